This design comes from an exercise in tuning for small area on the open sky130 flow, not from production work. RTL that was checked went through simulation tests only; none was proved equivalent to the original. Order is by start time. A run may have started before the one above it ended, and the first run may already hold edits. Not every run is shown, and edits may drop behaviour that the tests do not exercise. No functional check of the RTL was part of runs 5 and 6.

<file path="config.mk">
export PLATFORM = sky130hd
export DESIGN_NAME = axi_dfm_v1_0
export DESIGN_NICKNAME = axi_dfm_v1_0
export VERILOG_FILES = /design/flow/design.v
export SDC_FILE = /design/flow/constraint.sdc
export NUM_CORES = 4
export LEC_CHECK = 0
export CAP_MARGIN = 20
export CORE_MARGIN = 2
export CORE_UTILIZATION = 40
export PLACE_DENSITY = 0.6
export SLEW_MARGIN = 20
</file>
<file path="constraint.sdc">
create_clock -name core_clock -period 5.0 [get_ports {s_axi_aclk}]
set_input_delay 1.0000 -clock core_clock [delete_from_list [all_inputs] [get_ports {s_axi_aclk}]]
set_output_delay 1.0000 -clock core_clock [all_outputs]
set_load 0.01 [all_outputs]
</file>
<file path="design.v">
module data_syn(
    input logic clk_i,
    input logic rst_n_i,
    input logic data_i,
    output logic data_o
);
logic data_a, data_b;
assign data_o = data_b;
always_ff @(posedge clk_i or negedge rst_n_i)
begin
    if (!rst_n_i) begin
        data_a <= 1'b0;
        data_b <= 1'b0;
    end else begin
        data_a <= data_i;
        data_b <= data_a;
    end
end
endmodule
module edge2en(
    input logic clk_i,
    input logic rst_n_i,
    input logic data_i,
    output logic pos_edge_o,
    output logic neg_edge_o,
    output logic any_edge_o
);
logic data_a, data_b;
assign pos_edge_o = ~data_b & data_a;
assign neg_edge_o = ~data_a & data_b;
assign any_edge_o =  data_a ^ data_b;
always_ff @(posedge clk_i or negedge rst_n_i)
begin
    if (!rst_n_i) begin
        data_a <= 1'b0;
        data_b <= 1'b0;
    end else begin
        data_a <= data_i;
        data_b <= data_a;
    end
end
endmodule
module startup #(
    parameter int W = 32
) (
    input logic clk_i,
    input logic rst_n_i,
    input logic  [4:0] gate_sync_i,
    input logic [W-1:0] gate_shift_i,
    output logic [4:0] gate_en_o
);
logic  [4:0] gate_en;
logic [W-1:0] gate_cnt;
logic        gate_next;
logic        gate_done;
assign gate_en_o = gate_en;
edge2en gate_next_en(
    .clk_i(clk_i),
    .rst_n_i(rst_n_i),
    .data_i(gate_done & (gate_en == gate_sync_i)),
    .pos_edge_o(gate_next)
);
always_ff @(posedge clk_i or negedge rst_n_i)
begin
    if (!rst_n_i) begin
        gate_en   <= 5'b00000;
        gate_cnt  <= {W{1'b0}};
        gate_done <= 1'b0;
    end else begin
        gate_en   <= gate_next ? {gate_en[3:0], (gate_sync_i != 5'b01111)} : gate_en;
        gate_cnt  <= gate_next ? {W{1'b0}} : gate_cnt + 1'b1;
        gate_done <= gate_next ? 1'b0 : (gate_cnt == gate_shift_i) ? 1'b1 : gate_done;
    end
end
endmodule
module measure #(
    parameter int W = 32
) (
    input logic clk_i,
    input logic rst_n_i,
    input logic sig_clk_i,
    input logic        gate_en_i,
    input logic [W-1:0] gate_total_i,
    output logic        reg_wr_en_o,
    output logic [2*W-1:0] reg_wr_data_o,
    output logic gate_sync_o
);
logic sig_clk_s;
logic sig_clk_p;
logic gate_sync;
logic gate_sync_n;
logic        gate_en;
logic [W-1:0] gate_cnt;
logic [W-1:0] sig_clk_cnt;
logic [W-1:0] ref_clk_cnt;
logic        reg_wr_en;
logic [2*W-1:0] reg_wr_data;
assign reg_wr_en_o   = reg_wr_en;
assign reg_wr_data_o = reg_wr_data;
assign gate_sync_o = gate_sync;
data_syn sig_clk_syn(
    .clk_i(clk_i),
    .rst_n_i(rst_n_i),
    .data_i(sig_clk_i),
    .data_o(sig_clk_s)
);
edge2en sig_clk_en(
    .clk_i(clk_i),
    .rst_n_i(rst_n_i),
    .data_i(sig_clk_s),
    .pos_edge_o(sig_clk_p)
);
edge2en gate_sync_en(
    .clk_i(clk_i),
    .rst_n_i(rst_n_i),
    .data_i(gate_sync),
    .neg_edge_o(gate_sync_n)
);
always_ff @(posedge clk_i or negedge rst_n_i)
begin
    if (!rst_n_i) begin
        gate_en  <= 1'b0;
        gate_cnt <= {W{1'b0}};
        gate_sync <= 1'b0;
        sig_clk_cnt <= {W{1'b0}};
        ref_clk_cnt <= {W{1'b0}};
        reg_wr_en   <= 1'b0;
        reg_wr_data <= {(2*W){1'b0}};
    end else begin
        if (gate_sync) begin
            gate_en  <= (gate_cnt == gate_total_i) ? 1'b0 : gate_en;
            gate_cnt <= (gate_cnt == gate_total_i) ? {W{1'b0}} : gate_cnt + 1'b1;
            gate_sync <= (sig_clk_p & ~gate_en) ? 1'b0 : gate_sync;
            sig_clk_cnt <= sig_clk_p ? sig_clk_cnt + 1'b1 : sig_clk_cnt;
            ref_clk_cnt <= ref_clk_cnt + 1'b1;
        end else begin
            gate_en  <= gate_en_i;
            gate_cnt <= {W{1'b0}};
            gate_sync <= (sig_clk_p & gate_en) ? 1'b1 : gate_sync;
            sig_clk_cnt <= reg_wr_en ? {W{1'b0}} : sig_clk_cnt;
            ref_clk_cnt <= reg_wr_en ? {W{1'b0}} : ref_clk_cnt;
        end
        reg_wr_en   <= gate_sync_n;
        reg_wr_data <= gate_sync_n ? {ref_clk_cnt, sig_clk_cnt} : reg_wr_data;
    end
end
endmodule
`timescale 1ns / 1ps
module axi_dfm_v1_0(
    input logic s_axi_aclk,
    input logic s_axi_aresetn,
    input  logic [31:0] s_axi_awaddr,
    input  logic        s_axi_awvalid,
    output logic        s_axi_awready,
    input  logic [31:0] s_axi_wdata,
    input  logic        s_axi_wvalid,
    output logic        s_axi_wready,
    output logic s_axi_bvalid,
    input  logic s_axi_bready,
    input  logic [31:0] s_axi_araddr,
    input  logic        s_axi_arvalid,
    output logic        s_axi_arready,
    output logic [31:0] s_axi_rdata,
    output logic        s_axi_rvalid,
    input  logic        s_axi_rready,
    input  logic signal_in,
    output logic signal_done
);
localparam int W = 16;
logic [4:0] gate_en;
logic [4:0] gate_sync;
logic [W-1:0] gate_shift;
logic [W-1:0] gate_total;
logic     [4:0] raw_wr_en;
logic [2*W-1:0] raw_wr_data[5];
logic           reg_wr_en;
logic [2*W-1:0] reg_wr_data;
logic [2*W-1:0] reg_rd_data;
assign s_axi_awready = s_axi_aresetn && s_axi_awvalid && (!s_axi_bvalid || s_axi_bready);
assign s_axi_wready  = s_axi_aresetn && s_axi_wvalid  && (!s_axi_bvalid || s_axi_bready);
assign s_axi_arready = s_axi_aresetn && s_axi_arvalid && (!s_axi_rvalid || s_axi_rready);
assign signal_done = reg_wr_en;
always_ff @(posedge s_axi_aclk or negedge s_axi_aresetn)
begin
    if (!s_axi_aresetn) begin
        gate_shift <= {W{1'b0}};
        gate_total <= {W{1'b0}};
        reg_rd_data <= {(2*W){1'b0}};
        s_axi_bvalid <= 1'b0;
        s_axi_rvalid <= 1'b0;
        s_axi_rdata <= 32'h0000_0000;
    end else begin
        if (s_axi_awready) begin
            case (s_axi_awaddr[7:0])
                8'h00:
                    gate_shift <= s_axi_wdata[W-1:0];
                8'h04:
                    gate_total <= s_axi_wdata[W-1:0];
                default:
                    reg_rd_data <= reg_wr_data;
            endcase
        end
        if (s_axi_arready) begin
            case (s_axi_araddr[7:0])
                8'h00:
                    s_axi_rdata <= {{(32-W){1'b0}}, gate_shift};
                8'h04:
                    s_axi_rdata <= {{(32-W){1'b0}}, gate_total};
                8'h08:
                    s_axi_rdata <= {{(32-W){1'b0}}, reg_rd_data[W-1:0]};
                8'h0C:
                    s_axi_rdata <= {{(32-W){1'b0}}, reg_rd_data[2*W-1:W]};
                default:
                    s_axi_rdata <= 32'h0000_0000;
            endcase
        end
        s_axi_bvalid <= (s_axi_bvalid & ~s_axi_bready) | s_axi_awready;
        s_axi_rvalid <= (s_axi_rvalid & ~s_axi_rready) | s_axi_arready;
    end
end
startup #(.W(W)) startup(
    .clk_i(s_axi_aclk),
    .rst_n_i(s_axi_aresetn),
    .gate_sync_i(gate_sync),
    .gate_shift_i(gate_shift),
    .gate_en_o(gate_en)
);
genvar i;
generate
    for (i = 0; i < 5; i = i + 1) begin: measure_block
        measure #(.W(W)) measure(
            .clk_i(s_axi_aclk),
            .rst_n_i(s_axi_aresetn),
            .sig_clk_i(signal_in),
            .gate_en_i(gate_en[i]),
            .gate_total_i(gate_total),
            .reg_wr_en_o(raw_wr_en[i]),
            .reg_wr_data_o(raw_wr_data[i]),
            .gate_sync_o(gate_sync[i])
        );
    end
endgenerate
always_ff @(posedge s_axi_aclk or negedge s_axi_aresetn)
begin
    if (!s_axi_aresetn) begin
        reg_wr_en   <= 1'b0;
        reg_wr_data <= {(2*W){1'b0}};
    end else begin
        reg_wr_en <= raw_wr_en[0] | raw_wr_en[1] | raw_wr_en[2] | raw_wr_en[3] | raw_wr_en[4];
        case (raw_wr_en)
            5'b00001:
                reg_wr_data <= raw_wr_data[0];
            5'b00010:
                reg_wr_data <= raw_wr_data[1];
            5'b00100:
                reg_wr_data <= raw_wr_data[2];
            5'b01000:
                reg_wr_data <= raw_wr_data[3];
            5'b10000:
                reg_wr_data <= raw_wr_data[4];
            default:
                reg_wr_data <= reg_wr_data;
        endcase
    end
end
endmodule
</file>
<file path="run.sh">
#!/bin/bash
# synth_recipe.tcl (not shown) runs the flow's synth.tcl, then flattens the netlist and writes it again
# the make line also repeats each setting of config.mk as NAME=value (left out here)
make -C /OpenROAD-flow-scripts/flow DESIGN_CONFIG=/design/flow/config.mk WORK_HOME=/design/flow/orfs CLKGATE_MAP_FILE= SYNTH_SCRIPT=/design/flow/synth_recipe.tcl finish
</file>
==> results by group, run 1 <==
Clocking
  • Clk sinks: 568
  • Number of CTS-inserted buffers: 60
  • Library cell used as clock root buffer: sky130_fd_sc_hd__clkbuf_16
  • Resized Gates After CTS: 0
  • Clock insertion delay at the later pin of the skew report: 0.65 ns
  • TritonCTS clock tree: done
  • Count of H-tree levels built during CTS: 2
  • Setup fix buffers added after clock tree synthesis: 0
  • Count of hold buffers inserted by post-cts repair: 0
  • Clock Tree Buf Depth: 3
  • Clock transition at the register clock pins on the worst setup and hold paths after CTS: 0.05 ns

Global routing
  • Global-route track usage on met1: 27.9%
  • Congestion Overflow GR: 0
  • Global-route wire length before repair: 109 mm
  • Highest-utilization routing layer at the global route stage: met2
  • Overall fraction of global-route tracks in use: 19.6%
  • Maximum number of pins on one net before global-route repair: 184
  • Via count of the first global-routing pass: 19100
  • Routing usage on met2: 31.1%
  • Met3 demand-to-capacity share in global routing: 2.57%
  • Initial antenna violation count: 1

Drt
  • Vias per cell: 5.59
  • Remaining antenna violation count: 0
  • Iteration-0 DRC count of the detailed router: 1689
  • Vias post-DR: 19200
  • Post-route DRC violation count: 0
  • Pre-Repair DR Iteration Count: 5
  • Wire length reported by the detailed router: 67.4 mm
  • DR WL/cell: 19.6 um

Logic synthesis
  • Mapped Area: 27000 um2
  • EDFF count, synth: 0
  • Most frequent cells after synthesis: 568 x sky130_fd_sc_hd__dfrtp_1, 201 x sky130_fd_sc_hd__nand2_1, 187 x sky130_fd_sc_hd__mux2_2
  • Ranking of synthesized cells by area: sky130_fd_sc_hd__dfrtp_1 53%, sky130_fd_sc_hd__mux2_2 7.8%, sky130_fd_sc_hd__xnor2_1 3.9%
  • Synthesized netlist cell count: 2497
  • Synth cell types: 70
  • Top cell type's share of synthesized area: 52.7%
  • Most frequent cell after synthesis: sky130_fd_sc_hd__dfrtp_1
  • Largest area contributor in the netlist: sky130_fd_sc_hd__dfrtp_1
  • Top FF cell, synth: sky130_fd_sc_hd__dfrtp_1
  • Number of synthesis warnings: 6
  • Share of synthesized area occupied by flip-flops and latches: 52.7%
  • Syn avg cell area: 10.8 um2
  • Seq cells post-synth: 568
  • Post-synth ARST share: 100%

Worst setup path
  • Setup crit start kind: input port
  • Crit path cell chain: clkdlybuf4s50_1 -> nand2b_1 -> nand3_1 -> inv_1 -> clkdlybuf4s50_1
  • Crit Path Max Fanout: 3
  • Crit path capture type: output port
  • Most prevalent standard cell on the critical path: sky130_fd_sc_hd__clkdlybuf4s50_1
  • CP delay by family, top: buffers and inverters
  • Logic depth of the worst path, buffers included: 5
  • WP data required: 4.00 ns
  • Setup slack of the most critical reg-to-reg path: 2.13 ns
  • Delay of the slowest critical-path stage: 0.55 ns
  • Reg2reg path depth: 6
  • Slowest stage cell, crit path: sky130_fd_sc_hd__clkdlybuf4s50_1
  • Data arrival time of the worst path: 2.53 ns
  • Worst setup path class: in2out
  • Number of buffer and inverter stages on the critical path: 3

Finish
  • Fraction of layout cells with a size suffix above 1: 14.3%
  • Post-Route Utilization: 45.4%
  • Area added between synthesis and finish: 12.7%
  • Final net count: 2643
  • Final cell count without fillers: 3434

STA
  • RSZ-0062 raised after global routing: no
  • Slew Limit Headroom: 23.2%
  • Minimum period implied by the final worst setup slack: 3.53 ns
  • Final max-slew violation count: 0
  • Final hold violations: 0
  • Count of final setup violators: 0
  • Layout Skew: 0.0431 ns
  • Transition time of the tightest slew-check pin: 1.15 ns
  • Setup TNS Final: 0 ns
  • Period utilisation layout: 70.6%
  • FMAX: 283 MHz

Place
  • RePlAce Congestion: 0.847
  • Post-detailed-placement half-perimeter wirelength: 46.9 mm
  • Port Buffers: 61
  • Inst Count DP: 3328

Floorplanning
  • Top Ports: 142
  • Placement Rows: 95
  • Floorplan die area: 69500 um2
  • Die width: 264 um
  • Core area: 66900 um2
  • Starting density of the core: 40.3%
  • Height of the die: 264 um

Hold path
  • Worst hold stages: 0
  • Worst Hold Class: reg2reg

Run status
  • Status: complete, no violations

Job
  • Max-cap check violation count: 0
-- worst register-to-register path: stages (launching register included) --
cell and delay [ns]:
sky130_fd_sc_hd__dfrtp_1 0.57, sky130_fd_sc_hd__or3_1 0.57, sky130_fd_sc_hd__buf_4 0.40, sky130_fd_sc_hd__buf_4 0.21, sky130_fd_sc_hd__nor3_1 0.06, sky130_fd_sc_hd__nor4_1 0.74
sky130_fd_sc_hd__mux2i_1 0.15
-- state kept, by name, summed over array words and instances, names as in the netlist, 32 cells and up, named ones only --
register                           cells
measure_block.measure.sig_clk_cnt     80
measure_block.measure.ref_clk_cnt     80
reg_wr_data                           32
reg_rd_data                           32
measure_block.measure.gate_cnt        80
measure_block.measure.reg_wr_data    160
-- per-stage QoR --
stage,worst slack (ns),area [um2],hold WS [ns]
finish,1.47,30400,0.353
floorplan,2.22,27000,0.331
global route,1.32,30400,0.367
global placement,1.45,28400,0.334
detailed placement,1.38,28400,0.340
CTS,1.43,30300,0.342
-- placed cells by master, fill, tap and decap left out, types with 12 or more instances in the layout --
cell and instances:
sky130_fd_sc_hd__and4_1 20, sky130_fd_sc_hd__nor4_1 43, sky130_fd_sc_hd__or4_1 13, sky130_fd_sc_hd__nand2_1 201
sky130_fd_sc_hd__o211ai_1 16, sky130_fd_sc_hd__nand3_1 87, sky130_fd_sc_hd__a21oi_1 70, sky130_fd_sc_hd__or3_1 53
sky130_fd_sc_hd__conb_1 16, sky130_fd_sc_hd__nand4_1 82, sky130_fd_sc_hd__clkbuf_1 15, sky130_fd_sc_hd__ha_1 21
sky130_fd_sc_hd__clkbuf_16 61, sky130_fd_sc_hd__and3_1 75, sky130_fd_sc_hd__and2_1 12, sky130_fd_sc_hd__nor3_1 60
sky130_fd_sc_hd__o21ai_0 169, sky130_fd_sc_hd__inv_1 96, sky130_fd_sc_hd__dfrtp_1 568, sky130_fd_sc_hd__xnor2_1 121
sky130_fd_sc_hd__mux2_2 187, sky130_fd_sc_hd__mux4_2 16, sky130_fd_sc_hd__mux2i_1 71, sky130_fd_sc_hd__a22o_1 21
sky130_fd_sc_hd__buf_4 36, sky130_fd_sc_hd__xor2_1 71, sky130_fd_sc_hd__nor2_1 132, sky130_fd_sc_hd__clkdlybuf4s50_1 60
-- cell families after synthesis --
family | Yosys count | synth area share (%)
other | 1 | 0.0139
flip-flops | 568 | 52.7
XOR/XNOR | 192 | 6.24
adder cells (fa/ha/maj) | 21 | 0.975
buffers and inverters | 253 | 3.88
AO/OA/AOI/OAI | 365 | 8.49
AND/OR/NAND/NOR | 823 | 15.9
multiplexers | 274 | 11.8
-- path summary, 6_finish.rpt --
check	start	endpoint
worst min register to register	measure_block[2].measure.sig_clk_syn.data_a$_DFF_PN0_	measure_block[2].measure.sig_clk_syn.data_b$_DFF_PN0_
min in group asynchronous	s_axi_aresetn	measure_block[0].measure.reg_wr_data[23]$_DFFE_PN0P_
max in group asynchronous	s_axi_aresetn	measure_block[2].measure.gate_cnt[12]$_DFF_PN0_
worst max register to register	measure_block[1].measure.reg_wr_en$_DFF_PN0_	reg_wr_data[1]$_DFFE_PN0P_
worst min-delay path	measure_block[2].measure.sig_clk_syn.data_a$_DFF_PN0_	measure_block[2].measure.sig_clk_syn.data_b$_DFF_PN0_
worst max-delay path	s_axi_bready	s_axi_awready
-- layout make-up --
class,instances,area [um2]
Multi-Input combinational cell,1691,11800
Clock buffer,85,1710
Clock inverter,19,254
Timing Repair Buffer,101,951
Inverter,96,360
Tap cell,873,1090
Antenna cell,1,2.50
Fill cell,6134,36500
Sequential cell,568,14200
-- per-layer routing --
layer	routed length, um	vias to the layer above
met5	0	-
met2	31400	472
met4	1800	0
met3	3390	97
met1	30800	9698
li1	-	8932
Power of run 1 is not shown: the default activity estimate is doubtful for this run.
==> inputs of run 2 (changes only) <==
==> design.v (replaced) <==
module data_syn(
    input logic clk_i,
    input logic rst_n_i,
    input logic data_i,
    output logic pos_edge_o
);
logic [3:0] data;
assign pos_edge_o = data[2] & ~data[3];
always_ff @(posedge clk_i or negedge rst_n_i)
begin
    if (!rst_n_i) begin
        data <= 4'b0000;
    end else begin
        data <= {data[2:0], data_i};
    end
end
endmodule
module edge2en(
    input logic clk_i,
    input logic rst_n_i,
    input logic data_i,
    output logic pos_edge_o
);
logic data_a, data_b;
assign pos_edge_o = ~data_b & data_a;
always_ff @(posedge clk_i or negedge rst_n_i)
begin
    if (!rst_n_i) begin
        data_a <= 1'b0;
        data_b <= 1'b0;
    end else begin
        data_a <= data_i;
        data_b <= data_a;
    end
end
endmodule
module startup #(
    parameter int W = 32
) (
    input logic clk_i,
    input logic rst_n_i,
    input logic  [4:0] gate_sync_i,
    input logic [W-1:0] gate_shift_i,
    output logic [4:0] gate_en_o
);
logic  [4:0] gate_en;
logic [W-1:0] gate_cnt;
logic        gate_next;
logic        gate_done;
assign gate_en_o = gate_en;
edge2en gate_next_en(
    .clk_i(clk_i),
    .rst_n_i(rst_n_i),
    .data_i(gate_done & (gate_en == gate_sync_i)),
    .pos_edge_o(gate_next)
);
always_ff @(posedge clk_i or negedge rst_n_i)
begin
    if (!rst_n_i) begin
        gate_en   <= 5'b00000;
        gate_cnt  <= {W{1'b0}};
        gate_done <= 1'b0;
    end else begin
        gate_en   <= gate_next ? {gate_en[3:0], (gate_sync_i != 5'b01111)} : gate_en;
        gate_cnt  <= gate_next ? {W{1'b0}} : gate_cnt + 1'b1;
        gate_done <= gate_next ? 1'b0 : (gate_cnt == gate_shift_i) ? 1'b1 : gate_done;
    end
end
endmodule
module measure #(
    parameter int W = 32
) (
    input logic clk_i,
    input logic rst_n_i,
    input logic sig_clk_p_i,
    input logic         gate_en_i,
    input logic [W-1:0] gate_total_i,
    output logic           reg_wr_en_o,
    output logic [2*W-1:0] reg_wr_data_o,
    output logic gate_sync_o
);
logic gate_sync;
logic gate_sync_a;
logic gate_sync_b;
logic         gate_en;
logic [W-1:0] gate_cnt;
logic [W-1:0] sig_clk_cnt;
logic [W-1:0] ref_clk_cnt;
logic reg_wr_en;
assign reg_wr_en_o = reg_wr_en;
assign reg_wr_data_o = {ref_clk_cnt, sig_clk_cnt};
assign gate_sync_o = gate_sync;
always_ff @(posedge clk_i or negedge rst_n_i)
begin
    if (!rst_n_i) begin
        gate_en   <= 1'b0;
        gate_sync <= 1'b0;
        gate_sync_a <= 1'b0;
        gate_sync_b <= 1'b0;
        reg_wr_en <= 1'b0;
    end else begin
        if (gate_sync) begin
            gate_en   <= (gate_cnt == gate_total_i) ? 1'b0 : gate_en;
            gate_sync <= ~(sig_clk_p_i & ~gate_en);
        end else begin
            gate_en   <= gate_en_i;
            gate_sync <= sig_clk_p_i & gate_en;
        end
        gate_sync_a <= gate_sync;
        gate_sync_b <= gate_sync_a;
        reg_wr_en <= ~gate_sync_a & gate_sync_b;
    end
end
always_ff @(posedge clk_i)
begin
    if (gate_sync) begin
        gate_cnt    <= gate_cnt + 1'b1;
        sig_clk_cnt <= sig_clk_cnt + sig_clk_p_i;
        ref_clk_cnt <= ref_clk_cnt + 1'b1;
    end else begin
        gate_cnt    <= {W{1'b0}};
        if (!(gate_sync_a || gate_sync_b)) begin
            sig_clk_cnt <= {W{1'b0}};
            ref_clk_cnt <= {W{1'b0}};
        end
    end
end
endmodule
`timescale 1ns / 1ps
module axi_dfm_v1_0(
    input logic s_axi_aclk,
    input logic s_axi_aresetn,
    input  logic [31:0] s_axi_awaddr,
    input  logic        s_axi_awvalid,
    output logic        s_axi_awready,
    input  logic [31:0] s_axi_wdata,
    input  logic        s_axi_wvalid,
    output logic        s_axi_wready,
    output logic s_axi_bvalid,
    input  logic s_axi_bready,
    input  logic [31:0] s_axi_araddr,
    input  logic        s_axi_arvalid,
    output logic        s_axi_arready,
    output logic [31:0] s_axi_rdata,
    output logic        s_axi_rvalid,
    input  logic        s_axi_rready,
    input  logic signal_in,
    output logic signal_done
);
localparam int W = 16;
logic [4:0] gate_en;
logic [4:0] gate_sync;
logic [W-1:0] gate_shift;
logic [W-1:0] gate_total;
logic         sig_clk_p;
logic     [4:0] raw_wr_en;
logic [2*W-1:0] raw_wr_data[5];
logic           reg_wr_en;
logic [2*W-1:0] reg_wr_data;
logic [2*W-1:0] reg_rd_data;
logic  [W-1:0] rdata;
assign s_axi_awready = s_axi_aresetn && s_axi_awvalid && (!s_axi_bvalid || s_axi_bready);
assign s_axi_wready  = s_axi_aresetn && s_axi_wvalid  && (!s_axi_bvalid || s_axi_bready);
assign s_axi_arready = s_axi_aresetn && s_axi_arvalid && (!s_axi_rvalid || s_axi_rready);
assign s_axi_rdata = {{(32-W){1'b0}}, rdata};
assign signal_done = reg_wr_en;
always_ff @(posedge s_axi_aclk or negedge s_axi_aresetn)
begin
    if (!s_axi_aresetn) begin
        gate_shift <= {W{1'b0}};
        gate_total <= {W{1'b0}};
        reg_rd_data <= {(2*W){1'b0}};
        s_axi_bvalid <= 1'b0;
        s_axi_rvalid <= 1'b0;
    end else begin
        if (s_axi_awready) begin
            case (s_axi_awaddr[7:0])
                8'h00:
                    gate_shift <= s_axi_wdata[W-1:0];
                8'h04:
                    gate_total <= s_axi_wdata[W-1:0];
                default:
                    reg_rd_data <= reg_wr_data;
            endcase
        end
        s_axi_bvalid <= (s_axi_bvalid & ~s_axi_bready) | s_axi_awready;
        s_axi_rvalid <= (s_axi_rvalid & ~s_axi_rready) | s_axi_arready;
    end
end
always_ff @(posedge s_axi_aclk)
begin
    if (!s_axi_rvalid || s_axi_rready) begin
        case (s_axi_araddr[7:0])
            8'h00:
                rdata <= gate_shift;
            8'h04:
                rdata <= gate_total;
            8'h08:
                rdata <= reg_rd_data[W-1:0];
            8'h0C:
                rdata <= reg_rd_data[2*W-1:W];
            default:
                rdata <= {W{1'b0}};
        endcase
    end
end
data_syn sig_clk_syn(
    .clk_i(s_axi_aclk),
    .rst_n_i(s_axi_aresetn),
    .data_i(signal_in),
    .pos_edge_o(sig_clk_p)
);
startup #(.W(W)) startup(
    .clk_i(s_axi_aclk),
    .rst_n_i(s_axi_aresetn),
    .gate_sync_i(gate_sync),
    .gate_shift_i(gate_shift),
    .gate_en_o(gate_en)
);
genvar i;
generate
    for (i = 0; i < 5; i = i + 1) begin: measure_block
        measure #(.W(W)) measure(
            .clk_i(s_axi_aclk),
            .rst_n_i(s_axi_aresetn),
            .sig_clk_p_i(sig_clk_p),
            .gate_en_i(gate_en[i]),
            .gate_total_i(gate_total),
            .reg_wr_en_o(raw_wr_en[i]),
            .reg_wr_data_o(raw_wr_data[i]),
            .gate_sync_o(gate_sync[i])
        );
    end
endgenerate
logic [2*W-1:0] wr_data;
always_comb
begin
    wr_data = {(2*W){1'b0}};
    for (int k = 0; k < 5; k = k + 1)
        wr_data = wr_data | (raw_wr_data[k] & {(2*W){raw_wr_en[k]}});
end
logic wr_multi;
assign wr_multi = (raw_wr_en[0] & (|raw_wr_en[4:1])) | (raw_wr_en[1] & (|raw_wr_en[4:2]))
                | (raw_wr_en[2] & (|raw_wr_en[4:3])) | (raw_wr_en[3] & raw_wr_en[4]);
always_ff @(posedge s_axi_aclk or negedge s_axi_aresetn)
begin
    if (!s_axi_aresetn) begin
        reg_wr_en   <= 1'b0;
        reg_wr_data <= {(2*W){1'b0}};
    end else begin
        reg_wr_en <= |raw_wr_en;
        if ((|raw_wr_en) && !wr_multi)
            reg_wr_data <= wr_data;
    end
end
endmodule
==> run 2 against run 1 <==
Against the previous run:
- still clean
- clock skew fell by 0.032 ns
- flip-flop and latch count down 160
- sequential share of layout area is essentially flat
- die area is 24% lower
- fmax fell by 0.46%
- non-clock buffer count shrank 18
- worst hold slack got worse by 0.0036 ns
- largest cell class unchanged
==> results by group, run 2 <==
Run status
  • Status: complete, no violations (unchanged)

STA
  • Transition time of the tightest slew-check pin: 0.895 ns (was 1.15 ns)
  • Setup TNS Final: 0 ns (unchanged)
  • Slew Limit Headroom: 40.3% (was 23.2%)
  • Count of final setup violators: 0 (unchanged)
  • Period utilisation layout: 71.0% (was 70.6%)
  • FMAX: 282 MHz (was 283 MHz)
  • Layout Skew: 0.0114 ns (was 0.0431 ns)
  • Minimum period implied by the final worst setup slack: 3.55 ns (was 3.53 ns)
  • Worst hold margin: 0.350 ns (was 0.353 ns)
  • Final hold violations: 0 (unchanged)
  • RSZ-0062 raised after global routing: no (unchanged)
  • Final max-slew violation count: 0 (unchanged)

Logic synthesis
  • Ranking of synthesized cells by area: sky130_fd_sc_hd__edfxtp_1 26%, sky130_fd_sc_hd__dfrtp_1 19%, sky130_fd_sc_hd__dfxtp_1 7.9% (was sky130_fd_sc_hd__dfrtp_1 53%, sky130_fd_sc_hd__mux2_2 7.8%, sky130_fd_sc_hd__xnor2_1 3.9%)
  • Multiplexer share of the synthesized area: 7.76% (was 11.8%)
  • Post-synth ARST share: 37.3% (was 100%)
  • Syn avg cell area: 11.1 um2 (was 10.8 um2)
  • Most frequent cell after synthesis: sky130_fd_sc_hd__nor2_1 (was sky130_fd_sc_hd__dfrtp_1)
  • Post-Synth Adder-Cell Area: 1.61% (was 0.975%)
  • Synthesized netlist cell count: 1832 (was 2497)
  • EDFF count, synth: 176 (was 0)
  • Main combinational cell family by area after synthesis: simple AND/OR/NAND/NOR gates (unchanged)
  • Share of synthesized area occupied by flip-flops and latches: 52.8% (was 52.7%)
  • Top cell type's share of synthesized area: 26.1% (was 52.7%)
  • Post-synthesis compound-gate area fraction: 6.53% (was 8.49%)
  • Seq cells post-synth: 408 (was 568)
  • Most frequent cells after synthesis: 178 x sky130_fd_sc_hd__nor2_1, 176 x sky130_fd_sc_hd__edfxtp_1, 152 x sky130_fd_sc_hd__dfrtp_1 (was 568 x sky130_fd_sc_hd__dfrtp_1, 201 x sky130_fd_sc_hd__nand2_1, 187 x sky130_fd_sc_hd__mux2_2)
  • Mapped Area: 20300 um2 (was 27000 um2)
  • Number of synthesis warnings: 6 (unchanged)
  • Synth Area in Simple Gates: 17.2% (was 15.9%)
  • Largest area contributor in the netlist: sky130_fd_sc_hd__edfxtp_1 (was sky130_fd_sc_hd__dfrtp_1)
  • Top FF cell, synth: sky130_fd_sc_hd__edfxtp_1 (was sky130_fd_sc_hd__dfrtp_1)
  • Synth cell types: 48 (was 70)
  • Parity-gate share of the synthesized area counting xor and xnor cells: 11.1% (was 6.24%)

Hold path
  • Beginning of the worst hold path: sig_clk_syn.data[1]$_DFF_PN0_ (was measure_block[2].measure.sig_clk_syn.data_a$_DFF_PN0_)
  • Worst Hold Class: reg2reg (unchanged)
  • Worst-case hold path end point: sig_clk_syn.data[2]$_DFF_PN0_ (was measure_block[2].measure.sig_clk_syn.data_b$_DFF_PN0_)
  • Worst hold stages: 0 (unchanged)

Place
  • Port Buffers: 61 (unchanged)
  • RePlAce Congestion: 0.827 (was 0.847)
  • Post-detailed-placement half-perimeter wirelength: 35.2 mm (was 46.9 mm)

Finish
  • Commonest cells after routing, fill and taps aside: 177 x sky130_fd_sc_hd__nor2_1, 176 x sky130_fd_sc_hd__edfxtp_1, 152 x sky130_fd_sc_hd__dfrtp_1 (was 568 x sky130_fd_sc_hd__dfrtp_1, 201 x sky130_fd_sc_hd__nand2_1, 187 x sky130_fd_sc_hd__mux2_2)
  • Commonest non-fill, non-tap cell in the layout: sky130_fd_sc_hd__nor2_1 (was sky130_fd_sc_hd__dfrtp_1)
  • Diodes inserted: 0 (was 1)
  • Final net count: 1989 (was 2643)
  • Fraction of layout cells with a size suffix above 1: 11.9% (was 14.3%)
  • Biggest registers after layout: measure_block.measure.gate_cnt: 80 flops, measure_block.measure.ref_clk_cnt: 80 flops, measure_block.measure.sig_clk_cnt: 80 flops
  • Area added between synthesis and finish: 12.7% (about the same)
  • Post-Route Utilization: 45.6% (was 45.4%)

Global routing
  • Overall fraction of global-route tracks in use: 19.0% (was 19.6%)
  • Congestion Overflow GR: 0 (unchanged)
  • Global-route wire length before repair: 78.5 mm (was 109 mm)
  • Initial antenna violation count: 2 (was 1)
  • Maximum number of pins on one net before global-route repair: 61 (was 184)
  • Via count of the first global-routing pass: 13700 (was 19100)

Worst setup path
  • Slowest stage cell, crit path: sky130_fd_sc_hd__clkdlybuf4s50_1 (unchanged)
  • Setup crit start kind: input port (unchanged)
  • WP data required: 4.00 ns (about the same)
  • Reg2reg path depth: 8 (was 6)
  • R2r startpoint: sig_clk_syn.data[2]$_DFF_PN0_ (was measure_block[1].measure.reg_wr_en$_DFF_PN0_)
  • Crit path capture type: output port (unchanged)
  • Number of buffer and inverter stages on the critical path: 3 (unchanged)
  • Worst setup path class: in2out (unchanged)
  • Data arrival time of the worst path: 2.55 ns (was 2.53 ns)
  • CP delay by family, top: buffers and inverters (unchanged)
  • Reg-to-reg endpoint: measure_block[1].measure.sig_clk_cnt[14]$_SDFFCE_PN0P_ (was reg_wr_data[1]$_DFFE_PN0P_)
  • Crit path cell chain: clkdlybuf4s50_1 -> nand2b_1 -> buf_4 -> nor2b_1 -> clkdlybuf4s50_1 (was clkdlybuf4s50_1 -> nand2b_1 -> nand3_1 -> inv_1 -> clkdlybuf4s50_1)
  • Most prevalent standard cell on the critical path: sky130_fd_sc_hd__clkdlybuf4s50_1 (unchanged)
  • Delay of the slowest critical-path stage: 0.55 ns (about the same)
  • Setup slack of the most critical reg-to-reg path: 2.38 ns (was 2.13 ns)
  • Crit Path Max Fanout: 18 (was 3)

Drt
  • Max Used Layer: met4 (unchanged)
  • Remaining antenna violation count: 0 (unchanged)
  • Pre-Repair DR Iteration Count: 5 (unchanged)
  • Vias per cell: 5.53 (was 5.59)
  • Detailed-routing wirelength on met1: 22.8 mm (was 30.8 mm)
  • Wire length on met3: 2.17 mm (was 3.39 mm)
  • Vias post-DR: 14200 (was 19200)
  • DR WL/cell: 19.6 um (about the same)
  • Total length of routed met2 wires: 23.7 mm (was 31.4 mm)
  • Post-route DRC violation count: 0 (unchanged)
  • Wire length reported by the detailed router: 50.3 mm (was 67.4 mm)
  • Iteration-0 DRC count of the detailed router: 1170 (was 1689)

Floorplanning
  • Die width: 229 um (was 264 um)
  • Top Ports: 142 (unchanged)
  • Starting density of the core: 40.5% (was 40.3%)
  • Core area: 50100 um2 (was 66900 um2)
  • Placement Rows: 82 (was 95)
  • Floorplan die area: 52500 um2 (was 69500 um2)
  • Height of the die: 229 um (was 264 um)

Clocking
  • TritonCTS clock tree: done (unchanged)
  • Clock insertion delay at the later pin of the skew report: 0.57 ns (was 0.65 ns)
  • Clock transition at the register clock pins on the worst setup and hold paths after CTS: 0.05 ns (about the same)
  • Clock Tree Buf Depth: 3 (unchanged)
  • Resized Gates After CTS: 0 (unchanged)
  • Count of H-tree levels built during CTS: 2 (unchanged)
  • Clk sinks: 408 (was 568)
  • Count of hold buffers inserted by post-cts repair: 0 (unchanged)
  • Number of CTS-inserted buffers: 45 (was 60)
  • Library cell used as clock root buffer: sky130_fd_sc_hd__clkbuf_16 (unchanged)
  • Setup fix buffers added after clock tree synthesis: 0 (unchanged)

Job
  • Max-cap check violation count: 0 (unchanged)
-- run 2: cell types whose count changed after synthesis, sizes merged, moves of 54 or more --
| cell | previous run | this run |
|---|---|---|
| dfrtp | 568 | 152 |
| nand2 | 201 | 106 |
| o21ai | 169 | 64 |
| inv | 96 | 20 |
| dfxtp | 0 | 80 |
| xor2 | 71 | 125 |
| mux2 | 187 | 105 |
| mux2i | 71 | 3 |
| edfxtp | 0 | 176 |
-- run 2: stage by stage --
step / cells / cell area [um2] / setup WS [ns]
floorplan: 1847 / 20300 / 1.86
finish: 2565 / 22800 / 1.45
global route: 2565 / 22800 / 1.36
CTS: 2565 / 22800 / 1.45
detailed placement: 2484 / 21500 / 1.46
global placement: 2484 / 21500 / 1.49
-- run 2: worst max path at each step --
stage	start	endpoint	cells past startpoint
final	s_axi_rready	s_axi_arready	5
after global routing	s_axi_rready	s_axi_arready	5
after CTS	s_axi_rready	s_axi_arready	5
after detailed placement	s_axi_rready	s_axi_arready	5
after global placement	s_axi_rready	s_axi_arready	5
after floorplan	measure_block[0].measure.gate_sync_a$_DFF_PN0_	measure_block[0].measure.ref_clk_cnt[0]$_SDFFCE_PN0P_	1
-- run 2: area by class of cell --
type                    count  area (um2)
flip-flops and latches    408       10700
multi-input cells        1300        9070
inverters                  21        78.8
repair buffers             83         772
well taps                 672         841
fillers                  4707       27200
clock buffers              63        1260
clock inverters            18         118
-- run 2: cell families (layout without fill, tap and decap cells) --
logic type,after synthesis,in the layout
and+or+nand+nor,672,672
DFF,408,408
xor gates and xnor gates,257,257
AOI/OAI and AO/OA,205,205
buffers and inverters,139,185
muxes,124,124
adders and majority gates,26,26
other,1,16
-- run 2: per-layer routing --
metal / up-vias / track usage [%]
met3: 96 / 2.51
met1: 7064 / 26.1
met5: - / 0
met4: 0 / 7.33
li1: 6709 / -
met2: 323 / 30.7
-- run 2: worst register-to-register path, stage by stage (launching register included) --
cell	delay, ns
sky130_fd_sc_hd__dfrtp_1	0.33
sky130_fd_sc_hd__nor2b_1	0.12
sky130_fd_sc_hd__buf_4	0.25
sky130_fd_sc_hd__ha_1	0.28
sky130_fd_sc_hd__ha_1	0.25
sky130_fd_sc_hd__nand2_1	0.14
sky130_fd_sc_hd__or4_1	0.61
sky130_fd_sc_hd__or3_1	0.34
sky130_fd_sc_hd__a21oi_1	0.14
Power of run 2 is not shown: the default activity estimate is doubtful for this run.
==> inputs of run 3 (changes only) <==
--- a/design.v
+++ b/design.v
@@ -111,19 +111,13 @@
         reg_wr_en <= ~gate_sync_a & gate_sync_b;
     end
 end
+logic cnt_clr;
+assign cnt_clr = ~(gate_sync | gate_sync_a | gate_sync_b);
 always_ff @(posedge clk_i)
 begin
-    if (gate_sync) begin
-        gate_cnt    <= gate_cnt + 1'b1;
-        sig_clk_cnt <= sig_clk_cnt + sig_clk_p_i;
-        ref_clk_cnt <= ref_clk_cnt + 1'b1;
-    end else begin
-        gate_cnt    <= {W{1'b0}};
-        if (!(gate_sync_a || gate_sync_b)) begin
-            sig_clk_cnt <= {W{1'b0}};
-            ref_clk_cnt <= {W{1'b0}};
-        end
-    end
+    gate_cnt    <= gate_sync ? gate_cnt + 1'b1 : {W{1'b0}};
+    sig_clk_cnt <= cnt_clr ? {W{1'b0}} : sig_clk_cnt + (sig_clk_p_i & gate_sync);
+    ref_clk_cnt <= cnt_clr ? {W{1'b0}} : ref_clk_cnt + gate_sync;
 end
 endmodule
 `timescale 1ns / 1ps
@@ -158,6 +152,8 @@
 logic           reg_wr_en;
 logic [2*W-1:0] reg_wr_data;
 logic [2*W-1:0] reg_rd_data;
+logic           wr_valid;
+logic           rd_valid;
 logic  [W-1:0] rdata;
 assign s_axi_awready = s_axi_aresetn && s_axi_awvalid && (!s_axi_bvalid || s_axi_bready);
 assign s_axi_wready  = s_axi_aresetn && s_axi_wvalid  && (!s_axi_bvalid || s_axi_bready);
@@ -169,7 +165,7 @@
     if (!s_axi_aresetn) begin
         gate_shift <= {W{1'b0}};
         gate_total <= {W{1'b0}};
-        reg_rd_data <= {(2*W){1'b0}};
+        rd_valid <= 1'b0;
         s_axi_bvalid <= 1'b0;
         s_axi_rvalid <= 1'b0;
     end else begin
@@ -180,12 +176,17 @@
                 8'h04:
                     gate_total <= s_axi_wdata[W-1:0];
                 default:
-                    reg_rd_data <= reg_wr_data;
+                    rd_valid <= wr_valid;
             endcase
         end
         s_axi_bvalid <= (s_axi_bvalid & ~s_axi_bready) | s_axi_awready;
         s_axi_rvalid <= (s_axi_rvalid & ~s_axi_rready) | s_axi_arready;
     end
+end
+always_ff @(posedge s_axi_aclk)
+begin
+    if (s_axi_awready && s_axi_awaddr[7:0] != 8'h00 && s_axi_awaddr[7:0] != 8'h04)
+        reg_rd_data <= reg_wr_data;
 end
 always_ff @(posedge s_axi_aclk)
 begin
@@ -196,9 +197,9 @@
             8'h04:
                 rdata <= gate_total;
             8'h08:
-                rdata <= reg_rd_data[W-1:0];
+                rdata <= rd_valid ? reg_rd_data[W-1:0] : {W{1'b0}};
             8'h0C:
-                rdata <= reg_rd_data[2*W-1:W];
+                rdata <= rd_valid ? reg_rd_data[2*W-1:W] : {W{1'b0}};
             default:
                 rdata <= {W{1'b0}};
         endcase
@@ -245,12 +246,17 @@
 always_ff @(posedge s_axi_aclk or negedge s_axi_aresetn)
 begin
     if (!s_axi_aresetn) begin
-        reg_wr_en   <= 1'b0;
-        reg_wr_data <= {(2*W){1'b0}};
+        reg_wr_en <= 1'b0;
+        wr_valid  <= 1'b0;
     end else begin
         reg_wr_en <= |raw_wr_en;
         if ((|raw_wr_en) && !wr_multi)
-            reg_wr_data <= wr_data;
-    end
-end
-endmodule
+            wr_valid <= 1'b1;
+    end
+end
+always_ff @(posedge s_axi_aclk)
+begin
+    if ((|raw_wr_en) && !wr_multi)
+        reg_wr_data <= wr_data;
+end
+endmodule
==> run 3 against run 2 <==
Against the previous run:
- still clean on timing, DRC and antenna
- worst hold slack got worse by 0.0010 ns
- sequential share of layout area decreased by 2.2 points
- synthesized area down 8.9%
- synthesized cell count is 0.98% lower
- clock-buffer cell count is 7 lower
- cell count down 3.3%
- non-clock buffer count is 4 lower
- flip-flop and latch count increased by 2
- critical path type unchanged
- highest routed layer unchanged
==> results by group, run 3 <==
Floorplanning
  • Die width: 219 um (was 229 um)
  • Core area: 45500 um2 (was 50100 um2)
  • Placement Rows: 78 (was 82)
  • Floorplan die area: 47900 um2 (was 52500 um2)
  • Top Ports: 142 (unchanged)
  • Starting density of the core: 40.6% (was 40.5%)
  • Height of the die: 219 um (was 229 um)

Worst setup path
  • Setup slack of the most critical reg-to-reg path: 2.53 ns (was 2.38 ns)
  • Crit path capture type: output port (unchanged)
  • Data arrival time of the worst path: 2.52 ns (was 2.55 ns)
  • Delay of the slowest critical-path stage: 0.55 ns (about the same)
  • Worst setup startpoint: s_axi_rready (unchanged)
  • Worst setup path class: in2out (unchanged)
  • Most prevalent standard cell on the critical path: sky130_fd_sc_hd__clkdlybuf4s50_1 (unchanged)
  • Crit path to: s_axi_arready (unchanged)
  • WP data required: 4.00 ns (about the same)
  • Reg-to-reg endpoint: measure_block[4].measure.sig_clk_cnt[8]$_SDFF_PN0_ (was measure_block[1].measure.sig_clk_cnt[14]$_SDFFCE_PN0P_)
  • Slowest stage cell, crit path: sky130_fd_sc_hd__clkdlybuf4s50_1 (unchanged)
  • Crit path cell chain: clkdlybuf4s50_1 -> nand2b_1 -> buf_4 -> nor2b_1 -> clkdlybuf4s50_1 (unchanged)
  • Setup crit start kind: input port (unchanged)
  • Crit Path Max Fanout: 18 (unchanged)
  • R2r startpoint: sig_clk_syn.data[3]$_DFF_PN0_ (was sig_clk_syn.data[2]$_DFF_PN0_)
  • Reg2reg path depth: 8 (unchanged)

STA
  • FMAX: 284 MHz (was 282 MHz)
  • Period utilisation layout: 70.3% (was 71.0%)
  • Layout Skew: 0.0241 ns (was 0.0114 ns)
  • Setup TNS Final: 0 ns (unchanged)
  • Minimum period implied by the final worst setup slack: 3.52 ns (was 3.55 ns)
  • RSZ-0062 raised after global routing: no (unchanged)
  • Count of final setup violators: 0 (unchanged)
  • Slew Limit Headroom: 38.8% (was 40.3%)
  • Final max-slew violation count: 0 (unchanged)
  • Transition time of the tightest slew-check pin: 0.917 ns (was 0.895 ns)
  • Final hold violations: 0 (unchanged)

Finish
  • Final net count: 1984 (was 1989)
  • Fraction of layout cells with a size suffix above 1: 8.29% (was 11.9%)
  • Number of filler instances in the final layout: 4306 (was 4707)
  • Area added between synthesis and finish: 14.9% (was 12.7%)
  • Commonest non-fill, non-tap cell in the layout: sky130_fd_sc_hd__dfxtp_1 (was sky130_fd_sc_hd__nor2_1)
  • Commonest cells after routing, fill and taps aside: 240 x sky130_fd_sc_hd__dfxtp_1, 176 x sky130_fd_sc_hd__nor2_1, 140 x sky130_fd_sc_hd__xnor2_1 (was 177 x sky130_fd_sc_hd__nor2_1, 176 x sky130_fd_sc_hd__edfxtp_1, 152 x sky130_fd_sc_hd__dfrtp_1)
  • Area of combinational cells with multiple inputs: 8500 um2 (was 9070 um2)
  • Diodes inserted: 0 (unchanged)
  • Biggest registers after layout: measure_block.measure.gate_cnt: 80 flops, measure_block.measure.ref_clk_cnt: 80 flops, measure_block.measure.sig_clk_cnt: 80 flops (unchanged)
  • Register cell area after layout: 9460 um2 (was 10700 um2)

Logic synthesis
  • Number of synthesis warnings: 6 (unchanged)
  • Most frequent cells after synthesis: 240 x sky130_fd_sc_hd__dfxtp_1, 177 x sky130_fd_sc_hd__nor2_1, 140 x sky130_fd_sc_hd__xnor2_1 (was 178 x sky130_fd_sc_hd__nor2_1, 176 x sky130_fd_sc_hd__edfxtp_1, 152 x sky130_fd_sc_hd__dfrtp_1)
  • Syn avg cell area: 10.2 um2 (was 11.1 um2)
  • EDFF count, synth: 80 (was 176)
  • Top FF cell, synth: sky130_fd_sc_hd__dfxtp_1 (was sky130_fd_sc_hd__edfxtp_1)
  • Post-synth ARST share: 22.0% (was 37.3%)
  • Largest area contributor in the netlist: sky130_fd_sc_hd__dfxtp_1 (was sky130_fd_sc_hd__edfxtp_1)
  • Seq cells post-synth: 410 (was 408)
  • Synth cell types: 50 (was 48)
  • Synthesized netlist cell count: 1814 (was 1832)
  • Mapped Area: 18500 um2 (was 20300 um2)
  • Ranking of synthesized cells by area: sky130_fd_sc_hd__dfxtp_1 26%, sky130_fd_sc_hd__edfxtp_1 13%, sky130_fd_sc_hd__dfrtp_1 12% (was sky130_fd_sc_hd__edfxtp_1 26%, sky130_fd_sc_hd__dfrtp_1 19%, sky130_fd_sc_hd__dfxtp_1 7.9%)
  • Share of synthesized area occupied by flip-flops and latches: 51.2% (was 52.8%)
  • Top cell type's share of synthesized area: 26.0% (was 26.1%)
  • Most frequent cell after synthesis: sky130_fd_sc_hd__dfxtp_1 (was sky130_fd_sc_hd__nor2_1)

Clocking
  • Clock transition at the register clock pins on the worst setup and hold paths after CTS: 0.06 ns (was 0.05 ns)
  • Clock insertion delay at the later pin of the skew report: 0.56 ns (was 0.57 ns)
  • Clk sinks: 410 (was 408)
  • Count of H-tree levels built during CTS: 2 (unchanged)
  • Number of CTS-inserted buffers: 43 (was 45)
  • Library cell used as clock root buffer: sky130_fd_sc_hd__clkbuf_16 (unchanged)
  • Count of hold buffers inserted by post-cts repair: 0 (unchanged)
  • Clock Tree Buf Depth: 3 (unchanged)
  • TritonCTS clock tree: done (unchanged)
  • Resized Gates After CTS: 0 (unchanged)
  • Setup fix buffers added after clock tree synthesis: 0 (unchanged)

Global routing
  • Overall fraction of global-route tracks in use: 18.5% (was 19.0%)
  • Initial antenna violation count: 1 (was 2)
  • Via count of the first global-routing pass: 13100 (was 13700)
  • Maximum number of pins on one net before global-route repair: 61 (unchanged)
  • Global-route wire length before repair: 70.7 mm (was 78.5 mm)
  • Congestion Overflow GR: 0 (unchanged)

Place
  • Port Buffers: 61 (unchanged)
  • Post-detailed-placement half-perimeter wirelength: 31.3 mm (was 35.2 mm)
  • RePlAce Congestion: 0.830 (was 0.827)

Drt
  • Remaining antenna violation count: 0 (unchanged)
  • DR WL/cell: 17.8 um (was 19.6 um)
  • Post-route DRC violation count: 0 (unchanged)
  • Vias post-DR: 13500 (was 14200)
  • Pre-Repair DR Iteration Count: 8 (was 5)
  • Vias per cell: 5.44 (was 5.53)
  • Wire length reported by the detailed router: 44.2 mm (was 50.3 mm)
  • Iteration-0 DRC count of the detailed router: 1046 (was 1170)

Job
  • Max-cap check violation count: 0 (unchanged)

Run status
  • Status: complete, no violations (unchanged)

Hold path
  • Worst hold stages: 0 (unchanged)
  • Worst Hold Class: reg2reg (unchanged)
[run 3: logic make-up (layout without fill, tap and decap cells)]
group | after synthesis | count (layout) | share of synthesized area [%]
other cells | 1 | 16 | 0.0203
fa+ha+maj | 34 | 34 | 2.30
compound gates | 232 | 232 | 8.15
flops | 410 | 410 | 51.2
xor+xnor | 262 | 262 | 12.4
buf+inv | 136 | 188 | 3.18
simple gates | 681 | 681 | 19.2
mux | 58 | 58 | 3.43
[run 3: worst max-delay path: cells and delay by family]
family / cells / cell delay (ns)
buffers and inverters: 3 / 1.25
and+or+nand+nor: 2 / 0.26
[run 3: worst min path at each step]
stage	from	endpoint	slack (ns)
2_1_floorplan	sig_clk_syn.data[0]$_DFF_PN0_	sig_clk_syn.data[1]$_DFF_PN0_	0.33
3_3_place_gp	sig_clk_syn.data[1]$_DFF_PN0_	sig_clk_syn.data[2]$_DFF_PN0_	0.34
3_5_place_dp	sig_clk_syn.data[1]$_DFF_PN0_	sig_clk_syn.data[2]$_DFF_PN0_	0.34
4_1_cts	sig_clk_syn.data[1]$_DFF_PN0_	sig_clk_syn.data[2]$_DFF_PN0_	0.35
5_1_grt	sig_clk_syn.data[1]$_DFF_PN0_	sig_clk_syn.data[2]$_DFF_PN0_	0.36
6_report	sig_clk_syn.data[1]$_DFF_PN0_	sig_clk_syn.data[2]$_DFF_PN0_	0.35
[run 3: final cells by class]
class	instances	share of cell area [%]
Sequential cell	410	44.6
Multi-Input combinational cell	1283	40.1
Tap cell	600	3.54
Clock inverter	24	1.75
Timing Repair Buffer	79	3.73
Inverter	29	0.513
Clock buffer	56	5.79
[run 3: stage by stage]
step | area, um2 | util [%] | setup WS (ns) | cells | hold WS, ns
6_report | 21200 | 46.6 | 1.48 | 2481 | 0.349
5_1_grt | 21200 | 46.6 | 1.37 | 2481 | 0.358
4_1_cts | 21200 | 46.6 | 1.46 | 2481 | 0.351
3_5_place_dp | 19600 | 43.1 | 1.45 | 2401 | 0.337
3_3_place_gp | 19500 | 43.0 | 1.45 | 2398 | 0.337
2_1_floorplan | 18500 | - | 1.29 | 1829 | 0.331
[run 3: per-layer routing]
layer / vias to the layer above / GRT usage [%] / share of wire, %
li1: 6519 / - / -
met1: 6596 / 25.8 / 46
met2: 298 / 29.8 / 46
met3: 72 / 2.99 / 5.2
met4: 0 / 5.05 / 2.1
met5: - / 0 / 0
Power of run 3 is not shown: the default activity estimate is doubtful for this run.
==> inputs of run 4 (changes only) <==
--- a/config.mk
+++ b/config.mk
@@ -8,5 +8,6 @@
 export CAP_MARGIN = 20
 export CORE_MARGIN = 2
 export CORE_UTILIZATION = 40
+export CTS_BUF_LIST = sky130_fd_sc_hd__clkbuf_4
 export PLACE_DENSITY = 0.6
 export SLEW_MARGIN = 20
==> run 4 against run 3 <==
Against the previous run:
- critical endpoint unchanged
- still clean on timing, DRC and antenna
- critical path depth did not move
- via count increased by 3.2%
- non-clock buffer count did not move
- core utilization fell by 0.37 points
==> results by group, run 4 <==
Clocking
  • Number of CTS-inserted buffers: 104 (was 43)
  • Clock Tree Buf Depth: 3 (unchanged)
  • Library cell used as clock root buffer: sky130_fd_sc_hd__clkbuf_4 (was sky130_fd_sc_hd__clkbuf_16)
  • Count of H-tree levels built during CTS: 3 (was 2)
  • Clock insertion delay at the later pin of the skew report: 0.80 ns (was 0.56 ns)
  • Clk sinks: 410 (unchanged)
  • TritonCTS clock tree: done (unchanged)
  • Resized Gates After CTS: 0 (unchanged)
  • Setup fix buffers added after clock tree synthesis: 0 (unchanged)
  • Count of hold buffers inserted by post-cts repair: 0 (unchanged)
  • Clock transition at the register clock pins on the worst setup and hold paths after CTS: 0.06 ns (about the same)

Finish
  • Commonest cells after routing, fill and taps aside: 240 x sky130_fd_sc_hd__dfxtp_1, 176 x sky130_fd_sc_hd__nor2_1, 170 x sky130_fd_sc_hd__clkbuf_4 (was 240 x sky130_fd_sc_hd__dfxtp_1, 176 x sky130_fd_sc_hd__nor2_1, 140 x sky130_fd_sc_hd__xnor2_1)
  • Final std cell area, no fill: 21000 um2 (was 21200 um2)
  • Final net count: 2045 (was 1984)
  • Fraction of layout cells with a size suffix above 1: 13.0% (was 8.29%)
  • Area added between synthesis and finish: 14.0% (was 14.9%)
  • Biggest registers after layout: measure_block.measure.gate_cnt: 80 flops, measure_block.measure.ref_clk_cnt: 80 flops, measure_block.measure.sig_clk_cnt: 80 flops (unchanged)
  • Commonest non-fill, non-tap cell in the layout: sky130_fd_sc_hd__dfxtp_1 (unchanged)

Logic synthesis
  • Synthesized netlist cell count: 1814 (unchanged)
  • Synth cell types: 50 (unchanged)
  • Seq cells post-synth: 410 (unchanged)
  • Most frequent cell after synthesis: sky130_fd_sc_hd__dfxtp_1 (unchanged)
  • Ranking of synthesized cells by area: sky130_fd_sc_hd__dfxtp_1 26%, sky130_fd_sc_hd__edfxtp_1 13%, sky130_fd_sc_hd__dfrtp_1 12% (unchanged)
  • Post-Synth Adder-Cell Area: 2.30% (unchanged)
  • Share of synthesized area occupied by flip-flops and latches: 51.2% (unchanged)
  • Largest area contributor in the netlist: sky130_fd_sc_hd__dfxtp_1 (unchanged)
  • Parity-gate share of the synthesized area counting xor and xnor cells: 12.4% (unchanged)
  • Top FF cell, synth: sky130_fd_sc_hd__dfxtp_1 (unchanged)
  • EDFF count, synth: 80 (unchanged)
  • Post-synth ARST share: 22.0% (unchanged)
  • Number of synthesis warnings: 6 (unchanged)
  • Mapped Area: 18500 um2 (unchanged)
  • Main combinational cell family by area after synthesis: simple AND/OR/NAND/NOR gates (unchanged)
  • Syn avg cell area: 10.2 um2 (unchanged)
  • Post-synthesis compound-gate area fraction: 8.15% (unchanged)
  • Most frequent cells after synthesis: 240 x sky130_fd_sc_hd__dfxtp_1, 177 x sky130_fd_sc_hd__nor2_1, 140 x sky130_fd_sc_hd__xnor2_1 (unchanged)
  • Synth Area in Simple Gates: 19.2% (unchanged)
  • Multiplexer share of the synthesized area: 3.43% (unchanged)
  • Top cell type's share of synthesized area: 26.0% (unchanged)

STA
  • Final max-slew violation count: 0 (unchanged)
  • Count of final setup violators: 0 (unchanged)
  • Transition time of the tightest slew-check pin: 0.931 ns (was 0.917 ns)
  • RSZ-0062 raised after global routing: no (unchanged)
  • FMAX: 284 MHz (about the same)
  • Minimum period implied by the final worst setup slack: 3.53 ns (was 3.52 ns)
  • Setup TNS Final: 0 ns (unchanged)
  • Layout Skew: 0.0490 ns (was 0.0241 ns)
  • Slew Limit Headroom: 37.8% (was 38.8%)
  • Period utilisation layout: 70.5% (was 70.3%)
  • Final hold violations: 0 (unchanged)

Global routing
  • Global-route wire length before repair: 71.9 mm (was 70.7 mm)
  • Maximum number of pins on one net before global-route repair: 61 (unchanged)
  • Initial antenna violation count: 2 (was 1)
  • Via count of the first global-routing pass: 13600 (was 13100)
  • Overall fraction of global-route tracks in use: 18.9% (was 18.5%)
  • Congestion Overflow GR: 0 (unchanged)

Drt
  • Wire length reported by the detailed router: 44.7 mm (was 44.2 mm)
  • Pre-Repair DR Iteration Count: 6 (was 8)
  • Iteration-0 DRC count of the detailed router: 998 (was 1046)
  • Vias per cell: 5.36 (was 5.44)
  • Post-route DRC violation count: 0 (unchanged)
  • Vias post-DR: 13900 (was 13500)
  • Remaining antenna violation count: 0 (unchanged)
  • DR WL/cell: 17.2 um (was 17.8 um)

Worst setup path
  • Setup crit start kind: input port (unchanged)
  • R2r startpoint: sig_clk_syn.data[3]$_DFF_PN0_ (unchanged)
  • WP data required: 4.00 ns (about the same)
  • Worst setup path class: in2out (unchanged)
  • Crit path capture type: output port (unchanged)
  • Setup slack of the most critical reg-to-reg path: 2.54 ns (was 2.53 ns)
  • Data arrival time of the worst path: 2.53 ns (was 2.52 ns)
  • Crit Path Max Fanout: 18 (unchanged)
  • Worst setup startpoint: s_axi_rready (unchanged)

Floorplanning
  • Top Ports: 142 (unchanged)
  • Placement Rows: 78 (unchanged)
  • Core area: 45500 um2 (unchanged)
  • Height of the die: 219 um (unchanged)
  • Floorplan die area: 47900 um2 (unchanged)
  • Die width: 219 um (unchanged)
  • Starting density of the core: 40.6% (unchanged)

Hold path
  • Worst Hold Class: in2async (was reg2reg)

Job
  • Max-cap check violation count: 0 (unchanged)

Place
  • Total placed instance area: 19600 um2 (unchanged)
  • Port Buffers: 61 (unchanged)
  • RePlAce Congestion: 0.830 (unchanged)
  • Post-detailed-placement half-perimeter wirelength: 31.3 mm (unchanged)

Run status
  • Status: complete, no violations (unchanged)
-- run 4: through the flow --
stage                     util (%)  std cells  hold slack, ns  worst slack [ns]
final                         46.3       2596           0.154              1.47
after global routing          46.3       2595          0.0731              1.37
after CTS                     46.3       2594          0.0608              1.46
after detailed placement      43.1       2401           0.337              1.45
after global placement        43.0       2398           0.337              1.45
after floorplan                  -       1829           0.331              1.29
-- run 4: final cells by class --
| type | count | area (um2) |
|---|---|---|
| inverters | 29 | 109 |
| fillers | 4357 | 24400 |
| clock inverters | 23 | 150 |
| diodes | 2 | 5.00 |
| well taps | 600 | 751 |
| repair buffers | 79 | 791 |
| multi-input cells | 1283 | 8500 |
| flip-flops and latches | 410 | 9460 |
| clock buffers | 170 | 1280 |
-- run 4: kinds of logic after synthesis --
kind of cell	after synthesis
and+or+nand+nor	681
DFF	410
xor gates and xnor gates	262
AOI/OAI and AO/OA	232
buffers and inverters	136
muxes	58
adders and majority gates	34
other	1
-- run 4: path summary, 6_finish.rpt --
| path | endpoint | cells after the start |
|---|---|---|
| worst max-delay path | s_axi_arready | 5 |
| worst min-delay path | s_axi_rvalid$_DFF_PN0_ | 1 |
| worst max register to register | measure_block[4].measure.sig_clk_cnt[8]$_SDFF_PN0_ | 8 |
| worst min register to register | sig_clk_syn.data[1]$_DFF_PN0_ | 0 |
| max in group asynchronous | measure_block[2].measure.reg_wr_en$_DFF_PN0_ | 2 |
| min in group core_clock | sig_clk_syn.data[1]$_DFF_PN0_ | 0 |
-- run 4: worst max-delay path, stage by stage --
cell and delay [ns]:
sky130_fd_sc_hd__clkdlybuf4s50_1 0.45, sky130_fd_sc_hd__nand2b_1 0.09, sky130_fd_sc_hd__buf_4 0.26, sky130_fd_sc_hd__nor2b_1 0.18, sky130_fd_sc_hd__clkdlybuf4s50_1 0.55
-- run 4: layer usage --
layer / up-vias / track usage, % / part of all wire (%)
met5: - / 0 / 0
met4: 0 / 6.55 / 2.3
met3: 86 / 4.32 / 5.9
met2: 367 / 29.8 / 46
met1: 6755 / 25.6 / 46
li1: 6715 / - / -
Power of run 4 is not shown: the default activity estimate is doubtful for this run.
==> inputs of run 5 (changes only) <==
--- a/design.v
+++ b/design.v
@@ -80,13 +80,13 @@
     output logic gate_sync_o
 );
 logic gate_sync;
-logic gate_sync_a;
-logic gate_sync_b;
+logic [1:0] close_st;
 logic         gate_en;
 logic [W-1:0] gate_cnt;
 logic [W-1:0] sig_clk_cnt;
 logic [W-1:0] ref_clk_cnt;
 logic reg_wr_en;
+assign reg_wr_en = close_st[1] & ~close_st[0];
 assign reg_wr_en_o = reg_wr_en;
 assign reg_wr_data_o = {ref_clk_cnt, sig_clk_cnt};
 assign gate_sync_o = gate_sync;
@@ -95,9 +95,7 @@
     if (!rst_n_i) begin
         gate_en   <= 1'b0;
         gate_sync <= 1'b0;
-        gate_sync_a <= 1'b0;
-        gate_sync_b <= 1'b0;
-        reg_wr_en <= 1'b0;
+        close_st <= 2'b00;
     end else begin
         if (gate_sync) begin
             gate_en   <= (gate_cnt == gate_total_i) ? 1'b0 : gate_en;
@@ -106,13 +104,12 @@
             gate_en   <= gate_en_i;
             gate_sync <= sig_clk_p_i & gate_en;
         end
-        gate_sync_a <= gate_sync;
-        gate_sync_b <= gate_sync_a;
-        reg_wr_en <= ~gate_sync_a & gate_sync_b;
+        close_st[0] <= gate_sync | (close_st[0] & ~close_st[1]);
+        close_st[1] <= ~gate_sync & close_st[0];
     end
 end
 logic cnt_clr;
-assign cnt_clr = ~(gate_sync | gate_sync_a | gate_sync_b);
+assign cnt_clr = ~(gate_sync | close_st[0]);
 always_ff @(posedge clk_i)
 begin
     gate_cnt    <= gate_sync ? gate_cnt + 1'b1 : {W{1'b0}};
--- a/config.mk
+++ b/config.mk
@@ -8,6 +8,7 @@
 export CAP_MARGIN = 20
 export CORE_MARGIN = 2
 export CORE_UTILIZATION = 40
-export CTS_BUF_LIST = sky130_fd_sc_hd__clkbuf_4
+export CTS_CLUSTER_DIAMETER = 100
+export CTS_CLUSTER_SIZE = 30
 export PLACE_DENSITY = 0.6
 export SLEW_MARGIN = 20
==> run 5 against run 4 <==
Against the previous run:
- global-route usage fell by 1.2 points
- fmax rose by 0.58%
- synthesized area fell by 0.56%
- synthesized cell count rose by 0.94%
- worst setup slack improved by 0.020 ns
- non-clock buffer count did not move
- critical endpoint unchanged
==> results by group, run 5 <==
Run status
  • Status: complete, no violations (unchanged)

Logic synthesis
  • Syn avg cell area: 10.0 um2 (was 10.2 um2)
  • Most frequent cells after synthesis: 240 x sky130_fd_sc_hd__dfxtp_1, 190 x sky130_fd_sc_hd__nor2_1, 141 x sky130_fd_sc_hd__xnor2_1 (was 240 x sky130_fd_sc_hd__dfxtp_1, 177 x sky130_fd_sc_hd__nor2_1, 140 x sky130_fd_sc_hd__xnor2_1)
  • Post-synth ARST share: 21.0% (was 22.0%)
  • Largest area contributor in the netlist: sky130_fd_sc_hd__dfxtp_1 (unchanged)
  • Mapped Area: 18400 um2 (was 18500 um2)
  • Top FF cell, synth: sky130_fd_sc_hd__dfxtp_1 (unchanged)
  • EDFF count, synth: 80 (unchanged)
  • Top cell type's share of synthesized area: 26.2% (was 26.0%)
  • Share of synthesized area occupied by flip-flops and latches: 50.8% (was 51.2%)
  • Synth cell types: 50 (unchanged)
  • Most frequent cell after synthesis: sky130_fd_sc_hd__dfxtp_1 (unchanged)
  • Synthesized netlist cell count: 1831 (was 1814)
  • Ranking of synthesized cells by area: sky130_fd_sc_hd__dfxtp_1 26%, sky130_fd_sc_hd__edfxtp_1 13%, sky130_fd_sc_hd__dfrtp_1 12% (unchanged)
  • Seq cells post-synth: 405 (was 410)
  • Number of synthesis warnings: 6 (unchanged)

Global routing
  • Overall fraction of global-route tracks in use: 17.7% (was 18.9%)
  • Global-route wire length before repair: 68.1 mm (was 71.9 mm)
  • Congestion Overflow GR: 0 (unchanged)
  • Via count of the first global-routing pass: 12500 (was 13600)
  • Maximum number of pins on one net before global-route repair: 64 (was 61)
  • Initial antenna violation count: 0 (was 2)

STA
  • Transition time of the tightest slew-check pin: 1.00 ns (was 0.931 ns)
  • Setup TNS Final: 0 ns (unchanged)
  • Count of final setup violators: 0 (unchanged)
  • Minimum period implied by the final worst setup slack: 3.50 ns (was 3.53 ns)
  • FMAX: 285 MHz (was 284 MHz)
  • RSZ-0062 raised after global routing: no (unchanged)
  • Slew Limit Headroom: 33.0% (was 37.8%)
  • Layout Skew: 0.0255 ns (was 0.0490 ns)
  • Worst hold margin: 0.344 ns (was 0.154 ns)
  • Final hold violations: 0 (unchanged)
  • Final max-slew violation count: 0 (unchanged)
  • Period utilisation layout: 70.1% (was 70.5%)

Drt
  • Post-route DRC violation count: 0 (unchanged)
  • Wire length reported by the detailed router: 42.6 mm (was 44.7 mm)
  • Vias post-DR: 13200 (was 13900)
  • Vias per cell: 5.38 (was 5.36)
  • Remaining antenna violation count: 0 (unchanged)
  • Iteration-0 DRC count of the detailed router: 883 (was 998)
  • DR WL/cell: 17.4 um (was 17.2 um)
  • Pre-Repair DR Iteration Count: 6 (unchanged)

Worst setup path
  • Crit Path Max Fanout: 18 (unchanged)
  • Data arrival time of the worst path: 2.50 ns (was 2.53 ns)
  • Reg-to-reg endpoint: measure_block[4].measure.sig_clk_cnt[15]$_SDFF_PN0_ (was measure_block[4].measure.sig_clk_cnt[8]$_SDFF_PN0_)
  • WP data required: 4.00 ns (about the same)
  • Setup slack of the most critical reg-to-reg path: 2.19 ns (was 2.54 ns)
  • Worst setup path class: in2out (unchanged)
  • Delay of the slowest critical-path stage: 0.54 ns (was 0.55 ns)
  • Crit path cell chain: clkdlybuf4s50_1 -> nand2b_1 -> buf_4 -> nor2b_1 -> clkdlybuf4s50_1 (unchanged)
  • Most prevalent standard cell on the critical path: sky130_fd_sc_hd__clkdlybuf4s50_1 (unchanged)
  • Slowest stage cell, crit path: sky130_fd_sc_hd__clkdlybuf4s50_1 (unchanged)
  • Setup crit start kind: input port (unchanged)
  • Reg2reg path depth: 7 (was 8)
  • R2r startpoint: sig_clk_syn.data[2]$_DFF_PN0_ (was sig_clk_syn.data[3]$_DFF_PN0_)
  • Worst setup startpoint: s_axi_rready (unchanged)
  • Crit path to: s_axi_arready (unchanged)
  • Crit path capture type: output port (unchanged)

Place
  • Inst Count DP: 2427 (was 2401)
  • Total placed instance area: 19500 um2 (was 19600 um2)
  • RePlAce Congestion: 0.841 (was 0.830)
  • Port Buffers: 61 (unchanged)
  • Post-detailed-placement half-perimeter wirelength: 30.7 mm (was 31.3 mm)

Floorplanning
  • Height of the die: 218 um (was 219 um)
  • Core area: 45400 um2 (was 45500 um2)
  • Die width: 218 um (was 219 um)
  • Starting density of the core: 40.4% (was 40.6%)
  • Top Ports: 142 (unchanged)
  • Placement Rows: 78 (unchanged)
  • Floorplan die area: 47600 um2 (was 47900 um2)

Finish
  • Area added between synthesis and finish: 9.04% (was 14.0%)
  • Fraction of layout cells with a size suffix above 1: 5.76% (was 13.0%)
  • Commonest non-fill, non-tap cell in the layout: sky130_fd_sc_hd__dfxtp_1 (unchanged)
  • Biggest registers after layout: measure_block.measure.gate_cnt: 80 flops, measure_block.measure.ref_clk_cnt: 80 flops, measure_block.measure.sig_clk_cnt: 80 flops (unchanged)
  • Number of filler instances in the final layout: 4328 (was 4357)
  • Final net count: 1981 (was 2045)
  • Diodes inserted: 0 (was 2)
  • Commonest cells after routing, fill and taps aside: 240 x sky130_fd_sc_hd__dfxtp_1, 184 x sky130_fd_sc_hd__nor2_1, 141 x sky130_fd_sc_hd__xnor2_1 (was 240 x sky130_fd_sc_hd__dfxtp_1, 176 x sky130_fd_sc_hd__nor2_1, 170 x sky130_fd_sc_hd__clkbuf_4)
  • Final cell count without fillers: 2457 (was 2596)
  • Final std cell area, no fill: 20000 um2 (was 21000 um2)

Clocking
  • Clk sinks: 405 (was 410)
  • TritonCTS clock tree: done (unchanged)
  • Count of hold buffers inserted by post-cts repair: 0 (unchanged)
  • Clock insertion delay at the later pin of the skew report: 0.55 ns (was 0.80 ns)
  • Number of CTS-inserted buffers: 17 (was 104)
  • Library cell used as clock root buffer: sky130_fd_sc_hd__clkbuf_16 (was sky130_fd_sc_hd__clkbuf_4)
  • Clock Tree Buf Depth: 3 (unchanged)
  • Setup fix buffers added after clock tree synthesis: 0 (unchanged)
  • Count of H-tree levels built during CTS: 1 (was 3)
  • Clock transition at the register clock pins on the worst setup and hold paths after CTS: 0.12 ns (was 0.06 ns)
  • Resized Gates After CTS: 0 (unchanged)

Job
  • Max-cap check violation count: 0 (unchanged)

Hold path
  • Worst Hold Class: in2async (unchanged)
## run 5: metal layers
metal	routed length, um	vias to the layer above	global-route usage (%)
met1	20000	6489	24.4
met3	1660	34	2.45
met2	20400	224	30.1
met4	594	0	2.81
li1	-	6460	-
met5	0	-	0
## run 5: final cells by class
| class | count | area, um2 | area share [%] |
|---|---|---|---|
| Sequential cell | 405 | 9330 | 46.6 |
| Multi-Input combinational cell | 1315 | 8570 | 42.8 |
| Tap cell | 600 | 751 | 3.75 |
| Timing Repair Buffer | 79 | 743 | 3.71 |
| Clock buffer | 25 | 455 | 2.28 |
| Inverter | 28 | 105 | 0.525 |
| Clock inverter | 5 | 56.3 | 0.281 |
## run 5: worst min path at each step
stage | cells after the start | end | start
finish | 1 | measure_block[1].measure.close_st[0]$_DFF_PN0_ | s_axi_aresetn
global route | 1 | async pin | s_axi_aresetn
CTS | 1 | async pin | s_axi_aresetn
detailed placement | 0 | sig_clk_syn.data[1]$_DFF_PN0_ | sig_clk_syn.data[0]$_DFF_PN0_
global placement | 0 | sig_clk_syn.data[2]$_DFF_PN0_ | sig_clk_syn.data[1]$_DFF_PN0_
floorplan | 0 | sig_clk_syn.data[1]$_DFF_PN0_ | sig_clk_syn.data[0]$_DFF_PN0_
## run 5: per-stage QoR
stage / utilization [%] / worst slack (ns)
finish: 44.1 / 1.50
CTS: 44.1 / 1.48
floorplan: - / 1.12
detailed placement: 43.0 / 1.44
global route: 44.1 / 1.41
global placement: 43.0 / 1.46
## run 5: cell families (layout without fill, tap and decap cells)
kind of cell	count (synthesis)	count (layout)	synth area share, %
other	1	16	0.0204
muxes	59	59	3.50
DFF	405	405	50.8
and+or+nand+nor	714	714	20.3
AOI/OAI and AO/OA	231	231	7.65
buffers and inverters	126	137	2.99
xor gates and xnor gates	264	264	12.6
adders and majority gates	31	31	2.11
## run 5: worst max-delay path, delay by kind of cell
family	cells	cell delay (ns)
buffers and inverters	3	1.24
AND/OR/NAND/NOR	2	0.25
Power of run 5 is not shown: the default activity estimate is doubtful for this run.
==> inputs of run 6 (changes only) <==
==> flow/run.sh (new file) <==
#!/bin/bash
# Standard ORFS layout with smaller port buffers and a clock tree without dummy loads.
set -euo pipefail
export BUFFER_PORTS_ARGS="-buffer_cell sky130_fd_sc_hd__buf_1"
export CTS_ARGS="-sink_clustering_enable -repair_clock_nets -dont_use_dummy_load -sink_clustering_size 30 -sink_clustering_max_diameter 100"
bash standard.sh finish > flow_make.log 2>&1
==> standard.sh (new file) <==
#!/bin/bash
# synth_recipe.tcl (not shown) runs the flow's synth.tcl, then flattens the netlist and writes it again
# the make line also repeats each setting of config.mk as NAME=value (left out here)
make -C /OpenROAD-flow-scripts/flow DESIGN_CONFIG=/design/flow/config.mk WORK_HOME=/design/flow/orfs CLKGATE_MAP_FILE= SYNTH_SCRIPT=/design/flow/synth_recipe.tcl "${@:-finish}"
--- a/config.mk
+++ b/config.mk
@@ -8,7 +8,5 @@
 export CAP_MARGIN = 20
 export CORE_MARGIN = 2
 export CORE_UTILIZATION = 40
-export CTS_CLUSTER_DIAMETER = 100
-export CTS_CLUSTER_SIZE = 30
 export PLACE_DENSITY = 0.6
 export SLEW_MARGIN = 20
removed: run.sh
==> run 6 against run 5 <==
Against the previous run:
- still clean
- clock-buffer cell count fell by 8
- largest cell class unchanged
- worst hold slack improved by 0.028 ns
- core utilization fell by 1.0 points
- synthesized area did not move
- sequential share of layout area rose by 1.1 points
- final area fell by 2.3%
- critical endpoint is now s_axi_awready
- clock skew rose by 0.020 ns
==> results by group, run 6 <==
Finish
  • Final net count: 1981 (unchanged)
  • Fraction of layout cells with a size suffix above 1: 5.59% (was 5.76%)
  • Area of combinational cells with multiple inputs: 8570 um2 (about the same)
  • Biggest registers after layout: measure_block.measure.gate_cnt: 80 flops, measure_block.measure.ref_clk_cnt: 80 flops, measure_block.measure.sig_clk_cnt: 80 flops (unchanged)
  • Area added between synthesis and finish: 6.55% (was 9.04%)
  • Commonest cells after routing, fill and taps aside: 240 x sky130_fd_sc_hd__dfxtp_1, 184 x sky130_fd_sc_hd__nor2_1, 141 x sky130_fd_sc_hd__xnor2_1 (unchanged)
  • Register cell area after layout: 9330 um2 (unchanged)
  • Final cell count without fillers: 2445 (was 2457)
  • Number of filler instances in the final layout: 4374 (was 4328)
  • Commonest non-fill, non-tap cell in the layout: sky130_fd_sc_hd__dfxtp_1 (unchanged)

Global routing
  • Maximum number of pins on one net before global-route repair: 53 (was 64)
  • Routing usage on met2: 29.3% (was 30.1%)
  • Global-route track usage on met1: 25.3% (was 24.4%)
  • Met3 demand-to-capacity share in global routing: 2.09% (was 2.45%)
  • Highest-utilization routing layer at the global route stage: met2 (unchanged)
  • Global-route wire length before repair: 68.6 mm (was 68.1 mm)
  • Initial antenna violation count: 0 (unchanged)
  • Congestion Overflow GR: 0 (unchanged)
  • Overall fraction of global-route tracks in use: 18.0% (was 17.7%)
  • Via count of the first global-routing pass: 12400 (was 12500)

Logic synthesis
  • Most frequent cells after synthesis: 240 x sky130_fd_sc_hd__dfxtp_1, 190 x sky130_fd_sc_hd__nor2_1, 141 x sky130_fd_sc_hd__xnor2_1 (unchanged)
  • Share of synthesized area occupied by flip-flops and latches: 50.8% (unchanged)
  • Most frequent cell after synthesis: sky130_fd_sc_hd__dfxtp_1 (unchanged)
  • EDFF count, synth: 80 (unchanged)
  • Top FF cell, synth: sky130_fd_sc_hd__dfxtp_1 (unchanged)
  • Seq cells post-synth: 405 (unchanged)
  • Synthesized netlist cell count: 1831 (unchanged)
  • Mapped Area: 18400 um2 (unchanged)
  • Largest area contributor in the netlist: sky130_fd_sc_hd__dfxtp_1 (unchanged)
  • Ranking of synthesized cells by area: sky130_fd_sc_hd__dfxtp_1 26%, sky130_fd_sc_hd__edfxtp_1 13%, sky130_fd_sc_hd__dfrtp_1 12% (unchanged)
  • Syn avg cell area: 10.0 um2 (unchanged)
  • Top cell type's share of synthesized area: 26.2% (unchanged)
  • Synth cell types: 50 (unchanged)
  • Number of synthesis warnings: 6 (unchanged)
  • Post-synth ARST share: 21.0% (unchanged)

Clocking
  • Clock transition at the register clock pins on the worst setup and hold paths after CTS: 0.11 ns (was 0.12 ns)
  • Clk sinks: 405 (unchanged)
  • Count of hold buffers inserted by post-cts repair: 0 (unchanged)
  • Resized Gates After CTS: 0 (unchanged)
  • Library cell used as clock root buffer: sky130_fd_sc_hd__clkbuf_16 (unchanged)
  • TritonCTS clock tree: done (unchanged)
  • Setup fix buffers added after clock tree synthesis: 0 (unchanged)
  • Clock insertion delay at the later pin of the skew report: 0.55 ns (about the same)
  • Count of H-tree levels built during CTS: 1 (unchanged)
  • Clock Tree Buf Depth: 3 (unchanged)
  • Number of CTS-inserted buffers: 17 (unchanged)

Worst setup path
  • Crit path capture type: output port (unchanged)
  • Setup slack of the most critical reg-to-reg path: 2.29 ns (was 2.19 ns)
  • Crit path cell chain: clkbuf_4 -> nand3_1 -> inv_1 -> buf_1 (was clkdlybuf4s50_1 -> nand2b_1 -> buf_4 -> nor2b_1 -> clkdlybuf4s50_1)
  • Data arrival time of the worst path: 2.18 ns (was 2.50 ns)
  • Reg-to-reg endpoint: reg_wr_data[16]$_DFFE_PP_ (was measure_block[4].measure.sig_clk_cnt[15]$_SDFF_PN0_)
  • Delay of the slowest critical-path stage: 0.48 ns (was 0.54 ns)
  • Setup crit start kind: input port (unchanged)
  • Slowest stage cell, crit path: sky130_fd_sc_hd__clkbuf_4 (was sky130_fd_sc_hd__clkdlybuf4s50_1)
  • Crit Path Max Fanout: 38 (was 18)
  • WP data required: 4.00 ns (about the same)
  • Reg2reg path depth: 6 (was 7)
  • R2r startpoint: measure_block[3].measure.close_st[0]$_DFF_PN0_ (was sig_clk_syn.data[2]$_DFF_PN0_)
  • Worst setup path class: in2out (unchanged)

Floorplanning
  • Height of the die: 218 um (unchanged)
  • Floorplan die area: 47600 um2 (unchanged)
  • Die width: 218 um (unchanged)
  • Top Ports: 142 (unchanged)
  • Placement Rows: 78 (unchanged)
  • Starting density of the core: 40.4% (unchanged)
  • Core area: 45400 um2 (unchanged)

Drt
  • DR WL/cell: 17.5 um (was 17.4 um)
  • Remaining antenna violation count: 0 (unchanged)
  • Post-route DRC violation count: 0 (unchanged)
  • Iteration-0 DRC count of the detailed router: 1170 (was 883)
  • Vias per cell: 5.37 (was 5.38)
  • Vias post-DR: 13100 (was 13200)
  • Pre-Repair DR Iteration Count: 5 (was 6)
  • Wire length reported by the detailed router: 42.8 mm (was 42.6 mm)

Place
  • Port Buffers: 61 (unchanged)
  • Post-detailed-placement half-perimeter wirelength: 30.4 mm (was 30.7 mm)
  • Setup slack at placement: 1.77 ns (was 1.44 ns)
  • RePlAce Congestion: 0.825 (was 0.841)
  • Inst Count DP: 2427 (unchanged)

STA
  • Setup TNS Final: 0 ns (unchanged)
  • Count of final setup violators: 0 (unchanged)
  • Period utilisation layout: 63.5% (was 70.1%)
  • Minimum period implied by the final worst setup slack: 3.18 ns (was 3.50 ns)
  • Transition time of the tightest slew-check pin: 0.888 ns (was 1.00 ns)
  • Layout Skew: 0.0452 ns (was 0.0255 ns)
  • Slew Limit Headroom: 40.7% (was 33.0%)
  • RSZ-0062 raised after global routing: no (unchanged)
  • FMAX: 315 MHz (was 285 MHz)
  • Final Worst Setup Slack: 1.82 ns (was 1.50 ns)
  • Final max-slew violation count: 0 (unchanged)
  • Final hold violations: 0 (unchanged)

Hold path
  • Worst hold stages: 0
  • Worst-case hold path end point: sig_clk_syn.data[1]$_DFF_PN0_
  • Beginning of the worst hold path: sig_clk_syn.data[0]$_DFF_PN0_
  • Worst Hold Class: reg2reg (was in2async)

Run status
  • Status: complete, no violations (unchanged)

Job
  • Max-cap check violation count: 0 (unchanged)
## run 6: cell count changes in the layout (fill, tap and decap cells not counted), sizes merged
cell           delta
diode             +1
clkbuf            -7
clkinvlp          -1
inv               -1
clkdlybuf4s50    -60
buf              +59
bufinv            -1
clkinv            -2
## run 6: layout make-up
type | count | share of cell area (%)
Sequential cell | 405 | 47.7
Multi-Input combinational cell | 1315 | 43.8
Tap cell | 600 | 3.84
Clock buffer | 17 | 2.18
Timing Repair Buffer | 79 | 1.88
Inverter | 28 | 0.537
Antenna cell | 1 | 0.0128
## run 6: how the worst max path moves through the flow
stage                                                         from  cells after the start  slack [ns]                         to
finish                                               s_axi_aresetn                      4        1.82              s_axi_awready
global route                                         s_axi_aresetn                      4        1.68              s_axi_awready
CTS                                                  s_axi_aresetn                      4        1.78              s_axi_awready
detailed placement                                 s_axi_awaddr[5]                      5        1.77  gate_shift[0]$_DFFE_PN0P_
global placement                                   s_axi_awaddr[5]                      5        1.79  gate_shift[2]$_DFFE_PN0P_
floorplan           measure_block[2].measure.close_st[0]$_DFF_PN0_                      5        1.12   reg_wr_data[0]$_DFFE_PP_
## run 6: through the flow
| step | hold slack (ns) | util [%] | cell area (um2) |
|---|---|---|---|
| finish | 0.373 | 43.1 | 19600 |
| global route | 0.386 | 43.1 | 19600 |
| CTS | 0.381 | 43.1 | 19600 |
| detailed placement | 0.354 | 42.2 | 19100 |
| global placement | 0.336 | 42.2 | 19100 |
| floorplan | 0.331 | - | 18400 |
## run 6: metal layers
| metal | up-vias | wire, um | share of wire (%) |
|---|---|---|---|
| li1 | 6448 | - | - |
| met5 | - | 0 | 0 |
| met4 | 0 | 1010 | 2.4 |
| met1 | 6411 | 20300 | 47 |
| met3 | 49 | 1440 | 3.4 |
| met2 | 233 | 20100 | 47 |
## run 6: cell families after synthesis
logic type               count (synthesis)  share of synthesized area [%]
AND/OR/NAND/NOR                        714                           20.3
flip-flops                             405                           50.8
XOR/XNOR                               264                           12.6
AO/OA/AOI/OAI                          231                           7.65
buffers and inverters                  126                           2.99
multiplexers                            59                           3.50
adder cells (fa/ha/maj)                 31                           2.11
other                                    1                         0.0204
## run 6: critical path: cells and delay by family
kind / cells / cell delay [ns]
buffers and inverters: 3 / 0.82
AND/OR/NAND/NOR: 1 / 0.32
Power of run 6 is not shown: the default activity estimate is doubtful for this run.
==> inputs of run 7 (changes only) <==
--- a/design.v
+++ b/design.v
@@ -54,6 +54,14 @@
     .data_i(gate_done & (gate_en == gate_sync_i)),
     .pos_edge_o(gate_next)
 );
+logic [W-1:0] gate_cnt_c;
+assign gate_cnt_c[0] = 1'b1;
+genvar k;
+generate
+    for (k = 1; k < W; k = k + 1) begin: carry
+        assign gate_cnt_c[k] = gate_cnt_c[k-1] & gate_cnt[k-1];
+    end
+endgenerate
 always_ff @(posedge clk_i or negedge rst_n_i)
 begin
     if (!rst_n_i) begin
@@ -62,7 +70,7 @@
         gate_done <= 1'b0;
     end else begin
         gate_en   <= gate_next ? {gate_en[3:0], (gate_sync_i != 5'b01111)} : gate_en;
-        gate_cnt  <= gate_next ? {W{1'b0}} : gate_cnt + 1'b1;
+        gate_cnt  <= gate_next ? {W{1'b0}} : gate_cnt ^ gate_cnt_c;
         gate_done <= gate_next ? 1'b0 : (gate_cnt == gate_shift_i) ? 1'b1 : gate_done;
     end
 end
@@ -110,11 +118,27 @@
 end
 logic cnt_clr;
 assign cnt_clr = ~(gate_sync | close_st[0]);
+logic [W-1:0] gate_cnt_c, sig_clk_cnt_c, ref_clk_cnt_c;
+logic [W-1:0] gate_cnt_n, sig_clk_cnt_n, ref_clk_cnt_n;
+assign gate_cnt_c[0]    = 1'b1;
+assign sig_clk_cnt_c[0] = sig_clk_p_i & gate_sync;
+assign ref_clk_cnt_c[0] = gate_sync;
+genvar k;
+generate
+    for (k = 1; k < W; k = k + 1) begin: carry
+        assign gate_cnt_c[k]    = gate_cnt_c[k-1]    & gate_cnt[k-1];
+        assign sig_clk_cnt_c[k] = sig_clk_cnt_c[k-1] & sig_clk_cnt[k-1];
+        assign ref_clk_cnt_c[k] = ref_clk_cnt_c[k-1] & ref_clk_cnt[k-1];
+    end
+endgenerate
+assign gate_cnt_n    = gate_cnt    ^ gate_cnt_c;
+assign sig_clk_cnt_n = sig_clk_cnt ^ sig_clk_cnt_c;
+assign ref_clk_cnt_n = ref_clk_cnt ^ ref_clk_cnt_c;
 always_ff @(posedge clk_i)
 begin
-    gate_cnt    <= gate_sync ? gate_cnt + 1'b1 : {W{1'b0}};
-    sig_clk_cnt <= cnt_clr ? {W{1'b0}} : sig_clk_cnt + (sig_clk_p_i & gate_sync);
-    ref_clk_cnt <= cnt_clr ? {W{1'b0}} : ref_clk_cnt + gate_sync;
+    gate_cnt    <= gate_sync ? gate_cnt_n : {W{1'b0}};
+    sig_clk_cnt <= cnt_clr ? {W{1'b0}} : sig_clk_cnt_n;
+    ref_clk_cnt <= cnt_clr ? {W{1'b0}} : ref_clk_cnt_n;
 end
 endmodule
 `timescale 1ns / 1ps
==> run 7 against run 6 <==
Against the previous run:
- core utilization rose by 0.45 points
- largest cell class unchanged
- die area fell by 4.3%
- via count fell by 23%
- still clean on timing, DRC and antenna
- clock-buffer cell count did not move
==> results by group, run 7 <==
Drt
  • Pre-Repair DR Iteration Count: 5 (unchanged)
  • Vias per cell: 4.92 (was 5.37)
  • Remaining antenna violation count: 0 (unchanged)
  • Wire length reported by the detailed router: 36.3 mm (was 42.8 mm)
  • Post-route DRC violation count: 0 (unchanged)
  • Iteration-0 DRC count of the detailed router: 469 (was 1170)
  • DR WL/cell: 17.7 um (was 17.5 um)
  • Vias post-DR: 10100 (was 13100)

Worst setup path
  • Setup slack of the most critical reg-to-reg path: 0.95 ns (was 2.29 ns)
  • Setup crit start kind: flop (was input port)
  • Crit Path Max Fanout: 20 (was 38)
  • Most prevalent standard cell on the critical path: sky130_fd_sc_hd__ha_1
  • Data arrival time of the worst path: 4.48 ns (was 2.18 ns)
  • WP data required: 5.43 ns (was 4.00 ns)
  • Crit path cell chain: and2_1 -> ha_1 -> ha_1 -> ha_1 -> ha_1 -> ha_1 -> ha_1 -> ha_1 -> ha_1 -> ha_1 -> ha_1 -> ha_1 -> ha_1 -> ha_1 -> ha_1 -> ha_1 -> xnor2_1 -> nor2_1 (was clkbuf_4 -> nand3_1 -> inv_1 -> buf_1)
  • Crit path capture type: flop (was output port)
  • Delay of the slowest critical-path stage: 0.66 ns (was 0.48 ns)
  • Slowest stage cell, crit path: sky130_fd_sc_hd__dfrtp_1 (was sky130_fd_sc_hd__clkbuf_4)
  • Worst setup path class: reg2reg (was in2out)

Clocking
  • Clock transition at the register clock pins on the worst setup and hold paths after CTS: 0.12 ns (was 0.11 ns)
  • Count of hold buffers inserted by post-cts repair: 0 (unchanged)
  • Number of CTS-inserted buffers: 17 (unchanged)
  • Clock Tree Buf Depth: 3 (unchanged)
  • TritonCTS clock tree: done (unchanged)
  • Count of H-tree levels built during CTS: 1 (unchanged)
  • Library cell used as clock root buffer: sky130_fd_sc_hd__clkbuf_16 (unchanged)
  • Clk sinks: 405 (unchanged)
  • Clock insertion delay at the later pin of the skew report: 0.55 ns (about the same)
  • Resized Gates After CTS: 0 (unchanged)
  • Setup fix buffers added after clock tree synthesis: 0 (unchanged)

Run status
  • Status: complete, no violations (unchanged)

Finish
  • Commonest cells after routing, fill and taps aside: 240 x sky130_fd_sc_hd__dfxtp_1, 239 x sky130_fd_sc_hd__ha_1, 152 x sky130_fd_sc_hd__nor2b_1 (was 240 x sky130_fd_sc_hd__dfxtp_1, 184 x sky130_fd_sc_hd__nor2_1, 141 x sky130_fd_sc_hd__xnor2_1)
  • Area added between synthesis and finish: 7.14% (was 6.55%)
  • Biggest registers after layout: measure_block.measure.gate_cnt: 80 flops, measure_block.measure.ref_clk_cnt: 80 flops, measure_block.measure.sig_clk_cnt: 80 flops (unchanged)
  • Commonest non-fill, non-tap cell in the layout: sky130_fd_sc_hd__dfxtp_1 (unchanged)
  • Post-Route Utilization: 43.6% (was 43.1%)
  • Diodes inserted: 0 (was 1)
  • Fraction of layout cells with a size suffix above 1: 6.53% (was 5.59%)
  • Final net count: 1815 (was 1981)

Floorplanning
  • Top Ports: 142 (unchanged)
  • Die width: 213 um (was 218 um)
  • Core area: 43200 um2 (was 45400 um2)
  • Placement Rows: 76 (was 78)
  • Starting density of the core: 40.7% (was 40.4%)
  • Height of the die: 213 um (was 218 um)
  • Floorplan die area: 45600 um2 (was 47600 um2)

STA
  • Worst hold margin: 0.277 ns (was 0.373 ns)
  • Minimum period implied by the final worst setup slack: 4.05 ns (was 3.18 ns)
  • Layout Skew: 0.0352 ns (was 0.0452 ns)
  • Setup TNS Final: 0 ns (unchanged)
  • Transition time of the tightest slew-check pin: 1.04 ns (was 0.888 ns)
  • Final max-slew violation count: 0 (unchanged)
  • Final hold violations: 0 (unchanged)
  • RSZ-0062 raised after global routing: no (unchanged)
  • Count of final setup violators: 0 (unchanged)
  • Period utilisation layout: 81.0% (was 63.5%)
  • Slew Limit Headroom: 30.2% (was 40.7%)
  • FMAX: 247 MHz (was 315 MHz)

Logic synthesis
  • Ranking of synthesized cells by area: sky130_fd_sc_hd__dfxtp_1 27%, sky130_fd_sc_hd__ha_1 17%, sky130_fd_sc_hd__edfxtp_1 14% (was sky130_fd_sc_hd__dfxtp_1 26%, sky130_fd_sc_hd__edfxtp_1 13%, sky130_fd_sc_hd__dfrtp_1 12%)
  • Multiplexer share of the synthesized area: 3.41% (was 3.50%)
  • Main combinational cell family by area after synthesis: adder cells (was simple AND/OR/NAND/NOR gates)
  • Syn avg cell area: 12.2 um2 (was 10.0 um2)
  • Most frequent cell after synthesis: sky130_fd_sc_hd__dfxtp_1 (unchanged)
  • Synth cell types: 40 (was 50)
  • Post-Synth Adder-Cell Area: 17.0% (was 2.11%)
  • Share of synthesized area occupied by flip-flops and latches: 53.2% (was 50.8%)
  • Top FF cell, synth: sky130_fd_sc_hd__dfxtp_1 (unchanged)
  • Post-synthesis compound-gate area fraction: 4.65% (was 7.65%)
  • Parity-gate share of the synthesized area counting xor and xnor cells: 5.64% (was 12.6%)
  • Synth Area in Simple Gates: 13.5% (was 20.3%)
  • Mapped Area: 17500 um2 (was 18400 um2)
  • Number of synthesis warnings: 6 (unchanged)
  • Largest area contributor in the netlist: sky130_fd_sc_hd__dfxtp_1 (unchanged)
  • Synthesized netlist cell count: 1444 (was 1831)
  • Most frequent cells after synthesis: 240 x sky130_fd_sc_hd__dfxtp_1, 239 x sky130_fd_sc_hd__ha_1, 158 x sky130_fd_sc_hd__nor2b_1 (was 240 x sky130_fd_sc_hd__dfxtp_1, 190 x sky130_fd_sc_hd__nor2_1, 141 x sky130_fd_sc_hd__xnor2_1)
  • Seq cells post-synth: 405 (unchanged)
  • Post-synth ARST share: 21.0% (unchanged)
  • Top cell type's share of synthesized area: 27.4% (was 26.2%)
  • EDFF count, synth: 80 (unchanged)

Hold path
  • Worst Hold Class: in2async (was reg2reg)

Job
  • Max-cap check violation count: 0 (unchanged)

Global routing
  • Maximum number of pins on one net before global-route repair: 82 (was 53)
  • Via count of the first global-routing pass: 10200 (was 12400)
  • Congestion Overflow GR: 0 (unchanged)
  • Initial antenna violation count: 0 (unchanged)
  • Overall fraction of global-route tracks in use: 16.4% (was 18.0%)
  • Global-route wire length before repair: 57.4 mm (was 68.6 mm)

Place
  • RePlAce Congestion: 0.777 (was 0.825)
  • Port Buffers: 61 (unchanged)
  • Post-detailed-placement half-perimeter wirelength: 25.1 mm (was 30.4 mm)
## run 7: changes by cell type in the layout (fill, tap and decap cells not counted), moves of 45 or more
cell / previous run / this run
sky130_fd_sc_hd__nor2_1: 184 / 31
sky130_fd_sc_hd__xnor2_1: 141 / 96
sky130_fd_sc_hd__nand4_1: 84 / 21
sky130_fd_sc_hd__nor2b_1: 23 / 152
sky130_fd_sc_hd__or3_1: 54 / 0
sky130_fd_sc_hd__and2_1: 21 / 89
sky130_fd_sc_hd__xor2_1: 123 / 17
sky130_fd_sc_hd__o21ai_0: 78 / 26
sky130_fd_sc_hd__a21oi_1: 58 / 0
sky130_fd_sc_hd__nand3_1: 118 / 34
sky130_fd_sc_hd__ha_1: 31 / 239
sky130_fd_sc_hd__nand2_1: 108 / 56
## run 7: cell type report
cell class	count	area, um2
Multi-Input combinational cell	954	7880
Clock buffer	17	425
Tap cell	585	732
Fill cell	4146	24400
Inverter	13	48.8
Sequential cell	405	9330
Timing Repair Buffer	81	387
## run 7: metal layers
layer	track usage [%]	vias to the layer above	share of wire, %
met3	2.14	43	2.8
met4	2.87	0	1.9
met5	0	-	0
met2	27.7	104	47
li1	-	4996	-
met1	22.7	4960	48
## run 7: through the flow
| step | area [um2] | cells | setup WS, ns |
|---|---|---|---|
| 6_report | 18800 | 2055 | 0.952 |
| 4_1_cts | 18800 | 2055 | 0.804 |
| 3_5_place_dp | 18400 | 2038 | 0.808 |
| 2_1_floorplan | 17600 | 1459 | 1.12 |
| 3_3_place_gp | 18400 | 2038 | 0.823 |
| 5_1_grt | 18800 | 2055 | 0.752 |
## run 7: cell families after synthesis
family | Yosys count
and+or+nand+nor | 414
AOI/OAI and AO/OA | 117
buffers and inverters | 100
muxes | 55
xor gates and xnor gates | 113
other | 1
adders and majority gates | 239
DFF | 405
## run 7: path summary, 6_finish.rpt
kind	startpoint	end	cells past startpoint
min in group core_clock	sig_clk_syn.data[1]$_DFF_PN0_	sig_clk_syn.data[2]$_DFF_PN0_	0
min	s_axi_aresetn	sig_clk_syn.data[2]$_DFF_PN0_	1
max in group asynchronous	s_axi_aresetn	gate_total[13]$_DFFE_PN0P_	2
max	flop	measure_block[0].measure.sig_clk_cnt[15]$_SDFF_PN0_	18
min reg2reg	sig_clk_syn.data[1]$_DFF_PN0_	sig_clk_syn.data[2]$_DFF_PN0_	0
max reg2reg	flop	measure_block[0].measure.sig_clk_cnt[15]$_SDFF_PN0_	18
## run 7: critical path, delay by kind of cell, from the launching register on
family	cells	cell delay (ns)
simple gates	2	0.32
fa+ha+maj	15	2.84
xor+xnor	1	0.14
flops	1	0.66
Power of run 7 is not shown: the default activity estimate is doubtful for this run.
==> inputs of run 8 (changes only) <==
==> run.sh (new file) <==
#!/bin/bash
# synth_recipe.tcl (not shown) runs the flow's synth.tcl, then flattens the netlist and writes it again
# the make line also repeats each setting of config.mk as NAME=value (left out here)
make -C /OpenROAD-flow-scripts/flow DESIGN_CONFIG=/design/flow/config.mk WORK_HOME=/design/flow/orfs CLKGATE_MAP_FILE= SYNTH_SCRIPT=/design/flow/synth_recipe.tcl finish
--- a/config.mk
+++ b/config.mk
@@ -8,5 +8,7 @@
 export CAP_MARGIN = 20
 export CORE_MARGIN = 2
 export CORE_UTILIZATION = 40
+export CTS_CLUSTER_DIAMETER = 100
+export CTS_CLUSTER_SIZE = 30
 export PLACE_DENSITY = 0.6
 export SLEW_MARGIN = 20
removed: flow/run.sh
removed: standard.sh
==> run 8 against run 7 <==
Against the previous run:
- worst setup slack worse by 0.052 ns
- synthesized cell count unchanged
- sequential share of layout area down 1.2 points
- fmax down 1.3%
- flip-flop and latch count unchanged
- non-clock buffer count up 2
- first-iteration DRC count up 4.5%
- critical path type unchanged
==> results by group, run 8 <==
STA
  • Minimum period implied by the final worst setup slack: 4.10 ns (was 4.05 ns)
  • Setup TNS Final: 0 ns (unchanged)
  • RSZ-0062 raised after global routing: no (unchanged)
  • Slew Limit Headroom: 36.8% (was 30.2%)
  • Final max-slew violation count: 0 (unchanged)
  • Layout Skew: 0.0196 ns (was 0.0352 ns)
  • Transition time of the tightest slew-check pin: 0.945 ns (was 1.04 ns)
  • Period utilisation layout: 82.0% (was 81.0%)
  • FMAX: 244 MHz (was 247 MHz)
  • Count of final setup violators: 0 (unchanged)
  • Final hold violations: 0 (unchanged)
  • Final Worst Setup Slack: 0.900 ns (was 0.952 ns)

Worst setup path
  • Setup crit start kind: flop (unchanged)
  • Most prevalent standard cell on the critical path: sky130_fd_sc_hd__ha_1 (unchanged)
  • Data arrival time of the worst path: 4.53 ns (was 4.48 ns)
  • WP data required: 5.43 ns (about the same)
  • Delay of the slowest critical-path stage: 0.65 ns (was 0.66 ns)
  • Setup slack of the most critical reg-to-reg path: 0.90 ns (was 0.95 ns)
  • Number of buffer and inverter stages on the critical path: 0 (unchanged)
  • Worst setup path class: reg2reg (unchanged)
  • Crit Path Max Fanout: 20 (unchanged)
  • Reg2reg path depth: 17 (was 18)
  • Slowest stage cell, crit path: sky130_fd_sc_hd__dfrtp_1 (unchanged)
  • Logic depth of the worst path, buffers included: 17 (was 18)
  • Crit path cell chain: and2_1 -> ha_1 -> ha_1 -> ha_1 -> ha_1 -> ha_1 -> ha_1 -> ha_1 -> ha_1 -> ha_1 -> ha_1 -> ha_1 -> ha_1 -> ha_1 -> ha_1 -> ha_1 -> nor2b_1 (was and2_1 -> ha_1 -> ha_1 -> ha_1 -> ha_1 -> ha_1 -> ha_1 -> ha_1 -> ha_1 -> ha_1 -> ha_1 -> ha_1 -> ha_1 -> ha_1 -> ha_1 -> ha_1 -> xnor2_1 -> nor2_1)
  • CP delay by family, top: adder cells (unchanged)
  • Crit path capture type: flop (unchanged)

Finish
  • Commonest cells after routing, fill and taps aside: 240 x sky130_fd_sc_hd__dfxtp_1, 239 x sky130_fd_sc_hd__ha_1, 153 x sky130_fd_sc_hd__nor2b_1 (was 240 x sky130_fd_sc_hd__dfxtp_1, 239 x sky130_fd_sc_hd__ha_1, 152 x sky130_fd_sc_hd__nor2b_1)
  • Fraction of layout cells with a size suffix above 1: 6.67% (was 6.53%)
  • Final std cell area, no fill: 19300 um2 (was 18800 um2)
  • Diodes inserted: 0 (unchanged)
  • Area added between synthesis and finish: 9.70% (was 7.14%)
  • Biggest registers after layout: measure_block.measure.gate_cnt: 80 flops, measure_block.measure.ref_clk_cnt: 80 flops, measure_block.measure.sig_clk_cnt: 80 flops (unchanged)
  • Final cell count without fillers: 2070 (was 2055)
  • Final net count: 1817 (was 1815)
  • Commonest non-fill, non-tap cell in the layout: sky130_fd_sc_hd__dfxtp_1 (unchanged)

Logic synthesis
  • Share of synthesized area occupied by flip-flops and latches: 53.2% (unchanged)
  • Syn avg cell area: 12.2 um2 (unchanged)
  • Largest area contributor in the netlist: sky130_fd_sc_hd__dfxtp_1 (unchanged)
  • Most frequent cell after synthesis: sky130_fd_sc_hd__dfxtp_1 (unchanged)
  • Seq cells post-synth: 405 (unchanged)
  • Synth cell types: 40 (unchanged)
  • Synthesized netlist cell count: 1444 (unchanged)
  • Number of synthesis warnings: 6 (unchanged)
  • Top cell type's share of synthesized area: 27.4% (unchanged)
  • Ranking of synthesized cells by area: sky130_fd_sc_hd__dfxtp_1 27%, sky130_fd_sc_hd__ha_1 17%, sky130_fd_sc_hd__edfxtp_1 14% (unchanged)
  • Mapped Area: 17500 um2 (unchanged)
  • Top FF cell, synth: sky130_fd_sc_hd__dfxtp_1 (unchanged)
  • EDFF count, synth: 80 (unchanged)
  • Most frequent cells after synthesis: 240 x sky130_fd_sc_hd__dfxtp_1, 239 x sky130_fd_sc_hd__ha_1, 158 x sky130_fd_sc_hd__nor2b_1 (unchanged)
  • Post-synth ARST share: 21.0% (unchanged)

Place
  • Total placed instance area: 18800 um2 (was 18400 um2)
  • Port Buffers: 61 (unchanged)
  • Post-detailed-placement half-perimeter wirelength: 25.8 mm (was 25.1 mm)
  • Setup slack at placement: 0.884 ns (was 0.808 ns)
  • Inst Count DP: 2040 (was 2038)
  • RePlAce Congestion: 0.815 (was 0.777)

Clocking
  • Clock insertion delay at the later pin of the skew report: 0.54 ns (was 0.55 ns)
  • Count of hold buffers inserted by post-cts repair: 0 (unchanged)
  • Count of H-tree levels built during CTS: 1 (unchanged)
  • Clock Tree Buf Depth: 3 (unchanged)
  • Library cell used as clock root buffer: sky130_fd_sc_hd__clkbuf_16 (unchanged)
  • Clock transition at the register clock pins on the worst setup and hold paths after CTS: 0.12 ns (about the same)
  • Resized Gates After CTS: 0 (unchanged)
  • TritonCTS clock tree: done (unchanged)
  • Clk sinks: 405 (unchanged)
  • Number of CTS-inserted buffers: 17 (unchanged)
  • Setup fix buffers added after clock tree synthesis: 0 (unchanged)

Drt
  • Iteration-0 DRC count of the detailed router: 490 (was 469)
  • Vias per cell: 4.85 (was 4.92)
  • Post-route DRC violation count: 0 (unchanged)
  • DR WL/cell: 17.5 um (was 17.7 um)
  • Remaining antenna violation count: 0 (unchanged)
  • Vias post-DR: 10000 (was 10100)
  • Wire length reported by the detailed router: 36.3 mm (about the same)
  • Pre-Repair DR Iteration Count: 5 (unchanged)

Global routing
  • Congestion Overflow GR: 0 (unchanged)
  • Initial antenna violation count: 0 (unchanged)
  • Maximum number of pins on one net before global-route repair: 52 (was 82)
  • Global-route wire length before repair: 56.8 mm (was 57.4 mm)
  • Via count of the first global-routing pass: 10100 (was 10200)
  • Overall fraction of global-route tracks in use: 16.2% (was 16.4%)

Floorplanning
  • Die width: 213 um (unchanged)
  • Floorplan die area: 45600 um2 (unchanged)
  • Core area: 43200 um2 (unchanged)
  • Top Ports: 142 (unchanged)
  • Starting density of the core: 40.7% (unchanged)
  • Placement Rows: 76 (unchanged)
  • Height of the die: 213 um (unchanged)

Hold path
  • Worst Hold Class: reg2reg (was in2async)
  • Worst hold stages: 0

Run status
  • Status: complete, no violations (unchanged)

Job
  • Max-cap check violation count: 0 (unchanged)
==> run 8: kinds of logic (layout without fill, tap and decap cells) <==
logic type | Yosys count | after routing | synth area share, %
AOI/OAI and AO/OA | 117 | 117 | 4.65
xor gates and xnor gates | 113 | 113 | 5.64
adders and majority gates | 239 | 239 | 17.0
buffers and inverters | 100 | 126 | 2.57
DFF | 405 | 405 | 53.2
muxes | 55 | 55 | 3.41
other | 1 | 16 | 0.0214
and+or+nand+nor | 414 | 414 | 13.5
==> run 8: stage by stage <==
step	util [%]	hold slack, ns
CTS	44.6	0.376
global route	44.6	0.390
finish	44.6	0.370
detailed placement	43.5	0.350
global placement	43.5	0.339
floorplan	-	0.331
==> run 8: worst reg2reg max path, stage by stage, from the launching register on <==
cell and delay, ns:
sky130_fd_sc_hd__dfrtp_1 0.65, sky130_fd_sc_hd__and2_1 0.27, sky130_fd_sc_hd__ha_1 0.18, sky130_fd_sc_hd__ha_1 0.20, sky130_fd_sc_hd__ha_1 0.20, sky130_fd_sc_hd__ha_1 0.23
sky130_fd_sc_hd__ha_1 0.21, sky130_fd_sc_hd__ha_1 0.19, sky130_fd_sc_hd__ha_1 0.18, sky130_fd_sc_hd__ha_1 0.18, sky130_fd_sc_hd__ha_1 0.18, sky130_fd_sc_hd__ha_1 0.19
sky130_fd_sc_hd__ha_1 0.19, sky130_fd_sc_hd__ha_1 0.18, sky130_fd_sc_hd__ha_1 0.18, sky130_fd_sc_hd__ha_1 0.18, sky130_fd_sc_hd__ha_1 0.27, sky130_fd_sc_hd__nor2b_1 0.13
==> run 8: path summary, 6_finish.rpt <==
path,start,end
min reg2reg,sig_clk_syn.data[0]$_DFF_PN0_,sig_clk_syn.data[1]$_DFF_PN0_
max reg2reg,flop,measure_block[0].measure.sig_clk_cnt[14]$_SDFF_PN0_
max,flop,measure_block[0].measure.sig_clk_cnt[14]$_SDFF_PN0_
min,sig_clk_syn.data[0]$_DFF_PN0_,sig_clk_syn.data[1]$_DFF_PN0_
max in group asynchronous,s_axi_aresetn,measure_block[4].measure.close_st[0]$_DFF_PN0_
min in group asynchronous,s_axi_aresetn,s_axi_bvalid$_DFF_PN0_
==> run 8: cell type report <==
| type | instances | area, um2 |
|---|---|---|
| multi-input cells | 954 | 7870 |
| clock inverters | 2 | 25.0 |
| repair buffers | 83 | 773 |
| inverters | 13 | 48.8 |
| clock buffers | 28 | 467 |
| well taps | 585 | 732 |
| fillers | 4035 | 23900 |
| flip-flops and latches | 405 | 9330 |
==> run 8: metal layers <==
metal  global-route usage (%)  vias to the layer above  part of all wire, %
li1                         -                     5022                    -
met3                     1.98                       35                  3.3
met4                     3.14                        0                  1.8
met2                     27.9                      108                   48
met5                        0                        -                    0
met1                     22.1                     4883                   47
Power of run 8 is not shown: the default activity estimate is doubtful for this run.
==> inputs of run 9 (changes only) <==
==> flow/run.sh (new file) <==
#!/bin/bash
# Standard ORFS layout, except: an area-oriented ABC mapping script in synthesis
# (registers are mapped before ABC runs, so they are the standard synthesis's),
# smaller port buffers, and a clock tree without dummy loads.
set -euo pipefail
F=$(pwd)/flow
export MY_ABC_SCRIPT=$F/area.script
export BUFFER_PORTS_ARGS="-buffer_cell sky130_fd_sc_hd__buf_1"
export CTS_ARGS="-sink_clustering_enable -repair_clock_nets -dont_use_dummy_load $(cat $F/cts_args.txt)"
bash standard.sh SYNTH_SCRIPT=$F/my_synth.tcl finish > flow_make.log 2>&1
==> flow/area.script (new file) <==
&get -n
&st
&dch -f
&nf -a
&put
==> flow/cts_args.txt (new file) <==
-buf_list sky130_fd_sc_hd__clkbuf_8 -sink_clustering_size 18 -sink_clustering_max_diameter 60
==> flow/my_synth.tcl (new file) <==
proc synth {args} { yosys synth -nofsm -noshare {*}$args }
set fh [open $::env(SCRIPTS_DIR)/synth.tcl]
set body [read $fh]
close $fh
set old {log_cmd abc {*}$abc_args}
set new {set abc_args [lreplace $abc_args 1 1 $::env(MY_ABC_SCRIPT)]; log_cmd abc {*}$abc_args}
if {[string first $old $body] < 0} { error "abc call not found" }
set body [string map [list $old $new] $body]
eval $body
# left out here: clear keep_hierarchy, flatten, clean up, hide names made inside functions, write 1_2_yosys.v
==> standard.sh (new file) <==
#!/bin/bash
# synth_recipe.tcl (not shown) runs the flow's synth.tcl, then flattens the netlist and writes it again
# the make line also repeats each setting of config.mk as NAME=value (left out here)
make -C /OpenROAD-flow-scripts/flow DESIGN_CONFIG=/design/flow/config.mk WORK_HOME=/design/flow/orfs CLKGATE_MAP_FILE= SYNTH_SCRIPT=/design/flow/synth_recipe.tcl "${@:-finish}"
--- a/config.mk
+++ b/config.mk
@@ -8,7 +8,5 @@
 export CAP_MARGIN = 20
 export CORE_MARGIN = 2
 export CORE_UTILIZATION = 40
-export CTS_CLUSTER_DIAMETER = 100
-export CTS_CLUSTER_SIZE = 30
 export PLACE_DENSITY = 0.6
 export SLEW_MARGIN = 20
removed: run.sh
==> run 9 against run 8 <==
Against the previous run:
- global-route usage shrank 0.78 points
- synthesized cell count shrank 7.2%
- worst setup slack gained 0.14 ns
- non-clock buffer count shrank 3
- synthesized area shrank 2.3%
- critical path depth grew 1
- clock skew grew 0.055 ns
- first-iteration DRC count grew 14%
- die area shrank 2.2%
- register-to-register slack gained 0.14 ns
- still clean
- sequential share of layout area grew 1.7 points
- clock-buffer cell count grew 3
==> results by group, run 9 <==
Drt
  • Detailed-routing wirelength on met1: 15.5 mm (was 17.1 mm)
  • Post-route DRC violation count: 0 (unchanged)
  • Pre-Repair DR Iteration Count: 5 (unchanged)
  • Iteration-0 DRC count of the detailed router: 557 (was 490)
  • Vias per cell: 5.00 (was 4.85)
  • Remaining antenna violation count: 0 (unchanged)
  • Max Used Layer: met4 (unchanged)
  • DR WL/cell: 16.7 um (was 17.5 um)
  • Total length of routed met2 wires: 16.3 mm (was 17.3 mm)
  • Vias post-DR: 9949 (was 10000)
  • Wire length on met3: 1.04 mm (was 1.22 mm)
  • Wire length reported by the detailed router: 33.3 mm (was 36.3 mm)

Logic synthesis
  • Syn avg cell area: 12.8 um2 (was 12.2 um2)
  • Most frequent cell after synthesis: sky130_fd_sc_hd__dfxtp_1 (unchanged)
  • Synthesized netlist cell count: 1340 (was 1444)
  • Number of synthesis warnings: 6 (unchanged)
  • Top cell type's share of synthesized area: 28.0% (was 27.4%)
  • Synth cell types: 36 (was 40)
  • EDFF count, synth: 80 (unchanged)
  • Mapped Area: 17100 um2 (was 17500 um2)
  • Post-synth ARST share: 21.0% (unchanged)
  • Largest area contributor in the netlist: sky130_fd_sc_hd__dfxtp_1 (unchanged)
  • Most frequent cells after synthesis: 240 x sky130_fd_sc_hd__dfxtp_1, 239 x sky130_fd_sc_hd__ha_1, 164 x sky130_fd_sc_hd__nor2b_1 (was 240 x sky130_fd_sc_hd__dfxtp_1, 239 x sky130_fd_sc_hd__ha_1, 158 x sky130_fd_sc_hd__nor2b_1)
  • Top FF cell, synth: sky130_fd_sc_hd__dfxtp_1 (unchanged)
  • Ranking of synthesized cells by area: sky130_fd_sc_hd__dfxtp_1 28%, sky130_fd_sc_hd__ha_1 17%, sky130_fd_sc_hd__edfxtp_1 14% (was sky130_fd_sc_hd__dfxtp_1 27%, sky130_fd_sc_hd__ha_1 17%, sky130_fd_sc_hd__edfxtp_1 14%)
  • Seq cells post-synth: 405 (unchanged)
  • Share of synthesized area occupied by flip-flops and latches: 54.4% (was 53.2%)

Finish
  • Final std cell area, no fill: 18600 um2 (was 19300 um2)
  • Number of filler instances in the final layout: 3948 (was 4035)
  • Final net count: 1795 (was 1817)
  • Area added between synthesis and finish: 8.48% (was 9.70%)
  • Commonest cells after routing, fill and taps aside: 240 x sky130_fd_sc_hd__dfxtp_1, 239 x sky130_fd_sc_hd__ha_1, 159 x sky130_fd_sc_hd__nor2b_1 (was 240 x sky130_fd_sc_hd__dfxtp_1, 239 x sky130_fd_sc_hd__ha_1, 153 x sky130_fd_sc_hd__nor2b_1)
  • Diodes inserted: 0 (unchanged)
  • Commonest non-fill, non-tap cell in the layout: sky130_fd_sc_hd__dfxtp_1 (unchanged)
  • Fraction of layout cells with a size suffix above 1: 4.34% (was 6.67%)
  • Biggest registers after layout: measure_block.measure.gate_cnt: 80 flops, measure_block.measure.ref_clk_cnt: 80 flops, measure_block.measure.sig_clk_cnt: 80 flops (unchanged)

Floorplanning
  • Top Ports: 142 (unchanged)
  • Placement Rows: 75 (was 76)
  • Starting density of the core: 40.7% (about the same)
  • Core area: 42100 um2 (was 43200 um2)
  • Height of the die: 211 um (was 213 um)
  • Floorplan die area: 44500 um2 (was 45600 um2)
  • Die width: 211 um (was 213 um)

Clocking
  • Clock Tree Buf Depth: 3 (unchanged)
  • Count of hold buffers inserted by post-cts repair: 0 (unchanged)
  • Clk sinks: 405 (unchanged)
  • Clock transition at the register clock pins on the worst setup and hold paths after CTS: 0.10 ns (was 0.12 ns)
  • TritonCTS clock tree: done (unchanged)
  • Number of CTS-inserted buffers: 31 (was 17)
  • Library cell used as clock root buffer: sky130_fd_sc_hd__clkbuf_8 (was sky130_fd_sc_hd__clkbuf_16)
  • Count of H-tree levels built during CTS: 1 (unchanged)
  • Setup fix buffers added after clock tree synthesis: 0 (unchanged)
  • Clock insertion delay at the later pin of the skew report: 0.64 ns (was 0.54 ns)
  • Resized Gates After CTS: 0 (unchanged)

STA
  • Setup TNS Final: 0 ns (unchanged)
  • FMAX: 253 MHz (was 244 MHz)
  • Final hold violations: 0 (unchanged)
  • Transition time of the tightest slew-check pin: 1.05 ns (was 0.945 ns)
  • Count of final setup violators: 0 (unchanged)
  • RSZ-0062 raised after global routing: no (unchanged)
  • Minimum period implied by the final worst setup slack: 3.96 ns (was 4.10 ns)
  • Period utilisation layout: 79.2% (was 82.0%)
  • Slew Limit Headroom: 29.6% (was 36.8%)
  • Final Worst Setup Slack: 1.04 ns (was 0.900 ns)
  • Layout Skew: 0.0741 ns (was 0.0196 ns)
  • Final max-slew violation count: 0 (unchanged)

Job
  • Max-cap check violation count: 0 (unchanged)

Place
  • Port Buffers: 61 (unchanged)
  • Setup slack at placement: 0.947 ns (was 0.884 ns)
  • Total placed instance area: 18200 um2 (was 18800 um2)
  • RePlAce Congestion: 0.740 (was 0.815)
  • Post-detailed-placement half-perimeter wirelength: 23.3 mm (was 25.8 mm)

Global routing
  • Congestion Overflow GR: 0 (unchanged)
  • Initial antenna violation count: 0 (unchanged)
  • Overall fraction of global-route tracks in use: 15.4% (was 16.2%)
  • Maximum number of pins on one net before global-route repair: 63 (was 52)
  • Global-route wire length before repair: 54.1 mm (was 56.8 mm)
  • Via count of the first global-routing pass: 10400 (was 10100)

Worst setup path
  • Setup crit start kind: flop (unchanged)
  • WP data required: 5.52 ns (was 5.43 ns)
  • Crit Path Max Fanout: 15 (was 20)
  • R2r startpoint: sig_clk_syn.data[2]$_DFF_PN0_
  • Reg-to-reg endpoint: measure_block[4].measure.sig_clk_cnt[14]$_SDFF_PN0_ (was measure_block[0].measure.sig_clk_cnt[14]$_SDFF_PN0_)
  • Crit path capture type: flop (unchanged)
  • Setup slack of the most critical reg-to-reg path: 1.04 ns (was 0.90 ns)
  • Reg2reg path depth: 18 (was 17)
  • Worst setup path class: reg2reg (unchanged)
  • Data arrival time of the worst path: 4.48 ns (was 4.53 ns)

Hold path
  • Worst Hold Class: in2async (was reg2reg)

Run status
  • Status: complete, no violations (unchanged)
==> run 9: changes by cell type in the layout (fill, tap and decap cells not counted), moves of 18 or more <==
cell and change:
sky130_fd_sc_hd__a222oi_1 +36, sky130_fd_sc_hd__a22oi_1 -46, sky130_fd_sc_hd__and2_0 +89, sky130_fd_sc_hd__and2_1 -89
sky130_fd_sc_hd__buf_1 +60, sky130_fd_sc_hd__clkbuf_8 +31, sky130_fd_sc_hd__clkdlybuf4s50_1 -60, sky130_fd_sc_hd__mux2_1 +42
sky130_fd_sc_hd__mux2_2 -38, sky130_fd_sc_hd__o21ai_0 -18, sky130_fd_sc_hd__xnor2_1 -37, sky130_fd_sc_hd__xor2_1 +35
==> run 9: final cells by class <==
cell class                 instances  area, um2  area share [%]
sequential                       405       9330            50.2
clock buffer                      31        427            2.29
tap                              539        674            3.63
inverter                          10       37.5           0.202
multi-input combinational        924       7750            41.7
timing repair buffer              80        375            2.02
==> run 9: logic make-up (layout without fill, tap and decap cells) <==
logic type               count (synthesis)  after routing  synth area share (%)
buffers and inverters                   26            121                 0.919
flip-flops                             405            405                  54.4
XOR/XNOR                               111            111                  5.67
AND/OR/NAND/NOR                        408            408                  13.5
multiplexers                            42             42                  2.76
adder cells (fa/ha/maj)                241            241                  17.6
AO/OA/AOI/OAI                          106            106                  5.15
other                                    1             16                0.0219
==> run 9: how the worst max path moves through the flow <==
stage | startpoint | endpoint | slack, ns
after floorplan | measure_block[4].measure.close_st[0]$_DFF_PN0_ | reg_wr_data[0]$_DFFE_PP_ | 0.22
after global placement | sig_clk_syn.data[2]$_DFF_PN0_ | measure_block[0].measure.sig_clk_cnt[14]$_SDFF_PN0_ | 0.99
after detailed placement | sig_clk_syn.data[2]$_DFF_PN0_ | measure_block[4].measure.sig_clk_cnt[14]$_SDFF_PN0_ | 0.95
after CTS | sig_clk_syn.data[2]$_DFF_PN0_ | measure_block[1].measure.sig_clk_cnt[14]$_SDFF_PN0_ | 0.96
after global routing | sig_clk_syn.data[3]$_DFF_PN0_ | measure_block[4].measure.sig_clk_cnt[14]$_SDFF_PN0_ | 0.80
final | sig_clk_syn.data[2]$_DFF_PN0_ | measure_block[4].measure.sig_clk_cnt[14]$_SDFF_PN0_ | 1.04
==> run 9: critical path, cell delays in order, from the launching register on <==
cell and delay [ns]:
sky130_fd_sc_hd__dfrtp_1 0.38, sky130_fd_sc_hd__nor2b_1 0.29, sky130_fd_sc_hd__and2_0 0.24, sky130_fd_sc_hd__ha_1 0.19, sky130_fd_sc_hd__ha_1 0.18, sky130_fd_sc_hd__ha_1 0.19, sky130_fd_sc_hd__ha_1 0.19, sky130_fd_sc_hd__ha_1 0.18
sky130_fd_sc_hd__ha_1 0.18, sky130_fd_sc_hd__ha_1 0.19, sky130_fd_sc_hd__ha_1 0.19, sky130_fd_sc_hd__ha_1 0.18, sky130_fd_sc_hd__ha_1 0.18, sky130_fd_sc_hd__ha_1 0.18, sky130_fd_sc_hd__ha_1 0.19, sky130_fd_sc_hd__ha_1 0.18
sky130_fd_sc_hd__ha_1 0.19, sky130_fd_sc_hd__ha_1 0.27, sky130_fd_sc_hd__nor2b_1 0.13
==> run 9: per-layer routing <==
metal	track usage [%]	vias up
met5	0	-
met3	2.07	28
met2	27.5	107
met4	3.64	0
met1	19.8	4847
li1	-	4967
==> run 9: stage by stage <==
stage          util [%]  hold WS (ns)  cells
2_1_floorplan         -         0.331   1355
4_1_cts            44.1         0.268   1989
3_3_place_gp       43.1         0.333   1958
6_report           44.1         0.307   1989
3_5_place_dp       43.1         0.336   1958
5_1_grt            44.1         0.281   1989
Power of run 9 is not shown: the default activity estimate is doubtful for this run.
==> inputs of run 10 (changes only) <==
==> flow/cts_args.txt (replaced) <==
-sink_clustering_size 30 -sink_clustering_max_diameter 100
==> run 10 against run 9 <==
Against the previous run:
- synthesized area is the same
- critical endpoint unchanged
- global-route usage decreased by 0.25 points
- still clean
- fmax is 0.56% lower
- critical path depth is the same
- highest routed layer unchanged
- first-iteration DRC count is 4.8% lower
- synthesized cell count unchanged
- die area is the same
- routed wire length shrank 0.93%
==> results by group, run 10 <==
STA
  • Slew Limit Headroom: 29.7% (was 29.6%)
  • RSZ-0062 raised after global routing: no (unchanged)
  • Transition time of the tightest slew-check pin: 1.05 ns (about the same)
  • FMAX: 251 MHz (was 253 MHz)
  • Final max-slew violation count: 0 (unchanged)
  • Count of final setup violators: 0 (unchanged)
  • Layout Skew: 0.0378 ns (was 0.0741 ns)
  • Minimum period implied by the final worst setup slack: 3.98 ns (was 3.96 ns)
  • Setup TNS Final: 0 ns (unchanged)
  • Period utilisation layout: 79.6% (was 79.2%)
  • Final hold violations: 0 (unchanged)

Run status
  • Status: complete, no violations (unchanged)

Drt
  • Wire length reported by the detailed router: 33.0 mm (was 33.3 mm)
  • Vias post-DR: 9890 (was 9949)
  • Vias per cell: 5.01 (was 5.00)
  • Remaining antenna violation count: 0 (unchanged)
  • Post-route DRC violation count: 0 (unchanged)
  • Pre-Repair DR Iteration Count: 5 (unchanged)
  • DR WL/cell: 16.7 um (about the same)
  • Iteration-0 DRC count of the detailed router: 530 (was 557)

Worst setup path
  • Crit path cell chain: nor2b_1 -> and2_0 -> ha_1 -> ha_1 -> ha_1 -> ha_1 -> ha_1 -> ha_1 -> ha_1 -> ha_1 -> ha_1 -> ha_1 -> ha_1 -> ha_1 -> ha_1 -> ha_1 -> ha_1 -> nor2b_1 (unchanged)
  • WP data required: 5.41 ns (was 5.52 ns)
  • Worst setup path class: reg2reg (unchanged)
  • Setup crit start kind: flop (unchanged)
  • Delay of the slowest critical-path stage: 0.38 ns (about the same)
  • Slowest stage cell, crit path: sky130_fd_sc_hd__dfrtp_1 (unchanged)
  • Reg2reg path depth: 18 (unchanged)
  • Setup slack of the most critical reg-to-reg path: 1.02 ns (was 1.04 ns)
  • Data arrival time of the worst path: 4.39 ns (was 4.48 ns)
  • Reg-to-reg endpoint: measure_block[4].measure.sig_clk_cnt[14]$_SDFF_PN0_ (unchanged)
  • Crit Path Max Fanout: 15 (unchanged)
  • Most prevalent standard cell on the critical path: sky130_fd_sc_hd__ha_1 (unchanged)
  • Crit path capture type: flop (unchanged)
  • Number of buffer and inverter stages on the critical path: 0 (unchanged)
  • CP delay by family, top: adder cells (unchanged)
  • Logic depth of the worst path, buffers included: 18 (unchanged)
  • R2r startpoint: sig_clk_syn.data[2]$_DFF_PN0_ (unchanged)

Finish
  • Area added between synthesis and finish: 8.47% (was 8.48%)
  • Area of combinational cells with multiple inputs: 7750 um2 (unchanged)
  • Biggest registers after layout: measure_block.measure.gate_cnt: 80 flops, measure_block.measure.ref_clk_cnt: 80 flops, measure_block.measure.sig_clk_cnt: 80 flops (unchanged)
  • Diodes inserted: 0 (unchanged)
  • Post-Route Utilization: 44.1% (about the same)
  • Fraction of layout cells with a size suffix above 1: 3.41% (was 4.34%)
  • Commonest non-fill, non-tap cell in the layout: sky130_fd_sc_hd__dfxtp_1 (unchanged)
  • Final std cell area, no fill: 18600 um2 (about the same)
  • Register cell area after layout: 9330 um2 (unchanged)
  • Final net count: 1781 (was 1795)
  • Commonest cells after routing, fill and taps aside: 240 x sky130_fd_sc_hd__dfxtp_1, 239 x sky130_fd_sc_hd__ha_1, 159 x sky130_fd_sc_hd__nor2b_1 (unchanged)
  • Number of filler instances in the final layout: 3925 (was 3948)

Global routing
  • Maximum number of pins on one net before global-route repair: 63 (unchanged)
  • Overall fraction of global-route tracks in use: 15.2% (was 15.4%)
  • Congestion Overflow GR: 0 (unchanged)
  • Via count of the first global-routing pass: 10200 (was 10400)
  • Initial antenna violation count: 0 (unchanged)
  • Global-route wire length before repair: 53.3 mm (was 54.1 mm)

Logic synthesis
  • Multiplexer share of the synthesized area: 2.76% (unchanged)
  • Most frequent cell after synthesis: sky130_fd_sc_hd__dfxtp_1 (unchanged)
  • Parity-gate share of the synthesized area counting xor and xnor cells: 5.67% (unchanged)
  • Number of synthesis warnings: 6 (unchanged)
  • Ranking of synthesized cells by area: sky130_fd_sc_hd__dfxtp_1 28%, sky130_fd_sc_hd__ha_1 17%, sky130_fd_sc_hd__edfxtp_1 14% (unchanged)
  • Synth cell types: 36 (unchanged)
  • Top cell type's share of synthesized area: 28.0% (unchanged)
  • EDFF count, synth: 80 (unchanged)
  • Most frequent cells after synthesis: 240 x sky130_fd_sc_hd__dfxtp_1, 239 x sky130_fd_sc_hd__ha_1, 164 x sky130_fd_sc_hd__nor2b_1 (unchanged)
  • Seq cells post-synth: 405 (unchanged)
  • Top FF cell, synth: sky130_fd_sc_hd__dfxtp_1 (unchanged)
  • Syn avg cell area: 12.8 um2 (unchanged)
  • Main combinational cell family by area after synthesis: adder cells (unchanged)
  • Post-Synth Adder-Cell Area: 17.6% (unchanged)
  • Synthesized netlist cell count: 1340 (unchanged)
  • Mapped Area: 17100 um2 (unchanged)
  • Share of synthesized area occupied by flip-flops and latches: 54.4% (unchanged)
  • Post-synthesis compound-gate area fraction: 5.15% (unchanged)
  • Synth Area in Simple Gates: 13.5% (unchanged)
  • Post-synth ARST share: 21.0% (unchanged)
  • Largest area contributor in the netlist: sky130_fd_sc_hd__dfxtp_1 (unchanged)

Clocking
  • Clock insertion delay at the later pin of the skew report: 0.53 ns (was 0.64 ns)
  • Resized Gates After CTS: 0 (unchanged)
  • Count of hold buffers inserted by post-cts repair: 0 (unchanged)
  • Library cell used as clock root buffer: sky130_fd_sc_hd__clkbuf_16 (was sky130_fd_sc_hd__clkbuf_8)
  • Count of H-tree levels built during CTS: 1 (unchanged)
  • TritonCTS clock tree: done (unchanged)
  • Clock transition at the register clock pins on the worst setup and hold paths after CTS: 0.11 ns (was 0.10 ns)
  • Number of CTS-inserted buffers: 17 (was 31)
  • Setup fix buffers added after clock tree synthesis: 0 (unchanged)
  • Clk sinks: 405 (unchanged)
  • Clock Tree Buf Depth: 3 (unchanged)

Hold path
  • Worst Hold Class: reg2reg (was in2async)
  • Beginning of the worst hold path: sig_clk_syn.data[0]$_DFF_PN0_
  • Worst hold stages: 0
  • Worst-case hold path end point: sig_clk_syn.data[1]$_DFF_PN0_

Place
  • Port Buffers: 61 (unchanged)
  • Total placed instance area: 18200 um2 (unchanged)
  • Post-detailed-placement half-perimeter wirelength: 23.3 mm (unchanged)
  • RePlAce Congestion: 0.740 (unchanged)

Floorplanning
  • Placement Rows: 75 (unchanged)
  • Top Ports: 142 (unchanged)
  • Core area: 42100 um2 (unchanged)
  • Starting density of the core: 40.7% (unchanged)
  • Height of the die: 211 um (unchanged)
  • Floorplan die area: 44500 um2 (unchanged)
  • Die width: 211 um (unchanged)

Job
  • Max-cap check violation count: 0 (unchanged)
[run 10: layout make-up]
cell class                      instances  area share, %
Clock buffer                           17           2.29
Inverter                               10          0.202
Multi-Input combinational cell        924           41.7
Sequential cell                       405           50.2
Tap cell                              539           3.63
Timing Repair Buffer                   80           2.02
[run 10: logic make-up after synthesis]
logic type / count (synthesis)
DFF: 405
muxes: 42
xor gates and xnor gates: 111
other: 1
buffers and inverters: 26
AOI/OAI and AO/OA: 106
adders and majority gates: 241
and+or+nand+nor: 408
[run 10: metal layers]
metal / vias to the layer above / wire [um] / global-route usage, % / part of all wire [%]
li1: 4951 / - / - / -
met5: - / 0 / 0 / 0
met3: 30 / 1060 / 1.96 / 3.2
met1: 4808 / 15300 / 19.8 / 47
met4: 0 / 379 / 2.57 / 1.1
met2: 101 / 16200 / 27.2 / 49
[run 10: worst max-delay path by stage]
stage,start,endpoint
after global routing,sig_clk_syn.data[3]$_DFF_PN0_,measure_block[4].measure.sig_clk_cnt[14]$_SDFF_PN0_
after floorplan,measure_block[4].measure.close_st[0]$_DFF_PN0_,reg_wr_data[0]$_DFFE_PP_
after CTS,sig_clk_syn.data[2]$_DFF_PN0_,measure_block[4].measure.sig_clk_cnt[14]$_SDFF_PN0_
after global placement,sig_clk_syn.data[2]$_DFF_PN0_,measure_block[0].measure.sig_clk_cnt[14]$_SDFF_PN0_
after detailed placement,sig_clk_syn.data[2]$_DFF_PN0_,measure_block[4].measure.sig_clk_cnt[14]$_SDFF_PN0_
final,sig_clk_syn.data[2]$_DFF_PN0_,measure_block[4].measure.sig_clk_cnt[14]$_SDFF_PN0_
[run 10: stage by stage]
step | instances | setup WS (ns) | hold WS, ns
2_1_floorplan | 1355 | 0.220 | 0.331
3_3_place_gp | 1958 | 0.989 | 0.333
3_5_place_dp | 1958 | 0.947 | 0.336
4_1_cts | 1975 | 0.949 | 0.363
5_1_grt | 1975 | 0.768 | 0.374
6_report | 1975 | 1.02 | 0.361
Power of run 10 is not shown: the default activity estimate is doubtful for this run.
==> inputs of run 11 (changes only) <==
==> flow/cts_args.txt (replaced) <==
-buf_list sky130_fd_sc_hd__clkbuf_4 -sink_clustering_size 12 -sink_clustering_max_diameter 40
==> run 11 against run 10 <==
Against the previous run:
- clock-buffer cell count grew 37
- core utilization about the same
- final area about the same
- synthesized cell count unchanged
- non-clock buffer count unchanged
- synthesized area did not move
- die area did not move
- critical path type unchanged
- critical endpoint unchanged
==> results by group, run 11 <==
STA
  • Final hold violations: 0 (unchanged)
  • Transition time of the tightest slew-check pin: 1.04 ns (was 1.05 ns)
  • Final max-slew violation count: 0 (unchanged)
  • Layout Skew: 0.136 ns (was 0.0378 ns)
  • Count of final setup violators: 0 (unchanged)
  • Slew Limit Headroom: 30.7% (was 29.7%)
  • Minimum period implied by the final worst setup slack: 3.93 ns (was 3.98 ns)
  • Period utilisation layout: 78.6% (was 79.6%)
  • Setup TNS Final: 0 ns (unchanged)
  • FMAX: 255 MHz (was 251 MHz)
  • RSZ-0062 raised after global routing: no (unchanged)

Place
  • Port Buffers: 61 (unchanged)
  • Post-detailed-placement half-perimeter wirelength: 23.3 mm (unchanged)
  • RePlAce Congestion: 0.740 (unchanged)

Hold path
  • Worst Hold Class: in2async (was reg2reg)

Floorplanning
  • Placement Rows: 75 (unchanged)
  • Top Ports: 142 (unchanged)
  • Die width: 211 um (unchanged)
  • Starting density of the core: 40.7% (unchanged)
  • Height of the die: 211 um (unchanged)
  • Floorplan die area: 44500 um2 (unchanged)
  • Core area: 42100 um2 (unchanged)

Worst setup path
  • Reg-to-reg endpoint: measure_block[4].measure.sig_clk_cnt[14]$_SDFF_PN0_ (unchanged)
  • Crit path capture type: flop (unchanged)
  • Setup slack of the most critical reg-to-reg path: 1.07 ns (was 1.02 ns)
  • Data arrival time of the worst path: 4.56 ns (was 4.39 ns)
  • Worst setup path class: reg2reg (unchanged)
  • Reg2reg path depth: 18 (unchanged)
  • R2r startpoint: sig_clk_syn.data[2]$_DFF_PN0_ (unchanged)
  • Crit Path Max Fanout: 15 (unchanged)
  • WP data required: 5.63 ns (was 5.41 ns)
  • Setup crit start kind: flop (unchanged)

Finish
  • Commonest cells after routing, fill and taps aside: 240 x sky130_fd_sc_hd__dfxtp_1, 239 x sky130_fd_sc_hd__ha_1, 159 x sky130_fd_sc_hd__nor2b_1 (unchanged)
  • Final net count: 1818 (was 1781)
  • Area added between synthesis and finish: 8.37% (was 8.47%)
  • Fraction of layout cells with a size suffix above 1: 5.84% (was 3.41%)
  • Commonest non-fill, non-tap cell in the layout: sky130_fd_sc_hd__dfxtp_1 (unchanged)
  • Biggest registers after layout: measure_block.measure.gate_cnt: 80 flops, measure_block.measure.ref_clk_cnt: 80 flops, measure_block.measure.sig_clk_cnt: 80 flops (unchanged)

Logic synthesis
  • Number of synthesis warnings: 6 (unchanged)
  • Most frequent cell after synthesis: sky130_fd_sc_hd__dfxtp_1 (unchanged)
  • EDFF count, synth: 80 (unchanged)
  • Top cell type's share of synthesized area: 28.0% (unchanged)
  • Share of synthesized area occupied by flip-flops and latches: 54.4% (unchanged)
  • Synth cell types: 36 (unchanged)
  • Most frequent cells after synthesis: 240 x sky130_fd_sc_hd__dfxtp_1, 239 x sky130_fd_sc_hd__ha_1, 164 x sky130_fd_sc_hd__nor2b_1 (unchanged)
  • Synthesized netlist cell count: 1340 (unchanged)
  • Mapped Area: 17100 um2 (unchanged)
  • Syn avg cell area: 12.8 um2 (unchanged)
  • Ranking of synthesized cells by area: sky130_fd_sc_hd__dfxtp_1 28%, sky130_fd_sc_hd__ha_1 17%, sky130_fd_sc_hd__edfxtp_1 14% (unchanged)
  • Largest area contributor in the netlist: sky130_fd_sc_hd__dfxtp_1 (unchanged)
  • Seq cells post-synth: 405 (unchanged)
  • Post-synth ARST share: 21.0% (unchanged)
  • Top FF cell, synth: sky130_fd_sc_hd__dfxtp_1 (unchanged)

Drt
  • Wire length reported by the detailed router: 33.7 mm (was 33.0 mm)
  • DR WL/cell: 16.7 um (about the same)
  • Pre-Repair DR Iteration Count: 6 (was 5)
  • Remaining antenna violation count: 0 (unchanged)
  • Iteration-0 DRC count of the detailed router: 474 (was 530)
  • Vias post-DR: 10100 (was 9890)
  • Vias per cell: 5.01 (about the same)
  • Post-route DRC violation count: 0 (unchanged)

Clocking
  • TritonCTS clock tree: done (unchanged)
  • Count of hold buffers inserted by post-cts repair: 0 (unchanged)
  • Resized Gates After CTS: 0 (unchanged)
  • Number of CTS-inserted buffers: 54 (was 17)
  • Clock insertion delay at the later pin of the skew report: 0.80 ns (was 0.53 ns)
  • Setup fix buffers added after clock tree synthesis: 0 (unchanged)
  • Clock transition at the register clock pins on the worst setup and hold paths after CTS: 0.12 ns (was 0.11 ns)
  • Count of H-tree levels built during CTS: 2 (was 1)
  • Clk sinks: 405 (unchanged)
  • Library cell used as clock root buffer: sky130_fd_sc_hd__clkbuf_4 (was sky130_fd_sc_hd__clkbuf_16)
  • Clock Tree Buf Depth: 3 (unchanged)

Job
  • Max-cap check violation count: 0 (unchanged)

Run status
  • Status: complete, no violations (unchanged)

Global routing
  • Via count of the first global-routing pass: 10500 (was 10200)
  • Initial antenna violation count: 1 (was 0)
  • Congestion Overflow GR: 0 (unchanged)
  • Maximum number of pins on one net before global-route repair: 63 (unchanged)
  • Global-route wire length before repair: 54.3 mm (was 53.3 mm)
  • Overall fraction of global-route tracks in use: 15.7% (was 15.2%)
run 11: cell count changes in the layout (fill, tap and decap cells not counted), sizes merged:
cell	previous run	this run
clkbuf	18	55
diode	0	1
run 11: how the worst max path moves through the flow:
stage | start | end | slack, ns | cells past startpoint
6_report | sig_clk_syn.data[2]$_DFF_PN0_ | measure_block[4].measure.sig_clk_cnt[14]$_SDFF_PN0_ | 1.07 | 18
5_1_grt | sig_clk_syn.data[3]$_DFF_PN0_ | measure_block[4].measure.sig_clk_cnt[14]$_SDFF_PN0_ | 0.81 | 18
4_1_cts | sig_clk_syn.data[2]$_DFF_PN0_ | measure_block[4].measure.sig_clk_cnt[14]$_SDFF_PN0_ | 1.00 | 18
3_5_place_dp | sig_clk_syn.data[2]$_DFF_PN0_ | measure_block[4].measure.sig_clk_cnt[14]$_SDFF_PN0_ | 0.95 | 18
3_3_place_gp | sig_clk_syn.data[2]$_DFF_PN0_ | measure_block[0].measure.sig_clk_cnt[14]$_SDFF_PN0_ | 0.99 | 18
2_1_floorplan | measure_block[4].measure.close_st[0]$_DFF_PN0_ | reg_wr_data[0]$_DFFE_PP_ | 0.22 | 4
run 11: critical path: stages (launching register included):
cell and delay (ns):
sky130_fd_sc_hd__dfrtp_1 0.37, sky130_fd_sc_hd__nor2b_1 0.29, sky130_fd_sc_hd__and2_0 0.24, sky130_fd_sc_hd__ha_1 0.19
sky130_fd_sc_hd__ha_1 0.18, sky130_fd_sc_hd__ha_1 0.19, sky130_fd_sc_hd__ha_1 0.19, sky130_fd_sc_hd__ha_1 0.18
sky130_fd_sc_hd__ha_1 0.18, sky130_fd_sc_hd__ha_1 0.19, sky130_fd_sc_hd__ha_1 0.19, sky130_fd_sc_hd__ha_1 0.18
sky130_fd_sc_hd__ha_1 0.18, sky130_fd_sc_hd__ha_1 0.18, sky130_fd_sc_hd__ha_1 0.19, sky130_fd_sc_hd__ha_1 0.18
sky130_fd_sc_hd__ha_1 0.19, sky130_fd_sc_hd__ha_1 0.27, sky130_fd_sc_hd__nor2b_1 0.13
run 11: cells by family after synthesis:
kind of cell             count (synthesis)  synth area share (%)
multiplexers                            42                  2.76
other                                    1                0.0219
flip-flops                             405                  54.4
buffers and inverters                   26                 0.919
AND/OR/NAND/NOR                        408                  13.5
XOR/XNOR                               111                  5.67
AO/OA/AOI/OAI                          106                  5.15
adder cells (fa/ha/maj)                241                  17.6
run 11: area by class of cell:
type / count / area [um2]
diodes: 1 / 2.50
multi-input cells: 924 / 7750
repair buffers: 80 / 375
fillers: 3942 / 23600
well taps: 539 / 674
inverters: 10 / 37.5
clock buffers: 54 / 405
flip-flops and latches: 405 / 9330
run 11: metal layers:
metal	part of all wire [%]	wire length, um	vias up	GRT usage [%]
met5	0	0	-	0
met3	3.3	1130	61	2.85
met1	46	15500	4854	19.7
met2	48	16200	128	27.2
met4	2.5	843	0	5.56
li1	-	-	5040	-
run 11: per-stage QoR:
step	cell area, um2	setup WS (ns)	utilization, %	cells	hold slack (ns)
2_1_floorplan	17200	0.220	-	1355	0.331
3_3_place_gp	18200	0.989	43.1	1958	0.333
3_5_place_dp	18200	0.947	43.1	1958	0.336
4_1_cts	18600	1.00	44.1	2012	0.0485
5_1_grt	18600	0.815	44.1	2013	0.0953
6_report	18600	1.07	44.1	2013	0.132
Power of run 11 is not shown: the default activity estimate is doubtful for this run.
==> inputs of run 12 (changes only) <==
==> flow/run.sh (replaced) <==
#!/bin/bash
# Standard ORFS layout, except: an area-oriented ABC mapping script in synthesis
# (registers are mapped before ABC runs, so they are the standard synthesis's),
# no half/full-adder cell extraction (ABC maps the adders with the rest),
# smaller port buffers, and a clock tree without dummy loads.
set -euo pipefail
F=$(pwd)/flow
export MY_ABC_SCRIPT=$F/area.script
export BUFFER_PORTS_ARGS="-buffer_cell sky130_fd_sc_hd__buf_1"
export CTS_ARGS="-sink_clustering_enable -repair_clock_nets -dont_use_dummy_load $(cat $F/cts_args.txt)"
bash standard.sh SYNTH_SCRIPT=$F/my_synth.tcl ADDER_MAP_FILE= finish > flow_make.log 2>&1
==> flow/cts_args.txt (replaced) <==
-sink_clustering_size 30 -sink_clustering_max_diameter 100
==> run 12 against run 11 <==
Against the previous run:
- largest cell class unchanged
- fmax rose by 28%
- sequential share of layout area grew 2.2 points
- die area fell by 4.9%
- core utilization up 0.38 points
- register-to-register slack gained 0.91 ns
- routed wire length grew 20%
- cell count grew 7.9%
==> results by group, run 12 <==
Global routing
  • Global-route wire length before repair: 63.2 mm (was 54.3 mm)
  • Congestion Overflow GR: 0 (unchanged)
  • Overall fraction of global-route tracks in use: 19.0% (was 15.7%)
  • Initial antenna violation count: 0 (was 1)
  • Maximum number of pins on one net before global-route repair: 48 (was 63)
  • Via count of the first global-routing pass: 11400 (was 10500)

STA
  • Worst hold margin: 0.352 ns (was 0.132 ns)
  • FMAX: 325 MHz (was 255 MHz)
  • Count of final setup violators: 0 (unchanged)
  • Final max-slew violation count: 0 (unchanged)
  • Transition time of the tightest slew-check pin: 1.05 ns (was 1.04 ns)
  • Slew Limit Headroom: 29.8% (was 30.7%)
  • RSZ-0062 raised after global routing: no (unchanged)
  • Final hold violations: 0 (unchanged)
  • Minimum period implied by the final worst setup slack: 3.08 ns (was 3.93 ns)
  • Period utilisation layout: 61.6% (was 78.6%)
  • Layout Skew: 0.0253 ns (was 0.136 ns)
  • Setup TNS Final: 0 ns (unchanged)

Logic synthesis
  • Most frequent cell after synthesis: sky130_fd_sc_hd__dfxtp_1 (unchanged)
  • Number of synthesis warnings: 6 (unchanged)
  • Largest area contributor in the netlist: sky130_fd_sc_hd__dfxtp_1 (unchanged)
  • Synth Area in Simple Gates: 20.6% (was 13.5%)
  • Ranking of synthesized cells by area: sky130_fd_sc_hd__dfxtp_1 29%, sky130_fd_sc_hd__edfxtp_1 15%, sky130_fd_sc_hd__dfrtp_1 13% (was sky130_fd_sc_hd__dfxtp_1 28%, sky130_fd_sc_hd__ha_1 17%, sky130_fd_sc_hd__edfxtp_1 14%)
  • Synth cell types: 37 (was 36)
  • Parity-gate share of the synthesized area counting xor and xnor cells: 5.75% (was 5.67%)
  • Top cell type's share of synthesized area: 29.5% (was 28.0%)
  • Main combinational cell family by area after synthesis: simple AND/OR/NAND/NOR gates (was adder cells)
  • EDFF count, synth: 80 (unchanged)
  • Share of synthesized area occupied by flip-flops and latches: 57.3% (was 54.4%)
  • Multiplexer share of the synthesized area: 2.28% (was 2.76%)
  • Post-Synth Adder-Cell Area: 0% (was 17.6%)
  • Syn avg cell area: 10.6 um2 (was 12.8 um2)
  • Top FF cell, synth: sky130_fd_sc_hd__dfxtp_1 (unchanged)
  • Mapped Area: 16300 um2 (was 17100 um2)
  • Seq cells post-synth: 405 (unchanged)
  • Most frequent cells after synthesis: 240 x sky130_fd_sc_hd__dfxtp_1, 165 x sky130_fd_sc_hd__nor2_1, 121 x sky130_fd_sc_hd__a21oi_1 (was 240 x sky130_fd_sc_hd__dfxtp_1, 239 x sky130_fd_sc_hd__ha_1, 164 x sky130_fd_sc_hd__nor2b_1)
  • Post-synth ARST share: 21.0% (unchanged)
  • Synthesized netlist cell count: 1543 (was 1340)
  • Post-synthesis compound-gate area fraction: 13.1% (was 5.15%)

Job
  • Max-cap check violation count: 0 (unchanged)

Finish
  • Final net count: 1752 (was 1818)
  • Biggest registers after layout: measure_block.measure.gate_cnt: 80 flops, measure_block.measure.ref_clk_cnt: 80 flops, measure_block.measure.sig_clk_cnt: 80 flops (unchanged)
  • Commonest non-fill, non-tap cell in the layout: sky130_fd_sc_hd__dfxtp_1 (unchanged)
  • Area added between synthesis and finish: 9.23% (was 8.37%)
  • Final std cell area, no fill: 17800 um2 (was 18600 um2)
  • Post-Route Utilization: 44.5% (was 44.1%)
  • Fraction of layout cells with a size suffix above 1: 3.40% (was 5.84%)
  • Commonest cells after routing, fill and taps aside: 240 x sky130_fd_sc_hd__dfxtp_1, 164 x sky130_fd_sc_hd__nor2_1, 121 x sky130_fd_sc_hd__a21oi_1 (was 240 x sky130_fd_sc_hd__dfxtp_1, 239 x sky130_fd_sc_hd__ha_1, 159 x sky130_fd_sc_hd__nor2b_1)

Hold path
  • Worst Hold Class: reg2reg (was in2async)
  • Beginning of the worst hold path: sig_clk_syn.data[0]$_DFF_PN0_

Worst setup path
  • Crit Path Max Fanout: 18 (was 15)
  • Worst setup path class: in2out (was reg2reg)
  • Worst setup startpoint: s_axi_rready (was sig_clk_syn.data[2]$_DFF_PN0_)
  • Delay of the slowest critical-path stage: 0.65 ns (was 0.37 ns)
  • Data arrival time of the worst path: 2.08 ns (was 4.56 ns)
  • Setup crit start kind: input port (was flop)
  • Crit path capture type: output port (was flop)
  • Most prevalent standard cell on the critical path: sky130_fd_sc_hd__buf_1 (was sky130_fd_sc_hd__ha_1)
  • WP data required: 4.00 ns (was 5.63 ns)
  • Crit path cell chain: buf_1 -> nand2b_1 -> nor2b_1 -> buf_1 (was nor2b_1 -> and2_0 -> ha_1 -> ha_1 -> ha_1 -> ha_1 -> ha_1 -> ha_1 -> ha_1 -> ha_1 -> ha_1 -> ha_1 -> ha_1 -> ha_1 -> ha_1 -> ha_1 -> ha_1 -> nor2b_1)
  • Slowest stage cell, crit path: sky130_fd_sc_hd__nand2b_1 (was sky130_fd_sc_hd__dfrtp_1)

Run status
  • Status: complete, no violations (unchanged)

Drt
  • DR WL/cell: 18.5 um (was 16.7 um)
  • Wire length on met3: 1.57 mm (was 1.13 mm)
  • Detailed-routing wirelength on met1: 18.6 mm (was 15.5 mm)
  • Pre-Repair DR Iteration Count: 5 (was 6)
  • Post-route DRC violation count: 0 (unchanged)
  • Vias per cell: 5.67 (was 5.01)
  • Remaining antenna violation count: 0 (unchanged)
  • Max Used Layer: met4 (unchanged)
  • Wire length reported by the detailed router: 40.2 mm (was 33.7 mm)
  • Iteration-0 DRC count of the detailed router: 1143 (was 474)
  • Total length of routed met2 wires: 19.1 mm (was 16.2 mm)
  • Vias post-DR: 12300 (was 10100)

Clocking
  • Resized Gates After CTS: 0 (unchanged)
  • Clk sinks: 405 (unchanged)
  • Clock insertion delay at the later pin of the skew report: 0.53 ns (was 0.80 ns)
  • Setup fix buffers added after clock tree synthesis: 0 (unchanged)
  • Clock Tree Buf Depth: 3 (unchanged)
  • Clock transition at the register clock pins on the worst setup and hold paths after CTS: 0.09 ns (was 0.12 ns)
  • Number of CTS-inserted buffers: 17 (was 54)
  • Count of H-tree levels built during CTS: 1 (was 2)
  • TritonCTS clock tree: done (unchanged)
  • Library cell used as clock root buffer: sky130_fd_sc_hd__clkbuf_16 (was sky130_fd_sc_hd__clkbuf_4)
  • Count of hold buffers inserted by post-cts repair: 0 (unchanged)

Floorplanning
  • Placement Rows: 73 (was 75)
  • Floorplan die area: 42400 um2 (was 44500 um2)
  • Height of the die: 206 um (was 211 um)
  • Starting density of the core: 40.7% (about the same)
  • Die width: 206 um (was 211 um)
  • Top Ports: 142 (unchanged)
  • Core area: 40000 um2 (was 42100 um2)

Place
  • Port Buffers: 61 (unchanged)
  • RePlAce Congestion: 0.809 (was 0.740)
  • Total placed instance area: 17400 um2 (was 18200 um2)
  • Post-detailed-placement half-perimeter wirelength: 28.5 mm (was 23.3 mm)
run 12: cell type report:
class,instances,area (um2)
Sequential cell,405,9330
Antenna cell,2,5.00
Clock buffer,17,425
Multi-Input combinational cell,1127,6910
Tap cell,525,657
Inverter,10,37.5
Timing Repair Buffer,87,428
Fill cell,3791,22200
run 12: path summary, 6_finish.rpt:
| kind | to | slack [ns] | depth (start not counted) |
|---|---|---|---|
| min in group asynchronous | startup.gate_cnt[15]$_DFF_PN0_ | 0.59 | 2 |
| worst max-delay path | s_axi_arready | 1.92 | 4 |
| worst max register to register | measure_block[1].measure.sig_clk_cnt[15]$_SDFF_PN0_ | 1.98 | 7 |
| worst min-delay path | sig_clk_syn.data[1]$_DFF_PN0_ | 0.35 | 0 |
| max in group asynchronous | sig_clk_syn.data[1]$_DFF_PN0_ | 3.33 | 3 |
| worst min register to register | sig_clk_syn.data[1]$_DFF_PN0_ | 0.35 | 0 |
run 12: stage by stage:
| step | instances | setup slack (ns) |
|---|---|---|
| floorplan | 1558 | 0.536 |
| global route | 2171 | 1.78 |
| global placement | 2154 | 1.64 |
| detailed placement | 2154 | 1.56 |
| finish | 2173 | 1.92 |
| CTS | 2171 | 1.88 |
run 12: routing by layer:
metal | GRT usage (%) | vias up
met5 | 0 | -
met4 | 5.10 | 0
met3 | 2.19 | 61
met2 | 31.6 | 241
met1 | 26.1 | 5999
li1 | - | 6021
run 12: cells by family after synthesis:
kind of cell	Yosys count
muxes	33
DFF	405
AOI/OAI and AO/OA	348
xor gates and xnor gates	107
other	1
buffers and inverters	26
and+or+nand+nor	623
run 12: worst max-delay path, delay by kind of cell:
kind | cells | cell delay, ns
simple gates | 2 | 0.86
buf+inv | 2 | 0.22
Power of run 12 is not shown: the default activity estimate is doubtful for this run.
==> inputs of run 13 (changes only) <==
==> flow/area.script (replaced) <==
&get -n
&st
&dch -f
&nf -a -R 1000
&put
--- a/config.mk
+++ b/config.mk
@@ -5,8 +5,8 @@
 export SDC_FILE = /design/flow/constraint.sdc
 export NUM_CORES = 4
 export LEC_CHECK = 0
-export CAP_MARGIN = 20
+export CAP_MARGIN = 5
 export CORE_MARGIN = 2
 export CORE_UTILIZATION = 40
 export PLACE_DENSITY = 0.6
-export SLEW_MARGIN = 20
+export SLEW_MARGIN = 5
==> run 13 against run 12 <==
Against the previous run:
- worst setup slack worse by 0.57 ns
- register-to-register slack lost 0.63 ns
- core utilization is 0.29 points lower
- worst hold slack improved by 0.0088 ns
- non-clock buffer count increased by 1
- fmax shrank 16%
- routed wire length down 2.5%
- flip-flop and latch count unchanged
- critical path depth is 8 higher
- cell count shrank 1.5%
==> results by group, run 13 <==
Finish
  • Final cell count without fillers: 2141 (was 2173)
  • Final net count: 1722 (was 1752)
  • Area added between synthesis and finish: 9.42% (was 9.23%)
  • Register cell area after layout: 9330 um2 (unchanged)
  • Fraction of layout cells with a size suffix above 1: 3.47% (was 3.40%)
  • Area of combinational cells with multiple inputs: 6590 um2 (was 6910 um2)
  • Diodes inserted: 0 (was 2)
  • Commonest cells after routing, fill and taps aside: 240 x sky130_fd_sc_hd__dfxtp_1, 194 x sky130_fd_sc_hd__a21oi_1, 124 x sky130_fd_sc_hd__nor3_1 (was 240 x sky130_fd_sc_hd__dfxtp_1, 164 x sky130_fd_sc_hd__nor2_1, 121 x sky130_fd_sc_hd__a21oi_1)
  • Biggest registers after layout: measure_block.measure.gate_cnt: 80 flops, measure_block.measure.ref_clk_cnt: 80 flops, measure_block.measure.sig_clk_cnt: 80 flops (unchanged)
  • Number of filler instances in the final layout: 3763 (was 3791)
  • Commonest non-fill, non-tap cell in the layout: sky130_fd_sc_hd__dfxtp_1 (unchanged)

Drt
  • Wire length reported by the detailed router: 39.3 mm (was 40.2 mm)
  • Post-route DRC violation count: 0 (unchanged)
  • Remaining antenna violation count: 0 (unchanged)
  • Vias post-DR: 11900 (was 12300)
  • Iteration-0 DRC count of the detailed router: 1005 (was 1143)
  • DR WL/cell: 18.3 um (was 18.5 um)
  • Vias per cell: 5.54 (was 5.67)
  • Pre-Repair DR Iteration Count: 9 (was 5)

Clocking
  • Clock transition at the register clock pins on the worst setup and hold paths after CTS: 0.11 ns (was 0.09 ns)
  • Clk sinks: 405 (unchanged)
  • Resized Gates After CTS: 0 (unchanged)
  • Library cell used as clock root buffer: sky130_fd_sc_hd__clkbuf_16 (unchanged)
  • Number of CTS-inserted buffers: 17 (unchanged)
  • Clock insertion delay at the later pin of the skew report: 0.52 ns (was 0.53 ns)
  • Clock Tree Buf Depth: 3 (unchanged)
  • Count of H-tree levels built during CTS: 1 (unchanged)
  • Setup fix buffers added after clock tree synthesis: 0 (unchanged)
  • TritonCTS clock tree: done (unchanged)
  • Count of hold buffers inserted by post-cts repair: 0 (unchanged)

Logic synthesis
  • Seq cells post-synth: 405 (unchanged)
  • Most frequent cell after synthesis: sky130_fd_sc_hd__dfxtp_1 (unchanged)
  • Synth cell types: 34 (was 37)
  • Ranking of synthesized cells by area: sky130_fd_sc_hd__dfxtp_1 30%, sky130_fd_sc_hd__edfxtp_1 15%, sky130_fd_sc_hd__dfrtp_1 13% (was sky130_fd_sc_hd__dfxtp_1 29%, sky130_fd_sc_hd__edfxtp_1 15%, sky130_fd_sc_hd__dfrtp_1 13%)
  • Post-synth ARST share: 21.0% (unchanged)
  • Number of synthesis warnings: 6 (unchanged)
  • Synthesized netlist cell count: 1512 (was 1543)
  • Top cell type's share of synthesized area: 30.1% (was 29.5%)
  • Most frequent cells after synthesis: 240 x sky130_fd_sc_hd__dfxtp_1, 194 x sky130_fd_sc_hd__a21oi_1, 125 x sky130_fd_sc_hd__nor3_1 (was 240 x sky130_fd_sc_hd__dfxtp_1, 165 x sky130_fd_sc_hd__nor2_1, 121 x sky130_fd_sc_hd__a21oi_1)
  • Share of synthesized area occupied by flip-flops and latches: 58.4% (was 57.3%)
  • Syn avg cell area: 10.6 um2 (about the same)
  • Top FF cell, synth: sky130_fd_sc_hd__dfxtp_1 (unchanged)
  • Largest area contributor in the netlist: sky130_fd_sc_hd__dfxtp_1 (unchanged)
  • EDFF count, synth: 80 (unchanged)
  • Mapped Area: 16000 um2 (was 16300 um2)

Place
  • Port Buffers: 61 (unchanged)
  • Post-detailed-placement half-perimeter wirelength: 27.1 mm (was 28.5 mm)
  • Inst Count DP: 2124 (was 2154)
  • RePlAce Congestion: 0.800 (was 0.809)

STA
  • Slew Limit Headroom: 22.0% (was 29.8%)
  • Layout Skew: 0.0408 ns (was 0.0253 ns)
  • RSZ-0062 raised after global routing: no (unchanged)
  • Period utilisation layout: 73.0% (was 61.6%)
  • FMAX: 274 MHz (was 325 MHz)
  • Final hold violations: 0 (unchanged)
  • Final max-slew violation count: 0 (unchanged)
  • Count of final setup violators: 0 (unchanged)
  • Setup TNS Final: 0 ns (unchanged)
  • Minimum period implied by the final worst setup slack: 3.65 ns (was 3.08 ns)
  • Transition time of the tightest slew-check pin: 1.17 ns (was 1.05 ns)

Global routing
  • Initial antenna violation count: 0 (unchanged)
  • Via count of the first global-routing pass: 11200 (was 11400)
  • Congestion Overflow GR: 0 (unchanged)
  • Global-route wire length before repair: 62.3 mm (was 63.2 mm)
  • Maximum number of pins on one net before global-route repair: 46 (was 48)
  • Overall fraction of global-route tracks in use: 18.9% (was 19.0%)

Worst setup path
  • Setup crit start kind: flop (was input port)
  • Slowest stage cell, crit path: sky130_fd_sc_hd__dfrtp_1 (was sky130_fd_sc_hd__nand2b_1)
  • Crit path cell chain: and3_1 -> and3_1 -> and2_0 -> and3_1 -> and2_0 -> and3_1 -> and2_0 -> and3_1 -> and2_0 -> nand2_1 -> xor2_1 -> nor2_1 (was buf_1 -> nand2b_1 -> nor2b_1 -> buf_1)
  • WP data required: 5.38 ns (was 4.00 ns)
  • Crit Path Max Fanout: 21 (was 18)
  • Most prevalent standard cell on the critical path: sky130_fd_sc_hd__and3_1 (was sky130_fd_sc_hd__buf_1)
  • Delay of the slowest critical-path stage: 0.97 ns (was 0.65 ns)
  • Data arrival time of the worst path: 4.04 ns (was 2.08 ns)
  • Crit path capture type: flop (was output port)
  • Worst setup path class: reg2reg (was in2out)

Floorplanning
  • Starting density of the core: 40.4% (was 40.7%)
  • Floorplan die area: 41500 um2 (was 42400 um2)
  • Top Ports: 142 (unchanged)
  • Placement Rows: 73 (unchanged)
  • Core area: 39500 um2 (was 40000 um2)
  • Die width: 204 um (was 206 um)
  • Height of the die: 204 um (was 206 um)

Hold path
  • Worst Hold Class: reg2reg (unchanged)

Run status
  • Status: complete, no violations (unchanged)

Job
  • Max-cap check violation count: 0 (unchanged)
## run 13: cell types whose count changed in the layout (fill, tap and decap cells not counted), sizes merged, moves of 10 or more
cell   change
and3      +21
and2      +17
a31oi     -10
and4      -64
nor2      -63
a21oi     +73
o22ai     +15
o21ai     -17
nand4     -10
## run 13: logic make-up (layout without fill, tap and decap cells)
kind of cell              Yosys count  count (layout)  share of synthesized area [%]
and+or+nand+nor                   531             531                           17.0
AOI/OAI and AO/OA                 409             409                           15.3
DFF                               405             405                           58.4
xor gates and xnor gates          107             107                           5.87
muxes                              33              33                           2.33
buffers and inverters              26             115                          0.987
other                               1              16                         0.0235
## run 13: stage by stage
step | setup WS [ns] | hold WS [ns] | util (%) | instance area [um2]
detailed placement | 1.39 | 0.338 | 43.1 | 17100
CTS | 1.36 | 0.361 | 44.2 | 17500
floorplan | 0.536 | 0.331 | - | 16000
finish | 1.35 | 0.361 | 44.2 | 17500
global route | 0.979 | 0.357 | 44.2 | 17500
global placement | 1.44 | 0.337 | 43.1 | 17100
## run 13: critical path, delay by kind of cell, from the launching register on
kind | cells | cell delay [ns]
xor+xnor | 1 | 0.13
simple gates | 11 | 2.38
flops | 1 | 0.97
## run 13: layout make-up
cell class / instances / area share (%)
sequential: 405 / 53.4
multi-input combinational: 1096 / 37.7
tap: 525 / 3.76
timing repair buffer: 88 / 2.49
clock buffer: 17 / 2.43
inverter: 10 / 0.215
## run 13: worst paths after layout
check                      cells after the start                                                   to  slack [ns]                     startpoint
max reg2reg                                   12  measure_block[3].measure.ref_clk_cnt[15]$_SDFF_PN0_        1.35                           flop
min in group asynchronous                      1                       startup.gate_cnt[12]$_DFF_PN0_        0.51                  s_axi_aresetn
max                                           12  measure_block[3].measure.ref_clk_cnt[15]$_SDFF_PN0_        1.35                           flop
min                                            0                        sig_clk_syn.data[2]$_DFF_PN0_        0.36  sig_clk_syn.data[1]$_DFF_PN0_
max in group asynchronous                      2                                  reg_wr_en$_DFF_PN0_        3.36                  s_axi_aresetn
min reg2reg                                    0                        sig_clk_syn.data[2]$_DFF_PN0_        0.36  sig_clk_syn.data[1]$_DFF_PN0_
## run 13: routing by layer
| layer | track usage, % | wire (um) | vias to the layer above |
|---|---|---|---|
| met5 | 0 | 0 | - |
| li1 | - | - | 5868 |
| met4 | 5.94 | 1170 | 0 |
| met2 | 30.7 | 18200 | 249 |
| met1 | 26.7 | 18300 | 5690 |
| met3 | 1.79 | 1620 | 64 |
Power of run 13 is not shown: the default activity estimate is doubtful for this run.
==> inputs of run 14 (changes only) <==
--- a/config.mk
+++ b/config.mk
@@ -5,8 +5,9 @@
 export SDC_FILE = /design/flow/constraint.sdc
 export NUM_CORES = 4
 export LEC_CHECK = 0
-export CAP_MARGIN = 5
+export CAP_MARGIN = 20
 export CORE_MARGIN = 2
 export CORE_UTILIZATION = 40
+export GPL_TIMING_DRIVEN = 0
 export PLACE_DENSITY = 0.6
-export SLEW_MARGIN = 5
+export SLEW_MARGIN = 20
==> run 14 against run 13 <==
Against the previous run:
- fmax increased by 1.2%
- critical path depth is the same
- core utilization rose by 0.71 points
- critical path type unchanged
- non-clock buffer count grew 12
- first-iteration DRC count down 3.2%
- register-to-register slack better by 0.04 ns
- final area is 1.6% higher
- still clean
- largest cell class unchanged
- sequential share of layout area down 0.80 points
- worst hold slack worse by 0.031 ns
- global-route usage fell by 0.30 points
- clock skew down 0.0042 ns
- synthesized cell count stayed put
==> results by group, run 14 <==
Worst setup path
  • WP data required: 5.40 ns (was 5.38 ns)
  • Worst setup path class: reg2reg (unchanged)
  • Crit path capture type: flop (unchanged)
  • Data arrival time of the worst path: 4.00 ns (was 4.04 ns)
  • Setup crit start kind: flop (unchanged)
  • Crit Path Max Fanout: 30 (was 21)

Floorplanning
  • Starting density of the core: 40.4% (unchanged)
  • Die width: 204 um (unchanged)
  • Core area: 39500 um2 (unchanged)
  • Top Ports: 142 (unchanged)
  • Height of the die: 204 um (unchanged)
  • Floorplan die area: 41500 um2 (unchanged)
  • Placement Rows: 73 (unchanged)

Drt
  • Vias post-DR: 11900 (about the same)
  • Vias per cell: 5.55 (was 5.54)
  • DR WL/cell: 18.1 um (was 18.3 um)
  • Iteration-0 DRC count of the detailed router: 973 (was 1005)
  • Pre-Repair DR Iteration Count: 5 (was 9)
  • Remaining antenna violation count: 0 (unchanged)
  • Wire length reported by the detailed router: 39.0 mm (was 39.3 mm)
  • Post-route DRC violation count: 0 (unchanged)

Logic synthesis
  • Top cell type's share of synthesized area: 30.1% (unchanged)
  • Largest area contributor in the netlist: sky130_fd_sc_hd__dfxtp_1 (unchanged)
  • Mapped Area: 16000 um2 (unchanged)
  • Share of synthesized area occupied by flip-flops and latches: 58.4% (unchanged)
  • Number of synthesis warnings: 6 (unchanged)
  • Most frequent cells after synthesis: 240 x sky130_fd_sc_hd__dfxtp_1, 194 x sky130_fd_sc_hd__a21oi_1, 125 x sky130_fd_sc_hd__nor3_1 (unchanged)
  • EDFF count, synth: 80 (unchanged)
  • Ranking of synthesized cells by area: sky130_fd_sc_hd__dfxtp_1 30%, sky130_fd_sc_hd__edfxtp_1 15%, sky130_fd_sc_hd__dfrtp_1 13% (unchanged)
  • Seq cells post-synth: 405 (unchanged)
  • Post-synth ARST share: 21.0% (unchanged)
  • Top FF cell, synth: sky130_fd_sc_hd__dfxtp_1 (unchanged)
  • Synthesized netlist cell count: 1512 (unchanged)
  • Synth cell types: 34 (unchanged)
  • Most frequent cell after synthesis: sky130_fd_sc_hd__dfxtp_1 (unchanged)
  • Syn avg cell area: 10.6 um2 (unchanged)

STA
  • Minimum period implied by the final worst setup slack: 3.61 ns (was 3.65 ns)
  • Count of final setup violators: 0 (unchanged)
  • Worst hold margin: 0.330 ns (was 0.361 ns)
  • Period utilisation layout: 72.1% (was 73.0%)
  • Layout Skew: 0.0366 ns (was 0.0408 ns)
  • Slew Limit Headroom: 42.3% (was 22.0%)
  • Final hold violations: 0 (unchanged)
  • Final max-slew violation count: 0 (unchanged)
  • RSZ-0062 raised after global routing: no (unchanged)
  • FMAX: 277 MHz (was 274 MHz)
  • Transition time of the tightest slew-check pin: 0.865 ns (was 1.17 ns)

Clocking
  • Count of hold buffers inserted by post-cts repair: 0 (unchanged)
  • TritonCTS clock tree: done (unchanged)
  • Clock Tree Buf Depth: 3 (unchanged)
  • Number of CTS-inserted buffers: 17 (unchanged)
  • Setup fix buffers added after clock tree synthesis: 0 (unchanged)
  • Clock transition at the register clock pins on the worst setup and hold paths after CTS: 0.11 ns (about the same)
  • Resized Gates After CTS: 0 (unchanged)
  • Clk sinks: 405 (unchanged)
  • Count of H-tree levels built during CTS: 1 (unchanged)
  • Library cell used as clock root buffer: sky130_fd_sc_hd__clkbuf_16 (unchanged)
  • Clock insertion delay at the later pin of the skew report: 0.53 ns (was 0.52 ns)

Finish
  • Final std cell area, no fill: 17800 um2 (was 17500 um2)
  • Number of filler instances in the final layout: 3696 (was 3763)
  • Area added between synthesis and finish: 11.2% (was 9.42%)
  • Post-Route Utilization: 44.9% (was 44.2%)
  • Fraction of layout cells with a size suffix above 1: 4.91% (was 3.47%)
  • Diodes inserted: 0 (unchanged)
  • Commonest cells after routing, fill and taps aside: 240 x sky130_fd_sc_hd__dfxtp_1, 194 x sky130_fd_sc_hd__a21oi_1, 124 x sky130_fd_sc_hd__nor3_1 (unchanged)
  • Commonest non-fill, non-tap cell in the layout: sky130_fd_sc_hd__dfxtp_1 (unchanged)
  • Biggest registers after layout: measure_block.measure.gate_cnt: 80 flops, measure_block.measure.ref_clk_cnt: 80 flops, measure_block.measure.sig_clk_cnt: 80 flops (unchanged)
  • Final cell count without fillers: 2153 (was 2141)
  • Final net count: 1734 (was 1722)

Place
  • RePlAce Congestion: 0.798 (was 0.800)
  • Port Buffers: 61 (unchanged)
  • Total placed instance area: 17300 um2 (was 17100 um2)
  • Post-detailed-placement half-perimeter wirelength: 27.2 mm (was 27.1 mm)
  • Inst Count DP: 2134 (was 2124)

Global routing
  • Congestion Overflow GR: 0 (unchanged)
  • Initial antenna violation count: 0 (unchanged)
  • Global-route wire length before repair: 61.4 mm (was 62.3 mm)
  • Overall fraction of global-route tracks in use: 18.6% (was 18.9%)
  • Via count of the first global-routing pass: 11200 (about the same)
  • Maximum number of pins on one net before global-route repair: 36 (was 46)

Hold path
  • Worst Hold Class: in2async (was reg2reg)

Run status
  • Status: complete, no violations (unchanged)

Job
  • Max-cap check violation count: 0 (unchanged)
==> run 14: cell count changes in the layout (fill, tap and decap cells not counted), moves of 5 or more <==
cell,previous run,this run
sky130_fd_sc_hd__buf_4,27,19
sky130_fd_sc_hd__buf_6,0,6
sky130_fd_sc_hd__buf_12,0,5
sky130_fd_sc_hd__buf_2,0,5
sky130_fd_sc_hd__dfrtp_1,85,80
sky130_fd_sc_hd__dfrtp_2,0,5
sky130_fd_sc_hd__nor2_1,101,96
sky130_fd_sc_hd__nor2b_4,0,5
==> run 14: metal layers <==
| layer | GRT usage, % | vias to the layer above | part of all wire [%] |
|---|---|---|---|
| met5 | 0 | - | 0 |
| met4 | 5.29 | 0 | 2.8 |
| met3 | 2.07 | 51 | 3.9 |
| met2 | 31.0 | 239 | 46 |
| met1 | 25.6 | 5751 | 47 |
| li1 | - | 5904 | - |
==> run 14: final timing paths <==
path                                                                       endpoint  slack [ns]  cells past startpoint
worst max register to register  measure_block[4].measure.ref_clk_cnt[15]$_SDFF_PN0_        1.39                     12
min in group core_clock                               sig_clk_syn.data[2]$_DFF_PN0_        0.36                      0
max in group asynchronous                                                 async pin        4.00                      3
worst min register to register                        sig_clk_syn.data[2]$_DFF_PN0_        0.36                      0
worst min-delay path                                 startup.gate_cnt[11]$_DFF_PN0_        0.33                      1
worst max-delay path            measure_block[4].measure.ref_clk_cnt[15]$_SDFF_PN0_        1.39                     12
==> run 14: critical path, cell delays in order, from the launching register on <==
cell                      delay, ns
sky130_fd_sc_hd__dfrtp_2       0.88
sky130_fd_sc_hd__and3_1        0.37
sky130_fd_sc_hd__and3_1        0.22
sky130_fd_sc_hd__and2_0        0.27
sky130_fd_sc_hd__and3_1        0.24
sky130_fd_sc_hd__and2_0        0.26
sky130_fd_sc_hd__and3_1        0.23
sky130_fd_sc_hd__and2_0        0.25
sky130_fd_sc_hd__and3_1        0.23
sky130_fd_sc_hd__and2_0        0.24
sky130_fd_sc_hd__nand2_1       0.09
sky130_fd_sc_hd__xor2_1        0.13
sky130_fd_sc_hd__nor2_1        0.05
==> run 14: metrics by stage <==
stage,setup WS (ns),TNS [ns]
after floorplan,0.536,0
after CTS,1.18,0
final,1.39,0
after detailed placement,1.23,0
after global routing,1.10,0
after global placement,-4.55,-305.69
==> run 14: area by class of cell <==
class | instances | area (um2) | area share [%]
inverter | 10 | 37.5 | 0.211
tap | 525 | 657 | 3.70
sequential | 405 | 9340 | 52.6
timing repair buffer | 84 | 541 | 3.04
multi-input combinational | 1096 | 6630 | 37.4
clock buffer | 17 | 425 | 2.40
buffer | 16 | 120 | 0.677
==> run 14: logic make-up after synthesis <==
| family | share of synthesized area, % |
|---|---|
| multiplexers | 2.33 |
| other | 0.0235 |
| AND/OR/NAND/NOR | 17.0 |
| buffers and inverters | 0.987 |
| XOR/XNOR | 5.87 |
| flip-flops | 58.4 |
| AO/OA/AOI/OAI | 15.3 |
Power of run 14 is not shown: the default activity estimate is doubtful for this run.
==> inputs of run 15 (changes only) <==
--- a/design.v
+++ b/design.v
@@ -106,12 +106,12 @@
         close_st <= 2'b00;
     end else begin
         if (gate_sync) begin
-            gate_en   <= (gate_cnt == gate_total_i) ? 1'b0 : gate_en;
-            gate_sync <= ~(sig_clk_p_i & ~gate_en);
+            gate_en <= (gate_cnt == gate_total_i) ? 1'b0 : gate_en;
         end else begin
-            gate_en   <= gate_en_i;
-            gate_sync <= sig_clk_p_i & gate_en;
+            gate_en <= gate_en_i;
         end
+        if (sig_clk_p_i)
+            gate_sync <= gate_en;
         close_st[0] <= gate_sync | (close_st[0] & ~close_st[1]);
         close_st[1] <= ~gate_sync & close_st[0];
     end
--- a/config.mk
+++ b/config.mk
@@ -8,6 +8,5 @@
 export CAP_MARGIN = 20
 export CORE_MARGIN = 2
 export CORE_UTILIZATION = 40
-export GPL_TIMING_DRIVEN = 0
 export PLACE_DENSITY = 0.6
 export SLEW_MARGIN = 20
==> run 15 against run 14 <==
Against the previous run:
- still clean
- cell count fell by 1.2%
- via count down 2.5%
- global-route usage decreased by 0.80 points
- clock-buffer cell count is the same
- sequential share of layout area rose by 0.69 points
- critical path depth stayed put
- synthesized cell count decreased by 0.73%
- critical path type unchanged
- critical endpoint is now measure_block[4].measure.sig_clk_cnt[15]$_SDFF_PN0_
==> results by group, run 15 <==
Run status
  • Status: complete, no violations (unchanged)

Logic synthesis
  • Most frequent cell after synthesis: sky130_fd_sc_hd__dfxtp_1 (unchanged)
  • Largest area contributor in the netlist: sky130_fd_sc_hd__dfxtp_1 (unchanged)
  • Syn avg cell area: 10.7 um2 (was 10.6 um2)
  • Most frequent cells after synthesis: 240 x sky130_fd_sc_hd__dfxtp_1, 168 x sky130_fd_sc_hd__a21oi_1, 140 x sky130_fd_sc_hd__nor3_1 (was 240 x sky130_fd_sc_hd__dfxtp_1, 194 x sky130_fd_sc_hd__a21oi_1, 125 x sky130_fd_sc_hd__nor3_1)
  • Ranking of synthesized cells by area: sky130_fd_sc_hd__dfxtp_1 30%, sky130_fd_sc_hd__edfxtp_1 15%, sky130_fd_sc_hd__dfrtp_1 13% (unchanged)
  • Seq cells post-synth: 405 (unchanged)
  • Top cell type's share of synthesized area: 30.0% (was 30.1%)
  • Synthesized netlist cell count: 1501 (was 1512)
  • Number of synthesis warnings: 6 (unchanged)
  • EDFF count, synth: 80 (unchanged)
  • Top FF cell, synth: sky130_fd_sc_hd__dfxtp_1 (unchanged)
  • Post-synth ARST share: 21.0% (unchanged)
  • Synth cell types: 32 (was 34)
  • Mapped Area: 16000 um2 (about the same)
  • Share of synthesized area occupied by flip-flops and latches: 58.4% (about the same)

Finish
  • Post-Route Utilization: 44.2% (was 44.9%)
  • Final net count: 1708 (was 1734)
  • Commonest non-fill, non-tap cell in the layout: sky130_fd_sc_hd__dfxtp_1 (unchanged)
  • Commonest cells after routing, fill and taps aside: 240 x sky130_fd_sc_hd__dfxtp_1, 168 x sky130_fd_sc_hd__a21oi_1, 139 x sky130_fd_sc_hd__nor3_1 (was 240 x sky130_fd_sc_hd__dfxtp_1, 194 x sky130_fd_sc_hd__a21oi_1, 124 x sky130_fd_sc_hd__nor3_1)
  • Diodes inserted: 0 (unchanged)
  • Biggest registers after layout: measure_block.measure.gate_cnt: 80 flops, measure_block.measure.ref_clk_cnt: 80 flops, measure_block.measure.sig_clk_cnt: 80 flops (unchanged)
  • Fraction of layout cells with a size suffix above 1: 3.62% (was 4.91%)
  • Area added between synthesis and finish: 9.51% (was 11.2%)

Drt
  • DR WL/cell: 17.5 um (was 18.1 um)
  • Post-route DRC violation count: 0 (unchanged)
  • Vias per cell: 5.47 (was 5.55)
  • Pre-Repair DR Iteration Count: 8 (was 5)
  • Remaining antenna violation count: 0 (unchanged)
  • Wire length reported by the detailed router: 37.2 mm (was 39.0 mm)
  • Vias post-DR: 11600 (was 11900)
  • Iteration-0 DRC count of the detailed router: 936 (was 973)

Global routing
  • Global-route track usage on met1: 24.2% (was 25.6%)
  • Via count of the first global-routing pass: 11000 (was 11200)
  • Initial antenna violation count: 0 (unchanged)
  • Overall fraction of global-route tracks in use: 17.8% (was 18.6%)
  • Maximum number of pins on one net before global-route repair: 60 (was 36)
  • Congestion Overflow GR: 0 (unchanged)
  • Met3 demand-to-capacity share in global routing: 1.87% (was 2.07%)
  • Global-route wire length before repair: 59.4 mm (was 61.4 mm)
  • Highest-utilization routing layer at the global route stage: met2 (unchanged)
  • Routing usage on met2: 30.5% (was 31.0%)

Clocking
  • Count of hold buffers inserted by post-cts repair: 0 (unchanged)
  • Clock transition at the register clock pins on the worst setup and hold paths after CTS: 0.11 ns (about the same)
  • Resized Gates After CTS: 0 (unchanged)
  • Number of CTS-inserted buffers: 17 (unchanged)
  • Clk sinks: 405 (unchanged)
  • TritonCTS clock tree: done (unchanged)
  • Count of H-tree levels built during CTS: 1 (unchanged)
  • Clock Tree Buf Depth: 3 (unchanged)
  • Library cell used as clock root buffer: sky130_fd_sc_hd__clkbuf_16 (unchanged)
  • Clock insertion delay at the later pin of the skew report: 0.53 ns (about the same)
  • Setup fix buffers added after clock tree synthesis: 0 (unchanged)

Job
  • Max-cap check violation count: 0 (unchanged)

STA
  • Count of final setup violators: 0 (unchanged)
  • Setup TNS Final: 0 ns (unchanged)
  • Final hold violations: 0 (unchanged)
  • Transition time of the tightest slew-check pin: 0.984 ns (was 0.865 ns)
  • Minimum period implied by the final worst setup slack: 3.69 ns (was 3.61 ns)
  • FMAX: 271 MHz (was 277 MHz)
  • Period utilisation layout: 73.9% (was 72.1%)
  • Layout Skew: 0.0273 ns (was 0.0366 ns)
  • Slew Limit Headroom: 34.1% (was 42.3%)
  • Final max-slew violation count: 0 (unchanged)
  • RSZ-0062 raised after global routing: no (unchanged)

Worst setup path
  • Crit Path Max Fanout: 12 (was 30)
  • Crit path capture type: flop (unchanged)
  • Setup crit start kind: flop (unchanged)
  • Worst setup path class: reg2reg (unchanged)
  • WP data required: 5.39 ns (was 5.40 ns)
  • Slowest stage cell, crit path: sky130_fd_sc_hd__nor2b_1 (was sky130_fd_sc_hd__dfrtp_2)
  • Crit path cell chain: nor2b_1 -> and3_1 -> and3_1 -> and3_1 -> and2_0 -> and3_1 -> and2_0 -> and3_1 -> and2_0 -> and3_1 -> and3_1 -> nor3_1 (was and3_1 -> and3_1 -> and2_0 -> and3_1 -> and2_0 -> and3_1 -> and2_0 -> and3_1 -> and2_0 -> nand2_1 -> xor2_1 -> nor2_1)
  • Delay of the slowest critical-path stage: 0.69 ns (was 0.88 ns)
  • Most prevalent standard cell on the critical path: sky130_fd_sc_hd__and3_1 (unchanged)
  • Data arrival time of the worst path: 4.08 ns (was 4.00 ns)

Floorplanning
  • Placement Rows: 73 (unchanged)
  • Die width: 204 um (about the same)
  • Top Ports: 142 (unchanged)
  • Floorplan die area: 41600 um2 (was 41500 um2)
  • Core area: 39600 um2 (was 39500 um2)
  • Starting density of the core: 40.3% (was 40.4%)
  • Height of the die: 204 um (about the same)

Hold path
  • Worst Hold Class: reg2reg (was in2async)

Place
  • Post-detailed-placement half-perimeter wirelength: 26.4 mm (was 27.2 mm)
  • Port Buffers: 61 (unchanged)
  • RePlAce Congestion: 0.790 (was 0.798)
-- run 15: cell count changes after synthesis, moves of 15 or more --
cell                      before  now
sky130_fd_sc_hd__nand3_1      48    2
sky130_fd_sc_hd__xnor2_1      52   82
sky130_fd_sc_hd__a21oi_1     194  168
sky130_fd_sc_hd__o22ai_1      51   33
sky130_fd_sc_hd__nor3_1      125  140
sky130_fd_sc_hd__nor2_1      102  117
-- run 15: layout make-up --
type | count | area (um2)
multi-input combinational | 1076 | 6590
clock buffer | 17 | 425
tap | 525 | 657
fill | 3765 | 22100
sequential | 405 | 9330
timing repair buffer | 85 | 433
inverter | 19 | 71.3
-- run 15: layer usage --
layer	share of wire, %	vias to the layer above
li1	-	5743
met1	46	5656
met2	48	198
met3	3.4	44
met4	2.2	0
met5	0	-
-- run 15: through the flow --
step | std cells | cell area (um2) | worst slack [ns] | hold WS [ns]
global route | 2127 | 17500 | 0.846 | 0.387
floorplan | 1516 | 16000 | 0.584 | 0.331
finish | 2127 | 17500 | 1.31 | 0.359
CTS | 2126 | 17500 | 1.25 | 0.360
detailed placement | 2109 | 17100 | 1.28 | 0.335
global placement | 2109 | 17000 | 1.34 | 0.334
-- run 15: kinds of logic (layout without fill, tap and decap cells) --
| group | Yosys count | after routing | share of synthesized area [%] |
|---|---|---|---|
| other | 1 | 16 | 0.0234 |
| AND/OR/NAND/NOR | 523 | 523 | 16.7 |
| buffers and inverters | 35 | 121 | 1.20 |
| AO/OA/AOI/OAI | 377 | 377 | 14.5 |
| flip-flops | 405 | 405 | 58.4 |
| multiplexers | 32 | 32 | 2.25 |
| XOR/XNOR | 128 | 128 | 7.01 |
-- run 15: worst max-delay path, delay by kind of cell (launching register included) --
kind	cells	cell delay (ns)
and+or+nand+nor	12	3.20
DFF	1	0.35
-- run 15: final timing paths --
kind	from	end	slack, ns	cells after the start
setup / recovery	sig_clk_syn.data[2]$_DFF_PN0_	measure_block[4].measure.sig_clk_cnt[15]$_SDFF_PN0_	1.31	12
hold / removal	sig_clk_syn.data[1]$_DFF_PN0_	sig_clk_syn.data[2]$_DFF_PN0_	0.36	0
setup reg to reg	sig_clk_syn.data[2]$_DFF_PN0_	measure_block[4].measure.sig_clk_cnt[15]$_SDFF_PN0_	1.31	12
hold reg to reg	sig_clk_syn.data[1]$_DFF_PN0_	sig_clk_syn.data[2]$_DFF_PN0_	0.36	0
max in group asynchronous	s_axi_aresetn	measure_block[3].measure.gate_en$_DFFE_PN0P_	3.41	2
min in group asynchronous	s_axi_aresetn	startup.gate_cnt[1]$_DFF_PN0_	0.42	1
Power of run 15 is not shown: the default activity estimate is doubtful for this run.
==> inputs of run 16 (changes only) <==
--- a/config.mk
+++ b/config.mk
@@ -7,6 +7,6 @@
 export LEC_CHECK = 0
 export CAP_MARGIN = 20
 export CORE_MARGIN = 2
-export CORE_UTILIZATION = 40
-export PLACE_DENSITY = 0.6
+export CORE_UTILIZATION = 65
+export PLACE_DENSITY = 0.8
 export SLEW_MARGIN = 20
==> run 16 against run 15 <==
Against the previous run:
- still clean
- routed wire length down 5.3%
- fmax grew 4.1%
- final area down 1.7%
- synthesized cell count unchanged
- flip-flop and latch count is the same
- clock-buffer cell count unchanged
- worst setup slack improved by 0.14 ns
- critical path type unchanged
- largest cell class unchanged
==> results by group, run 16 <==
Run status
  • Status: complete, no violations (unchanged)

Drt
  • Iteration-0 DRC count of the detailed router: 1161 (was 936)
  • Pre-Repair DR Iteration Count: 6 (was 8)
  • Wire length reported by the detailed router: 35.3 mm (was 37.2 mm)
  • DR WL/cell: 18.3 um (was 17.5 um)
  • Vias post-DR: 11900 (was 11600)
  • Post-route DRC violation count: 0 (unchanged)
  • Vias per cell: 6.17 (was 5.47)
  • Remaining antenna violation count: 0 (unchanged)

Finish
  • Commonest non-fill, non-tap cell in the layout: sky130_fd_sc_hd__dfxtp_1 (unchanged)
  • Final std cell area, no fill: 17200 um2 (was 17500 um2)
  • Commonest cells after routing, fill and taps aside: 240 x sky130_fd_sc_hd__dfxtp_1, 168 x sky130_fd_sc_hd__a21oi_1, 140 x sky130_fd_sc_hd__nor3_1 (was 240 x sky130_fd_sc_hd__dfxtp_1, 168 x sky130_fd_sc_hd__a21oi_1, 139 x sky130_fd_sc_hd__nor3_1)
  • Fraction of layout cells with a size suffix above 1: 3.38% (was 3.62%)
  • Biggest registers after layout: measure_block.measure.gate_cnt: 80 flops, measure_block.measure.ref_clk_cnt: 80 flops, measure_block.measure.sig_clk_cnt: 80 flops (unchanged)
  • Diodes inserted: 0 (unchanged)
  • Final net count: 1705 (was 1708)
  • Final cell count without fillers: 1923 (was 2127)
  • Area added between synthesis and finish: 7.68% (was 9.51%)

Global routing
  • Initial antenna violation count: 1 (was 0)
  • Overall fraction of global-route tracks in use: 27.2% (was 17.8%)
  • Congestion Overflow GR: 0 (unchanged)
  • Global-route wire length before repair: 56.8 mm (was 59.4 mm)
  • Via count of the first global-routing pass: 11100 (was 11000)
  • Maximum number of pins on one net before global-route repair: 70 (was 60)

Logic synthesis
  • Synth cell types: 32 (unchanged)
  • Parity-gate share of the synthesized area counting xor and xnor cells: 7.01% (unchanged)
  • Number of synthesis warnings: 6 (unchanged)
  • Mapped Area: 16000 um2 (unchanged)
  • Top cell type's share of synthesized area: 30.0% (unchanged)
  • Synthesized netlist cell count: 1501 (unchanged)
  • Seq cells post-synth: 405 (unchanged)
  • EDFF count, synth: 80 (unchanged)
  • Post-synthesis compound-gate area fraction: 14.5% (unchanged)
  • Most frequent cells after synthesis: 240 x sky130_fd_sc_hd__dfxtp_1, 168 x sky130_fd_sc_hd__a21oi_1, 140 x sky130_fd_sc_hd__nor3_1 (unchanged)
  • Syn avg cell area: 10.7 um2 (unchanged)
  • Ranking of synthesized cells by area: sky130_fd_sc_hd__dfxtp_1 30%, sky130_fd_sc_hd__edfxtp_1 15%, sky130_fd_sc_hd__dfrtp_1 13% (unchanged)
  • Synth Area in Simple Gates: 16.7% (unchanged)
  • Multiplexer share of the synthesized area: 2.25% (unchanged)
  • Share of synthesized area occupied by flip-flops and latches: 58.4% (unchanged)
  • Top FF cell, synth: sky130_fd_sc_hd__dfxtp_1 (unchanged)
  • Post-Synth Adder-Cell Area: 0% (unchanged)
  • Most frequent cell after synthesis: sky130_fd_sc_hd__dfxtp_1 (unchanged)
  • Largest area contributor in the netlist: sky130_fd_sc_hd__dfxtp_1 (unchanged)
  • Main combinational cell family by area after synthesis: simple AND/OR/NAND/NOR gates (unchanged)
  • Post-synth ARST share: 21.0% (unchanged)

Clocking
  • Count of H-tree levels built during CTS: 1 (unchanged)
  • Library cell used as clock root buffer: sky130_fd_sc_hd__clkbuf_16 (unchanged)
  • Resized Gates After CTS: 0 (unchanged)
  • Clock Tree Buf Depth: 3 (unchanged)
  • Setup fix buffers added after clock tree synthesis: 0 (unchanged)
  • TritonCTS clock tree: done (unchanged)
  • Number of CTS-inserted buffers: 17 (unchanged)
  • Count of hold buffers inserted by post-cts repair: 0 (unchanged)
  • Clk sinks: 405 (unchanged)
  • Clock transition at the register clock pins on the worst setup and hold paths after CTS: 0.11 ns (about the same)
  • Clock insertion delay at the later pin of the skew report: 0.53 ns (about the same)

Worst setup path
  • Data arrival time of the worst path: 3.95 ns (was 4.08 ns)
  • Setup crit start kind: flop (unchanged)
  • Reg-to-reg endpoint: measure_block[4].measure.sig_clk_cnt[15]$_SDFF_PN0_ (unchanged)
  • Setup slack of the most critical reg-to-reg path: 1.45 ns (was 1.31 ns)
  • Logic depth of the worst path, buffers included: 12 (unchanged)
  • Delay of the slowest critical-path stage: 0.52 ns (was 0.69 ns)
  • WP data required: 5.40 ns (was 5.39 ns)
  • Worst setup path class: reg2reg (unchanged)
  • Slowest stage cell, crit path: sky130_fd_sc_hd__nor2b_1 (unchanged)
  • Reg2reg path depth: 12 (unchanged)
  • Most prevalent standard cell on the critical path: sky130_fd_sc_hd__and3_1 (unchanged)
  • Crit path capture type: flop (unchanged)
  • Crit path cell chain: nor2b_1 -> and3_1 -> and3_1 -> and3_1 -> and2_0 -> and3_1 -> and2_0 -> and3_1 -> and2_0 -> and3_1 -> and3_1 -> nor3_1 (unchanged)
  • Number of buffer and inverter stages on the critical path: 0 (unchanged)
  • R2r startpoint: sig_clk_syn.data[2]$_DFF_PN0_ (unchanged)
  • CP delay by family, top: simple AND/OR/NAND/NOR gates (unchanged)
  • Crit Path Max Fanout: 10 (was 12)

Hold path
  • Worst hold stages: 0 (unchanged)
  • Beginning of the worst hold path: sig_clk_syn.data[0]$_DFF_PN0_ (was sig_clk_syn.data[1]$_DFF_PN0_)
  • Worst-case hold path end point: sig_clk_syn.data[1]$_DFF_PN0_ (was sig_clk_syn.data[2]$_DFF_PN0_)
  • Worst Hold Class: reg2reg (unchanged)

STA
  • Slew Limit Headroom: 28.2% (was 34.1%)
  • Setup TNS Final: 0 ns (unchanged)
  • Layout Skew: 0.0408 ns (was 0.0273 ns)
  • Period utilisation layout: 71.0% (was 73.9%)
  • Final hold violations: 0 (unchanged)
  • Minimum period implied by the final worst setup slack: 3.55 ns (was 3.69 ns)
  • Final max-slew violation count: 0 (unchanged)
  • Worst hold margin: 0.359 ns (about the same)
  • RSZ-0062 raised after global routing: no (unchanged)
  • FMAX: 282 MHz (was 271 MHz)
  • Count of final setup violators: 0 (unchanged)
  • Transition time of the tightest slew-check pin: 1.07 ns (was 0.984 ns)

Floorplanning
  • Floorplan die area: 25900 um2 (was 41600 um2)
  • Top Ports: 142 (unchanged)
  • Die width: 161 um (was 204 um)
  • Placement Rows: 57 (was 73)
  • Core area: 24200 um2 (was 39600 um2)
  • Starting density of the core: 65.9% (was 40.3%)
  • Height of the die: 161 um (was 204 um)

Place
  • Total placed instance area: 16800 um2 (was 17100 um2)
  • Port Buffers: 61 (unchanged)
  • RePlAce Congestion: 0.830 (was 0.790)
  • Post-detailed-placement half-perimeter wirelength: 24.9 mm (was 26.4 mm)
  • Inst Count DP: 1906 (was 2109)

Job
  • Max-cap check violation count: 0 (unchanged)
-- run 16: cell type report --
type	count	area, um2
fillers	1818	7030
repair buffers	82	398
well taps	324	405
flip-flops and latches	405	9330
inverters	19	71.3
multi-input cells	1076	6590
clock buffers	17	425
-- run 16: metal layers --
metal  vias up  global-route usage (%)  wire (um)
li1       5746                       -          -
met1      5775                    37.2      15600
met2       295                    46.4      17100
met3        54                    3.07       1630
met4         0                    7.22        888
met5         -                       0          0
-- run 16: kinds of logic (layout without fill, tap and decap cells) --
family	Yosys count	in the layout
buffers and inverters	35	118
and+or+nand+nor	523	523
AOI/OAI and AO/OA	377	377
DFF	405	405
other	1	16
muxes	32	32
xor gates and xnor gates	128	128
-- run 16: worst reg2reg max path, stage by stage, from the launching register on --
cell and delay [ns]:
sky130_fd_sc_hd__dfrtp_1 0.35, sky130_fd_sc_hd__nor2b_1 0.52, sky130_fd_sc_hd__and3_1 0.30, sky130_fd_sc_hd__and3_1 0.28
sky130_fd_sc_hd__and3_1 0.22, sky130_fd_sc_hd__and2_0 0.26, sky130_fd_sc_hd__and3_1 0.24, sky130_fd_sc_hd__and2_0 0.26
sky130_fd_sc_hd__and3_1 0.23, sky130_fd_sc_hd__and2_0 0.25, sky130_fd_sc_hd__and3_1 0.27, sky130_fd_sc_hd__and3_1 0.18
sky130_fd_sc_hd__nor3_1 0.05
-- run 16: worst max-delay path by stage --
stage / from / to
floorplan: s_axi_bready / reg_rd_data[0]$_DFFE_PP_
global placement: measure_block[3].measure.gate_sync$_DFFE_PN0N_ / measure_block[3].measure.ref_clk_cnt[15]$_SDFF_PN0_
detailed placement: sig_clk_syn.data[2]$_DFF_PN0_ / measure_block[4].measure.sig_clk_cnt[15]$_SDFF_PN0_
CTS: sig_clk_syn.data[2]$_DFF_PN0_ / measure_block[4].measure.sig_clk_cnt[15]$_SDFF_PN0_
global route: measure_block[3].measure.gate_sync$_DFFE_PN0N_ / measure_block[3].measure.ref_clk_cnt[15]$_SDFF_PN0_
finish: sig_clk_syn.data[2]$_DFF_PN0_ / measure_block[4].measure.sig_clk_cnt[15]$_SDFF_PN0_
-- run 16: per-stage QoR --
step	utilization (%)	worst slack, ns
floorplan	-	0.584
global placement	69.1	1.52
detailed placement	69.2	1.47
CTS	71.0	1.45
global route	71.0	1.11
finish	71.0	1.45
Power of run 16 is not shown: the default activity estimate is doubtful for this run.
==> inputs of run 17 (changes only) <==
--- a/design.v
+++ b/design.v
@@ -209,22 +209,20 @@
     if (s_axi_awready && s_axi_awaddr[7:0] != 8'h00 && s_axi_awaddr[7:0] != 8'h04)
         reg_rd_data <= reg_wr_data;
 end
+logic rd_ld;
+logic rd_00, rd_04, rd_08, rd_0c;
+assign rd_ld = !s_axi_rvalid || s_axi_rready;
+assign rd_00 = rd_ld && s_axi_araddr[7:0] == 8'h00;
+assign rd_04 = rd_ld && s_axi_araddr[7:0] == 8'h04;
+assign rd_08 = rd_ld && s_axi_araddr[7:0] == 8'h08 && rd_valid;
+assign rd_0c = rd_ld && s_axi_araddr[7:0] == 8'h0C && rd_valid;
 always_ff @(posedge s_axi_aclk)
 begin
-    if (!s_axi_rvalid || s_axi_rready) begin
-        case (s_axi_araddr[7:0])
-            8'h00:
-                rdata <= gate_shift;
-            8'h04:
-                rdata <= gate_total;
-            8'h08:
-                rdata <= rd_valid ? reg_rd_data[W-1:0] : {W{1'b0}};
-            8'h0C:
-                rdata <= rd_valid ? reg_rd_data[2*W-1:W] : {W{1'b0}};
-            default:
-                rdata <= {W{1'b0}};
-        endcase
-    end
+    rdata <= ({W{rd_00}} & gate_shift)
+           | ({W{rd_04}} & gate_total)
+           | ({W{rd_08}} & reg_rd_data[W-1:0])
+           | ({W{rd_0c}} & reg_rd_data[2*W-1:W])
+           | ({W{!rd_ld}} & rdata);
 end
 data_syn sig_clk_syn(
     .clk_i(s_axi_aclk),
@@ -254,12 +252,13 @@
         );
     end
 endgenerate
+logic           wr_one;
 logic [2*W-1:0] wr_data;
 always_comb
 begin
     wr_data = {(2*W){1'b0}};
     for (int k = 0; k < 5; k = k + 1)
-        wr_data = wr_data | (raw_wr_data[k] & {(2*W){raw_wr_en[k]}});
+        wr_data = wr_data | (raw_wr_data[k] & {(2*W){raw_wr_en[k] & wr_one}});
 end
 logic wr_multi;
 assign wr_multi = (raw_wr_en[0] & (|raw_wr_en[4:1])) | (raw_wr_en[1] & (|raw_wr_en[4:2]))
@@ -271,13 +270,13 @@
         wr_valid  <= 1'b0;
     end else begin
         reg_wr_en <= |raw_wr_en;
-        if ((|raw_wr_en) && !wr_multi)
+        if (wr_one)
             wr_valid <= 1'b1;
     end
 end
+assign wr_one = (|raw_wr_en) && !wr_multi;
 always_ff @(posedge s_axi_aclk)
 begin
-    if ((|raw_wr_en) && !wr_multi)
-        reg_wr_data <= wr_data;
-end
-endmodule
+    reg_wr_data <= wr_data | (reg_wr_data & {(2*W){!wr_one}});
+end
+endmodule
==> run 17 against run 16 <==
Against the previous run:
- still clean on timing, DRC and antenna
- global-route usage grew 2.9 points
- synthesized cell count rose by 0.13%
- clock skew decreased by 0.0043 ns
- critical path depth did not move
- flip-flop and latch count stayed put
- worst setup slack worse by 0.24 ns
- worst hold slack better by 0.0026 ns
==> results by group, run 17 <==
Floorplanning
  • Core area: 23500 um2 (was 24200 um2)
  • Top Ports: 142 (unchanged)
  • Die width: 159 um (was 161 um)
  • Height of the die: 159 um (was 161 um)
  • Placement Rows: 56 (was 57)
  • Starting density of the core: 66.2% (was 65.9%)
  • Floorplan die area: 25200 um2 (was 25900 um2)

Logic synthesis
  • Mapped Area: 15600 um2 (was 16000 um2)
  • EDFF count, synth: 32 (was 80)
  • Share of synthesized area occupied by flip-flops and latches: 56.8% (was 58.4%)
  • Most frequent cells after synthesis: 288 x sky130_fd_sc_hd__dfxtp_1, 184 x sky130_fd_sc_hd__a21oi_1, 131 x sky130_fd_sc_hd__nor3_1 (was 240 x sky130_fd_sc_hd__dfxtp_1, 168 x sky130_fd_sc_hd__a21oi_1, 140 x sky130_fd_sc_hd__nor3_1)
  • Synth cell types: 32 (unchanged)
  • Parity-gate share of the synthesized area counting xor and xnor cells: 6.68% (was 7.01%)
  • Main combinational cell family by area after synthesis: simple AND/OR/NAND/NOR gates (unchanged)
  • Top FF cell, synth: sky130_fd_sc_hd__dfxtp_1 (unchanged)
  • Post-synth ARST share: 21.0% (unchanged)
  • Multiplexer share of the synthesized area: 2.38% (was 2.25%)
  • Most frequent cell after synthesis: sky130_fd_sc_hd__dfxtp_1 (unchanged)
  • Top cell type's share of synthesized area: 37.0% (was 30.0%)
  • Number of synthesis warnings: 6 (unchanged)
  • Ranking of synthesized cells by area: sky130_fd_sc_hd__dfxtp_1 37%, sky130_fd_sc_hd__dfrtp_1 14%, sky130_fd_sc_hd__edfxtp_1 6.2% (was sky130_fd_sc_hd__dfxtp_1 30%, sky130_fd_sc_hd__edfxtp_1 15%, sky130_fd_sc_hd__dfrtp_1 13%)
  • Post-synthesis compound-gate area fraction: 16.1% (was 14.5%)
  • Syn avg cell area: 10.4 um2 (was 10.7 um2)
  • Seq cells post-synth: 405 (unchanged)
  • Post-Synth Adder-Cell Area: 0% (unchanged)
  • Synth Area in Simple Gates: 17.1% (was 16.7%)
  • Synthesized netlist cell count: 1503 (was 1501)
  • Largest area contributor in the netlist: sky130_fd_sc_hd__dfxtp_1 (unchanged)

Clocking
  • Clock insertion delay at the later pin of the skew report: 0.52 ns (was 0.53 ns)
  • Clock Tree Buf Depth: 3 (unchanged)
  • Library cell used as clock root buffer: sky130_fd_sc_hd__clkbuf_16 (unchanged)
  • Number of CTS-inserted buffers: 17 (unchanged)
  • Setup fix buffers added after clock tree synthesis: 0 (unchanged)
  • Clk sinks: 405 (unchanged)
  • TritonCTS clock tree: done (unchanged)
  • Count of H-tree levels built during CTS: 1 (unchanged)
  • Resized Gates After CTS: 0 (unchanged)
  • Clock transition at the register clock pins on the worst setup and hold paths after CTS: 0.11 ns (about the same)
  • Count of hold buffers inserted by post-cts repair: 0 (unchanged)

Run status
  • Status: complete, no violations (unchanged)

Job
  • Max-cap check violation count: 0 (unchanged)

Worst setup path
  • Crit path capture type: flop (unchanged)
  • Delay of the slowest critical-path stage: 0.67 ns (was 0.52 ns)
  • CP delay by family, top: simple AND/OR/NAND/NOR gates (unchanged)
  • Data arrival time of the worst path: 4.20 ns (was 3.95 ns)
  • Reg-to-reg endpoint: measure_block[3].measure.sig_clk_cnt[15]$_SDFF_PN0_ (was measure_block[4].measure.sig_clk_cnt[15]$_SDFF_PN0_)
  • Worst setup path class: reg2reg (unchanged)
  • Most prevalent standard cell on the critical path: sky130_fd_sc_hd__and3_1 (unchanged)
  • Number of buffer and inverter stages on the critical path: 0 (unchanged)
  • Crit path cell chain: nor2b_1 -> and3_1 -> and3_1 -> and3_1 -> and2_0 -> and3_1 -> and2_0 -> and3_1 -> and2_0 -> and3_1 -> and3_1 -> nor3_1 (unchanged)
  • Crit Path Max Fanout: 11 (was 10)
  • Setup crit start kind: flop (unchanged)
  • WP data required: 5.41 ns (was 5.40 ns)
  • Slowest stage cell, crit path: sky130_fd_sc_hd__nor2b_1 (unchanged)
  • Reg2reg path depth: 12 (unchanged)
  • R2r startpoint: sig_clk_syn.data[3]$_DFF_PN0_ (was sig_clk_syn.data[2]$_DFF_PN0_)
  • Setup slack of the most critical reg-to-reg path: 1.21 ns (was 1.45 ns)

Drt
  • Vias post-DR: 12400 (was 11900)
  • Pre-Repair DR Iteration Count: 8 (was 6)
  • Vias per cell: 6.44 (was 6.17)
  • Post-route DRC violation count: 0 (unchanged)
  • Iteration-0 DRC count of the detailed router: 1462 (was 1161)
  • DR WL/cell: 20.0 um (was 18.3 um)
  • Remaining antenna violation count: 0 (unchanged)
  • Wire length reported by the detailed router: 38.4 mm (was 35.3 mm)

Global routing
  • Maximum number of pins on one net before global-route repair: 51 (was 70)
  • Congestion Overflow GR: 0 (unchanged)
  • Global-route wire length before repair: 61.5 mm (was 56.8 mm)
  • Initial antenna violation count: 0 (was 1)
  • Via count of the first global-routing pass: 11900 (was 11100)
  • Overall fraction of global-route tracks in use: 30.0% (was 27.2%)

Finish
  • Diodes inserted: 0 (unchanged)
  • Commonest cells after routing, fill and taps aside: 288 x sky130_fd_sc_hd__dfxtp_1, 184 x sky130_fd_sc_hd__a21oi_1, 130 x sky130_fd_sc_hd__nor3_1 (was 240 x sky130_fd_sc_hd__dfxtp_1, 168 x sky130_fd_sc_hd__a21oi_1, 140 x sky130_fd_sc_hd__nor3_1)
  • Fraction of layout cells with a size suffix above 1: 3.19% (was 3.38%)
  • Area added between synthesis and finish: 7.77% (was 7.68%)
  • Biggest registers after layout: measure_block.measure.gate_cnt: 80 flops, measure_block.measure.ref_clk_cnt: 80 flops, measure_block.measure.sig_clk_cnt: 80 flops (unchanged)
  • Commonest non-fill, non-tap cell in the layout: sky130_fd_sc_hd__dfxtp_1 (unchanged)
  • Final net count: 1707 (was 1705)

Place
  • Post-detailed-placement half-perimeter wirelength: 26.2 mm (was 24.9 mm)
  • RePlAce Congestion: 0.843 (was 0.830)
  • Port Buffers: 61 (unchanged)
  • Setup slack at placement: 1.30 ns (was 1.47 ns)

STA
  • RSZ-0062 raised after global routing: no (unchanged)
  • Slew Limit Headroom: 31.0% (was 28.2%)
  • Layout Skew: 0.0365 ns (was 0.0408 ns)
  • Setup TNS Final: 0 ns (unchanged)
  • Final Worst Setup Slack: 1.21 ns (was 1.45 ns)
  • Transition time of the tightest slew-check pin: 1.03 ns (was 1.07 ns)
  • FMAX: 264 MHz (was 282 MHz)
  • Final max-slew violation count: 0 (unchanged)
  • Count of final setup violators: 0 (unchanged)
  • Period utilisation layout: 75.8% (was 71.0%)
  • Final hold violations: 0 (unchanged)
  • Minimum period implied by the final worst setup slack: 3.79 ns (was 3.55 ns)

Hold path
  • Worst-case hold path end point: sig_clk_syn.data[2]$_DFF_PN0_ (was sig_clk_syn.data[1]$_DFF_PN0_)
  • Beginning of the worst hold path: sig_clk_syn.data[1]$_DFF_PN0_ (was sig_clk_syn.data[0]$_DFF_PN0_)
  • Worst Hold Class: reg2reg (unchanged)
  • Worst hold stages: 0 (unchanged)
==> run 17: cell count changes after synthesis, sizes merged, moves of 8 or more <==
cell,delta
a222oi,+39
dfxtp,+48
o22ai,+8
clkinv,-13
nor3,-9
xor2,+8
edfxtp,-48
a21oi,+16
a22oi,-31
nand2,+15
xnor2,-17
==> run 17: routing by layer <==
metal | vias to the layer above | routed length (um) | GRT usage, %
met5 | - | 0 | 0
met4 | 0 | 1360 | 10.6
met3 | 81 | 2850 | 2.72
met2 | 486 | 18800 | 52.3
met1 | 5974 | 15400 | 39.5
li1 | 5828 | - | -
==> run 17: kinds of logic after synthesis <==
kind of cell	Yosys count
xor gates and xnor gates	119
muxes	33
other	1
DFF	405
and+or+nand+nor	524
AOI/OAI and AO/OA	399
buffers and inverters	22
==> run 17: stage by stage <==
stage / util (%) / cell area [um2] / cells / hold WS, ns
CTS: 71.4 / 16800 / 1920 / 0.363
global placement: 69.6 / 16400 / 1903 / 0.334
floorplan: - / 15600 / 1518 / 0.331
finish: 71.4 / 16800 / 1920 / 0.361
detailed placement: 69.6 / 16400 / 1903 / 0.338
global route: 71.4 / 16800 / 1920 / 0.378
==> run 17: how the worst max path moves through the flow <==
stage                                                   startpoint  cells past startpoint  slack [ns]                                                   to
floorplan           measure_block[0].measure.close_st[0]$_DFF_PN0_                      6        0.40                               reg_wr_data[0]$_DFF_P_
global placement                     sig_clk_syn.data[3]$_DFF_PN0_                     12        1.45  measure_block[3].measure.sig_clk_cnt[15]$_SDFF_PN0_
detailed placement                   sig_clk_syn.data[3]$_DFF_PN0_                     12        1.30  measure_block[3].measure.sig_clk_cnt[15]$_SDFF_PN0_
CTS                                  sig_clk_syn.data[3]$_DFF_PN0_                     12        1.23  measure_block[3].measure.sig_clk_cnt[15]$_SDFF_PN0_
global route                         sig_clk_syn.data[3]$_DFF_PN0_                     12        0.97  measure_block[4].measure.sig_clk_cnt[15]$_SDFF_PN0_
finish                               sig_clk_syn.data[3]$_DFF_PN0_                     12        1.21  measure_block[3].measure.sig_clk_cnt[15]$_SDFF_PN0_
==> run 17: cell type report <==
type | instances | area, um2
sequential | 405 | 8850
multi-input combinational | 1091 | 6710
timing repair buffer | 82 | 390
fill | 1774 | 6740
inverter | 6 | 22.5
clock buffer | 17 | 425
tap | 319 | 399
Power of run 17 is not shown: the default activity estimate is doubtful for this run.
==> inputs of run 18 (changes only) <==
==> flow/area.script (replaced) <==
&get -n
&st
&deepsyn -T 30
&dch -f
&nf -a -R 1000
&put
==> run 18 against run 17 <==
Against the previous run:
- still clean
- first-iteration DRC count is 9.5% higher
- fmax is 1.6% higher
- synthesized cell count is 2.9% higher
- worst setup slack better by 0.058 ns
- sequential share of layout area is 0.090 points higher
- critical path type unchanged
- largest cell class unchanged
- highest routed layer unchanged
==> results by group, run 18 <==
Logic synthesis
  • Seq cells post-synth: 405 (unchanged)
  • Top FF cell, synth: sky130_fd_sc_hd__dfxtp_1 (unchanged)
  • Syn avg cell area: 10.1 um2 (was 10.4 um2)
  • Most frequent cells after synthesis: 288 x sky130_fd_sc_hd__dfxtp_1, 183 x sky130_fd_sc_hd__a21oi_1, 123 x sky130_fd_sc_hd__nor2_1 (was 288 x sky130_fd_sc_hd__dfxtp_1, 184 x sky130_fd_sc_hd__a21oi_1, 131 x sky130_fd_sc_hd__nor3_1)
  • Post-synth ARST share: 21.0% (unchanged)
  • Post-Synth Adder-Cell Area: 0.129% (was 0%)
  • Share of synthesized area occupied by flip-flops and latches: 56.8% (about the same)
  • Number of synthesis warnings: 6 (unchanged)
  • Post-synthesis compound-gate area fraction: 20.1% (was 16.1%)
  • Mapped Area: 15600 um2 (about the same)
  • EDFF count, synth: 32 (unchanged)
  • Multiplexer share of the synthesized area: 1.08% (was 2.38%)
  • Main combinational cell family by area after synthesis: compound AO/OA/AOI/OAI gates (was simple AND/OR/NAND/NOR gates)
  • Synth cell types: 43 (was 32)
  • Most frequent cell after synthesis: sky130_fd_sc_hd__dfxtp_1 (unchanged)
  • Ranking of synthesized cells by area: sky130_fd_sc_hd__dfxtp_1 37%, sky130_fd_sc_hd__dfrtp_1 14%, sky130_fd_sc_hd__edfxtp_1 6.2% (unchanged)
  • Parity-gate share of the synthesized area counting xor and xnor cells: 3.09% (was 6.68%)
  • Synth Area in Simple Gates: 16.4% (was 17.1%)
  • Synthesized netlist cell count: 1546 (was 1503)
  • Largest area contributor in the netlist: sky130_fd_sc_hd__dfxtp_1 (unchanged)
  • Top cell type's share of synthesized area: 37.0% (about the same)

Global routing
  • Global-route wire length before repair: 63.9 mm (was 61.5 mm)
  • Maximum number of pins on one net before global-route repair: 53 (was 51)
  • Via count of the first global-routing pass: 12200 (was 11900)
  • Overall fraction of global-route tracks in use: 31.3% (was 30.0%)
  • Initial antenna violation count: 0 (unchanged)
  • Congestion Overflow GR: 0 (unchanged)

STA
  • RSZ-0062 raised after global routing: no (unchanged)
  • Slew Limit Headroom: 31.0% (about the same)
  • Layout Skew: 0.0372 ns (was 0.0365 ns)
  • Period utilisation layout: 74.7% (was 75.8%)
  • Final hold violations: 0 (unchanged)
  • Minimum period implied by the final worst setup slack: 3.73 ns (was 3.79 ns)
  • FMAX: 268 MHz (was 264 MHz)
  • Setup TNS Final: 0 ns (unchanged)
  • Final max-slew violation count: 0 (unchanged)
  • Transition time of the tightest slew-check pin: 1.03 ns (about the same)
  • Count of final setup violators: 0 (unchanged)

Place
  • Post-detailed-placement half-perimeter wirelength: 28.0 mm (was 26.2 mm)
  • RePlAce Congestion: 0.897 (was 0.843)
  • Total placed instance area: 16300 um2 (was 16400 um2)
  • Inst Count DP: 1946 (was 1903)
  • Port Buffers: 61 (unchanged)

Clocking
  • Count of hold buffers inserted by post-cts repair: 0 (unchanged)
  • Resized Gates After CTS: 0 (unchanged)
  • TritonCTS clock tree: done (unchanged)
  • Number of CTS-inserted buffers: 17 (unchanged)
  • Clk sinks: 405 (unchanged)
  • Clock insertion delay at the later pin of the skew report: 0.53 ns (was 0.52 ns)
  • Library cell used as clock root buffer: sky130_fd_sc_hd__clkbuf_16 (unchanged)
  • Count of H-tree levels built during CTS: 1 (unchanged)
  • Setup fix buffers added after clock tree synthesis: 0 (unchanged)
  • Clock Tree Buf Depth: 3 (unchanged)
  • Clock transition at the register clock pins on the worst setup and hold paths after CTS: 0.11 ns (about the same)

Finish
  • Commonest non-fill, non-tap cell in the layout: sky130_fd_sc_hd__dfxtp_1 (unchanged)
  • Commonest cells after routing, fill and taps aside: 288 x sky130_fd_sc_hd__dfxtp_1, 182 x sky130_fd_sc_hd__a21oi_1, 117 x sky130_fd_sc_hd__nor2_1 (was 288 x sky130_fd_sc_hd__dfxtp_1, 184 x sky130_fd_sc_hd__a21oi_1, 130 x sky130_fd_sc_hd__nor3_1)
  • Number of filler instances in the final layout: 1791 (was 1774)
  • Final cell count without fillers: 1964 (was 1920)
  • Diodes inserted: 0 (unchanged)
  • Final net count: 1751 (was 1707)
  • Biggest registers after layout: measure_block.measure.gate_cnt: 80 flops, measure_block.measure.ref_clk_cnt: 80 flops, measure_block.measure.sig_clk_cnt: 80 flops (unchanged)
  • Area added between synthesis and finish: 7.69% (was 7.77%)
  • Final std cell area, no fill: 16800 um2 (about the same)
  • Fraction of layout cells with a size suffix above 1: 3.04% (was 3.19%)

Floorplanning
  • Floorplan die area: 25200 um2 (about the same)
  • Starting density of the core: 66.4% (was 66.2%)
  • Top Ports: 142 (unchanged)
  • Die width: 159 um (about the same)
  • Height of the die: 159 um (about the same)
  • Placement Rows: 56 (unchanged)
  • Core area: 23500 um2 (about the same)

Worst setup path
  • Worst setup path class: reg2reg (unchanged)
  • Crit path capture type: flop (unchanged)
  • WP data required: 5.40 ns (was 5.41 ns)
  • Setup crit start kind: flop (unchanged)
  • Data arrival time of the worst path: 4.14 ns (was 4.20 ns)
  • Crit Path Max Fanout: 14 (was 11)

Drt
  • Remaining antenna violation count: 0 (unchanged)
  • Wire length reported by the detailed router: 40.5 mm (was 38.4 mm)
  • Pre-Repair DR Iteration Count: 9 (was 8)
  • DR WL/cell: 20.6 um (was 20.0 um)
  • Vias post-DR: 12900 (was 12400)
  • Post-route DRC violation count: 0 (unchanged)
  • Iteration-0 DRC count of the detailed router: 1601 (was 1462)
  • Vias per cell: 6.57 (was 6.44)

Job
  • Max-cap check violation count: 0 (unchanged)

Hold path
  • Worst Hold Class: reg2reg (unchanged)

Run status
  • Status: complete, no violations (unchanged)
-- run 18: stage by stage --
stage / util [%] / setup WS (ns) / hold slack, ns
after detailed placement: 69.6 / 1.38 / 0.342
after global placement: 69.6 / 1.47 / 0.336
after floorplan: - / 1.57 / 0.331
final: 71.5 / 1.27 / 0.362
after global routing: 71.5 / 0.872 / 0.371
after CTS: 71.4 / 1.33 / 0.368
-- run 18: cell type report --
type | count | area, um2 | area share (%)
Multi-Input combinational cell | 1077 | 6460 | 38.5
Clock buffer | 17 | 425 | 2.54
Tap cell | 319 | 399 | 2.38
Timing Repair Buffer | 83 | 398 | 2.37
Inverter | 63 | 236 | 1.41
Sequential cell | 405 | 8850 | 52.8
-- run 18: logic make-up (layout without fill, tap and decap cells) --
group | after synthesis | after routing
AOI/OAI and AO/OA | 479 | 479
xor gates and xnor gates | 55 | 55
adders and majority gates | 2 | 2
buffers and inverters | 79 | 163
DFF | 405 | 405
muxes | 15 | 15
other | 1 | 16
and+or+nand+nor | 510 | 510
-- run 18: final timing paths --
| path | from | to | slack (ns) | cells past startpoint |
|---|---|---|---|---|
| worst max-delay path | sig_clk_syn.data[3]$_DFF_PN0_ | measure_block[2].measure.sig_clk_cnt[15]$_SDFF_PN0_ | 1.27 | 12 |
| worst min-delay path | sig_clk_syn.data[0]$_DFF_PN0_ | sig_clk_syn.data[1]$_DFF_PN0_ | 0.36 | 0 |
| worst max register to register | sig_clk_syn.data[3]$_DFF_PN0_ | measure_block[2].measure.sig_clk_cnt[15]$_SDFF_PN0_ | 1.27 | 12 |
| worst min register to register | sig_clk_syn.data[0]$_DFF_PN0_ | sig_clk_syn.data[1]$_DFF_PN0_ | 0.36 | 0 |
| max in group asynchronous | s_axi_aresetn | startup.gate_cnt[6]$_DFF_PN0_ | 3.44 | 2 |
| min in group asynchronous | s_axi_aresetn | sig_clk_syn.data[3]$_DFF_PN0_ | 0.46 | 1 |
-- run 18: metal layers --
layer | track usage (%) | part of all wire (%) | vias to the layer above | wire (um)
li1 | - | - | 6024 | -
met1 | 41.1 | 40 | 6207 | 16400
met2 | 52.4 | 47 | 572 | 19200
met3 | 4.81 | 8.5 | 99 | 3430
met4 | 12.7 | 3.6 | 0 | 1470
met5 | 0 | 0 | - | 0
-- run 18: critical path, cell delays in order (launching register included) --
cell and delay [ns]:
sky130_fd_sc_hd__dfrtp_1 0.38, sky130_fd_sc_hd__nor2b_1 0.67, sky130_fd_sc_hd__and3_1 0.35, sky130_fd_sc_hd__and3_1 0.26
sky130_fd_sc_hd__and3_1 0.22, sky130_fd_sc_hd__and2_0 0.26, sky130_fd_sc_hd__and3_1 0.23, sky130_fd_sc_hd__and2_0 0.24
sky130_fd_sc_hd__and3_1 0.25, sky130_fd_sc_hd__and2_0 0.26, sky130_fd_sc_hd__and3_1 0.27, sky130_fd_sc_hd__and3_1 0.17
sky130_fd_sc_hd__nor3_1 0.05
Power of run 18 is not shown: the default activity estimate is doubtful for this run.
==> inputs of run 19 (changes only) <==
==> flow/run.sh (replaced) <==
#!/bin/bash
# Standard ORFS layout, except: an area-oriented ABC mapping script in synthesis
# (registers are mapped before ABC runs, so they are the standard synthesis's),
# no half/full-adder cell extraction (ABC maps the adders with the rest),
# placement-time buffering not kept (repair_design after placement does it),
# smaller port buffers, and a clock tree without dummy loads.
set -euo pipefail
F=$(pwd)/flow
export MY_ABC_SCRIPT=$F/area.script
export GPL_KEEP_OVERFLOW=0
export BUFFER_PORTS_ARGS="-buffer_cell sky130_fd_sc_hd__buf_1"
export CTS_ARGS="-sink_clustering_enable -repair_clock_nets -dont_use_dummy_load $(cat $F/cts_args.txt)"
bash standard.sh SYNTH_SCRIPT=$F/my_synth.tcl ADDER_MAP_FILE= finish > flow_make.log 2>&1
==> flow/area.script (replaced) <==
&get -n
&st
&dch -f
&nf -a -R 1000
&put
mfs3 -ae
&get -n
&st
&dch -f
&nf -a -R 1000
&put
mfs3 -ae
&get -n
&st
&dch -f
&nf -a -R 1000
&put
==> run 19 against run 18 <==
Against the previous run:
- still clean on timing, DRC and antenna
- sequential share of layout area up 0.17 points
- non-clock buffer count is 11 lower
- flip-flop and latch count unchanged
- first-iteration DRC count is 18% lower
- synthesized area down 0.61%
==> results by group, run 19 <==
Drt
  • Post-route DRC violation count: 0 (unchanged)
  • Total length of routed met2 wires: 17.8 mm (was 19.2 mm)
  • Vias per cell: 6.36 (was 6.57)
  • Iteration-0 DRC count of the detailed router: 1315 (was 1601)
  • Remaining antenna violation count: 0 (unchanged)
  • Max Used Layer: met4 (unchanged)
  • Detailed-routing wirelength on met1: 15.2 mm (was 16.4 mm)
  • Pre-Repair DR Iteration Count: 9 (unchanged)
  • Vias post-DR: 12100 (was 12900)
  • Wire length reported by the detailed router: 36.4 mm (was 40.5 mm)
  • DR WL/cell: 19.1 um (was 20.6 um)
  • Wire length on met3: 2.54 mm (was 3.43 mm)

Worst setup path
  • WP data required: 4.00 ns (was 5.40 ns)
  • Data arrival time of the worst path: 2.62 ns (was 4.14 ns)
  • Crit Path Max Fanout: 32 (was 14)
  • Worst setup path class: in2out (was reg2reg)
  • Reg2reg path depth: 11 (was 12)
  • Setup crit start kind: input port (was flop)
  • Crit path capture type: output port (was flop)
  • Setup slack of the most critical reg-to-reg path: 1.46 ns (was 1.27 ns)
  • Slowest stage cell, crit path: sky130_fd_sc_hd__buf_2 (was sky130_fd_sc_hd__nor2b_1)
  • Delay of the slowest critical-path stage: 0.57 ns (was 0.67 ns)
  • Reg-to-reg endpoint: measure_block[1].measure.sig_clk_cnt[15]$_SDFF_PN0_ (was measure_block[2].measure.sig_clk_cnt[15]$_SDFF_PN0_)
  • Number of buffer and inverter stages on the critical path: 4 (was 0)
  • Crit path cell chain: buf_2 -> buf_12 -> buf_12 -> nand2_1 -> nor2b_1 -> buf_1 (was nor2b_1 -> and3_1 -> and3_1 -> and3_1 -> and2_0 -> and3_1 -> and2_0 -> and3_1 -> and2_0 -> and3_1 -> and3_1 -> nor3_1)
  • Most prevalent standard cell on the critical path: sky130_fd_sc_hd__buf_12 (was sky130_fd_sc_hd__and3_1)
  • CP delay by family, top: buffers and inverters (was simple AND/OR/NAND/NOR gates)
  • R2r startpoint: measure_block[1].measure.gate_sync$_DFFE_PN0N_ (was sig_clk_syn.data[3]$_DFF_PN0_)

Hold path
  • Worst Hold Class: reg2reg (unchanged)
  • Worst hold stages: 0 (unchanged)
  • Worst-case hold path end point: sig_clk_syn.data[2]$_DFF_PN0_ (was sig_clk_syn.data[1]$_DFF_PN0_)
  • Beginning of the worst hold path: sig_clk_syn.data[1]$_DFF_PN0_ (was sig_clk_syn.data[0]$_DFF_PN0_)

Logic synthesis
  • EDFF count, synth: 32 (unchanged)
  • Mapped Area: 15500 um2 (was 15600 um2)
  • Synthesized netlist cell count: 1498 (was 1546)
  • Share of synthesized area occupied by flip-flops and latches: 57.2% (was 56.8%)
  • Number of synthesis warnings: 6 (unchanged)
  • Most frequent cell after synthesis: sky130_fd_sc_hd__dfxtp_1 (unchanged)
  • Seq cells post-synth: 405 (unchanged)
  • Top cell type's share of synthesized area: 37.2% (was 37.0%)
  • Largest area contributor in the netlist: sky130_fd_sc_hd__dfxtp_1 (unchanged)
  • Syn avg cell area: 10.3 um2 (was 10.1 um2)
  • Ranking of synthesized cells by area: sky130_fd_sc_hd__dfxtp_1 37%, sky130_fd_sc_hd__dfrtp_1 14%, sky130_fd_sc_hd__a21oi_1 7.0% (was sky130_fd_sc_hd__dfxtp_1 37%, sky130_fd_sc_hd__dfrtp_1 14%, sky130_fd_sc_hd__edfxtp_1 6.2%)
  • Most frequent cells after synthesis: 288 x sky130_fd_sc_hd__dfxtp_1, 215 x sky130_fd_sc_hd__a21oi_1, 153 x sky130_fd_sc_hd__o21ai_0 (was 288 x sky130_fd_sc_hd__dfxtp_1, 183 x sky130_fd_sc_hd__a21oi_1, 123 x sky130_fd_sc_hd__nor2_1)
  • Synth cell types: 33 (was 43)
  • Post-synth ARST share: 21.0% (unchanged)
  • Top FF cell, synth: sky130_fd_sc_hd__dfxtp_1 (unchanged)

Place
  • Post-detailed-placement half-perimeter wirelength: 24.8 mm (was 28.0 mm)
  • Total placed instance area: 16300 um2 (about the same)
  • RePlAce Congestion: 0.803 (was 0.897)
  • Port Buffers: 61 (unchanged)

Clocking
  • Clock transition at the register clock pins on the worst setup and hold paths after CTS: 0.07 ns (was 0.11 ns)
  • Clock Tree Buf Depth: 3 (unchanged)
  • Count of H-tree levels built during CTS: 1 (unchanged)
  • Clock insertion delay at the later pin of the skew report: 0.52 ns (was 0.53 ns)
  • Resized Gates After CTS: 0 (unchanged)
  • Count of hold buffers inserted by post-cts repair: 0 (unchanged)
  • Clk sinks: 405 (unchanged)
  • TritonCTS clock tree: done (unchanged)
  • Number of CTS-inserted buffers: 17 (unchanged)
  • Library cell used as clock root buffer: sky130_fd_sc_hd__clkbuf_16 (unchanged)
  • Setup fix buffers added after clock tree synthesis: 0 (unchanged)

STA
  • Minimum period implied by the final worst setup slack: 3.62 ns (was 3.73 ns)
  • Final max-slew violation count: 0 (unchanged)
  • Slew Limit Headroom: 41.4% (was 31.0%)
  • RSZ-0062 raised after global routing: no (unchanged)
  • Period utilisation layout: 72.4% (was 74.7%)
  • Transition time of the tightest slew-check pin: 0.878 ns (was 1.03 ns)
  • FMAX: 276 MHz (was 268 MHz)
  • Count of final setup violators: 0 (unchanged)
  • Layout Skew: 0.0366 ns (was 0.0372 ns)
  • Final hold violations: 0 (unchanged)

Finish
  • Biggest registers after layout: measure_block.measure.gate_cnt: 80 flops, measure_block.measure.ref_clk_cnt: 80 flops, measure_block.measure.sig_clk_cnt: 80 flops (unchanged)
  • Commonest non-fill, non-tap cell in the layout: sky130_fd_sc_hd__dfxtp_1 (unchanged)
  • Commonest cells after routing, fill and taps aside: 288 x sky130_fd_sc_hd__dfxtp_1, 215 x sky130_fd_sc_hd__a21oi_1, 153 x sky130_fd_sc_hd__o21ai_0 (was 288 x sky130_fd_sc_hd__dfxtp_1, 182 x sky130_fd_sc_hd__a21oi_1, 117 x sky130_fd_sc_hd__nor2_1)
  • Fraction of layout cells with a size suffix above 1: 3.09% (was 3.04%)
  • Area of combinational cells with multiple inputs: 6620 um2 (was 6460 um2)
  • Register cell area after layout: 8850 um2 (unchanged)
  • Final std cell area, no fill: 16700 um2 (was 16800 um2)
  • Area added between synthesis and finish: 7.99% (was 7.69%)
  • Number of filler instances in the final layout: 1723 (was 1791)
  • Diodes inserted: 0 (unchanged)
  • Final net count: 1692 (was 1751)

Floorplanning
  • Starting density of the core: 66.2% (was 66.4%)
  • Die width: 158 um (was 159 um)
  • Placement Rows: 56 (unchanged)
  • Height of the die: 158 um (was 159 um)
  • Top Ports: 142 (unchanged)
  • Floorplan die area: 25100 um2 (was 25200 um2)
  • Core area: 23400 um2 (was 23500 um2)

Global routing
  • Via count of the first global-routing pass: 11200 (was 12200)
  • Global-route wire length before repair: 57.0 mm (was 63.9 mm)
  • Maximum number of pins on one net before global-route repair: 39 (was 53)
  • Initial antenna violation count: 0 (unchanged)
  • Congestion Overflow GR: 0 (unchanged)
  • Overall fraction of global-route tracks in use: 28.9% (was 31.3%)

Job
  • Max-cap check violation count: 0 (unchanged)

Run status
  • Status: complete, no violations (unchanged)
==> run 19: cell types whose count changed after synthesis, moves of 18 or more <==
cell                       change
sky130_fd_sc_hd__nor2_1       -46
sky130_fd_sc_hd__clkinv_1     -54
sky130_fd_sc_hd__o22ai_1      -19
sky130_fd_sc_hd__a21oi_1      +32
sky130_fd_sc_hd__xor2_1       +39
sky130_fd_sc_hd__o21ai_0      +53
sky130_fd_sc_hd__mux2_1       +18
==> run 19: cell families (layout without fill, tap and decap cells) <==
group | after synthesis | after routing | synth area share (%)
AO/OA/AOI/OAI | 482 | 482 | 18.7
XOR/XNOR | 96 | 96 | 5.43
buffers and inverters | 25 | 98 | 0.994
flip-flops | 405 | 405 | 57.2
multiplexers | 33 | 33 | 2.40
other | 1 | 16 | 0.0242
AND/OR/NAND/NOR | 456 | 456 | 15.2
==> run 19: layout make-up <==
| type | count | share of cell area (%) |
|---|---|---|
| sequential | 405 | 53.0 |
| multi-input combinational | 1083 | 39.6 |
| clock buffer | 17 | 2.54 |
| tap | 319 | 2.39 |
| timing repair buffer | 72 | 2.34 |
| inverter | 9 | 0.202 |
==> run 19: worst max path at each step <==
stage,startpoint,to,cells after the start
floorplan,measure_block[4].measure.close_st[0]$_DFF_PN0_,reg_wr_data[0]$_DFF_P_,9
global placement,s_axi_aresetn,rd_valid$_DFFE_PN0P_,5
detailed placement,s_axi_aresetn,gate_total[8]$_DFFE_PN0P_,7
CTS,s_axi_aresetn,s_axi_awready,6
global route,s_axi_aresetn,s_axi_awready,6
finish,s_axi_aresetn,s_axi_awready,6
==> run 19: per-stage QoR <==
step | hold slack (ns) | util (%) | setup slack, ns | instances | setup TNS, ns
finish | 0.348 | 71.4 | 1.38 | 1905 | 0
CTS | 0.352 | 71.4 | 1.34 | 1905 | 0
detailed placement | 0.336 | 69.6 | 1.17 | 1888 | 0
global route | 0.370 | 71.4 | 1.15 | 1905 | 0
floorplan | 0.331 | - | 1.39 | 1513 | 0
global placement | 0.335 | 68.6 | -2.69 | 1877 | -197.45
==> run 19: layer usage <==
layer / GRT usage (%) / vias to the layer above
li1: - / 5793
met1: 38.0 / 5857
met2: 51.1 / 400
met3: 3.35 / 61
met4: 7.21 / 0
met5: 0 / -
==> run 19: worst register-to-register path, stage by stage, from the launching register on <==
cell                      delay, ns
sky130_fd_sc_hd__dfrtp_1       0.90
sky130_fd_sc_hd__and3_1        0.39
sky130_fd_sc_hd__and3_1        0.27
sky130_fd_sc_hd__and3_1        0.21
sky130_fd_sc_hd__and2_0        0.26
sky130_fd_sc_hd__and3_1        0.22
sky130_fd_sc_hd__and2_0        0.24
sky130_fd_sc_hd__and3_1        0.27
sky130_fd_sc_hd__and3_1        0.28
sky130_fd_sc_hd__and3_1        0.22
sky130_fd_sc_hd__o21ai_0       0.08
sky130_fd_sc_hd__a21oi_1       0.14
Power of run 19 is not shown: the default activity estimate is doubtful for this run.
==> inputs of run 20 (changes only) <==
==> flow/run.sh (replaced) <==
#!/bin/bash
# Standard ORFS layout, except: an area-oriented ABC mapping script in synthesis
# (registers are mapped before ABC runs, so they are the standard synthesis's),
# no half/full-adder cell extraction (ABC maps the adders with the rest),
# smaller port buffers, and a clock tree without dummy loads.
set -euo pipefail
F=$(pwd)/flow
export MY_ABC_SCRIPT=$F/area.script
export BUFFER_PORTS_ARGS="-buffer_cell sky130_fd_sc_hd__buf_1"
export CTS_ARGS="-sink_clustering_enable -repair_clock_nets -dont_use_dummy_load $(cat $F/cts_args.txt)"
bash standard.sh SYNTH_SCRIPT=$F/my_synth.tcl ADDER_MAP_FILE= finish > flow_make.log 2>&1
==> run 20 against run 19 <==
Against the previous run:
- core utilization is 0.070 points lower
- flip-flop and latch count unchanged
- first-iteration DRC count is 3.3% higher
- synthesized area is the same
- non-clock buffer count grew 12
- final area about the same
- clock skew rose by 0.0040 ns
- routed wire length grew 2.2%
- via count increased by 0.64%
- critical path type is now reg2reg
- largest cell class unchanged
==> results by group, run 20 <==
Run status
  • Status: complete, no violations (unchanged)

Clocking
  • Library cell used as clock root buffer: sky130_fd_sc_hd__clkbuf_16 (unchanged)
  • Clock transition at the register clock pins on the worst setup and hold paths after CTS: 0.10 ns (was 0.07 ns)
  • Number of CTS-inserted buffers: 17 (unchanged)
  • Clock insertion delay at the later pin of the skew report: 0.53 ns (was 0.52 ns)
  • TritonCTS clock tree: done (unchanged)
  • Resized Gates After CTS: 0 (unchanged)
  • Count of H-tree levels built during CTS: 1 (unchanged)
  • Clock Tree Buf Depth: 3 (unchanged)
  • Clk sinks: 405 (unchanged)
  • Setup fix buffers added after clock tree synthesis: 0 (unchanged)
  • Count of hold buffers inserted by post-cts repair: 0 (unchanged)

STA
  • Slew Limit Headroom: 29.1% (was 41.4%)
  • Layout Skew: 0.0406 ns (was 0.0366 ns)
  • Count of final setup violators: 0 (unchanged)
  • Period utilisation layout: 68.8% (was 72.4%)
  • Setup TNS Final: 0 ns (unchanged)
  • Minimum period implied by the final worst setup slack: 3.44 ns (was 3.62 ns)
  • Final hold violations: 0 (unchanged)
  • Final max-slew violation count: 0 (unchanged)
  • Worst hold margin: 0.358 ns (was 0.348 ns)
  • FMAX: 291 MHz (was 276 MHz)
  • Transition time of the tightest slew-check pin: 1.06 ns (was 0.878 ns)
  • RSZ-0062 raised after global routing: no (unchanged)

Hold path
  • Beginning of the worst hold path: sig_clk_syn.data[1]$_DFF_PN0_ (unchanged)
  • Worst hold stages: 0 (unchanged)
  • Worst Hold Class: reg2reg (unchanged)
  • Worst-case hold path end point: sig_clk_syn.data[2]$_DFF_PN0_ (unchanged)

Logic synthesis
  • Post-synth ARST share: 21.0% (unchanged)
  • Most frequent cell after synthesis: sky130_fd_sc_hd__dfxtp_1 (unchanged)
  • Share of synthesized area occupied by flip-flops and latches: 57.2% (unchanged)
  • Most frequent cells after synthesis: 288 x sky130_fd_sc_hd__dfxtp_1, 215 x sky130_fd_sc_hd__a21oi_1, 153 x sky130_fd_sc_hd__o21ai_0 (unchanged)
  • Number of synthesis warnings: 6 (unchanged)
  • Largest area contributor in the netlist: sky130_fd_sc_hd__dfxtp_1 (unchanged)
  • Syn avg cell area: 10.3 um2 (unchanged)
  • EDFF count, synth: 32 (unchanged)
  • Synthesized netlist cell count: 1498 (unchanged)
  • Synth cell types: 33 (unchanged)
  • Top FF cell, synth: sky130_fd_sc_hd__dfxtp_1 (unchanged)
  • Seq cells post-synth: 405 (unchanged)
  • Mapped Area: 15500 um2 (unchanged)
  • Top cell type's share of synthesized area: 37.2% (unchanged)
  • Ranking of synthesized cells by area: sky130_fd_sc_hd__dfxtp_1 37%, sky130_fd_sc_hd__dfrtp_1 14%, sky130_fd_sc_hd__a21oi_1 7.0% (unchanged)

Drt
  • Wire length reported by the detailed router: 37.2 mm (was 36.4 mm)
  • Post-route DRC violation count: 0 (unchanged)
  • Vias post-DR: 12200 (was 12100)
  • DR WL/cell: 19.4 um (was 19.1 um)
  • Remaining antenna violation count: 0 (unchanged)
  • Pre-Repair DR Iteration Count: 8 (was 9)
  • Iteration-0 DRC count of the detailed router: 1359 (was 1315)
  • Vias per cell: 6.36 (about the same)

Global routing
  • Initial antenna violation count: 0 (unchanged)
  • Global-route wire length before repair: 58.3 mm (was 57.0 mm)
  • Congestion Overflow GR: 0 (unchanged)
  • Via count of the first global-routing pass: 11500 (was 11200)
  • Maximum number of pins on one net before global-route repair: 57 (was 39)
  • Overall fraction of global-route tracks in use: 29.5% (was 28.9%)

Place
  • RePlAce Congestion: 0.843 (was 0.803)
  • Port Buffers: 61 (unchanged)
  • Post-detailed-placement half-perimeter wirelength: 25.0 mm (was 24.8 mm)
  • Inst Count DP: 1899 (was 1888)

Worst setup path
  • Crit path cell chain: nor2b_1 -> and3_1 -> and3_1 -> and3_1 -> and2_0 -> and3_1 -> and2_0 -> and3_1 -> and2_0 -> and3_1 -> nand2_1 -> nand3_1 -> o21ai_0 (was buf_2 -> buf_12 -> buf_12 -> nand2_1 -> nor2b_1 -> buf_1)
  • Number of buffer and inverter stages on the critical path: 0 (was 4)
  • Reg-to-reg endpoint: measure_block[3].measure.sig_clk_cnt[15]$_SDFF_PN0_ (was measure_block[1].measure.sig_clk_cnt[15]$_SDFF_PN0_)
  • R2r startpoint: sig_clk_syn.data[2]$_DFF_PN0_ (was measure_block[1].measure.gate_sync$_DFFE_PN0N_)
  • Crit Path Max Fanout: 10 (was 32)
  • Slowest stage cell, crit path: sky130_fd_sc_hd__nor2b_1 (was sky130_fd_sc_hd__buf_2)
  • WP data required: 5.42 ns (was 4.00 ns)
  • Setup slack of the most critical reg-to-reg path: 1.56 ns (was 1.46 ns)
  • Worst setup path class: reg2reg (was in2out)
  • Delay of the slowest critical-path stage: 0.47 ns (was 0.57 ns)
  • Reg2reg path depth: 13 (was 11)
  • Most prevalent standard cell on the critical path: sky130_fd_sc_hd__and3_1 (was sky130_fd_sc_hd__buf_12)
  • Data arrival time of the worst path: 3.86 ns (was 2.62 ns)
  • Setup crit start kind: flop (was input port)
  • Crit path capture type: flop (was output port)
  • CP delay by family, top: simple AND/OR/NAND/NOR gates (was buffers and inverters)

Finish
  • Area of combinational cells with multiple inputs: 6580 um2 (was 6620 um2)
  • Biggest registers after layout: measure_block.measure.gate_cnt: 80 flops, measure_block.measure.ref_clk_cnt: 80 flops, measure_block.measure.sig_clk_cnt: 80 flops (unchanged)
  • Register cell area after layout: 8850 um2 (unchanged)
  • Area added between synthesis and finish: 7.89% (was 7.99%)
  • Commonest cells after routing, fill and taps aside: 288 x sky130_fd_sc_hd__dfxtp_1, 215 x sky130_fd_sc_hd__a21oi_1, 153 x sky130_fd_sc_hd__o21ai_0 (unchanged)
  • Fraction of layout cells with a size suffix above 1: 3.19% (was 3.09%)
  • Final net count: 1704 (was 1692)
  • Final cell count without fillers: 1917 (was 1905)
  • Diodes inserted: 0 (unchanged)
  • Number of filler instances in the final layout: 1742 (was 1723)
  • Commonest non-fill, non-tap cell in the layout: sky130_fd_sc_hd__dfxtp_1 (unchanged)

Floorplanning
  • Placement Rows: 56 (unchanged)
  • Die width: 158 um (unchanged)
  • Core area: 23400 um2 (unchanged)
  • Floorplan die area: 25100 um2 (unchanged)
  • Starting density of the core: 66.2% (unchanged)
  • Height of the die: 158 um (unchanged)
  • Top Ports: 142 (unchanged)

Job
  • Max-cap check violation count: 0 (unchanged)
run 20: cell types whose count changed in the layout (fill, tap and decap cells not counted), moves of 4 or more:
| cell | previous run | this run |
|---|---|---|
| sky130_fd_sc_hd__buf_4 | 4 | 22 |
| sky130_fd_sc_hd__nor2_1 | 66 | 72 |
| sky130_fd_sc_hd__nor2_2 | 7 | 3 |
| sky130_fd_sc_hd__or2_1 | 5 | 1 |
| sky130_fd_sc_hd__or2_0 | 0 | 4 |
run 20: layer usage:
metal	global-route usage, %	wire length, um	up-vias
met5	0	0	-
met4	10.9	1260	0
met3	4.00	2310	75
met2	51.0	18000	402
met1	38.0	15600	5877
li1	-	-	5834
run 20: how the worst max path moves through the flow:
| stage | startpoint | endpoint | slack (ns) | depth (start not counted) |
|---|---|---|---|---|
| 4_1_cts | sig_clk_syn.data[2]$_DFF_PN0_ | measure_block[3].measure.sig_clk_cnt[15]$_SDFF_PN0_ | 1.56 | 13 |
| 6_report | sig_clk_syn.data[2]$_DFF_PN0_ | measure_block[3].measure.sig_clk_cnt[15]$_SDFF_PN0_ | 1.56 | 13 |
| 3_3_place_gp | s_axi_awaddr[1] | gate_total[1]$_DFFE_PN0P_ | 1.48 | 5 |
| 3_5_place_dp | s_axi_awaddr[1] | gate_total[3]$_DFFE_PN0P_ | 1.38 | 5 |
| 2_1_floorplan | measure_block[4].measure.close_st[0]$_DFF_PN0_ | reg_wr_data[0]$_DFF_P_ | 1.39 | 9 |
| 5_1_grt | sig_clk_syn.data[2]$_DFF_PN0_ | measure_block[2].measure.sig_clk_cnt[15]$_SDFF_PN0_ | 1.14 | 12 |
run 20: kinds of logic (layout without fill, tap and decap cells):
logic type,after synthesis,count (layout),share of synthesized area [%]
simple gates,456,456,15.2
other cells,1,16,0.0242
flops,405,405,57.2
mux,33,33,2.40
compound gates,482,482,18.7
buf+inv,25,110,0.994
xor+xnor,96,96,5.43
run 20: per-stage QoR:
stage	util (%)	instance area, um2	worst slack (ns)
5_1_grt	71.4	16700	1.14
6_report	71.4	16700	1.56
4_1_cts	71.3	16700	1.56
3_3_place_gp	69.5	16300	1.48
2_1_floorplan	-	15500	1.39
3_5_place_dp	69.5	16300	1.38
run 20: area by class of cell:
type	count	share of cell area, %
multi-input combinational	1083	39.4
tap	319	2.39
clock buffer	17	2.55
inverter	9	0.202
sequential	405	53.0
timing repair buffer	84	2.45
run 20: worst register-to-register path: stages, from the launching register on:
cell and delay (ns):
sky130_fd_sc_hd__dfrtp_1 0.36, sky130_fd_sc_hd__nor2b_1 0.47, sky130_fd_sc_hd__and3_1 0.33, sky130_fd_sc_hd__and3_1 0.27, sky130_fd_sc_hd__and3_1 0.22, sky130_fd_sc_hd__and2_0 0.24
sky130_fd_sc_hd__and3_1 0.22, sky130_fd_sc_hd__and2_0 0.24, sky130_fd_sc_hd__and3_1 0.23, sky130_fd_sc_hd__and2_0 0.26, sky130_fd_sc_hd__and3_1 0.26, sky130_fd_sc_hd__nand2_1 0.08
sky130_fd_sc_hd__nand3_1 0.08, sky130_fd_sc_hd__o21ai_0 0.08
Power of run 20 is not shown: the default activity estimate is doubtful for this run.
==> inputs of run 21 (changes only) <==
--- a/flow/area.script
+++ b/flow/area.script
@@ -1,5 +1,6 @@
 &get -n
 &st
+&deepsyn -T 30
 &dch -f
 &nf -a -R 1000
 &put
==> run 21 against run 20 <==
Against the previous run:
- fmax is 0.69% lower
- synthesized cell count grew 2.5%
- still clean on timing, DRC and antenna
- routed wire length is 8.6% higher
==> results by group, run 21 <==
Logic synthesis
  • Post-synth ARST share: 21.0% (unchanged)
  • Top cell type's share of synthesized area: 37.4% (was 37.2%)
  • EDFF count, synth: 32 (unchanged)
  • Ranking of synthesized cells by area: sky130_fd_sc_hd__dfxtp_1 37%, sky130_fd_sc_hd__dfrtp_1 14%, sky130_fd_sc_hd__a21oi_1 7.4% (was sky130_fd_sc_hd__dfxtp_1 37%, sky130_fd_sc_hd__dfrtp_1 14%, sky130_fd_sc_hd__a21oi_1 7.0%)
  • Most frequent cells after synthesis: 288 x sky130_fd_sc_hd__dfxtp_1, 229 x sky130_fd_sc_hd__a21oi_1, 150 x sky130_fd_sc_hd__o21ai_0 (was 288 x sky130_fd_sc_hd__dfxtp_1, 215 x sky130_fd_sc_hd__a21oi_1, 153 x sky130_fd_sc_hd__o21ai_0)
  • Top FF cell, synth: sky130_fd_sc_hd__dfxtp_1 (unchanged)
  • Mapped Area: 15400 um2 (was 15500 um2)
  • Synth cell types: 42 (was 33)
  • Most frequent cell after synthesis: sky130_fd_sc_hd__dfxtp_1 (unchanged)
  • Seq cells post-synth: 405 (unchanged)
  • Syn avg cell area: 10.0 um2 (was 10.3 um2)
  • Synthesized netlist cell count: 1536 (was 1498)
  • Share of synthesized area occupied by flip-flops and latches: 57.4% (was 57.2%)
  • Number of synthesis warnings: 6 (unchanged)
  • Largest area contributor in the netlist: sky130_fd_sc_hd__dfxtp_1 (unchanged)

Drt
  • Vias per cell: 6.55 (was 6.36)
  • Vias post-DR: 12800 (was 12200)
  • Pre-Repair DR Iteration Count: 9 (was 8)
  • DR WL/cell: 20.7 um (was 19.4 um)
  • Remaining antenna violation count: 0 (unchanged)
  • Wire length reported by the detailed router: 40.4 mm (was 37.2 mm)
  • Post-route DRC violation count: 0 (unchanged)
  • Iteration-0 DRC count of the detailed router: 1657 (was 1359)

Global routing
  • Initial antenna violation count: 0 (unchanged)
  • Global-route wire length before repair: 63.1 mm (was 58.3 mm)
  • Congestion Overflow GR: 0 (unchanged)
  • Maximum number of pins on one net before global-route repair: 56 (was 57)
  • Via count of the first global-routing pass: 11900 (was 11500)
  • Overall fraction of global-route tracks in use: 32.2% (was 29.5%)

Worst setup path
  • Worst setup path class: reg2reg (unchanged)
  • Crit path capture type: flop (unchanged)
  • Data arrival time of the worst path: 3.89 ns (was 3.86 ns)
  • R2r startpoint: measure_block[2].measure.gate_sync$_DFFE_PN0N_ (was sig_clk_syn.data[2]$_DFF_PN0_)
  • Setup crit start kind: flop (unchanged)
  • Worst setup startpoint: measure_block[2].measure.gate_sync$_DFFE_PN0N_ (was sig_clk_syn.data[2]$_DFF_PN0_)
  • WP data required: 5.42 ns (about the same)
  • Crit Path Max Fanout: 22 (was 10)

Clocking
  • Setup fix buffers added after clock tree synthesis: 0 (unchanged)
  • Count of hold buffers inserted by post-cts repair: 0 (unchanged)
  • Count of H-tree levels built during CTS: 1 (unchanged)
  • TritonCTS clock tree: done (unchanged)
  • Clock insertion delay at the later pin of the skew report: 0.54 ns (was 0.53 ns)
  • Library cell used as clock root buffer: sky130_fd_sc_hd__clkbuf_16 (unchanged)
  • Clk sinks: 405 (unchanged)
  • Clock transition at the register clock pins on the worst setup and hold paths after CTS: 0.12 ns (was 0.10 ns)
  • Number of CTS-inserted buffers: 17 (unchanged)
  • Clock Tree Buf Depth: 3 (unchanged)
  • Resized Gates After CTS: 0 (unchanged)

Floorplanning
  • Top Ports: 142 (unchanged)
  • Height of the die: 158 um (about the same)
  • Starting density of the core: 65.9% (was 66.2%)
  • Placement Rows: 56 (unchanged)
  • Core area: 23400 um2 (unchanged)
  • Floorplan die area: 25000 um2 (was 25100 um2)
  • Die width: 158 um (about the same)

Finish
  • Area added between synthesis and finish: 7.83% (was 7.89%)
  • Diodes inserted: 0 (unchanged)
  • Commonest cells after routing, fill and taps aside: 288 x sky130_fd_sc_hd__dfxtp_1, 229 x sky130_fd_sc_hd__a21oi_1, 150 x sky130_fd_sc_hd__o21ai_0 (was 288 x sky130_fd_sc_hd__dfxtp_1, 215 x sky130_fd_sc_hd__a21oi_1, 153 x sky130_fd_sc_hd__o21ai_0)
  • Biggest registers after layout: measure_block.measure.gate_cnt: 80 flops, measure_block.measure.ref_clk_cnt: 80 flops, measure_block.measure.sig_clk_cnt: 80 flops (unchanged)
  • Fraction of layout cells with a size suffix above 1: 3.12% (was 3.19%)
  • Final net count: 1743 (was 1704)
  • Commonest non-fill, non-tap cell in the layout: sky130_fd_sc_hd__dfxtp_1 (unchanged)
  • Final std cell area, no fill: 16600 um2 (was 16700 um2)

STA
  • Slew Limit Headroom: 35.4% (was 29.1%)
  • Final hold violations: 0 (unchanged)
  • Count of final setup violators: 0 (unchanged)
  • Minimum period implied by the final worst setup slack: 3.46 ns (was 3.44 ns)
  • Final Worst Setup Slack: 1.54 ns (was 1.56 ns)
  • Setup TNS Final: 0 ns (unchanged)
  • FMAX: 289 MHz (was 291 MHz)
  • RSZ-0062 raised after global routing: no (unchanged)
  • Final max-slew violation count: 0 (unchanged)
  • Transition time of the tightest slew-check pin: 0.967 ns (was 1.06 ns)
  • Period utilisation layout: 69.3% (was 68.8%)
  • Layout Skew: 0.0436 ns (was 0.0406 ns)

Place
  • Port Buffers: 61 (unchanged)
  • Total placed instance area: 16200 um2 (was 16300 um2)
  • Post-detailed-placement half-perimeter wirelength: 27.6 mm (was 25.0 mm)
  • Setup slack at placement: 1.61 ns (was 1.38 ns)
  • RePlAce Congestion: 0.951 (was 0.843)

Job
  • Max-cap check violation count: 0 (unchanged)

Run status
  • Status: complete, no violations (unchanged)

Hold path
  • Worst Hold Class: reg2reg (unchanged)
  • Beginning of the worst hold path: sig_clk_syn.data[0]$_DFF_PN0_ (was sig_clk_syn.data[1]$_DFF_PN0_)
-- run 21: cell count changes in the layout (fill, tap and decap cells not counted), sizes merged, moves of 14 or more --
cell / previous run / this run
nand2: 64 / 79
clkinv: 9 / 49
xnor2: 35 / 8
xor2: 61 / 23
and2: 49 / 35
a221oi: 0 / 18
o22ai: 3 / 24
mux2: 33 / 16
a21oi: 215 / 229
-- run 21: cell families (layout without fill, tap and decap cells) --
group                      count (synthesis)  after routing  share of synthesized area, %
AOI/OAI and AO/OA                        558            558                          22.5
xor gates and xnor gates                  31             31                          1.76
adders and majority gates                  2              2                         0.130
buffers and inverters                     65            151                          1.97
DFF                                      405            405                          57.4
muxes                                     16             16                          1.17
other                                      1             16                        0.0243
and+or+nand+nor                          458            458                          15.1
-- run 21: per-layer routing --
layer  track usage (%)  wire length, um
met5                 0                0
met4              12.4             1560
met3              4.65             3280
met2              53.6            19000
met1              42.8            16500
-- run 21: final cells by class --
cell class                      count  area (um2)
Clock buffer                       17         425
Fill cell                        1814        6770
Inverter                           49         184
Multi-Input combinational cell   1081        6360
Sequential cell                   405        8850
Tap cell                          319         399
Timing Repair Buffer               85         413
-- run 21: path summary, 6_finish.rpt --
| check | to | slack, ns | depth (start not counted) |
|---|---|---|---|
| min | sig_clk_syn.data[1]$_DFF_PN0_ | 0.36 | 0 |
| min in group asynchronous | sig_clk_syn.data[0]$_DFF_PN0_ | 0.44 | 1 |
| max in group asynchronous | startup.gate_cnt[12]$_DFF_PN0_ | 3.43 | 2 |
| max | measure_block[2].measure.sig_clk_cnt[15]$_SDFF_PN0_ | 1.54 | 12 |
| max reg2reg | measure_block[2].measure.sig_clk_cnt[15]$_SDFF_PN0_ | 1.54 | 12 |
| min reg2reg | sig_clk_syn.data[1]$_DFF_PN0_ | 0.36 | 0 |
-- run 21: critical path: stages, from the launching register on --
cell and delay, ns:
sky130_fd_sc_hd__dfrtp_1 0.83, sky130_fd_sc_hd__and3_1 0.36, sky130_fd_sc_hd__and3_1 0.26, sky130_fd_sc_hd__and3_1 0.21, sky130_fd_sc_hd__and2_0 0.24, sky130_fd_sc_hd__and3_1 0.23
sky130_fd_sc_hd__and2_0 0.24, sky130_fd_sc_hd__and3_1 0.24, sky130_fd_sc_hd__and2_0 0.26, sky130_fd_sc_hd__and3_1 0.25, sky130_fd_sc_hd__nand2_1 0.08, sky130_fd_sc_hd__nand3_1 0.08
sky130_fd_sc_hd__o21ai_0 0.09
-- run 21: per-stage QoR --
step	utilization, %	hold slack (ns)	cells
5_1_grt	71.1	0.369	1956
3_5_place_dp	69.3	0.339	1939
2_1_floorplan	-	0.331	1551
6_report	71.1	0.360	1956
4_1_cts	71.1	0.365	1956
3_3_place_gp	69.3	0.337	1939
Power of run 21 is not shown: the default activity estimate is doubtful for this run.
==> inputs of run 22 (changes only) <==
--- a/flow/area.script
+++ b/flow/area.script
@@ -1,6 +1,5 @@
 &get -n
 &st
-&deepsyn -T 30
 &dch -f
 &nf -a -R 1000
 &put
--- a/config.mk
+++ b/config.mk
@@ -7,6 +7,6 @@
 export LEC_CHECK = 0
 export CAP_MARGIN = 20
 export CORE_MARGIN = 2
-export CORE_UTILIZATION = 65
-export PLACE_DENSITY = 0.8
+export CORE_UTILIZATION = 70
+export PLACE_DENSITY = 0.85
 export SLEW_MARGIN = 20
==> run 22 against run 21 <==
Against the previous run:
- still clean on timing, DRC and antenna
- register-to-register slack got worse by 0.06 ns
- synthesized cell count decreased by 2.5%
- clock-buffer cell count unchanged
- critical path depth decreased by 1
- cell count decreased by 4.2%
- worst setup slack got worse by 0.058 ns
- die area decreased by 6.6%
- core utilization increased by 5.3 points
- highest routed layer unchanged
- clock skew decreased by 0.0034 ns
- synthesized area increased by 0.35%
- fmax decreased by 1.6%
==> results by group, run 22 <==
STA
  • Count of final setup violators: 0 (unchanged)
  • Layout Skew: 0.0402 ns (was 0.0436 ns)
  • Slew Limit Headroom: 25.0% (was 35.4%)
  • Final hold violations: 0 (unchanged)
  • Transition time of the tightest slew-check pin: 1.12 ns (was 0.967 ns)
  • Worst hold margin: 0.346 ns (was 0.360 ns)
  • FMAX: 284 MHz (was 289 MHz)
  • RSZ-0062 raised after global routing: no (unchanged)
  • Final max-slew violation count: 0 (unchanged)
  • Period utilisation layout: 70.4% (was 69.3%)
  • Setup TNS Final: 0 ns (unchanged)
  • Minimum period implied by the final worst setup slack: 3.52 ns (was 3.46 ns)

Floorplanning
  • Floorplan die area: 23300 um2 (was 25000 um2)
  • Starting density of the core: 71.2% (was 65.9%)
  • Die width: 153 um (was 158 um)
  • Top Ports: 142 (unchanged)
  • Placement Rows: 54 (was 56)
  • Core area: 21800 um2 (was 23400 um2)
  • Height of the die: 153 um (was 158 um)

Global routing
  • Global-route wire length before repair: 58.9 mm (was 63.1 mm)
  • Maximum number of pins on one net before global-route repair: 70 (was 56)
  • Initial antenna violation count: 0 (unchanged)
  • Via count of the first global-routing pass: 11600 (was 11900)
  • Congestion Overflow GR: 0 (unchanged)
  • Overall fraction of global-route tracks in use: 31.0% (was 32.2%)

Worst setup path
  • WP data required: 5.41 ns (was 5.42 ns)
  • Crit Path Max Fanout: 24 (was 22)
  • Crit path capture type: flop (unchanged)
  • Reg2reg path depth: 11 (was 12)
  • Setup crit start kind: flop (unchanged)
  • Data arrival time of the worst path: 3.93 ns (was 3.89 ns)
  • Worst setup path class: reg2reg (unchanged)

Finish
  • Area added between synthesis and finish: 7.40% (was 7.83%)
  • Commonest non-fill, non-tap cell in the layout: sky130_fd_sc_hd__dfxtp_1 (unchanged)
  • Diodes inserted: 0 (unchanged)
  • Fraction of layout cells with a size suffix above 1: 2.95% (was 3.12%)
  • Final net count: 1700 (was 1743)
  • Final std cell area, no fill: 16600 um2 (about the same)
  • Biggest registers after layout: measure_block.measure.gate_cnt: 80 flops, measure_block.measure.ref_clk_cnt: 80 flops, measure_block.measure.sig_clk_cnt: 80 flops (unchanged)
  • Commonest cells after routing, fill and taps aside: 288 x sky130_fd_sc_hd__dfxtp_1, 215 x sky130_fd_sc_hd__a21oi_1, 153 x sky130_fd_sc_hd__o21ai_0 (was 288 x sky130_fd_sc_hd__dfxtp_1, 229 x sky130_fd_sc_hd__a21oi_1, 150 x sky130_fd_sc_hd__o21ai_0)

Logic synthesis
  • Share of synthesized area occupied by flip-flops and latches: 57.2% (was 57.4%)
  • Seq cells post-synth: 405 (unchanged)
  • Most frequent cell after synthesis: sky130_fd_sc_hd__dfxtp_1 (unchanged)
  • Syn avg cell area: 10.3 um2 (was 10.0 um2)
  • Number of synthesis warnings: 6 (unchanged)
  • Synth cell types: 33 (was 42)
  • Synthesized netlist cell count: 1498 (was 1536)
  • Largest area contributor in the netlist: sky130_fd_sc_hd__dfxtp_1 (unchanged)
  • Mapped Area: 15500 um2 (was 15400 um2)
  • Top FF cell, synth: sky130_fd_sc_hd__dfxtp_1 (unchanged)
  • Most frequent cells after synthesis: 288 x sky130_fd_sc_hd__dfxtp_1, 215 x sky130_fd_sc_hd__a21oi_1, 153 x sky130_fd_sc_hd__o21ai_0 (was 288 x sky130_fd_sc_hd__dfxtp_1, 229 x sky130_fd_sc_hd__a21oi_1, 150 x sky130_fd_sc_hd__o21ai_0)
  • Top cell type's share of synthesized area: 37.2% (was 37.4%)
  • EDFF count, synth: 32 (unchanged)
  • Ranking of synthesized cells by area: sky130_fd_sc_hd__dfxtp_1 37%, sky130_fd_sc_hd__dfrtp_1 14%, sky130_fd_sc_hd__a21oi_1 7.0% (was sky130_fd_sc_hd__dfxtp_1 37%, sky130_fd_sc_hd__dfrtp_1 14%, sky130_fd_sc_hd__a21oi_1 7.4%)
  • Post-synth ARST share: 21.0% (unchanged)

Clocking
  • TritonCTS clock tree: done (unchanged)
  • Count of hold buffers inserted by post-cts repair: 0 (unchanged)
  • Count of H-tree levels built during CTS: 1 (unchanged)
  • Clock transition at the register clock pins on the worst setup and hold paths after CTS: 0.11 ns (was 0.12 ns)
  • Clock Tree Buf Depth: 3 (unchanged)
  • Setup fix buffers added after clock tree synthesis: 0 (unchanged)
  • Clk sinks: 405 (unchanged)
  • Library cell used as clock root buffer: sky130_fd_sc_hd__clkbuf_16 (unchanged)
  • Clock insertion delay at the later pin of the skew report: 0.52 ns (was 0.54 ns)
  • Number of CTS-inserted buffers: 17 (unchanged)
  • Resized Gates After CTS: 0 (unchanged)

Hold path
  • Worst Hold Class: reg2reg (unchanged)
  • Worst hold stages: 0 (unchanged)

Drt
  • Remaining antenna violation count: 0 (unchanged)
  • Vias per cell: 6.54 (was 6.55)
  • Post-route DRC violation count: 0 (unchanged)
  • Iteration-0 DRC count of the detailed router: 1296 (was 1657)
  • DR WL/cell: 19.6 um (was 20.7 um)
  • Pre-Repair DR Iteration Count: 9 (unchanged)
  • Wire length reported by the detailed router: 36.8 mm (was 40.4 mm)
  • Vias post-DR: 12300 (was 12800)

Run status
  • Status: complete, no violations (unchanged)

Job
  • Max-cap check violation count: 0 (unchanged)

Place
  • Post-detailed-placement half-perimeter wirelength: 25.1 mm (was 27.6 mm)
  • Total placed instance area: 16200 um2 (about the same)
  • Port Buffers: 61 (unchanged)
  • RePlAce Congestion: 0.851 (was 0.951)
-- run 22: changes by cell type after synthesis, moves of 8 or more --
cell and delta:
sky130_fd_sc_hd__mux2_1 +17, sky130_fd_sc_hd__and2_0 +14, sky130_fd_sc_hd__nand2_1 -15, sky130_fd_sc_hd__o2bb2ai_1 -10
sky130_fd_sc_hd__a221oi_1 -18, sky130_fd_sc_hd__clkinv_1 -40, sky130_fd_sc_hd__a21oi_1 -14, sky130_fd_sc_hd__nor4_1 +8
sky130_fd_sc_hd__o22ai_1 -21, sky130_fd_sc_hd__xnor2_1 +27, sky130_fd_sc_hd__xor2_1 +38, sky130_fd_sc_hd__nor2_1 -8
-- run 22: path summary, 6_finish.rpt --
| kind | endpoint | from | slack [ns] |
|---|---|---|---|
| worst max register to register | measure_block[1].measure.ref_clk_cnt[15]$_SDFF_PN0_ | measure_block[1].measure.gate_sync$_DFFE_PN0N_ | 1.48 |
| max in group asynchronous | measure_block[2].measure.gate_en$_DFFE_PN0P_ | s_axi_aresetn | 3.44 |
| worst min register to register | sig_clk_syn.data[3]$_DFF_PN0_ | sig_clk_syn.data[2]$_DFF_PN0_ | 0.35 |
| worst min-delay path | sig_clk_syn.data[3]$_DFF_PN0_ | sig_clk_syn.data[2]$_DFF_PN0_ | 0.35 |
| worst max-delay path | measure_block[1].measure.ref_clk_cnt[15]$_SDFF_PN0_ | measure_block[1].measure.gate_sync$_DFFE_PN0N_ | 1.48 |
| min in group asynchronous | wr_valid$_DFFE_PN0P_ | s_axi_aresetn | 0.39 |
-- run 22: critical path, stage by stage (launching register included) --
cell and delay, ns:
sky130_fd_sc_hd__dfrtp_1 0.86, sky130_fd_sc_hd__and3_1 0.36, sky130_fd_sc_hd__and3_1 0.23, sky130_fd_sc_hd__and2_0 0.27
sky130_fd_sc_hd__and3_1 0.24, sky130_fd_sc_hd__and2_0 0.25, sky130_fd_sc_hd__and3_1 0.23, sky130_fd_sc_hd__and2_0 0.24
sky130_fd_sc_hd__and3_1 0.23, sky130_fd_sc_hd__and2_0 0.26, sky130_fd_sc_hd__and3_1 0.19, sky130_fd_sc_hd__nor3_1 0.04
-- run 22: cell families (layout without fill, tap and decap cells) --
family	Yosys count	after routing	synth area share, %
compound gates	482	482	18.7
xor+xnor	96	96	5.43
simple gates	456	456	15.2
other cells	1	16	0.0242
mux	33	33	2.40
flops	405	405	57.2
buf+inv	25	106	0.994
-- run 22: per-stage QoR --
stage          utilization (%)  worst slack, ns  cells
2_1_floorplan                -             1.39   1513
3_3_place_gp              74.4             1.48   1856
3_5_place_dp              74.4             1.46   1857
4_1_cts                   76.4             1.49   1874
5_1_grt                   76.4             1.02   1874
6_report                  76.4             1.48   1874
-- run 22: layout make-up --
type / instances / area (um2)
Clock buffer: 17 / 425
Fill cell: 1477 / 5130
Inverter: 9 / 33.8
Multi-Input combinational cell: 1083 / 6590
Sequential cell: 405 / 8850
Tap cell: 280 / 350
Timing Repair Buffer: 80 / 379
-- run 22: metal layers --
layer  wire length [um]  vias to the layer above  global-route usage (%)  part of all wire (%)
li1                   -                     5810                       -                     -
met1              14700                     5899                    40.7                    40
met2              18000                      467                    54.0                    49
met3               2780                       78                    3.56                   7.6
met4               1290                        0                    10.5                   3.5
met5                  0                        -                       0                     0
Power of run 22 is not shown: the default activity estimate is doubtful for this run.
==> inputs of run 23 (changes only) <==
--- a/flow/area.script
+++ b/flow/area.script
@@ -1,5 +1,6 @@
 &get -n
 &st
+&deepsyn -T 30
 &dch -f
 &nf -a -R 1000
 &put
==> run 23 against run 22 <==
Against the previous run:
- via count rose by 7.4%
- clock skew rose by 0.0065 ns
- synthesized area fell by 0.35%
- sequential share of layout area rose by 0.092 points
- routed wire length rose by 11%
- still clean on timing, DRC and antenna
==> results by group, run 23 <==
Drt
  • Remaining antenna violation count: 0 (unchanged)
  • Post-route DRC violation count: 0 (unchanged)
  • Iteration-0 DRC count of the detailed router: 1866 (was 1296)
  • Pre-Repair DR Iteration Count: 8 (was 9)
  • DR WL/cell: 21.3 um (was 19.6 um)
  • Vias post-DR: 13200 (was 12300)
  • Wire length reported by the detailed router: 40.9 mm (was 36.8 mm)
  • Vias per cell: 6.86 (was 6.54)

Global routing
  • Global-route wire length before repair: 65.1 mm (was 58.9 mm)
  • Initial antenna violation count: 1 (was 0)
  • Maximum number of pins on one net before global-route repair: 79 (was 70)
  • Overall fraction of global-route tracks in use: 34.3% (was 31.0%)
  • Routing usage on met2: 58.7% (was 54.0%)
  • Global-route track usage on met1: 46.1% (was 40.7%)
  • Highest-utilization routing layer at the global route stage: met2 (unchanged)
  • Met3 demand-to-capacity share in global routing: 3.81% (was 3.56%)
  • Via count of the first global-routing pass: 12500 (was 11600)
  • Congestion Overflow GR: 0 (unchanged)

Worst setup path
  • Reg2reg path depth: 12 (was 11)
  • Data arrival time of the worst path: 3.97 ns (was 3.93 ns)
  • Setup slack of the most critical reg-to-reg path: 1.46 ns (was 1.48 ns)
  • Crit Path Max Fanout: 22 (was 24)
  • WP data required: 5.43 ns (was 5.41 ns)
  • Crit path capture type: flop (unchanged)
  • Setup crit start kind: flop (unchanged)
  • Worst setup startpoint: measure_block[2].measure.gate_sync$_DFFE_PN0N_ (was measure_block[1].measure.gate_sync$_DFFE_PN0N_)
  • Reg-to-reg endpoint: measure_block[2].measure.sig_clk_cnt[15]$_SDFF_PN0_ (was measure_block[1].measure.ref_clk_cnt[15]$_SDFF_PN0_)
  • Worst setup path class: reg2reg (unchanged)
  • R2r startpoint: measure_block[2].measure.gate_sync$_DFFE_PN0N_ (was measure_block[1].measure.gate_sync$_DFFE_PN0N_)

Finish
  • Diodes inserted: 0 (unchanged)
  • Fraction of layout cells with a size suffix above 1: 3.11% (was 2.95%)
  • Commonest non-fill, non-tap cell in the layout: sky130_fd_sc_hd__dfxtp_1 (unchanged)
  • Area added between synthesis and finish: 7.59% (was 7.40%)
  • Commonest cells after routing, fill and taps aside: 288 x sky130_fd_sc_hd__dfxtp_1, 229 x sky130_fd_sc_hd__a21oi_1, 150 x sky130_fd_sc_hd__o21ai_0 (was 288 x sky130_fd_sc_hd__dfxtp_1, 215 x sky130_fd_sc_hd__a21oi_1, 153 x sky130_fd_sc_hd__o21ai_0)
  • Number of filler instances in the final layout: 1500 (was 1477)
  • Final net count: 1744 (was 1700)
  • Biggest registers after layout: measure_block.measure.gate_cnt: 80 flops, measure_block.measure.ref_clk_cnt: 80 flops, measure_block.measure.sig_clk_cnt: 80 flops (unchanged)

Clocking
  • Count of H-tree levels built during CTS: 1 (unchanged)
  • Clk sinks: 405 (unchanged)
  • Clock transition at the register clock pins on the worst setup and hold paths after CTS: 0.12 ns (was 0.11 ns)
  • TritonCTS clock tree: done (unchanged)
  • Library cell used as clock root buffer: sky130_fd_sc_hd__clkbuf_16 (unchanged)
  • Clock insertion delay at the later pin of the skew report: 0.53 ns (was 0.52 ns)
  • Count of hold buffers inserted by post-cts repair: 0 (unchanged)
  • Resized Gates After CTS: 0 (unchanged)
  • Setup fix buffers added after clock tree synthesis: 0 (unchanged)
  • Number of CTS-inserted buffers: 17 (unchanged)
  • Clock Tree Buf Depth: 3 (unchanged)

Logic synthesis
  • Ranking of synthesized cells by area: sky130_fd_sc_hd__dfxtp_1 37%, sky130_fd_sc_hd__dfrtp_1 14%, sky130_fd_sc_hd__a21oi_1 7.4% (was sky130_fd_sc_hd__dfxtp_1 37%, sky130_fd_sc_hd__dfrtp_1 14%, sky130_fd_sc_hd__a21oi_1 7.0%)
  • Top FF cell, synth: sky130_fd_sc_hd__dfxtp_1 (unchanged)
  • Most frequent cell after synthesis: sky130_fd_sc_hd__dfxtp_1 (unchanged)
  • Syn avg cell area: 10.0 um2 (was 10.3 um2)
  • EDFF count, synth: 32 (unchanged)
  • Mapped Area: 15400 um2 (was 15500 um2)
  • Post-synth ARST share: 21.0% (unchanged)
  • Top cell type's share of synthesized area: 37.4% (was 37.2%)
  • Share of synthesized area occupied by flip-flops and latches: 57.4% (was 57.2%)
  • Number of synthesis warnings: 6 (unchanged)
  • Largest area contributor in the netlist: sky130_fd_sc_hd__dfxtp_1 (unchanged)
  • Synthesized netlist cell count: 1536 (was 1498)
  • Seq cells post-synth: 405 (unchanged)
  • Synth cell types: 42 (was 33)
  • Most frequent cells after synthesis: 288 x sky130_fd_sc_hd__dfxtp_1, 229 x sky130_fd_sc_hd__a21oi_1, 150 x sky130_fd_sc_hd__o21ai_0 (was 288 x sky130_fd_sc_hd__dfxtp_1, 215 x sky130_fd_sc_hd__a21oi_1, 153 x sky130_fd_sc_hd__o21ai_0)

STA
  • Transition time of the tightest slew-check pin: 0.994 ns (was 1.12 ns)
  • FMAX: 282 MHz (was 284 MHz)
  • Final hold violations: 0 (unchanged)
  • Minimum period implied by the final worst setup slack: 3.54 ns (was 3.52 ns)
  • Slew Limit Headroom: 33.7% (was 25.0%)
  • Count of final setup violators: 0 (unchanged)
  • Layout Skew: 0.0467 ns (was 0.0402 ns)
  • Final max-slew violation count: 0 (unchanged)
  • Setup TNS Final: 0 ns (unchanged)
  • Period utilisation layout: 70.9% (was 70.4%)
  • RSZ-0062 raised after global routing: no (unchanged)

Floorplanning
  • Floorplan die area: 23200 um2 (was 23300 um2)
  • Top Ports: 142 (unchanged)
  • Placement Rows: 54 (unchanged)
  • Core area: 21800 um2 (unchanged)
  • Starting density of the core: 70.9% (was 71.2%)
  • Height of the die: 152 um (was 153 um)
  • Die width: 152 um (was 153 um)

Place
  • Post-detailed-placement half-perimeter wirelength: 27.7 mm (was 25.1 mm)
  • RePlAce Congestion: 0.887 (was 0.851)
  • Port Buffers: 61 (unchanged)

Job
  • Max-cap check violation count: 0 (unchanged)

Run status
  • Status: complete, no violations (unchanged)

Hold path
  • Worst Hold Class: in2async (was reg2reg)
==> run 23: worst max-delay path by stage <==
stage / to / slack, ns / cells past startpoint
after floorplan: measure_block[2].measure.sig_clk_cnt[15]$_SDFF_PN0_ / 1.65 / 13
after global placement: measure_block[2].measure.sig_clk_cnt[15]$_SDFF_PN0_ / 1.69 / 12
after detailed placement: measure_block[2].measure.sig_clk_cnt[15]$_SDFF_PN0_ / 1.50 / 12
after CTS: measure_block[2].measure.sig_clk_cnt[15]$_SDFF_PN0_ / 1.47 / 12
after global routing: measure_block[2].measure.sig_clk_cnt[15]$_SDFF_PN0_ / 1.04 / 12
final: measure_block[2].measure.sig_clk_cnt[15]$_SDFF_PN0_ / 1.46 / 12
==> run 23: cells by family after synthesis <==
| group | count (synthesis) | share of synthesized area, % |
|---|---|---|
| xor+xnor | 31 | 1.76 |
| mux | 16 | 1.17 |
| simple gates | 458 | 15.1 |
| buf+inv | 65 | 1.97 |
| flops | 405 | 57.4 |
| other cells | 1 | 0.0243 |
| fa+ha+maj | 2 | 0.130 |
| compound gates | 558 | 22.5 |
==> run 23: final cells by class <==
type	count	area [um2]	area share (%)
clock buffers	17	425	2.56
flip-flops and latches	405	8850	53.3
inverters	49	184	1.11
well taps	280	350	2.11
multi-input cells	1081	6370	38.4
repair buffers	86	420	2.53
==> run 23: per-layer routing <==
metal	part of all wire [%]	up-vias
li1	-	6061
met1	39	6317
met2	48	667
met3	9.0	119
met4	3.9	0
met5	0	-
==> run 23: worst max-delay path: stages (launching register included) <==
cell and delay [ns]:
sky130_fd_sc_hd__dfrtp_1 0.81, sky130_fd_sc_hd__and3_1 0.36, sky130_fd_sc_hd__and3_1 0.26, sky130_fd_sc_hd__and3_1 0.23
sky130_fd_sc_hd__and2_0 0.29, sky130_fd_sc_hd__and3_1 0.24, sky130_fd_sc_hd__and2_0 0.26, sky130_fd_sc_hd__and3_1 0.24
sky130_fd_sc_hd__and2_0 0.26, sky130_fd_sc_hd__and3_1 0.27, sky130_fd_sc_hd__nand2_1 0.09, sky130_fd_sc_hd__nand3_1 0.08
sky130_fd_sc_hd__o21ai_0 0.07
==> run 23: through the flow <==
| stage | instance area [um2] | hold WS (ns) | worst slack [ns] | cells | utilization [%] |
|---|---|---|---|---|---|
| after floorplan | 15500 | 0.331 | 1.65 | 1551 | - |
| after global routing | 16600 | 0.310 | 1.04 | 1918 | 76.3 |
| after detailed placement | 16200 | 0.335 | 1.50 | 1901 | 74.3 |
| after CTS | 16600 | 0.312 | 1.47 | 1918 | 76.3 |
| final | 16600 | 0.319 | 1.46 | 1918 | 76.3 |
| after global placement | 16200 | 0.335 | 1.69 | 1901 | 74.3 |
Power of run 23 is not shown: the default activity estimate is doubtful for this run.
==> inputs of run 24 (changes only) <==
--- a/flow/area.script
+++ b/flow/area.script
@@ -1,6 +1,5 @@
 &get -n
 &st
-&deepsyn -T 30
 &dch -f
 &nf -a -R 1000
 &put
--- a/config.mk
+++ b/config.mk
@@ -5,8 +5,8 @@
 export SDC_FILE = /design/flow/constraint.sdc
 export NUM_CORES = 4
 export LEC_CHECK = 0
-export CAP_MARGIN = 20
+export CAP_MARGIN = 5
 export CORE_MARGIN = 2
 export CORE_UTILIZATION = 70
 export PLACE_DENSITY = 0.85
-export SLEW_MARGIN = 20
+export SLEW_MARGIN = 5
==> run 24 against run 23 <==
Against the previous run:
- still clean
- critical path depth is 1 lower
- die area is 0.34% higher
- core utilization hardly changed
- first-iteration DRC count is 34% lower
- clock-buffer cell count stayed put
- largest cell class unchanged
- highest routed layer unchanged
==> results by group, run 24 <==
Logic synthesis
  • Most frequent cell after synthesis: sky130_fd_sc_hd__dfxtp_1 (unchanged)
  • Share of synthesized area occupied by flip-flops and latches: 57.2% (was 57.4%)
  • Top cell type's share of synthesized area: 37.2% (was 37.4%)
  • Ranking of synthesized cells by area: sky130_fd_sc_hd__dfxtp_1 37%, sky130_fd_sc_hd__dfrtp_1 14%, sky130_fd_sc_hd__a21oi_1 7.0% (was sky130_fd_sc_hd__dfxtp_1 37%, sky130_fd_sc_hd__dfrtp_1 14%, sky130_fd_sc_hd__a21oi_1 7.4%)
  • Synth Area in Simple Gates: 15.2% (was 15.1%)
  • Synth cell types: 33 (was 42)
  • EDFF count, synth: 32 (unchanged)
  • Post-synthesis compound-gate area fraction: 18.7% (was 22.5%)
  • Most frequent cells after synthesis: 288 x sky130_fd_sc_hd__dfxtp_1, 215 x sky130_fd_sc_hd__a21oi_1, 153 x sky130_fd_sc_hd__o21ai_0 (was 288 x sky130_fd_sc_hd__dfxtp_1, 229 x sky130_fd_sc_hd__a21oi_1, 150 x sky130_fd_sc_hd__o21ai_0)
  • Seq cells post-synth: 405 (unchanged)
  • Largest area contributor in the netlist: sky130_fd_sc_hd__dfxtp_1 (unchanged)
  • Main combinational cell family by area after synthesis: compound AO/OA/AOI/OAI gates (unchanged)
  • Parity-gate share of the synthesized area counting xor and xnor cells: 5.43% (was 1.76%)
  • Number of synthesis warnings: 6 (unchanged)
  • Post-Synth Adder-Cell Area: 0% (was 0.130%)
  • Syn avg cell area: 10.3 um2 (was 10.0 um2)
  • Top FF cell, synth: sky130_fd_sc_hd__dfxtp_1 (unchanged)
  • Mapped Area: 15500 um2 (was 15400 um2)
  • Synthesized netlist cell count: 1498 (was 1536)
  • Post-synth ARST share: 21.0% (unchanged)
  • Multiplexer share of the synthesized area: 2.40% (was 1.17%)

STA
  • Minimum period implied by the final worst setup slack: 3.55 ns (was 3.54 ns)
  • Layout Skew: 0.0371 ns (was 0.0467 ns)
  • Setup TNS Final: 0 ns (unchanged)
  • Final hold violations: 0 (unchanged)
  • RSZ-0062 raised after global routing: no (unchanged)
  • Final Worst Setup Slack: 1.45 ns (was 1.46 ns)
  • Period utilisation layout: 71.1% (was 70.9%)
  • Slew Limit Headroom: 18.8% (was 33.7%)
  • FMAX: 281 MHz (was 282 MHz)
  • Transition time of the tightest slew-check pin: 1.22 ns (was 0.994 ns)
  • Final max-slew violation count: 0 (unchanged)
  • Count of final setup violators: 0 (unchanged)

Worst setup path
  • Crit Path Max Fanout: 24 (was 22)
  • Reg2reg path depth: 11 (was 12)
  • Setup crit start kind: flop (unchanged)
  • Setup slack of the most critical reg-to-reg path: 1.45 ns (was 1.46 ns)
  • Most prevalent standard cell on the critical path: sky130_fd_sc_hd__and3_1 (unchanged)
  • R2r startpoint: measure_block[1].measure.gate_sync$_DFFE_PN0N_ (was measure_block[2].measure.gate_sync$_DFFE_PN0N_)
  • Worst setup path class: reg2reg (unchanged)
  • Slowest stage cell, crit path: sky130_fd_sc_hd__dfrtp_1 (unchanged)
  • CP delay by family, top: simple AND/OR/NAND/NOR gates (unchanged)
  • Crit path capture type: flop (unchanged)
  • Crit path cell chain: and3_1 -> and3_1 -> and3_1 -> and2_0 -> and3_1 -> and2_0 -> and3_1 -> and3_1 -> and3_1 -> o21ai_0 -> a21oi_1 (was and3_1 -> and3_1 -> and3_1 -> and2_0 -> and3_1 -> and2_0 -> and3_1 -> and2_0 -> and3_1 -> nand2_1 -> nand3_1 -> o21ai_0)
  • WP data required: 5.45 ns (was 5.43 ns)
  • Reg-to-reg endpoint: measure_block[1].measure.sig_clk_cnt[15]$_SDFF_PN0_ (was measure_block[2].measure.sig_clk_cnt[15]$_SDFF_PN0_)
  • Delay of the slowest critical-path stage: 0.88 ns (was 0.81 ns)
  • Number of buffer and inverter stages on the critical path: 0 (unchanged)
  • Data arrival time of the worst path: 4.01 ns (was 3.97 ns)

Finish
  • Fraction of layout cells with a size suffix above 1: 2.76% (was 3.11%)
  • Commonest cells after routing, fill and taps aside: 288 x sky130_fd_sc_hd__dfxtp_1, 215 x sky130_fd_sc_hd__a21oi_1, 153 x sky130_fd_sc_hd__o21ai_0 (was 288 x sky130_fd_sc_hd__dfxtp_1, 229 x sky130_fd_sc_hd__a21oi_1, 150 x sky130_fd_sc_hd__o21ai_0)
  • Diodes inserted: 0 (unchanged)
  • Final net count: 1699 (was 1744)
  • Biggest registers after layout: measure_block.measure.gate_cnt: 80 flops, measure_block.measure.ref_clk_cnt: 80 flops, measure_block.measure.sig_clk_cnt: 80 flops (unchanged)
  • Post-Route Utilization: 76.3% (about the same)
  • Area added between synthesis and finish: 7.26% (was 7.59%)
  • Commonest non-fill, non-tap cell in the layout: sky130_fd_sc_hd__dfxtp_1 (unchanged)
  • Number of filler instances in the final layout: 1482 (was 1500)

Drt
  • DR WL/cell: 19.7 um (was 21.3 um)
  • Iteration-0 DRC count of the detailed router: 1229 (was 1866)
  • Post-route DRC violation count: 0 (unchanged)
  • Vias post-DR: 12300 (was 13200)
  • Vias per cell: 6.58 (was 6.86)
  • Wire length on met3: 2.74 mm (was 3.66 mm)
  • Wire length reported by the detailed router: 36.9 mm (was 40.9 mm)
  • Pre-Repair DR Iteration Count: 12 (was 8)
  • Total length of routed met2 wires: 18.1 mm (was 19.6 mm)
  • Detailed-routing wirelength on met1: 14.8 mm (was 16.0 mm)
  • Max Used Layer: met4 (unchanged)
  • Remaining antenna violation count: 0 (unchanged)

Hold path
  • Worst Hold Class: reg2reg (was in2async)
  • Beginning of the worst hold path: sig_clk_syn.data[2]$_DFF_PN0_
  • Worst hold stages: 0
  • Worst-case hold path end point: sig_clk_syn.data[3]$_DFF_PN0_

Global routing
  • Initial antenna violation count: 0 (was 1)
  • Congestion Overflow GR: 0 (unchanged)
  • Global-route wire length before repair: 59.1 mm (was 65.1 mm)
  • Maximum number of pins on one net before global-route repair: 70 (was 79)
  • Via count of the first global-routing pass: 11700 (was 12500)
  • Overall fraction of global-route tracks in use: 31.1% (was 34.3%)

Clocking
  • Count of H-tree levels built during CTS: 1 (unchanged)
  • Library cell used as clock root buffer: sky130_fd_sc_hd__clkbuf_16 (unchanged)
  • Clock Tree Buf Depth: 3 (unchanged)
  • TritonCTS clock tree: done (unchanged)
  • Resized Gates After CTS: 0 (unchanged)
  • Clk sinks: 405 (unchanged)
  • Clock insertion delay at the later pin of the skew report: 0.52 ns (was 0.53 ns)
  • Number of CTS-inserted buffers: 17 (unchanged)
  • Clock transition at the register clock pins on the worst setup and hold paths after CTS: 0.11 ns (was 0.12 ns)
  • Setup fix buffers added after clock tree synthesis: 0 (unchanged)
  • Count of hold buffers inserted by post-cts repair: 0 (unchanged)

Place
  • RePlAce Congestion: 0.851 (was 0.887)
  • Port Buffers: 61 (unchanged)
  • Post-detailed-placement half-perimeter wirelength: 25.0 mm (was 27.7 mm)
  • Setup slack at placement: 1.42 ns (was 1.50 ns)

Floorplanning
  • Top Ports: 142 (unchanged)
  • Placement Rows: 54 (unchanged)
  • Core area: 21800 um2 (unchanged)
  • Starting density of the core: 71.2% (was 70.9%)
  • Floorplan die area: 23300 um2 (was 23200 um2)
  • Height of the die: 153 um (was 152 um)
  • Die width: 153 um (was 152 um)

Job
  • Max-cap check violation count: 0 (unchanged)

Run status
  • Status: complete, no violations (unchanged)
==> run 24: cell count changes after synthesis, sizes merged, moves of 8 or more <==
cell	before	now
o2bb2ai	10	0
o22ai	24	3
mux2	16	33
nor4	10	18
a221oi	18	0
clkinv	49	9
xnor2	8	35
xor2	23	61
nand2	79	64
nor2	85	77
and2	35	49
a21oi	229	215
==> run 24: layout make-up <==
| class | instances | area (um2) | area share, % |
|---|---|---|---|
| flip-flops and latches | 405 | 8850 | 53.3 |
| repair buffers | 79 | 368 | 2.22 |
| well taps | 280 | 350 | 2.11 |
| multi-input cells | 1083 | 6580 | 39.6 |
| clock buffers | 17 | 425 | 2.56 |
| inverters | 9 | 33.8 | 0.203 |
==> run 24: kinds of logic after synthesis <==
group,after synthesis
buffers and inverters,25
and+or+nand+nor,456
other,1
AOI/OAI and AO/OA,482
xor gates and xnor gates,96
muxes,33
DFF,405
==> run 24: worst max path at each step <==
| stage | slack, ns | depth (start not counted) | end | from |
|---|---|---|---|---|
| floorplan | 1.39 | 9 | reg_wr_data[0]$_DFF_P_ | measure_block[4].measure.close_st[0]$_DFF_PN0_ |
| global placement | 1.48 | 5 | gate_total[7]$_DFFE_PN0P_ | s_axi_awaddr[1] |
| detailed placement | 1.42 | 5 | gate_total[7]$_DFFE_PN0P_ | s_axi_awaddr[1] |
| CTS | 1.49 | 12 | measure_block[4].measure.sig_clk_cnt[15]$_SDFF_PN0_ | sig_clk_syn.data[3]$_DFF_PN0_ |
| global route | 1.07 | 12 | measure_block[4].measure.sig_clk_cnt[15]$_SDFF_PN0_ | sig_clk_syn.data[3]$_DFF_PN0_ |
| finish | 1.45 | 11 | measure_block[1].measure.sig_clk_cnt[15]$_SDFF_PN0_ | measure_block[1].measure.gate_sync$_DFFE_PN0N_ |
==> run 24: worst reg2reg max path: cells and delay by family (launching register included) <==
kind	cells	cell delay [ns]
AO/OA/AOI/OAI	2	0.20
AND/OR/NAND/NOR	9	2.41
flip-flops	1	0.88
==> run 24: stage by stage <==
step	hold slack [ns]	cell area (um2)	std cells
CTS	0.346	16600	1873
floorplan	0.331	15500	1513
finish	0.340	16600	1873
global placement	0.335	16200	1856
detailed placement	0.344	16200	1856
global route	0.351	16600	1873
==> run 24: layer usage <==
metal	track usage, %	up-vias
met2	54.5	497
li1	-	5817
met5	0	-
met4	10.7	0
met3	3.33	92
met1	40.4	5922
Power of run 24 is not shown: the default activity estimate is doubtful for this run.
==> inputs of run 25 (changes only) <==
==> flow/cts_args.txt (replaced) <==
-sink_clustering_size 30 -sink_clustering_max_diameter 100 -distance_between_buffers 1000 -branching_point_buffers_distance 1000
--- a/config.mk
+++ b/config.mk
@@ -5,8 +5,8 @@
 export SDC_FILE = /design/flow/constraint.sdc
 export NUM_CORES = 4
 export LEC_CHECK = 0
-export CAP_MARGIN = 5
+export CAP_MARGIN = 20
 export CORE_MARGIN = 2
 export CORE_UTILIZATION = 70
 export PLACE_DENSITY = 0.85
-export SLEW_MARGIN = 5
+export SLEW_MARGIN = 20
==> run 25 against run 24 <==
Against the previous run:
- global-route usage barely moved
- worst setup slack improved by 0.034 ns
- worst hold slack gained 0.0056 ns
- die area stayed put
- first-iteration DRC count is 5.5% higher
- flip-flop and latch count is the same
- core utilization is 0.10 points higher
- fmax is 0.95% higher
- critical path depth stayed put
- clock-buffer cell count did not move
- largest cell class unchanged
==> results by group, run 25 <==
Run status
  • Status: complete, no violations (unchanged)

STA
  • RSZ-0062 raised after global routing: no (unchanged)
  • Worst hold margin: 0.346 ns (was 0.340 ns)
  • FMAX: 284 MHz (was 281 MHz)
  • Slew Limit Headroom: 25.0% (was 18.8%)
  • Setup TNS Final: 0 ns (unchanged)
  • Transition time of the tightest slew-check pin: 1.12 ns (was 1.22 ns)
  • Final hold violations: 0 (unchanged)
  • Final max-slew violation count: 0 (unchanged)
  • Layout Skew: 0.0402 ns (was 0.0371 ns)
  • Minimum period implied by the final worst setup slack: 3.52 ns (was 3.55 ns)
  • Period utilisation layout: 70.4% (was 71.1%)
  • Count of final setup violators: 0 (unchanged)

Logic synthesis
  • Post-synth ARST share: 21.0% (unchanged)
  • Most frequent cells after synthesis: 288 x sky130_fd_sc_hd__dfxtp_1, 215 x sky130_fd_sc_hd__a21oi_1, 153 x sky130_fd_sc_hd__o21ai_0 (unchanged)
  • Seq cells post-synth: 405 (unchanged)
  • Synth cell types: 33 (unchanged)
  • Synthesized netlist cell count: 1498 (unchanged)
  • EDFF count, synth: 32 (unchanged)
  • Top FF cell, synth: sky130_fd_sc_hd__dfxtp_1 (unchanged)
  • Largest area contributor in the netlist: sky130_fd_sc_hd__dfxtp_1 (unchanged)
  • Ranking of synthesized cells by area: sky130_fd_sc_hd__dfxtp_1 37%, sky130_fd_sc_hd__dfrtp_1 14%, sky130_fd_sc_hd__a21oi_1 7.0% (unchanged)
  • Share of synthesized area occupied by flip-flops and latches: 57.2% (unchanged)
  • Most frequent cell after synthesis: sky130_fd_sc_hd__dfxtp_1 (unchanged)
  • Syn avg cell area: 10.3 um2 (unchanged)
  • Number of synthesis warnings: 6 (unchanged)
  • Mapped Area: 15500 um2 (unchanged)
  • Top cell type's share of synthesized area: 37.2% (unchanged)

Clocking
  • Count of H-tree levels built during CTS: 1 (unchanged)
  • Clock transition at the register clock pins on the worst setup and hold paths after CTS: 0.11 ns (about the same)
  • Count of hold buffers inserted by post-cts repair: 0 (unchanged)
  • TritonCTS clock tree: done (unchanged)
  • Clk sinks: 405 (unchanged)
  • Number of CTS-inserted buffers: 17 (unchanged)
  • Resized Gates After CTS: 0 (unchanged)
  • Clock Tree Buf Depth: 3 (unchanged)
  • Setup fix buffers added after clock tree synthesis: 0 (unchanged)
  • Library cell used as clock root buffer: sky130_fd_sc_hd__clkbuf_16 (unchanged)
  • Clock insertion delay at the later pin of the skew report: 0.52 ns (about the same)

Place
  • Post-detailed-placement half-perimeter wirelength: 25.1 mm (was 25.0 mm)
  • RePlAce Congestion: 0.851 (unchanged)
  • Port Buffers: 61 (unchanged)

Floorplanning
  • Height of the die: 153 um (unchanged)
  • Core area: 21800 um2 (unchanged)
  • Floorplan die area: 23300 um2 (unchanged)
  • Starting density of the core: 71.2% (unchanged)
  • Die width: 153 um (unchanged)
  • Placement Rows: 54 (unchanged)
  • Top Ports: 142 (unchanged)

Finish
  • Diodes inserted: 0 (unchanged)
  • Final net count: 1700 (was 1699)
  • Biggest registers after layout: measure_block.measure.gate_cnt: 80 flops, measure_block.measure.ref_clk_cnt: 80 flops, measure_block.measure.sig_clk_cnt: 80 flops (unchanged)
  • Number of filler instances in the final layout: 1477 (was 1482)
  • Area added between synthesis and finish: 7.40% (was 7.26%)
  • Fraction of layout cells with a size suffix above 1: 2.95% (was 2.76%)
  • Commonest cells after routing, fill and taps aside: 288 x sky130_fd_sc_hd__dfxtp_1, 215 x sky130_fd_sc_hd__a21oi_1, 153 x sky130_fd_sc_hd__o21ai_0 (unchanged)
  • Commonest non-fill, non-tap cell in the layout: sky130_fd_sc_hd__dfxtp_1 (unchanged)

Hold path
  • Worst Hold Class: reg2reg (unchanged)

Global routing
  • Initial antenna violation count: 0 (unchanged)
  • Congestion Overflow GR: 0 (unchanged)
  • Maximum number of pins on one net before global-route repair: 70 (unchanged)
  • Global-route wire length before repair: 58.9 mm (was 59.1 mm)
  • Via count of the first global-routing pass: 11600 (was 11700)
  • Overall fraction of global-route tracks in use: 31.0% (was 31.1%)

Worst setup path
  • CP delay by family, top: simple AND/OR/NAND/NOR gates (unchanged)
  • Data arrival time of the worst path: 3.93 ns (was 4.01 ns)
  • Crit path capture type: flop (unchanged)
  • WP data required: 5.41 ns (was 5.45 ns)
  • Delay of the slowest critical-path stage: 0.86 ns (was 0.88 ns)
  • Number of buffer and inverter stages on the critical path: 0 (unchanged)
  • Crit path cell chain: and3_1 -> and3_1 -> and2_0 -> and3_1 -> and2_0 -> and3_1 -> and2_0 -> and3_1 -> and2_0 -> and3_1 -> nor3_1 (was and3_1 -> and3_1 -> and3_1 -> and2_0 -> and3_1 -> and2_0 -> and3_1 -> and3_1 -> and3_1 -> o21ai_0 -> a21oi_1)
  • Worst setup path class: reg2reg (unchanged)
  • Setup crit start kind: flop (unchanged)
  • Slowest stage cell, crit path: sky130_fd_sc_hd__dfrtp_1 (unchanged)
  • Most prevalent standard cell on the critical path: sky130_fd_sc_hd__and3_1 (unchanged)
  • Crit Path Max Fanout: 24 (unchanged)

Drt
  • Vias post-DR: 12300 (about the same)
  • Iteration-0 DRC count of the detailed router: 1296 (was 1229)
  • Vias per cell: 6.54 (was 6.58)
  • Wire length reported by the detailed router: 36.8 mm (was 36.9 mm)
  • DR WL/cell: 19.6 um (was 19.7 um)
  • Remaining antenna violation count: 0 (unchanged)
  • Pre-Repair DR Iteration Count: 9 (was 12)
  • Post-route DRC violation count: 0 (unchanged)

Job
  • Max-cap check violation count: 0 (unchanged)
-- run 25: cell type report --
type	instances	area [um2]	area share [%]
Multi-Input combinational cell	1083	6590	39.6
Clock buffer	17	425	2.56
Timing Repair Buffer	80	379	2.28
Sequential cell	405	8850	53.2
Tap cell	280	350	2.11
Inverter	9	33.8	0.203
-- run 25: cell families after synthesis --
group | after synthesis | share of synthesized area [%]
AOI/OAI and AO/OA | 482 | 18.7
xor gates and xnor gates | 96 | 5.43
buffers and inverters | 25 | 0.994
DFF | 405 | 57.2
muxes | 33 | 2.40
other | 1 | 0.0242
and+or+nand+nor | 456 | 15.2
-- run 25: stage by stage --
stage	utilization [%]	setup WS [ns]	std cells	cell area, um2
floorplan	-	1.39	1513	15500
global placement	74.4	1.48	1856	16200
detailed placement	74.4	1.46	1857	16200
global route	76.4	1.02	1874	16600
finish	76.4	1.48	1874	16600
CTS	76.4	1.49	1874	16600
-- run 25: path summary, 6_finish.rpt --
kind,startpoint,slack [ns],to,cells past startpoint
worst max-delay path,measure_block[1].measure.gate_sync$_DFFE_PN0N_,1.48,measure_block[1].measure.ref_clk_cnt[15]$_SDFF_PN0_,11
worst min-delay path,sig_clk_syn.data[2]$_DFF_PN0_,0.35,sig_clk_syn.data[3]$_DFF_PN0_,0
worst max register to register,measure_block[1].measure.gate_sync$_DFFE_PN0N_,1.48,measure_block[1].measure.ref_clk_cnt[15]$_SDFF_PN0_,11
worst min register to register,sig_clk_syn.data[2]$_DFF_PN0_,0.35,sig_clk_syn.data[3]$_DFF_PN0_,0
max in group asynchronous,s_axi_aresetn,3.44,measure_block[2].measure.gate_en$_DFFE_PN0P_,2
min in group asynchronous,s_axi_aresetn,0.39,wr_valid$_DFFE_PN0P_,1
-- run 25: routing by layer --
layer / track usage (%) / wire length (um) / share of wire (%)
met1: 40.7 / 14700 / 40
met2: 54.0 / 18000 / 49
met3: 3.56 / 2780 / 7.6
met4: 10.5 / 1290 / 3.5
met5: 0 / 0 / 0
Power of run 25 is not shown: the default activity estimate is doubtful for this run.
==> inputs of run 26 (changes only) <==
--- a/flow/area.script
+++ b/flow/area.script
@@ -1,5 +1,6 @@
 &get -n
 &st
+&deepsyn -T 30
 &dch -f
 &nf -a -R 1000
 &put
==> flow/cts_args.txt (replaced) <==
-sink_clustering_size 30 -sink_clustering_max_diameter 100
--- a/config.mk
+++ b/config.mk
@@ -5,8 +5,8 @@
 export SDC_FILE = /design/flow/constraint.sdc
 export NUM_CORES = 4
 export LEC_CHECK = 0
-export CAP_MARGIN = 20
+export CAP_MARGIN = 5
 export CORE_MARGIN = 2
 export CORE_UTILIZATION = 70
 export PLACE_DENSITY = 0.85
-export SLEW_MARGIN = 20
+export SLEW_MARGIN = 5
==> run 26 against run 25 <==
Against the previous run:
- cell count grew 2.3%
- die area shrank 0.34%
- core utilization shrank 0.17 points
- final area shrank 0.23%
- synthesized area shrank 0.35%
- worst setup slack lost 0.032 ns
- critical path depth grew 1
- global-route usage grew 3.3 points
- highest routed layer unchanged
==> results by group, run 26 <==
Run status
  • Status: complete, no violations (unchanged)

Floorplanning
  • Starting density of the core: 70.9% (was 71.2%)
  • Die width: 152 um (was 153 um)
  • Floorplan die area: 23200 um2 (was 23300 um2)
  • Core area: 21800 um2 (unchanged)
  • Top Ports: 142 (unchanged)
  • Height of the die: 152 um (was 153 um)
  • Placement Rows: 54 (unchanged)

Global routing
  • Via count of the first global-routing pass: 12500 (was 11600)
  • Initial antenna violation count: 1 (was 0)
  • Global-route wire length before repair: 65.1 mm (was 58.9 mm)
  • Congestion Overflow GR: 0 (unchanged)
  • Overall fraction of global-route tracks in use: 34.3% (was 31.0%)
  • Maximum number of pins on one net before global-route repair: 79 (was 70)

Clocking
  • Count of hold buffers inserted by post-cts repair: 0 (unchanged)
  • Count of H-tree levels built during CTS: 1 (unchanged)
  • Library cell used as clock root buffer: sky130_fd_sc_hd__clkbuf_16 (unchanged)
  • Clock transition at the register clock pins on the worst setup and hold paths after CTS: 0.11 ns (about the same)
  • Number of CTS-inserted buffers: 17 (unchanged)
  • Clock insertion delay at the later pin of the skew report: 0.53 ns (was 0.52 ns)
  • Clock Tree Buf Depth: 3 (unchanged)
  • Resized Gates After CTS: 0 (unchanged)
  • Clk sinks: 405 (unchanged)
  • TritonCTS clock tree: done (unchanged)
  • Setup fix buffers added after clock tree synthesis: 0 (unchanged)

Drt
  • Vias per cell: 6.85 (was 6.54)
  • DR WL/cell: 21.3 um (was 19.6 um)
  • Vias post-DR: 13100 (was 12300)
  • Iteration-0 DRC count of the detailed router: 1834 (was 1296)
  • Pre-Repair DR Iteration Count: 8 (was 9)
  • Wire length reported by the detailed router: 40.9 mm (was 36.8 mm)
  • Remaining antenna violation count: 0 (unchanged)
  • Post-route DRC violation count: 0 (unchanged)

Logic synthesis
  • Top cell type's share of synthesized area: 37.4% (was 37.2%)
  • Seq cells post-synth: 405 (unchanged)
  • Ranking of synthesized cells by area: sky130_fd_sc_hd__dfxtp_1 37%, sky130_fd_sc_hd__dfrtp_1 14%, sky130_fd_sc_hd__a21oi_1 7.4% (was sky130_fd_sc_hd__dfxtp_1 37%, sky130_fd_sc_hd__dfrtp_1 14%, sky130_fd_sc_hd__a21oi_1 7.0%)
  • Mapped Area: 15400 um2 (was 15500 um2)
  • Syn avg cell area: 10.0 um2 (was 10.3 um2)
  • Share of synthesized area occupied by flip-flops and latches: 57.4% (was 57.2%)
  • Synth cell types: 42 (was 33)
  • Most frequent cells after synthesis: 288 x sky130_fd_sc_hd__dfxtp_1, 229 x sky130_fd_sc_hd__a21oi_1, 150 x sky130_fd_sc_hd__o21ai_0 (was 288 x sky130_fd_sc_hd__dfxtp_1, 215 x sky130_fd_sc_hd__a21oi_1, 153 x sky130_fd_sc_hd__o21ai_0)
  • Synthesized netlist cell count: 1536 (was 1498)
  • Most frequent cell after synthesis: sky130_fd_sc_hd__dfxtp_1 (unchanged)
  • Number of synthesis warnings: 6 (unchanged)
  • Largest area contributor in the netlist: sky130_fd_sc_hd__dfxtp_1 (unchanged)
  • Top FF cell, synth: sky130_fd_sc_hd__dfxtp_1 (unchanged)
  • Post-synth ARST share: 21.0% (unchanged)
  • EDFF count, synth: 32 (unchanged)

STA
  • Slew Limit Headroom: 19.2% (was 25.0%)
  • Layout Skew: 0.0466 ns (was 0.0402 ns)
  • Final hold violations: 0 (unchanged)
  • Transition time of the tightest slew-check pin: 1.21 ns (was 1.12 ns)
  • Minimum period implied by the final worst setup slack: 3.55 ns (was 3.52 ns)
  • RSZ-0062 raised after global routing: no (unchanged)
  • Setup TNS Final: 0 ns (unchanged)
  • Period utilisation layout: 71.1% (was 70.4%)
  • Final max-slew violation count: 0 (unchanged)
  • FMAX: 281 MHz (was 284 MHz)
  • Count of final setup violators: 0 (unchanged)

Finish
  • Number of filler instances in the final layout: 1504 (was 1477)
  • Biggest registers after layout: measure_block.measure.gate_cnt: 80 flops, measure_block.measure.ref_clk_cnt: 80 flops, measure_block.measure.sig_clk_cnt: 80 flops (unchanged)
  • Commonest cells after routing, fill and taps aside: 288 x sky130_fd_sc_hd__dfxtp_1, 229 x sky130_fd_sc_hd__a21oi_1, 150 x sky130_fd_sc_hd__o21ai_0 (was 288 x sky130_fd_sc_hd__dfxtp_1, 215 x sky130_fd_sc_hd__a21oi_1, 153 x sky130_fd_sc_hd__o21ai_0)
  • Area of combinational cells with multiple inputs: 6360 um2 (was 6590 um2)
  • Final net count: 1744 (was 1700)
  • Register cell area after layout: 8850 um2 (unchanged)
  • Area added between synthesis and finish: 7.53% (was 7.40%)
  • Diodes inserted: 0 (unchanged)
  • Fraction of layout cells with a size suffix above 1: 3.05% (was 2.95%)
  • Commonest non-fill, non-tap cell in the layout: sky130_fd_sc_hd__dfxtp_1 (unchanged)

Worst setup path
  • Slowest stage cell, crit path: sky130_fd_sc_hd__dfrtp_1 (unchanged)
  • Crit path cell chain: and3_1 -> and3_1 -> and3_1 -> and2_0 -> and3_1 -> and2_0 -> and3_1 -> and2_0 -> and3_1 -> nand2_1 -> nand3_1 -> o21ai_0 (was and3_1 -> and3_1 -> and2_0 -> and3_1 -> and2_0 -> and3_1 -> and2_0 -> and3_1 -> and2_0 -> and3_1 -> nor3_1)
  • Data arrival time of the worst path: 3.98 ns (was 3.93 ns)
  • CP delay by family, top: simple AND/OR/NAND/NOR gates (unchanged)
  • Number of buffer and inverter stages on the critical path: 0 (unchanged)
  • Reg2reg path depth: 12 (was 11)
  • Crit Path Max Fanout: 22 (was 24)
  • Crit path capture type: flop (unchanged)
  • Worst setup path class: reg2reg (unchanged)
  • WP data required: 5.42 ns (was 5.41 ns)
  • Delay of the slowest critical-path stage: 0.82 ns (was 0.86 ns)
  • Setup crit start kind: flop (unchanged)
  • Most prevalent standard cell on the critical path: sky130_fd_sc_hd__and3_1 (unchanged)
  • Logic depth of the worst path, buffers included: 12 (was 11)

Job
  • Max-cap check violation count: 0 (unchanged)

Place
  • Post-detailed-placement half-perimeter wirelength: 27.7 mm (was 25.1 mm)
  • RePlAce Congestion: 0.887 (was 0.851)
  • Port Buffers: 61 (unchanged)

Hold path
  • Worst Hold Class: in2async (was reg2reg)
run 26: area by class of cell:
cell class | instances | share of cell area, %
clock buffer | 17 | 2.56
timing repair buffer | 86 | 2.53
inverter | 49 | 1.11
multi-input combinational | 1081 | 38.3
tap | 280 | 2.11
sequential | 405 | 53.4
run 26: final timing paths:
path	slack, ns	end	from
min reg2reg	0.36	sig_clk_syn.data[2]$_DFF_PN0_	sig_clk_syn.data[1]$_DFF_PN0_
min in group core_clock	0.36	sig_clk_syn.data[2]$_DFF_PN0_	sig_clk_syn.data[1]$_DFF_PN0_
max	1.45	measure_block[2].measure.sig_clk_cnt[15]$_SDFF_PN0_	measure_block[2].measure.gate_sync$_DFFE_PN0N_
min	0.32	wr_valid$_DFFE_PN0P_	s_axi_aresetn
max in group asynchronous	3.44	measure_block[3].measure.gate_sync$_DFFE_PN0N_	s_axi_aresetn
max reg2reg	1.45	measure_block[2].measure.sig_clk_cnt[15]$_SDFF_PN0_	measure_block[2].measure.gate_sync$_DFFE_PN0N_
run 26: kinds of logic (layout without fill, tap and decap cells):
group / Yosys count / in the layout / synth area share [%]
adders and majority gates: 2 / 2 / 0.130
and+or+nand+nor: 458 / 458 / 15.1
xor gates and xnor gates: 31 / 31 / 1.76
buffers and inverters: 65 / 152 / 1.97
DFF: 405 / 405 / 57.4
AOI/OAI and AO/OA: 558 / 558 / 22.5
muxes: 16 / 16 / 1.17
other: 1 / 16 / 0.0243
run 26: worst reg2reg max path, delay by kind of cell, from the launching register on:
kind | cells | cell delay [ns]
AND/OR/NAND/NOR | 11 | 2.60
flip-flops | 1 | 0.82
AO/OA/AOI/OAI | 1 | 0.07
run 26: per-stage QoR:
| step | cells | util [%] | cell area, um2 | hold WS [ns] | worst slack [ns] |
|---|---|---|---|---|---|
| after floorplan | 1551 | - | 15500 | 0.331 | 1.65 |
| after global placement | 1901 | 74.3 | 16200 | 0.335 | 1.69 |
| after detailed placement | 1901 | 74.3 | 16200 | 0.335 | 1.50 |
| after CTS | 1918 | 76.3 | 16600 | 0.312 | 1.47 |
| after global routing | 1918 | 76.3 | 16600 | 0.310 | 1.04 |
| final | 1918 | 76.3 | 16600 | 0.318 | 1.45 |
run 26: metal layers:
metal	wire length [um]	vias up	share of wire, %	track usage (%)
met5	0	-	0	0
met4	1490	0	3.6	11.9
met3	3720	104	9.1	3.81
met2	19600	646	48	58.7
met1	16000	6323	39	46.1
li1	-	6056	-	-
Power of run 26 is not shown: the default activity estimate is doubtful for this run.
==> inputs of run 27 (changes only) <==
--- a/flow/area.script
+++ b/flow/area.script
@@ -1,6 +1,5 @@
 &get -n
 &st
-&deepsyn -T 30
 &dch -f
 &nf -a -R 1000
 &put
==> flow/cts_args.txt (replaced) <==
-sink_clustering_size 36 -sink_clustering_max_diameter 50
==> run 27 against run 26 <==
Against the previous run:
- critical path type unchanged
- sequential share of layout area fell by 1.5 points
- still clean on timing, DRC and antenna
- register-to-register slack got worse by 0.04 ns
- critical path depth is the same
- critical endpoint is now measure_block[4].measure.sig_clk_cnt[15]$_SDFF_PN0_
- non-clock buffer count down 7
- synthesized cell count is 2.5% lower
- highest routed layer unchanged
- die area up 0.34%
- cell count is 1.4% lower
- first-iteration DRC count decreased by 28%
- final area rose by 2.8%
- core utilization rose by 2.1 points
==> results by group, run 27 <==
Run status
  • Status: complete, no violations (unchanged)

Finish
  • Final cell count without fillers: 1891 (was 1918)
  • Register cell area after layout: 8850 um2 (unchanged)
  • Number of filler instances in the final layout: 1422 (was 1504)
  • Post-Route Utilization: 78.4% (was 76.3%)
  • Commonest non-fill, non-tap cell in the layout: sky130_fd_sc_hd__dfxtp_1 (unchanged)
  • Area of combinational cells with multiple inputs: 6580 um2 (was 6360 um2)
  • Area added between synthesis and finish: 10.2% (was 7.53%)
  • Final net count: 1717 (was 1744)
  • Biggest registers after layout: measure_block.measure.gate_cnt: 80 flops, measure_block.measure.ref_clk_cnt: 80 flops, measure_block.measure.sig_clk_cnt: 80 flops (unchanged)
  • Fraction of layout cells with a size suffix above 1: 3.85% (was 3.05%)
  • Diodes inserted: 0 (unchanged)
  • Commonest cells after routing, fill and taps aside: 288 x sky130_fd_sc_hd__dfxtp_1, 215 x sky130_fd_sc_hd__a21oi_1, 153 x sky130_fd_sc_hd__o21ai_0 (was 288 x sky130_fd_sc_hd__dfxtp_1, 229 x sky130_fd_sc_hd__a21oi_1, 150 x sky130_fd_sc_hd__o21ai_0)

Global routing
  • Via count of the first global-routing pass: 12200 (was 12500)
  • Congestion Overflow GR: 0 (unchanged)
  • Maximum number of pins on one net before global-route repair: 70 (was 79)
  • Global-route wire length before repair: 61.6 mm (was 65.1 mm)
  • Overall fraction of global-route tracks in use: 32.7% (was 34.3%)
  • Initial antenna violation count: 0 (was 1)

Logic synthesis
  • Syn avg cell area: 10.3 um2 (was 10.0 um2)
  • Mapped Area: 15500 um2 (was 15400 um2)
  • Synthesized netlist cell count: 1498 (was 1536)
  • Largest area contributor in the netlist: sky130_fd_sc_hd__dfxtp_1 (unchanged)
  • Top cell type's share of synthesized area: 37.2% (was 37.4%)
  • Share of synthesized area occupied by flip-flops and latches: 57.2% (was 57.4%)
  • EDFF count, synth: 32 (unchanged)
  • Most frequent cell after synthesis: sky130_fd_sc_hd__dfxtp_1 (unchanged)
  • Ranking of synthesized cells by area: sky130_fd_sc_hd__dfxtp_1 37%, sky130_fd_sc_hd__dfrtp_1 14%, sky130_fd_sc_hd__a21oi_1 7.0% (was sky130_fd_sc_hd__dfxtp_1 37%, sky130_fd_sc_hd__dfrtp_1 14%, sky130_fd_sc_hd__a21oi_1 7.4%)
  • Synth cell types: 33 (was 42)
  • Number of synthesis warnings: 6 (unchanged)
  • Most frequent cells after synthesis: 288 x sky130_fd_sc_hd__dfxtp_1, 215 x sky130_fd_sc_hd__a21oi_1, 153 x sky130_fd_sc_hd__o21ai_0 (was 288 x sky130_fd_sc_hd__dfxtp_1, 229 x sky130_fd_sc_hd__a21oi_1, 150 x sky130_fd_sc_hd__o21ai_0)
  • Top FF cell, synth: sky130_fd_sc_hd__dfxtp_1 (unchanged)
  • Seq cells post-synth: 405 (unchanged)
  • Post-synth ARST share: 21.0% (unchanged)

Place
  • Post-detailed-placement half-perimeter wirelength: 25.0 mm (was 27.7 mm)
  • Inst Count DP: 1856 (was 1901)
  • RePlAce Congestion: 0.851 (was 0.887)
  • Port Buffers: 61 (unchanged)

Drt
  • Post-route DRC violation count: 0 (unchanged)
  • Remaining antenna violation count: 0 (unchanged)
  • Pre-Repair DR Iteration Count: 7 (was 8)
  • Vias post-DR: 12600 (was 13100)
  • Iteration-0 DRC count of the detailed router: 1312 (was 1834)
  • Vias per cell: 6.64 (was 6.85)
  • DR WL/cell: 20.3 um (was 21.3 um)
  • Wire length reported by the detailed router: 38.5 mm (was 40.9 mm)

Clocking
  • Count of hold buffers inserted by post-cts repair: 0 (unchanged)
  • Library cell used as clock root buffer: sky130_fd_sc_hd__clkbuf_16 (unchanged)
  • Number of CTS-inserted buffers: 35 (was 17)
  • Setup fix buffers added after clock tree synthesis: 0 (unchanged)
  • Count of H-tree levels built during CTS: 2 (was 1)
  • Clk sinks: 405 (unchanged)
  • TritonCTS clock tree: done (unchanged)
  • Clock transition at the register clock pins on the worst setup and hold paths after CTS: 0.07 ns (was 0.11 ns)
  • Clock insertion delay at the later pin of the skew report: 0.52 ns (was 0.53 ns)
  • Resized Gates After CTS: 0 (unchanged)
  • Clock Tree Buf Depth: 3 (unchanged)

STA
  • Slew Limit Headroom: 16.0% (was 19.2%)
  • FMAX: 279 MHz (was 281 MHz)
  • Final max-slew violation count: 0 (unchanged)
  • RSZ-0062 raised after global routing: no (unchanged)
  • Worst hold margin: 0.351 ns (was 0.318 ns)
  • Setup TNS Final: 0 ns (unchanged)
  • Final hold violations: 0 (unchanged)
  • Count of final setup violators: 0 (unchanged)
  • Transition time of the tightest slew-check pin: 1.26 ns (was 1.21 ns)
  • Layout Skew: 0.0400 ns (was 0.0466 ns)
  • Period utilisation layout: 71.8% (was 71.1%)
  • Minimum period implied by the final worst setup slack: 3.59 ns (was 3.55 ns)

Worst setup path
  • Reg2reg path depth: 12 (unchanged)
  • Data arrival time of the worst path: 3.94 ns (was 3.98 ns)
  • WP data required: 5.35 ns (was 5.42 ns)
  • Crit path capture type: flop (unchanged)
  • Setup crit start kind: flop (unchanged)
  • Worst setup path class: reg2reg (unchanged)
  • Crit Path Max Fanout: 10 (was 22)

Floorplanning
  • Die width: 153 um (was 152 um)
  • Core area: 21800 um2 (unchanged)
  • Height of the die: 153 um (was 152 um)
  • Placement Rows: 54 (unchanged)
  • Top Ports: 142 (unchanged)
  • Floorplan die area: 23300 um2 (was 23200 um2)
  • Starting density of the core: 71.2% (was 70.9%)

Job
  • Max-cap check violation count: 0 (unchanged)

Hold path
  • Worst hold stages: 0
  • Worst Hold Class: reg2reg (was in2async)
run 27: cell type report:
cell class / instances / share of cell area [%]
sequential: 405 / 51.9
multi-input combinational: 1083 / 38.5
clock buffer: 35 / 5.13
timing repair buffer: 79 / 2.16
tap: 280 / 2.05
inverter: 9 / 0.198
run 27: final timing paths:
| check | startpoint | to | slack, ns |
|---|---|---|---|
| setup / recovery | sig_clk_syn.data[2]$_DFF_PN0_ | measure_block[4].measure.sig_clk_cnt[15]$_SDFF_PN0_ | 1.41 |
| hold / removal | sig_clk_syn.data[0]$_DFF_PN0_ | sig_clk_syn.data[1]$_DFF_PN0_ | 0.35 |
| setup reg to reg | sig_clk_syn.data[2]$_DFF_PN0_ | measure_block[4].measure.sig_clk_cnt[15]$_SDFF_PN0_ | 1.41 |
| hold reg to reg | sig_clk_syn.data[0]$_DFF_PN0_ | sig_clk_syn.data[1]$_DFF_PN0_ | 0.35 |
| max in group asynchronous | s_axi_aresetn | startup.gate_next_en.data_b$_DFF_PN0_ | 3.41 |
| min in group asynchronous | s_axi_aresetn | wr_valid$_DFFE_PN0P_ | 0.40 |
run 27: cell families (layout without fill, tap and decap cells):
family | count (synthesis) | after routing | synth area share, %
AOI/OAI and AO/OA | 482 | 482 | 18.7
xor gates and xnor gates | 96 | 96 | 5.43
buffers and inverters | 25 | 123 | 0.994
DFF | 405 | 405 | 57.2
muxes | 33 | 33 | 2.40
other | 1 | 16 | 0.0242
and+or+nand+nor | 456 | 456 | 15.2
run 27: metal layers:
metal | part of all wire, % | vias to the layer above | track usage, %
met2 | 49 | 510 | 56.5
met5 | 0 | - | 0
met1 | 40 | 6074 | 41.3
met3 | 7.6 | 118 | 4.49
li1 | - | 5856 | -
met4 | 4.2 | 0 | 14.3
run 27: critical path: stages (launching register included):
cell,delay (ns)
sky130_fd_sc_hd__dfrtp_1,0.34
sky130_fd_sc_hd__nor2b_1,0.58
sky130_fd_sc_hd__and3_1,0.34
sky130_fd_sc_hd__and3_1,0.25
sky130_fd_sc_hd__and3_1,0.21
sky130_fd_sc_hd__and2_0,0.25
sky130_fd_sc_hd__and3_1,0.24
sky130_fd_sc_hd__and2_0,0.25
sky130_fd_sc_hd__and3_1,0.23
sky130_fd_sc_hd__and2_0,0.25
sky130_fd_sc_hd__and3_1,0.27
sky130_fd_sc_hd__and3_1,0.18
sky130_fd_sc_hd__nor3_1,0.04
run 27: metrics by stage:
step	setup WS, ns	instance area (um2)
after floorplan	1.39	15500
after global placement	1.48	16200
after detailed placement	1.42	16200
after CTS	1.48	17100
after global routing	1.08	17100
final	1.41	17100
Power of run 27 is not shown: the default activity estimate is doubtful for this run.
==> inputs of run 28 (changes only) <==
==> flow/cts_args.txt (replaced) <==
-sink_clustering_size 30 -sink_clustering_max_diameter 100
--- a/config.mk
+++ b/config.mk
@@ -7,6 +7,6 @@
 export LEC_CHECK = 0
 export CAP_MARGIN = 5
 export CORE_MARGIN = 2
-export CORE_UTILIZATION = 70
-export PLACE_DENSITY = 0.85
+export CORE_UTILIZATION = 80
+export PLACE_DENSITY = 0.92
 export SLEW_MARGIN = 5
==> run 28 against run 27 <==
Against the previous run:
- fmax down 2.7%
- highest routed layer unchanged
- synthesized area stayed put
- critical path depth unchanged
- die area down 12%
- global-route usage rose by 6.5 points
- register-to-register slack worse by 0.10 ns
- routed wire length up 4.0%
- via count increased by 2.0%
- sequential share of layout area rose by 1.4 points
- synthesized cell count did not move
- cell count decreased by 1.7%
==> results by group, run 28 <==
Logic synthesis
  • Top cell type's share of synthesized area: 37.2% (unchanged)
  • Number of synthesis warnings: 6 (unchanged)
  • Top FF cell, synth: sky130_fd_sc_hd__dfxtp_1 (unchanged)
  • EDFF count, synth: 32 (unchanged)
  • Synthesized netlist cell count: 1498 (unchanged)
  • Synth cell types: 33 (unchanged)
  • Seq cells post-synth: 405 (unchanged)
  • Ranking of synthesized cells by area: sky130_fd_sc_hd__dfxtp_1 37%, sky130_fd_sc_hd__dfrtp_1 14%, sky130_fd_sc_hd__a21oi_1 7.0% (unchanged)
  • Share of synthesized area occupied by flip-flops and latches: 57.2% (unchanged)
  • Largest area contributor in the netlist: sky130_fd_sc_hd__dfxtp_1 (unchanged)
  • Mapped Area: 15500 um2 (unchanged)
  • Most frequent cell after synthesis: sky130_fd_sc_hd__dfxtp_1 (unchanged)
  • Syn avg cell area: 10.3 um2 (unchanged)
  • Most frequent cells after synthesis: 288 x sky130_fd_sc_hd__dfxtp_1, 215 x sky130_fd_sc_hd__a21oi_1, 153 x sky130_fd_sc_hd__o21ai_0 (unchanged)
  • Post-synth ARST share: 21.0% (unchanged)

Finish
  • Final net count: 1703 (was 1717)
  • Commonest non-fill, non-tap cell in the layout: sky130_fd_sc_hd__dfxtp_1 (unchanged)
  • Biggest registers after layout: measure_block.measure.gate_cnt: 80 flops, measure_block.measure.ref_clk_cnt: 80 flops, measure_block.measure.sig_clk_cnt: 80 flops (unchanged)
  • Area added between synthesis and finish: 7.29% (was 10.2%)
  • Register cell area after layout: 8850 um2 (unchanged)
  • Number of filler instances in the final layout: 943 (was 1422)
  • Commonest cells after routing, fill and taps aside: 288 x sky130_fd_sc_hd__dfxtp_1, 215 x sky130_fd_sc_hd__a21oi_1, 153 x sky130_fd_sc_hd__o21ai_0 (unchanged)
  • Fraction of layout cells with a size suffix above 1: 3.01% (was 3.85%)
  • Area of combinational cells with multiple inputs: 6570 um2 (was 6580 um2)

STA
  • Setup TNS Final: 0 ns (unchanged)
  • Transition time of the tightest slew-check pin: 1.21 ns (was 1.26 ns)
  • Layout Skew: 0.0365 ns (was 0.0400 ns)
  • Final max-slew violation count: 0 (unchanged)
  • Period utilisation layout: 73.8% (was 71.8%)
  • Final hold violations: 0 (unchanged)
  • RSZ-0062 raised after global routing: no (unchanged)
  • Minimum period implied by the final worst setup slack: 3.69 ns (was 3.59 ns)
  • Slew Limit Headroom: 19.3% (was 16.0%)
  • FMAX: 271 MHz (was 279 MHz)
  • Count of final setup violators: 0 (unchanged)

Clocking
  • Setup fix buffers added after clock tree synthesis: 0 (unchanged)
  • Clk sinks: 405 (unchanged)
  • Clock transition at the register clock pins on the worst setup and hold paths after CTS: 0.11 ns (was 0.07 ns)
  • TritonCTS clock tree: done (unchanged)
  • Resized Gates After CTS: 0 (unchanged)
  • Number of CTS-inserted buffers: 17 (was 35)
  • Clock insertion delay at the later pin of the skew report: 0.52 ns (about the same)
  • Count of H-tree levels built during CTS: 1 (was 2)
  • Library cell used as clock root buffer: sky130_fd_sc_hd__clkbuf_16 (unchanged)
  • Count of hold buffers inserted by post-cts repair: 0 (unchanged)
  • Clock Tree Buf Depth: 3 (unchanged)

Drt
  • Iteration-0 DRC count of the detailed router: 1716 (was 1312)
  • Remaining antenna violation count: 0 (unchanged)
  • Vias post-DR: 12800 (was 12600)
  • Wire length reported by the detailed router: 40.0 mm (was 38.5 mm)
  • Post-route DRC violation count: 0 (unchanged)
  • Pre-Repair DR Iteration Count: 7 (unchanged)
  • DR WL/cell: 21.5 um (was 20.3 um)
  • Vias per cell: 6.89 (was 6.64)

Hold path
  • Worst Hold Class: reg2reg (unchanged)
  • Beginning of the worst hold path: sig_clk_syn.data[0]$_DFF_PN0_ (unchanged)

Place
  • Port Buffers: 61 (unchanged)
  • RePlAce Congestion: 0.828 (was 0.851)
  • Post-detailed-placement half-perimeter wirelength: 26.7 mm (was 25.0 mm)

Worst setup path
  • Worst setup startpoint: sig_clk_syn.data[2]$_DFF_PN0_ (unchanged)
  • Worst setup path class: reg2reg (unchanged)
  • Setup crit start kind: flop (unchanged)
  • Data arrival time of the worst path: 4.14 ns (was 3.94 ns)
  • Crit path capture type: flop (unchanged)
  • R2r startpoint: sig_clk_syn.data[2]$_DFF_PN0_ (unchanged)
  • Crit Path Max Fanout: 10 (unchanged)
  • WP data required: 5.45 ns (was 5.35 ns)

Global routing
  • Maximum number of pins on one net before global-route repair: 51 (was 70)
  • Overall fraction of global-route tracks in use: 39.2% (was 32.7%)
  • Met3 demand-to-capacity share in global routing: 5.30% (was 4.49%)
  • Initial antenna violation count: 2 (was 0)
  • Highest-utilization routing layer at the global route stage: met2 (unchanged)
  • Congestion Overflow GR: 0 (unchanged)
  • Global-route track usage on met1: 49.9% (was 41.3%)
  • Routing usage on met2: 65.9% (was 56.5%)
  • Via count of the first global-routing pass: 12400 (was 12200)
  • Global-route wire length before repair: 62.9 mm (was 61.6 mm)

Floorplanning
  • Core area: 18800 um2 (was 21800 um2)
  • Die width: 143 um (was 153 um)
  • Starting density of the core: 82.2% (was 71.2%)
  • Top Ports: 142 (unchanged)
  • Height of the die: 143 um (was 153 um)
  • Floorplan die area: 20500 um2 (was 23300 um2)
  • Placement Rows: 50 (was 54)

Run status
  • Status: complete, no violations (unchanged)

Job
  • Max-cap check violation count: 0 (unchanged)
[run 28: cell counts after synthesis]
No cell type changed its count.
[run 28: cell families after synthesis]
logic type	after synthesis	synth area share (%)
AOI/OAI and AO/OA	482	18.7
and+or+nand+nor	456	15.2
DFF	405	57.2
xor gates and xnor gates	96	5.43
muxes	33	2.40
buffers and inverters	25	0.994
other	1	0.0242
[run 28: per-layer routing]
layer,vias to the layer above,wire length (um)
li1,5816,-
met1,6092,14800
met2,748,19300
met3,159,3950
met4,0,1950
met5,-,0
[run 28: area by class of cell]
| type | count | area share [%] |
|---|---|---|
| Sequential cell | 405 | 53.3 |
| Multi-Input combinational cell | 1083 | 39.6 |
| Antenna cell | 2 | 0.0301 |
| Timing Repair Buffer | 83 | 2.40 |
| Clock buffer | 17 | 2.56 |
| Inverter | 9 | 0.203 |
| Tap cell | 260 | 1.96 |
[run 28: stage by stage]
| stage | worst slack [ns] | util (%) | hold slack [ns] | instances | instance area, um2 |
|---|---|---|---|---|---|
| 3_3_place_gp | 1.61 | 85.9 | 0.335 | 1840 | 16200 |
| 6_report | 1.31 | 88.2 | 0.365 | 1859 | 16600 |
| 4_1_cts | 1.39 | 88.2 | 0.366 | 1857 | 16600 |
| 3_5_place_dp | 1.41 | 85.9 | 0.339 | 1840 | 16200 |
| 2_1_floorplan | 1.39 | - | 0.331 | 1513 | 15500 |
| 5_1_grt | 1.00 | 88.2 | 0.370 | 1857 | 16600 |
[run 28: path summary, 6_finish.rpt]
check	cells past startpoint	to	slack, ns
min in group asynchronous	1	gate_total[4]$_DFFE_PN0P_	0.43
setup / recovery	12	measure_block[1].measure.sig_clk_cnt[15]$_SDFF_PN0_	1.31
setup reg to reg	12	measure_block[1].measure.sig_clk_cnt[15]$_SDFF_PN0_	1.31
max in group asynchronous	2	measure_block[3].measure.close_st[1]$_DFF_PN0_	3.49
hold / removal	0	sig_clk_syn.data[1]$_DFF_PN0_	0.37
hold reg to reg	0	sig_clk_syn.data[1]$_DFF_PN0_	0.37
[run 28: worst max-delay path, stage by stage (launching register included)]
cell and delay, ns:
sky130_fd_sc_hd__dfrtp_1 0.36, sky130_fd_sc_hd__nor2b_1 0.57, sky130_fd_sc_hd__and3_1 0.38, sky130_fd_sc_hd__and3_1 0.26, sky130_fd_sc_hd__and3_1 0.22, sky130_fd_sc_hd__and2_0 0.29
sky130_fd_sc_hd__and3_1 0.24, sky130_fd_sc_hd__and2_0 0.26, sky130_fd_sc_hd__and3_1 0.28, sky130_fd_sc_hd__and3_1 0.28, sky130_fd_sc_hd__and3_1 0.23, sky130_fd_sc_hd__o21ai_0 0.09
sky130_fd_sc_hd__a21oi_1 0.17
Power of run 28 is not shown: the default activity estimate is doubtful for this run.

static timing again, ports no longer ideal:
In the flow no input, the clock included, has a driving cell. The finished layouts below were timed again as built, in two steps.
Step 1, drivers: a clkbuf_16 drives s_axi_aclk and a buf_2 each remaining input, both assumed.
Step 2 moves the port delays by t, midway between the first and last clock arrival at a register: inputs arrive t later, outputs are due t later. That takes back most of the time a late clock gives input paths.
a / b / c = no drivers / after step 1 / after step 2; a / b = the first two.
run	t (ns)	setup WS [ns]	worst setup path after step 2	latest minus earliest clock arrival (ns)	worst data-port slew with drivers (ns)
run 1	0.682	1.469 / 1.429 / 1.407	input to register	0.046 / 0.045	0.05
run 2	0.621	1.452 / 1.422 / 1.422	input to output	0.015 / 0.015	0.06
run 3	0.597	1.484 / 1.460 / 1.429	input to register	0.026 / 0.026	0.07
run 4	0.829	1.475 / 1.451 / 1.409	input to register	0.052 / 0.051	0.07
run 5	0.596	1.495 / 1.467 / 1.432	input to register	0.030 / 0.030	0.08
run 6	0.578	1.823 / 1.798 / 1.753	input to register	0.052 / 0.052	0.04
run 7	0.581	0.952 / 0.952 / 0.952	register to register	0.036 / 0.035	0.07
run 8	0.583	0.900 / 0.900 / 0.900	register to register	0.022 / 0.023	0.05
run 9	0.649	1.041 / 1.041 / 1.041	register to register	0.074 / 0.075	0.05
run 10	0.557	1.019 / 1.019 / 1.019	register to register	0.050 / 0.050	0.05
run 11	0.788	1.071 / 1.071 / 1.071	register to register	0.144 / 0.144	0.05
run 12	0.571	1.921 / 1.895 / 1.578	input to register	0.027 / 0.027	0.06
run 13	0.554	1.349 / 1.349 / 1.349	register to register	0.042 / 0.042	0.05
run 14	0.559	1.393 / 1.393 / 1.393	register to register	0.041 / 0.041	0.05
run 15	0.567	1.306 / 1.306 / 1.306	register to register	0.028 / 0.027	0.08
run 16	0.561	1.450 / 1.450 / 1.450	register to register	0.041 / 0.041	0.05
run 17	0.554	1.208 / 1.208 / 1.208	register to register	0.037 / 0.037	0.05
run 18	0.565	1.266 / 1.266 / 1.266	register to register	0.038 / 0.037	0.05
run 19	0.549	1.379 / 1.358 / 1.242	input to register	0.036 / 0.036	0.04
run 20	0.562	1.561 / 1.561 / 1.349	input to register	0.048 / 0.047	0.05
run 21	0.569	1.537 / 1.537 / 1.537	register to register	0.044 / 0.044	0.04
run 22	0.548	1.479 / 1.479 / 1.474	input to register	0.040 / 0.040	0.05
run 23	0.554	1.457 / 1.457 / 1.457	register to register	0.047 / 0.048	0.08
run 24	0.548	1.446 / 1.446 / 1.446	register to register	0.039 / 0.039	0.05
run 25	0.548	1.479 / 1.479 / 1.474	input to register	0.040 / 0.040	0.05
run 26	0.554	1.447 / 1.447 / 1.447	register to register	0.048 / 0.047	0.08
run 27	0.550	1.411 / 1.411 / 1.345	input to register	0.041 / 0.041	0.05
run 28	0.545	1.309 / 1.309 / 1.309	register to register	0.037 / 0.037	0.05
After both steps setup and hold are still met in every run listed. The setup slack of run 12, which loses most, moves by -0.026 ns with the drivers and by -0.343 ns with both steps.
